This is an optimization exercise on Yosys and OpenROAD, whose aim is small area, a short achievable clock period and few clock cycles per item, not a production implementation.
RTL that was checked went through simulation tests only; none was proved equivalent to the original.
The runs stand in the order in which they began. Some may have run side by side, so a run need not build on the results above it, and the first need not be the original design.
Some runs may be left out. An edit can pass the tests and still lose a function that they never use.
No functional check of the RTL was part of runs 2, 14, 19 and 21 to 24.
Power figures rest on the tool's default switching activity, not on a simulated workload.

[flow/config.mk]
export PLATFORM = sky130hd
export DESIGN_NAME = BoothRadix4
export DESIGN_NICKNAME = BoothRadix4
export VERILOG_FILES = /design/flow/design.v
export SDC_FILE = /design/flow/constraint.sdc
export NUM_CORES = 4
export LEC_CHECK = 0
export CAP_MARGIN = 20
export CORE_MARGIN = 2
export CORE_UTILIZATION = 40
export PLACE_DENSITY = 0.6
export SLEW_MARGIN = 20
[flow/constraint.sdc]
create_clock -name core_clock -period 3.5 [get_ports {clk}]
set_input_delay 0.7000 -clock core_clock [delete_from_list [all_inputs] [get_ports {clk}]]
set_output_delay 0.7000 -clock core_clock [all_outputs]
set_load 0.01 [all_outputs]
[flow/design.v]
`timescale 1ns / 100 ps
module BoothRadix4 #(parameter N = 18)   
(
    output reg [2*N-1:0] product,    
    output reg           done,       
    input wire [N-1:0]   mplier,     
    input wire [N-1:0]   mcand,      
    input wire           n_reset,    
    input wire           start,      
    input wire           clk         
);
parameter IDLE = 2'b01, BUSY = 2'b10;   
reg [1:0] state_reg, state_next;   
reg [$clog2(N>>1):0] q_reg, q_next;   
reg [2*N+1:0] prod_reg, prod_next;   
reg result_reg;   
reg [N-1:0] mcand_reg, mcand_next;   
reg q_add, q_reset;   
always @ (posedge clk) begin : FSM_Synch
    if (n_reset == 1'b0) begin   
        state_reg <= IDLE;   
        q_reg <= {($clog2(N>>1)+1){1'b0}};   
        prod_reg <= {(2*N+2){1'b0}};   
        result_reg <= 1'b0;   
        mcand_reg <= {N{1'b0}};   
    end else begin   
        q_reg <= q_next;   
        state_reg <= state_next;   
        prod_reg <= {prod_next[2*N+1], prod_next[2*N+1:1]};   
        result_reg <= prod_next[0];   
        mcand_reg <= mcand_next;   
    end
end
always @ (q_reset, q_add, q_reg) begin : Counter
    case ({q_reset, q_add})   
        2'b00: q_next = q_reg;   
        2'b01: q_next = q_reg + 1;   
        default: q_next = {($clog2(N>>1)+1){1'b0}};   
    endcase
end
always @ (*) begin : FSM_Comb
    q_add = 1'b0;   
    q_reset = 1'b0;   
    done = 1'b0;   
    state_next = state_reg;   
    prod_next = prod_reg;   
    mcand_next = mcand_reg;   
    /*verilator lint_off CASEINCOMPLETE*/
    case (state_reg)
        IDLE: begin   
            if (start == 1'b1) begin   
                mcand_next = mcand;   
                prod_next = {{(N+1){1'b0}}, mplier, 1'b0};   
                state_next = BUSY;   
            end else begin
                mcand_next = mcand_reg;   
            end
        end
        BUSY: begin   
            q_add = 1'b1;   
            if ((q_reg == (N >> 1)) && (start != 1'b1)) begin   
                done = 1'b1;   
                q_add = 1'b0;   
                q_reset = 1'b1;   
                state_next = IDLE;   
            end
            case ({prod_reg[1:0], result_reg})
                3'b001: prod_next = {({prod_reg[2*N+1], prod_reg[2*N+1:N+1]} + {{2{mcand_reg[N-1]}}, mcand_reg}), prod_reg[N:1]};   
                3'b010: prod_next = {({prod_reg[2*N+1], prod_reg[2*N+1:N+1]} + {{2{mcand_reg[N-1]}}, mcand_reg}), prod_reg[N:1]};   
                3'b011: prod_next = {({prod_reg[2*N+1], prod_reg[2*N+1:N+1]} + {mcand_reg[N-1], mcand_reg, 1'b0}), prod_reg[N:1]};   
                3'b100: prod_next = {({prod_reg[2*N+1], prod_reg[2*N+1:N+1]} - {mcand_reg[N-1], mcand_reg, 1'b0}), prod_reg[N:1]};   
                3'b101: prod_next = {({prod_reg[2*N+1], prod_reg[2*N+1:N+1]} - {{2{mcand_reg[N-1]}}, mcand_reg}), prod_reg[N:1]};   
                3'b110: prod_next = {({prod_reg[2*N+1], prod_reg[2*N+1:N+1]} - {{2{mcand_reg[N-1]}}, mcand_reg}), prod_reg[N:1]};   
                default: prod_next = {prod_reg[2*N+1], prod_reg[2*N+1:1]};   
            endcase
        end
    endcase
    /*verilator lint_on CASEINCOMPLETE*/
end
always @ (posedge clk) begin : Synch_Output
    if (done) begin   
        product <= prod_reg[2*N:1];   
    end
end
endmodule
[flow/run.sh]
#!/bin/bash
# synth_recipe.tcl (not shown) runs the flow's synth.tcl, then flattens the netlist and writes it again
# the make line also repeats each setting of config.mk as NAME=value (left out here)
make -C /OpenROAD-flow-scripts/flow DESIGN_CONFIG=/design/flow/config.mk WORK_HOME=/design/flow/orfs CLKGATE_MAP_FILE= SYNTH_SCRIPT=/design/flow/synth_recipe.tcl finish
==> reports/metrics.yaml, run 1 <==
status: "timing/DRC/antenna clean"
cts_buffers: 9
maxSlewViolCount: 0
start_util_pct: 40.90
yosysWarnings: 1
leakagePower_uw: 0.003224
cts.clk_slew.worst_paths_ns: 0.08
nFillCells: 1562
cts_buffer_depth: 2
drv_cap: 0
synthFlopType: "dfxtp_1"
largest_reg_flops: 37
skew_ns: 0.01135
dp_cells: 1071
synth_edf_count: 36
syn_avg_cell_area_um2: 8.809
ios: 76
die_w_um: 134.2
ys_top_cells_by_area: "dfxtp_1 (19%), edfxtp_1 (16%), ha_1 (11%)"
period_needed_ns: 3.326
die_h_um: 134.2
grt_max_degree: 39
endpoint_kind: "register"
setup_viol: 0
die_area_mm2: 0.01802
fin_nets: 963
yosys.area.top_type: "dfxtp_1"
cp.arrival_ns: 3.55
cts.sinks: 99
hold_viol: 0
fp.coreArea_mm2: 0.01658
routed_wl_mm: 19.75
tightest_slew_ns: 1.047
relSlewSlack_pct: 29.94
p_per_area_mw_per_mm2: 419.8
post-route-util_pct: 50.45
syn_inst: 770
portBuffers: 75
tritoncts: "done"
yosysTopAreaCellShare_pct: 18.59
hp-class: "register to register"
cts_resized: 0
area_delta_synth_final_pct: 23.34
worst_setup_path_start_kind: "register"
grt_first_pass_wirelength_mm: 31.22
path_class: "register to register"
setup_slack_ns: 0.1743
ctsHtreeMaxLevel: 3
ys_ff_latch: 99
fin_crit_sh_pct: 95.02
fmax_ghz: 0.3007
rsz0062_at_grt: "true"
drc: 0
hold_slack_ns: 0.4629
post_cts_buffers: 0
synthArstFlopShare_pct: 0
peakVddDrop_v: 0.0002355
firstDrtPassIters: 8
grt.total_usage_pct: 21.95
diodes: 0
wire_per_inst_um: 18.17
grt_overflow: 0
syn-cell-area_mm2: 0.006783
cts-root-buf: "clkbuf_16"
ctsHoldBuffers: 0
antenna_found_initial: 0
drive_above_1_share_pct: 10.96
grt_pass1_vias: 5895
drt-vias-per-instance: 5.698
path_max_fanout: 4
place_ws_ns: 0.06493
drt_iter0_markers: 492
synth.net_count: 871
hpwl_mm: 14.95
place.gp.congestion: 0.8979
finalNonFillerCells: 1087
crit_required_ns: 3.72
postRouteAntennaNets: 0
ys_types: 68
row_count: 47
ys_seq_area_share_pct: 34.53
vias: 6194
rrSetupSlack_ns: 0.17
clock_latency_ns: 0.35
## critical path, stage by stage, from the launching register on
cell      delay [ns]
dfxtp_1         0.35
nor4_2          0.26
buf_4           0.18
nand3_2         0.15
o41ai_4         0.32
xnor2_1         0.17
ha_1            0.28
and2_1          0.18
a31oi_1         0.17
o21a_2          0.22
nand2b_1        0.11
a41oi_2         0.20
xnor2_1         0.09
a222oi_1        0.35
a21boi_0        0.14
## logic make-up after synthesis
group | synth area share (%)
AOI/OAI and AO/OA | 24.11
xor gates and xnor gates | 6.715
adders and majority gates | 11.94
buffers and inverters | 5.017
DFF | 34.53
muxes | 0.7379
and+or+nand+nor | 16.95
## metrics by stage
stage	setup TNS (ns)	total power [uW]	area, um^2
floorplan	0	2081	6783
global placement	0	2432	7983
detailed placement	0	2445	7983
CTS	0	3508	8292
global route	-0.004054	3709	8366
finish	0	3512	8366
## cell usage after synthesis, drive strengths merged, types with 9 or more instances
library cell,count
inv,42
o21ai,52
dfxtp,63
nor3,10
ha,59
a21oi,43
a22oi,10
buf,10
nand2b,13
a21boi,23
a222oi,22
xor2,17
edfxtp,36
a21o,9
clkbuf,32
xnor2,35
nand2,73
nand3,12
nor2,53
nor2b,43
## power breakdown
group | internal [uW] | switching (uW) | total (uW)
registers | 1230 | 44.8 | 1270
logic | 510 | 674 | 1180
clock network | 568 | 486 | 1050
## area by class of cell
class | count | area [um^2] | share of cell area, %
repair buffers | 123 | 1106 | 13.22
well taps | 220 | 275.3 | 3.290
flip-flops and latches | 99 | 2347 | 28.06
multi-input cells | 587 | 4170 | 49.85
clock inverters | 7 | 83.83 | 1.002
clock buffers | 9 | 225.2 | 2.692
inverters | 42 | 157.7 | 1.885
## cell usage in the layout, fill, tap and decap left out, types with 9 or more instances in the layout
master and count:
inv_1 42, a21boi_0 23, nor2_1 52, clkdlybuf4s50_1 74, a22oi_1 10, clkbuf_16 9, a222oi_1 22, buf_4 48
edfxtp_1 36, ha_1 57, a21oi_1 41, nand3_1 11, o21ai_0 48, xnor2_1 35, nand2_1 73, dfxtp_1 59
a21o_1 9, nor2b_1 42, xor2_1 17, nor3_1 10, nand2b_1 13
## metal layers
layer	vias up	GRT usage, %	routed length, um
met5	-	0	0
met4	0	5.731	280
met3	23	2.948	1298
met2	226	36.28	9166
met1	2951	30.26	9004
li1	2994	-	-
## worst paths after layout
check                     from           end  depth (start not counted)
setup reg to reg  mcand_reg[3]  prod_reg[34]                         14
hold / removal     prod_reg[8]    product[7]                          0
setup / recovery  mcand_reg[3]  prod_reg[34]                         14
hold reg to reg    prod_reg[8]    product[7]                          0
Testbench counts, summed over its fixed seeds: cycles 26,408, items 2,400.
==> inputs of run 2 (changes only) <==
==> flow/design.v (replaced) <==
`timescale 1ns / 100 ps
module BoothRadix4 #(parameter N = 18)
(
    output wire [2*N-1:0] product,
    output wire          done,
    input wire [N-1:0]   mplier,
    input wire [N-1:0]   mcand,
    input wire           n_reset,
    input wire           start,
    input wire           clk
);
reg [N-1:0] a_reg, b_reg;
assign done = start & n_reset;
always @(posedge clk)
    if (done) begin a_reg <= mplier; b_reg <= mcand; end
assign product = $signed(a_reg) * $signed(b_reg);
endmodule
==> run 2 against run 1 <==
The layout now fails its checks (setup timing). Global-route usage shrank 0.90 points. Cell area grew 110%. Via count grew 60%. First-iteration DRC count shrank 21%. Worst hold slack gained 0.51 ns. Maximum frequency shrank 52%.
==> reports/metrics.yaml, run 2 <==
status: "finished with violations"  # was timing/DRC/antenna clean
violatedChecks: "setup timing"
rsz0062_at_grt: "true"  # unchanged
grt.total_usage_pct: 21.05  # was 21.95%
setup_viol: 32  # was 0
fin_crit_sh_pct: 199.4  # was 95.02%
fmax_ghz: 0.1433  # was 0.3007 GHz
worst_setup_path_start_kind: "register"  # unchanged
final_common_cell: "inv_1"  # was clkdlybuf4s50_1
grt_first_pass_wirelength_mm: 56.90  # was 31.22 mm
synthArstFlopShare_pct: 0  # unchanged
wire_per_inst_um: 15.99  # was 18.17 um
hp-class: "primary input to register"  # was register to register
syn_avg_cell_area_um2: 9.593  # was 8.809 um^2
yosysTopAreaCellShare_pct: 49.72  # was 18.59%
cts-root-buf: "clkbuf_16"  # unchanged
synthTopCellsByCount: "inv_1 (369), fa_1 (329), nand2_1 (166)"  # was nand2_1 (73), dfxtp_1 (63), ha_1 (59)
yosysWarnings: 1  # unchanged
synth.net_count: 1842  # was 871
synthFlopType: "edfxtp_1"  # was dfxtp_1
syn-cell-area_mm2: 0.01325  # was 0.006783 mm^2
tightest_slew_ns: 0.4667  # was 1.047 ns
synth_edf_count: 36  # unchanged
fp.coreArea_mm2: 0.03254  # was 0.01658 mm^2
cp_top_family: "adder cells"  # was compound AO/OA/AOI/OAI gates
synth_most_common_cell: "inv_1"  # was nand2_1
ios: 76  # unchanged
drt-vias-per-instance: 4.668  # was 5.698
grt_pass1_vias: 11150  # was 5895
cts.sinks: 36  # was 99
drive_above_1_share_pct: 30.87  # was 10.96%
relSlewSlack_pct: 68.89  # was 29.94%
dp_cells: 2048  # was 1071
path_class: "register to output port"  # was register to register
start_util_pct: 40.72  # was 40.90%
ys_top_cells_by_area: "fa_1 (50%), inv_1 (10%), ha_1 (8.8%)"  # was dfxtp_1 (19%), edfxtp_1 (16%), ha_1 (11%)
die_h_um: 186.0  # was 134.2 um
ys_ff_latch: 36  # was 99
endpoint_kind: "output port"  # was register
die_area_mm2: 0.03459  # was 0.01802 mm^2
grt_overflow: 0  # unchanged
area_delta_synth_final_pct: 35.56  # was 23.34%
place.gp.congestion: 0.8847  # was 0.8979
nFillCells: 2896  # was 1562
cts_buffer_depth: 2  # unchanged
cp_slowest_cell: "fa_2"  # was dfxtp_1
crit_buf_inv: 7  # was 1
hold_viol: 0  # unchanged
ctsHtreeMaxLevel: 2  # was 3
antenna_found_initial: 0  # unchanged
crit_chain: "buf_6 > buf_8 > buf_4 > nor2b_2 > fa_2 > fa_2 > fa_2 > fa_2 > fa_1 > inv_1 > fa_1 > inv_1 > ha_4 > and4_4 > nand2_2 > a221o_1 > buf_6 > a21oi_4 > o31ai_4 > a2111o_1 > o211ai_1 > buf_2"  # was nor4_2 > buf_4 > nand3_2 > o41ai_4 > xnor2_1 > ha_1 > and2_1 > a31oi_1 > o21a_2 > nand2b_1 > a41oi_2 > xnor2_1 > a222oi_1 > a21boi_0
portBuffers: 75  # unchanged
vias: 9914  # was 6194
syn_inst: 1381  # was 770
maxSlewViolCount: 0  # unchanged
cts_buffers: 5  # was 9
hpwl_mm: 28.68  # was 14.95 mm
row_count: 66  # was 47
routed_wl_mm: 33.97  # was 19.75 mm
die_w_um: 186.0  # was 134.2 um
place_ws_ns: -3.893  # was 0.06493 ns
firstDrtPassIters: 5  # was 8
ys_types: 45  # was 68
setup_slack_ns: -3.479  # was 0.1743 ns
path_max_fanout: 7  # was 4
worst_path_most_repeated_cell: "fa_2"  # was xnor2_1
postRouteAntennaNets: 0  # unchanged
drc: 0  # unchanged
crit_required_ns: 2.80  # was 3.72 ns
grt_max_degree: 37  # was 39
final_cell_mix: "inv_1 (332), fa_1 (304), buf_4 (182)"  # was clkdlybuf4s50_1 (74), nand2_1 (73), dfxtp_1 (59)
period_needed_ns: 6.979  # was 3.326 ns
finalNonFillerCells: 2124  # was 1087
cts.clk_slew.worst_paths_ns: 0.05  # was 0.08 ns
tritoncts: "done"  # unchanged
fin_nets: 2141  # was 963
yosys.area.top_type: "fa_1"  # was dfxtp_1
ys_seq_area_share_pct: 8.160  # was 34.53%
drt_iter0_markers: 390  # was 492
cp.arrival_ns: 6.28  # was 3.55 ns
drv_cap: 0  # unchanged
cpPeakStageDelay_ns: 0.59  # was 0.35 ns
[run 2: changes by cell type in the layout (fill, tap and decap cells not counted), moves of 59 or more]
cell,previous run,this run
and2_1,6,139
dfxtp_1,59,0
fa_1,3,304
buf_6,0,70
inv_1,42,332
buf_4,48,182
nand2_1,73,146
[run 2: stage by stage]
stage,area (um^2),util [%],setup TNS [ns],hold WS [ns]
after global placement,16400,50.41,-93.62,1.257
after floorplan,13850,-,-66.51,0.7989
after detailed placement,16400,50.41,-94.94,1.258
after CTS,17390,53.44,-90.53,0.9649
final,17960,55.20,-88.98,0.9715
after global routing,17960,55.19,-95.26,0.9661
[run 2: cell type report]
type	instances	area, um^2	area share, %
multi-input cells	929	11760	65.47
repair buffers	339	3015	16.79
inverters	369	1385	7.713
flip-flops and latches	36	1081	6.020
well taps	442	553.0	3.079
clock buffers	6	128.9	0.7176
clock inverters	2	35.03	0.1951
diodes	1	2.502	0.01393
[run 2: path summary, 6_finish.rpt]
check	end	start	cells after the start
max	product[34]	a_reg[6]	22
min	a_reg[13]	mplier[13]	1
[run 2: layer usage]
layer	track usage (%)	wire length, um
met2	37.13	17080
met1	28.47	14930
met5	0	0
met4	5.102	817
met3	1.272	1142
[run 2: cells by family (layout without fill, tap and decap cells)]
| family | after synthesis | after routing | share of synthesized area, % |
|---|---|---|---|
| muxes | 2 | 2 | 0.1606 |
| DFF | 36 | 36 | 8.160 |
| buffers and inverters | 416 | 716 | 11.80 |
| AOI/OAI and AO/OA | 82 | 82 | 4.241 |
| other | 0 | 1 | 0 |
| adders and majority gates | 422 | 422 | 58.50 |
| xor gates and xnor gates | 34 | 34 | 2.248 |
| and+or+nand+nor | 389 | 389 | 14.89 |
[run 2: what timing repair did]
item                       4_1_cts  5_1_grt
pin swaps                      113      108
buffers inserted                44       29
setup endpoints to repair       33       33
hold buffers                     0        0
gates resized for setup        286      101
gates cloned                     1        0
Power of run 2 is not shown: default switching activity piles up to over one toggle a cycle in this logic, so the estimate is an artifact.
==> inputs of run 3 (changes only) <==
==> flow/design.v (replaced) <==
`timescale 1ns / 100 ps
module BoothRadix4 #(parameter N = 18)
(
    output wire [2*N-1:0] product,
    output wire           done,
    input wire [N-1:0]    mplier,
    input wire [N-1:0]    mcand,
    input wire            n_reset,
    input wire            start,
    input wire            clk
);
assign done = start & n_reset;
wire [N+1:0] b = {mplier, 1'b0};    
wire [N:0] x = {mcand[N-1], mcand};   
wire [8:0] one, two, neg;
genvar gi;
generate for (gi = 0; gi < 9; gi = gi + 1) begin : enc
    assign one[gi] = b[2*gi+1] ^ b[2*gi];
    assign two[gi] = (b[2*gi+2] & ~b[2*gi+1] & ~b[2*gi]) | (~b[2*gi+2] & b[2*gi+1] & b[2*gi]);
    assign neg[gi] = b[2*gi+2];
end endgenerate
wire [18:0] pp0 = (({19{one[0]}} & x) | ({19{two[0]}} & {x[17:0], 1'b0})) ^ {19{neg[0]}};
wire [18:0] pp1 = (({19{one[1]}} & x) | ({19{two[1]}} & {x[17:0], 1'b0})) ^ {19{neg[1]}};
wire [18:0] pp2 = (({19{one[2]}} & x) | ({19{two[2]}} & {x[17:0], 1'b0})) ^ {19{neg[2]}};
wire [18:0] pp3 = (({19{one[3]}} & x) | ({19{two[3]}} & {x[17:0], 1'b0})) ^ {19{neg[3]}};
wire [18:0] pp4 = (({19{one[4]}} & x) | ({19{two[4]}} & {x[17:0], 1'b0})) ^ {19{neg[4]}};
wire [18:0] pp5 = (({19{one[5]}} & x) | ({19{two[5]}} & {x[17:0], 1'b0})) ^ {19{neg[5]}};
wire [18:0] pp6 = (({19{one[6]}} & x) | ({19{two[6]}} & {x[17:0], 1'b0})) ^ {19{neg[6]}};
wire [18:0] pp7 = (({19{one[7]}} & x) | ({19{two[7]}} & {x[17:0], 1'b0})) ^ {19{neg[7]}};
wire [18:0] pp8 = (({19{one[8]}} & x) | ({19{two[8]}} & {x[17:0], 1'b0})) ^ {19{neg[8]}};
wire h0_s = neg[1] ^ pp0[2];
wire h0_c = neg[1] & pp0[2];
wire h1_s = pp0[3] ^ pp1[1];
wire h1_c = pp0[3] & pp1[1];
wire f0_s = neg[2] ^ pp0[4] ^ pp1[2];
wire f0_c = (neg[2] & pp0[4]) | (neg[2] & pp1[2]) | (pp0[4] & pp1[2]);
wire h2_s = pp2[0] ^ h1_c;
wire h2_c = pp2[0] & h1_c;
wire f1_s = pp0[5] ^ pp1[3] ^ pp2[1];
wire f1_c = (pp0[5] & pp1[3]) | (pp0[5] & pp2[1]) | (pp1[3] & pp2[1]);
wire h3_s = f0_c ^ f1_s;
wire h3_c = f0_c & f1_s;
wire f2_s = neg[3] ^ pp0[6] ^ pp1[4];
wire f2_c = (neg[3] & pp0[6]) | (neg[3] & pp1[4]) | (pp0[6] & pp1[4]);
wire f3_s = pp2[2] ^ pp3[0] ^ f1_c;
wire f3_c = (pp2[2] & pp3[0]) | (pp2[2] & f1_c) | (pp3[0] & f1_c);
wire h4_s = f2_s ^ h3_c;
wire h4_c = f2_s & h3_c;
wire f4_s = pp0[7] ^ pp1[5] ^ pp2[3];
wire f4_c = (pp0[7] & pp1[5]) | (pp0[7] & pp2[3]) | (pp1[5] & pp2[3]);
wire f5_s = pp3[1] ^ f2_c ^ f4_s;
wire f5_c = (pp3[1] & f2_c) | (pp3[1] & f4_s) | (f2_c & f4_s);
wire h5_s = f3_c ^ f5_s;
wire h5_c = f3_c & f5_s;
wire f6_s = neg[4] ^ pp0[8] ^ pp1[6];
wire f6_c = (neg[4] & pp0[8]) | (neg[4] & pp1[6]) | (pp0[8] & pp1[6]);
wire f7_s = pp2[4] ^ pp3[2] ^ pp4[0];
wire f7_c = (pp2[4] & pp3[2]) | (pp2[4] & pp4[0]) | (pp3[2] & pp4[0]);
wire f8_s = f4_c ^ f6_s ^ f7_s;
wire f8_c = (f4_c & f6_s) | (f4_c & f7_s) | (f6_s & f7_s);
wire h6_s = f5_c ^ f8_s;
wire h6_c = f5_c & f8_s;
wire f9_s = pp0[9] ^ pp1[7] ^ pp2[5];
wire f9_c = (pp0[9] & pp1[7]) | (pp0[9] & pp2[5]) | (pp1[7] & pp2[5]);
wire f10_s = pp3[3] ^ pp4[1] ^ f6_c;
wire f10_c = (pp3[3] & pp4[1]) | (pp3[3] & f6_c) | (pp4[1] & f6_c);
wire f11_s = f7_c ^ f9_s ^ f10_s;
wire f11_c = (f7_c & f9_s) | (f7_c & f10_s) | (f9_s & f10_s);
wire h7_s = f8_c ^ f11_s;
wire h7_c = f8_c & f11_s;
wire f12_s = neg[5] ^ pp0[10] ^ pp1[8];
wire f12_c = (neg[5] & pp0[10]) | (neg[5] & pp1[8]) | (pp0[10] & pp1[8]);
wire f13_s = pp2[6] ^ pp3[4] ^ pp4[2];
wire f13_c = (pp2[6] & pp3[4]) | (pp2[6] & pp4[2]) | (pp3[4] & pp4[2]);
wire f14_s = pp5[0] ^ f9_c ^ f12_s;
wire f14_c = (pp5[0] & f9_c) | (pp5[0] & f12_s) | (f9_c & f12_s);
wire f15_s = f13_s ^ f10_c ^ f14_s;
wire f15_c = (f13_s & f10_c) | (f13_s & f14_s) | (f10_c & f14_s);
wire h8_s = f11_c ^ f15_s;
wire h8_c = f11_c & f15_s;
wire f16_s = pp0[11] ^ pp1[9] ^ pp2[7];
wire f16_c = (pp0[11] & pp1[9]) | (pp0[11] & pp2[7]) | (pp1[9] & pp2[7]);
wire f17_s = pp3[5] ^ pp4[3] ^ pp5[1];
wire f17_c = (pp3[5] & pp4[3]) | (pp3[5] & pp5[1]) | (pp4[3] & pp5[1]);
wire f18_s = f12_c ^ f13_c ^ f16_s;
wire f18_c = (f12_c & f13_c) | (f12_c & f16_s) | (f13_c & f16_s);
wire f19_s = f17_s ^ f14_c ^ f18_s;
wire f19_c = (f17_s & f14_c) | (f17_s & f18_s) | (f14_c & f18_s);
wire h9_s = f15_c ^ f19_s;
wire h9_c = f15_c & f19_s;
wire f20_s = neg[6] ^ pp0[12] ^ pp1[10];
wire f20_c = (neg[6] & pp0[12]) | (neg[6] & pp1[10]) | (pp0[12] & pp1[10]);
wire f21_s = pp2[8] ^ pp3[6] ^ pp4[4];
wire f21_c = (pp2[8] & pp3[6]) | (pp2[8] & pp4[4]) | (pp3[6] & pp4[4]);
wire f22_s = pp5[2] ^ pp6[0] ^ f16_c;
wire f22_c = (pp5[2] & pp6[0]) | (pp5[2] & f16_c) | (pp6[0] & f16_c);
wire f23_s = f17_c ^ f20_s ^ f21_s;
wire f23_c = (f17_c & f20_s) | (f17_c & f21_s) | (f20_s & f21_s);
wire f24_s = f22_s ^ f18_c ^ f23_s;
wire f24_c = (f22_s & f18_c) | (f22_s & f23_s) | (f18_c & f23_s);
wire f25_s = pp0[13] ^ pp1[11] ^ pp2[9];
wire f25_c = (pp0[13] & pp1[11]) | (pp0[13] & pp2[9]) | (pp1[11] & pp2[9]);
wire f26_s = pp3[7] ^ pp4[5] ^ pp5[3];
wire f26_c = (pp3[7] & pp4[5]) | (pp3[7] & pp5[3]) | (pp4[5] & pp5[3]);
wire f27_s = pp6[1] ^ f20_c ^ f21_c;
wire f27_c = (pp6[1] & f20_c) | (pp6[1] & f21_c) | (f20_c & f21_c);
wire f28_s = f25_s ^ f26_s ^ f22_c;
wire f28_c = (f25_s & f26_s) | (f25_s & f22_c) | (f26_s & f22_c);
wire h10_s = f23_c ^ f27_s;
wire h10_c = f23_c & f27_s;
wire f29_s = neg[7] ^ pp0[14] ^ pp1[12];
wire f29_c = (neg[7] & pp0[14]) | (neg[7] & pp1[12]) | (pp0[14] & pp1[12]);
wire f30_s = pp2[10] ^ pp3[8] ^ pp4[6];
wire f30_c = (pp2[10] & pp3[8]) | (pp2[10] & pp4[6]) | (pp3[8] & pp4[6]);
wire f31_s = pp5[4] ^ pp6[2] ^ pp7[0];
wire f31_c = (pp5[4] & pp6[2]) | (pp5[4] & pp7[0]) | (pp6[2] & pp7[0]);
wire f32_s = f25_c ^ f26_c ^ f29_s;
wire f32_c = (f25_c & f26_c) | (f25_c & f29_s) | (f26_c & f29_s);
wire f33_s = f30_s ^ f31_s ^ f27_c;
wire f33_c = (f30_s & f31_s) | (f30_s & f27_c) | (f31_s & f27_c);
wire h11_s = f32_s ^ f28_c;
wire h11_c = f32_s & f28_c;
wire f34_s = pp0[15] ^ pp1[13] ^ pp2[11];
wire f34_c = (pp0[15] & pp1[13]) | (pp0[15] & pp2[11]) | (pp1[13] & pp2[11]);
wire f35_s = pp3[9] ^ pp4[7] ^ pp5[5];
wire f35_c = (pp3[9] & pp4[7]) | (pp3[9] & pp5[5]) | (pp4[7] & pp5[5]);
wire f36_s = pp6[3] ^ pp7[1] ^ f29_c;
wire f36_c = (pp6[3] & pp7[1]) | (pp6[3] & f29_c) | (pp7[1] & f29_c);
wire f37_s = f30_c ^ f31_c ^ f34_s;
wire f37_c = (f30_c & f31_c) | (f30_c & f34_s) | (f31_c & f34_s);
wire f38_s = f35_s ^ f36_s ^ f32_c;
wire f38_c = (f35_s & f36_s) | (f35_s & f32_c) | (f36_s & f32_c);
wire h12_s = f37_s ^ f33_c;
wire h12_c = f37_s & f33_c;
wire f39_s = neg[8] ^ pp0[16] ^ pp1[14];
wire f39_c = (neg[8] & pp0[16]) | (neg[8] & pp1[14]) | (pp0[16] & pp1[14]);
wire f40_s = pp2[12] ^ pp3[10] ^ pp4[8];
wire f40_c = (pp2[12] & pp3[10]) | (pp2[12] & pp4[8]) | (pp3[10] & pp4[8]);
wire f41_s = pp5[6] ^ pp6[4] ^ pp7[2];
wire f41_c = (pp5[6] & pp6[4]) | (pp5[6] & pp7[2]) | (pp6[4] & pp7[2]);
wire f42_s = pp8[0] ^ f34_c ^ f35_c;
wire f42_c = (pp8[0] & f34_c) | (pp8[0] & f35_c) | (f34_c & f35_c);
wire f43_s = f39_s ^ f40_s ^ f41_s;
wire f43_c = (f39_s & f40_s) | (f39_s & f41_s) | (f40_s & f41_s);
wire f44_s = f36_c ^ f37_c ^ f42_s;
wire f44_c = (f36_c & f37_c) | (f36_c & f42_s) | (f37_c & f42_s);
wire h13_s = f43_s ^ f38_c;
wire h13_c = f43_s & f38_c;
wire f45_s = pp0[17] ^ pp1[15] ^ pp2[13];
wire f45_c = (pp0[17] & pp1[15]) | (pp0[17] & pp2[13]) | (pp1[15] & pp2[13]);
wire f46_s = pp3[11] ^ pp4[9] ^ pp5[7];
wire f46_c = (pp3[11] & pp4[9]) | (pp3[11] & pp5[7]) | (pp4[9] & pp5[7]);
wire f47_s = pp6[5] ^ pp7[3] ^ pp8[1];
wire f47_c = (pp6[5] & pp7[3]) | (pp6[5] & pp8[1]) | (pp7[3] & pp8[1]);
wire f48_s = f39_c ^ f40_c ^ f41_c;
wire f48_c = (f39_c & f40_c) | (f39_c & f41_c) | (f40_c & f41_c);
wire f49_s = f45_s ^ f46_s ^ f47_s;
wire f49_c = (f45_s & f46_s) | (f45_s & f47_s) | (f46_s & f47_s);
wire f50_s = f42_c ^ f43_c ^ f48_s;
wire f50_c = (f42_c & f43_c) | (f42_c & f48_s) | (f43_c & f48_s);
wire h14_s = f49_s ^ f44_c;
wire h14_c = f49_s & f44_c;
wire f51_s = 1'b1 ^ pp1[16] ^ pp2[14];
wire f51_c = (1'b1 & pp1[16]) | (1'b1 & pp2[14]) | (pp1[16] & pp2[14]);
wire f52_s = pp3[12] ^ pp4[10] ^ pp5[8];
wire f52_c = (pp3[12] & pp4[10]) | (pp3[12] & pp5[8]) | (pp4[10] & pp5[8]);
wire f53_s = pp6[6] ^ pp7[4] ^ pp8[2];
wire f53_c = (pp6[6] & pp7[4]) | (pp6[6] & pp8[2]) | (pp7[4] & pp8[2]);
wire f54_s = ~pp0[18] ^ f45_c ^ f46_c;
wire f54_c = (~pp0[18] & f45_c) | (~pp0[18] & f46_c) | (f45_c & f46_c);
wire f55_s = f47_c ^ f51_s ^ f52_s;
wire f55_c = (f47_c & f51_s) | (f47_c & f52_s) | (f51_s & f52_s);
wire f56_s = f53_s ^ f48_c ^ f49_c;
wire f56_c = (f53_s & f48_c) | (f53_s & f49_c) | (f48_c & f49_c);
wire f57_s = f54_s ^ f55_s ^ f50_c;
wire f57_c = (f54_s & f55_s) | (f54_s & f50_c) | (f55_s & f50_c);
wire f58_s = 1'b1 ^ pp1[17] ^ pp2[15];
wire f58_c = (1'b1 & pp1[17]) | (1'b1 & pp2[15]) | (pp1[17] & pp2[15]);
wire f59_s = pp3[13] ^ pp4[11] ^ pp5[9];
wire f59_c = (pp3[13] & pp4[11]) | (pp3[13] & pp5[9]) | (pp4[11] & pp5[9]);
wire f60_s = pp6[7] ^ pp7[5] ^ pp8[3];
wire f60_c = (pp6[7] & pp7[5]) | (pp6[7] & pp8[3]) | (pp7[5] & pp8[3]);
wire f61_s = f51_c ^ f52_c ^ f53_c;
wire f61_c = (f51_c & f52_c) | (f51_c & f53_c) | (f52_c & f53_c);
wire f62_s = f58_s ^ f59_s ^ f60_s;
wire f62_c = (f58_s & f59_s) | (f58_s & f60_s) | (f59_s & f60_s);
wire f63_s = f54_c ^ f55_c ^ f61_s;
wire f63_c = (f54_c & f55_c) | (f54_c & f61_s) | (f55_c & f61_s);
wire h15_s = f62_s ^ f56_c;
wire h15_c = f62_s & f56_c;
wire f64_s = pp2[16] ^ pp3[14] ^ pp4[12];
wire f64_c = (pp2[16] & pp3[14]) | (pp2[16] & pp4[12]) | (pp3[14] & pp4[12]);
wire f65_s = pp5[10] ^ pp6[8] ^ pp7[6];
wire f65_c = (pp5[10] & pp6[8]) | (pp5[10] & pp7[6]) | (pp6[8] & pp7[6]);
wire f66_s = pp8[4] ^ ~pp1[18] ^ f58_c;
wire f66_c = (pp8[4] & ~pp1[18]) | (pp8[4] & f58_c) | (~pp1[18] & f58_c);
wire f67_s = f59_c ^ f60_c ^ f64_s;
wire f67_c = (f59_c & f60_c) | (f59_c & f64_s) | (f60_c & f64_s);
wire f68_s = f65_s ^ f66_s ^ f61_c;
wire f68_c = (f65_s & f66_s) | (f65_s & f61_c) | (f66_s & f61_c);
wire f69_s = f62_c ^ f67_s ^ f68_s;
wire f69_c = (f62_c & f67_s) | (f62_c & f68_s) | (f67_s & f68_s);
wire f70_s = 1'b1 ^ pp2[17] ^ pp3[15];
wire f70_c = (1'b1 & pp2[17]) | (1'b1 & pp3[15]) | (pp2[17] & pp3[15]);
wire f71_s = pp4[13] ^ pp5[11] ^ pp6[9];
wire f71_c = (pp4[13] & pp5[11]) | (pp4[13] & pp6[9]) | (pp5[11] & pp6[9]);
wire f72_s = pp7[7] ^ pp8[5] ^ f64_c;
wire f72_c = (pp7[7] & pp8[5]) | (pp7[7] & f64_c) | (pp8[5] & f64_c);
wire f73_s = f65_c ^ f70_s ^ f71_s;
wire f73_c = (f65_c & f70_s) | (f65_c & f71_s) | (f70_s & f71_s);
wire f74_s = f66_c ^ f72_s ^ f67_c;
wire f74_c = (f66_c & f72_s) | (f66_c & f67_c) | (f72_s & f67_c);
wire h16_s = f73_s ^ f68_c;
wire h16_c = f73_s & f68_c;
wire f75_s = pp3[16] ^ pp4[14] ^ pp5[12];
wire f75_c = (pp3[16] & pp4[14]) | (pp3[16] & pp5[12]) | (pp4[14] & pp5[12]);
wire f76_s = pp6[10] ^ pp7[8] ^ pp8[6];
wire f76_c = (pp6[10] & pp7[8]) | (pp6[10] & pp8[6]) | (pp7[8] & pp8[6]);
wire f77_s = ~pp2[18] ^ f70_c ^ f71_c;
wire f77_c = (~pp2[18] & f70_c) | (~pp2[18] & f71_c) | (f70_c & f71_c);
wire f78_s = f75_s ^ f76_s ^ f72_c;
wire f78_c = (f75_s & f76_s) | (f75_s & f72_c) | (f76_s & f72_c);
wire f79_s = f73_c ^ f77_s ^ f78_s;
wire f79_c = (f73_c & f77_s) | (f73_c & f78_s) | (f77_s & f78_s);
wire f80_s = 1'b1 ^ pp3[17] ^ pp4[15];
wire f80_c = (1'b1 & pp3[17]) | (1'b1 & pp4[15]) | (pp3[17] & pp4[15]);
wire f81_s = pp5[13] ^ pp6[11] ^ pp7[9];
wire f81_c = (pp5[13] & pp6[11]) | (pp5[13] & pp7[9]) | (pp6[11] & pp7[9]);
wire f82_s = pp8[7] ^ f75_c ^ f76_c;
wire f82_c = (pp8[7] & f75_c) | (pp8[7] & f76_c) | (f75_c & f76_c);
wire f83_s = f80_s ^ f81_s ^ f77_c;
wire f83_c = (f80_s & f81_s) | (f80_s & f77_c) | (f81_s & f77_c);
wire h17_s = f82_s ^ f78_c;
wire h17_c = f82_s & f78_c;
wire f84_s = pp4[16] ^ pp5[14] ^ pp6[12];
wire f84_c = (pp4[16] & pp5[14]) | (pp4[16] & pp6[12]) | (pp5[14] & pp6[12]);
wire f85_s = pp7[10] ^ pp8[8] ^ ~pp3[18];
wire f85_c = (pp7[10] & pp8[8]) | (pp7[10] & ~pp3[18]) | (pp8[8] & ~pp3[18]);
wire f86_s = f80_c ^ f81_c ^ f84_s;
wire f86_c = (f80_c & f81_c) | (f80_c & f84_s) | (f81_c & f84_s);
wire f87_s = f85_s ^ f82_c ^ f86_s;
wire f87_c = (f85_s & f82_c) | (f85_s & f86_s) | (f82_c & f86_s);
wire f88_s = 1'b1 ^ pp4[17] ^ pp5[15];
wire f88_c = (1'b1 & pp4[17]) | (1'b1 & pp5[15]) | (pp4[17] & pp5[15]);
wire f89_s = pp6[13] ^ pp7[11] ^ pp8[9];
wire f89_c = (pp6[13] & pp7[11]) | (pp6[13] & pp8[9]) | (pp7[11] & pp8[9]);
wire f90_s = f84_c ^ f85_c ^ f88_s;
wire f90_c = (f84_c & f85_c) | (f84_c & f88_s) | (f85_c & f88_s);
wire h18_s = f89_s ^ f86_c;
wire h18_c = f89_s & f86_c;
wire f91_s = pp5[16] ^ pp6[14] ^ pp7[12];
wire f91_c = (pp5[16] & pp6[14]) | (pp5[16] & pp7[12]) | (pp6[14] & pp7[12]);
wire f92_s = pp8[10] ^ ~pp4[18] ^ f88_c;
wire f92_c = (pp8[10] & ~pp4[18]) | (pp8[10] & f88_c) | (~pp4[18] & f88_c);
wire f93_s = f89_c ^ f91_s ^ f92_s;
wire f93_c = (f89_c & f91_s) | (f89_c & f92_s) | (f91_s & f92_s);
wire f94_s = 1'b1 ^ pp5[17] ^ pp6[15];
wire f94_c = (1'b1 & pp5[17]) | (1'b1 & pp6[15]) | (pp5[17] & pp6[15]);
wire f95_s = pp7[13] ^ pp8[11] ^ f91_c;
wire f95_c = (pp7[13] & pp8[11]) | (pp7[13] & f91_c) | (pp8[11] & f91_c);
wire f96_s = f94_s ^ f92_c ^ f95_s;
wire f96_c = (f94_s & f92_c) | (f94_s & f95_s) | (f92_c & f95_s);
wire f97_s = pp6[16] ^ pp7[14] ^ pp8[12];
wire f97_c = (pp6[16] & pp7[14]) | (pp6[16] & pp8[12]) | (pp7[14] & pp8[12]);
wire f98_s = ~pp5[18] ^ f94_c ^ f97_s;
wire f98_c = (~pp5[18] & f94_c) | (~pp5[18] & f97_s) | (f94_c & f97_s);
wire h19_s = f95_c ^ f98_s;
wire h19_c = f95_c & f98_s;
wire f99_s = 1'b1 ^ pp6[17] ^ pp7[15];
wire f99_c = (1'b1 & pp6[17]) | (1'b1 & pp7[15]) | (pp6[17] & pp7[15]);
wire f100_s = pp8[13] ^ f97_c ^ f99_s;
wire f100_c = (pp8[13] & f97_c) | (pp8[13] & f99_s) | (f97_c & f99_s);
wire h20_s = f98_c ^ f100_s;
wire h20_c = f98_c & f100_s;
wire f101_s = pp7[16] ^ pp8[14] ^ ~pp6[18];
wire f101_c = (pp7[16] & pp8[14]) | (pp7[16] & ~pp6[18]) | (pp8[14] & ~pp6[18]);
wire f102_s = f99_c ^ f101_s ^ f100_c;
wire f102_c = (f99_c & f101_s) | (f99_c & f100_c) | (f101_s & f100_c);
wire f103_s = 1'b1 ^ pp7[17] ^ pp8[15];
wire f103_c = (1'b1 & pp7[17]) | (1'b1 & pp8[15]) | (pp7[17] & pp8[15]);
wire h21_s = f101_c ^ f103_s;
wire h21_c = f101_c & f103_s;
wire f104_s = pp8[16] ^ ~pp7[18] ^ f103_c;
wire f104_c = (pp8[16] & ~pp7[18]) | (pp8[16] & f103_c) | (~pp7[18] & f103_c);
wire f105_s = 1'b1 ^ pp8[17] ^ f104_c;
wire f105_c = (1'b1 & pp8[17]) | (1'b1 & f104_c) | (pp8[17] & f104_c);
reg r0_0;
reg r0_1;
reg r1_0;
reg r2_0;
reg r2_1;
reg r3_0;
reg r3_1;
reg r4_0;
reg r4_1;
reg r5_0;
reg r5_1;
reg r6_0;
reg r6_1;
reg r7_0;
reg r7_1;
reg r8_0;
reg r8_1;
reg r9_0;
reg r9_1;
reg r10_0;
reg r10_1;
reg r11_0;
reg r11_1;
reg r12_0;
reg r12_1;
reg r12_2;
reg r13_0;
reg r13_1;
reg r13_2;
reg r14_0;
reg r14_1;
reg r14_2;
reg r15_0;
reg r15_1;
reg r15_2;
reg r16_0;
reg r16_1;
reg r16_2;
reg r17_0;
reg r17_1;
reg r17_2;
reg r18_0;
reg r18_1;
reg r18_2;
reg r19_0;
reg r19_1;
reg r19_2;
reg r20_0;
reg r20_1;
reg r20_2;
reg r21_0;
reg r21_1;
reg r21_2;
reg r22_0;
reg r22_1;
reg r22_2;
reg r23_0;
reg r23_1;
reg r23_2;
reg r24_0;
reg r24_1;
reg r24_2;
reg r25_0;
reg r25_1;
reg r25_2;
reg r26_0;
reg r26_1;
reg r26_2;
reg r27_0;
reg r27_1;
reg r28_0;
reg r28_1;
reg r29_0;
reg r29_1;
reg r30_0;
reg r30_1;
reg r31_0;
reg r31_1;
reg r32_0;
reg r32_1;
reg r33_0;
reg r34_0;
reg r34_1;
always @(posedge clk) begin
    if (done) begin
        r0_0 <= neg[0];
        r0_1 <= pp0[0];
        r1_0 <= pp0[1];
        r2_0 <= pp1[0];
        r2_1 <= h0_s;
        r3_0 <= h0_c;
        r3_1 <= h1_s;
        r4_0 <= f0_s;
        r4_1 <= h2_s;
        r5_0 <= h2_c;
        r5_1 <= h3_s;
        r6_0 <= f3_s;
        r6_1 <= h4_s;
        r7_0 <= h4_c;
        r7_1 <= h5_s;
        r8_0 <= h5_c;
        r8_1 <= h6_s;
        r9_0 <= h6_c;
        r9_1 <= h7_s;
        r10_0 <= h7_c;
        r10_1 <= h8_s;
        r11_0 <= h8_c;
        r11_1 <= h9_s;
        r12_0 <= f19_c;
        r12_1 <= f24_s;
        r12_2 <= h9_c;
        r13_0 <= f28_s;
        r13_1 <= h10_s;
        r13_2 <= f24_c;
        r14_0 <= h10_c;
        r14_1 <= f33_s;
        r14_2 <= h11_s;
        r15_0 <= f38_s;
        r15_1 <= h11_c;
        r15_2 <= h12_s;
        r16_0 <= f44_s;
        r16_1 <= h12_c;
        r16_2 <= h13_s;
        r17_0 <= f50_s;
        r17_1 <= h13_c;
        r17_2 <= h14_s;
        r18_0 <= f56_s;
        r18_1 <= h14_c;
        r18_2 <= f57_s;
        r19_0 <= f63_s;
        r19_1 <= h15_s;
        r19_2 <= f57_c;
        r20_0 <= f63_c;
        r20_1 <= h15_c;
        r20_2 <= f69_s;
        r21_0 <= f74_s;
        r21_1 <= h16_s;
        r21_2 <= f69_c;
        r22_0 <= f74_c;
        r22_1 <= h16_c;
        r22_2 <= f79_s;
        r23_0 <= f83_s;
        r23_1 <= h17_s;
        r23_2 <= f79_c;
        r24_0 <= f83_c;
        r24_1 <= f87_s;
        r24_2 <= h17_c;
        r25_0 <= f90_s;
        r25_1 <= h18_s;
        r25_2 <= f87_c;
        r26_0 <= f90_c;
        r26_1 <= h18_c;
        r26_2 <= f93_s;
        r27_0 <= f93_c;
        r27_1 <= f96_s;
        r28_0 <= f96_c;
        r28_1 <= h19_s;
        r29_0 <= h19_c;
        r29_1 <= h20_s;
        r30_0 <= h20_c;
        r30_1 <= f102_s;
        r31_0 <= h21_s;
        r31_1 <= f102_c;
        r32_0 <= h21_c;
        r32_1 <= f104_s;
        r33_0 <= f105_s;
        r34_0 <= ~pp8[18];
        r34_1 <= f105_c;
    end
end
wire oh22_s = r12_0 ^ r12_1;
wire oh22_c = r12_0 & r12_1;
wire of106_s = r13_0 ^ r13_1 ^ r13_2;
wire of106_c = (r13_0 & r13_1) | (r13_0 & r13_2) | (r13_1 & r13_2);
wire of107_s = r14_0 ^ r14_1 ^ r14_2;
wire of107_c = (r14_0 & r14_1) | (r14_0 & r14_2) | (r14_1 & r14_2);
wire of108_s = r15_0 ^ r15_1 ^ r15_2;
wire of108_c = (r15_0 & r15_1) | (r15_0 & r15_2) | (r15_1 & r15_2);
wire of109_s = r16_0 ^ r16_1 ^ r16_2;
wire of109_c = (r16_0 & r16_1) | (r16_0 & r16_2) | (r16_1 & r16_2);
wire of110_s = r17_0 ^ r17_1 ^ r17_2;
wire of110_c = (r17_0 & r17_1) | (r17_0 & r17_2) | (r17_1 & r17_2);
wire of111_s = r18_0 ^ r18_1 ^ r18_2;
wire of111_c = (r18_0 & r18_1) | (r18_0 & r18_2) | (r18_1 & r18_2);
wire of112_s = r19_0 ^ r19_1 ^ r19_2;
wire of112_c = (r19_0 & r19_1) | (r19_0 & r19_2) | (r19_1 & r19_2);
wire of113_s = r20_0 ^ r20_1 ^ r20_2;
wire of113_c = (r20_0 & r20_1) | (r20_0 & r20_2) | (r20_1 & r20_2);
wire of114_s = r21_0 ^ r21_1 ^ r21_2;
wire of114_c = (r21_0 & r21_1) | (r21_0 & r21_2) | (r21_1 & r21_2);
wire of115_s = r22_0 ^ r22_1 ^ r22_2;
wire of115_c = (r22_0 & r22_1) | (r22_0 & r22_2) | (r22_1 & r22_2);
wire of116_s = r23_0 ^ r23_1 ^ r23_2;
wire of116_c = (r23_0 & r23_1) | (r23_0 & r23_2) | (r23_1 & r23_2);
wire of117_s = r24_0 ^ r24_1 ^ r24_2;
wire of117_c = (r24_0 & r24_1) | (r24_0 & r24_2) | (r24_1 & r24_2);
wire of118_s = r25_0 ^ r25_1 ^ r25_2;
wire of118_c = (r25_0 & r25_1) | (r25_0 & r25_2) | (r25_1 & r25_2);
wire of119_s = r26_0 ^ r26_1 ^ r26_2;
wire of119_c = (r26_0 & r26_1) | (r26_0 & r26_2) | (r26_1 & r26_2);
wire oh23_s = r27_0 ^ r27_1;
wire oh23_c = r27_0 & r27_1;
wire oh24_s = r28_0 ^ r28_1;
wire oh24_c = r28_0 & r28_1;
wire oh25_s = r29_0 ^ r29_1;
wire oh25_c = r29_0 & r29_1;
wire oh26_s = r30_0 ^ r30_1;
wire oh26_c = r30_0 & r30_1;
wire oh27_s = r31_0 ^ r31_1;
wire oh27_c = r31_0 & r31_1;
wire oh28_s = r32_0 ^ r32_1;
wire oh28_c = r32_0 & r32_1;
wire [35:0] sum_a = {1'b1, r34_0, r33_0, oh27_c, oh26_c, oh25_c, oh24_c, oh23_c, oh23_s, of118_c, of117_c, of116_c, of115_c, of114_c, of113_c, of112_c, of111_c, of110_c, of109_c, of108_c, of107_c, of106_c, oh22_c, r12_2, r11_0, r10_0, r9_0, r8_0, r7_0, r6_0, r5_0, r4_0, r3_0, r2_0, r1_0, r0_0};
wire [35:0] sum_b = {1'b0, r34_1, oh28_c, oh28_s, oh27_s, oh26_s, oh25_s, oh24_s, of119_c, of119_s, of118_s, of117_s, of116_s, of115_s, of114_s, of113_s, of112_s, of111_s, of110_s, of109_s, of108_s, of107_s, of106_s, oh22_s, r11_1, r10_1, r9_1, r8_1, r7_1, r6_1, r5_1, r4_1, r3_1, r2_1, 1'b0, r0_1};
assign product = sum_a + sum_b;
endmodule
--- a/flow/config.mk
+++ b/flow/config.mk
@@ -5,6 +5,7 @@
 export SDC_FILE = /design/flow/constraint.sdc
 export NUM_CORES = 4
 export LEC_CHECK = 0
+export ABC_AREA = 1
 export CAP_MARGIN = 20
 export CORE_MARGIN = 2
 export CORE_UTILIZATION = 40
==> run 3 against run 2 <==
The run now finishes clean. Synthesized cell count fell by 6.9%. Utilization is 1.5 points lower. Clock-buffer cell count is 3 higher. Global-route usage rose by 1.7 points. Via count down 3.8%. Setup slack better by 3.5 ns. First-iteration DRC count up 110%. Final cell count shrank 12%. Sequential share of layout area grew 11 points. Cell area is 17% lower. Area after synthesis decreased by 16%. Highest routed layer unchanged.
==> reports/metrics.yaml, run 3 <==
final_common_cell: "nand2_1"  # was inv_1
status: "timing/DRC/antenna clean"  # was finished with violations
cts-root-buf: "clkbuf_16"  # unchanged
synth_most_common_cell: "nand2_1"  # was inv_1
vias: 9538  # was 9914
ys_seq_area_share_pct: 22.32  # was 8.160%
place.gp.congestion: 0.9402  # was 0.8847
final_cell_mix: "nand2_1 (188), inv_1 (186), xor2_1 (161)"  # was inv_1 (332), fa_1 (304), buf_4 (182)
leakagePower_uw: 0.006759
hold_viol: 0  # unchanged
setup_slack_ns: 0.05498  # was -3.479 ns
cts.sinks: 83  # was 36
path_max_fanout: 5  # was 7
tightest_slew_ns: 0.5527  # was 0.4667 ns
synth_edf_count: 83  # was 36
hpwl_mm: 27.11  # was 28.68 mm
die_h_um: 171.1  # was 186.0 um
row_count: 61  # was 66
p_per_area_mw_per_mm2: 839.6
nFillCells: 2553  # was 2896
synth.net_count: 1509  # was 1842
grt_pass1_vias: 9497  # was 11150
grt.total_usage_pct: 22.75  # was 21.05%
routed_wl_mm: 33.18  # was 33.97 mm
place_ws_ns: -0.8298  # was -3.893 ns
synthArstFlopShare_pct: 0  # unchanged
yosysTopAreaCellShare_pct: 22.32  # was 49.72%
maxSlewViolCount: 0  # unchanged
fmax_ghz: 0.2903  # was 0.1433 GHz
yosys.area.top_type: "edfxtp_1"  # was fa_1
die_area_mm2: 0.02927  # was 0.03459 mm^2
crit_chain: "clkdlybuf4s50_1 > clkinv_2 > buf_4 > o22ai_2 > xor2_1 > fa_1 > fa_2 > fa_2 > fa_1"  # was buf_6 > buf_8 > buf_4 > nor2b_2 > fa_2 > fa_2 > fa_2 > fa_2 > fa_1 > inv_1 > fa_1 > inv_1 > ha_4 > and4_4 > nand2_2 > a221o_1 > buf_6 > a21oi_4 > o31ai_4 > a2111o_1 > o211ai_1 > buf_2
cpPeakStageDelay_ns: 0.48  # was 0.59 ns
cts_buffer_depth: 2  # unchanged
setup_viol: 0  # was 32
syn_inst: 1286  # was 1381
fin_nets: 1718  # was 2141
crit_required_ns: 3.56  # was 2.80 ns
cp.arrival_ns: 3.50  # was 6.28 ns
grt_overflow: 0  # unchanged
drc: 0  # unchanged
wire_per_inst_um: 17.67  # was 15.99 um
area_delta_synth_final_pct: 32.97  # was 35.56%
portBuffers: 75  # unchanged
ctsHtreeMaxLevel: 3  # was 2
grt_max_degree: 84  # was 37
antenna_found_initial: 1  # was 0
path_class: "primary input to register"  # was register to output port
worst_setup_path_start_kind: "primary input"  # was register
start_util_pct: 40.42  # was 40.72%
postRouteAntennaNets: 0  # unchanged
ys_top_cells_by_area: "edfxtp_1 (22%), fa_1 (20%), xor2_1 (14%)"  # was fa_1 (50%), inv_1 (10%), ha_1 (8.8%)
crit_buf_inv: 3  # was 7
cp_top_family: "adder cells"  # unchanged
diodes: 0  # was 1
die_w_um: 171.1  # was 186.0 um
drive_above_1_share_pct: 28.00  # was 30.87%
fin_crit_sh_pct: 98.43  # was 199.4%
drv_cap: 0  # unchanged
period_needed_ns: 3.445  # was 6.979 ns
fp.coreArea_mm2: 0.02763  # was 0.03254 mm^2
relSlewSlack_pct: 62.77  # was 68.89%
cts.clk_slew.worst_paths_ns: 0.06  # was 0.05 ns
report.power.total_uw: 12470
drt-vias-per-instance: 5.079  # was 4.668
cts_buffers: 9  # was 5
firstDrtPassIters: 5  # unchanged
peakVddDrop_v: 0.0004491
yosysWarnings: 1  # unchanged
syn_avg_cell_area_um2: 8.683  # was 9.593 um^2
drt_iter0_markers: 816  # was 390
hp-class: "primary input to register"  # unchanged
setup-tns-final_ns: 0  # was -88.98 ns
ys_types: 34  # was 45
synthTopCellsByCount: "nand2_1 (217), inv_1 (197), xor2_1 (177)"  # was inv_1 (369), fa_1 (329), nand2_1 (166)
endpoint_kind: "register"  # was output port
tritoncts: "done"  # unchanged
grt_first_pass_wirelength_mm: 51.72  # was 56.90 mm
ios: 76  # unchanged
syn-cell-area_mm2: 0.01117  # was 0.01325 mm^2
synthFlopType: "edfxtp_1"  # unchanged
cp_slowest_cell: "fa_1"  # was fa_2
ys_ff_latch: 83  # was 36
rsz0062_at_grt: "true"  # unchanged
run 3: changes by cell type in the layout (fill, tap and decap cells not counted), sizes merged, moves of 119 or more:
cell	delta
and2	-162
fa	-218
inv	-157
buf	-119
xor2	+171
o22ai	+152
run 3: timing repair:
item,CTS,global route
pin swaps,30,61
setup buffers,11,11
resized for setup,139,170
setup endpoints to repair,68,37
gates cloned,0,2
hold buffers,0,0
run 3: final cells by class:
class / count / area (um^2) / share of cell area [%]
inverters: 223 / 863.3 / 5.814
multi-input cells: 925 / 8498 / 57.23
repair buffers: 253 / 2198 / 14.80
well taps: 378 / 473.0 / 3.185
clock inverters: 7 / 98.84 / 0.6657
flip-flops and latches: 83 / 2492 / 16.78
clock buffers: 9 / 225.2 / 1.517
run 3: worst paths after layout:
check             startpoint     to  cells after the start
setup / recovery   mcand[16]  r18_2                      9
hold / removal     mplier[1]   r0_0                      1
run 3: power by group:
part	switching, uW	internal (uW)
registers	130	1650
clock network	371	629
logic	5430	4260
run 3: per-stage QoR:
step	area (um^2)	instances	hold WS, ns	utilization (%)
2_1_floorplan	11340	1286	0.7989	-
3_5_place_dp	13440	1838	1.438	48.66
6_report	14850	1878	0.6738	53.75
5_1_grt	14850	1878	0.6813	53.75
4_1_cts	14200	1865	0.8164	51.40
3_3_place_gp	13440	1838	1.415	48.66
run 3: cells by family after synthesis:
| family | count (synthesis) | synth area share (%) |
|---|---|---|
| buffers and inverters | 278 | 10.53 |
| and+or+nand+nor | 324 | 11.59 |
| AOI/OAI and AO/OA | 239 | 13.52 |
| xor gates and xnor gates | 178 | 13.96 |
| DFF | 83 | 22.32 |
| adders and majority gates | 184 | 28.08 |
run 3: metal layers:
metal / vias up / wire length [um] / track usage, %
li1: 4621 / - / -
met3: 48 / 1601 / 1.550
met5: - / 0 / 0
met2: 305 / 14990 / 37.03
met1: 4564 / 15590 / 32.65
met4: 0 / 1009 / 6.595
Testbench counts for the RTL of run 3, summed over its fixed seeds: cycles 2,408, items 2,400.
==> inputs of run 4 (changes only) <==
--- a/flow/config.mk
+++ b/flow/config.mk
@@ -6,8 +6,9 @@
 export NUM_CORES = 4
 export LEC_CHECK = 0
 export ABC_AREA = 1
-export CAP_MARGIN = 20
+export CAP_MARGIN = 0
 export CORE_MARGIN = 2
-export CORE_UTILIZATION = 40
-export PLACE_DENSITY = 0.6
-export SLEW_MARGIN = 20
+export CORE_UTILIZATION = 60
+export GPL_TIMING_DRIVEN = 0
+export PLACE_DENSITY = 0.7
+export SLEW_MARGIN = 0
==> run 4 against run 3 <==
The layout now fails its checks (setup timing). Non-clock buffer count decreased by 11. Final cell count is 8.5% lower. Critical path depth up 2. Worst hold slack lost 0.099 ns. Clock-buffer cell count is 2 higher. Wire length is 14% higher.
==> reports/metrics.yaml, run 4 <==
status: "finished with violations"  # was timing/DRC/antenna clean
violatedChecks: "setup timing"
die_h_um: 140.4  # was 171.1 um
peakVddDrop_v: 0.0005504  # was 0.0004491 V
postRouteAntennaNets: 0  # unchanged
grt_first_pass_wirelength_mm: 56.37  # was 51.72 mm
firstDrtPassIters: 8  # was 5
syn-cell-area_mm2: 0.01117  # unchanged
place.gp.congestion: 1.040  # was 0.9402
synth_most_common_cell: "nand2_1"  # unchanged
p_sw_uw: 6170  # was 5931 uW
drive_above_1_share_pct: 28.68  # was 28.00%
area_delta_synth_final_pct: 30.49  # was 32.97%
cts-root-buf: "clkbuf_16"  # unchanged
leakagePower_uw: 0.006737  # was 0.006759 uW
maxSlewViolCount: 0  # unchanged
seqPwrFrac_pct: 14.2  # was 14.3%
setup_viol: 1  # was 0
hpwl_mm: 25.92  # was 27.11 mm
synthTopCellsByCount: "nand2_1 (217), inv_1 (197), xor2_1 (177)"  # unchanged
setup_slack_ns: -0.01001  # was 0.05498 ns
cp_slowest_cell: "fa_1"  # unchanged
yosysTopAreaCellShare_pct: 22.32  # unchanged
regArea_mm2: 0.002492  # unchanged
crit_chain: "clkbuf_4 > nand2_2 > nand2_2 > o21ai_4 > buf_6 > buf_4 > o22ai_1 > xor2_1 > fa_1 > fa_1 > fa_1"  # was clkdlybuf4s50_1 > clkinv_2 > buf_4 > o22ai_2 > xor2_1 > fa_1 > fa_2 > fa_2 > fa_1
wire_per_inst_um: 22.03  # was 17.67 um
hold_slack_ns: 0.5746  # was 0.6738 ns
crit_buf_inv: 3  # unchanged
final_common_cell: "nand2_1"  # unchanged
clock_power_share_pct: 7.0  # was 8.0%
placed_area_mm2: 0.01239  # was 0.01344 mm^2
ys_top_cells_by_area: "edfxtp_1 (22%), fa_1 (20%), xor2_1 (14%)"  # unchanged
relSlewSlack_pct: 49.37  # was 62.77%
fin_nets: 1707  # was 1718
min_to: "r0_0"  # unchanged
grt_overflow: 0  # unchanged
ys_seq_area_share_pct: 22.32  # unchanged
fp.coreArea_mm2: 0.01809  # was 0.02763 mm^2
cpPeakStageDelay_ns: 0.59  # was 0.48 ns
drc: 0  # unchanged
die_w_um: 140.4  # was 171.1 um
fmax_ghz: 0.2849  # was 0.2903 GHz
cts_buffers: 9  # unchanged
syn_inst: 1286  # unchanged
synth.net_count: 1509  # unchanged
fin_crit_sh_pct: 100.3  # was 98.43%
yosysWarnings: 1  # unchanged
drt-vias-per-instance: 6.062  # was 5.079
die_area_mm2: 0.01972  # was 0.02927 mm^2
combPwrFrac_pct: 78.8  # was 77.7%
synthFlopType: "edfxtp_1"  # unchanged
p_per_area_mw_per_mm2: 866.4  # was 839.6 mW/mm^2
routed_wl_mm: 37.85  # was 33.18 mm
post-route-util_pct: 80.57  # was 53.75%
worst_path_most_repeated_cell: "fa_1"
vias: 10420  # was 9538
ys_ff_latch: 83  # unchanged
holdPathStages: 1  # unchanged
worst_setup_path_start_kind: "primary input"  # unchanged
path_class: "primary input to register"  # unchanged
cts.sinks: 83  # unchanged
period_needed_ns: 3.510  # was 3.445 ns
multi_input_area_mm2: 0.008408  # was 0.008498 mm^2
syn_avg_cell_area_um2: 8.683  # unchanged
ios: 76  # unchanged
fin_area_mm2: 0.01457  # was 0.01485 mm^2
hold_viol: 0  # unchanged
path_max_fanout: 7  # was 5
yosys.area.top_type: "edfxtp_1"  # unchanged
grt_max_degree: 84  # unchanged
nFillCells: 1123  # was 2553
endpoint_kind: "register"  # unchanged
power.internal_uw: 6455  # was 6537 uW
hp-class: "primary input to register"  # unchanged
final_cell_mix: "nand2_1 (188), inv_1 (181), xor2_1 (167)"  # was nand2_1 (188), inv_1 (186), xor2_1 (161)
start_util_pct: 61.74  # was 40.42%
p_sw_share_pct: 48.87  # was 47.57%
antenna_found_initial: 1  # unchanged
grt_pass1_vias: 10060  # was 9497
grt.total_usage_pct: 37.49  # was 22.75%
drt_iter0_markers: 1342  # was 816
diodes: 0  # unchanged
setup-tns-final_ns: -0.01001  # was 0 ns
drv_cap: 0  # unchanged
synthArstFlopShare_pct: 0  # unchanged
cts.clk_slew.worst_paths_ns: 0.06  # about the same
tritoncts: "done"  # unchanged
cp.arrival_ns: 3.57  # was 3.50 ns
tightest_slew_ns: 0.7594  # was 0.5527 ns
crit_required_ns: 3.56  # about the same
cp_top_family: "adder cells"  # unchanged
synth_edf_count: 83  # unchanged
worstHoldStart: "mplier[1]"  # unchanged
ctsHtreeMaxLevel: 3  # unchanged
row_count: 49  # was 61
cts_buffer_depth: 2  # unchanged
ys_types: 34  # unchanged
portBuffers: 73  # was 75
==> run 4: cell count changes in the layout (fill, tap and decap cells not counted), sizes merged <==
cell,before,now
buf,178,162
clkbuf,30,43
clkdlybuf4s50,32,19
inv,212,203
clkinv,15,22
dlymetal6s2s,6,12
dlygate4sd2,12,14
bufinv,2,1
clkdlybuf4s15,4,3
clkinvlp,1,2
==> run 4: cell families (layout without fill, tap and decap cells) <==
family          count (synthesis)  after routing  share of synthesized area [%]
flops                          83             83                          22.32
compound gates                239            239                          13.52
xor+xnor                      178            178                          13.96
buf+inv                       278            481                          10.53
fa+ha+maj                     184            184                          28.08
simple gates                  324            324                          11.59
==> run 4: final cells by class <==
type | count | area share (%)
plain buffers | 54 | 3.984
clock buffers | 11 | 1.597
clock inverters | 5 | 0.3692
inverters | 223 | 6.569
multi-input cells | 925 | 57.70
flip-flops and latches | 83 | 17.10
well taps | 229 | 1.966
repair buffers | 188 | 10.71
==> run 4: power by group through the flow <==
stage                     clock network, uW  logic [uW]  registers (uW)
final                                   889        9950            1790
after floorplan                           0        5150            1760
after global routing                    932       10900            1820
after CTS                               899        9150            1790
after global placement                    0        8150            1790
after detailed placement                  0        8330            1800
==> run 4: timing repair <==
item                                    CTS  global route
pin swaps                                52            52
setup buffers                            78            36
resized for setup                       267           145
endpoints found under the setup margin   80            38
hold buffers                              0             0
==> run 4: worst max path at each step <==
stage          slack (ns)  cells past startpoint  startpoint          end
2_1_floorplan      -0.006                     11  mplier[15]        r18_2
4_1_cts             -0.02                     10    mcand[3]        r18_2
3_5_place_dp        -1.12                     12  mplier[13]        r18_2
6_report            -0.01                     11   mplier[3]        r12_1
5_1_grt             -0.05                     11       r14_1  product[35]
3_3_place_gp        -1.34                      4       start         done
==> run 4: through the flow <==
step	setup slack (ns)	power, uW	cells
after floorplan	-0.006289	6913	1286
final	-0.01001	12630	1718
after detailed placement	-1.115	10140	1589
after global routing	-0.05109	13650	1718
after global placement	-1.340	9936	1588
after CTS	-0.02303	11840	1683
==> run 4: layer usage <==
metal / wire, um / vias to the layer above / GRT usage (%) / share of wire (%)
met1: 14500 / 4820 / 49.39 / 38
met5: 8 / - / 0 / 0.021
met3: 4085 / 189 / 7.145 / 11
li1: - / 4608 / - / -
met2: 16980 / 796 / 61.20 / 45
met4: 2276 / 2 / 15.68 / 6.0
==> inputs of run 5 (changes only) <==
==> flow/flow/run.sh (new file) <==
#!/bin/bash
# Own layout flow: the standard ORFS flow, with the port buffers made of
# plain sky130 buffers (buf_4) instead of the cell buffer_ports picks by itself.
# The full make output goes to standard.log in the work folder; ORFS's per-step
# logs stay under orfs/logs/.
set -euo pipefail
export BUFFER_PORTS_ARGS="-buffer_cell sky130_fd_sc_hd__buf_4"
if ! bash standard.sh > standard.log 2>&1; then
  tail -40 standard.log
  exit 1
fi
tail -5 standard.log
==> flow/standard.sh (new file) <==
#!/bin/bash
# synth_recipe.tcl (not shown) runs the flow's synth.tcl, then flattens the netlist and writes it again
# the make line also repeats each setting of config.mk as NAME=value (left out here)
make -C /OpenROAD-flow-scripts/flow DESIGN_CONFIG=/design/flow/config.mk WORK_HOME=/design/flow/orfs CLKGATE_MAP_FILE= SYNTH_SCRIPT=/design/flow/synth_recipe.tcl "${@:-finish}"
==> flow/config.mk (replaced) <==
export PLATFORM = sky130hd
export DESIGN_NAME = BoothRadix4
export DESIGN_NICKNAME = BoothRadix4
export VERILOG_FILES = /design/flow/design.v
export SDC_FILE = /design/flow/constraint.sdc
export NUM_CORES = 4
export LEC_CHECK = 0
export ABC_AREA = 1
export CAP_MARGIN = 20
export CORE_MARGIN = 2
export CORE_UTILIZATION = 40
export PLACE_DENSITY = 0.6
export SLEW_MARGIN = 20
removed: flow/run.sh
==> run 5 against run 4 <==
Maximum frequency is 4.5% higher. Largest cell class unchanged. Critical endpoint is now product[31]. Now clean on timing, DRC and antenna. First-iteration DRC count down 51%. Sequential power barely moved.
==> reports/metrics.yaml, run 5 <==
crit_required_ns: 2.80  # was 3.56 ns
leakagePower_uw: 0.006315  # was 0.006737 uW
area_delta_synth_final_pct: 22.32  # was 30.49%
min_to: "r0_1"  # was r0_0
period_needed_ns: 3.359  # was 3.510 ns
fp.coreArea_mm2: 0.02763  # was 0.01809 mm^2
start_util_pct: 40.42  # was 61.74%
path_max_fanout: 5  # was 7
hold_slack_ns: 0.7495  # was 0.5746 ns
hold_viol: 0  # unchanged
yosysTopAreaCellShare_pct: 22.32  # unchanged
drt-vias-per-instance: 5.129  # was 6.062
drc: 0  # unchanged
antenna_found_initial: 1  # unchanged
final_cell_mix: "nand2_1 (202), inv_1 (194), buf_4 (188)"  # was nand2_1 (188), inv_1 (181), xor2_1 (167)
cts-root-buf: "clkbuf_16"  # unchanged
drt_iter0_markers: 663  # was 1342
die_area_mm2: 0.02927  # was 0.01972 mm^2
placed_area_mm2: 0.01311  # was 0.01239 mm^2
cts.sinks: 83  # unchanged
path_class: "register to output port"  # was primary input to register
grt_overflow: 0  # unchanged
endpoint_kind: "output port"  # was register
yosysWarnings: 1  # unchanged
ys_top_cells_by_area: "edfxtp_1 (22%), fa_1 (20%), xor2_1 (14%)"  # unchanged
fin_nets: 1666  # was 1707
synth_edf_count: 83  # unchanged
status: "timing/DRC/antenna clean"  # was finished with violations
cts_buffer_depth: 2  # unchanged
ys_types: 34  # unchanged
die_w_um: 171.1  # was 140.4 um
cp.arrival_ns: 2.66  # was 3.57 ns
ctsHtreeMaxLevel: 3  # unchanged
row_count: 61  # was 49
finalNonFillerCells: 1827  # was 1718
dp_cells: 1809  # was 1589
syn_inst: 1286  # unchanged
portBuffers: 75  # was 73
routed_wl_mm: 32.89  # was 37.85 mm
place.gp.congestion: 0.9296  # was 1.040
post-route-util_pct: 49.44  # was 80.57%
cts.clk_slew.worst_paths_ns: 0.07  # was 0.06 ns
hp-class: "primary input to register"  # unchanged
grt_max_degree: 85  # was 84
grt.total_usage_pct: 23.10  # was 37.49%
grt_pass1_vias: 9450  # was 10060
peakVddDrop_v: 0.0005160  # was 0.0005504 V
grt_first_pass_wirelength_mm: 52.40  # was 56.37 mm
fin_crit_sh_pct: 95.96  # was 100.3%
report.power.total_uw: 11710  # was 12630 uW
drv_cap: 0  # unchanged
relSlewSlack_pct: 59.41  # was 49.37%
synth_most_common_cell: "nand2_1"  # unchanged
syn-cell-area_mm2: 0.01117  # unchanged
worstHoldStart: "mcand[0]"  # was mplier[1]
final_common_cell: "nand2_1"  # unchanged
worst_setup_path_start_kind: "register"  # was primary input
firstDrtPassIters: 5  # was 8
synthFlopType: "edfxtp_1"  # unchanged
synth.net_count: 1509  # unchanged
yosys.area.top_type: "edfxtp_1"  # unchanged
wire_per_inst_um: 18.00  # was 22.03 um
fin_area_mm2: 0.01366  # was 0.01457 mm^2
synthArstFlopShare_pct: 0  # unchanged
tightest_slew_ns: 0.6025  # was 0.7594 ns
ctsHoldBuffers: 0  # unchanged
synthTopCellsByCount: "nand2_1 (217), inv_1 (197), xor2_1 (177)"  # unchanged
holdPathStages: 3  # was 1
cts_buffers: 9  # unchanged
maxSlewViolCount: 0  # unchanged
fmax_ghz: 0.2978  # was 0.2849 GHz
hpwl_mm: 27.27  # was 25.92 mm
setup_viol: 0  # was 1
ys_ff_latch: 83  # unchanged
tritoncts: "done"  # unchanged
vias: 9371  # was 10420
p_per_area_mw_per_mm2: 857.1  # was 866.4 mW/mm^2
postRouteAntennaNets: 0  # unchanged
drive_above_1_share_pct: 21.69  # was 28.68%
ios: 76  # unchanged
syn_avg_cell_area_um2: 8.683  # unchanged
ys_seq_area_share_pct: 22.32  # unchanged
die_h_um: 171.1  # was 140.4 um
[run 5: cell counts after synthesis]
Identical to the previous run, type by type.
[run 5: timing repair]
item	CTS	global route
endpoints found under the setup margin	0	19
gates resized for setup	0	60
setup buffers	0	1
[run 5: kinds of logic after synthesis]
logic type               synth area share, %
AO/OA/AOI/OAI                          13.52
XOR/XNOR                               13.96
adder cells (fa/ha/maj)                28.08
buffers and inverters                  10.53
flip-flops                             22.32
AND/OR/NAND/NOR                        11.59
[run 5: stage by stage]
step           setup TNS [ns]  worst slack, ns
2_1_floorplan       -0.006289        -0.006289
3_3_place_gp           -1.104          -0.1623
3_5_place_dp           -1.838          -0.1855
4_1_cts                     0          0.02655
5_1_grt              -0.01847         -0.01122
6_report                    0           0.1415
[run 5: worst max path at each step]
stage	start	to	slack, ns	cells past startpoint
finish	r22_0	product[31]	0.14	11
global route	r24_0	product[30]	-0.01	11
CTS	r17_0	product[34]	0.03	11
detailed placement	mplier[3]	r10_1	-0.19	12
global placement	mplier[3]	r10_1	-0.16	12
floorplan	mplier[15]	r18_2	-0.006	11
[run 5: critical path: stages, from the launching register on]
cell and delay, ns:
edfxtp_1 0.40, fa_1 0.55, ha_2 0.32, a21oi_2 0.20, o21ai_0 0.16, inv_1 0.08
nand2_1 0.07, a21oi_1 0.24, nand2_1 0.08, nand2_1 0.06, nand2_1 0.04, buf_4 0.13
[run 5: layout make-up]
type	instances	area, um^2
tap	378	473.0
clock inverter	6	88.84
timing repair buffer	201	1672
inverter	223	854.6
fill	2722	13970
antenna	1	2.502
multi-input combinational	925	7848
clock buffer	10	229.0
sequential	83	2492
[run 5: power breakdown]
part	switching (uW)	leakage (uW)	internal, uW
sequential	148	0.000768	1650
combinational	5180	0.00540	3720
clock	380	0.000151	627
[run 5: layer usage]
metal	track usage, %	vias to the layer above	routed length [um]
met4	7.443	0	990
li1	-	4538	-
met3	3.539	49	2198
met5	0	-	0
met2	36.71	341	14740
met1	32.35	4443	14960
==> inputs of run 6 (changes only) <==
==> flow/flow/run.sh (replaced) <==
#!/bin/bash
# Own layout flow: the standard ORFS flow (standard.sh, unchanged synthesis)
# with these changes to the layout steps:
#  - port buffers are plain sky130 buffers (buf_2) instead of the cell
#    buffer_ports picks by itself;
#  - extra ORFS make settings: MATCH_CELL_FOOTPRINT=0 RECOVER_POWER=100
# The full make output goes to standard.log in the work folder; ORFS's per-step
# logs stay under orfs/logs/.
set -euo pipefail
export BUFFER_PORTS_ARGS="-buffer_cell sky130_fd_sc_hd__buf_2"
if ! bash standard.sh MATCH_CELL_FOOTPRINT=0 RECOVER_POWER=100 finish > standard.log 2>&1; then
  tail -40 standard.log
  exit 1
fi
tail -5 standard.log
==> run 6 against run 5 <==
Now fails the layout checks on capacitance limit, slew limit. Die area did not move. Final cell count up 0.11%. First-iteration DRC count down 13%. Via count decreased by 1.4%. Combinational power fell by 8.7%. Sequential power about the same. Worst hold slack improved by 0.0060 ns. Clock power hardly changed. Sequential share of layout area rose by 0.61 points. Area after synthesis is the same. Maximum frequency down 1.1%.
==> reports/metrics.yaml, run 6 <==
post-route-util_pct: 47.84  # was 49.44%
p_per_area_mw_per_mm2: 827.3  # was 857.1 mW/mm^2
row_count: 61  # unchanged
peakVddDrop_v: 0.0003957  # was 0.0005160 V
ys_seq_area_share_pct: 22.32  # unchanged
path_class: "primary input to register"  # was register to output port
ys_types: 34  # unchanged
ys_ff_latch: 83  # unchanged
tritoncts: "done"  # unchanged
ys_top_cells_by_area: "edfxtp_1 (22%), fa_1 (20%), xor2_1 (14%)"  # unchanged
crit_required_ns: 3.55  # was 2.80 ns
syn_avg_cell_area_um2: 8.683  # unchanged
place.gp.congestion: 0.9430  # was 0.9296
grt_pass1_vias: 9172  # was 9450
synth_edf_count: 83  # unchanged
status: "finished with violations"  # was timing/DRC/antenna clean
postRouteAntennaNets: 0  # unchanged
hold_viol: 0  # unchanged
setup_viol: 0  # unchanged
setup-tns-final_ns: 0  # unchanged
hpwl_mm: 26.87  # was 27.27 mm
final_cell_mix: "nand2_1 (203), inv_1 (195), xor2_1 (177)"  # was nand2_1 (202), inv_1 (194), buf_4 (188)
area_delta_synth_final_pct: 18.35  # was 22.32%
place_ws_ns: -0.2586  # was -0.1855 ns
final_common_cell: "nand2_1"  # unchanged
ctsHtreeMaxLevel: 3  # unchanged
synth.net_count: 1509  # unchanged
hp-class: "primary input to register"  # unchanged
cts_buffer_depth: 2  # unchanged
wire_per_inst_um: 17.47  # was 18.00 um
nFillCells: 2762  # was 2722
leakagePower_uw: 0.006131  # was 0.006315 uW
synthArstFlopShare_pct: 0  # unchanged
finalNonFillerCells: 1829  # was 1827
grt_max_degree: 84  # was 85
cts-root-buf: "clkbuf_16"  # unchanged
yosys.area.top_type: "edfxtp_1"  # unchanged
cp.arrival_ns: 3.44  # was 2.66 ns
die_w_um: 171.1  # unchanged
synthTopCellsByCount: "nand2_1 (217), inv_1 (197), xor2_1 (177)"  # unchanged
synthFlopType: "edfxtp_1"  # unchanged
cts.clk_slew.worst_paths_ns: 0.07  # about the same
path_max_fanout: 8  # was 5
syn-cell-area_mm2: 0.01117  # unchanged
grt_first_pass_wirelength_mm: 50.72  # was 52.40 mm
yosysTopAreaCellShare_pct: 22.32  # unchanged
antenna_found_initial: 1  # unchanged
violatedChecks: "capacitance limit, slew limit"
ctsHoldBuffers: 0  # unchanged
maxSlewViolCount: 84  # was 0
fin_nets: 1669  # was 1666
syn_inst: 1286  # unchanged
yosysWarnings: 1  # unchanged
cp-startpoint: "mcand[9]"  # was r22_0
diodes: 0  # was 1
tightest_slew_ns: 2.051  # was 0.6025 ns
endpoint_kind: "register"  # was output port
routed_wl_mm: 31.95  # was 32.89 mm
grt_overflow: 0  # unchanged
drc: 0  # unchanged
worst_setup_path_start_kind: "primary input"  # was register
firstDrtPassIters: 5  # unchanged
cts_buffers: 9  # unchanged
period_needed_ns: 3.396  # was 3.359 ns
fp.coreArea_mm2: 0.02763  # unchanged
portBuffers: 75  # unchanged
grt.total_usage_pct: 22.44  # was 23.10%
synth_most_common_cell: "nand2_1"  # unchanged
start_util_pct: 40.42  # unchanged
dp_cells: 1812  # was 1809
vias: 9243  # was 9371
rsz0062_at_grt: "true"
setup_slack_ns: 0.1044  # was 0.1415 ns
drive_above_1_share_pct: 19.09  # was 21.69%
relSlewSlack_pct: -36.70  # was 59.41%
report.power.total_uw: 10930  # was 11710 uW
die_h_um: 171.1  # unchanged
fin_crit_sh_pct: 97.02  # was 95.96%
critPathCapture: "r19_2"  # was product[31]
fmax_ghz: 0.2945  # was 0.2978 GHz
drv_cap: 1  # was 0
ios: 76  # unchanged
drt_iter0_markers: 576  # was 663
cts.sinks: 83  # unchanged
drt-vias-per-instance: 5.054  # was 5.129
die_area_mm2: 0.02927  # unchanged
run 6: final cells by class:
class,count,area [um^2],share of cell area (%)
clock inverters,6,86.33,0.6532
inverters,223,854.6,6.466
multi-input cells,925,7750,58.64
clock buffers,10,229.0,1.732
well taps,378,473.0,3.579
flip-flops and latches,83,2492,18.86
repair buffers,204,1331,10.07
run 6: cells by family (layout without fill, tap and decap cells):
logic type                 Yosys count  count (layout)  share of synthesized area (%)
and+or+nand+nor                    324             324                          11.59
adders and majority gates          184             184                          28.08
buffers and inverters              278             443                          10.53
xor gates and xnor gates           178             178                          13.96
DFF                                 83              83                          22.32
AOI/OAI and AO/OA                  239             239                          13.52
run 6: routing by layer:
layer,share of wire [%],vias up,wire length [um],global-route usage (%)
met5,0,-,0,0
li1,-,4538,-,-
met3,6.7,44,2146,2.822
met1,46,4346,14610,31.95
met4,3.2,0,1030,7.775
met2,44,315,14160,35.26
run 6: what timing repair did:
item                       CTS  global route
buffers inserted             0             1
pin swaps                    1             1
setup endpoints to repair    1            19
resized for setup            0            44
run 6: worst min-delay path by stage:
| stage | slack (ns) | start | cells after the start | to |
|---|---|---|---|---|
| 2_1_floorplan | 0.80 | mplier[1] | 0 | r0_0 |
| 3_3_place_gp | 1.08 | mcand[0] | 3 | r0_1 |
| 3_5_place_dp | 1.10 | mcand[0] | 3 | r0_1 |
| 4_1_cts | 0.75 | mcand[0] | 3 | r0_1 |
| 5_1_grt | 0.78 | mcand[0] | 3 | r0_1 |
| 6_report | 0.76 | mcand[0] | 3 | r0_1 |
run 6: worst max-delay path, cell delays in order:
cell	delay [ns]
buf_2	0.08
clkinv_1	0.28
clkbuf_4	0.25
o22ai_1	0.15
xor2_1	0.26
fa_1	0.52
fa_2	0.39
fa_2	0.37
fa_1	0.44
run 6: per-stage QoR:
step	hold WS, ns	cell area, um^2
global route	0.7816	13220
detailed placement	1.097	12830
finish	0.7554	13220
CTS	0.7486	13150
global placement	1.084	12830
floorplan	0.7989	11340
run 6: where the power goes:
part / switching (uW) / leakage [uW] / internal (uW)
clock network: 379 / 0.000155 / 627
logic: 4980 / 0.00521 / 3150
registers: 143 / 0.000768 / 1650
==> inputs of run 7 (changes only) <==
==> flow/flow/run.sh (replaced) <==
#!/bin/bash
# Own layout flow: the ORFS flow through standard.sh, with these changes:
#  - synthesis: synth_recipe.tcl with -noabc added to its synth calls, so Yosys's quick
#    ABC pass does not remap the adder logic before extract_fa (all else as standard);
#  - port buffers are plain sky130 buffers (buf_4) instead of the cell
#    buffer_ports picks by itself;
#  - extra ORFS make settings for the layout steps: MATCH_CELL_FOOTPRINT=0 RECOVER_POWER=100
# The full make output goes to standard.log in the work folder; ORFS's per-step
# logs stay under orfs/logs/.
set -euo pipefail
SYNTH=""
sed "1s/-nofsm -noshare /-nofsm -noshare -noabc /" synth_recipe.tcl > own_synth.tcl
SYNTH="SYNTH_SCRIPT=$PWD/own_synth.tcl"
export BUFFER_PORTS_ARGS="-buffer_cell sky130_fd_sc_hd__buf_4"
if ! bash standard.sh $SYNTH MATCH_CELL_FOOTPRINT=0 RECOVER_POWER=100 finish > standard.log 2>&1; then
  tail -40 standard.log
  exit 1
fi
tail -5 standard.log
==> run 7 against run 6 <==
Now clean on timing, DRC and antenna. Global-route usage shrank 2.1 points. Clock-buffer cell count shrank 1. Maximum frequency shrank 1.3%. Via count shrank 1.4%. Combinational power grew 12%. Clock power shrank 6%. Area after synthesis grew 4.5%. Critical path depth grew 1. Setup slack lost 0.044 ns. Synthesized cell count shrank 4.3%. Wire length shrank 3.0%. Largest cell class unchanged. Largest power group unchanged.
==> reports/metrics.yaml, run 7 <==
diodes: 0  # unchanged
cpPeakStageDelay_ns: 0.56  # was 0.52 ns
yosys.area.top_type: "edfxtp_1"  # unchanged
ys_top_cells_by_area: "edfxtp_1 (21%), fa_1 (19%), xor2_1 (13%)"  # was edfxtp_1 (22%), fa_1 (20%), xor2_1 (14%)
cts_buffers: 9  # unchanged
grt_max_degree: 37  # was 84
p_per_area_mw_per_mm2: 859.2  # was 827.3 mW/mm^2
crit_chain: "clkbuf_2 > inv_6 > nor2_1 > o21ai_4 > o22ai_1 > xor2_1 > fa_1 > fa_2 > fa_1 > fa_1"  # was buf_2 > clkinv_1 > clkbuf_4 > o22ai_1 > xor2_1 > fa_1 > fa_2 > fa_2 > fa_1
worst_path_most_repeated_cell: "fa_1"
power.internal_uw: 6034  # was 5430 uW
leakagePower_uw: 0.006016  # was 0.006131 uW
place_ws_ns: -0.2126  # was -0.2586 ns
path_max_fanout: 7  # was 8
die_h_um: 174.8  # was 171.1 um
p_sw_share_pct: 49.28  # was 50.34%
area_delta_synth_final_pct: 18.65  # was 18.35%
period_needed_ns: 3.440  # was 3.396 ns
grt.total_usage_pct: 20.29  # was 22.44%
peakVddDrop_v: 0.0005002  # was 0.0003957 V
tightest_slew_ns: 1.238  # was 2.051 ns
vias: 9116  # was 9243
clock_power_share_pct: 8.0  # was 9.2%
maxSlewViolCount: 0  # was 84
row_count: 62  # was 61
crit_buf_inv: 2  # was 3
path_class: "primary input to register"  # unchanged
antenna_found_initial: 0  # was 1
wire_per_inst_um: 17.59  # was 17.47 um
yosysTopAreaCellShare_pct: 21.36  # was 22.32%
final_common_cell: "nand2_1"  # unchanged
nFillCells: 2749  # was 2762
ios: 76  # unchanged
post-route-util_pct: 48.23  # was 47.84%
setup_slack_ns: 0.06024  # was 0.1044 ns
cts-root-buf: "clkbuf_16"  # unchanged
synthArstFlopShare_pct: 0  # unchanged
fp.coreArea_mm2: 0.02870  # was 0.02763 mm^2
grt_overflow: 0  # unchanged
start_util_pct: 40.65  # was 40.42%
crit_required_ns: 3.56  # was 3.55 ns
die_w_um: 174.8  # was 171.1 um
combPwrFrac_pct: 76.6  # was 74.4%
synthFlopType: "edfxtp_1"  # unchanged
hold_viol: 0  # unchanged
drt-vias-per-instance: 5.177  # was 5.054
drt_iter0_markers: 620  # was 576
tritoncts: "done"  # unchanged
hp-class: "primary input to register"  # unchanged
fmax_ghz: 0.2907  # was 0.2945 GHz
fin_area_mm2: 0.01384  # was 0.01322 mm^2
worst_setup_path_start_kind: "primary input"  # unchanged
syn-cell-area_mm2: 0.01167  # was 0.01117 mm^2
p_sw_uw: 5862  # was 5503 uW
synthTopCellsByCount: "nand2_1 (204), xor2_1 (176), inv_1 (136)"  # was nand2_1 (217), inv_1 (197), xor2_1 (177)
ys_seq_area_share_pct: 21.36  # was 22.32%
portBuffers: 75  # unchanged
ys_ff_latch: 83  # unchanged
syn_inst: 1231  # was 1286
cts.clk_slew.worst_paths_ns: 0.06  # was 0.07 ns
grt_pass1_vias: 9193  # was 9172
cts.sinks: 83  # unchanged
cp_top_family: "adder cells"  # unchanged
grt_first_pass_wirelength_mm: 49.39  # was 50.72 mm
report.power.total_uw: 11900  # was 10930 uW
relSlewSlack_pct: 17.44  # was -36.70%
fin_crit_sh_pct: 98.28  # was 97.02%
cp_slowest_cell: "fa_1"  # unchanged
rsz0062_at_grt: "true"  # unchanged
ctsHtreeMaxLevel: 3  # unchanged
cts_buffer_depth: 2  # unchanged
hpwl_mm: 25.69  # was 26.87 mm
postRouteAntennaNets: 0  # unchanged
endpoint_kind: "register"  # unchanged
status: "timing/DRC/antenna clean"  # was finished with violations
seqPwrFrac_pct: 15.4  # was 16.4%
final_cell_mix: "nand2_1 (201), xor2_1 (176), inv_1 (136)"  # was nand2_1 (203), inv_1 (195), xor2_1 (177)
ys_types: 37  # was 34
placed_area_mm2: 0.01349  # was 0.01283 mm^2
drc: 0  # unchanged
routed_wl_mm: 30.98  # was 31.95 mm
place.gp.congestion: 0.9310  # was 0.9430
setup_viol: 0  # unchanged
fin_nets: 1595  # was 1669
cp.arrival_ns: 3.50  # was 3.44 ns
drv_cap: 0  # was 1
syn_avg_cell_area_um2: 9.479  # was 8.683 um^2
synth_most_common_cell: "nand2_1"  # unchanged
yosysWarnings: 1  # unchanged
die_area_mm2: 0.03055  # was 0.02927 mm^2
drive_above_1_share_pct: 23.89  # was 19.09%
synth.net_count: 1454  # was 1509
synth_edf_count: 83  # unchanged
firstDrtPassIters: 5  # unchanged
==> run 7: cell count changes in the layout (fill, tap and decap cells not counted), moves of 15 or more <==
cell     delta
o22ai_2    +67
buf_2      -50
buf_4      +21
inv_1      -59
o22ai_1    -67
buf_12     +15
==> run 7: kinds of logic after synthesis <==
family | synth area share, %
and+or+nand+nor | 11.49
DFF | 21.36
buffers and inverters | 8.331
xor gates and xnor gates | 14.98
AOI/OAI and AO/OA | 16.96
adders and majority gates | 26.87
==> run 7: power groups by stage <==
stage	clock [uW]	combinational, uW	sequential [uW]
after floorplan	0	5540	1800
after global placement	0	8540	1850
after detailed placement	0	8710	1860
after CTS	968	8890	1830
after global routing	1010	10200	1860
final	948	9120	1830
==> run 7: layer usage <==
metal,share of wire (%),up-vias,GRT usage [%]
met5,0,-,0
met4,2.1,0,6.076
met3,5.9,38,1.871
met2,45,305,32.11
met1,47,4375,29.55
li1,-,4398,-
==> run 7: final timing paths <==
kind	startpoint	to	slack [ns]	cells after the start
hold / removal	mcand[0]	r0_1	0.88	3
setup / recovery	mplier[9]	r22_2	0.06	10
==> run 7: worst min-delay path: cells and delay by family <==
family                 cells  cell delay, ns
AND/OR/NAND/NOR            1            0.06
XOR/XNOR                   1            0.15
buffers and inverters      1            0.11
==> run 7: cell type report <==
class	instances	area [um^2]	share of cell area, %
Clock buffer	9	225.2	1.627
Clock inverter	7	75.07	0.5423
Inverter	163	661.9	4.781
Multi-Input combinational cell	931	8404	60.71
Sequential cell	83	2492	18.00
Tap cell	384	480.5	3.470
Timing Repair Buffer	184	1505	10.87
==> run 7: stage by stage <==
step	hold slack, ns	cells	setup TNS, ns
2_1_floorplan	0.7989	1231	-0.05299
3_3_place_gp	1.216	1743	-1.320
3_5_place_dp	1.216	1743	-1.979
4_1_cts	0.8633	1759	0
5_1_grt	0.9045	1761	-0.3677
6_report	0.8832	1761	0
==> run 7: what timing repair did <==
action	CTS	global route
setup endpoints to repair	1	15
resized for setup	6	40
hold buffers	0	0
setup buffers	0	2
pin swaps	0	5
==> inputs of run 8 (changes only) <==
==> flow/flow/run.sh (replaced) <==
#!/bin/bash
# Own layout flow: the standard ORFS flow (standard.sh, unchanged synthesis)
# with these changes to the layout steps:
#  - port buffers are plain sky130 buffers (buf_4) instead of the cell
#    buffer_ports picks by itself;
#  - extra ORFS make settings: MATCH_CELL_FOOTPRINT=0 RECOVER_POWER=100
# The full make output goes to standard.log in the work folder; ORFS's per-step
# logs stay under orfs/logs/.
set -euo pipefail
export BUFFER_PORTS_ARGS="-buffer_cell sky130_fd_sc_hd__buf_4"
if ! bash standard.sh MATCH_CELL_FOOTPRINT=0 RECOVER_POWER=100 finish > standard.log 2>&1; then
  tail -40 standard.log
  exit 1
fi
tail -5 standard.log
==> run 8 against run 7 <==
Final cell count is 3.7% higher. Flip-flop and latch count stayed put. Still clean. Worst hold slack worse by 0.13 ns. Die area is 4.2% lower. Maximum frequency is 2.3% higher. Critical path type is now register to output port. Non-clock buffer count is 17 higher. Sequential power hardly changed. Largest cell class unchanged. Setup slack better by 0.079 ns. Synthesized cell count is 4.5% higher. Combinational power is 4.3% lower. Largest power group unchanged. Via count is 2.4% higher.
==> reports/metrics.yaml, run 8 <==
synth_edf_count: 83  # unchanged
die_w_um: 171.1  # was 174.8 um
cts.sinks: 83  # unchanged
routed_wl_mm: 32.86  # was 30.98 mm
worst_path_most_repeated_cell: "nand2_1"  # was fa_1
vias: 9335  # was 9116
maxSlewViolCount: 0  # unchanged
yosys.area.top_type: "edfxtp_1"  # unchanged
worstHoldStart: "mcand[0]"  # unchanged
die_h_um: 171.1  # was 174.8 um
row_count: 61  # was 62
drv_cap: 0  # unchanged
drc: 0  # unchanged
synth.net_count: 1509  # was 1454
hold_viol: 0  # unchanged
ys_seq_area_share_pct: 22.32  # was 21.36%
grt_first_pass_wirelength_mm: 52.40  # was 49.39 mm
synthFlopType: "edfxtp_1"  # unchanged
grt_overflow: 0  # unchanged
setup-tns-final_ns: 0  # unchanged
grt.total_usage_pct: 23.10  # was 20.29%
hp-class: "primary input to register"  # unchanged
fmax_ghz: 0.2975  # was 0.2907 GHz
worst_setup_path_start_kind: "register"  # was primary input
cts-root-buf: "clkbuf_16"  # unchanged
portBuffers: 75  # unchanged
dp_cells: 1809  # was 1743
ios: 76  # unchanged
final_cell_mix: "nand2_1 (204), inv_1 (195), xor2_1 (177)"  # was nand2_1 (201), xor2_1 (176), inv_1 (136)
crit_chain: "fa_1 > ha_2 > a21oi_2 > o21ai_0 > inv_1 > nand2_1 > a21oi_1 > nand2_1 > nand2_1 > nand2_1 > buf_4"  # was clkbuf_2 > inv_6 > nor2_1 > o21ai_4 > o22ai_1 > xor2_1 > fa_1 > fa_2 > fa_1 > fa_1
tightest_slew_ns: 0.5820  # was 1.238 ns
firstDrtPassIters: 5  # unchanged
ys_types: 34  # was 37
cp_slowest_cell: "fa_1"  # unchanged
syn_inst: 1286  # was 1231
start_util_pct: 40.42  # was 40.65%
hpwl_mm: 27.27  # was 25.69 mm
grt_max_degree: 85  # was 37
drt-vias-per-instance: 5.109  # was 5.177
fin_nets: 1666  # was 1595
fp.coreArea_mm2: 0.02763  # was 0.02870 mm^2
ctsHtreeMaxLevel: 3  # unchanged
syn-cell-area_mm2: 0.01117  # was 0.01167 mm^2
synth_most_common_cell: "nand2_1"  # unchanged
p_per_area_mw_per_mm2: 853.9  # was 859.2 mW/mm^2
yosysTopAreaCellShare_pct: 22.32  # was 21.36%
place.gp.congestion: 0.9296  # was 0.9310
cts_buffers: 9  # unchanged
ys_top_cells_by_area: "edfxtp_1 (22%), fa_1 (20%), xor2_1 (14%)"  # was edfxtp_1 (21%), fa_1 (19%), xor2_1 (13%)
ys_ff_latch: 83  # unchanged
die_area_mm2: 0.02927  # was 0.03055 mm^2
final_common_cell: "nand2_1"  # unchanged
cpPeakStageDelay_ns: 0.55  # was 0.56 ns
synthTopCellsByCount: "nand2_1 (217), inv_1 (197), xor2_1 (177)"  # was nand2_1 (204), xor2_1 (176), inv_1 (136)
leakagePower_uw: 0.006203  # was 0.006016 uW
area_delta_synth_final_pct: 20.92  # was 18.65%
period_needed_ns: 3.361  # was 3.440 ns
peakVddDrop_v: 0.0004961  # was 0.0005002 V
postRouteAntennaNets: 0  # unchanged
cp-startpoint: "r22_0"  # was mplier[9]
status: "timing/DRC/antenna clean"  # unchanged
syn_avg_cell_area_um2: 8.683  # was 9.479 um^2
crit_required_ns: 2.80  # was 3.56 ns
path_class: "register to output port"  # was primary input to register
relSlewSlack_pct: 60.79  # was 17.44%
drt_iter0_markers: 660  # was 620
tritoncts: "done"  # unchanged
wire_per_inst_um: 17.99  # was 17.59 um
cts_buffer_depth: 2  # unchanged
endpoint_kind: "output port"  # was register
finalNonFillerCells: 1827  # was 1761
drive_above_1_share_pct: 19.20  # was 23.89%
ctsHoldBuffers: 0  # unchanged
cp.arrival_ns: 2.66  # was 3.50 ns
yosysWarnings: 1  # unchanged
grt_pass1_vias: 9450  # was 9193
synthArstFlopShare_pct: 0  # unchanged
antenna_found_initial: 1  # was 0
cts.clk_slew.worst_paths_ns: 0.07  # was 0.06 ns
path_max_fanout: 5  # was 7
fin_crit_sh_pct: 96.03  # was 98.28%
setup_viol: 0  # unchanged
run 8: changes by cell type after synthesis, moves of 8 or more:
cell | before | now
o21ai_4 | 8 | 0
o22ai_2 | 80 | 10
a21oi_1 | 36 | 44
o21ai_2 | 0 | 8
inv_1 | 136 | 197
nand2_1 | 204 | 217
nor2_1 | 71 | 60
o22ai_1 | 72 | 142
run 8: final timing paths:
check	cells after the start	slack [ns]	endpoint
max	11	0.14	product[31]
min	3	0.75	r0_1
run 8: stage by stage:
step	total power (uW)	instance area (um^2)	hold WS, ns	setup slack [ns]	utilization, %
floorplan	6913	11340	0.7989	-0.006289	-
global placement	9874	13110	1.082	-0.1623	47.46
detailed placement	9985	13110	1.090	-0.1855	47.46
CTS	11030	13430	0.7406	0.02655	48.61
global route	12720	13500	0.7700	-0.01524	48.87
finish	11530	13500	0.7491	0.1391	48.87
run 8: area by class of cell:
type,instances,area [um^2]
fill,2756,14130
multi-input combinational,925,7787
sequential,83,2492
timing repair buffer,201,1575
inverter,223,854.6
tap,378,473.0
clock buffer,10,229.0
clock inverter,6,88.84
antenna,1,2.502
run 8: what timing repair did:
item | CTS | global route
setup buffers | 0 | 1
resized for setup | 0 | 60
setup endpoints to repair | 0 | 19
run 8: per-layer routing:
metal	routed length (um)	GRT usage, %	vias to the layer above
met5	0	0	-
met4	940	7.443	0
met3	2217	3.539	48
met2	14800	36.71	340
met1	14900	32.35	4416
li1	-	-	4531
run 8: cell families after synthesis:
family / synth area share, %
flip-flops: 22.32
buffers and inverters: 10.53
adder cells (fa/ha/maj): 28.08
AND/OR/NAND/NOR: 11.59
XOR/XNOR: 13.96
AO/OA/AOI/OAI: 13.52
run 8: worst max-delay path: cells and delay by family (launching register included):
kind | cells | cell delay (ns)
buffers and inverters | 2 | 0.21
adders and majority gates | 2 | 0.86
AOI/OAI and AO/OA | 3 | 0.60
DFF | 1 | 0.40
and+or+nand+nor | 4 | 0.25
run 8: where the power goes:
group | total [uW] | internal, uW | switching, uW | leakage (uW)
Clock | 1010 | 627 | 381 | 0.000151
Combinational | 8730 | 3560 | 5170 | 0.00528
Sequential | 1800 | 1650 | 146 | 0.000768
Total | 11500 | 5830 | 5700 | 0.00620
==> inputs of run 9 (changes only) <==
==> flow/flow/run.sh (replaced) <==
#!/bin/bash
# Own layout flow: the ORFS flow through standard.sh, with these changes:
#  - synthesis: standard synthesis (synth_recipe.tcl unchanged);
#  - port buffers are plain sky130 buffers (buf_4) instead of the cell
#    buffer_ports picks by itself;
#  - extra ORFS make settings for the layout steps: MATCH_CELL_FOOTPRINT=0 PRE_GLOBAL_PLACE_TCL=$PWD/flow/fanout.tcl
# The full make output goes to standard.log in the work folder; ORFS's per-step
# logs stay under orfs/logs/.
set -euo pipefail
SYNTH=""

export BUFFER_PORTS_ARGS="-buffer_cell sky130_fd_sc_hd__buf_4"
if ! bash standard.sh $SYNTH MATCH_CELL_FOOTPRINT=0 PRE_GLOBAL_PLACE_TCL=$PWD/flow/fanout.tcl finish > standard.log 2>&1; then
  tail -40 standard.log
  exit 1
fi
tail -5 standard.log
==> flow/flow/fanout.tcl (new file) <==
set_max_fanout 10 [current_design]
==> run 9 against run 8 <==
Maximum frequency decreased by 2.2%. Still clean on timing, DRC and antenna. Largest power group unchanged. Final cell count increased by 2.4%. Worst hold slack got worse by 0.011 ns. Clock power decreased by 5%. Non-clock buffer count increased by 46. Flip-flop and latch count unchanged. Cell area increased by 2.5%. Via count increased by 2.4%. Wire length decreased by 1.2%. Sequential share of layout area decreased by 0.45 points. Sequential power about the same.
==> reports/metrics.yaml, run 9 <==
setup-tns-final_ns: 0  # unchanged
min_to: "r0_0"  # was r0_1
p_sw_uw: 5557  # was 5695 uW
hpwl_mm: 27.81  # was 27.27 mm
endpoint_kind: "output port"  # unchanged
drt_iter0_markers: 556  # was 660
cts.sinks: 83  # unchanged
worstHoldStart: "mplier[1]"  # was mcand[0]
ios: 76  # unchanged
ys_seq_area_share_pct: 22.32  # unchanged
wire_per_inst_um: 17.36  # was 17.99 um
routed_wl_mm: 32.48  # was 32.86 mm
synthFlopType: "edfxtp_1"  # unchanged
ys_top_cells_by_area: "edfxtp_1 (22%), fa_1 (20%), xor2_1 (14%)"  # unchanged
die_area_mm2: 0.02927  # unchanged
die_w_um: 171.1  # unchanged
start_util_pct: 40.42  # unchanged
syn_avg_cell_area_um2: 8.683  # unchanged
die_h_um: 171.1  # unchanged
ctsHtreeMaxLevel: 3  # unchanged
ys_types: 34  # unchanged
drc: 0  # unchanged
p_sw_share_pct: 48.30  # was 49.40%
peakVddDrop_v: 0.0004471  # was 0.0004961 V
cp.arrival_ns: 2.74  # was 2.66 ns
path_max_fanout: 4  # was 5
final_cell_mix: "buf_4 (243), nand2_1 (205), inv_1 (195)"  # was nand2_1 (204), inv_1 (195), xor2_1 (177)
ctsHoldBuffers: 0  # unchanged
yosys.area.top_type: "edfxtp_1"  # unchanged
period_needed_ns: 3.438  # was 3.361 ns
fp.coreArea_mm2: 0.02763  # unchanged
cts-root-buf: "clkbuf_16"  # unchanged
postRouteAntennaNets: 0  # unchanged
yosysTopAreaCellShare_pct: 22.32  # unchanged
combPwrFrac_pct: 76.1  # was 75.7%
grt_overflow: 0  # unchanged
clock_power_share_pct: 8.4  # was 8.7%
setup_viol: 0  # unchanged
post-route-util_pct: 50.08  # was 48.87%
cts_buffer_depth: 2  # unchanged
firstDrtPassIters: 5  # unchanged
seqPwrFrac_pct: 15.5  # was 15.6%
antenna_found_initial: 0  # was 1
synthArstFlopShare_pct: 0  # unchanged
crit_required_ns: 2.80  # about the same
place.gp.congestion: 0.9551  # was 0.9296
portBuffers: 75  # unchanged
place_ws_ns: -0.2657  # was -0.1855 ns
tightest_slew_ns: 0.5869  # was 0.5820 ns
synth_edf_count: 83  # unchanged
hp-class: "primary input to register"  # unchanged
p_per_area_mw_per_mm2: 831.4  # was 853.9 mW/mm^2
row_count: 61  # unchanged
synthTopCellsByCount: "nand2_1 (217), inv_1 (197), xor2_1 (177)"  # unchanged
fin_crit_sh_pct: 98.22  # was 96.03%
worst_setup_path_start_kind: "register"  # unchanged
yosysWarnings: 1  # unchanged
vias: 9560  # was 9335
cts_buffers: 9  # unchanged
grt_max_degree: 14  # was 85
rsz0062_at_grt: "true"
status: "timing/DRC/antenna clean"  # unchanged
cts.clk_slew.worst_paths_ns: 0.06  # was 0.07 ns
diodes: 0  # was 1
leakagePower_uw: 0.006488  # was 0.006203 uW
fin_nets: 1712  # was 1666
hold_viol: 0  # unchanged
setup_slack_ns: 0.06231  # was 0.1391 ns
drive_above_1_share_pct: 23.58  # was 19.20%
holdPathStages: 2  # was 3
synth_most_common_cell: "nand2_1"  # unchanged
synth.net_count: 1509  # unchanged
syn-cell-area_mm2: 0.01117  # unchanged
grt_first_pass_wirelength_mm: 51.12  # was 52.40 mm
relSlewSlack_pct: 60.46  # was 60.79%
drv_cap: 0  # unchanged
syn_inst: 1286  # unchanged
drt-vias-per-instance: 5.110  # was 5.109
tritoncts: "done"  # unchanged
grt_pass1_vias: 9465  # was 9450
final_common_cell: "buf_4"  # was nand2_1
ys_ff_latch: 83  # unchanged
grt.total_usage_pct: 22.56  # was 23.10%
path_class: "register to output port"  # unchanged
area_delta_synth_final_pct: 23.91  # was 20.92%
power.internal_uw: 5947  # was 5835 uW
maxSlewViolCount: 0  # unchanged
hold_slack_ns: 0.7384  # was 0.7491 ns
fmax_ghz: 0.2909  # was 0.2975 GHz
==> run 9: cell counts after synthesis <==
No cell type changed its count.
==> run 9: how the worst max path moves through the flow <==
stage                     from          end  slack, ns  depth (start not counted)
floorplan           mplier[15]        r18_2     -0.006                         11
global placement     mplier[5]        r18_2      -0.17                         10
detailed placement   mplier[3]        r18_2      -0.27                         10
CTS                      r17_0  product[34]      0.005                         11
global route             r16_1  product[33]      -0.05                         13
finish                   r16_1  product[33]       0.06                         13
==> run 9: critical path, stage by stage, from the launching register on <==
cell	delay, ns
edfxtp_1	0.39
fa_1	0.62
ha_4	0.24
nand2_2	0.12
inv_1	0.05
nand2_1	0.06
nand2_1	0.10
a21oi_1	0.23
nand3_4	0.14
nand2_1	0.12
nand2_1	0.06
nand2_1	0.06
nand2_1	0.06
buf_4	0.14
==> run 9: kinds of logic after synthesis <==
logic type                 count (synthesis)  share of synthesized area (%)
AOI/OAI and AO/OA                        239                          13.52
xor gates and xnor gates                 178                          13.96
adders and majority gates                184                          28.08
and+or+nand+nor                          324                          11.59
buffers and inverters                    278                          10.53
DFF                                       83                          22.32
==> run 9: area by class of cell <==
type	instances	area, um^2
Clock buffer	10	229.0
Inverter	223	854.6
Fill cell	2674	13790
Timing Repair Buffer	247	1904
Sequential cell	83	2492
Tap cell	378	473.0
Clock inverter	5	78.83
Multi-Input combinational cell	925	7805
==> run 9: what timing repair did <==
action | 4_1_cts | 5_1_grt
endpoints found under the setup margin | 2 | 20
pin swaps | 0 | 4
gates resized for setup | 1 | 49
setup buffers | 0 | 1
==> run 9: metal layers <==
metal  wire, um  part of all wire (%)  track usage, %
met5          0                     0               0
met4        738                   2.3           6.669
met3       1666                   5.1           1.897
met2      14910                    46           36.87
met1      15160                    47           31.97
==> run 9: through the flow <==
step                instances  total power [uW]  instance area (um^2)
global placement         1855              9857                 13350
global route             1871             12740                 13840
floorplan                1286              6913                 11340
CTS                      1870             10990                 13660
detailed placement       1855              9967                 13350
finish                   1871             11500                 13840
==> run 9: power by group through the flow <==
stage | sequential [uW] | combinational (uW) | clock [uW]
after floorplan | 1760 | 5150 | 0
after global placement | 1800 | 8060 | 0
after detailed placement | 1810 | 8160 | 0
after CTS | 1790 | 8210 | 988
after global routing | 1810 | 9890 | 1030
final | 1790 | 8750 | 964
==> inputs of run 10 (changes only) <==
==> flow/flow/run.sh (replaced) <==
#!/bin/bash
# Own layout flow: the ORFS flow through standard.sh, with these changes:
#  - synthesis: standard synthesis (synth_recipe.tcl unchanged);
#  - port buffers are plain sky130 buffers (buf_2) instead of the cell
#    buffer_ports picks by itself;
#  - extra ORFS make settings for the layout steps: MATCH_CELL_FOOTPRINT=0
# The full make output goes to standard.log in the work folder; ORFS's per-step
# logs stay under orfs/logs/.
set -euo pipefail
SYNTH=""

export BUFFER_PORTS_ARGS="-buffer_cell sky130_fd_sc_hd__buf_2"
if ! bash standard.sh $SYNTH MATCH_CELL_FOOTPRINT=0 finish > standard.log 2>&1; then
  tail -40 standard.log
  exit 1
fi
tail -5 standard.log
removed: flow/flow/fanout.tcl
==> run 10 against run 9 <==
Highest routed layer is now met5. Final cell count shrank 2.2%. Maximum frequency grew 1.1%. Synthesized cell count is the same. Combinational power shrank 6.1%. Sequential power is essentially flat. Area after synthesis is the same. Die area is the same. Via count shrank 3.5%. Non-clock buffer count shrank 43. Power shrank 4.2%. Clock-buffer cell count is the same.
==> reports/metrics.yaml, run 10 <==
rsz0062_at_grt: "true"  # unchanged
die_area_mm2: 0.02927  # unchanged
crit_required_ns: 3.55  # was 2.80 ns
cp.arrival_ns: 3.45  # was 2.74 ns
final_cell_mix: "nand2_1 (203), inv_1 (194), xor2_1 (177)"  # was buf_4 (243), nand2_1 (205), inv_1 (195)
drt_iter0_markers: 606  # was 556
drt-vias-per-instance: 5.044  # was 5.110
fmax_ghz: 0.2940  # was 0.2909 GHz
cts_buffers: 9  # unchanged
p_per_area_mw_per_mm2: 827.4  # was 831.4 mW/mm^2
placed_area_mm2: 0.01283  # was 0.01335 mm^2
maxSlewViolCount: 0  # unchanged
synth_most_common_cell: "nand2_1"  # unchanged
ys_seq_area_share_pct: 22.32  # unchanged
start_util_pct: 40.42  # unchanged
min_to: "r0_1"  # was r0_0
row_count: 61  # unchanged
synth_edf_count: 83  # unchanged
holdPathStages: 3  # was 2
ios: 76  # unchanged
ctsHoldBuffers: 0  # unchanged
synthXorXnorAreaFrac_pct: 13.96  # unchanged
ys_types: 34  # unchanged
area_delta_synth_final_pct: 19.26  # was 23.91%
synth_compound_area_share_pct: 13.52  # unchanged
grt.total_usage_pct: 22.44  # was 22.56%
die_h_um: 171.1  # unchanged
yosys.area.top_type: "edfxtp_1"  # unchanged
synthArstFlopShare_pct: 0  # unchanged
hpwl_mm: 26.87  # was 27.81 mm
portBuffers: 75  # unchanged
fin_area_mm2: 0.01332  # was 0.01384 mm^2
relSlewSlack_pct: 66.15  # was 60.46%
cts.sinks: 83  # unchanged
drv_cap: 0  # unchanged
worstHoldStart: "mcand[0]"  # was mplier[1]
endpoint_kind: "register"  # was output port
antenna_found_initial: 2  # was 0
cts.clk_slew.worst_paths_ns: 0.07  # was 0.06 ns
final_common_cell: "nand2_1"  # was buf_4
routed_wl_mm: 32.00  # was 32.48 mm
place.gp.congestion: 0.9430  # was 0.9551
setup_viol: 0  # unchanged
fp.coreArea_mm2: 0.02763  # unchanged
syn_avg_cell_area_um2: 8.683  # unchanged
tightest_slew_ns: 0.5024  # was 0.5869 ns
ys_ff_latch: 83  # unchanged
synthFlopType: "edfxtp_1"  # unchanged
path_class: "primary input to register"  # was register to output port
wire_per_inst_um: 17.49  # was 17.36 um
ys_top_cells_by_area: "edfxtp_1 (22%), fa_1 (20%), xor2_1 (14%)"  # unchanged
yosysWarnings: 1  # unchanged
report.power.total_uw: 11020  # was 11500 uW
hp-class: "primary input to register"  # unchanged
synth.net_count: 1509  # unchanged
leakagePower_uw: 0.006227  # was 0.006488 uW
grt_first_pass_wirelength_mm: 50.72  # was 51.12 mm
yosysTopAreaCellShare_pct: 22.32  # unchanged
yosys.area_share.adder_pct: 28.08  # unchanged
synthTopCellsByCount: "nand2_1 (217), inv_1 (197), xor2_1 (177)"  # unchanged
vias: 9226  # was 9560
syn-cell-area_mm2: 0.01117  # unchanged
period_needed_ns: 3.402  # was 3.438 ns
diodes: 0  # unchanged
grt_max_degree: 84  # was 14
peakVddDrop_v: 0.0003984  # was 0.0004471 V
ctsHtreeMaxLevel: 3  # unchanged
synth_top_family_by_area: "adder cells"  # unchanged
hold_viol: 0  # unchanged
drc: 0  # unchanged
postRouteAntennaNets: 0  # unchanged
grt_overflow: 0  # unchanged
grt_pass1_vias: 9172  # was 9465
status: "timing/DRC/antenna clean"  # unchanged
die_w_um: 171.1  # unchanged
synthSimpleGateAreaFrac_pct: 11.59  # unchanged
drive_above_1_share_pct: 21.36  # was 23.58%
path_max_fanout: 8  # was 4
cts-root-buf: "clkbuf_16"  # unchanged
tritoncts: "done"  # unchanged
syn_inst: 1286  # unchanged
firstDrtPassIters: 5  # unchanged
fin_nets: 1669  # was 1712
cts_buffer_depth: 2  # unchanged
muxShareOfSynthArea_pct: 0  # unchanged
worst_setup_path_start_kind: "primary input"  # was register
fin_crit_sh_pct: 97.20  # was 98.22%
-- run 10: cell count changes in the layout (fill, tap and decap cells not counted), moves of 2 or more --
cell / previous run / this run
o21ai_0: 19 / 21
o21ai_1: 5 / 3
nor2_1: 46 / 48
inv_6: 3 / 5
clkinvlp_4: 2 / 0
nand2_1: 205 / 203
buf_2: 0 / 75
nand2_2: 13 / 15
buf_4: 243 / 125
-- run 10: critical path, cell delays in order --
cell and delay (ns):
buf_2 0.21, inv_4 0.07, nand2_1 0.11, o21ai_4 0.11, buf_4 0.19, o22ai_1 0.22, xor2_1 0.27, fa_1 0.21
inv_1 0.05, fa_1 0.45, fa_2 0.41, fa_1 0.44
-- run 10: power by group --
part	leakage, uW	internal (uW)	switching, uW
sequential	0.000768	1650	143
combinational	0.00530	3240	4980
clock	0.000155	627	381
total	0.00623	5520	5500
-- run 10: worst max-delay path by stage --
stage | startpoint | endpoint | slack [ns]
after floorplan | mplier[15] | r18_2 | -0.006
after global placement | mplier[13] | r20_2 | -0.21
after detailed placement | mcand[9] | r18_2 | -0.26
after CTS | r13_0 | product[33] | 0.007
after global routing | r19_0 | product[33] | -0.02
final | mplier[7] | r19_2 | 0.1
-- run 10: kinds of logic after synthesis --
group                      Yosys count
and+or+nand+nor                    324
xor gates and xnor gates           178
AOI/OAI and AO/OA                  239
buffers and inverters              278
DFF                                 83
adders and majority gates          184
-- run 10: routing by layer --
metal / part of all wire [%] / track usage [%]
met1: 46 / 31.95
met2: 44 / 35.26
met3: 6.3 / 2.822
met4: 3.3 / 7.775
met5: 0.034 / 0
-- run 10: timing repair --
action	in CTS	in global routing
pin swaps	1	1
endpoints found under the setup margin	1	19
resized for setup	0	44
setup buffers	0	1
-- run 10: layout make-up --
type,count,area (um^2)
clock buffers,10,229.0
clock inverters,6,86.33
fillers,2735,14310
inverters,223,854.6
multi-input cells,925,7789
flip-flops and latches,83,2492
well taps,378,473.0
repair buffers,204,1394
-- run 10: per-stage QoR --
| step | setup WS, ns | TNS (ns) | hold slack [ns] | cells | utilization [%] |
|---|---|---|---|---|---|
| CTS | 0.006640 | 0 | 0.7486 | 1828 | 47.60 |
| global route | -0.01580 | -0.02100 | 0.7816 | 1829 | 48.20 |
| global placement | -0.2070 | -2.448 | 1.084 | 1812 | 46.45 |
| floorplan | -0.006289 | -0.006289 | 0.7989 | 1286 | - |
| finish | 0.09806 | 0 | 0.7555 | 1829 | 48.20 |
| detailed placement | -0.2586 | -2.962 | 1.097 | 1812 | 46.45 |
==> inputs of run 11 (changes only) <==
==> flow/flow/run.sh (replaced) <==
#!/bin/bash
# Own layout flow: the ORFS flow through standard.sh, with these changes:
#  - synthesis: standard synthesis (synth_recipe.tcl unchanged);
#  - port buffers are plain sky130 buffers (buf_4) instead of the cell
#    buffer_ports picks by itself;
#  - extra ORFS make settings for the layout steps: MATCH_CELL_FOOTPRINT=0
# The full make output goes to standard.log in the work folder; ORFS's per-step
# logs stay under orfs/logs/.
set -euo pipefail
SYNTH=""

export BUFFER_PORTS_ARGS="-buffer_cell sky130_fd_sc_hd__buf_4"
if ! bash standard.sh $SYNTH MATCH_CELL_FOOTPRINT=0 finish > standard.log 2>&1; then
  tail -40 standard.log
  exit 1
fi
tail -5 standard.log
==> run 11 against run 10 <==
Still clean. Setup slack better by 0.043 ns. Die area unchanged. Final cell count fell by 0.11%. Power is 6.2% higher. Maximum frequency is 1.3% higher. First-iteration DRC count is 9.4% higher. Wire length rose by 2.8%. Critical path type is now register to output port. Largest cell class unchanged.
==> reports/metrics.yaml, run 11 <==
hold_viol: 0  # unchanged
wire_per_inst_um: 18.00  # was 17.49 um
cts.sinks: 83  # unchanged
die_h_um: 171.1  # unchanged
die_area_mm2: 0.02927  # unchanged
postRouteAntennaNets: 0  # unchanged
yosysWarnings: 1  # unchanged
cts_buffers: 9  # unchanged
syn_inst: 1286  # unchanged
maxSlewViolCount: 0  # unchanged
multi_input_area_mm2: 0.007848  # was 0.007789 mm^2
cp.arrival_ns: 2.66  # was 3.45 ns
ctsHoldBuffers: 0  # unchanged
drt_iter0_markers: 663  # was 606
fmax_ghz: 0.2978  # was 0.2940 GHz
peakVddDrop_v: 0.0005160  # was 0.0003984 V
min_to: "r0_1"  # unchanged
syn_avg_cell_area_um2: 8.683  # unchanged
worstHoldStart: "mcand[0]"  # unchanged
worst_path_most_repeated_cell: "nand2_1"  # was fa_1
fp.coreArea_mm2: 0.02763  # unchanged
synth_edf_count: 83  # unchanged
hpwl_mm: 27.27  # was 26.87 mm
status: "timing/DRC/antenna clean"  # unchanged
antenna_found_initial: 1  # was 2
period_needed_ns: 3.359  # was 3.402 ns
holdPathStages: 3  # unchanged
placed_area_mm2: 0.01311  # was 0.01283 mm^2
hp-class: "primary input to register"  # unchanged
die_w_um: 171.1  # unchanged
place.gp.congestion: 0.9296  # was 0.9430
vias: 9371  # was 9226
portBuffers: 75  # unchanged
drv_cap: 0  # unchanged
cpPeakStageDelay_ns: 0.55  # was 0.45 ns
tritoncts: "done"  # unchanged
nFillCells: 2722  # was 2735
synthTopCellsByCount: "nand2_1 (217), inv_1 (197), xor2_1 (177)"  # unchanged
grt_max_degree: 85  # was 84
crit_chain: "fa_1 > ha_2 > a21oi_2 > o21ai_0 > inv_1 > nand2_1 > a21oi_1 > nand2_1 > nand2_1 > nand2_1 > buf_4"  # was buf_2 > inv_4 > nand2_1 > o21ai_4 > buf_4 > o22ai_1 > xor2_1 > fa_1 > inv_1 > fa_1 > fa_2 > fa_1
syn-cell-area_mm2: 0.01117  # unchanged
area_delta_synth_final_pct: 22.32  # was 19.26%
synthFlopType: "edfxtp_1"  # unchanged
hold_slack_ns: 0.7495  # was 0.7555 ns
fin_area_mm2: 0.01366  # was 0.01332 mm^2
drc: 0  # unchanged
setup_viol: 0  # unchanged
synth.net_count: 1509  # unchanged
crit_required_ns: 2.80  # was 3.55 ns
cts-root-buf: "clkbuf_16"  # unchanged
drt-vias-per-instance: 5.129  # was 5.044
leakagePower_uw: 0.006315  # was 0.006227 uW
final_common_cell: "nand2_1"  # unchanged
firstDrtPassIters: 5  # unchanged
p_per_area_mw_per_mm2: 857.1  # was 827.4 mW/mm^2
grt_pass1_vias: 9450  # was 9172
ys_ff_latch: 83  # unchanged
ctsHtreeMaxLevel: 3  # unchanged
yosys.area.top_type: "edfxtp_1"  # unchanged
ios: 76  # unchanged
endpoint_kind: "output port"  # was register
crit_buf_inv: 2  # was 4
fin_nets: 1666  # was 1669
regArea_mm2: 0.002492  # unchanged
grt.total_usage_pct: 23.10  # was 22.44%
ys_types: 34  # unchanged
cp_top_family: "adder cells"  # unchanged
ys_top_cells_by_area: "edfxtp_1 (22%), fa_1 (20%), xor2_1 (14%)"  # unchanged
final_cell_mix: "nand2_1 (202), inv_1 (194), buf_4 (188)"  # was nand2_1 (203), inv_1 (194), xor2_1 (177)
cp_slowest_cell: "fa_1"  # unchanged
path_max_fanout: 5  # was 8
synth_most_common_cell: "nand2_1"  # unchanged
tightest_slew_ns: 0.6025  # was 0.5024 ns
cts_buffer_depth: 2  # unchanged
synthArstFlopShare_pct: 0  # unchanged
cts.clk_slew.worst_paths_ns: 0.07  # about the same
relSlewSlack_pct: 59.41  # was 66.15%
routed_wl_mm: 32.89  # was 32.00 mm
yosysTopAreaCellShare_pct: 22.32  # unchanged
drive_above_1_share_pct: 21.69  # was 21.36%
fin_crit_sh_pct: 95.96  # was 97.20%
grt_overflow: 0  # unchanged
start_util_pct: 40.42  # unchanged
row_count: 61  # unchanged
ys_seq_area_share_pct: 22.32  # unchanged
grt_first_pass_wirelength_mm: 52.40  # was 50.72 mm
path_class: "register to output port"  # was primary input to register
worst_setup_path_start_kind: "register"  # was primary input
-- run 11: cell counts after synthesis --
No cell type changed its count.
-- run 11: what timing repair did --
| item | CTS | global route |
|---|---|---|
| buffers inserted | 0 | 1 |
| endpoints found under the setup margin | 0 | 19 |
| gates resized for setup | 0 | 60 |
-- run 11: area by class of cell --
type	instances	share of cell area, %
inverter	223	6.256
tap	378	3.462
multi-input combinational	925	57.45
sequential	83	18.25
clock buffer	10	1.676
timing repair buffer	201	12.24
antenna	1	0.01832
clock inverter	6	0.6504
-- run 11: per-layer routing --
metal | vias up | global-route usage [%] | wire length, um
li1 | 4538 | - | -
met1 | 4443 | 32.35 | 14960
met2 | 341 | 36.71 | 14740
met3 | 49 | 3.539 | 2198
met4 | 0 | 7.443 | 990
met5 | - | 0 | 0
-- run 11: kinds of logic (layout without fill, tap and decap cells) --
kind of cell / count (synthesis) / count (layout) / synth area share, %
simple gates: 324 / 324 / 11.59
buf+inv: 278 / 440 / 10.53
compound gates: 239 / 239 / 13.52
fa+ha+maj: 184 / 184 / 28.08
xor+xnor: 178 / 178 / 13.96
flops: 83 / 83 / 22.32
other cells: 0 / 1 / 0
-- run 11: stage by stage --
| stage | cells | utilization [%] | TNS [ns] | worst slack (ns) | power (uW) |
|---|---|---|---|---|---|
| after floorplan | 1286 | - | -0.006289 | -0.006289 | 6913 |
| after global placement | 1809 | 47.46 | -1.104 | -0.1623 | 9874 |
| after detailed placement | 1809 | 47.46 | -1.838 | -0.1855 | 9985 |
| after CTS | 1825 | 48.61 | 0 | 0.02655 | 11030 |
| after global routing | 1827 | 49.44 | -0.01847 | -0.01122 | 12900 |
| final | 1827 | 49.44 | 0 | 0.1415 | 11710 |
-- run 11: worst min-delay path, cell delays in order --
cell and delay (ns):
buf_4 0.09, nand2_1 0.05, xor2_1 0.12
-- run 11: worst max path at each step --
stage | start | endpoint | slack [ns] | cells past startpoint
2_1_floorplan | mplier[15] | r18_2 | -0.006 | 11
3_3_place_gp | mplier[3] | r10_1 | -0.16 | 12
3_5_place_dp | mplier[3] | r10_1 | -0.19 | 12
4_1_cts | r17_0 | product[34] | 0.03 | 11
5_1_grt | r24_0 | product[30] | -0.01 | 11
6_report | r22_0 | product[31] | 0.14 | 11
-- run 11: power by group --
part,switching [uW],internal (uW)
clock network,380,627
registers,148,1650
logic,5180,3720
total,5710,6000
==> inputs of run 12 (changes only) <==
==> flow/flow/run.sh (replaced) <==
#!/bin/bash
# Own layout flow: the ORFS flow through standard.sh, with these changes:
#  - synthesis: standard synthesis (synth_recipe.tcl unchanged);
#  - port buffers are plain sky130 buffers (buf_2) instead of the cell
#    buffer_ports picks by itself;
#  - extra ORFS make settings for the layout steps: MATCH_CELL_FOOTPRINT=0 RECOVER_POWER=100 PRE_GLOBAL_ROUTE_TCL=$PWD/flow/dt.tcl
# The full make output goes to standard.log in the work folder; ORFS's per-step
# logs stay under orfs/logs/.
set -euo pipefail
SYNTH=""

export BUFFER_PORTS_ARGS="-buffer_cell sky130_fd_sc_hd__buf_2"
if ! bash standard.sh $SYNTH MATCH_CELL_FOOTPRINT=0 RECOVER_POWER=100 PRE_GLOBAL_ROUTE_TCL=$PWD/flow/dt.tcl finish > standard.log 2>&1; then
  tail -40 standard.log
  exit 1
fi
tail -5 standard.log
==> flow/flow/dt.tcl (new file) <==
# Keep the drivers of the register enable net as repaired so far: power
# recovery must not downsize them (their fanout is every register).
set dt_cells {}
foreach pin [get_pins -hierarchical */DE] {
  set net [get_nets -of_objects $pin]
  foreach drv [get_pins -of_objects $net -filter "direction == output"] {
    lappend dt_cells [get_full_name [get_cells -of_objects $drv]]
  }
}
set dt_cells [lsort -unique $dt_cells]
puts "dont_touch on enable drivers: $dt_cells"
foreach c $dt_cells { set_dont_touch [get_cells $c] }
==> run 12 against run 11 <==
Clock power hardly changed. Combinational power is 8.4% lower. Die area stayed put. Via count is 1.1% lower. Flip-flop and latch count stayed put. Power is 6.5% lower. Synthesized cell count stayed put. Maximum frequency is 1.2% lower.
==> reports/metrics.yaml, run 12 <==
place.gp.congestion: 0.9430  # was 0.9296
yosys.area.top_type: "edfxtp_1"  # unchanged
syn_avg_cell_area_um2: 8.683  # unchanged
hold_viol: 0  # unchanged
p_sw_share_pct: 50.37  # was 48.76%
met3_usage_pct: 2.822  # was 3.539%
hold_slack_ns: 0.7555  # was 0.7495 ns
synth_most_common_cell: "nand2_1"  # unchanged
yosysWarnings: 1  # unchanged
hp-class: "primary input to register"  # unchanged
antenna_found_initial: 1  # unchanged
placed_area_mm2: 0.01283  # was 0.01311 mm^2
setup_viol: 0  # unchanged
ctsHoldBuffers: 0  # unchanged
hpwl_mm: 26.87  # was 27.27 mm
fp.coreArea_mm2: 0.02763  # unchanged
cts-root-buf: "clkbuf_16"  # unchanged
vias: 9268  # was 9371
clock_power_share_pct: 9.2  # was 8.6%
synth.net_count: 1509  # unchanged
endpoint_kind: "register"  # was output port
synthArstFlopShare_pct: 0  # unchanged
postRouteAntennaNets: 0  # unchanged
path_class: "primary input to register"  # was register to output port
die_w_um: 171.1  # unchanged
tightest_slew_ns: 0.5360  # was 0.6025 ns
relSlewSlack_pct: 64.27  # was 59.41%
nFillCells: 2761  # was 2722
grt_max_degree: 84  # was 85
place_ws_ns: -0.2586  # was -0.1855 ns
firstDrtPassIters: 5  # unchanged
area_delta_synth_final_pct: 18.49  # was 22.32%
p_sw_uw: 5514  # was 5708 uW
cts.sinks: 83  # unchanged
period_needed_ns: 3.400  # was 3.359 ns
worst_setup_path_start_kind: "primary input"  # was register
p_per_area_mw_per_mm2: 827.3  # was 857.1 mW/mm^2
path_max_fanout: 8  # was 5
fin_crit_sh_pct: 97.14  # was 95.96%
grt.total_usage_pct: 22.44  # was 23.10%
final_common_cell: "nand2_1"  # unchanged
drc: 0  # unchanged
syn-cell-area_mm2: 0.01117  # unchanged
portBuffers: 75  # unchanged
ys_types: 34  # unchanged
rsz0062_at_grt: "true"
grt_overflow: 0  # unchanged
peakVddDrop_v: 0.0003966  # was 0.0005160 V
row_count: 61  # unchanged
status: "timing/DRC/antenna clean"  # unchanged
fmax_ghz: 0.2941  # was 0.2978 GHz
drt-vias-per-instance: 5.067  # was 5.129
diodes: 0  # was 1
die_area_mm2: 0.02927  # unchanged
syn_inst: 1286  # unchanged
cts.clk_slew.worst_paths_ns: 0.07  # about the same
power.internal_uw: 5432  # was 5999 uW
drive_above_1_share_pct: 19.09  # was 21.69%
synthFlopType: "edfxtp_1"  # unchanged
fin_nets: 1669  # was 1666
ios: 76  # unchanged
cp.arrival_ns: 3.45  # was 2.66 ns
crit_required_ns: 3.55  # was 2.80 ns
start_util_pct: 40.42  # unchanged
cts_buffer_depth: 2  # unchanged
ys_seq_area_share_pct: 22.32  # unchanged
cts_buffers: 9  # unchanged
seqPwrFrac_pct: 16.4  # was 15.4%
drv_cap: 0  # unchanged
maxSlewViolCount: 0  # unchanged
setup_slack_ns: 0.09993  # was 0.1415 ns
grt_pass1_vias: 9172  # was 9450
ys_top_cells_by_area: "edfxtp_1 (22%), fa_1 (20%), xor2_1 (14%)"  # unchanged
leakagePower_uw: 0.006141  # was 0.006315 uW
final_cell_mix: "nand2_1 (203), inv_1 (196), xor2_1 (177)"  # was nand2_1 (202), inv_1 (194), buf_4 (188)
combPwrFrac_pct: 74.4  # was 76.0%
ctsHtreeMaxLevel: 3  # unchanged
globalRouteMet2Util_pct: 35.26  # was 36.71%
synth_edf_count: 83  # unchanged
drt_iter0_markers: 680  # was 663
tritoncts: "done"  # unchanged
yosysTopAreaCellShare_pct: 22.32  # unchanged
synthTopCellsByCount: "nand2_1 (217), inv_1 (197), xor2_1 (177)"  # unchanged
grt_first_pass_wirelength_mm: 50.72  # was 52.40 mm
gr-usage-met1_pct: 31.95  # was 32.35%
fin_area_mm2: 0.01323  # was 0.01366 mm^2
report.power.total_uw: 10950  # was 11710 uW
die_h_um: 171.1  # unchanged
grt_busiest_layer: "met2"  # unchanged
ys_ff_latch: 83  # unchanged
wire_per_inst_um: 17.49  # was 18.00 um
routed_wl_mm: 31.99  # was 32.89 mm
[run 12: path summary, 6_finish.rpt]
| path | from | endpoint | slack [ns] | cells after the start |
|---|---|---|---|---|
| worst max-delay path | mcand[9] | r19_2 | 0.1 | 9 |
| worst min-delay path | mcand[0] | r0_1 | 0.76 | 3 |
[run 12: cell families after synthesis]
family	synth area share (%)
AND/OR/NAND/NOR	11.59
AO/OA/AOI/OAI	13.52
adder cells (fa/ha/maj)	28.08
XOR/XNOR	13.96
buffers and inverters	10.53
flip-flops	22.32
[run 12: per-stage QoR]
step                      setup TNS, ns  std cells  util, %
after detailed placement         -2.962       1812    46.45
after CTS                             0       1828    47.60
after global placement           -2.448       1812    46.45
final                                 0       1829    47.89
after floorplan               -0.006289       1286        -
after global routing           -0.02430       1829    47.89
[run 12: final cells by class]
type | count | area, um^2 | share of cell area (%)
multi-input cells | 925 | 7750 | 58.57
flip-flops and latches | 83 | 2492 | 18.84
repair buffers | 204 | 1346 | 10.17
inverters | 223 | 854.6 | 6.459
well taps | 378 | 473.0 | 3.574
clock buffers | 10 | 229.0 | 1.731
clock inverters | 6 | 86.33 | 0.6525
[run 12: power by group through the flow]
stage / logic, uW / clock network, uW / registers (uW)
6_report: 8150 / 1010 / 1790
4_1_cts: 7780 / 1020 / 1800
5_1_grt: 9270 / 1070 / 1830
3_5_place_dp: 7750 / 0 / 1820
2_1_floorplan: 5150 / 0 / 1760
3_3_place_gp: 7600 / 0 / 1810
[run 12: routing by layer]
metal / wire [um] / share of wire, %
met5: 0 / 0
met4: 1043 / 3.3
met3: 1979 / 6.2
met2: 14180 / 44
met1: 14790 / 46
[run 12: what timing repair did]
action,CTS,global route
pin swaps,1,1
setup endpoints to repair,1,19
hold endpoints to repair,0,0
resized for setup,0,44
setup buffers,0,1
cloned,0,0
[run 12: critical path: stages]
cell	delay, ns
buf_2	0.08
clkinv_1	0.28
clkbuf_4	0.25
o22ai_1	0.15
xor2_1	0.26
fa_1	0.52
fa_2	0.40
fa_2	0.37
fa_1	0.44
==> inputs of run 13 (changes only) <==
--- a/flow/config.mk
+++ b/flow/config.mk
@@ -8,6 +8,6 @@
 export ABC_AREA = 1
 export CAP_MARGIN = 20
 export CORE_MARGIN = 2
-export CORE_UTILIZATION = 40
-export PLACE_DENSITY = 0.6
+export CORE_UTILIZATION = 55
+export PLACE_DENSITY = 0.7
 export SLEW_MARGIN = 20
==> run 13 against run 12 <==
Area after synthesis did not move. Critical path depth is the same. Critical path type unchanged. Highest routed layer unchanged. First-iteration DRC count shrank 6.6%. Utilization up 18 points. Die area down 27%. Setup slack better by 0.026 ns. Final cell count fell by 5.2%. Cell area rose by 0.20%. Flip-flop and latch count unchanged.
==> reports/metrics.yaml, run 13 <==
globalRouteMet2Util_pct: 48.44  # was 35.26%
synth.net_count: 1509  # unchanged
diodes: 0  # unchanged
finalNonFillerCells: 1734  # was 1829
endpoint_kind: "register"  # unchanged
ys_top_cells_by_area: "edfxtp_1 (22%), fa_1 (20%), xor2_1 (14%)"  # unchanged
ys_types: 34  # unchanged
grt_first_pass_wirelength_mm: 50.33  # was 50.72 mm
portBuffers: 75  # unchanged
yosysWarnings: 1  # unchanged
met3_usage_pct: 5.656  # was 2.822%
crit_required_ns: 3.57  # was 3.55 ns
grt_max_degree: 84  # unchanged
grt_overflow: 0  # unchanged
setup_viol: 0  # unchanged
synthFlopType: "edfxtp_1"  # unchanged
cts-root-buf: "clkbuf_16"  # unchanged
cts.sinks: 83  # unchanged
hold_viol: 0  # unchanged
cts_buffer_depth: 2  # unchanged
row_count: 52  # was 61
setup-tns-final_ns: 0  # unchanged
fmax_ghz: 0.2964  # was 0.2941 GHz
rsz0062_at_grt: "true"  # unchanged
worst_setup_path_start_kind: "primary input"  # unchanged
grt.total_usage_pct: 30.16  # was 22.44%
maxSlewViolCount: 0  # unchanged
cpPeakStageDelay_ns: 0.49  # was 0.52 ns
relSlewSlack_pct: 62.15  # was 64.27%
yosysTopAreaCellShare_pct: 22.32  # unchanged
vias: 9535  # was 9268
die_h_um: 146.5  # was 171.1 um
setup_slack_ns: 0.1263  # was 0.09993 ns
path_class: "primary input to register"  # unchanged
drv_cap: 0  # unchanged
leakagePower_uw: 0.006219  # was 0.006141 uW
ctsHtreeMaxLevel: 3  # unchanged
synthArstFlopShare_pct: 0  # unchanged
peakVddDrop_v: 0.0005251  # was 0.0003966 V
ios: 76  # unchanged
antenna_found_initial: 0  # was 1
syn-cell-area_mm2: 0.01117  # unchanged
synth_edf_count: 83  # unchanged
postRouteAntennaNets: 0  # unchanged
crit_chain: "buf_2 > clkbuf_1 > inv_2 > xor2_1 > fa_1 > fa_1 > inv_1 > fa_1 > ha_1"  # was buf_2 > clkinv_1 > clkbuf_4 > o22ai_1 > xor2_1 > fa_1 > fa_2 > fa_2 > fa_1
final_cell_mix: "nand2_1 (206), inv_1 (195), xor2_1 (177)"  # was nand2_1 (203), inv_1 (196), xor2_1 (177)
hpwl_mm: 26.13  # was 26.87 mm
dp_cells: 1716  # was 1812
grt_busiest_layer: "met2"  # unchanged
synth_most_common_cell: "nand2_1"  # unchanged
status: "timing/DRC/antenna clean"  # unchanged
routed_wl_mm: 31.71  # was 31.99 mm
gr-usage-met1_pct: 41.36  # was 31.95%
fin_area_mm2: 0.01326  # was 0.01323 mm^2
final_common_cell: "nand2_1"  # unchanged
period_needed_ns: 3.374  # was 3.400 ns
fin_nets: 1682  # was 1669
ys_seq_area_share_pct: 22.32  # unchanged
syn_inst: 1286  # unchanged
die_w_um: 146.5  # was 171.1 um
firstDrtPassIters: 5  # unchanged
die_area_mm2: 0.02146  # was 0.02927 mm^2
nFillCells: 1705  # was 2761
tritoncts: "done"  # unchanged
wire_per_inst_um: 18.28  # was 17.49 um
start_util_pct: 55.55  # was 40.42%
drt_iter0_markers: 635  # was 680
synthTopCellsByCount: "nand2_1 (217), inv_1 (197), xor2_1 (177)"  # unchanged
cp.arrival_ns: 3.45  # about the same
placed_area_mm2: 0.01283  # about the same
drt-vias-per-instance: 5.499  # was 5.067
cts_buffers: 9  # unchanged
syn_avg_cell_area_um2: 8.683  # unchanged
place.gp.congestion: 0.9709  # was 0.9430
hp-class: "primary input to register"  # unchanged
post-route-util_pct: 65.94  # was 47.89%
drc: 0  # unchanged
ys_ff_latch: 83  # unchanged
tightest_slew_ns: 0.5677  # was 0.5360 ns
place_ws_ns: -0.2457  # was -0.2586 ns
multi_input_area_mm2: 0.007805  # was 0.007750 mm^2
cts.clk_slew.worst_paths_ns: 0.07  # about the same
yosys.area.top_type: "edfxtp_1"  # unchanged
worst_path_most_repeated_cell: "fa_1"
regArea_mm2: 0.002492  # unchanged
drive_above_1_share_pct: 20.36  # was 19.09%
area_delta_synth_final_pct: 18.72  # was 18.49%
fin_crit_sh_pct: 96.39  # was 97.14%
grt_pass1_vias: 9357  # was 9172
cp_slowest_cell: "fa_1"  # unchanged
p_per_area_mw_per_mm2: 830.0  # was 827.3 mW/mm^2
fp.coreArea_mm2: 0.02010  # was 0.02763 mm^2
path_max_fanout: 8  # unchanged
-- run 13: cells by family after synthesis --
family          Yosys count  synth area share [%]
fa+ha+maj               184                 28.08
buf+inv                 278                 10.53
compound gates          239                 13.52
flops                    83                 22.32
simple gates            324                 11.59
xor+xnor                178                 13.96
-- run 13: through the flow --
| stage | hold slack [ns] | total power, uW |
|---|---|---|
| finish | 0.7549 | 11000 |
| CTS | 0.7424 | 10440 |
| global placement | 1.083 | 9226 |
| floorplan | 0.7989 | 6913 |
| global route | 0.7520 | 12080 |
| detailed placement | 1.094 | 9453 |
-- run 13: path summary, 6_finish.rpt --
kind	startpoint	to	slack, ns	cells past startpoint
worst min-delay path	mcand[0]	r0_1	0.75	3
worst max-delay path	mplier[1]	r11_1	0.13	9
-- run 13: worst max-delay path: cells and delay by family --
kind	cells	cell delay (ns)
buffers and inverters	4	0.84
adder cells (fa/ha/maj)	4	1.68
XOR/XNOR	1	0.22
-- run 13: where the power goes --
part / leakage (uW) / switching, uW / total, uW / internal, uW
Clock: 0.000139 / 404 / 897 / 493
Sequential: 0.000768 / 147 / 1800 / 1650
Combinational: 0.00531 / 5040 / 8310 / 3270
-- run 13: layout make-up --
cell class | instances | share of cell area, %
clock inverter | 7 | 0.4436
inverter | 223 | 6.446
tap | 270 | 2.548
clock buffer | 9 | 1.699
timing repair buffer | 217 | 11.19
sequential | 83 | 18.80
multi-input combinational | 925 | 58.87
-- run 13: routing by layer --
metal	part of all wire [%]	wire length (um)
met5	0	0
met4	3.1	991
met1	42	13470
met2	46	14560
met3	8.5	2684
-- run 13: repair_timing --
item / CTS / global route
hold buffers: 0 / 0
resized for setup: 1 / 52
pin swaps: 0 / 2
buffers inserted: 0 / 2
endpoints found under the setup margin: 2 / 21
==> inputs of run 14 (changes only) <==
--- a/flow/design.v
+++ b/flow/design.v
@@ -498,5 +498,184 @@
 wire oh28_c = r32_0 & r32_1;
 wire [35:0] sum_a = {1'b1, r34_0, r33_0, oh27_c, oh26_c, oh25_c, oh24_c, oh23_c, oh23_s, of118_c, of117_c, of116_c, of115_c, of114_c, of113_c, of112_c, of111_c, of110_c, of109_c, of108_c, of107_c, of106_c, oh22_c, r12_2, r11_0, r10_0, r9_0, r8_0, r7_0, r6_0, r5_0, r4_0, r3_0, r2_0, r1_0, r0_0};
 wire [35:0] sum_b = {1'b0, r34_1, oh28_c, oh28_s, oh27_s, oh26_s, oh25_s, oh24_s, of119_c, of119_s, of118_s, of117_s, of116_s, of115_s, of114_s, of113_s, of112_s, of111_s, of110_s, of109_s, of108_s, of107_s, of106_s, oh22_s, r11_1, r10_1, r9_1, r8_1, r7_1, r6_1, r5_1, r4_1, r3_1, r2_1, 1'b0, r0_1};
-assign product = sum_a + sum_b;
+wire [35:0] g0 = sum_a & sum_b;
+wire [35:0] p0 = sum_a ^ sum_b;
+wire gg0 = g0[1] | (p0[1] & g0[0]);
+wire pp_0 = p0[1] & p0[0];
+wire gg1 = g0[3] | (p0[3] & g0[2]);
+wire pp_1 = p0[3] & p0[2];
+wire gg2 = g0[5] | (p0[5] & g0[4]);
+wire pp_2 = p0[5] & p0[4];
+wire gg3 = g0[7] | (p0[7] & g0[6]);
+wire pp_3 = p0[7] & p0[6];
+wire gg4 = g0[9] | (p0[9] & g0[8]);
+wire pp_4 = p0[9] & p0[8];
+wire gg5 = g0[11] | (p0[11] & g0[10]);
+wire pp_5 = p0[11] & p0[10];
+wire gg6 = g0[13] | (p0[13] & g0[12]);
+wire pp_6 = p0[13] & p0[12];
+wire gg7 = g0[15] | (p0[15] & g0[14]);
+wire pp_7 = p0[15] & p0[14];
+wire gg8 = g0[17] | (p0[17] & g0[16]);
+wire pp_8 = p0[17] & p0[16];
+wire gg9 = g0[19] | (p0[19] & g0[18]);
+wire pp_9 = p0[19] & p0[18];
+wire gg10 = g0[21] | (p0[21] & g0[20]);
+wire pp_10 = p0[21] & p0[20];
+wire gg11 = g0[23] | (p0[23] & g0[22]);
+wire pp_11 = p0[23] & p0[22];
+wire gg12 = g0[25] | (p0[25] & g0[24]);
+wire pp_12 = p0[25] & p0[24];
+wire gg13 = g0[27] | (p0[27] & g0[26]);
+wire pp_13 = p0[27] & p0[26];
+wire gg14 = g0[29] | (p0[29] & g0[28]);
+wire pp_14 = p0[29] & p0[28];
+wire gg15 = g0[31] | (p0[31] & g0[30]);
+wire pp_15 = p0[31] & p0[30];
+wire gg16 = g0[33] | (p0[33] & g0[32]);
+wire pp_16 = p0[33] & p0[32];
+wire gg17 = g0[35] | (p0[35] & g0[34]);
+wire pp_17 = p0[35] & p0[34];
+wire gg18 = g0[2] | (p0[2] & gg0);
+wire pp_18 = p0[2] & pp_0;
+wire gg19 = gg1 | (pp_1 & gg0);
+wire pp_19 = pp_1 & pp_0;
+wire gg20 = g0[6] | (p0[6] & gg2);
+wire pp_20 = p0[6] & pp_2;
+wire gg21 = gg3 | (pp_3 & gg2);
+wire pp_21 = pp_3 & pp_2;
+wire gg22 = g0[10] | (p0[10] & gg4);
+wire pp_22 = p0[10] & pp_4;
+wire gg23 = gg5 | (pp_5 & gg4);
+wire pp_23 = pp_5 & pp_4;
+wire gg24 = g0[14] | (p0[14] & gg6);
+wire pp_24 = p0[14] & pp_6;
+wire gg25 = gg7 | (pp_7 & gg6);
+wire pp_25 = pp_7 & pp_6;
+wire gg26 = g0[18] | (p0[18] & gg8);
+wire pp_26 = p0[18] & pp_8;
+wire gg27 = gg9 | (pp_9 & gg8);
+wire pp_27 = pp_9 & pp_8;
+wire gg28 = g0[22] | (p0[22] & gg10);
+wire pp_28 = p0[22] & pp_10;
+wire gg29 = gg11 | (pp_11 & gg10);
+wire pp_29 = pp_11 & pp_10;
+wire gg30 = g0[26] | (p0[26] & gg12);
+wire pp_30 = p0[26] & pp_12;
+wire gg31 = gg13 | (pp_13 & gg12);
+wire pp_31 = pp_13 & pp_12;
+wire gg32 = g0[30] | (p0[30] & gg14);
+wire pp_32 = p0[30] & pp_14;
+wire gg33 = gg15 | (pp_15 & gg14);
+wire pp_33 = pp_15 & pp_14;
+wire gg34 = g0[34] | (p0[34] & gg16);
+wire pp_34 = p0[34] & pp_16;
+wire gg35 = gg17 | (pp_17 & gg16);
+wire pp_35 = pp_17 & pp_16;
+wire gg36 = g0[4] | (p0[4] & gg19);
+wire pp_36 = p0[4] & pp_19;
+wire gg37 = gg2 | (pp_2 & gg19);
+wire pp_37 = pp_2 & pp_19;
+wire gg38 = gg20 | (pp_20 & gg19);
+wire pp_38 = pp_20 & pp_19;
+wire gg39 = gg21 | (pp_21 & gg19);
+wire pp_39 = pp_21 & pp_19;
+wire gg40 = g0[12] | (p0[12] & gg23);
+wire pp_40 = p0[12] & pp_23;
+wire gg41 = gg6 | (pp_6 & gg23);
+wire pp_41 = pp_6 & pp_23;
+wire gg42 = gg24 | (pp_24 & gg23);
+wire pp_42 = pp_24 & pp_23;
+wire gg43 = gg25 | (pp_25 & gg23);
+wire pp_43 = pp_25 & pp_23;
+wire gg44 = g0[20] | (p0[20] & gg27);
+wire pp_44 = p0[20] & pp_27;
+wire gg45 = gg10 | (pp_10 & gg27);
+wire pp_45 = pp_10 & pp_27;
+wire gg46 = gg28 | (pp_28 & gg27);
+wire pp_46 = pp_28 & pp_27;
+wire gg47 = gg29 | (pp_29 & gg27);
+wire pp_47 = pp_29 & pp_27;
+wire gg48 = g0[28] | (p0[28] & gg31);
+wire pp_48 = p0[28] & pp_31;
+wire gg49 = gg14 | (pp_14 & gg31);
+wire pp_49 = pp_14 & pp_31;
+wire gg50 = gg32 | (pp_32 & gg31);
+wire pp_50 = pp_32 & pp_31;
+wire gg51 = gg33 | (pp_33 & gg31);
+wire pp_51 = pp_33 & pp_31;
+wire gg52 = g0[8] | (p0[8] & gg39);
+wire pp_52 = p0[8] & pp_39;
+wire gg53 = gg4 | (pp_4 & gg39);
+wire pp_53 = pp_4 & pp_39;
+wire gg54 = gg22 | (pp_22 & gg39);
+wire pp_54 = pp_22 & pp_39;
+wire gg55 = gg23 | (pp_23 & gg39);
+wire pp_55 = pp_23 & pp_39;
+wire gg56 = gg40 | (pp_40 & gg39);
+wire pp_56 = pp_40 & pp_39;
+wire gg57 = gg41 | (pp_41 & gg39);
+wire pp_57 = pp_41 & pp_39;
+wire gg58 = gg42 | (pp_42 & gg39);
+wire pp_58 = pp_42 & pp_39;
+wire gg59 = gg43 | (pp_43 & gg39);
+wire pp_59 = pp_43 & pp_39;
+wire gg60 = g0[24] | (p0[24] & gg47);
+wire pp_60 = p0[24] & pp_47;
+wire gg61 = gg12 | (pp_12 & gg47);
+wire pp_61 = pp_12 & pp_47;
+wire gg62 = gg30 | (pp_30 & gg47);
+wire pp_62 = pp_30 & pp_47;
+wire gg63 = gg31 | (pp_31 & gg47);
+wire pp_63 = pp_31 & pp_47;
+wire gg64 = gg48 | (pp_48 & gg47);
+wire pp_64 = pp_48 & pp_47;
+wire gg65 = gg49 | (pp_49 & gg47);
+wire pp_65 = pp_49 & pp_47;
+wire gg66 = gg50 | (pp_50 & gg47);
+wire pp_66 = pp_50 & pp_47;
+wire gg67 = gg51 | (pp_51 & gg47);
+wire pp_67 = pp_51 & pp_47;
+wire gg68 = g0[16] | (p0[16] & gg59);
+wire pp_68 = p0[16] & pp_59;
+wire gg69 = gg8 | (pp_8 & gg59);
+wire pp_69 = pp_8 & pp_59;
+wire gg70 = gg26 | (pp_26 & gg59);
+wire pp_70 = pp_26 & pp_59;
+wire gg71 = gg27 | (pp_27 & gg59);
+wire pp_71 = pp_27 & pp_59;
+wire gg72 = gg44 | (pp_44 & gg59);
+wire pp_72 = pp_44 & pp_59;
+wire gg73 = gg45 | (pp_45 & gg59);
+wire pp_73 = pp_45 & pp_59;
+wire gg74 = gg46 | (pp_46 & gg59);
+wire pp_74 = pp_46 & pp_59;
+wire gg75 = gg47 | (pp_47 & gg59);
+wire pp_75 = pp_47 & pp_59;
+wire gg76 = gg60 | (pp_60 & gg59);
+wire pp_76 = pp_60 & pp_59;
+wire gg77 = gg61 | (pp_61 & gg59);
+wire pp_77 = pp_61 & pp_59;
+wire gg78 = gg62 | (pp_62 & gg59);
+wire pp_78 = pp_62 & pp_59;
+wire gg79 = gg63 | (pp_63 & gg59);
+wire pp_79 = pp_63 & pp_59;
+wire gg80 = gg64 | (pp_64 & gg59);
+wire pp_80 = pp_64 & pp_59;
+wire gg81 = gg65 | (pp_65 & gg59);
+wire pp_81 = pp_65 & pp_59;
+wire gg82 = gg66 | (pp_66 & gg59);
+wire pp_82 = pp_66 & pp_59;
+wire gg83 = gg67 | (pp_67 & gg59);
+wire pp_83 = pp_67 & pp_59;
+wire gg84 = g0[32] | (p0[32] & gg83);
+wire pp_84 = p0[32] & pp_83;
+wire gg85 = gg16 | (pp_16 & gg83);
+wire pp_85 = pp_16 & pp_83;
+wire gg86 = gg34 | (pp_34 & gg83);
+wire pp_86 = pp_34 & pp_83;
+wire gg87 = gg35 | (pp_35 & gg83);
+wire pp_87 = pp_35 & pp_83;
+wire [35:0] cpre = {gg87, gg86, gg85, gg84, gg83, gg82, gg81, gg80, gg79, gg78, gg77, gg76, gg75, gg74, gg73, gg72, gg71, gg70, gg69, gg68, gg59, gg58, gg57, gg56, gg55, gg54, gg53, gg52, gg39, gg38, gg37, gg36, gg19, gg18, gg0, g0[0]};
+assign product = p0 ^ {cpre[34:0], 1'b0};
 endmodule
--- a/flow/config.mk
+++ b/flow/config.mk
@@ -8,6 +8,6 @@
 export ABC_AREA = 1
 export CAP_MARGIN = 20
 export CORE_MARGIN = 2
-export CORE_UTILIZATION = 55
-export PLACE_DENSITY = 0.7
+export CORE_UTILIZATION = 40
+export PLACE_DENSITY = 0.6
 export SLEW_MARGIN = 20
==> run 14 against run 13 <==
The layout now fails its checks (setup timing). Clock-buffer cell count rose by 1. Sequential share of layout area hardly changed. Sequential power down 3%. Combinational power decreased by 0.8%. Clock power rose by 23%. Power up 0.79%. Critical path type is now register to output port. Critical endpoint is now product[32].
==> reports/metrics.yaml, run 14 <==
cts.clk_slew.worst_paths_ns: 0.07  # about the same
diodes: 0  # unchanged
endpoint_kind: "output port"  # was register
syn_inst: 1110  # was 1286
highest_layer: "met4"  # unchanged
final_common_cell: "xor2_1"  # was nand2_1
grt_pass1_vias: 8596  # was 9357
crit_required_ns: 2.80  # was 3.57 ns
report.power.total_uw: 11090  # was 11000 uW
cpPeakStageDelay_ns: 0.61  # was 0.49 ns
tritoncts: "done"  # unchanged
synth.net_count: 1338  # was 1509
setup_viol: 19  # was 0
p_sw_share_pct: 45.50  # was 50.83%
drive_above_1_share_pct: 26.88  # was 20.36%
cp_slowest_cell: "fa_1"  # unchanged
drt_iter0_markers: 582  # was 635
synthTopCellsByCount: "inv_1 (181), xor2_1 (175), o22ai_1 (142)"  # was nand2_1 (217), inv_1 (197), xor2_1 (177)
grt_max_degree: 57  # was 84
start_util_pct: 40.58  # was 55.55%
crit_buf_inv: 1  # was 4
cts_buffer_depth: 2  # unchanged
fin_nets: 1530  # was 1682
hold_viol: 0  # unchanged
ys_types: 31  # was 34
hp-class: "primary input to register"  # unchanged
seqPwrFrac_pct: 15.8  # was 16.3%
tightest_slew_ns: 0.8838  # was 0.5677 ns
p_sw_uw: 5046  # was 5593 uW
routed_wl_mm: 29.11  # was 31.71 mm
setup-tns-final_ns: -0.8178  # was 0 ns
cp_top_family: "adder cells"  # unchanged
syn_avg_cell_area_um2: 9.499  # was 8.683 um^2
grt.total_usage_pct: 21.78  # was 30.16%
combPwrFrac_pct: 74.3  # was 75.5%
area_delta_synth_final_pct: 25.45  # was 18.72%
rsz0062_at_grt: "true"  # unchanged
yosys.area.top_type: "edfxtp_1"  # unchanged
detailroute.wirelength.met2_mm: 13.17  # was 14.56 mm
die_h_um: 166.4  # was 146.5 um
nFillCells: 2462  # was 1705
cts_buffers: 9  # unchanged
cts-root-buf: "clkbuf_16"  # unchanged
ios: 76  # unchanged
wire_per_inst_um: 17.74  # was 18.28 um
fin_crit_sh_pct: 103.0  # was 96.39%
critPathCapture: "product[32]"  # was r11_1
wl_met3_mm: 1.953  # was 2.684 mm
yosysTopAreaCellShare_pct: 23.64  # was 22.32%
ctsHoldBuffers: 0  # unchanged
drt-vias-per-instance: 5.138  # was 5.499
path_class: "register to output port"  # was primary input to register
die_w_um: 166.4  # was 146.5 um
cp.arrival_ns: 2.90  # was 3.45 ns
hpwl_mm: 23.19  # was 26.13 mm
synth_most_common_cell: "inv_1"  # was nand2_1
maxSlewViolCount: 0  # unchanged
portBuffers: 75  # unchanged
fp.coreArea_mm2: 0.02598  # was 0.02010 mm^2
path_max_fanout: 3  # was 8
vias: 8432  # was 9535
synthArstFlopShare_pct: 0  # unchanged
leakagePower_uw: 0.006083  # was 0.006219 uW
grt_first_pass_wirelength_mm: 47.32  # was 50.33 mm
ys_seq_area_share_pct: 23.64  # was 22.32%
cts.sinks: 83  # unchanged
p_per_area_mw_per_mm2: 838.5  # was 830.0 mW/mm^2
setup_slack_ns: -0.1033  # was 0.1263 ns
status: "finished with violations"  # was timing/DRC/antenna clean
ys_ff_latch: 83  # unchanged
drc: 0  # unchanged
power.internal_uw: 6045  # was 5410 uW
synthFlopType: "edfxtp_1"  # unchanged
cp-startpoint: "r13_0"  # was mplier[1]
place.gp.congestion: 0.9560  # was 0.9709
firstDrtPassIters: 5  # unchanged
ctsHtreeMaxLevel: 3  # unchanged
worst_setup_path_start_kind: "register"  # was primary input
fmax_ghz: 0.2775  # was 0.2964 GHz
crit_chain: "fa_1 > ha_4 > nand2_4 > nand2_4 > nand2_2 > nand2_2 > a21oi_4 > nand2_8 > nand2_4 > nand2_4 > fa_2 > buf_6"  # was buf_2 > clkbuf_1 > inv_2 > xor2_1 > fa_1 > fa_1 > inv_1 > fa_1 > ha_1
final_cell_mix: "xor2_1 (174), inv_1 (173), o22ai_1 (143)"  # was nand2_1 (206), inv_1 (195), xor2_1 (177)
cp.depth: 12  # was 9
drv_cap: 0  # unchanged
ys_top_cells_by_area: "edfxtp_1 (24%), fa_1 (22%), xor2_1 (15%)"  # was edfxtp_1 (22%), fa_1 (20%), xor2_1 (14%)
syn-cell-area_mm2: 0.01054  # was 0.01117 mm^2
synth_edf_count: 83  # unchanged
row_count: 59  # was 52
worst_path_most_repeated_cell: "nand2_4"  # was fa_1
period_needed_ns: 3.603  # was 3.374 ns
postRouteAntennaNets: 0  # unchanged
antenna_found_initial: 0  # unchanged
peakVddDrop_v: 0.0008294  # was 0.0005251 V
violatedChecks: "setup timing"
clock_power_share_pct: 9.9  # was 8.1%
die_area_mm2: 0.02767  # was 0.02146 mm^2
hold_slack_ns: 0.7377  # was 0.7549 ns
grt_overflow: 0  # unchanged
relSlewSlack_pct: 41.08  # was 62.15%
wl_met1_mm: 13.75  # was 13.47 mm
yosysWarnings: 1  # unchanged
## run 14: changes by cell type in the layout (fill, tap and decap cells not counted), moves of 7 or more
cell and delta:
buf_2 -8, inv_1 -22, nand2_4 +10, nand2_1 -123
a21oi_1 -18, nor2_1 -22, nand2_2 +21, o21ai_0 -14
nand3_1 -9, nor2_2 -7, buf_6 +10, buf_4 +12
## run 14: worst min path at each step
stage / from / end / cells past startpoint
2_1_floorplan: mplier[1] / r0_0 / 0
3_5_place_dp: mplier[1] / r0_0 / 1
6_report: mcand[0] / r0_1 / 3
5_1_grt: mcand[0] / r0_1 / 3
3_3_place_gp: mplier[1] / r0_0 / 1
4_1_cts: mplier[1] / r0_0 / 1
## run 14: logic make-up after synthesis
kind of cell | after synthesis | share of synthesized area (%)
AO/OA/AOI/OAI | 206 | 12.84
XOR/XNOR | 180 | 14.95
adder cells (fa/ha/maj) | 189 | 30.69
buffers and inverters | 263 | 10.53
flip-flops | 83 | 23.64
AND/OR/NAND/NOR | 189 | 7.357
## run 14: power by group through the flow
stage          sequential, uW  combinational, uW  clock [uW]
2_1_floorplan            1750               4510           0
3_3_place_gp             1770               6670           0
3_5_place_dp             1780               6810           0
4_1_cts                  1760               7770        1120
5_1_grt                  1790               9310        1160
6_report                 1750               8240        1100
## run 14: timing repair
item,in CTS,in global routing
setup endpoints to repair,22,30
pin swaps,24,20
buffers inserted,2,7
resized for setup,53,48
## run 14: layout make-up
cell class,instances,area [um^2],area share (%)
inverter,207,795.8,6.016
clock buffer,10,229.0,1.731
sequential,83,2492,18.84
timing repair buffer,237,1728,13.06
tap,335,419.2,3.169
clock inverter,5,102.6,0.7756
multi-input combinational,764,7461,56.40
## run 14: stage by stage
| stage | setup WS (ns) | std cells | utilization (%) | cell area (um^2) |
|---|---|---|---|---|
| 2_1_floorplan | -0.004609 | 1110 | - | 10770 |
| 3_3_place_gp | -0.3841 | 1617 | 47.88 | 12440 |
| 3_5_place_dp | -0.4160 | 1617 | 47.88 | 12440 |
| 4_1_cts | -0.1546 | 1634 | 50.34 | 13080 |
| 5_1_grt | -0.2138 | 1641 | 50.91 | 13230 |
| 6_report | -0.1033 | 1641 | 50.91 | 13230 |
## run 14: per-layer routing
layer / vias to the layer above / global-route usage, %
met1: 4165 / 31.43
met5: - / 0
li1: 4029 / -
met3: 17 / 4.671
met2: 221 / 34.49
met4: 0 / 3.373
==> inputs of run 15 (changes only) <==
--- a/flow/design.v
+++ b/flow/design.v
@@ -160,68 +160,70 @@
 wire f50_c = (f42_c & f43_c) | (f42_c & f48_s) | (f43_c & f48_s);
 wire h14_s = f49_s ^ f44_c;
 wire h14_c = f49_s & f44_c;
-wire f51_s = 1'b1 ^ pp1[16] ^ pp2[14];
-wire f51_c = (1'b1 & pp1[16]) | (1'b1 & pp2[14]) | (pp1[16] & pp2[14]);
+wire f51_s = pp0[18] ^ pp1[16] ^ pp2[14];
+wire f51_c = (pp0[18] & pp1[16]) | (pp0[18] & pp2[14]) | (pp1[16] & pp2[14]);
 wire f52_s = pp3[12] ^ pp4[10] ^ pp5[8];
 wire f52_c = (pp3[12] & pp4[10]) | (pp3[12] & pp5[8]) | (pp4[10] & pp5[8]);
 wire f53_s = pp6[6] ^ pp7[4] ^ pp8[2];
 wire f53_c = (pp6[6] & pp7[4]) | (pp6[6] & pp8[2]) | (pp7[4] & pp8[2]);
-wire f54_s = ~pp0[18] ^ f45_c ^ f46_c;
-wire f54_c = (~pp0[18] & f45_c) | (~pp0[18] & f46_c) | (f45_c & f46_c);
-wire f55_s = f47_c ^ f51_s ^ f52_s;
-wire f55_c = (f47_c & f51_s) | (f47_c & f52_s) | (f51_s & f52_s);
-wire f56_s = f53_s ^ f48_c ^ f49_c;
-wire f56_c = (f53_s & f48_c) | (f53_s & f49_c) | (f48_c & f49_c);
-wire f57_s = f54_s ^ f55_s ^ f50_c;
-wire f57_c = (f54_s & f55_s) | (f54_s & f50_c) | (f55_s & f50_c);
-wire f58_s = 1'b1 ^ pp1[17] ^ pp2[15];
-wire f58_c = (1'b1 & pp1[17]) | (1'b1 & pp2[15]) | (pp1[17] & pp2[15]);
-wire f59_s = pp3[13] ^ pp4[11] ^ pp5[9];
-wire f59_c = (pp3[13] & pp4[11]) | (pp3[13] & pp5[9]) | (pp4[11] & pp5[9]);
-wire f60_s = pp6[7] ^ pp7[5] ^ pp8[3];
-wire f60_c = (pp6[7] & pp7[5]) | (pp6[7] & pp8[3]) | (pp7[5] & pp8[3]);
-wire f61_s = f51_c ^ f52_c ^ f53_c;
-wire f61_c = (f51_c & f52_c) | (f51_c & f53_c) | (f52_c & f53_c);
-wire f62_s = f58_s ^ f59_s ^ f60_s;
-wire f62_c = (f58_s & f59_s) | (f58_s & f60_s) | (f59_s & f60_s);
-wire f63_s = f54_c ^ f55_c ^ f61_s;
-wire f63_c = (f54_c & f55_c) | (f54_c & f61_s) | (f55_c & f61_s);
-wire h15_s = f62_s ^ f56_c;
-wire h15_c = f62_s & f56_c;
-wire f64_s = pp2[16] ^ pp3[14] ^ pp4[12];
-wire f64_c = (pp2[16] & pp3[14]) | (pp2[16] & pp4[12]) | (pp3[14] & pp4[12]);
-wire f65_s = pp5[10] ^ pp6[8] ^ pp7[6];
-wire f65_c = (pp5[10] & pp6[8]) | (pp5[10] & pp7[6]) | (pp6[8] & pp7[6]);
-wire f66_s = pp8[4] ^ ~pp1[18] ^ f58_c;
-wire f66_c = (pp8[4] & ~pp1[18]) | (pp8[4] & f58_c) | (~pp1[18] & f58_c);
-wire f67_s = f59_c ^ f60_c ^ f64_s;
-wire f67_c = (f59_c & f60_c) | (f59_c & f64_s) | (f60_c & f64_s);
-wire f68_s = f65_s ^ f66_s ^ f61_c;
-wire f68_c = (f65_s & f66_s) | (f65_s & f61_c) | (f66_s & f61_c);
-wire f69_s = f62_c ^ f67_s ^ f68_s;
-wire f69_c = (f62_c & f67_s) | (f62_c & f68_s) | (f67_s & f68_s);
-wire f70_s = 1'b1 ^ pp2[17] ^ pp3[15];
-wire f70_c = (1'b1 & pp2[17]) | (1'b1 & pp3[15]) | (pp2[17] & pp3[15]);
-wire f71_s = pp4[13] ^ pp5[11] ^ pp6[9];
-wire f71_c = (pp4[13] & pp5[11]) | (pp4[13] & pp6[9]) | (pp5[11] & pp6[9]);
-wire f72_s = pp7[7] ^ pp8[5] ^ f64_c;
-wire f72_c = (pp7[7] & pp8[5]) | (pp7[7] & f64_c) | (pp8[5] & f64_c);
-wire f73_s = f65_c ^ f70_s ^ f71_s;
-wire f73_c = (f65_c & f70_s) | (f65_c & f71_s) | (f70_s & f71_s);
-wire f74_s = f66_c ^ f72_s ^ f67_c;
-wire f74_c = (f66_c & f72_s) | (f66_c & f67_c) | (f72_s & f67_c);
-wire h16_s = f73_s ^ f68_c;
-wire h16_c = f73_s & f68_c;
+wire f54_s = f45_c ^ f46_c ^ f47_c;
+wire f54_c = (f45_c & f46_c) | (f45_c & f47_c) | (f46_c & f47_c);
+wire f55_s = f51_s ^ f52_s ^ f53_s;
+wire f55_c = (f51_s & f52_s) | (f51_s & f53_s) | (f52_s & f53_s);
+wire f56_s = f48_c ^ f49_c ^ f54_s;
+wire f56_c = (f48_c & f49_c) | (f48_c & f54_s) | (f49_c & f54_s);
+wire h15_s = f55_s ^ f50_c;
+wire h15_c = f55_s & f50_c;
+wire f57_s = pp0[18] ^ pp1[17] ^ pp2[15];
+wire f57_c = (pp0[18] & pp1[17]) | (pp0[18] & pp2[15]) | (pp1[17] & pp2[15]);
+wire f58_s = pp3[13] ^ pp4[11] ^ pp5[9];
+wire f58_c = (pp3[13] & pp4[11]) | (pp3[13] & pp5[9]) | (pp4[11] & pp5[9]);
+wire f59_s = pp6[7] ^ pp7[5] ^ pp8[3];
+wire f59_c = (pp6[7] & pp7[5]) | (pp6[7] & pp8[3]) | (pp7[5] & pp8[3]);
+wire f60_s = f51_c ^ f52_c ^ f53_c;
+wire f60_c = (f51_c & f52_c) | (f51_c & f53_c) | (f52_c & f53_c);
+wire f61_s = f57_s ^ f58_s ^ f59_s;
+wire f61_c = (f57_s & f58_s) | (f57_s & f59_s) | (f58_s & f59_s);
+wire f62_s = f54_c ^ f55_c ^ f60_s;
+wire f62_c = (f54_c & f55_c) | (f54_c & f60_s) | (f55_c & f60_s);
+wire h16_s = f61_s ^ f56_c;
+wire h16_c = f61_s & f56_c;
+wire f63_s = pp2[16] ^ pp3[14] ^ pp4[12];
+wire f63_c = (pp2[16] & pp3[14]) | (pp2[16] & pp4[12]) | (pp3[14] & pp4[12]);
+wire f64_s = pp5[10] ^ pp6[8] ^ pp7[6];
+wire f64_c = (pp5[10] & pp6[8]) | (pp5[10] & pp7[6]) | (pp6[8] & pp7[6]);
+wire f65_s = pp8[4] ^ ~pp0[18] ^ ~pp1[18];
+wire f65_c = (pp8[4] & ~pp0[18]) | (pp8[4] & ~pp1[18]) | (~pp0[18] & ~pp1[18]);
+wire f66_s = f57_c ^ f58_c ^ f59_c;
+wire f66_c = (f57_c & f58_c) | (f57_c & f59_c) | (f58_c & f59_c);
+wire f67_s = f63_s ^ f64_s ^ f65_s;
+wire f67_c = (f63_s & f64_s) | (f63_s & f65_s) | (f64_s & f65_s);
+wire f68_s = f60_c ^ f61_c ^ f66_s;
+wire f68_c = (f60_c & f61_c) | (f60_c & f66_s) | (f61_c & f66_s);
+wire h17_s = f67_s ^ f62_c;
+wire h17_c = f67_s & f62_c;
+wire f69_s = 1'b1 ^ pp2[17] ^ pp3[15];
+wire f69_c = (1'b1 & pp2[17]) | (1'b1 & pp3[15]) | (pp2[17] & pp3[15]);
+wire f70_s = pp4[13] ^ pp5[11] ^ pp6[9];
+wire f70_c = (pp4[13] & pp5[11]) | (pp4[13] & pp6[9]) | (pp5[11] & pp6[9]);
+wire f71_s = pp7[7] ^ pp8[5] ^ f63_c;
+wire f71_c = (pp7[7] & pp8[5]) | (pp7[7] & f63_c) | (pp8[5] & f63_c);
+wire f72_s = f64_c ^ f65_c ^ f69_s;
+wire f72_c = (f64_c & f65_c) | (f64_c & f69_s) | (f65_c & f69_s);
+wire f73_s = f70_s ^ f71_s ^ f66_c;
+wire f73_c = (f70_s & f71_s) | (f70_s & f66_c) | (f71_s & f66_c);
+wire f74_s = f67_c ^ f72_s ^ f73_s;
+wire f74_c = (f67_c & f72_s) | (f67_c & f73_s) | (f72_s & f73_s);
 wire f75_s = pp3[16] ^ pp4[14] ^ pp5[12];
 wire f75_c = (pp3[16] & pp4[14]) | (pp3[16] & pp5[12]) | (pp4[14] & pp5[12]);
 wire f76_s = pp6[10] ^ pp7[8] ^ pp8[6];
 wire f76_c = (pp6[10] & pp7[8]) | (pp6[10] & pp8[6]) | (pp7[8] & pp8[6]);
-wire f77_s = ~pp2[18] ^ f70_c ^ f71_c;
-wire f77_c = (~pp2[18] & f70_c) | (~pp2[18] & f71_c) | (f70_c & f71_c);
-wire f78_s = f75_s ^ f76_s ^ f72_c;
-wire f78_c = (f75_s & f76_s) | (f75_s & f72_c) | (f76_s & f72_c);
-wire f79_s = f73_c ^ f77_s ^ f78_s;
-wire f79_c = (f73_c & f77_s) | (f73_c & f78_s) | (f77_s & f78_s);
+wire f77_s = ~pp2[18] ^ f69_c ^ f70_c;
+wire f77_c = (~pp2[18] & f69_c) | (~pp2[18] & f70_c) | (f69_c & f70_c);
+wire f78_s = f75_s ^ f76_s ^ f71_c;
+wire f78_c = (f75_s & f76_s) | (f75_s & f71_c) | (f76_s & f71_c);
+wire f79_s = f72_c ^ f77_s ^ f78_s;
+wire f79_c = (f72_c & f77_s) | (f72_c & f78_s) | (f77_s & f78_s);
 wire f80_s = 1'b1 ^ pp3[17] ^ pp4[15];
 wire f80_c = (1'b1 & pp3[17]) | (1'b1 & pp4[15]) | (pp3[17] & pp4[15]);
 wire f81_s = pp5[13] ^ pp6[11] ^ pp7[9];
@@ -230,8 +232,8 @@
 wire f82_c = (pp8[7] & f75_c) | (pp8[7] & f76_c) | (f75_c & f76_c);
 wire f83_s = f80_s ^ f81_s ^ f77_c;
 wire f83_c = (f80_s & f81_s) | (f80_s & f77_c) | (f81_s & f77_c);
-wire h17_s = f82_s ^ f78_c;
-wire h17_c = f82_s & f78_c;
+wire h18_s = f82_s ^ f78_c;
+wire h18_c = f82_s & f78_c;
 wire f84_s = pp4[16] ^ pp5[14] ^ pp6[12];
 wire f84_c = (pp4[16] & pp5[14]) | (pp4[16] & pp6[12]) | (pp5[14] & pp6[12]);
 wire f85_s = pp7[10] ^ pp8[8] ^ ~pp3[18];
@@ -246,8 +248,8 @@
 wire f89_c = (pp6[13] & pp7[11]) | (pp6[13] & pp8[9]) | (pp7[11] & pp8[9]);
 wire f90_s = f84_c ^ f85_c ^ f88_s;
 wire f90_c = (f84_c & f85_c) | (f84_c & f88_s) | (f85_c & f88_s);
-wire h18_s = f89_s ^ f86_c;
-wire h18_c = f89_s & f86_c;
+wire h19_s = f89_s ^ f86_c;
+wire h19_c = f89_s & f86_c;
 wire f91_s = pp5[16] ^ pp6[14] ^ pp7[12];
 wire f91_c = (pp5[16] & pp6[14]) | (pp5[16] & pp7[12]) | (pp6[14] & pp7[12]);
 wire f92_s = pp8[10] ^ ~pp4[18] ^ f88_c;
@@ -264,22 +266,22 @@
 wire f97_c = (pp6[16] & pp7[14]) | (pp6[16] & pp8[12]) | (pp7[14] & pp8[12]);
 wire f98_s = ~pp5[18] ^ f94_c ^ f97_s;
 wire f98_c = (~pp5[18] & f94_c) | (~pp5[18] & f97_s) | (f94_c & f97_s);
-wire h19_s = f95_c ^ f98_s;
-wire h19_c = f95_c & f98_s;
+wire h20_s = f95_c ^ f98_s;
+wire h20_c = f95_c & f98_s;
 wire f99_s = 1'b1 ^ pp6[17] ^ pp7[15];
 wire f99_c = (1'b1 & pp6[17]) | (1'b1 & pp7[15]) | (pp6[17] & pp7[15]);
 wire f100_s = pp8[13] ^ f97_c ^ f99_s;
 wire f100_c = (pp8[13] & f97_c) | (pp8[13] & f99_s) | (f97_c & f99_s);
-wire h20_s = f98_c ^ f100_s;
-wire h20_c = f98_c & f100_s;
+wire h21_s = f98_c ^ f100_s;
+wire h21_c = f98_c & f100_s;
 wire f101_s = pp7[16] ^ pp8[14] ^ ~pp6[18];
 wire f101_c = (pp7[16] & pp8[14]) | (pp7[16] & ~pp6[18]) | (pp8[14] & ~pp6[18]);
 wire f102_s = f99_c ^ f101_s ^ f100_c;
 wire f102_c = (f99_c & f101_s) | (f99_c & f100_c) | (f101_s & f100_c);
 wire f103_s = 1'b1 ^ pp7[17] ^ pp8[15];
 wire f103_c = (1'b1 & pp7[17]) | (1'b1 & pp8[15]) | (pp7[17] & pp8[15]);
-wire h21_s = f101_c ^ f103_s;
-wire h21_c = f101_c & f103_s;
+wire h22_s = f101_c ^ f103_s;
+wire h22_c = f101_c & f103_s;
 wire f104_s = pp8[16] ^ ~pp7[18] ^ f103_c;
 wire f104_c = (pp8[16] & ~pp7[18]) | (pp8[16] & f103_c) | (~pp7[18] & f103_c);
 wire f105_s = 1'b1 ^ pp8[17] ^ f104_c;
@@ -412,50 +414,50 @@
         r17_2 <= h14_s;
         r18_0 <= f56_s;
         r18_1 <= h14_c;
-        r18_2 <= f57_s;
-        r19_0 <= f63_s;
-        r19_1 <= h15_s;
-        r19_2 <= f57_c;
-        r20_0 <= f63_c;
-        r20_1 <= h15_c;
-        r20_2 <= f69_s;
-        r21_0 <= f74_s;
-        r21_1 <= h16_s;
-        r21_2 <= f69_c;
-        r22_0 <= f74_c;
-        r22_1 <= h16_c;
-        r22_2 <= f79_s;
+        r18_2 <= h15_s;
+        r19_0 <= f62_s;
+        r19_1 <= h15_c;
+        r19_2 <= h16_s;
+        r20_0 <= f68_s;
+        r20_1 <= h16_c;
+        r20_2 <= h17_s;
+        r21_0 <= f68_c;
+        r21_1 <= h17_c;
+        r21_2 <= f74_s;
+        r22_0 <= f73_c;
+        r22_1 <= f79_s;
+        r22_2 <= f74_c;
         r23_0 <= f83_s;
-        r23_1 <= h17_s;
+        r23_1 <= h18_s;
         r23_2 <= f79_c;
         r24_0 <= f83_c;
         r24_1 <= f87_s;
-        r24_2 <= h17_c;
+        r24_2 <= h18_c;
         r25_0 <= f90_s;
-        r25_1 <= h18_s;
+        r25_1 <= h19_s;
         r25_2 <= f87_c;
         r26_0 <= f90_c;
-        r26_1 <= h18_c;
+        r26_1 <= h19_c;
         r26_2 <= f93_s;
         r27_0 <= f93_c;
         r27_1 <= f96_s;
         r28_0 <= f96_c;
-        r28_1 <= h19_s;
-        r29_0 <= h19_c;
-        r29_1 <= h20_s;
-        r30_0 <= h20_c;
+        r28_1 <= h20_s;
+        r29_0 <= h20_c;
+        r29_1 <= h21_s;
+        r30_0 <= h21_c;
         r30_1 <= f102_s;
-        r31_0 <= h21_s;
+        r31_0 <= h22_s;
         r31_1 <= f102_c;
-        r32_0 <= h21_c;
+        r32_0 <= h22_c;
         r32_1 <= f104_s;
         r33_0 <= f105_s;
         r34_0 <= ~pp8[18];
         r34_1 <= f105_c;
     end
 end
-wire oh22_s = r12_0 ^ r12_1;
-wire oh22_c = r12_0 & r12_1;
+wire oh23_s = r12_0 ^ r12_1;
+wire oh23_c = r12_0 & r12_1;
 wire of106_s = r13_0 ^ r13_1 ^ r13_2;
 wire of106_c = (r13_0 & r13_1) | (r13_0 & r13_2) | (r13_1 & r13_2);
 wire of107_s = r14_0 ^ r14_1 ^ r14_2;
@@ -484,20 +486,20 @@
 wire of118_c = (r25_0 & r25_1) | (r25_0 & r25_2) | (r25_1 & r25_2);
 wire of119_s = r26_0 ^ r26_1 ^ r26_2;
 wire of119_c = (r26_0 & r26_1) | (r26_0 & r26_2) | (r26_1 & r26_2);
-wire oh23_s = r27_0 ^ r27_1;
-wire oh23_c = r27_0 & r27_1;
-wire oh24_s = r28_0 ^ r28_1;
-wire oh24_c = r28_0 & r28_1;
-wire oh25_s = r29_0 ^ r29_1;
-wire oh25_c = r29_0 & r29_1;
-wire oh26_s = r30_0 ^ r30_1;
-wire oh26_c = r30_0 & r30_1;
-wire oh27_s = r31_0 ^ r31_1;
-wire oh27_c = r31_0 & r31_1;
-wire oh28_s = r32_0 ^ r32_1;
-wire oh28_c = r32_0 & r32_1;
-wire [35:0] sum_a = {1'b1, r34_0, r33_0, oh27_c, oh26_c, oh25_c, oh24_c, oh23_c, oh23_s, of118_c, of117_c, of116_c, of115_c, of114_c, of113_c, of112_c, of111_c, of110_c, of109_c, of108_c, of107_c, of106_c, oh22_c, r12_2, r11_0, r10_0, r9_0, r8_0, r7_0, r6_0, r5_0, r4_0, r3_0, r2_0, r1_0, r0_0};
-wire [35:0] sum_b = {1'b0, r34_1, oh28_c, oh28_s, oh27_s, oh26_s, oh25_s, oh24_s, of119_c, of119_s, of118_s, of117_s, of116_s, of115_s, of114_s, of113_s, of112_s, of111_s, of110_s, of109_s, of108_s, of107_s, of106_s, oh22_s, r11_1, r10_1, r9_1, r8_1, r7_1, r6_1, r5_1, r4_1, r3_1, r2_1, 1'b0, r0_1};
+wire oh24_s = r27_0 ^ r27_1;
+wire oh24_c = r27_0 & r27_1;
+wire oh25_s = r28_0 ^ r28_1;
+wire oh25_c = r28_0 & r28_1;
+wire oh26_s = r29_0 ^ r29_1;
+wire oh26_c = r29_0 & r29_1;
+wire oh27_s = r30_0 ^ r30_1;
+wire oh27_c = r30_0 & r30_1;
+wire oh28_s = r31_0 ^ r31_1;
+wire oh28_c = r31_0 & r31_1;
+wire oh29_s = r32_0 ^ r32_1;
+wire oh29_c = r32_0 & r32_1;
+wire [35:0] sum_a = {1'b1, r34_0, r33_0, oh28_c, oh27_c, oh26_c, oh25_c, oh24_c, oh24_s, of118_c, of117_c, of116_c, of115_c, of114_c, of113_c, of112_c, of111_c, of110_c, of109_c, of108_c, of107_c, of106_c, oh23_c, r12_2, r11_0, r10_0, r9_0, r8_0, r7_0, r6_0, r5_0, r4_0, r3_0, r2_0, r1_0, r0_0};
+wire [35:0] sum_b = {1'b0, r34_1, oh29_c, oh29_s, oh28_s, oh27_s, oh26_s, oh25_s, of119_c, of119_s, of118_s, of117_s, of116_s, of115_s, of114_s, of113_s, of112_s, of111_s, of110_s, of109_s, of108_s, of107_s, of106_s, oh23_s, r11_1, r10_1, r9_1, r8_1, r7_1, r6_1, r5_1, r4_1, r3_1, r2_1, 1'b0, r0_1};
 wire [35:0] g0 = sum_a & sum_b;
 wire [35:0] p0 = sum_a ^ sum_b;
 wire gg0 = g0[1] | (p0[1] & g0[0]);
@@ -536,8 +538,8 @@
 wire pp_16 = p0[33] & p0[32];
 wire gg17 = g0[35] | (p0[35] & g0[34]);
 wire pp_17 = p0[35] & p0[34];
-wire gg18 = g0[2] | (p0[2] & gg0);
-wire pp_18 = p0[2] & pp_0;
+wire gq18 = g0[2] | (p0[2] & g0[1]);
+wire gg18 = gq18 | (p0[2] & p0[1] & g0[0]);
 wire gg19 = gg1 | (pp_1 & gg0);
 wire pp_19 = pp_1 & pp_0;
 wire gg20 = g0[6] | (p0[6] & gg2);
@@ -572,8 +574,8 @@
 wire pp_34 = p0[34] & pp_16;
 wire gg35 = gg17 | (pp_17 & gg16);
 wire pp_35 = pp_17 & pp_16;
-wire gg36 = g0[4] | (p0[4] & gg19);
-wire pp_36 = p0[4] & pp_19;
+wire gq36 = g0[4] | (p0[4] & g0[3]);
+wire gg36 = gq36 | (p0[4] & p0[3] & gg18);
 wire gg37 = gg2 | (pp_2 & gg19);
 wire pp_37 = pp_2 & pp_19;
 wire gg38 = gg20 | (pp_20 & gg19);
@@ -604,8 +606,8 @@
 wire pp_50 = pp_32 & pp_31;
 wire gg51 = gg33 | (pp_33 & gg31);
 wire pp_51 = pp_33 & pp_31;
-wire gg52 = g0[8] | (p0[8] & gg39);
-wire pp_52 = p0[8] & pp_39;
+wire gq52 = g0[8] | (p0[8] & g0[7]);
+wire gg52 = gq52 | (p0[8] & p0[7] & gg38);
 wire gg53 = gg4 | (pp_4 & gg39);
 wire pp_53 = pp_4 & pp_39;
 wire gg54 = gg22 | (pp_22 & gg39);
@@ -636,8 +638,8 @@
 wire pp_66 = pp_50 & pp_47;
 wire gg67 = gg51 | (pp_51 & gg47);
 wire pp_67 = pp_51 & pp_47;
-wire gg68 = g0[16] | (p0[16] & gg59);
-wire pp_68 = p0[16] & pp_59;
+wire gq68 = g0[16] | (p0[16] & g0[15]);
+wire gg68 = gq68 | (p0[16] & p0[15] & gg58);
 wire gg69 = gg8 | (pp_8 & gg59);
 wire pp_69 = pp_8 & pp_59;
 wire gg70 = gg26 | (pp_26 & gg59);
@@ -668,8 +670,8 @@
 wire pp_82 = pp_66 & pp_59;
 wire gg83 = gg67 | (pp_67 & gg59);
 wire pp_83 = pp_67 & pp_59;
-wire gg84 = g0[32] | (p0[32] & gg83);
-wire pp_84 = p0[32] & pp_83;
+wire gq84 = g0[32] | (p0[32] & g0[31]);
+wire gg84 = gq84 | (p0[32] & p0[31] & gg82);
 wire gg85 = gg16 | (pp_16 & gg83);
 wire pp_85 = pp_16 & pp_83;
 wire gg86 = gg34 | (pp_34 & gg83);
==> flow/flow/run.sh (replaced) <==
#!/bin/bash
# Own layout flow: the ORFS flow through standard.sh, with these changes:
#  - synthesis: standard synthesis (synth_recipe.tcl unchanged);
#  - port buffers are plain sky130 buffers (buf_2) instead of the cell
#    buffer_ports picks by itself;
#  - extra ORFS make settings for the layout steps: MATCH_CELL_FOOTPRINT=0
# The full make output goes to standard.log in the work folder; ORFS's per-step
# logs stay under orfs/logs/.
set -euo pipefail
SYNTH=""

export BUFFER_PORTS_ARGS="-buffer_cell sky130_fd_sc_hd__buf_2"
if ! bash standard.sh $SYNTH MATCH_CELL_FOOTPRINT=0 finish > standard.log 2>&1; then
  tail -40 standard.log
  exit 1
fi
tail -5 standard.log
--- a/flow/config.mk
+++ b/flow/config.mk
@@ -10,4 +10,5 @@
 export CORE_MARGIN = 2
 export CORE_UTILIZATION = 40
 export PLACE_DENSITY = 0.6
+export SETUP_SLACK_MARGIN = 0.04
 export SLEW_MARGIN = 20
removed: flow/flow/dt.tcl
==> run 15 against run 14 <==
The run now finishes clean. Critical path depth is 1 lower. Flip-flop and latch count stayed put. Combinational power is 2% higher. Sequential power hardly changed. Utilization is 0.42 points lower.
==> reports/metrics.yaml, run 15 <==
area_delta_synth_final_pct: 23.94  # was 25.45%
drv_cap: 0  # unchanged
synthArstFlopShare_pct: 0  # unchanged
antenna_found_initial: 0  # unchanged
cts_buffer_depth: 2  # unchanged
start_util_pct: 40.73  # was 40.58%
crit_required_ns: 2.80  # about the same
relSlewSlack_pct: 53.69  # was 41.08%
path_max_fanout: 7  # was 3
die_w_um: 166.9  # was 166.4 um
worst_setup_path_start_kind: "register"  # unchanged
tritoncts: "done"  # unchanged
syn_avg_cell_area_um2: 9.460  # was 9.499 um^2
cp_top_family: "adder cells"  # unchanged
finalNonFillerCells: 1626  # was 1641
syn_inst: 1122  # was 1110
cts.clk_slew.worst_paths_ns: 0.07  # about the same
fin_crit_sh_pct: 98.68  # was 103.0%
synth_most_common_cell: "xor2_1"  # was inv_1
syn-cell-area_mm2: 0.01061  # was 0.01054 mm^2
cts_buffers: 9  # unchanged
cp.arrival_ns: 2.75  # was 2.90 ns
die_area_mm2: 0.02785  # was 0.02767 mm^2
rsz0062_at_grt: "true"  # unchanged
wire_per_inst_um: 17.76  # was 17.74 um
ys_types: 36  # was 31
ios: 76  # unchanged
endpoint_kind: "output port"  # unchanged
vias: 8412  # was 8432
grt.total_usage_pct: 21.08  # was 21.78%
grt_max_degree: 55  # was 57
drt_iter0_markers: 459  # was 582
hpwl_mm: 22.40  # was 23.19 mm
ys_ff_latch: 83  # unchanged
cts-root-buf: "clkbuf_16"  # unchanged
period_needed_ns: 3.454  # was 3.603 ns
grt_first_pass_wirelength_mm: 46.49  # was 47.32 mm
crit_chain: "fa_1 > ha_4 > a21oi_1 > nand2_2 > a21oi_4 > nand2_8 > buf_12 > nand3_4 > nand2_2 > xor2_1 > buf_2"  # was fa_1 > ha_4 > nand2_4 > nand2_4 > nand2_2 > nand2_2 > a21oi_4 > nand2_8 > nand2_4 > nand2_4 > fa_2 > buf_6
ys_seq_area_share_pct: 23.48  # was 23.64%
drc: 0  # unchanged
post-route-util_pct: 50.48  # was 50.91%
die_h_um: 166.9  # was 166.4 um
yosysTopAreaCellShare_pct: 23.48  # was 23.64%
setup_viol: 0  # was 19
hp-class: "primary input to register"  # unchanged
yosys.area.top_type: "edfxtp_1"  # unchanged
worst_path_most_repeated_cell: "nand2_2"  # was nand2_4
status: "timing/DRC/antenna clean"  # was finished with violations
grt_overflow: 0  # unchanged
final_cell_mix: "xor2_1 (182), inv_1 (167), o22ai_1 (151)"  # was xor2_1 (174), inv_1 (173), o22ai_1 (143)
cpPeakStageDelay_ns: 0.60  # was 0.61 ns
maxSlewViolCount: 0  # unchanged
diodes: 0  # unchanged
portBuffers: 75  # unchanged
ctsHtreeMaxLevel: 3  # unchanged
ys_top_cells_by_area: "edfxtp_1 (23%), fa_1 (21%), xor2_1 (15%)"  # was edfxtp_1 (24%), fa_1 (22%), xor2_1 (15%)
fin_nets: 1510  # was 1530
firstDrtPassIters: 5  # unchanged
drive_above_1_share_pct: 27.19  # was 26.88%
synth_edf_count: 83  # unchanged
synth.net_count: 1346  # was 1338
postRouteAntennaNets: 0  # unchanged
dp_cells: 1598  # was 1617
fmax_ghz: 0.2895  # was 0.2775 GHz
crit_buf_inv: 2  # was 1
tightest_slew_ns: 0.6874  # was 0.8838 ns
cts.sinks: 83  # unchanged
synthTopCellsByCount: "xor2_1 (182), inv_1 (169), o22ai_1 (152)"  # was inv_1 (181), xor2_1 (175), o22ai_1 (142)
drt-vias-per-instance: 5.173  # was 5.138
hold_viol: 0  # unchanged
yosysWarnings: 1  # unchanged
leakagePower_uw: 0.006059  # was 0.006083 uW
fp.coreArea_mm2: 0.02606  # was 0.02598 mm^2
cp_slowest_cell: "fa_1"  # unchanged
synthFlopType: "edfxtp_1"  # unchanged
path_class: "register to output port"  # unchanged
place.gp.congestion: 0.9160  # was 0.9560
row_count: 59  # unchanged
final_common_cell: "xor2_1"  # unchanged
peakVddDrop_v: 0.0006106  # was 0.0008294 V
grt_pass1_vias: 8738  # was 8596
p_per_area_mw_per_mm2: 856.8  # was 838.5 mW/mm^2
routed_wl_mm: 28.88  # was 29.11 mm
## run 15: area by class of cell
class	instances	area, um^2
clock buffer	9	225.2
clock inverter	7	98.84
fill	2392	12900
inverter	201	783.3
multi-input combinational	783	7576
sequential	83	2492
tap	335	419.2
timing repair buffer	208	1560
## run 15: layer usage
metal / share of wire, % / vias to the layer above / global-route usage [%]
met5: 0 / - / 0
met4: 1.7 / 0 / 5.547
met3: 6.1 / 34 / 4.515
met2: 47 / 277 / 34.35
met1: 45 / 4084 / 28.60
li1: - / 4017 / -
## run 15: cells by family after synthesis
logic type | share of synthesized area (%)
AOI/OAI and AO/OA | 12.40
xor gates and xnor gates | 15.35
adders and majority gates | 29.80
buffers and inverters | 10.03
DFF | 23.48
and+or+nand+nor | 8.936
## run 15: power breakdown
part / internal (uW) / switching [uW] / leakage (uW) / total (uW)
combinational: 3650 / 4790 / 0.00514 / 8440
clock: 630 / 426 / 0.000156 / 1060
sequential: 1660 / 120 / 0.000767 / 1780
total: 5930 / 5340 / 0.00606 / 11300
## run 15: timing repair
| item | 4_1_cts | 5_1_grt |
|---|---|---|
| cloned | 1 | 0 |
| buffers inserted | 7 | 4 |
| hold buffers | 0 | 0 |
| endpoints found under the setup margin | 17 | 21 |
| pin swaps | 10 | 24 |
| gates resized for setup | 25 | 49 |
## run 15: path summary, 6_finish.rpt
kind | end | startpoint | slack [ns] | cells past startpoint
hold / removal | r0_0 | mplier[1] | 0.60 | 1
setup / recovery | product[29] | r15_2 | 0.05 | 11
## run 15: per-stage QoR
step / setup TNS, ns / cell area, um^2 / power [uW] / hold WS, ns / setup slack [ns]
final: 0 / 13160 / 11270 / 0.6011 / 0.04605
after global placement: -1.810 / 12340 / 8528 / 0.9685 / -0.1954
after global routing: -0.6522 / 13160 / 12440 / 0.6132 / -0.07662
after detailed placement: -2.744 / 12340 / 8750 / 0.9776 / -0.2394
after floorplan: 0 / 10860 / 6646 / 0.7989 / 0.02730
after CTS: 0 / 12890 / 10600 / 0.5986 / 0.04165
Testbench counts for the RTL of run 15, summed over its fixed seeds: cycles 2,408, items 2,400.
==> inputs of run 16 (changes only) <==
==> flow/flow/run.sh (replaced) <==
#!/bin/bash
# Own layout flow: the ORFS flow through standard.sh, with these changes:
#  - synthesis: synth_recipe.tcl and ORFS's synth.tcl, except that
#    (a) Yosys's synth runs with -noabc (as well as -nofsm -noshare), so its
#        quick ABC pass does not remap the adder logic before extract_fa, and
#    (b) the final ABC mapping runs flow/abc_own.script (plain technology
#        mapping, no ABC buffering or gate sizing; OpenROAD's resizer sizes and
#        buffers the netlist instead).
#    Registers, flattening and renaming are as in the standard synthesis;
#  - port buffers are plain sky130 buffers (buf_2) instead of the cell
#    buffer_ports picks by itself;
#  - flow/dt.tcl (before global routing) keeps the drivers of the register
#    enable net from being downsized by power recovery;
#  - extra ORFS make settings for the layout steps: MATCH_CELL_FOOTPRINT=0 RECOVER_POWER=100
# The full make output goes to standard.log in the work folder; ORFS's per-step
# logs (synthesis included) stay under orfs/logs/.
set -euo pipefail
sed "s#log_cmd abc {\*}\$abc_args#log_cmd abc {*}[lreplace \$abc_args 1 1 $PWD/flow/abc_own.script]#" "$FLOW_HOME/scripts/synth.tcl" > own_synth_core.tcl
grep -q abc_own.script own_synth_core.tcl
sed -e "s#source \$::env(SCRIPTS_DIR)/synth.tcl#source $PWD/own_synth_core.tcl#" -e "1s/-nofsm -noshare /-nofsm -noshare -noabc /" synth_recipe.tcl > own_synth.tcl
grep -q own_synth_core.tcl own_synth.tcl
grep -q -- "-noabc" own_synth.tcl
export BUFFER_PORTS_ARGS="-buffer_cell sky130_fd_sc_hd__buf_2"
if ! bash standard.sh SYNTH_SCRIPT=$PWD/own_synth.tcl PRE_GLOBAL_ROUTE_TCL=$PWD/flow/dt.tcl MATCH_CELL_FOOTPRINT=0 RECOVER_POWER=100 finish > standard.log 2>&1; then
  tail -40 standard.log
  exit 1
fi
tail -5 standard.log
==> flow/flow/abc_own.script (new file) <==
strash
dch
map -B 0.9
topo
==> flow/flow/dt.tcl (new file) <==
# Keep the drivers of the register enable net as repaired so far: power
# recovery must not downsize them (their fanout is every register).
set dt_cells {}
foreach pin [get_pins -hierarchical */DE] {
  set net [get_nets -of_objects $pin]
  foreach drv [get_pins -of_objects $net -filter "direction == output"] {
    lappend dt_cells [get_full_name [get_cells -of_objects $drv]]
  }
}
set dt_cells [lsort -unique $dt_cells]
puts "dont_touch on enable drivers: $dt_cells"
foreach c $dt_cells { set_dont_touch [get_cells $c] }
==> run 16 against run 15 <==
Still clean. Combinational power fell by 6.0%. Clock power barely moved. Die area fell by 7.6%. First-iteration DRC count rose by 27%. Global-route usage rose by 0.91 points. Critical path type is now primary input to register. Critical endpoint is now r19_2. Largest power group unchanged.
==> reports/metrics.yaml, run 16 <==
p_per_area_mw_per_mm2: 850.0  # was 856.8 mW/mm^2
drive_above_1_share_pct: 25.52  # was 27.19%
cpPeakStageDelay_ns: 0.43  # was 0.60 ns
antenna_found_initial: 0  # unchanged
row_count: 57  # was 59
drt-vias-per-instance: 5.377  # was 5.173
hpwl_mm: 21.60  # was 22.40 mm
rsz0062_at_grt: "true"  # unchanged
cts.clk_slew.worst_paths_ns: 0.07  # about the same
tritoncts: "done"  # unchanged
cp_top_family: "adder cells"  # unchanged
place_ws_ns: -0.3474  # was -0.2394 ns
syn_inst: 976  # was 1122
synth_most_common_cell: "xor2_1"  # unchanged
syn_avg_cell_area_um2: 10.03  # was 9.460 um^2
grt_max_degree: 59  # was 55
period_needed_ns: 3.435  # was 3.454 ns
ctsHtreeMaxLevel: 3  # unchanged
leakagePower_uw: 0.005144  # was 0.006059 uW
relSlewSlack_pct: 52.11  # was 53.69%
die_w_um: 160.4  # was 166.9 um
firstDrtPassIters: 7  # was 5
yosysTopAreaCellShare_pct: 25.46  # was 23.48%
final_cell_mix: "xor2_1 (184), o22ai_1 (145), fa_1 (107)"  # was xor2_1 (182), inv_1 (167), o22ai_1 (151)
crit_required_ns: 3.60  # was 2.80 ns
critPathCapture: "r19_2"  # was product[29]
ys_top_cells_by_area: "edfxtp_1 (25%), fa_1 (23%), xor2_1 (17%)"  # was edfxtp_1 (23%), fa_1 (21%), xor2_1 (15%)
crit_chain: "buf_4 > clkinvlp_4 > nor2_4 > o21ai_4 > o22ai_1 > xor2_1 > buf_4 > fa_1 > fa_1 > fa_1 > ha_1"  # was fa_1 > ha_4 > a21oi_1 > nand2_2 > a21oi_4 > nand2_8 > buf_12 > nand3_4 > nand2_2 > xor2_1 > buf_2
hp-class: "primary input to register"  # unchanged
routed_wl_mm: 28.21  # was 28.88 mm
status: "timing/DRC/antenna clean"  # unchanged
area_delta_synth_final_pct: 29.58  # was 23.94%
cp.arrival_ns: 3.53  # was 2.75 ns
report.power.total_uw: 10780  # was 11270 uW
vias: 8168  # was 8412
synthArstFlopShare_pct: 0  # unchanged
postRouteAntennaNets: 0  # unchanged
path_max_fanout: 6  # was 7
finalNonFillerCells: 1519  # was 1626
cp.depth: 11  # unchanged
hold_viol: 0  # unchanged
setup-tns-final_ns: 0  # unchanged
ios: 76  # unchanged
start_util_pct: 40.49  # was 40.73%
syn-cell-area_mm2: 0.009789  # was 0.01061 mm^2
fp.coreArea_mm2: 0.02418  # was 0.02606 mm^2
diodes: 0  # unchanged
synthFlopType: "edfxtp_1"  # unchanged
cp_slowest_cell: "fa_1"  # unchanged
crit_buf_inv: 3  # was 2
setup_slack_ns: 0.06526  # was 0.04605 ns
ys_seq_area_share_pct: 25.46  # was 23.48%
wire_per_inst_um: 18.57  # was 17.76 um
fmax_ghz: 0.2911  # was 0.2895 GHz
regArea_mm2: 0.002492  # unchanged
hold_slack_ns: 0.8279  # was 0.6011 ns
drc: 0  # unchanged
synthTopCellsByCount: "xor2_1 (189), o22ai_1 (152), nand2_1 (129)"  # was xor2_1 (182), inv_1 (169), o22ai_1 (152)
cts_buffers: 9  # unchanged
dp_cells: 1491  # was 1598
ctsHoldBuffers: 0  # unchanged
synth_edf_count: 83  # unchanged
place.gp.congestion: 0.9040  # was 0.9160
drt_iter0_markers: 582  # was 459
peakVddDrop_v: 0.0007063  # was 0.0006106 V
worstHoldStart: "mplier[16]"  # was mplier[1]
grt_first_pass_wirelength_mm: 44.13  # was 46.49 mm
synth.net_count: 1200  # was 1346
endpoint_kind: "register"  # was output port
worst_setup_path_start_kind: "primary input"  # was register
grt.total_usage_pct: 22.00  # was 21.08%
yosys.area.top_type: "edfxtp_1"  # unchanged
setup_viol: 0  # unchanged
yosysWarnings: 1  # unchanged
worst_path_most_repeated_cell: "fa_1"  # was nand2_2
fin_crit_sh_pct: 98.14  # was 98.68%
grt_overflow: 0  # unchanged
maxSlewViolCount: 0  # unchanged
portBuffers: 75  # unchanged
cts_buffer_depth: 2  # unchanged
nFillCells: 2188  # was 2392
cts.sinks: 83  # unchanged
tightest_slew_ns: 0.7183  # was 0.6874 ns
grt_pass1_vias: 8316  # was 8738
final_common_cell: "xor2_1"  # unchanged
ys_ff_latch: 83  # unchanged
fin_nets: 1414  # was 1510
cp-startpoint: "mplier[5]"  # was r15_2
cts-root-buf: "clkbuf_16"  # unchanged
die_h_um: 160.4  # was 166.9 um
path_class: "primary input to register"  # was register to output port
multi_input_area_mm2: 0.007495  # was 0.007576 mm^2
drv_cap: 0  # unchanged
ys_types: 20  # was 36
die_area_mm2: 0.02574  # was 0.02785 mm^2
-- run 16: cell families after synthesis --
family                     share of synthesized area (%)
AOI/OAI and AO/OA                                  12.85
and+or+nand+nor                                    7.784
xor gates and xnor gates                           17.27
adders and majority gates                          32.31
buffers and inverters                              4.333
DFF                                                25.46
-- run 16: worst min-delay path by stage --
stage / end / slack [ns] / depth (start not counted)
CTS: r34_0 / 0.83 / 4
finish: r34_0 / 0.83 / 4
detailed placement: r34_0 / 1.18 / 4
global placement: r34_0 / 1.21 / 4
floorplan: r0_0 / 0.80 / 0
global route: r34_0 / 0.86 / 4
-- run 16: cell type report --
type | count | share of cell area (%)
flip-flops and latches | 83 | 19.65
clock buffers | 9 | 1.775
multi-input cells | 783 | 59.08
inverters | 111 | 3.502
clock inverters | 7 | 0.7694
well taps | 324 | 3.196
repair buffers | 202 | 12.02
-- run 16: power by group --
part	total, uW	internal [uW]	leakage, uW	switching, uW
clock	1040	629	0.000154	413
sequential	1810	1680	0.000767	130
combinational	7930	3470	0.00422	4450
total	10800	5790	0.00514	5000
-- run 16: what timing repair did --
action / CTS / global route
resized for setup: 25 / 78
setup endpoints to repair: 20 / 37
setup buffers: 1 / 9
cloned: 0 / 2
pin swaps: 4 / 20
-- run 16: layer usage --
layer | part of all wire, % | global-route usage [%]
met2 | 46 | 35.97
met1 | 44 | 29.64
met5 | 0 | 0
met3 | 6.5 | 4.158
met4 | 2.9 | 7.125
-- run 16: metrics by stage --
step | utilization, % | area [um^2]
floorplan | - | 9998
finish | 52.47 | 12680
detailed placement | 49.07 | 11860
global route | 52.47 | 12680
global placement | 49.07 | 11860
CTS | 51.10 | 12360
==> inputs of run 17 (changes only) <==
--- a/flow/flow/run.sh
+++ b/flow/flow/run.sh
@@ -11,7 +11,7 @@
 #    buffer_ports picks by itself;
 #  - flow/dt.tcl (before global routing) keeps the drivers of the register
 #    enable net from being downsized by power recovery;
-#  - extra ORFS make settings for the layout steps: MATCH_CELL_FOOTPRINT=0 RECOVER_POWER=100
+#  - extra ORFS make settings for the layout steps: MATCH_CELL_FOOTPRINT=0 RECOVER_POWER=50 GPL_TIMING_DRIVEN=0
 # The full make output goes to standard.log in the work folder; ORFS's per-step
 # logs (synthesis included) stay under orfs/logs/.
 set -euo pipefail
@@ -21,7 +21,7 @@
 grep -q own_synth_core.tcl own_synth.tcl
 grep -q -- "-noabc" own_synth.tcl
 export BUFFER_PORTS_ARGS="-buffer_cell sky130_fd_sc_hd__buf_2"
-if ! bash standard.sh SYNTH_SCRIPT=$PWD/own_synth.tcl PRE_GLOBAL_ROUTE_TCL=$PWD/flow/dt.tcl MATCH_CELL_FOOTPRINT=0 RECOVER_POWER=100 finish > standard.log 2>&1; then
+if ! bash standard.sh SYNTH_SCRIPT=$PWD/own_synth.tcl PRE_GLOBAL_ROUTE_TCL=$PWD/flow/dt.tcl MATCH_CELL_FOOTPRINT=0 RECOVER_POWER=50 GPL_TIMING_DRIVEN=0 finish > standard.log 2>&1; then
   tail -40 standard.log
   exit 1
 fi
==> run 17 against run 16 <==
Setup slack worse by 0.12 ns. Sequential share of layout area hardly changed. Synthesized cell count stayed put. Cell area hardly changed. Worst hold slack worse by 0.094 ns. Now fails the layout checks on setup timing. Global-route usage is 0.48 points lower. First-iteration DRC count is 5.5% lower. Clock power is 16% lower. Critical endpoint is now r11_1. Clock-buffer cell count is 1 higher. Critical path depth is 1 lower.
==> reports/metrics.yaml, run 17 <==
drc: 0  # unchanged
yosysWarnings: 1  # unchanged
drive_above_1_share_pct: 27.71  # was 25.52%
hold_slack_ns: 0.7341  # was 0.8279 ns
crit_required_ns: 3.60  # about the same
drt_iter0_markers: 550  # was 582
antenna_found_initial: 0  # unchanged
synthTopCellsByCount: "xor2_1 (189), o22ai_1 (152), nand2_1 (129)"  # unchanged
relSlewSlack_pct: 43.31  # was 52.11%
p_sw_uw: 5159  # was 4997 uW
vias: 8194  # was 8168
routed_wl_mm: 28.53  # was 28.21 mm
ios: 76  # unchanged
cts.clk_slew.worst_paths_ns: 0.07  # about the same
leakagePower_uw: 0.005030  # was 0.005144 uW
ys_top_cells_by_area: "edfxtp_1 (25%), fa_1 (23%), xor2_1 (17%)"  # unchanged
syn_inst: 976  # unchanged
synth_most_common_cell: "xor2_1"  # unchanged
cp_top_family: "adder cells"  # unchanged
tritoncts: "done"  # unchanged
worst_path_most_repeated_cell: "fa_1"  # unchanged
combPwrFrac_pct: 75.3  # was 73.5%
nFillCells: 2158  # was 2188
ys_seq_area_share_pct: 25.46  # unchanged
die_h_um: 160.4  # unchanged
cts_buffers: 9  # unchanged
fin_area_mm2: 0.01267  # was 0.01268 mm^2
area_delta_synth_final_pct: 29.45  # was 29.58%
p_per_area_mw_per_mm2: 855.6  # was 850.0 mW/mm^2
cts.sinks: 83  # unchanged
place.gp.congestion: 0.8398  # was 0.9040
drt-vias-per-instance: 5.582  # was 5.377
grt.total_usage_pct: 21.52  # was 22.00%
power.internal_uw: 5683  # was 5785 uW
endpoint_kind: "register"  # unchanged
path_class: "primary input to register"  # unchanged
drv_cap: 0  # unchanged
setup_viol: 1  # was 0
hpwl_mm: 18.29  # was 21.60 mm
fmax_ghz: 0.2811  # was 0.2911 GHz
grt_first_pass_wirelength_mm: 43.45  # was 44.13 mm
postRouteAntennaNets: 0  # unchanged
hp-class: "primary input to register"  # unchanged
worstHoldStart: "mplier[3]"  # was mplier[16]
start_util_pct: 40.49  # unchanged
period_needed_ns: 3.558  # was 3.435 ns
multi_input_area_mm2: 0.007701  # was 0.007495 mm^2
grt_max_degree: 57  # was 59
p_sw_share_pct: 47.58  # was 46.34%
tightest_slew_ns: 0.8504  # was 0.7183 ns
syn_avg_cell_area_um2: 10.03  # unchanged
yosys.area.top_type: "edfxtp_1"  # unchanged
wire_per_inst_um: 19.43  # was 18.57 um
cp_slowest_cell: "fa_1"  # unchanged
peakVddDrop_v: 0.0004888  # was 0.0007063 V
setup_slack_ns: -0.05805  # was 0.06526 ns
syn-cell-area_mm2: 0.009789  # unchanged
crit_chain: "buf_16 > clkinvlp_2 > nor2_4 > o21ai_2 > o22ai_1 > xor2_1 > fa_1 > fa_1 > fa_1 > ha_1"  # was buf_4 > clkinvlp_4 > nor2_4 > o21ai_4 > o22ai_1 > xor2_1 > buf_4 > fa_1 > fa_1 > fa_1 > ha_1
report.power.total_uw: 10840  # was 10780 uW
path_max_fanout: 11  # was 6
die_area_mm2: 0.02574  # unchanged
ctsHtreeMaxLevel: 3  # unchanged
fin_nets: 1364  # was 1414
die_w_um: 160.4  # unchanged
crit_buf_inv: 2  # was 3
violatedChecks: "setup timing"
diodes: 0  # unchanged
maxSlewViolCount: 0  # unchanged
synth.net_count: 1200  # unchanged
rsz0062_at_grt: "true"  # unchanged
cp-startpoint: "mplier[3]"  # was mplier[5]
fp.coreArea_mm2: 0.02418  # unchanged
firstDrtPassIters: 5  # was 7
yosysTopAreaCellShare_pct: 25.46  # unchanged
final_cell_mix: "xor2_1 (181), o22ai_1 (135), nand2_1 (103)"  # was xor2_1 (184), o22ai_1 (145), fa_1 (107)
cts-root-buf: "clkbuf_16"  # unchanged
final_common_cell: "xor2_1"  # unchanged
cpPeakStageDelay_ns: 0.57  # was 0.43 ns
worst_setup_path_start_kind: "primary input"  # unchanged
ys_types: 20  # unchanged
status: "finished with violations"  # was timing/DRC/antenna clean
synthFlopType: "edfxtp_1"  # unchanged
synth_edf_count: 83  # unchanged
synthArstFlopShare_pct: 0  # unchanged
grt_overflow: 0  # unchanged
ys_ff_latch: 83  # unchanged
cp.arrival_ns: 3.66  # was 3.53 ns
placed_area_mm2: 0.01081  # was 0.01186 mm^2
fin_crit_sh_pct: 101.7  # was 98.14%
clock_power_share_pct: 8.1  # was 9.7%
regArea_mm2: 0.002492  # unchanged
grt_pass1_vias: 7924  # was 8316
seqPwrFrac_pct: 16.7  # was 16.8%
row_count: 57  # unchanged
cts_buffer_depth: 2  # unchanged
hold_viol: 0  # unchanged
portBuffers: 75  # unchanged
run 17: cell counts after synthesis:
No cell type changed its count.
run 17: kinds of logic after synthesis:
group | Yosys count | synth area share [%]
AO/OA/AOI/OAI | 209 | 12.85
AND/OR/NAND/NOR | 194 | 7.784
XOR/XNOR | 193 | 17.27
adder cells (fa/ha/maj) | 185 | 32.31
buffers and inverters | 112 | 4.333
flip-flops | 83 | 25.46
run 17: worst paths after layout:
path                  endpoint  slack (ns)  cells after the start
worst max-delay path     r11_1       -0.06                     10
worst min-delay path      r2_1        0.73                      2
run 17: metrics by stage:
step | worst slack (ns) | util, % | setup TNS, ns | instances
final | -0.05805 | 52.41 | -0.05805 | 1468
after global routing | -0.1505 | 52.41 | -1.618 | 1468
after CTS | 0.02365 | 49.11 | 0 | 1437
after detailed placement | -1.053 | 44.71 | -42.82 | 1376
after global placement | -1.128 | 44.58 | -105.71 | 1375
after floorplan | 0.01537 | - | 0 | 976
run 17: repair_timing:
action                     in CTS  in global routing
pin swaps                      13                 47
buffers inserted               45                 24
setup endpoints to repair      80                 42
hold buffers                    0                  0
gates cloned                    1                  7
gates resized for setup       100                115
run 17: layout make-up:
type | count | area share (%)
Buffer | 1 | 0.05924
Clock buffer | 10 | 1.807
Clock inverter | 5 | 0.2468
Inverter | 111 | 4.512
Multi-Input combinational cell | 785 | 60.77
Sequential cell | 83 | 19.67
Tap cell | 324 | 3.199
Timing Repair Buffer | 149 | 9.735
run 17: power groups by stage:
stage	Clock, uW	Sequential [uW]	Combinational [uW]
2_1_floorplan	0	1800	4570
3_5_place_dp	0	1830	6670
4_1_cts	888	1810	7450
3_3_place_gp	0	1830	6550
5_1_grt	926	1840	9200
6_report	873	1810	8160
run 17: metal layers:
metal / share of wire, % / track usage (%)
met1: 41 / 28.74
met2: 47 / 35.11
met3: 8.3 / 4.726
met4: 2.9 / 6.716
met5: 0 / 0
==> inputs of run 18 (changes only) <==
--- a/flow/flow/run.sh
+++ b/flow/flow/run.sh
@@ -10,8 +10,9 @@
 #  - port buffers are plain sky130 buffers (buf_2) instead of the cell
 #    buffer_ports picks by itself;
 #  - flow/dt.tcl (before global routing) keeps the drivers of the register
-#    enable net from being downsized by power recovery;
-#  - extra ORFS make settings for the layout steps: MATCH_CELL_FOOTPRINT=0 RECOVER_POWER=50 GPL_TIMING_DRIVEN=0
+#    enable net from being downsized by power recovery; flow/undt.tcl lifts that
+#    again once global routing is done;
+#  - extra ORFS make settings for the layout steps: MATCH_CELL_FOOTPRINT=0 RECOVER_POWER=100
 # The full make output goes to standard.log in the work folder; ORFS's per-step
 # logs (synthesis included) stay under orfs/logs/.
 set -euo pipefail
@@ -21,7 +22,7 @@
 grep -q own_synth_core.tcl own_synth.tcl
 grep -q -- "-noabc" own_synth.tcl
 export BUFFER_PORTS_ARGS="-buffer_cell sky130_fd_sc_hd__buf_2"
-if ! bash standard.sh SYNTH_SCRIPT=$PWD/own_synth.tcl PRE_GLOBAL_ROUTE_TCL=$PWD/flow/dt.tcl MATCH_CELL_FOOTPRINT=0 RECOVER_POWER=50 GPL_TIMING_DRIVEN=0 finish > standard.log 2>&1; then
+if ! bash standard.sh SYNTH_SCRIPT=$PWD/own_synth.tcl PRE_GLOBAL_ROUTE_TCL=$PWD/flow/dt.tcl POST_GLOBAL_ROUTE_TCL=$PWD/flow/undt.tcl MATCH_CELL_FOOTPRINT=0 RECOVER_POWER=100 finish > standard.log 2>&1; then
   tail -40 standard.log
   exit 1
 fi
==> flow/flow/dt.tcl (replaced) <==
# Keep the drivers of the register enable net as repaired so far: power
# recovery must not downsize them (their fanout is every register).
proc enable_drivers {} {
  set cells {}
  foreach pin [get_pins -hierarchical */DE] {
    set net [get_nets -of_objects $pin]
    foreach drv [get_pins -of_objects $net -filter "direction == output"] {
      lappend cells [get_full_name [get_cells -of_objects $drv]]
    }
  }
  return [lsort -unique $cells]
}
set ::dt_cells [enable_drivers]
puts "dont_touch on enable drivers: $::dt_cells"
foreach c $::dt_cells { set_dont_touch [get_cells $c] }
==> flow/flow/undt.tcl (new file) <==
# Lift the dont_touch that flow/dt.tcl set, now that power recovery is done,
# so later steps treat those cells like any other (power hookup included).
foreach c $::dt_cells { unset_dont_touch [get_cells $c] }
puts "dont_touch lifted: $::dt_cells"
==> run 18 against run 17 <==
The run now finishes clean. First-iteration DRC count increased by 5.8%. Final cell count increased by 3.5%. Area after synthesis unchanged. Sequential power about the same. Flip-flop and latch count unchanged. Power decreased by 0.55%. Worst hold slack improved by 0.094 ns. Highest routed layer unchanged. Largest power group unchanged. Maximum frequency increased by 3.6%. Non-clock buffer count increased by 52.
==> reports/metrics.yaml, run 18 <==
antenna_found_initial: 0  # unchanged
routed_wl_mm: 28.21  # was 28.53 mm
portBuffers: 75  # unchanged
status: "timing/DRC/antenna clean"  # was finished with violations
synthArstFlopShare_pct: 0  # unchanged
drt_iter0_markers: 582  # was 550
hold_viol: 0  # unchanged
fin_area_mm2: 0.01268  # was 0.01267 mm^2
hpwl_mm: 21.60  # was 18.29 mm
syn_avg_cell_area_um2: 10.03  # unchanged
setup_viol: 0  # was 1
final_cell_mix: "xor2_1 (184), o22ai_1 (145), fa_1 (107)"  # was xor2_1 (181), o22ai_1 (135), nand2_1 (103)
cts_resized: 25  # was 100
synthFlopType: "edfxtp_1"  # unchanged
ys_seq_area_share_pct: 25.46  # unchanged
post_cts_buffers: 1  # was 45
drive_above_1_share_pct: 25.52  # was 27.71%
ios: 76  # unchanged
finalNonFillerCells: 1519  # was 1468
firstDrtPassIters: 7  # was 5
yosysTopAreaCellShare_pct: 25.46  # unchanged
relSlewSlack_pct: 52.11  # was 43.31%
drt-vias-per-instance: 5.377  # was 5.582
postRouteAntennaNets: 0  # unchanged
grt_overflow: 0  # unchanged
synth.net_count: 1200  # unchanged
cp.arrival_ns: 3.53  # was 3.66 ns
tritoncts: "done"  # unchanged
ys_top_cells_by_area: "edfxtp_1 (25%), fa_1 (23%), xor2_1 (17%)"  # unchanged
path_max_fanout: 6  # was 11
cts_buffer_depth: 2  # unchanged
die_area_mm2: 0.02574  # unchanged
cts_buffers: 9  # unchanged
placed_area_mm2: 0.01186  # was 0.01081 mm^2
die_w_um: 160.4  # unchanged
p_per_area_mw_per_mm2: 850.0  # was 855.6 mW/mm^2
diodes: 0  # unchanged
cts.sinks: 83  # unchanged
drv_cap: 0  # unchanged
hp-class: "primary input to register"  # unchanged
ctsHoldBuffers: 0  # unchanged
synth_most_common_cell: "xor2_1"  # unchanged
hold_slack_ns: 0.8279  # was 0.7341 ns
die_h_um: 160.4  # unchanged
synth_edf_count: 83  # unchanged
ys_ff_latch: 83  # unchanged
grt_max_degree: 59  # was 57
ys_types: 20  # unchanged
grt.total_usage_pct: 22.00  # was 21.52%
row_count: 57  # unchanged
fin_crit_sh_pct: 98.14  # was 101.7%
yosysWarnings: 1  # unchanged
area_delta_synth_final_pct: 29.58  # was 29.45%
crit_required_ns: 3.60  # about the same
cts.clk_slew.worst_paths_ns: 0.07  # about the same
worst_setup_path_start_kind: "primary input"  # unchanged
place.gp.congestion: 0.9040  # was 0.8398
leakagePower_uw: 0.005144  # was 0.005030 uW
dp_cells: 1491  # was 1376
fp.coreArea_mm2: 0.02418  # unchanged
final_common_cell: "xor2_1"  # unchanged
endpoint_kind: "register"  # unchanged
maxSlewViolCount: 0  # unchanged
grt_pass1_vias: 8316  # was 7924
drc: 0  # unchanged
start_util_pct: 40.49  # unchanged
grt_first_pass_wirelength_mm: 44.13  # was 43.45 mm
period_needed_ns: 3.435  # was 3.558 ns
fmax_ghz: 0.2911  # was 0.2811 GHz
syn-cell-area_mm2: 0.009789  # unchanged
tightest_slew_ns: 0.7183  # was 0.8504 ns
fin_nets: 1414  # was 1364
ctsHtreeMaxLevel: 3  # unchanged
vias: 8168  # was 8194
syn_inst: 976  # unchanged
cts-root-buf: "clkbuf_16"  # unchanged
wire_per_inst_um: 18.57  # was 19.43 um
synthTopCellsByCount: "xor2_1 (189), o22ai_1 (152), nand2_1 (129)"  # unchanged
yosys.area.top_type: "edfxtp_1"  # unchanged
peakVddDrop_v: 0.0007063  # was 0.0004888 V
path_class: "primary input to register"  # unchanged
[run 18: changes by cell type in the layout (fill, tap and decap cells not counted), moves of 12 or more]
| cell | delta |
|---|---|
| clkinv_1 | +22 |
| buf_2 | -12 |
| clkbuf_1 | +20 |
| buf_4 | +41 |
| clkinvlp_4 | -21 |
[run 18: per-layer routing]
layer	vias up	track usage (%)	wire, um
met4	0	7.125	814
met5	-	0	0
met1	3976	29.64	12480
met3	61	4.158	1843
li1	3825	-	-
met2	306	35.97	13070
[run 18: per-stage QoR]
step           setup WS [ns]  setup TNS (ns)  power [uW]  utilization, %
2_1_floorplan        0.01537               0        6377               -
3_3_place_gp         -0.2804          -5.186        8621           49.07
3_5_place_dp         -0.3474          -6.519        8798           49.07
4_1_cts              0.03385               0       10350           51.10
6_report             0.06526               0       10780           52.47
[run 18: cells by family (layout without fill, tap and decap cells)]
logic type | after synthesis | in the layout | synth area share (%)
AOI/OAI and AO/OA | 209 | 211 | 12.85
xor gates and xnor gates | 193 | 193 | 17.27
adders and majority gates | 185 | 185 | 32.31
buffers and inverters | 112 | 329 | 4.333
DFF | 83 | 83 | 25.46
and+or+nand+nor | 194 | 194 | 7.784
[run 18: final timing paths]
check	start	end	slack [ns]	cells past startpoint
min	mplier[16]	r34_0	0.83	4
max	mplier[5]	r19_2	0.07	11
[run 18: final cells by class]
| class | instances | area, um^2 |
|---|---|---|
| clock buffer | 9 | 225.2 |
| multi-input combinational | 783 | 7495 |
| sequential | 83 | 2492 |
| fill | 2188 | 11490 |
| inverter | 111 | 444.2 |
| tap | 324 | 405.4 |
| clock inverter | 7 | 97.59 |
| timing repair buffer | 202 | 1525 |
[run 18: worst max-delay path: stages]
cell	delay, ns
buf_4	0.17
clkinvlp_4	0.18
nor2_4	0.21
o21ai_4	0.13
o22ai_1	0.18
xor2_1	0.26
buf_4	0.17
fa_1	0.40
fa_1	0.43
fa_1	0.40
ha_1	0.30
[run 18: power breakdown]
| group | switching, uW | internal (uW) |
|---|---|---|
| registers | 130 | 1680 |
| clock network | 413 | 629 |
| logic | 4450 | 3470 |
==> inputs of run 19 (changes only) <==
==> flow/design.v (replaced) <==
`timescale 1ns / 100 ps
module BoothRadix4 #(parameter N = 18)
(
    output wire [2*N-1:0] product,
    output wire           done,
    input wire [N-1:0]    mplier,
    input wire [N-1:0]    mcand,
    input wire            n_reset,
    input wire            start,
    input wire            clk
);
assign done = start & n_reset;
wire [N+1:0] b = {mplier, 1'b0};    
wire [N:0] x = {mcand[N-1], mcand};   
wire [8:0] one, two, neg;
genvar gi;
generate for (gi = 0; gi < 9; gi = gi + 1) begin : enc
    assign one[gi] = b[2*gi+1] ^ b[2*gi];
    assign two[gi] = (b[2*gi+2] & ~b[2*gi+1] & ~b[2*gi]) | (~b[2*gi+2] & b[2*gi+1] & b[2*gi]);
    assign neg[gi] = b[2*gi+2];
end endgenerate
wire [18:0] pp0 = (({19{one[0]}} & x) | ({19{two[0]}} & {x[17:0], 1'b0})) ^ {19{neg[0]}};
wire [18:0] pp1 = (({19{one[1]}} & x) | ({19{two[1]}} & {x[17:0], 1'b0})) ^ {19{neg[1]}};
wire [18:0] pp2 = (({19{one[2]}} & x) | ({19{two[2]}} & {x[17:0], 1'b0})) ^ {19{neg[2]}};
wire [18:0] pp3 = (({19{one[3]}} & x) | ({19{two[3]}} & {x[17:0], 1'b0})) ^ {19{neg[3]}};
wire [18:0] pp4 = (({19{one[4]}} & x) | ({19{two[4]}} & {x[17:0], 1'b0})) ^ {19{neg[4]}};
wire [18:0] pp5 = (({19{one[5]}} & x) | ({19{two[5]}} & {x[17:0], 1'b0})) ^ {19{neg[5]}};
wire [18:0] pp6 = (({19{one[6]}} & x) | ({19{two[6]}} & {x[17:0], 1'b0})) ^ {19{neg[6]}};
wire [18:0] pp7 = (({19{one[7]}} & x) | ({19{two[7]}} & {x[17:0], 1'b0})) ^ {19{neg[7]}};
wire [18:0] pp8 = (({19{one[8]}} & x) | ({19{two[8]}} & {x[17:0], 1'b0})) ^ {19{neg[8]}};
wire h0_s = neg[1] ^ pp0[2];
wire h0_c = neg[1] & pp0[2];
wire h1_s = pp0[3] ^ pp1[1];
wire h1_c = pp0[3] & pp1[1];
wire f0_s = neg[2] ^ pp0[4] ^ pp1[2];
wire f0_c = (neg[2] & pp0[4]) | (neg[2] & pp1[2]) | (pp0[4] & pp1[2]);
wire h2_s = pp2[0] ^ h1_c;
wire h2_c = pp2[0] & h1_c;
wire f1_s = pp0[5] ^ pp1[3] ^ pp2[1];
wire f1_c = (pp0[5] & pp1[3]) | (pp0[5] & pp2[1]) | (pp1[3] & pp2[1]);
wire h3_s = f0_c ^ f1_s;
wire h3_c = f0_c & f1_s;
wire f2_s = neg[3] ^ pp0[6] ^ pp1[4];
wire f2_c = (neg[3] & pp0[6]) | (neg[3] & pp1[4]) | (pp0[6] & pp1[4]);
wire f3_s = pp2[2] ^ pp3[0] ^ f1_c;
wire f3_c = (pp2[2] & pp3[0]) | (pp2[2] & f1_c) | (pp3[0] & f1_c);
wire h4_s = f2_s ^ h3_c;
wire h4_c = f2_s & h3_c;
wire f4_s = pp0[7] ^ pp1[5] ^ pp2[3];
wire f4_c = (pp0[7] & pp1[5]) | (pp0[7] & pp2[3]) | (pp1[5] & pp2[3]);
wire f5_s = pp3[1] ^ f2_c ^ f4_s;
wire f5_c = (pp3[1] & f2_c) | (pp3[1] & f4_s) | (f2_c & f4_s);
wire h5_s = f3_c ^ f5_s;
wire h5_c = f3_c & f5_s;
wire f6_s = neg[4] ^ pp0[8] ^ pp1[6];
wire f6_c = (neg[4] & pp0[8]) | (neg[4] & pp1[6]) | (pp0[8] & pp1[6]);
wire f7_s = pp2[4] ^ pp3[2] ^ pp4[0];
wire f7_c = (pp2[4] & pp3[2]) | (pp2[4] & pp4[0]) | (pp3[2] & pp4[0]);
wire f8_s = f4_c ^ f6_s ^ f7_s;
wire f8_c = (f4_c & f6_s) | (f4_c & f7_s) | (f6_s & f7_s);
wire h6_s = f5_c ^ f8_s;
wire h6_c = f5_c & f8_s;
wire f9_s = pp0[9] ^ pp1[7] ^ pp2[5];
wire f9_c = (pp0[9] & pp1[7]) | (pp0[9] & pp2[5]) | (pp1[7] & pp2[5]);
wire f10_s = pp3[3] ^ pp4[1] ^ f6_c;
wire f10_c = (pp3[3] & pp4[1]) | (pp3[3] & f6_c) | (pp4[1] & f6_c);
wire f11_s = f7_c ^ f9_s ^ f10_s;
wire f11_c = (f7_c & f9_s) | (f7_c & f10_s) | (f9_s & f10_s);
wire h7_s = f8_c ^ f11_s;
wire h7_c = f8_c & f11_s;
wire f12_s = neg[5] ^ pp0[10] ^ pp1[8];
wire f12_c = (neg[5] & pp0[10]) | (neg[5] & pp1[8]) | (pp0[10] & pp1[8]);
wire f13_s = pp2[6] ^ pp3[4] ^ pp4[2];
wire f13_c = (pp2[6] & pp3[4]) | (pp2[6] & pp4[2]) | (pp3[4] & pp4[2]);
wire f14_s = pp5[0] ^ f9_c ^ f12_s;
wire f14_c = (pp5[0] & f9_c) | (pp5[0] & f12_s) | (f9_c & f12_s);
wire f15_s = f13_s ^ f10_c ^ f14_s;
wire f15_c = (f13_s & f10_c) | (f13_s & f14_s) | (f10_c & f14_s);
wire f16_s = pp0[11] ^ pp1[9] ^ pp2[7];
wire f16_c = (pp0[11] & pp1[9]) | (pp0[11] & pp2[7]) | (pp1[9] & pp2[7]);
wire f17_s = pp3[5] ^ pp4[3] ^ pp5[1];
wire f17_c = (pp3[5] & pp4[3]) | (pp3[5] & pp5[1]) | (pp4[3] & pp5[1]);
wire f18_s = f12_c ^ f13_c ^ f16_s;
wire f18_c = (f12_c & f13_c) | (f12_c & f16_s) | (f13_c & f16_s);
wire h8_s = f17_s ^ f14_c;
wire h8_c = f17_s & f14_c;
wire f19_s = neg[6] ^ pp0[12] ^ pp1[10];
wire f19_c = (neg[6] & pp0[12]) | (neg[6] & pp1[10]) | (pp0[12] & pp1[10]);
wire f20_s = pp2[8] ^ pp3[6] ^ pp4[4];
wire f20_c = (pp2[8] & pp3[6]) | (pp2[8] & pp4[4]) | (pp3[6] & pp4[4]);
wire f21_s = pp5[2] ^ pp6[0] ^ f16_c;
wire f21_c = (pp5[2] & pp6[0]) | (pp5[2] & f16_c) | (pp6[0] & f16_c);
wire f22_s = f17_c ^ f19_s ^ f20_s;
wire f22_c = (f17_c & f19_s) | (f17_c & f20_s) | (f19_s & f20_s);
wire h9_s = f21_s ^ f18_c;
wire h9_c = f21_s & f18_c;
wire f23_s = pp0[13] ^ pp1[11] ^ pp2[9];
wire f23_c = (pp0[13] & pp1[11]) | (pp0[13] & pp2[9]) | (pp1[11] & pp2[9]);
wire f24_s = pp3[7] ^ pp4[5] ^ pp5[3];
wire f24_c = (pp3[7] & pp4[5]) | (pp3[7] & pp5[3]) | (pp4[5] & pp5[3]);
wire f25_s = pp6[1] ^ f19_c ^ f20_c;
wire f25_c = (pp6[1] & f19_c) | (pp6[1] & f20_c) | (f19_c & f20_c);
wire f26_s = f23_s ^ f24_s ^ f21_c;
wire f26_c = (f23_s & f24_s) | (f23_s & f21_c) | (f24_s & f21_c);
wire h10_s = f22_c ^ f25_s;
wire h10_c = f22_c & f25_s;
wire f27_s = neg[7] ^ pp0[14] ^ pp1[12];
wire f27_c = (neg[7] & pp0[14]) | (neg[7] & pp1[12]) | (pp0[14] & pp1[12]);
wire f28_s = pp2[10] ^ pp3[8] ^ pp4[6];
wire f28_c = (pp2[10] & pp3[8]) | (pp2[10] & pp4[6]) | (pp3[8] & pp4[6]);
wire f29_s = pp5[4] ^ pp6[2] ^ pp7[0];
wire f29_c = (pp5[4] & pp6[2]) | (pp5[4] & pp7[0]) | (pp6[2] & pp7[0]);
wire f30_s = f23_c ^ f24_c ^ f27_s;
wire f30_c = (f23_c & f24_c) | (f23_c & f27_s) | (f24_c & f27_s);
wire f31_s = f28_s ^ f29_s ^ f25_c;
wire f31_c = (f28_s & f29_s) | (f28_s & f25_c) | (f29_s & f25_c);
wire h11_s = f30_s ^ f26_c;
wire h11_c = f30_s & f26_c;
wire f32_s = pp0[15] ^ pp1[13] ^ pp2[11];
wire f32_c = (pp0[15] & pp1[13]) | (pp0[15] & pp2[11]) | (pp1[13] & pp2[11]);
wire f33_s = pp3[9] ^ pp4[7] ^ pp5[5];
wire f33_c = (pp3[9] & pp4[7]) | (pp3[9] & pp5[5]) | (pp4[7] & pp5[5]);
wire f34_s = pp6[3] ^ pp7[1] ^ f27_c;
wire f34_c = (pp6[3] & pp7[1]) | (pp6[3] & f27_c) | (pp7[1] & f27_c);
wire f35_s = f28_c ^ f29_c ^ f32_s;
wire f35_c = (f28_c & f29_c) | (f28_c & f32_s) | (f29_c & f32_s);
wire f36_s = f33_s ^ f34_s ^ f30_c;
wire f36_c = (f33_s & f34_s) | (f33_s & f30_c) | (f34_s & f30_c);
wire h12_s = f35_s ^ f31_c;
wire h12_c = f35_s & f31_c;
wire f37_s = neg[8] ^ pp0[16] ^ pp1[14];
wire f37_c = (neg[8] & pp0[16]) | (neg[8] & pp1[14]) | (pp0[16] & pp1[14]);
wire f38_s = pp2[12] ^ pp3[10] ^ pp4[8];
wire f38_c = (pp2[12] & pp3[10]) | (pp2[12] & pp4[8]) | (pp3[10] & pp4[8]);
wire f39_s = pp5[6] ^ pp6[4] ^ pp7[2];
wire f39_c = (pp5[6] & pp6[4]) | (pp5[6] & pp7[2]) | (pp6[4] & pp7[2]);
wire f40_s = pp8[0] ^ f32_c ^ f33_c;
wire f40_c = (pp8[0] & f32_c) | (pp8[0] & f33_c) | (f32_c & f33_c);
wire f41_s = f37_s ^ f38_s ^ f39_s;
wire f41_c = (f37_s & f38_s) | (f37_s & f39_s) | (f38_s & f39_s);
wire f42_s = f34_c ^ f35_c ^ f40_s;
wire f42_c = (f34_c & f35_c) | (f34_c & f40_s) | (f35_c & f40_s);
wire h13_s = f41_s ^ f36_c;
wire h13_c = f41_s & f36_c;
wire f43_s = pp0[17] ^ pp1[15] ^ pp2[13];
wire f43_c = (pp0[17] & pp1[15]) | (pp0[17] & pp2[13]) | (pp1[15] & pp2[13]);
wire f44_s = pp3[11] ^ pp4[9] ^ pp5[7];
wire f44_c = (pp3[11] & pp4[9]) | (pp3[11] & pp5[7]) | (pp4[9] & pp5[7]);
wire f45_s = pp6[5] ^ pp7[3] ^ pp8[1];
wire f45_c = (pp6[5] & pp7[3]) | (pp6[5] & pp8[1]) | (pp7[3] & pp8[1]);
wire f46_s = f37_c ^ f38_c ^ f39_c;
wire f46_c = (f37_c & f38_c) | (f37_c & f39_c) | (f38_c & f39_c);
wire f47_s = f43_s ^ f44_s ^ f45_s;
wire f47_c = (f43_s & f44_s) | (f43_s & f45_s) | (f44_s & f45_s);
wire f48_s = f40_c ^ f41_c ^ f46_s;
wire f48_c = (f40_c & f41_c) | (f40_c & f46_s) | (f41_c & f46_s);
wire h14_s = f47_s ^ f42_c;
wire h14_c = f47_s & f42_c;
wire f49_s = pp0[18] ^ pp1[16] ^ pp2[14];
wire f49_c = (pp0[18] & pp1[16]) | (pp0[18] & pp2[14]) | (pp1[16] & pp2[14]);
wire f50_s = pp3[12] ^ pp4[10] ^ pp5[8];
wire f50_c = (pp3[12] & pp4[10]) | (pp3[12] & pp5[8]) | (pp4[10] & pp5[8]);
wire f51_s = pp6[6] ^ pp7[4] ^ pp8[2];
wire f51_c = (pp6[6] & pp7[4]) | (pp6[6] & pp8[2]) | (pp7[4] & pp8[2]);
wire f52_s = f43_c ^ f44_c ^ f45_c;
wire f52_c = (f43_c & f44_c) | (f43_c & f45_c) | (f44_c & f45_c);
wire f53_s = f49_s ^ f50_s ^ f51_s;
wire f53_c = (f49_s & f50_s) | (f49_s & f51_s) | (f50_s & f51_s);
wire f54_s = f46_c ^ f47_c ^ f52_s;
wire f54_c = (f46_c & f47_c) | (f46_c & f52_s) | (f47_c & f52_s);
wire h15_s = f53_s ^ f48_c;
wire h15_c = f53_s & f48_c;
wire f55_s = pp0[18] ^ pp1[17] ^ pp2[15];
wire f55_c = (pp0[18] & pp1[17]) | (pp0[18] & pp2[15]) | (pp1[17] & pp2[15]);
wire f56_s = pp3[13] ^ pp4[11] ^ pp5[9];
wire f56_c = (pp3[13] & pp4[11]) | (pp3[13] & pp5[9]) | (pp4[11] & pp5[9]);
wire f57_s = pp6[7] ^ pp7[5] ^ pp8[3];
wire f57_c = (pp6[7] & pp7[5]) | (pp6[7] & pp8[3]) | (pp7[5] & pp8[3]);
wire f58_s = f49_c ^ f50_c ^ f51_c;
wire f58_c = (f49_c & f50_c) | (f49_c & f51_c) | (f50_c & f51_c);
wire f59_s = f55_s ^ f56_s ^ f57_s;
wire f59_c = (f55_s & f56_s) | (f55_s & f57_s) | (f56_s & f57_s);
wire f60_s = f52_c ^ f53_c ^ f58_s;
wire f60_c = (f52_c & f53_c) | (f52_c & f58_s) | (f53_c & f58_s);
wire h16_s = f59_s ^ f54_c;
wire h16_c = f59_s & f54_c;
wire f61_s = pp2[16] ^ pp3[14] ^ pp4[12];
wire f61_c = (pp2[16] & pp3[14]) | (pp2[16] & pp4[12]) | (pp3[14] & pp4[12]);
wire f62_s = pp5[10] ^ pp6[8] ^ pp7[6];
wire f62_c = (pp5[10] & pp6[8]) | (pp5[10] & pp7[6]) | (pp6[8] & pp7[6]);
wire f63_s = pp8[4] ^ ~pp0[18] ^ ~pp1[18];
wire f63_c = (pp8[4] & ~pp0[18]) | (pp8[4] & ~pp1[18]) | (~pp0[18] & ~pp1[18]);
wire f64_s = f55_c ^ f56_c ^ f57_c;
wire f64_c = (f55_c & f56_c) | (f55_c & f57_c) | (f56_c & f57_c);
wire f65_s = f61_s ^ f62_s ^ f63_s;
wire f65_c = (f61_s & f62_s) | (f61_s & f63_s) | (f62_s & f63_s);
wire f66_s = f58_c ^ f59_c ^ f64_s;
wire f66_c = (f58_c & f59_c) | (f58_c & f64_s) | (f59_c & f64_s);
wire h17_s = f65_s ^ f60_c;
wire h17_c = f65_s & f60_c;
wire f67_s = 1'b1 ^ pp2[17] ^ pp3[15];
wire f67_c = (1'b1 & pp2[17]) | (1'b1 & pp3[15]) | (pp2[17] & pp3[15]);
wire f68_s = pp4[13] ^ pp5[11] ^ pp6[9];
wire f68_c = (pp4[13] & pp5[11]) | (pp4[13] & pp6[9]) | (pp5[11] & pp6[9]);
wire f69_s = pp7[7] ^ pp8[5] ^ f61_c;
wire f69_c = (pp7[7] & pp8[5]) | (pp7[7] & f61_c) | (pp8[5] & f61_c);
wire f70_s = f62_c ^ f63_c ^ f67_s;
wire f70_c = (f62_c & f63_c) | (f62_c & f67_s) | (f63_c & f67_s);
wire f71_s = f68_s ^ f69_s ^ f64_c;
wire f71_c = (f68_s & f69_s) | (f68_s & f64_c) | (f69_s & f64_c);
wire f72_s = f65_c ^ f70_s ^ f71_s;
wire f72_c = (f65_c & f70_s) | (f65_c & f71_s) | (f70_s & f71_s);
wire f73_s = pp3[16] ^ pp4[14] ^ pp5[12];
wire f73_c = (pp3[16] & pp4[14]) | (pp3[16] & pp5[12]) | (pp4[14] & pp5[12]);
wire f74_s = pp6[10] ^ pp7[8] ^ pp8[6];
wire f74_c = (pp6[10] & pp7[8]) | (pp6[10] & pp8[6]) | (pp7[8] & pp8[6]);
wire f75_s = ~pp2[18] ^ f67_c ^ f68_c;
wire f75_c = (~pp2[18] & f67_c) | (~pp2[18] & f68_c) | (f67_c & f68_c);
wire f76_s = f73_s ^ f74_s ^ f69_c;
wire f76_c = (f73_s & f74_s) | (f73_s & f69_c) | (f74_s & f69_c);
wire f77_s = f70_c ^ f75_s ^ f76_s;
wire f77_c = (f70_c & f75_s) | (f70_c & f76_s) | (f75_s & f76_s);
wire f78_s = 1'b1 ^ pp3[17] ^ pp4[15];
wire f78_c = (1'b1 & pp3[17]) | (1'b1 & pp4[15]) | (pp3[17] & pp4[15]);
wire f79_s = pp5[13] ^ pp6[11] ^ pp7[9];
wire f79_c = (pp5[13] & pp6[11]) | (pp5[13] & pp7[9]) | (pp6[11] & pp7[9]);
wire f80_s = pp8[7] ^ f73_c ^ f74_c;
wire f80_c = (pp8[7] & f73_c) | (pp8[7] & f74_c) | (f73_c & f74_c);
wire f81_s = f78_s ^ f79_s ^ f75_c;
wire f81_c = (f78_s & f79_s) | (f78_s & f75_c) | (f79_s & f75_c);
wire h18_s = f80_s ^ f76_c;
wire h18_c = f80_s & f76_c;
wire f82_s = pp4[16] ^ pp5[14] ^ pp6[12];
wire f82_c = (pp4[16] & pp5[14]) | (pp4[16] & pp6[12]) | (pp5[14] & pp6[12]);
wire f83_s = pp7[10] ^ pp8[8] ^ ~pp3[18];
wire f83_c = (pp7[10] & pp8[8]) | (pp7[10] & ~pp3[18]) | (pp8[8] & ~pp3[18]);
wire f84_s = f78_c ^ f79_c ^ f82_s;
wire f84_c = (f78_c & f79_c) | (f78_c & f82_s) | (f79_c & f82_s);
wire f85_s = f83_s ^ f80_c ^ f84_s;
wire f85_c = (f83_s & f80_c) | (f83_s & f84_s) | (f80_c & f84_s);
wire f86_s = 1'b1 ^ pp4[17] ^ pp5[15];
wire f86_c = (1'b1 & pp4[17]) | (1'b1 & pp5[15]) | (pp4[17] & pp5[15]);
wire f87_s = pp6[13] ^ pp7[11] ^ pp8[9];
wire f87_c = (pp6[13] & pp7[11]) | (pp6[13] & pp8[9]) | (pp7[11] & pp8[9]);
wire f88_s = f82_c ^ f83_c ^ f86_s;
wire f88_c = (f82_c & f83_c) | (f82_c & f86_s) | (f83_c & f86_s);
wire h19_s = f87_s ^ f84_c;
wire h19_c = f87_s & f84_c;
wire f89_s = pp5[16] ^ pp6[14] ^ pp7[12];
wire f89_c = (pp5[16] & pp6[14]) | (pp5[16] & pp7[12]) | (pp6[14] & pp7[12]);
wire f90_s = pp8[10] ^ ~pp4[18] ^ f86_c;
wire f90_c = (pp8[10] & ~pp4[18]) | (pp8[10] & f86_c) | (~pp4[18] & f86_c);
wire f91_s = f87_c ^ f89_s ^ f90_s;
wire f91_c = (f87_c & f89_s) | (f87_c & f90_s) | (f89_s & f90_s);
wire f92_s = 1'b1 ^ pp5[17] ^ pp6[15];
wire f92_c = (1'b1 & pp5[17]) | (1'b1 & pp6[15]) | (pp5[17] & pp6[15]);
wire f93_s = pp7[13] ^ pp8[11] ^ f89_c;
wire f93_c = (pp7[13] & pp8[11]) | (pp7[13] & f89_c) | (pp8[11] & f89_c);
wire f94_s = f92_s ^ f90_c ^ f93_s;
wire f94_c = (f92_s & f90_c) | (f92_s & f93_s) | (f90_c & f93_s);
wire f95_s = pp6[16] ^ pp7[14] ^ pp8[12];
wire f95_c = (pp6[16] & pp7[14]) | (pp6[16] & pp8[12]) | (pp7[14] & pp8[12]);
wire f96_s = ~pp5[18] ^ f92_c ^ f95_s;
wire f96_c = (~pp5[18] & f92_c) | (~pp5[18] & f95_s) | (f92_c & f95_s);
wire h20_s = f93_c ^ f96_s;
wire h20_c = f93_c & f96_s;
wire f97_s = 1'b1 ^ pp6[17] ^ pp7[15];
wire f97_c = (1'b1 & pp6[17]) | (1'b1 & pp7[15]) | (pp6[17] & pp7[15]);
wire f98_s = pp8[13] ^ f95_c ^ f97_s;
wire f98_c = (pp8[13] & f95_c) | (pp8[13] & f97_s) | (f95_c & f97_s);
wire h21_s = f96_c ^ f98_s;
wire h21_c = f96_c & f98_s;
wire f99_s = pp7[16] ^ pp8[14] ^ ~pp6[18];
wire f99_c = (pp7[16] & pp8[14]) | (pp7[16] & ~pp6[18]) | (pp8[14] & ~pp6[18]);
wire f100_s = f97_c ^ f99_s ^ f98_c;
wire f100_c = (f97_c & f99_s) | (f97_c & f98_c) | (f99_s & f98_c);
wire f101_s = 1'b1 ^ pp7[17] ^ pp8[15];
wire f101_c = (1'b1 & pp7[17]) | (1'b1 & pp8[15]) | (pp7[17] & pp8[15]);
wire h22_s = f99_c ^ f101_s;
wire h22_c = f99_c & f101_s;
wire f102_s = pp8[16] ^ ~pp7[18] ^ f101_c;
wire f102_c = (pp8[16] & ~pp7[18]) | (pp8[16] & f101_c) | (~pp7[18] & f101_c);
wire f103_s = 1'b1 ^ pp8[17] ^ f102_c;
wire f103_c = (1'b1 & pp8[17]) | (1'b1 & f102_c) | (pp8[17] & f102_c);
reg r0_0;
reg r0_1;
reg r1_0;
reg r2_0;
reg r2_1;
reg r3_0;
reg r3_1;
reg r4_0;
reg r4_1;
reg r5_0;
reg r5_1;
reg r6_0;
reg r6_1;
reg r7_0;
reg r7_1;
reg r8_0;
reg r8_1;
reg r9_0;
reg r9_1;
reg r10_0;
reg r10_1;
reg r10_2;
reg r11_0;
reg r11_1;
reg r11_2;
reg r12_0;
reg r12_1;
reg r12_2;
reg r13_0;
reg r13_1;
reg r13_2;
reg r14_0;
reg r14_1;
reg r14_2;
reg r15_0;
reg r15_1;
reg r15_2;
reg r16_0;
reg r16_1;
reg r16_2;
reg r17_0;
reg r17_1;
reg r17_2;
reg r18_0;
reg r18_1;
reg r18_2;
reg r19_0;
reg r19_1;
reg r19_2;
reg r20_0;
reg r20_1;
reg r20_2;
reg r21_0;
reg r21_1;
reg r21_2;
reg r22_0;
reg r22_1;
reg r22_2;
reg r23_0;
reg r23_1;
reg r23_2;
reg r24_0;
reg r24_1;
reg r24_2;
reg r25_0;
reg r25_1;
reg r25_2;
reg r26_0;
reg r26_1;
reg r26_2;
reg r27_0;
reg r27_1;
reg r28_0;
reg r28_1;
reg r29_0;
reg r29_1;
reg r30_0;
reg r30_1;
reg r31_0;
reg r31_1;
reg r32_0;
reg r32_1;
reg r33_0;
reg r34_0;
reg r34_1;
always @(posedge clk) begin
    if (done) begin
        r0_0 <= neg[0];
        r0_1 <= pp0[0];
        r1_0 <= pp0[1];
        r2_0 <= pp1[0];
        r2_1 <= h0_s;
        r3_0 <= h0_c;
        r3_1 <= h1_s;
        r4_0 <= f0_s;
        r4_1 <= h2_s;
        r5_0 <= h2_c;
        r5_1 <= h3_s;
        r6_0 <= f3_s;
        r6_1 <= h4_s;
        r7_0 <= h4_c;
        r7_1 <= h5_s;
        r8_0 <= h5_c;
        r8_1 <= h6_s;
        r9_0 <= h6_c;
        r9_1 <= h7_s;
        r10_0 <= f11_c;
        r10_1 <= f15_s;
        r10_2 <= h7_c;
        r11_0 <= f18_s;
        r11_1 <= h8_s;
        r11_2 <= f15_c;
        r12_0 <= f22_s;
        r12_1 <= h8_c;
        r12_2 <= h9_s;
        r13_0 <= h9_c;
        r13_1 <= f26_s;
        r13_2 <= h10_s;
        r14_0 <= h10_c;
        r14_1 <= f31_s;
        r14_2 <= h11_s;
        r15_0 <= f36_s;
        r15_1 <= h11_c;
        r15_2 <= h12_s;
        r16_0 <= f42_s;
        r16_1 <= h12_c;
        r16_2 <= h13_s;
        r17_0 <= f48_s;
        r17_1 <= h13_c;
        r17_2 <= h14_s;
        r18_0 <= f54_s;
        r18_1 <= h14_c;
        r18_2 <= h15_s;
        r19_0 <= f60_s;
        r19_1 <= h15_c;
        r19_2 <= h16_s;
        r20_0 <= f66_s;
        r20_1 <= h16_c;
        r20_2 <= h17_s;
        r21_0 <= f66_c;
        r21_1 <= h17_c;
        r21_2 <= f72_s;
        r22_0 <= f71_c;
        r22_1 <= f77_s;
        r22_2 <= f72_c;
        r23_0 <= f81_s;
        r23_1 <= h18_s;
        r23_2 <= f77_c;
        r24_0 <= f81_c;
        r24_1 <= f85_s;
        r24_2 <= h18_c;
        r25_0 <= f88_s;
        r25_1 <= h19_s;
        r25_2 <= f85_c;
        r26_0 <= f88_c;
        r26_1 <= h19_c;
        r26_2 <= f91_s;
        r27_0 <= f91_c;
        r27_1 <= f94_s;
        r28_0 <= f94_c;
        r28_1 <= h20_s;
        r29_0 <= h20_c;
        r29_1 <= h21_s;
        r30_0 <= h21_c;
        r30_1 <= f100_s;
        r31_0 <= h22_s;
        r31_1 <= f100_c;
        r32_0 <= h22_c;
        r32_1 <= f102_s;
        r33_0 <= f103_s;
        r34_0 <= ~pp8[18];
        r34_1 <= f103_c;
    end
end
wire oh23_s = r10_0 ^ r10_1;
wire oh23_c = r10_0 & r10_1;
wire of104_s = r11_0 ^ r11_1 ^ r11_2;
wire of104_c = (r11_0 & r11_1) | (r11_0 & r11_2) | (r11_1 & r11_2);
wire of105_s = r12_0 ^ r12_1 ^ r12_2;
wire of105_c = (r12_0 & r12_1) | (r12_0 & r12_2) | (r12_1 & r12_2);
wire of106_s = r13_0 ^ r13_1 ^ r13_2;
wire of106_c = (r13_0 & r13_1) | (r13_0 & r13_2) | (r13_1 & r13_2);
wire of107_s = r14_0 ^ r14_1 ^ r14_2;
wire of107_c = (r14_0 & r14_1) | (r14_0 & r14_2) | (r14_1 & r14_2);
wire of108_s = r15_0 ^ r15_1 ^ r15_2;
wire of108_c = (r15_0 & r15_1) | (r15_0 & r15_2) | (r15_1 & r15_2);
wire of109_s = r16_0 ^ r16_1 ^ r16_2;
wire of109_c = (r16_0 & r16_1) | (r16_0 & r16_2) | (r16_1 & r16_2);
wire of110_s = r17_0 ^ r17_1 ^ r17_2;
wire of110_c = (r17_0 & r17_1) | (r17_0 & r17_2) | (r17_1 & r17_2);
wire of111_s = r18_0 ^ r18_1 ^ r18_2;
wire of111_c = (r18_0 & r18_1) | (r18_0 & r18_2) | (r18_1 & r18_2);
wire of112_s = r19_0 ^ r19_1 ^ r19_2;
wire of112_c = (r19_0 & r19_1) | (r19_0 & r19_2) | (r19_1 & r19_2);
wire of113_s = r20_0 ^ r20_1 ^ r20_2;
wire of113_c = (r20_0 & r20_1) | (r20_0 & r20_2) | (r20_1 & r20_2);
wire of114_s = r21_0 ^ r21_1 ^ r21_2;
wire of114_c = (r21_0 & r21_1) | (r21_0 & r21_2) | (r21_1 & r21_2);
wire of115_s = r22_0 ^ r22_1 ^ r22_2;
wire of115_c = (r22_0 & r22_1) | (r22_0 & r22_2) | (r22_1 & r22_2);
wire of116_s = r23_0 ^ r23_1 ^ r23_2;
wire of116_c = (r23_0 & r23_1) | (r23_0 & r23_2) | (r23_1 & r23_2);
wire of117_s = r24_0 ^ r24_1 ^ r24_2;
wire of117_c = (r24_0 & r24_1) | (r24_0 & r24_2) | (r24_1 & r24_2);
wire of118_s = r25_0 ^ r25_1 ^ r25_2;
wire of118_c = (r25_0 & r25_1) | (r25_0 & r25_2) | (r25_1 & r25_2);
wire of119_s = r26_0 ^ r26_1 ^ r26_2;
wire of119_c = (r26_0 & r26_1) | (r26_0 & r26_2) | (r26_1 & r26_2);
wire oh24_s = r27_0 ^ r27_1;
wire oh24_c = r27_0 & r27_1;
wire oh25_s = r28_0 ^ r28_1;
wire oh25_c = r28_0 & r28_1;
wire oh26_s = r29_0 ^ r29_1;
wire oh26_c = r29_0 & r29_1;
wire oh27_s = r30_0 ^ r30_1;
wire oh27_c = r30_0 & r30_1;
wire oh28_s = r31_0 ^ r31_1;
wire oh28_c = r31_0 & r31_1;
wire oh29_s = r32_0 ^ r32_1;
wire oh29_c = r32_0 & r32_1;
wire [35:0] sum_a = {1'b1, r34_0, r33_0, oh28_c, oh27_c, oh26_c, oh25_c, oh24_c, oh24_s, of118_c, of117_c, of116_c, of115_c, of114_c, of113_c, of112_c, of111_c, of110_c, of109_c, of108_c, of107_c, of106_c, of105_c, of104_c, oh23_c, r10_2, r9_0, r8_0, r7_0, r6_0, r5_0, r4_0, r3_0, r2_0, r1_0, r0_0};
wire [35:0] sum_b = {1'b0, r34_1, oh29_c, oh29_s, oh28_s, oh27_s, oh26_s, oh25_s, of119_c, of119_s, of118_s, of117_s, of116_s, of115_s, of114_s, of113_s, of112_s, of111_s, of110_s, of109_s, of108_s, of107_s, of106_s, of105_s, of104_s, oh23_s, r9_1, r8_1, r7_1, r6_1, r5_1, r4_1, r3_1, r2_1, 1'b0, r0_1};
wire [35:0] g0 = sum_a & sum_b;
wire [35:0] p0 = sum_a ^ sum_b;
wire gg0 = g0[1] | (p0[1] & g0[0]);
wire pp_0 = p0[1] & p0[0];
wire gg1 = g0[3] | (p0[3] & g0[2]);
wire pp_1 = p0[3] & p0[2];
wire gg2 = g0[5] | (p0[5] & g0[4]);
wire pp_2 = p0[5] & p0[4];
wire gg3 = g0[7] | (p0[7] & g0[6]);
wire pp_3 = p0[7] & p0[6];
wire gg4 = g0[9] | (p0[9] & g0[8]);
wire pp_4 = p0[9] & p0[8];
wire gg5 = g0[11] | (p0[11] & g0[10]);
wire pp_5 = p0[11] & p0[10];
wire gg6 = g0[13] | (p0[13] & g0[12]);
wire pp_6 = p0[13] & p0[12];
wire gg7 = g0[15] | (p0[15] & g0[14]);
wire pp_7 = p0[15] & p0[14];
wire gg8 = g0[17] | (p0[17] & g0[16]);
wire pp_8 = p0[17] & p0[16];
wire gg9 = g0[19] | (p0[19] & g0[18]);
wire pp_9 = p0[19] & p0[18];
wire gg10 = g0[21] | (p0[21] & g0[20]);
wire pp_10 = p0[21] & p0[20];
wire gg11 = g0[23] | (p0[23] & g0[22]);
wire pp_11 = p0[23] & p0[22];
wire gg12 = g0[25] | (p0[25] & g0[24]);
wire pp_12 = p0[25] & p0[24];
wire gg13 = g0[27] | (p0[27] & g0[26]);
wire pp_13 = p0[27] & p0[26];
wire gg14 = g0[29] | (p0[29] & g0[28]);
wire pp_14 = p0[29] & p0[28];
wire gg15 = g0[31] | (p0[31] & g0[30]);
wire pp_15 = p0[31] & p0[30];
wire gg16 = g0[33] | (p0[33] & g0[32]);
wire pp_16 = p0[33] & p0[32];
wire gg17 = g0[35] | (p0[35] & g0[34]);
wire pp_17 = p0[35] & p0[34];
wire gq18 = g0[2] | (p0[2] & g0[1]);
wire gg18 = gq18 | (p0[2] & p0[1] & g0[0]);
wire gg19 = gg1 | (pp_1 & gg0);
wire pp_19 = pp_1 & pp_0;
wire gg20 = g0[6] | (p0[6] & gg2);
wire pp_20 = p0[6] & pp_2;
wire gg21 = gg3 | (pp_3 & gg2);
wire pp_21 = pp_3 & pp_2;
wire gg22 = g0[10] | (p0[10] & gg4);
wire pp_22 = p0[10] & pp_4;
wire gg23 = gg5 | (pp_5 & gg4);
wire pp_23 = pp_5 & pp_4;
wire gg24 = g0[14] | (p0[14] & gg6);
wire pp_24 = p0[14] & pp_6;
wire gg25 = gg7 | (pp_7 & gg6);
wire pp_25 = pp_7 & pp_6;
wire gg26 = g0[18] | (p0[18] & gg8);
wire pp_26 = p0[18] & pp_8;
wire gg27 = gg9 | (pp_9 & gg8);
wire pp_27 = pp_9 & pp_8;
wire gg28 = g0[22] | (p0[22] & gg10);
wire pp_28 = p0[22] & pp_10;
wire gg29 = gg11 | (pp_11 & gg10);
wire pp_29 = pp_11 & pp_10;
wire gg30 = g0[26] | (p0[26] & gg12);
wire pp_30 = p0[26] & pp_12;
wire gg31 = gg13 | (pp_13 & gg12);
wire pp_31 = pp_13 & pp_12;
wire gg32 = g0[30] | (p0[30] & gg14);
wire pp_32 = p0[30] & pp_14;
wire gg33 = gg15 | (pp_15 & gg14);
wire pp_33 = pp_15 & pp_14;
wire gg34 = g0[34] | (p0[34] & gg16);
wire pp_34 = p0[34] & pp_16;
wire gg35 = gg17 | (pp_17 & gg16);
wire pp_35 = pp_17 & pp_16;
wire gq36 = g0[4] | (p0[4] & g0[3]);
wire gg36 = gq36 | (p0[4] & p0[3] & gg18);
wire gg37 = gg2 | (pp_2 & gg19);
wire pp_37 = pp_2 & pp_19;
wire gg38 = gg20 | (pp_20 & gg19);
wire pp_38 = pp_20 & pp_19;
wire gg39 = gg21 | (pp_21 & gg19);
wire pp_39 = pp_21 & pp_19;
wire gg40 = g0[12] | (p0[12] & gg23);
wire pp_40 = p0[12] & pp_23;
wire gg41 = gg6 | (pp_6 & gg23);
wire pp_41 = pp_6 & pp_23;
wire gg42 = gg24 | (pp_24 & gg23);
wire pp_42 = pp_24 & pp_23;
wire gg43 = gg25 | (pp_25 & gg23);
wire pp_43 = pp_25 & pp_23;
wire gg44 = g0[20] | (p0[20] & gg27);
wire pp_44 = p0[20] & pp_27;
wire gg45 = gg10 | (pp_10 & gg27);
wire pp_45 = pp_10 & pp_27;
wire gg46 = gg28 | (pp_28 & gg27);
wire pp_46 = pp_28 & pp_27;
wire gg47 = gg29 | (pp_29 & gg27);
wire pp_47 = pp_29 & pp_27;
wire gg48 = g0[28] | (p0[28] & gg31);
wire pp_48 = p0[28] & pp_31;
wire gg49 = gg14 | (pp_14 & gg31);
wire pp_49 = pp_14 & pp_31;
wire gg50 = gg32 | (pp_32 & gg31);
wire pp_50 = pp_32 & pp_31;
wire gg51 = gg33 | (pp_33 & gg31);
wire pp_51 = pp_33 & pp_31;
wire gq52 = g0[8] | (p0[8] & g0[7]);
wire gg52 = gq52 | (p0[8] & p0[7] & gg38);
wire gg53 = gg4 | (pp_4 & gg39);
wire pp_53 = pp_4 & pp_39;
wire gg54 = gg22 | (pp_22 & gg39);
wire pp_54 = pp_22 & pp_39;
wire gg55 = gg23 | (pp_23 & gg39);
wire pp_55 = pp_23 & pp_39;
wire gg56 = gg40 | (pp_40 & gg39);
wire pp_56 = pp_40 & pp_39;
wire gg57 = gg41 | (pp_41 & gg39);
wire pp_57 = pp_41 & pp_39;
wire gg58 = gg42 | (pp_42 & gg39);
wire pp_58 = pp_42 & pp_39;
wire gg59 = gg43 | (pp_43 & gg39);
wire pp_59 = pp_43 & pp_39;
wire gg60 = g0[24] | (p0[24] & gg47);
wire pp_60 = p0[24] & pp_47;
wire gg61 = gg12 | (pp_12 & gg47);
wire pp_61 = pp_12 & pp_47;
wire gg62 = gg30 | (pp_30 & gg47);
wire pp_62 = pp_30 & pp_47;
wire gg63 = gg31 | (pp_31 & gg47);
wire pp_63 = pp_31 & pp_47;
wire gg64 = gg48 | (pp_48 & gg47);
wire pp_64 = pp_48 & pp_47;
wire gg65 = gg49 | (pp_49 & gg47);
wire pp_65 = pp_49 & pp_47;
wire gg66 = gg50 | (pp_50 & gg47);
wire pp_66 = pp_50 & pp_47;
wire gg67 = gg51 | (pp_51 & gg47);
wire pp_67 = pp_51 & pp_47;
wire gq68 = g0[16] | (p0[16] & g0[15]);
wire gg68 = gq68 | (p0[16] & p0[15] & gg58);
wire gg69 = gg8 | (pp_8 & gg59);
wire pp_69 = pp_8 & pp_59;
wire gg70 = gg26 | (pp_26 & gg59);
wire pp_70 = pp_26 & pp_59;
wire gg71 = gg27 | (pp_27 & gg59);
wire pp_71 = pp_27 & pp_59;
wire gg72 = gg44 | (pp_44 & gg59);
wire pp_72 = pp_44 & pp_59;
wire gg73 = gg45 | (pp_45 & gg59);
wire pp_73 = pp_45 & pp_59;
wire gg74 = gg46 | (pp_46 & gg59);
wire pp_74 = pp_46 & pp_59;
wire gg75 = gg47 | (pp_47 & gg59);
wire pp_75 = pp_47 & pp_59;
wire gg76 = gg60 | (pp_60 & gg59);
wire pp_76 = pp_60 & pp_59;
wire gg77 = gg61 | (pp_61 & gg59);
wire pp_77 = pp_61 & pp_59;
wire gg78 = gg62 | (pp_62 & gg59);
wire pp_78 = pp_62 & pp_59;
wire gg79 = gg63 | (pp_63 & gg59);
wire pp_79 = pp_63 & pp_59;
wire gg80 = gg64 | (pp_64 & gg59);
wire pp_80 = pp_64 & pp_59;
wire gg81 = gg65 | (pp_65 & gg59);
wire pp_81 = pp_65 & pp_59;
wire gg82 = gg66 | (pp_66 & gg59);
wire pp_82 = pp_66 & pp_59;
wire gg83 = gg67 | (pp_67 & gg59);
wire pp_83 = pp_67 & pp_59;
wire gq84 = g0[32] | (p0[32] & g0[31]);
wire gg84 = gq84 | (p0[32] & p0[31] & gg82);
wire gg85 = gg16 | (pp_16 & gg83);
wire pp_85 = pp_16 & pp_83;
wire gg86 = gg34 | (pp_34 & gg83);
wire pp_86 = pp_34 & pp_83;
wire gg87 = gg35 | (pp_35 & gg83);
wire pp_87 = pp_35 & pp_83;
wire [35:0] cpre = {gg87, gg86, gg85, gg84, gg83, gg82, gg81, gg80, gg79, gg78, gg77, gg76, gg75, gg74, gg73, gg72, gg71, gg70, gg69, gg68, gg59, gg58, gg57, gg56, gg55, gg54, gg53, gg52, gg39, gg38, gg37, gg36, gg19, gg18, gg0, g0[0]};
assign product = p0 ^ {cpre[34:0], 1'b0};
endmodule
==> run 19 against run 18 <==
The layout now fails its checks (setup timing). Non-clock buffer count grew 14. Sequential power is essentially flat. Global-route usage grew 0.25 points. Cell area grew 0.85%.
==> reports/metrics.yaml, run 19 <==
cts_resized: 20  # was 25
place.gp.congestion: 0.9389  # was 0.9040
p_sw_share_pct: 46.29  # was 46.34%
path_max_fanout: 5  # was 6
fp.coreArea_mm2: 0.02425  # was 0.02418 mm^2
die_h_um: 160.9  # was 160.4 um
tightest_slew_ns: 0.7224  # was 0.7183 ns
wire_per_inst_um: 18.77  # was 18.57 um
ctsHtreeMaxLevel: 3  # unchanged
final_cell_mix: "xor2_1 (184), o22ai_1 (144), buf_4 (121)"  # was xor2_1 (184), o22ai_1 (145), fa_1 (107)
setup_viol: 11  # was 0
drt_iter0_markers: 648  # was 582
peakVddDrop_v: 0.0006831  # was 0.0007063 V
postRouteAntennaNets: 0  # unchanged
tritoncts: "done"  # unchanged
cts-root-buf: "clkbuf_16"  # unchanged
clock_power_share_pct: 9.4  # was 9.7%
ys_top_cells_by_area: "edfxtp_1 (26%), fa_1 (23%), xor2_1 (17%)"  # was edfxtp_1 (25%), fa_1 (23%), xor2_1 (17%)
ys_seq_area_share_pct: 25.91  # was 25.46%
cpPeakStageDelay_ns: 0.60  # was 0.43 ns
antenna_found_initial: 1  # was 0
diodes: 0  # unchanged
leakagePower_uw: 0.005260  # was 0.005144 uW
post_cts_buffers: 1  # unchanged
drt-vias-per-instance: 5.411  # was 5.377
ctsHoldBuffers: 0  # unchanged
syn_inst: 978  # was 976
grt_max_degree: 60  # was 59
die_w_um: 160.9  # was 160.4 um
grt.total_usage_pct: 22.25  # was 22.00%
cp.arrival_ns: 2.88  # was 3.53 ns
fin_area_mm2: 0.01279  # was 0.01268 mm^2
synth.net_count: 1202  # was 1200
crit_chain: "fa_1 > ha_4 > nand2_2 > clkinv_1 > nand2_1 > nand2_1 > a21oi_2 > nand2_4 > buf_12 > clkbuf_16 > a21oi_1 > xnor2_1 > buf_2"  # was buf_4 > clkinvlp_4 > nor2_4 > o21ai_4 > o22ai_1 > xor2_1 > buf_4 > fa_1 > fa_1 > fa_1 > ha_1
maxSlewViolCount: 0  # unchanged
vias: 8295  # was 8168
setup-tns-final_ns: -0.4121  # was 0 ns
synthFlopType: "edfxtp_1"  # unchanged
status: "finished with violations"  # was timing/DRC/antenna clean
setup_slack_ns: -0.07615  # was 0.06526 ns
worst_path_most_repeated_cell: "nand2_1"  # was fa_1
syn_avg_cell_area_um2: 10.07  # was 10.03 um^2
drive_above_1_share_pct: 27.54  # was 25.52%
combPwrFrac_pct: 74.3  # was 73.5%
endpoint_kind: "output port"  # was register
hp-class: "primary input to register"  # unchanged
grt_pass1_vias: 8210  # was 8316
period_needed_ns: 3.576  # was 3.435 ns
die_area_mm2: 0.02590  # was 0.02574 mm^2
fin_nets: 1428  # was 1414
report.power.total_uw: 11160  # was 10780 uW
yosys.area.top_type: "edfxtp_1"  # unchanged
yosysTopAreaCellShare_pct: 25.91  # was 25.46%
routed_wl_mm: 28.77  # was 28.21 mm
seqPwrFrac_pct: 16.3  # was 16.8%
p_per_area_mw_per_mm2: 872.5  # was 850.0 mW/mm^2
synthArstFlopShare_pct: 0  # unchanged
row_count: 57  # unchanged
final_common_cell: "xor2_1"  # unchanged
cts.sinks: 85  # was 83
hold_slack_ns: 0.7907  # was 0.8279 ns
yosysWarnings: 1  # unchanged
fin_crit_sh_pct: 102.2  # was 98.14%
crit_required_ns: 2.80  # was 3.60 ns
synthTopCellsByCount: "xor2_1 (189), o22ai_1 (152), nand2_1 (130)"  # was xor2_1 (189), o22ai_1 (152), nand2_1 (129)
placed_area_mm2: 0.01185  # was 0.01186 mm^2
cts.clk_slew.worst_paths_ns: 0.07  # about the same
hold_viol: 0  # unchanged
worst_setup_path_start_kind: "register"  # was primary input
violatedChecks: "setup timing"
power.internal_uw: 5995  # was 5785 uW
drv_cap: 0  # unchanged
drc: 0  # unchanged
ys_ff_latch: 85  # was 83
grt_first_pass_wirelength_mm: 44.85  # was 44.13 mm
syn-cell-area_mm2: 0.009849  # was 0.009789 mm^2
cts_buffer_depth: 2  # unchanged
cp_slowest_cell: "fa_1"  # unchanged
synth_most_common_cell: "xor2_1"  # unchanged
cts_buffers: 9  # unchanged
synth_edf_count: 85  # was 83
relSlewSlack_pct: 51.84  # was 52.11%
area_delta_synth_final_pct: 29.88  # was 29.58%
ys_types: 20  # unchanged
firstDrtPassIters: 5  # was 7
path_class: "register to output port"  # was primary input to register
fmax_ghz: 0.2796  # was 0.2911 GHz
start_util_pct: 40.62  # was 40.49%
hpwl_mm: 21.85  # was 21.60 mm
portBuffers: 75  # unchanged
ios: 76  # unchanged
p_sw_uw: 5166  # was 4997 uW
grt_overflow: 0  # unchanged
[run 19: cell families after synthesis]
kind of cell	share of synthesized area (%)
AO/OA/AOI/OAI	12.77
XOR/XNOR	17.16
AND/OR/NAND/NOR	7.736
adder cells (fa/ha/maj)	32.11
flip-flops	25.91
buffers and inverters	4.306
[run 19: final cells by class]
cell class | count | area [um^2]
inverter | 111 | 442.9
sequential | 85 | 2552
fill | 2213 | 11460
timing repair buffer | 216 | 1584
clock buffer | 9 | 225.2
tap | 324 | 405.4
multi-input combinational | 781 | 7485
clock inverter | 7 | 97.59
[run 19: final timing paths]
| path | from | to | slack, ns | depth (start not counted) |
|---|---|---|---|---|
| min | mplier[0] | r0_1 | 0.79 | 3 |
| max | r15_0 | product[24] | -0.08 | 13 |
[run 19: critical path: cells and delay by family (launching register included)]
family	cells	cell delay, ns
flops	1	0.41
compound gates	2	0.32
simple gates	4	0.33
xor+xnor	1	0.13
buf+inv	4	0.50
fa+ha+maj	2	0.83
[run 19: power by group through the flow]
| stage | Combinational [uW] | Clock, uW | Sequential (uW) |
|---|---|---|---|
| after CTS | 7150 | 1070 | 1820 |
| final | 8300 | 1050 | 1820 |
| after detailed placement | 6770 | 0 | 1850 |
| after global placement | 6680 | 0 | 1830 |
| after floorplan | 4500 | 0 | 1810 |
[run 19: routing by layer]
layer	global-route usage, %	vias up	share of wire (%)
met4	6.818	0	2.8
met1	30.34	4043	43
met5	0	-	0
met3	4.700	60	7.8
met2	35.76	332	47
li1	-	3860	-
[run 19: per-stage QoR]
stage,util [%],setup slack [ns],cells
after CTS,50.62,-0.01085,1516
final,52.76,-0.07615,1533
after floorplan,-,0.01865,978
after detailed placement,48.86,-0.2855,1499
after global placement,48.86,-0.2409,1499
==> inputs of run 20 (changes only) <==
==> flow/design.v: back to that of run 15 <==
--- a/flow/flow/run.sh
+++ b/flow/flow/run.sh
@@ -21,6 +21,8 @@
 sed -e "s#source \$::env(SCRIPTS_DIR)/synth.tcl#source $PWD/own_synth_core.tcl#" -e "1s/-nofsm -noshare /-nofsm -noshare -noabc /" synth_recipe.tcl > own_synth.tcl
 grep -q own_synth_core.tcl own_synth.tcl
 grep -q -- "-noabc" own_synth.tcl
+# Clock tree: no dummy loads (CTS otherwise adds unused buffers only to balance it).
+export CTS_ARGS="-sink_clustering_enable -repair_clock_nets -dont_use_dummy_load"
 export BUFFER_PORTS_ARGS="-buffer_cell sky130_fd_sc_hd__buf_2"
 if ! bash standard.sh SYNTH_SCRIPT=$PWD/own_synth.tcl PRE_GLOBAL_ROUTE_TCL=$PWD/flow/dt.tcl POST_GLOBAL_ROUTE_TCL=$PWD/flow/undt.tcl MATCH_CELL_FOOTPRINT=0 RECOVER_POWER=100 finish > standard.log 2>&1; then
   tail -40 standard.log
--- a/flow/config.mk
+++ b/flow/config.mk
@@ -9,6 +9,7 @@
 export CAP_MARGIN = 20
 export CORE_MARGIN = 2
 export CORE_UTILIZATION = 40
+export CTS_BUF_LIST = sky130_fd_sc_hd__clkbuf_8
 export PLACE_DENSITY = 0.6
 export SETUP_SLACK_MARGIN = 0.04
 export SLEW_MARGIN = 20
==> run 20 against run 19 <==
The run now finishes clean. First-iteration DRC count is 2.8% higher. Via count is 2.4% lower. Critical path depth fell by 3. Utilization shrank 0.78 points. Setup slack improved by 0.12 ns. Non-clock buffer count is 17 lower. Clock-buffer cell count did not move. Sequential share of layout area shrank 0.12 points. Wire length is 1.7% lower. Sequential power hardly changed. Maximum frequency up 3.5%.
==> reports/metrics.yaml, run 20 <==
yosysTopAreaCellShare_pct: 25.46  # was 25.91%
grt_first_pass_wirelength_mm: 44.09  # was 44.85 mm
routed_wl_mm: 28.29  # was 28.77 mm
status: "timing/DRC/antenna clean"  # was finished with violations
crit_chain: "buf_6 > clkinvlp_2 > nor2_4 > o21ai_4 > o22ai_1 > xor2_1 > fa_2 > fa_2 > fa_1 > fa_1"  # was fa_1 > ha_4 > nand2_2 > clkinv_1 > nand2_1 > nand2_1 > a21oi_2 > nand2_4 > buf_12 > clkbuf_16 > a21oi_1 > xnor2_1 > buf_2
hpwl_mm: 21.60  # was 21.85 mm
drv_cap: 0  # unchanged
dp_cells: 1491  # was 1499
synth_most_common_cell: "xor2_1"  # unchanged
yosys.area.top_type: "edfxtp_1"  # unchanged
finalNonFillerCells: 1510  # was 1533
setup_slack_ns: 0.04468  # was -0.07615 ns
final_common_cell: "xor2_1"  # unchanged
drt_iter0_markers: 666  # was 648
antenna_found_initial: 0  # was 1
cts.sinks: 83  # was 85
vias: 8100  # was 8295
die_area_mm2: 0.02574  # was 0.02590 mm^2
leakagePower_uw: 0.005094  # was 0.005260 uW
path_max_fanout: 5  # unchanged
worst_setup_path_start_kind: "primary input"  # was register
yosysWarnings: 1  # unchanged
fin_area_mm2: 0.01257  # was 0.01279 mm^2
synthArstFlopShare_pct: 0  # unchanged
ctsHoldBuffers: 0  # unchanged
setup_viol: 0  # was 11
final_cell_mix: "xor2_1 (184), o22ai_1 (142), fa_1 (107)"  # was xor2_1 (184), o22ai_1 (144), buf_4 (121)
fp.coreArea_mm2: 0.02418  # was 0.02425 mm^2
tightest_slew_ns: 0.7144  # was 0.7224 ns
cts.clk_slew.worst_paths_ns: 0.07  # about the same
grt_max_degree: 59  # was 60
fin_nets: 1412  # was 1428
synth_edf_count: 83  # was 85
relSlewSlack_pct: 51.87  # was 51.84%
path_class: "primary input to register"  # was register to output port
ys_types: 20  # unchanged
ios: 76  # unchanged
start_util_pct: 40.49  # was 40.62%
crit_buf_inv: 2  # was 4
area_delta_synth_final_pct: 28.37  # was 29.88%
fmax_ghz: 0.2894  # was 0.2796 GHz
placed_area_mm2: 0.01186  # was 0.01185 mm^2
cts_buffer_depth: 2  # unchanged
fin_crit_sh_pct: 98.72  # was 102.2%
ys_seq_area_share_pct: 25.46  # was 25.91%
postRouteAntennaNets: 0  # unchanged
crit_required_ns: 3.57  # was 2.80 ns
place.gp.congestion: 0.9040  # was 0.9389
ys_top_cells_by_area: "edfxtp_1 (25%), fa_1 (23%), xor2_1 (17%)"  # was edfxtp_1 (26%), fa_1 (23%), xor2_1 (17%)
drive_above_1_share_pct: 24.96  # was 27.54%
hp-class: "primary input to register"  # unchanged
cp.arrival_ns: 3.52  # was 2.88 ns
synth.net_count: 1200  # was 1202
post_cts_buffers: 1  # unchanged
p_per_area_mw_per_mm2: 839.7  # was 872.5 mW/mm^2
place_ws_ns: -0.3474  # was -0.2855 ns
drc: 0  # unchanged
synthFlopType: "edfxtp_1"  # unchanged
wire_per_inst_um: 18.74  # was 18.77 um
row_count: 57  # unchanged
ys_ff_latch: 83  # was 85
synthTopCellsByCount: "xor2_1 (189), o22ai_1 (152), nand2_1 (129)"  # was xor2_1 (189), o22ai_1 (152), nand2_1 (130)
firstDrtPassIters: 5  # unchanged
peakVddDrop_v: 0.0007041  # was 0.0006831 V
cpPeakStageDelay_ns: 0.57  # was 0.60 ns
syn_inst: 976  # was 978
hold_viol: 0  # unchanged
maxSlewViolCount: 0  # unchanged
cts_buffers: 9  # unchanged
syn-cell-area_mm2: 0.009789  # was 0.009849 mm^2
cts-root-buf: "clkbuf_16"  # unchanged
grt_overflow: 0  # unchanged
diodes: 0  # unchanged
die_w_um: 160.4  # was 160.9 um
period_needed_ns: 3.455  # was 3.576 ns
cp_top_family: "adder cells"  # unchanged
drt-vias-per-instance: 5.364  # was 5.411
portBuffers: 75  # unchanged
post-route-util_pct: 51.98  # was 52.76%
cts_resized: 25  # was 20
grt_pass1_vias: 8316  # was 8210
syn_avg_cell_area_um2: 10.03  # was 10.07 um^2
cp_slowest_cell: "fa_1"  # unchanged
setup-tns-final_ns: 0  # was -0.4121 ns
grt.total_usage_pct: 21.98  # was 22.25%
die_h_um: 160.4  # was 160.9 um
tritoncts: "done"  # unchanged
endpoint_kind: "register"  # was output port
ctsHtreeMaxLevel: 3  # unchanged
==> run 20: cell types whose count changed after synthesis, sizes merged <==
| cell | before | now |
|---|---|---|
| nor2 | 38 | 39 |
| edfxtp | 85 | 83 |
| a21oi | 27 | 26 |
| nand2 | 130 | 129 |
| o21ai | 22 | 23 |
==> run 20: stage by stage <==
step	power, uW	hold slack [ns]
6_report	10550	0.8327
4_1_cts	10110	0.8324
3_5_place_dp	8798	1.180
3_3_place_gp	8621	1.208
2_1_floorplan	6377	0.7989
==> run 20: per-layer routing <==
layer | vias up | track usage (%) | wire length (um)
met1 | 3926 | 29.55 | 12670
met5 | - | 0 | 0
met2 | 303 | 36.09 | 13130
met4 | 0 | 7.002 | 719
li1 | 3819 | - | -
met3 | 52 | 4.158 | 1774
==> run 20: final cells by class <==
cell class | instances | area, um^2
clock buffer | 9 | 225.2
timing repair buffer | 199 | 1486
inverter | 111 | 441.7
sequential | 83 | 2492
multi-input combinational | 784 | 7516
fill | 2204 | 11610
tap | 324 | 405.4
==> run 20: report_power, final <==
part | internal, uW | switching [uW] | total [uW]
clock network | 451 | 347 | 798
registers | 1680 | 130 | 1810
logic | 3440 | 4500 | 7940
total | 5570 | 4980 | 10600
==> run 20: path summary, 6_finish.rpt <==
check / cells past startpoint / slack [ns] / end / startpoint
hold / removal: 4 / 0.83 / r34_0 / mplier[16]
setup / recovery: 10 / 0.04 / r21_2 / mplier[11]
==> run 20: logic make-up after synthesis <==
logic type / count (synthesis) / share of synthesized area [%]
compound gates: 209 / 12.85
simple gates: 194 / 7.784
xor+xnor: 193 / 17.27
fa+ha+maj: 185 / 32.31
buf+inv: 112 / 4.333
flops: 83 / 25.46
Testbench counts for the RTL of run 20, summed over its fixed seeds: cycles 2,408, items 2,400.
==> inputs of run 21 (changes only) <==
--- a/flow/design.v
+++ b/flow/design.v
@@ -12,36 +12,46 @@
 assign done = start & n_reset;
 wire [N+1:0] b = {mplier, 1'b0};    
 wire [N:0] x = {mcand[N-1], mcand};   
-wire [8:0] one, two, neg;
+wire [8:0] one, two, neg, nadd;
 genvar gi;
 generate for (gi = 0; gi < 9; gi = gi + 1) begin : enc
     assign one[gi] = b[2*gi+1] ^ b[2*gi];
     assign two[gi] = (b[2*gi+2] & ~b[2*gi+1] & ~b[2*gi]) | (~b[2*gi+2] & b[2*gi+1] & b[2*gi]);
     assign neg[gi] = b[2*gi+2];
+    assign nadd[gi] = b[2*gi+2] & ~(b[2*gi+1] & b[2*gi]);
 end endgenerate
-wire [18:0] pp0 = (({19{one[0]}} & x) | ({19{two[0]}} & {x[17:0], 1'b0})) ^ {19{neg[0]}};
-wire [18:0] pp1 = (({19{one[1]}} & x) | ({19{two[1]}} & {x[17:0], 1'b0})) ^ {19{neg[1]}};
-wire [18:0] pp2 = (({19{one[2]}} & x) | ({19{two[2]}} & {x[17:0], 1'b0})) ^ {19{neg[2]}};
-wire [18:0] pp3 = (({19{one[3]}} & x) | ({19{two[3]}} & {x[17:0], 1'b0})) ^ {19{neg[3]}};
-wire [18:0] pp4 = (({19{one[4]}} & x) | ({19{two[4]}} & {x[17:0], 1'b0})) ^ {19{neg[4]}};
-wire [18:0] pp5 = (({19{one[5]}} & x) | ({19{two[5]}} & {x[17:0], 1'b0})) ^ {19{neg[5]}};
-wire [18:0] pp6 = (({19{one[6]}} & x) | ({19{two[6]}} & {x[17:0], 1'b0})) ^ {19{neg[6]}};
-wire [18:0] pp7 = (({19{one[7]}} & x) | ({19{two[7]}} & {x[17:0], 1'b0})) ^ {19{neg[7]}};
-wire [18:0] pp8 = (({19{one[8]}} & x) | ({19{two[8]}} & {x[17:0], 1'b0})) ^ {19{neg[8]}};
-wire h0_s = neg[1] ^ pp0[2];
-wire h0_c = neg[1] & pp0[2];
+wire [18:0] xn0 = x ^ {19{neg[0]}};
+wire [18:0] pp0 = ({19{one[0]}} & xn0) | ({19{two[0]}} & {xn0[17:0], neg[0]});
+wire [18:0] xn1 = x ^ {19{neg[1]}};
+wire [18:0] pp1 = ({19{one[1]}} & xn1) | ({19{two[1]}} & {xn1[17:0], neg[1]});
+wire [18:0] xn2 = x ^ {19{neg[2]}};
+wire [18:0] pp2 = ({19{one[2]}} & xn2) | ({19{two[2]}} & {xn2[17:0], neg[2]});
+wire [18:0] xn3 = x ^ {19{neg[3]}};
+wire [18:0] pp3 = ({19{one[3]}} & xn3) | ({19{two[3]}} & {xn3[17:0], neg[3]});
+wire [18:0] xn4 = x ^ {19{neg[4]}};
+wire [18:0] pp4 = ({19{one[4]}} & xn4) | ({19{two[4]}} & {xn4[17:0], neg[4]});
+wire [18:0] xn5 = x ^ {19{neg[5]}};
+wire [18:0] pp5 = ({19{one[5]}} & xn5) | ({19{two[5]}} & {xn5[17:0], neg[5]});
+wire [18:0] xn6 = x ^ {19{neg[6]}};
+wire [18:0] pp6 = ({19{one[6]}} & xn6) | ({19{two[6]}} & {xn6[17:0], neg[6]});
+wire [18:0] xn7 = x ^ {19{neg[7]}};
+wire [18:0] pp7 = ({19{one[7]}} & xn7) | ({19{two[7]}} & {xn7[17:0], neg[7]});
+wire [18:0] xn8 = x ^ {19{neg[8]}};
+wire [18:0] pp8 = ({19{one[8]}} & xn8) | ({19{two[8]}} & {xn8[17:0], neg[8]});
+wire h0_s = nadd[1] ^ pp0[2];
+wire h0_c = nadd[1] & pp0[2];
 wire h1_s = pp0[3] ^ pp1[1];
 wire h1_c = pp0[3] & pp1[1];
-wire f0_s = neg[2] ^ pp0[4] ^ pp1[2];
-wire f0_c = (neg[2] & pp0[4]) | (neg[2] & pp1[2]) | (pp0[4] & pp1[2]);
+wire f0_s = nadd[2] ^ pp0[4] ^ pp1[2];
+wire f0_c = (nadd[2] & pp0[4]) | (nadd[2] & pp1[2]) | (pp0[4] & pp1[2]);
 wire h2_s = pp2[0] ^ h1_c;
 wire h2_c = pp2[0] & h1_c;
 wire f1_s = pp0[5] ^ pp1[3] ^ pp2[1];
 wire f1_c = (pp0[5] & pp1[3]) | (pp0[5] & pp2[1]) | (pp1[3] & pp2[1]);
 wire h3_s = f0_c ^ f1_s;
 wire h3_c = f0_c & f1_s;
-wire f2_s = neg[3] ^ pp0[6] ^ pp1[4];
-wire f2_c = (neg[3] & pp0[6]) | (neg[3] & pp1[4]) | (pp0[6] & pp1[4]);
+wire f2_s = nadd[3] ^ pp0[6] ^ pp1[4];
+wire f2_c = (nadd[3] & pp0[6]) | (nadd[3] & pp1[4]) | (pp0[6] & pp1[4]);
 wire f3_s = pp2[2] ^ pp3[0] ^ f1_c;
 wire f3_c = (pp2[2] & pp3[0]) | (pp2[2] & f1_c) | (pp3[0] & f1_c);
 wire h4_s = f2_s ^ h3_c;
@@ -52,8 +62,8 @@
 wire f5_c = (pp3[1] & f2_c) | (pp3[1] & f4_s) | (f2_c & f4_s);
 wire h5_s = f3_c ^ f5_s;
 wire h5_c = f3_c & f5_s;
-wire f6_s = neg[4] ^ pp0[8] ^ pp1[6];
-wire f6_c = (neg[4] & pp0[8]) | (neg[4] & pp1[6]) | (pp0[8] & pp1[6]);
+wire f6_s = nadd[4] ^ pp0[8] ^ pp1[6];
+wire f6_c = (nadd[4] & pp0[8]) | (nadd[4] & pp1[6]) | (pp0[8] & pp1[6]);
 wire f7_s = pp2[4] ^ pp3[2] ^ pp4[0];
 wire f7_c = (pp2[4] & pp3[2]) | (pp2[4] & pp4[0]) | (pp3[2] & pp4[0]);
 wire f8_s = f4_c ^ f6_s ^ f7_s;
@@ -68,8 +78,8 @@
 wire f11_c = (f7_c & f9_s) | (f7_c & f10_s) | (f9_s & f10_s);
 wire h7_s = f8_c ^ f11_s;
 wire h7_c = f8_c & f11_s;
-wire f12_s = neg[5] ^ pp0[10] ^ pp1[8];
-wire f12_c = (neg[5] & pp0[10]) | (neg[5] & pp1[8]) | (pp0[10] & pp1[8]);
+wire f12_s = nadd[5] ^ pp0[10] ^ pp1[8];
+wire f12_c = (nadd[5] & pp0[10]) | (nadd[5] & pp1[8]) | (pp0[10] & pp1[8]);
 wire f13_s = pp2[6] ^ pp3[4] ^ pp4[2];
 wire f13_c = (pp2[6] & pp3[4]) | (pp2[6] & pp4[2]) | (pp3[4] & pp4[2]);
 wire f14_s = pp5[0] ^ f9_c ^ f12_s;
@@ -88,8 +98,8 @@
 wire f19_c = (f17_s & f14_c) | (f17_s & f18_s) | (f14_c & f18_s);
 wire h9_s = f15_c ^ f19_s;
 wire h9_c = f15_c & f19_s;
-wire f20_s = neg[6] ^ pp0[12] ^ pp1[10];
-wire f20_c = (neg[6] & pp0[12]) | (neg[6] & pp1[10]) | (pp0[12] & pp1[10]);
+wire f20_s = nadd[6] ^ pp0[12] ^ pp1[10];
+wire f20_c = (nadd[6] & pp0[12]) | (nadd[6] & pp1[10]) | (pp0[12] & pp1[10]);
 wire f21_s = pp2[8] ^ pp3[6] ^ pp4[4];
 wire f21_c = (pp2[8] & pp3[6]) | (pp2[8] & pp4[4]) | (pp3[6] & pp4[4]);
 wire f22_s = pp5[2] ^ pp6[0] ^ f16_c;
@@ -108,8 +118,8 @@
 wire f28_c = (f25_s & f26_s) | (f25_s & f22_c) | (f26_s & f22_c);
 wire h10_s = f23_c ^ f27_s;
 wire h10_c = f23_c & f27_s;
-wire f29_s = neg[7] ^ pp0[14] ^ pp1[12];
-wire f29_c = (neg[7] & pp0[14]) | (neg[7] & pp1[12]) | (pp0[14] & pp1[12]);
+wire f29_s = nadd[7] ^ pp0[14] ^ pp1[12];
+wire f29_c = (nadd[7] & pp0[14]) | (nadd[7] & pp1[12]) | (pp0[14] & pp1[12]);
 wire f30_s = pp2[10] ^ pp3[8] ^ pp4[6];
 wire f30_c = (pp2[10] & pp3[8]) | (pp2[10] & pp4[6]) | (pp3[8] & pp4[6]);
 wire f31_s = pp5[4] ^ pp6[2] ^ pp7[0];
@@ -132,8 +142,8 @@
 wire f38_c = (f35_s & f36_s) | (f35_s & f32_c) | (f36_s & f32_c);
 wire h12_s = f37_s ^ f33_c;
 wire h12_c = f37_s & f33_c;
-wire f39_s = neg[8] ^ pp0[16] ^ pp1[14];
-wire f39_c = (neg[8] & pp0[16]) | (neg[8] & pp1[14]) | (pp0[16] & pp1[14]);
+wire f39_s = nadd[8] ^ pp0[16] ^ pp1[14];
+wire f39_c = (nadd[8] & pp0[16]) | (nadd[8] & pp1[14]) | (pp0[16] & pp1[14]);
 wire f40_s = pp2[12] ^ pp3[10] ^ pp4[8];
 wire f40_c = (pp2[12] & pp3[10]) | (pp2[12] & pp4[8]) | (pp3[10] & pp4[8]);
 wire f41_s = pp5[6] ^ pp6[4] ^ pp7[2];
@@ -371,7 +381,7 @@
 reg r34_1;
 always @(posedge clk) begin
     if (done) begin
-        r0_0 <= neg[0];
+        r0_0 <= nadd[0];
         r0_1 <= pp0[0];
         r1_0 <= pp0[1];
         r2_0 <= pp1[0];
--- a/flow/flow/run.sh
+++ b/flow/flow/run.sh
@@ -21,8 +21,6 @@
 sed -e "s#source \$::env(SCRIPTS_DIR)/synth.tcl#source $PWD/own_synth_core.tcl#" -e "1s/-nofsm -noshare /-nofsm -noshare -noabc /" synth_recipe.tcl > own_synth.tcl
 grep -q own_synth_core.tcl own_synth.tcl
 grep -q -- "-noabc" own_synth.tcl
-# Clock tree: no dummy loads (CTS otherwise adds unused buffers only to balance it).
-export CTS_ARGS="-sink_clustering_enable -repair_clock_nets -dont_use_dummy_load"
 export BUFFER_PORTS_ARGS="-buffer_cell sky130_fd_sc_hd__buf_2"
 if ! bash standard.sh SYNTH_SCRIPT=$PWD/own_synth.tcl PRE_GLOBAL_ROUTE_TCL=$PWD/flow/dt.tcl POST_GLOBAL_ROUTE_TCL=$PWD/flow/undt.tcl MATCH_CELL_FOOTPRINT=0 RECOVER_POWER=100 finish > standard.log 2>&1; then
   tail -40 standard.log
--- a/flow/config.mk
+++ b/flow/config.mk
@@ -9,7 +9,6 @@
 export CAP_MARGIN = 20
 export CORE_MARGIN = 2
 export CORE_UTILIZATION = 40
-export CTS_BUF_LIST = sky130_fd_sc_hd__clkbuf_8
 export PLACE_DENSITY = 0.6
-export SETUP_SLACK_MARGIN = 0.04
+export SETUP_SLACK_MARGIN = 0.02
 export SLEW_MARGIN = 20
==> run 21 against run 20 <==
Now fails the layout checks on setup timing. Combinational power shrank 5.2%. Sequential share of layout area is essentially flat. Flip-flop and latch count is the same. Largest cell class unchanged. Largest power group unchanged.
==> reports/metrics.yaml, run 21 <==
grt_max_degree: 84  # was 59
ys_types: 23  # was 20
tightest_slew_ns: 0.6486  # was 0.7144 ns
multi_input_area_mm2: 0.007446  # was 0.007516 mm^2
ys_ff_latch: 83  # unchanged
gr-usage-met1_pct: 33.61  # was 29.55%
crit_chain: "buf_2 > buf_4 > buf_4 > clkbuf_2 > xnor2_1 > o22ai_1 > fa_1 > fa_1 > fa_1 > ha_1"  # was buf_6 > clkinvlp_2 > nor2_4 > o21ai_4 > o22ai_1 > xor2_1 > fa_2 > fa_2 > fa_1 > fa_1
grt_busiest_layer: "met2"  # unchanged
cp_top_family: "adder cells"  # unchanged
synth_edf_count: 83  # unchanged
setup-tns-final_ns: -0.05274  # was 0 ns
globalRouteMet2Util_pct: 35.90  # was 36.09%
crit_required_ns: 3.60  # was 3.57 ns
endpoint_kind: "register"  # unchanged
vias: 8247  # was 8100
path_class: "primary input to register"  # unchanged
post-route-util_pct: 51.79  # was 51.98%
routed_wl_mm: 29.61  # was 28.29 mm
status: "finished with violations"  # was timing/DRC/antenna clean
syn_inst: 982  # was 976
met3_usage_pct: 3.672  # was 4.158%
drive_above_1_share_pct: 24.55  # was 24.96%
violatedChecks: "setup timing"
crit_buf_inv: 4  # was 2
synth_most_common_cell: "nand2_1"  # was xor2_1
cts.sinks: 83  # unchanged
portBuffers: 75  # unchanged
diodes: 0  # unchanged
tritoncts: "done"  # unchanged
final_common_cell: "xnor2_1"  # was xor2_1
grt_overflow: 0  # unchanged
post_cts_buffers: 0  # was 1
cts-root-buf: "clkbuf_16"  # unchanged
wire_per_inst_um: 19.15  # was 18.74 um
final_cell_mix: "xnor2_1 (135), buf_4 (133), o22ai_1 (112)"  # was xor2_1 (184), o22ai_1 (142), fa_1 (107)
fin_crit_sh_pct: 101.0  # was 98.72%
drt-vias-per-instance: 5.334  # was 5.364
ys_seq_area_share_pct: 25.25  # was 25.46%
die_h_um: 161.1  # was 160.4 um
cp.arrival_ns: 3.63  # was 3.52 ns
area_delta_synth_final_pct: 27.24  # was 28.37%
worst_path_most_repeated_cell: "fa_1"
synthArstFlopShare_pct: 0  # unchanged
fmax_ghz: 0.2830  # was 0.2894 GHz
maxSlewViolCount: 0  # unchanged
cts_buffer_depth: 2  # unchanged
fp.coreArea_mm2: 0.02425  # was 0.02418 mm^2
syn_avg_cell_area_um2: 10.05  # was 10.03 um^2
die_w_um: 161.1  # was 160.4 um
cts_resized: 22  # was 25
cpPeakStageDelay_ns: 0.50  # was 0.57 ns
drv_cap: 0  # unchanged
ios: 76  # unchanged
place.gp.congestion: 0.9743  # was 0.9040
yosysTopAreaCellShare_pct: 25.25  # was 25.46%
hpwl_mm: 23.93  # was 21.60 mm
synthFlopType: "edfxtp_1"  # unchanged
die_area_mm2: 0.02595  # was 0.02574 mm^2
grt.total_usage_pct: 22.99  # was 21.98%
postRouteAntennaNets: 0  # unchanged
grt_first_pass_wirelength_mm: 45.54  # was 44.09 mm
setup_slack_ns: -0.03377  # was 0.04468 ns
yosysWarnings: 1  # unchanged
path_max_fanout: 10  # was 5
report.power.total_uw: 10210  # was 10550 uW
start_util_pct: 40.70  # was 40.49%
ctsHoldBuffers: 0  # unchanged
regArea_mm2: 0.002492  # unchanged
drt_iter0_markers: 720  # was 666
syn-cell-area_mm2: 0.009869  # was 0.009789 mm^2
drc: 0  # unchanged
hold_slack_ns: 0.7204  # was 0.8327 ns
row_count: 57  # unchanged
nFillCells: 2290  # was 2204
cts_buffers: 9  # unchanged
ys_top_cells_by_area: "edfxtp_1 (25%), fa_1 (23%), xnor2_1 (12%)"  # was edfxtp_1 (25%), fa_1 (23%), xor2_1 (17%)
period_needed_ns: 3.534  # was 3.455 ns
hold_viol: 0  # unchanged
cp_slowest_cell: "fa_1"  # unchanged
hp-class: "primary input to register"  # unchanged
place_ws_ns: -0.2983  # was -0.3474 ns
worst_setup_path_start_kind: "primary input"  # unchanged
fin_nets: 1449  # was 1412
grt_pass1_vias: 8300  # was 8316
p_per_area_mw_per_mm2: 812.7  # was 839.7 mW/mm^2
peakVddDrop_v: 0.0006024  # was 0.0007041 V
yosys.area.top_type: "edfxtp_1"  # unchanged
ctsHtreeMaxLevel: 3  # unchanged
antenna_found_initial: 0  # unchanged
relSlewSlack_pct: 56.30  # was 51.87%
synth.net_count: 1214  # was 1200
setup_viol: 4  # was 0
synthTopCellsByCount: "nand2_1 (144), xnor2_1 (135), o22ai_1 (114)"  # was xor2_1 (189), o22ai_1 (152), nand2_1 (129)
firstDrtPassIters: 5  # unchanged
cts.clk_slew.worst_paths_ns: 0.07  # about the same
leakagePower_uw: 0.004963  # was 0.005094 uW
## run 21: cell types whose count changed after synthesis, moves of 5 or more
cell / change
xor2_1: -137
xnor2_1: +131
o22ai_1: -38
nand2_1: +15
a22oi_1: +14
a21oi_1: +13
clkinv_1: -11
ha_1: +8
nand3_1: +7
a22o_2: +5
## run 21: final cells by class
cell class | count | area share, %
Multi-Input combinational cell | 798 | 59.29
Sequential cell | 83 | 19.85
Timing Repair Buffer | 224 | 12.09
Tap cell | 324 | 3.228
Inverter | 100 | 3.108
Clock buffer | 9 | 1.793
Clock inverter | 7 | 0.6078
Timing Repair inverter | 1 | 0.03985
## run 21: power breakdown
part           total, uW  switching, uW  internal [uW]
clock network        991            433            558
registers           1680            107           1580
logic               7530           4180           3350
total              10200           4720           5490
## run 21: per-stage QoR
stage / cells / cell area (um^2)
6_report: 1546 / 12560
4_1_cts: 1536 / 12160
3_5_place_dp: 1520 / 11720
2_1_floorplan: 982 / 9872
3_3_place_gp: 1520 / 11720
## run 21: kinds of logic (layout without fill, tap and decap cells)
group,count (synthesis),after routing,share of synthesized area [%]
AND/OR/NAND/NOR,214,214,8.595
adder cells (fa/ha/maj),193,193,33.06
AO/OA/AOI/OAI,204,204,12.61
XOR/XNOR,187,187,16.59
flip-flops,83,83,25.25
buffers and inverters,101,341,3.879
## run 21: per-layer routing
layer,up-vias,routed length (um)
met2,272,13300
met4,0,659
met3,31,2067
met1,4045,13580
met5,-,0
li1,3899,-
## run 21: path summary, 6_finish.rpt
check                      from  depth (start not counted)    end
worst min-delay path  mplier[1]                          2   r0_0
worst max-delay path  mplier[3]                         10  r20_2
==> inputs of run 22 (changes only) <==
--- a/flow/flow/run.sh
+++ b/flow/flow/run.sh
@@ -21,6 +21,8 @@
 sed -e "s#source \$::env(SCRIPTS_DIR)/synth.tcl#source $PWD/own_synth_core.tcl#" -e "1s/-nofsm -noshare /-nofsm -noshare -noabc /" synth_recipe.tcl > own_synth.tcl
 grep -q own_synth_core.tcl own_synth.tcl
 grep -q -- "-noabc" own_synth.tcl
+# Clock tree: no dummy loads (CTS otherwise adds unused buffers only to balance it).
+export CTS_ARGS="-sink_clustering_enable -repair_clock_nets -dont_use_dummy_load"
 export BUFFER_PORTS_ARGS="-buffer_cell sky130_fd_sc_hd__buf_2"
 if ! bash standard.sh SYNTH_SCRIPT=$PWD/own_synth.tcl PRE_GLOBAL_ROUTE_TCL=$PWD/flow/dt.tcl POST_GLOBAL_ROUTE_TCL=$PWD/flow/undt.tcl MATCH_CELL_FOOTPRINT=0 RECOVER_POWER=100 finish > standard.log 2>&1; then
   tail -40 standard.log
--- a/flow/config.mk
+++ b/flow/config.mk
@@ -10,5 +10,5 @@
 export CORE_MARGIN = 2
 export CORE_UTILIZATION = 40
 export PLACE_DENSITY = 0.6
-export SETUP_SLACK_MARGIN = 0.02
+export SETUP_SLACK_MARGIN = 0.04
 export SLEW_MARGIN = 20
==> run 22 against run 21 <==
Largest cell class unchanged. Synthesized cell count did not move. Setup slack improved by 0.015 ns. Worst hold slack better by 0.0038 ns. Via count down 0.96%. Still fails the layout checks on setup timing. First-iteration DRC count rose by 3.9%. Flip-flop and latch count is the same.
==> reports/metrics.yaml, run 22 <==
fp.coreArea_mm2: 0.02425  # unchanged
place_ws_ns: -0.2983  # unchanged
drc: 0  # unchanged
fmax_ghz: 0.2842  # was 0.2830 GHz
grt_max_degree: 84  # unchanged
leakagePower_uw: 0.004956  # was 0.004963 uW
grt.total_usage_pct: 22.89  # was 22.99%
finalNonFillerCells: 1542  # was 1546
grt_first_pass_wirelength_mm: 45.51  # was 45.54 mm
holdPathStages: 2  # unchanged
hold_slack_ns: 0.7242  # was 0.7204 ns
path_class: "primary input to register"  # unchanged
diodes: 0  # unchanged
row_count: 57  # unchanged
ctsHtreeMaxLevel: 3  # unchanged
cts.clk_slew.worst_paths_ns: 0.06  # was 0.07 ns
setup_viol: 4  # unchanged
p_sw_uw: 4670  # was 4718 uW
ys_ff_latch: 83  # unchanged
setup-tns-final_ns: -0.03876  # was -0.05274 ns
hpwl_mm: 23.93  # unchanged
wire_per_inst_um: 19.18  # was 19.15 um
post_cts_buffers: 0  # unchanged
peakVddDrop_v: 0.0005974  # was 0.0006024 V
p_per_area_mw_per_mm2: 801.0  # was 812.7 mW/mm^2
p_sw_share_pct: 46.56  # was 46.23%
cts_resized: 25  # was 22
clock_power_share_pct: 8.1  # was 9.7%
yosysWarnings: 1  # unchanged
relSlewSlack_pct: 59.10  # was 56.30%
cp.arrival_ns: 3.61  # was 3.63 ns
routed_wl_mm: 29.58  # was 29.61 mm
ys_seq_area_share_pct: 25.25  # unchanged
cts-root-buf: "clkbuf_16"  # unchanged
start_util_pct: 40.70  # unchanged
ios: 76  # unchanged
endpoint_kind: "register"  # unchanged
worst_setup_path_start_kind: "primary input"  # unchanged
yosysTopAreaCellShare_pct: 25.25  # unchanged
drt_iter0_markers: 748  # was 720
crit_required_ns: 3.59  # was 3.60 ns
die_h_um: 161.1  # unchanged
post-route-util_pct: 51.64  # was 51.79%
dp_cells: 1520  # unchanged
drt-vias-per-instance: 5.297  # was 5.334
area_delta_synth_final_pct: 26.88  # was 27.24%
final_cell_mix: "xnor2_1 (134), buf_4 (133), o22ai_1 (110), fa_1 (110), nand2_1 (109)"  # was xnor2_1 (135), buf_4 (133), o22ai_1 (112)
seqPwrFrac_pct: 16.8  # was 16.5%
synth.net_count: 1214  # unchanged
drive_above_1_share_pct: 24.88  # was 24.55%
die_area_mm2: 0.02595  # unchanged
tritoncts: "done"  # unchanged
maxSlewViolCount: 0  # unchanged
synth_edf_count: 83  # unchanged
hp-class: "primary input to register"  # unchanged
combPwrFrac_pct: 75.1  # was 73.8%
fin_nets: 1452  # was 1449
drv_cap: 0  # unchanged
grt_pass1_vias: 8287  # was 8300
synthArstFlopShare_pct: 0  # unchanged
worstHoldStart: "mplier[1]"  # unchanged
die_w_um: 161.1  # unchanged
tightest_slew_ns: 0.6071  # was 0.6486 ns
syn_inst: 982  # unchanged
vias: 8168  # was 8247
fin_crit_sh_pct: 100.5  # was 101.0%
ctsHoldBuffers: 0  # unchanged
cts_buffers: 9  # unchanged
min_to: "r0_0"  # unchanged
yosys.area.top_type: "edfxtp_1"  # unchanged
synthTopCellsByCount: "nand2_1 (144), xnor2_1 (135), o22ai_1 (114)"  # unchanged
violatedChecks: "setup timing"  # unchanged
period_needed_ns: 3.519  # was 3.534 ns
firstDrtPassIters: 5  # unchanged
grt_overflow: 0  # unchanged
cts.sinks: 83  # unchanged
syn-cell-area_mm2: 0.009869  # unchanged
antenna_found_initial: 0  # unchanged
syn_avg_cell_area_um2: 10.05  # unchanged
hold_viol: 0  # unchanged
setup_slack_ns: -0.01916  # was -0.03377 ns
synthFlopType: "edfxtp_1"  # unchanged
final_common_cell: "xnor2_1"  # unchanged
postRouteAntennaNets: 0  # unchanged
power.internal_uw: 5360  # was 5488 uW
status: "finished with violations"  # unchanged
synth_most_common_cell: "nand2_1"  # unchanged
ys_types: 23  # unchanged
place.gp.congestion: 0.9743  # unchanged
cts_buffer_depth: 2  # unchanged
path_max_fanout: 10  # unchanged
ys_top_cells_by_area: "edfxtp_1 (25%), fa_1 (23%), xnor2_1 (12%)"  # unchanged
portBuffers: 75  # unchanged
run 22: cell types whose count changed in the layout (fill, tap and decap cells not counted), sizes merged:
| cell | previous run | this run |
|---|---|---|
| clkinvlp | 9 | 8 |
| buf | 193 | 196 |
| nand2 | 144 | 145 |
| clkbuf | 40 | 39 |
| bufinv | 1 | 0 |
| clkinv | 95 | 90 |
run 22: cell type report:
class                   instances  area, um^2
repair buffers                226        1548
repair inverters                1       7.507
well taps                     324       405.4
flip-flops and latches         83        2492
clock buffers                   9       225.2
multi-input cells             799        7452
inverters                     100       391.6
fillers                      2301       11730
run 22: how the worst max path moves through the flow:
stage / end / cells past startpoint / startpoint
after floorplan: r21_2 / 7 / mplier[5]
after global placement: r21_2 / 9 / mplier[11]
after detailed placement: r11_1 / 10 / mplier[3]
after CTS: product[21] / 14 / r13_2
final: r20_2 / 10 / mplier[3]
run 22: routing by layer:
layer  up-vias  routed length [um]  track usage, %
li1       3897                   -               -
met1      3969               13970           33.85
met2       280               13430           36.54
met3        22                1805           3.005
met4         0                 368           3.977
met5         -                   0               0
run 22: logic make-up after synthesis:
logic type / synth area share [%]
AND/OR/NAND/NOR: 8.595
flip-flops: 25.25
adder cells (fa/ha/maj): 33.06
buffers and inverters: 3.879
AO/OA/AOI/OAI: 12.61
XOR/XNOR: 16.59
run 22: power by group through the flow:
stage                     clock, uW  sequential (uW)  combinational, uW
after CTS                       831             1690               6480
after global placement            0             1700               5970
after detailed placement          0             1710               6080
final                           814             1690               7530
after floorplan                   0             1680               3950
run 22: stage by stage:
| stage | cell area (um^2) | total power (uW) |
|---|---|---|
| floorplan | 9872 | 5631 |
| global placement | 11720 | 7671 |
| detailed placement | 11720 | 7792 |
| CTS | 12090 | 9004 |
| finish | 12520 | 10030 |
run 22: critical path, stage by stage:
cell	delay [ns]
buf_2	0.12
buf_4	0.14
buf_4	0.16
clkbuf_2	0.26
xnor2_1	0.36
o22ai_1	0.16
fa_1	0.48
fa_1	0.50
fa_1	0.44
ha_1	0.30
==> inputs of run 23 (changes only) <==
--- a/flow/design.v
+++ b/flow/design.v
@@ -258,44 +258,48 @@
 wire f89_c = (pp6[13] & pp7[11]) | (pp6[13] & pp8[9]) | (pp7[11] & pp8[9]);
 wire f90_s = f84_c ^ f85_c ^ f88_s;
 wire f90_c = (f84_c & f85_c) | (f84_c & f88_s) | (f85_c & f88_s);
-wire h19_s = f89_s ^ f86_c;
-wire h19_c = f89_s & f86_c;
-wire f91_s = pp5[16] ^ pp6[14] ^ pp7[12];
-wire f91_c = (pp5[16] & pp6[14]) | (pp5[16] & pp7[12]) | (pp6[14] & pp7[12]);
-wire f92_s = pp8[10] ^ ~pp4[18] ^ f88_c;
-wire f92_c = (pp8[10] & ~pp4[18]) | (pp8[10] & f88_c) | (~pp4[18] & f88_c);
-wire f93_s = f89_c ^ f91_s ^ f92_s;
-wire f93_c = (f89_c & f91_s) | (f89_c & f92_s) | (f91_s & f92_s);
-wire f94_s = 1'b1 ^ pp5[17] ^ pp6[15];
-wire f94_c = (1'b1 & pp5[17]) | (1'b1 & pp6[15]) | (pp5[17] & pp6[15]);
-wire f95_s = pp7[13] ^ pp8[11] ^ f91_c;
-wire f95_c = (pp7[13] & pp8[11]) | (pp7[13] & f91_c) | (pp8[11] & f91_c);
-wire f96_s = f94_s ^ f92_c ^ f95_s;
-wire f96_c = (f94_s & f92_c) | (f94_s & f95_s) | (f92_c & f95_s);
-wire f97_s = pp6[16] ^ pp7[14] ^ pp8[12];
-wire f97_c = (pp6[16] & pp7[14]) | (pp6[16] & pp8[12]) | (pp7[14] & pp8[12]);
-wire f98_s = ~pp5[18] ^ f94_c ^ f97_s;
-wire f98_c = (~pp5[18] & f94_c) | (~pp5[18] & f97_s) | (f94_c & f97_s);
-wire h20_s = f95_c ^ f98_s;
-wire h20_c = f95_c & f98_s;
-wire f99_s = 1'b1 ^ pp6[17] ^ pp7[15];
-wire f99_c = (1'b1 & pp6[17]) | (1'b1 & pp7[15]) | (pp6[17] & pp7[15]);
-wire f100_s = pp8[13] ^ f97_c ^ f99_s;
-wire f100_c = (pp8[13] & f97_c) | (pp8[13] & f99_s) | (f97_c & f99_s);
-wire h21_s = f98_c ^ f100_s;
-wire h21_c = f98_c & f100_s;
-wire f101_s = pp7[16] ^ pp8[14] ^ ~pp6[18];
-wire f101_c = (pp7[16] & pp8[14]) | (pp7[16] & ~pp6[18]) | (pp8[14] & ~pp6[18]);
-wire f102_s = f99_c ^ f101_s ^ f100_c;
-wire f102_c = (f99_c & f101_s) | (f99_c & f100_c) | (f101_s & f100_c);
-wire f103_s = 1'b1 ^ pp7[17] ^ pp8[15];
-wire f103_c = (1'b1 & pp7[17]) | (1'b1 & pp8[15]) | (pp7[17] & pp8[15]);
-wire h22_s = f101_c ^ f103_s;
-wire h22_c = f101_c & f103_s;
-wire f104_s = pp8[16] ^ ~pp7[18] ^ f103_c;
-wire f104_c = (pp8[16] & ~pp7[18]) | (pp8[16] & f103_c) | (~pp7[18] & f103_c);
-wire f105_s = 1'b1 ^ pp8[17] ^ f104_c;
-wire f105_c = (1'b1 & pp8[17]) | (1'b1 & f104_c) | (pp8[17] & f104_c);
+wire f91_s = f89_s ^ f86_c ^ f90_s;
+wire f91_c = (f89_s & f86_c) | (f89_s & f90_s) | (f86_c & f90_s);
+wire f92_s = pp5[16] ^ pp6[14] ^ pp7[12];
+wire f92_c = (pp5[16] & pp6[14]) | (pp5[16] & pp7[12]) | (pp6[14] & pp7[12]);
+wire f93_s = pp8[10] ^ ~pp4[18] ^ f88_c;
+wire f93_c = (pp8[10] & ~pp4[18]) | (pp8[10] & f88_c) | (~pp4[18] & f88_c);
+wire f94_s = f89_c ^ f92_s ^ f93_s;
+wire f94_c = (f89_c & f92_s) | (f89_c & f93_s) | (f92_s & f93_s);
+wire h19_s = f90_c ^ f94_s;
+wire h19_c = f90_c & f94_s;
+wire f95_s = 1'b1 ^ pp5[17] ^ pp6[15];
+wire f95_c = (1'b1 & pp5[17]) | (1'b1 & pp6[15]) | (pp5[17] & pp6[15]);
+wire f96_s = pp7[13] ^ pp8[11] ^ f92_c;
+wire f96_c = (pp7[13] & pp8[11]) | (pp7[13] & f92_c) | (pp8[11] & f92_c);
+wire f97_s = f95_s ^ f93_c ^ f96_s;
+wire f97_c = (f95_s & f93_c) | (f95_s & f96_s) | (f93_c & f96_s);
+wire h20_s = f94_c ^ f97_s;
+wire h20_c = f94_c & f97_s;
+wire f98_s = pp6[16] ^ pp7[14] ^ pp8[12];
+wire f98_c = (pp6[16] & pp7[14]) | (pp6[16] & pp8[12]) | (pp7[14] & pp8[12]);
+wire f99_s = ~pp5[18] ^ f95_c ^ f98_s;
+wire f99_c = (~pp5[18] & f95_c) | (~pp5[18] & f98_s) | (f95_c & f98_s);
+wire f100_s = f96_c ^ f99_s ^ f97_c;
+wire f100_c = (f96_c & f99_s) | (f96_c & f97_c) | (f99_s & f97_c);
+wire f101_s = 1'b1 ^ pp6[17] ^ pp7[15];
+wire f101_c = (1'b1 & pp6[17]) | (1'b1 & pp7[15]) | (pp6[17] & pp7[15]);
+wire f102_s = pp8[13] ^ f98_c ^ f101_s;
+wire f102_c = (pp8[13] & f98_c) | (pp8[13] & f101_s) | (f98_c & f101_s);
+wire h21_s = f99_c ^ f102_s;
+wire h21_c = f99_c & f102_s;
+wire f103_s = pp7[16] ^ pp8[14] ^ ~pp6[18];
+wire f103_c = (pp7[16] & pp8[14]) | (pp7[16] & ~pp6[18]) | (pp8[14] & ~pp6[18]);
+wire f104_s = f101_c ^ f103_s ^ f102_c;
+wire f104_c = (f101_c & f103_s) | (f101_c & f102_c) | (f103_s & f102_c);
+wire f105_s = 1'b1 ^ pp7[17] ^ pp8[15];
+wire f105_c = (1'b1 & pp7[17]) | (1'b1 & pp8[15]) | (pp7[17] & pp8[15]);
+wire h22_s = f103_c ^ f105_s;
+wire h22_c = f103_c & f105_s;
+wire f106_s = pp8[16] ^ ~pp7[18] ^ f105_c;
+wire f106_c = (pp8[16] & ~pp7[18]) | (pp8[16] & f105_c) | (~pp7[18] & f105_c);
+wire f107_s = 1'b1 ^ pp8[17] ^ f106_c;
+wire f107_c = (1'b1 & pp8[17]) | (1'b1 & f106_c) | (pp8[17] & f106_c);
 reg r0_0;
 reg r0_1;
 reg r1_0;
@@ -360,10 +364,8 @@
 reg r24_2;
 reg r25_0;
 reg r25_1;
-reg r25_2;
 reg r26_0;
 reg r26_1;
-reg r26_2;
 reg r27_0;
 reg r27_1;
 reg r28_0;
@@ -443,73 +445,71 @@
         r24_0 <= f83_c;
         r24_1 <= f87_s;
         r24_2 <= h18_c;
-        r25_0 <= f90_s;
-        r25_1 <= h19_s;
-        r25_2 <= f87_c;
-        r26_0 <= f90_c;
-        r26_1 <= h19_c;
-        r26_2 <= f93_s;
-        r27_0 <= f93_c;
-        r27_1 <= f96_s;
-        r28_0 <= f96_c;
-        r28_1 <= h20_s;
-        r29_0 <= h20_c;
-        r29_1 <= h21_s;
+        r25_0 <= f87_c;
+        r25_1 <= f91_s;
+        r26_0 <= f91_c;
+        r26_1 <= h19_s;
+        r27_0 <= h19_c;
+        r27_1 <= h20_s;
+        r28_0 <= h20_c;
+        r28_1 <= f100_s;
+        r29_0 <= h21_s;
+        r29_1 <= f100_c;
         r30_0 <= h21_c;
-        r30_1 <= f102_s;
+        r30_1 <= f104_s;
         r31_0 <= h22_s;
-        r31_1 <= f102_c;
+        r31_1 <= f104_c;
         r32_0 <= h22_c;
-        r32_1 <= f104_s;
-        r33_0 <= f105_s;
+        r32_1 <= f106_s;
+        r33_0 <= f107_s;
         r34_0 <= ~pp8[18];
-        r34_1 <= f105_c;
+        r34_1 <= f107_c;
     end
 end
 wire oh23_s = r12_0 ^ r12_1;
 wire oh23_c = r12_0 & r12_1;
-wire of106_s = r13_0 ^ r13_1 ^ r13_2;
-wire of106_c = (r13_0 & r13_1) | (r13_0 & r13_2) | (r13_1 & r13_2);
-wire of107_s = r14_0 ^ r14_1 ^ r14_2;
-wire of107_c = (r14_0 & r14_1) | (r14_0 & r14_2) | (r14_1 & r14_2);
-wire of108_s = r15_0 ^ r15_1 ^ r15_2;
-wire of108_c = (r15_0 & r15_1) | (r15_0 & r15_2) | (r15_1 & r15_2);
-wire of109_s = r16_0 ^ r16_1 ^ r16_2;
-wire of109_c = (r16_0 & r16_1) | (r16_0 & r16_2) | (r16_1 & r16_2);
-wire of110_s = r17_0 ^ r17_1 ^ r17_2;
-wire of110_c = (r17_0 & r17_1) | (r17_0 & r17_2) | (r17_1 & r17_2);
-wire of111_s = r18_0 ^ r18_1 ^ r18_2;
-wire of111_c = (r18_0 & r18_1) | (r18_0 & r18_2) | (r18_1 & r18_2);
-wire of112_s = r19_0 ^ r19_1 ^ r19_2;
-wire of112_c = (r19_0 & r19_1) | (r19_0 & r19_2) | (r19_1 & r19_2);
-wire of113_s = r20_0 ^ r20_1 ^ r20_2;
-wire of113_c = (r20_0 & r20_1) | (r20_0 & r20_2) | (r20_1 & r20_2);
-wire of114_s = r21_0 ^ r21_1 ^ r21_2;
-wire of114_c = (r21_0 & r21_1) | (r21_0 & r21_2) | (r21_1 & r21_2);
-wire of115_s = r22_0 ^ r22_1 ^ r22_2;
-wire of115_c = (r22_0 & r22_1) | (r22_0 & r22_2) | (r22_1 & r22_2);
-wire of116_s = r23_0 ^ r23_1 ^ r23_2;
-wire of116_c = (r23_0 & r23_1) | (r23_0 & r23_2) | (r23_1 & r23_2);
-wire of117_s = r24_0 ^ r24_1 ^ r24_2;
-wire of117_c = (r24_0 & r24_1) | (r24_0 & r24_2) | (r24_1 & r24_2);
-wire of118_s = r25_0 ^ r25_1 ^ r25_2;
-wire of118_c = (r25_0 & r25_1) | (r25_0 & r25_2) | (r25_1 & r25_2);
-wire of119_s = r26_0 ^ r26_1 ^ r26_2;
-wire of119_c = (r26_0 & r26_1) | (r26_0 & r26_2) | (r26_1 & r26_2);
-wire oh24_s = r27_0 ^ r27_1;
-wire oh24_c = r27_0 & r27_1;
-wire oh25_s = r28_0 ^ r28_1;
-wire oh25_c = r28_0 & r28_1;
-wire oh26_s = r29_0 ^ r29_1;
-wire oh26_c = r29_0 & r29_1;
-wire oh27_s = r30_0 ^ r30_1;
-wire oh27_c = r30_0 & r30_1;
-wire oh28_s = r31_0 ^ r31_1;
-wire oh28_c = r31_0 & r31_1;
-wire oh29_s = r32_0 ^ r32_1;
-wire oh29_c = r32_0 & r32_1;
-wire [35:0] sum_a = {1'b1, r34_0, r33_0, oh28_c, oh27_c, oh26_c, oh25_c, oh24_c, oh24_s, of118_c, of117_c, of116_c, of115_c, of114_c, of113_c, of112_c, of111_c, of110_c, of109_c, of108_c, of107_c, of106_c, oh23_c, r12_2, r11_0, r10_0, r9_0, r8_0, r7_0, r6_0, r5_0, r4_0, r3_0, r2_0, r1_0, r0_0};
-wire [35:0] sum_b = {1'b0, r34_1, oh29_c, oh29_s, oh28_s, oh27_s, oh26_s, oh25_s, of119_c, of119_s, of118_s, of117_s, of116_s, of115_s, of114_s, of113_s, of112_s, of111_s, of110_s, of109_s, of108_s, of107_s, of106_s, oh23_s, r11_1, r10_1, r9_1, r8_1, r7_1, r6_1, r5_1, r4_1, r3_1, r2_1, 1'b0, r0_1};
+wire of108_s = r13_0 ^ r13_1 ^ r13_2;
+wire of108_c = (r13_0 & r13_1) | (r13_0 & r13_2) | (r13_1 & r13_2);
+wire of109_s = r14_0 ^ r14_1 ^ r14_2;
+wire of109_c = (r14_0 & r14_1) | (r14_0 & r14_2) | (r14_1 & r14_2);
+wire of110_s = r15_0 ^ r15_1 ^ r15_2;
+wire of110_c = (r15_0 & r15_1) | (r15_0 & r15_2) | (r15_1 & r15_2);
+wire of111_s = r16_0 ^ r16_1 ^ r16_2;
+wire of111_c = (r16_0 & r16_1) | (r16_0 & r16_2) | (r16_1 & r16_2);
+wire of112_s = r17_0 ^ r17_1 ^ r17_2;
+wire of112_c = (r17_0 & r17_1) | (r17_0 & r17_2) | (r17_1 & r17_2);
+wire of113_s = r18_0 ^ r18_1 ^ r18_2;
+wire of113_c = (r18_0 & r18_1) | (r18_0 & r18_2) | (r18_1 & r18_2);
+wire of114_s = r19_0 ^ r19_1 ^ r19_2;
+wire of114_c = (r19_0 & r19_1) | (r19_0 & r19_2) | (r19_1 & r19_2);
+wire of115_s = r20_0 ^ r20_1 ^ r20_2;
+wire of115_c = (r20_0 & r20_1) | (r20_0 & r20_2) | (r20_1 & r20_2);
+wire of116_s = r21_0 ^ r21_1 ^ r21_2;
+wire of116_c = (r21_0 & r21_1) | (r21_0 & r21_2) | (r21_1 & r21_2);
+wire of117_s = r22_0 ^ r22_1 ^ r22_2;
+wire of117_c = (r22_0 & r22_1) | (r22_0 & r22_2) | (r22_1 & r22_2);
+wire of118_s = r23_0 ^ r23_1 ^ r23_2;
+wire of118_c = (r23_0 & r23_1) | (r23_0 & r23_2) | (r23_1 & r23_2);
+wire of119_s = r24_0 ^ r24_1 ^ r24_2;
+wire of119_c = (r24_0 & r24_1) | (r24_0 & r24_2) | (r24_1 & r24_2);
+wire oh24_s = r25_0 ^ r25_1;
+wire oh24_c = r25_0 & r25_1;
+wire oh25_s = r26_0 ^ r26_1;
+wire oh25_c = r26_0 & r26_1;
+wire oh26_s = r27_0 ^ r27_1;
+wire oh26_c = r27_0 & r27_1;
+wire oh27_s = r28_0 ^ r28_1;
+wire oh27_c = r28_0 & r28_1;
+wire oh28_s = r29_0 ^ r29_1;
+wire oh28_c = r29_0 & r29_1;
+wire oh29_s = r30_0 ^ r30_1;
+wire oh29_c = r30_0 & r30_1;
+wire oh30_s = r31_0 ^ r31_1;
+wire oh30_c = r31_0 & r31_1;
+wire oh31_s = r32_0 ^ r32_1;
+wire oh31_c = r32_0 & r32_1;
+wire [35:0] sum_a = {1'b1, r34_0, r33_0, oh30_c, oh29_c, oh28_c, oh27_c, oh26_c, oh25_c, oh24_c, oh24_s, of118_c, of117_c, of116_c, of115_c, of114_c, of113_c, of112_c, of111_c, of110_c, of109_c, of108_c, oh23_c, r12_2, r11_0, r10_0, r9_0, r8_0, r7_0, r6_0, r5_0, r4_0, r3_0, r2_0, r1_0, r0_0};
+wire [35:0] sum_b = {1'b0, r34_1, oh31_c, oh31_s, oh30_s, oh29_s, oh28_s, oh27_s, oh26_s, oh25_s, of119_c, of119_s, of118_s, of117_s, of116_s, of115_s, of114_s, of113_s, of112_s, of111_s, of110_s, of109_s, of108_s, oh23_s, r11_1, r10_1, r9_1, r8_1, r7_1, r6_1, r5_1, r4_1, r3_1, r2_1, 1'b0, r0_1};
 wire [35:0] g0 = sum_a & sum_b;
 wire [35:0] p0 = sum_a ^ sum_b;
 wire gg0 = g0[1] | (p0[1] & g0[0]);
--- a/flow/flow/run.sh
+++ b/flow/flow/run.sh
@@ -21,8 +21,6 @@
 sed -e "s#source \$::env(SCRIPTS_DIR)/synth.tcl#source $PWD/own_synth_core.tcl#" -e "1s/-nofsm -noshare /-nofsm -noshare -noabc /" synth_recipe.tcl > own_synth.tcl
 grep -q own_synth_core.tcl own_synth.tcl
 grep -q -- "-noabc" own_synth.tcl
-# Clock tree: no dummy loads (CTS otherwise adds unused buffers only to balance it).
-export CTS_ARGS="-sink_clustering_enable -repair_clock_nets -dont_use_dummy_load"
 export BUFFER_PORTS_ARGS="-buffer_cell sky130_fd_sc_hd__buf_2"
 if ! bash standard.sh SYNTH_SCRIPT=$PWD/own_synth.tcl PRE_GLOBAL_ROUTE_TCL=$PWD/flow/dt.tcl POST_GLOBAL_ROUTE_TCL=$PWD/flow/undt.tcl MATCH_CELL_FOOTPRINT=0 RECOVER_POWER=100 finish > standard.log 2>&1; then
   tail -40 standard.log
--- a/flow/config.mk
+++ b/flow/config.mk
@@ -10,5 +10,5 @@
 export CORE_MARGIN = 2
 export CORE_UTILIZATION = 40
 export PLACE_DENSITY = 0.6
-export SETUP_SLACK_MARGIN = 0.04
+export SETUP_SLACK_MARGIN = 0.06
 export SLEW_MARGIN = 20
==> run 23 against run 22 <==
The layout still fails its checks (setup timing). Synthesized cell count is 0.10% lower. Maximum frequency down 0.92%. Clock power grew 12%. Worst hold slack improved by 0.11 ns. Utilization rose by 1.1 points. Setup slack worse by 0.033 ns. Largest cell class unchanged.
==> reports/metrics.yaml, run 23 <==
fin_area_mm2: 0.01280  # was 0.01252 mm^2
drive_above_1_share_pct: 26.73  # was 24.88%
syn_avg_cell_area_um2: 10.03  # was 10.05 um^2
fin_crit_sh_pct: 101.5  # was 100.5%
synth.net_count: 1215  # was 1214
worst_setup_path_start_kind: "primary input"  # unchanged
synthTopCellsByCount: "nand2_1 (142), xnor2_1 (135), o22ai_1 (114)"  # was nand2_1 (144), xnor2_1 (135), o22ai_1 (114)
final_cell_mix: "buf_4 (149), xnor2_1 (135), nand2_1 (114)"  # was xnor2_1 (134), buf_4 (133), o22ai_1 (110), fa_1 (110), nand2_1 (109)
die_w_um: 160.8  # was 161.1 um
post_cts_buffers: 1  # was 0
routed_wl_mm: 30.23  # was 29.58 mm
setup_slack_ns: -0.05201  # was -0.01916 ns
yosys.area_share.adder_pct: 33.43  # was 33.06%
maxSlewViolCount: 0  # unchanged
drt_iter0_markers: 629  # was 748
muxShareOfSynthArea_pct: 0  # unchanged
hold_viol: 0  # unchanged
diodes: 0  # unchanged
grt_pass1_vias: 8269  # was 8287
fin_nets: 1475  # was 1452
min_to: "r0_0"  # unchanged
hpwl_mm: 24.30  # was 23.93 mm
synthFlopType: "edfxtp_1"  # unchanged
start_util_pct: 40.56  # was 40.70%
hold_slack_ns: 0.8364  # was 0.7242 ns
grt_overflow: 0  # unchanged
yosys.area.top_type: "edfxtp_1"  # unchanged
status: "finished with violations"  # unchanged
placed_area_mm2: 0.01197  # was 0.01172 mm^2
ctsHtreeMaxLevel: 3  # unchanged
yosysTopAreaCellShare_pct: 24.73  # was 25.25%
cts.clk_slew.worst_paths_ns: 0.07  # was 0.06 ns
peakVddDrop_v: 0.0006304  # was 0.0005974 V
fmax_ghz: 0.2815  # was 0.2842 GHz
cts_buffers: 9  # unchanged
ios: 76  # unchanged
grt_first_pass_wirelength_mm: 45.48  # was 45.51 mm
tritoncts: "done"  # unchanged
endpoint_kind: "register"  # unchanged
cts_resized: 24  # was 25
final_common_cell: "buf_4"  # was xnor2_1
portBuffers: 75  # unchanged
grt.total_usage_pct: 23.16  # was 22.89%
synthSimpleGateAreaFrac_pct: 8.498  # was 8.595%
path_max_fanout: 5  # was 10
worstHoldStart: "mplier[1]"  # unchanged
nFillCells: 2220  # was 2301
place_ws_ns: -0.4071  # was -0.2983 ns
die_h_um: 160.8  # was 161.1 um
drv_cap: 0  # unchanged
setup_viol: 2  # was 4
syn-cell-area_mm2: 0.009836  # was 0.009869 mm^2
hp-class: "primary input to register"  # unchanged
p_per_area_mw_per_mm2: 794.2  # was 801.0 mW/mm^2
fp.coreArea_mm2: 0.02425  # unchanged
leakagePower_uw: 0.005098  # was 0.004956 uW
cp.arrival_ns: 3.65  # was 3.61 ns
drt-vias-per-instance: 5.335  # was 5.297
finalNonFillerCells: 1570  # was 1542
yosysWarnings: 1  # unchanged
synthXorXnorAreaFrac_pct: 16.74  # was 16.59%
cts.sinks: 81  # was 83
vias: 8376  # was 8168
cts-root-buf: "clkbuf_16"  # unchanged
die_area_mm2: 0.02586  # was 0.02595 mm^2
row_count: 57  # unchanged
postRouteAntennaNets: 0  # unchanged
synth_top_family_by_area: "adder cells"  # unchanged
synth_most_common_cell: "nand2_1"  # unchanged
relSlewSlack_pct: 58.03  # was 59.10%
report.power.total_uw: 10160  # was 10030 uW
place.gp.congestion: 1.000  # was 0.9743
cts_buffer_depth: 2  # unchanged
firstDrtPassIters: 5  # unchanged
grt_max_degree: 62  # was 84
holdPathStages: 2  # unchanged
area_delta_synth_final_pct: 30.11  # was 26.88%
drc: 0  # unchanged
crit_required_ns: 3.60  # was 3.59 ns
tightest_slew_ns: 0.6296  # was 0.6071 ns
synth_edf_count: 81  # was 83
ys_top_cells_by_area: "edfxtp_1 (25%), fa_1 (23%), xnor2_1 (12%)"  # unchanged
violatedChecks: "setup timing"  # unchanged
dp_cells: 1542  # was 1520
path_class: "primary input to register"  # unchanged
ctsHoldBuffers: 0  # unchanged
ys_seq_area_share_pct: 24.73  # was 25.25%
ys_types: 23  # unchanged
antenna_found_initial: 0  # unchanged
wire_per_inst_um: 19.25  # was 19.18 um
synthArstFlopShare_pct: 0  # unchanged
syn_inst: 981  # was 982
period_needed_ns: 3.552  # was 3.519 ns
synth_compound_area_share_pct: 12.71  # was 12.61%
ys_ff_latch: 81  # was 83
[run 23: critical path: stages]
cell        delay [ns]
buf_2             0.17
clkinvlp_4        0.17
nor2_1            0.11
nand2_1           0.09
nand2_2           0.17
clkinvlp_2        0.28
o22ai_1           0.32
fa_1              0.50
fa_1              0.43
fa_1              0.41
ha_1              0.31
[run 23: worst max-delay path by stage]
stage | slack [ns] | to | startpoint
after floorplan | 0.07 | r11_1 | mplier[0]
after global placement | -0.38 | r19_2 | mplier[9]
after detailed placement | -0.41 | r19_2 | mplier[9]
after CTS | 0.01 | product[23] | r13_2
final | -0.05 | r19_2 | mplier[9]
[run 23: area by class of cell]
type / instances / area [um^2] / area share, %
inverters: 100 / 420.4 / 3.285
repair buffers: 245 / 1748 / 13.66
clock inverters: 7 / 53.80 / 0.4204
flip-flops and latches: 81 / 2432 / 19.01
clock buffers: 9 / 225.2 / 1.760
repair inverters: 4 / 27.53 / 0.2151
well taps: 324 / 405.4 / 3.168
multi-input cells: 800 / 7485 / 58.49
[run 23: logic make-up after synthesis]
family	count (synthesis)
flip-flops	81
AND/OR/NAND/NOR	211
buffers and inverters	101
adder cells (fa/ha/maj)	195
XOR/XNOR	188
AO/OA/AOI/OAI	205
[run 23: layer usage]
layer	share of wire [%]	GRT usage, %	vias to the layer above	wire, um
met3	6.9	3.719	45	2089
met4	2.6	7.914	0	794
met2	45	37.46	318	13750
met1	45	31.81	4074	13600
li1	-	-	3939	-
met5	0	0	-	0
[run 23: power by group]
group	switching [uW]	leakage, uW	internal, uW
clock	429	0.000128	486
sequential	106	0.000738	1560
combinational	4220	0.00423	3360
[run 23: metrics by stage]
stage                     TNS [ns]  util (%)
after detailed placement    -6.766     49.34
after global placement      -6.608     49.34
after CTS                        0     51.10
after floorplan                  0         -
final                     -0.07288     52.78
==> inputs of run 24 (changes only) <==
==> flow/design.v: back to that of run 21 <==
--- a/flow/config.mk
+++ b/flow/config.mk
@@ -10,5 +10,5 @@
 export CORE_MARGIN = 2
 export CORE_UTILIZATION = 40
 export PLACE_DENSITY = 0.6
-export SETUP_SLACK_MARGIN = 0.06
+export SETUP_SLACK_MARGIN = 0.08
 export SLEW_MARGIN = 20
==> run 24 against run 23 <==
The run now finishes clean. Final cell count unchanged. Clock power up 13%. Worst hold slack worse by 0.10 ns. Flip-flop and latch count grew 2. Largest power group unchanged.
==> reports/metrics.yaml, run 24 <==
yosysWarnings: 1  # unchanged
ys_ff_latch: 83  # was 81
fmax_ghz: 0.2910  # was 0.2815 GHz
worst_setup_path_start_kind: "primary input"  # unchanged
dp_cells: 1541  # was 1542
synth_edf_count: 83  # was 81
hp-class: "primary input to register"  # unchanged
routed_wl_mm: 31.18  # was 30.23 mm
synth_most_common_cell: "nand2_1"  # unchanged
firstDrtPassIters: 5  # unchanged
worstHoldStart: "mplier[1]"  # unchanged
setup_slack_ns: 0.06404  # was -0.05201 ns
cts.sinks: 83  # was 81
cts_buffer_depth: 2  # unchanged
report.power.total_uw: 10400  # was 10160 uW
postRouteAntennaNets: 0  # unchanged
post_cts_buffers: 5  # was 1
die_h_um: 161.1  # was 160.8 um
ctsHoldBuffers: 0  # unchanged
fin_crit_sh_pct: 98.17  # was 101.5%
drv_cap: 0  # unchanged
leakagePower_uw: 0.005132  # was 0.005098 uW
ys_types: 23  # unchanged
antenna_found_initial: 0  # unchanged
place_ws_ns: -0.3156  # was -0.4071 ns
drt-vias-per-instance: 5.378  # was 5.335
path_class: "primary input to register"  # unchanged
tritoncts: "done"  # unchanged
yosys.area.top_type: "edfxtp_1"  # unchanged
start_util_pct: 40.70  # was 40.56%
place.gp.congestion: 1.034  # was 1.000
p_per_area_mw_per_mm2: 807.0  # was 794.2 mW/mm^2
die_w_um: 161.1  # was 160.8 um
cts-root-buf: "clkbuf_16"  # unchanged
finalNonFillerCells: 1570  # unchanged
status: "timing/DRC/antenna clean"  # was finished with violations
die_area_mm2: 0.02595  # was 0.02586 mm^2
wl_met3_mm: 2.363  # was 2.089 mm
syn_avg_cell_area_um2: 10.05  # was 10.03 um^2
detailroute.wirelength.met2_mm: 14.36  # was 13.75 mm
ios: 76  # unchanged
highest_layer: "met4"  # unchanged
grt.total_usage_pct: 24.53  # was 23.16%
maxSlewViolCount: 0  # unchanged
cts.clk_slew.worst_paths_ns: 0.07  # about the same
diodes: 0  # unchanged
grt_pass1_vias: 8553  # was 8269
cts_resized: 47  # was 24
grt_first_pass_wirelength_mm: 47.90  # was 45.48 mm
syn-cell-area_mm2: 0.009869  # was 0.009836 mm^2
synthFlopType: "edfxtp_1"  # unchanged
final_cell_mix: "buf_4 (151), xnor2_1 (135), nand2_1 (114)"  # was buf_4 (149), xnor2_1 (135), nand2_1 (114)
peakVddDrop_v: 0.0007880  # was 0.0006304 V
yosysTopAreaCellShare_pct: 25.25  # was 24.73%
hpwl_mm: 25.23  # was 24.30 mm
grt_overflow: 0  # unchanged
relSlewSlack_pct: 51.52  # was 58.03%
syn_inst: 982  # was 981
setup_viol: 0  # was 2
endpoint_kind: "register"  # unchanged
period_needed_ns: 3.436  # was 3.552 ns
final_common_cell: "buf_4"  # unchanged
setup-tns-final_ns: 0  # was -0.07288 ns
portBuffers: 75  # unchanged
hold_viol: 0  # unchanged
cts_buffers: 9  # unchanged
drive_above_1_share_pct: 26.97  # was 26.73%
row_count: 57  # unchanged
cp.arrival_ns: 3.52  # was 3.65 ns
tightest_slew_ns: 0.7196  # was 0.6296 ns
ys_seq_area_share_pct: 25.25  # was 24.73%
synthArstFlopShare_pct: 0  # unchanged
fin_nets: 1475  # unchanged
crit_required_ns: 3.59  # was 3.60 ns
ctsHtreeMaxLevel: 3  # unchanged
area_delta_synth_final_pct: 30.60  # was 30.11%
synth.net_count: 1214  # was 1215
cp-startpoint: "mplier[11]"  # was mplier[9]
nFillCells: 2289  # was 2220
drc: 0  # unchanged
vias: 8443  # was 8376
hold_slack_ns: 0.7325  # was 0.8364 ns
wl_met1_mm: 13.69  # was 13.60 mm
drt_iter0_markers: 740  # was 629
fp.coreArea_mm2: 0.02425  # unchanged
path_max_fanout: 6  # was 5
wire_per_inst_um: 19.86  # was 19.25 um
ys_top_cells_by_area: "edfxtp_1 (25%), fa_1 (23%), xnor2_1 (12%)"  # unchanged
synthTopCellsByCount: "nand2_1 (144), xnor2_1 (135), o22ai_1 (114)"  # was nand2_1 (142), xnor2_1 (135), o22ai_1 (114)
grt_max_degree: 51  # was 62
==> run 24: area by class of cell <==
class / instances / area, um^2 / area share [%]
clock buffer: 9 / 225.2 / 1.747
clock inverter: 5 / 80.08 / 0.6212
inverter: 100 / 404.1 / 3.135
multi-input combinational: 798 / 7486 / 58.08
sequential: 83 / 2492 / 19.34
tap: 324 / 405.4 / 3.145
timing repair buffer: 250 / 1789 / 13.88
timing repair inverter: 1 / 7.507 / 0.05824
==> run 24: where the power goes <==
| part | switching [uW] | internal (uW) | total, uW |
|---|---|---|---|
| Sequential | 107 | 1580 | 1680 |
| Clock | 411 | 616 | 1030 |
| Combinational | 4240 | 3450 | 7690 |
| Total | 4760 | 5650 | 10400 |
==> run 24: critical path, cell delays in order <==
cell	delay [ns]
buf_2	0.14
clkbuf_1	0.23
ha_1	0.30
inv_2	0.13
o22ai_1	0.12
fa_1	0.47
fa_1	0.45
fa_1	0.58
fa_1	0.41
==> run 24: kinds of logic after synthesis <==
family | synth area share [%]
simple gates | 8.595
fa+ha+maj | 33.06
buf+inv | 3.879
flops | 25.25
compound gates | 12.61
xor+xnor | 16.59
==> run 24: final timing paths <==
kind	endpoint	slack (ns)	cells after the start
setup / recovery	r21_2	0.06	9
hold / removal	r0_0	0.73	2
==> run 24: layer usage <==
| metal | vias to the layer above | track usage [%] |
|---|---|---|
| met5 | - | 0 |
| met4 | 0 | 6.575 |
| met3 | 53 | 4.700 |
| met2 | 322 | 39.60 |
| met1 | 4122 | 34.00 |
| li1 | 3946 | - |
==> run 24: per-stage QoR <==
step           instance area (um^2)  util (%)
2_1_floorplan                  9888         -
3_3_place_gp                  12000     49.47
3_5_place_dp                  12000     49.47
4_1_cts                       12640     52.13
6_report                      12890     53.16
==> inputs of run 25 (changes only) <==
==> flow/design.v: back to that of run 15 <==
--- a/flow/flow/run.sh
+++ b/flow/flow/run.sh
@@ -21,6 +21,8 @@
 sed -e "s#source \$::env(SCRIPTS_DIR)/synth.tcl#source $PWD/own_synth_core.tcl#" -e "1s/-nofsm -noshare /-nofsm -noshare -noabc /" synth_recipe.tcl > own_synth.tcl
 grep -q own_synth_core.tcl own_synth.tcl
 grep -q -- "-noabc" own_synth.tcl
+# Clock tree: no dummy loads (CTS otherwise adds unused buffers only to balance it).
+export CTS_ARGS="-sink_clustering_enable -repair_clock_nets -dont_use_dummy_load -sink_clustering_size 40 -sink_clustering_max_diameter 100"
 export BUFFER_PORTS_ARGS="-buffer_cell sky130_fd_sc_hd__buf_2"
 if ! bash standard.sh SYNTH_SCRIPT=$PWD/own_synth.tcl PRE_GLOBAL_ROUTE_TCL=$PWD/flow/dt.tcl POST_GLOBAL_ROUTE_TCL=$PWD/flow/undt.tcl MATCH_CELL_FOOTPRINT=0 RECOVER_POWER=100 finish > standard.log 2>&1; then
   tail -40 standard.log
--- a/flow/config.mk
+++ b/flow/config.mk
@@ -10,5 +10,5 @@
 export CORE_MARGIN = 2
 export CORE_UTILIZATION = 40
 export PLACE_DENSITY = 0.6
-export SETUP_SLACK_MARGIN = 0.08
+export SETUP_SLACK_MARGIN = 0.04
 export SLEW_MARGIN = 20
==> run 25 against run 24 <==
Still clean on timing, DRC and antenna. Flip-flop and latch count did not move. Combinational power rose by 3.3%. Clock power fell by 23%. Die area fell by 0.79%. Utilization fell by 1.2 points. Critical endpoint unchanged. First-iteration DRC count fell by 10%. Via count fell by 4.1%.
==> reports/metrics.yaml, run 25 <==
ys_seq_area_share_pct: 25.46  # was 25.25%
firstDrtPassIters: 5  # unchanged
post-route-util_pct: 51.98  # was 53.16%
hold_viol: 0  # unchanged
grt_overflow: 0  # unchanged
ys_types: 20  # was 23
vias: 8100  # was 8443
area_delta_synth_final_pct: 28.37  # was 30.60%
fin_nets: 1412  # was 1475
status: "timing/DRC/antenna clean"  # unchanged
start_util_pct: 40.49  # was 40.70%
cts.sinks: 83  # unchanged
ctsHtreeMaxLevel: 3  # unchanged
p_sw_uw: 4980  # was 4756 uW
die_w_um: 160.4  # was 161.1 um
regArea_mm2: 0.002492  # unchanged
worst_setup_path_start_kind: "primary input"  # unchanged
ctsHoldBuffers: 0  # unchanged
nFillCells: 2204  # was 2289
tightest_slew_ns: 0.7144  # was 0.7196 ns
ys_ff_latch: 83  # unchanged
relSlewSlack_pct: 51.87  # was 51.52%
synthTopCellsByCount: "xor2_1 (189), o22ai_1 (152), nand2_1 (129)"  # was nand2_1 (144), xnor2_1 (135), o22ai_1 (114)
syn_inst: 976  # was 982
grt_pass1_vias: 8316  # was 8553
synth_most_common_cell: "xor2_1"  # was nand2_1
portBuffers: 75  # unchanged
gr-usage-met1_pct: 29.55  # was 34.00%
postRouteAntennaNets: 0  # unchanged
power.internal_uw: 5572  # was 5647 uW
synth_edf_count: 83  # unchanged
drive_above_1_share_pct: 24.96  # was 26.97%
hold_slack_ns: 0.8327  # was 0.7325 ns
syn-cell-area_mm2: 0.009789  # was 0.009869 mm^2
combPwrFrac_pct: 75.2  # was 73.9%
crit_required_ns: 3.57  # was 3.59 ns
endpoint_kind: "register"  # unchanged
clock_power_share_pct: 7.6  # was 9.9%
final_common_cell: "xor2_1"  # was buf_4
synth.net_count: 1200  # was 1214
cp-startpoint: "mplier[11]"  # unchanged
p_per_area_mw_per_mm2: 839.7  # was 807.0 mW/mm^2
globalRouteMet2Util_pct: 36.09  # was 39.60%
final_cell_mix: "xor2_1 (184), o22ai_1 (142), fa_1 (107)"  # was buf_4 (151), xnor2_1 (135), nand2_1 (114)
cts-root-buf: "clkbuf_16"  # unchanged
report.power.total_uw: 10550  # was 10400 uW
cts.clk_slew.worst_paths_ns: 0.07  # about the same
drt_iter0_markers: 666  # was 740
finalNonFillerCells: 1510  # was 1570
fin_crit_sh_pct: 98.72  # was 98.17%
p_sw_share_pct: 47.20  # was 45.72%
path_max_fanout: 5  # was 6
met3_usage_pct: 4.158  # was 4.700%
fmax_ghz: 0.2894  # was 0.2910 GHz
yosys.area.top_type: "edfxtp_1"  # unchanged
yosysTopAreaCellShare_pct: 25.46  # was 25.25%
fp.coreArea_mm2: 0.02418  # was 0.02425 mm^2
grt_max_degree: 59  # was 51
diodes: 0  # unchanged
place.gp.congestion: 0.9040  # was 1.034
period_needed_ns: 3.455  # was 3.436 ns
wire_per_inst_um: 18.74  # was 19.86 um
seqPwrFrac_pct: 17.2  # was 16.2%
syn_avg_cell_area_um2: 10.03  # was 10.05 um^2
cts_buffer_depth: 2  # unchanged
die_area_mm2: 0.02574  # was 0.02595 mm^2
cts_resized: 25  # was 47
multi_input_area_mm2: 0.007516  # was 0.007486 mm^2
cts_buffers: 9  # unchanged
peakVddDrop_v: 0.0007041  # was 0.0007880 V
post_cts_buffers: 1  # was 5
row_count: 57  # unchanged
grt_busiest_layer: "met2"  # unchanged
ys_top_cells_by_area: "edfxtp_1 (25%), fa_1 (23%), xor2_1 (17%)"  # was edfxtp_1 (25%), fa_1 (23%), xnor2_1 (12%)
routed_wl_mm: 28.29  # was 31.18 mm
drc: 0  # unchanged
leakagePower_uw: 0.005094  # was 0.005132 uW
yosysWarnings: 1  # unchanged
hpwl_mm: 21.60  # was 25.23 mm
critPathCapture: "r21_2"  # unchanged
ios: 76  # unchanged
die_h_um: 160.4  # was 161.1 um
synthFlopType: "edfxtp_1"  # unchanged
grt.total_usage_pct: 21.98  # was 24.53%
dp_cells: 1491  # was 1541
setup_viol: 0  # unchanged
cp.arrival_ns: 3.52  # about the same
drt-vias-per-instance: 5.364  # was 5.378
maxSlewViolCount: 0  # unchanged
tritoncts: "done"  # unchanged
drv_cap: 0  # unchanged
hp-class: "primary input to register"  # unchanged
path_class: "primary input to register"  # unchanged
grt_first_pass_wirelength_mm: 44.09  # was 47.90 mm
antenna_found_initial: 0  # unchanged
synthArstFlopShare_pct: 0  # unchanged
[run 25: logic make-up (layout without fill, tap and decap cells)]
family / after synthesis / in the layout / share of synthesized area [%]
XOR/XNOR: 193 / 193 / 17.27
AO/OA/AOI/OAI: 209 / 211 / 12.85
flip-flops: 83 / 83 / 25.46
adder cells (fa/ha/maj): 185 / 185 / 32.31
buffers and inverters: 112 / 319 / 4.333
AND/OR/NAND/NOR: 194 / 195 / 7.784
[run 25: worst min-delay path by stage]
stage | from | end | slack [ns] | cells after the start
floorplan | mplier[1] | r0_0 | 0.80 | 0
global placement | mplier[16] | r34_0 | 1.21 | 4
detailed placement | mplier[16] | r34_0 | 1.18 | 4
CTS | mplier[16] | r34_0 | 0.83 | 4
finish | mplier[16] | r34_0 | 0.83 | 4
[run 25: metrics by stage]
| stage | instance area (um^2) | setup TNS [ns] | setup slack, ns |
|---|---|---|---|
| floorplan | 9998 | 0 | 0.01537 |
| global placement | 11860 | -5.186 | -0.2804 |
| detailed placement | 11860 | -6.519 | -0.3474 |
| CTS | 12260 | 0 | 0.04155 |
| finish | 12570 | 0 | 0.04468 |
[run 25: layout make-up]
type,instances,area share (%)
Inverter,111,3.515
Multi-Input combinational cell,784,59.81
Clock buffer,9,1.792
Tap cell,324,3.226
Timing Repair Buffer,199,11.83
Sequential cell,83,19.83
[run 25: power groups by stage]
stage               Clock, uW  Sequential [uW]  Combinational (uW)
floorplan                   0             1800                4570
global placement            0             1830                6790
detailed placement          0             1840                6960
CTS                       821             1820                7470
finish                    798             1810                7940
[run 25: critical path, cell delays in order]
cell,delay [ns]
buf_6,0.14
clkinvlp_2,0.24
nor2_4,0.27
o21ai_4,0.14
o22ai_1,0.16
xor2_1,0.11
fa_2,0.38
fa_2,0.39
fa_1,0.57
fa_1,0.42
[run 25: layer usage]
layer  wire, um  share of wire (%)
met5          0                  0
met3       1774                6.3
met1      12670                 45
met4        719                2.5
met2      13130                 46
Testbench counts for the RTL of run 25, summed over its fixed seeds: cycles 2,408, items 2,400.
==> inputs of run 26 (changes only) <==
--- a/flow/flow/run.sh
+++ b/flow/flow/run.sh
@@ -22,7 +22,7 @@
 grep -q own_synth_core.tcl own_synth.tcl
 grep -q -- "-noabc" own_synth.tcl
 # Clock tree: no dummy loads (CTS otherwise adds unused buffers only to balance it).
-export CTS_ARGS="-sink_clustering_enable -repair_clock_nets -dont_use_dummy_load -sink_clustering_size 40 -sink_clustering_max_diameter 100"
+export CTS_ARGS="-sink_clustering_enable -repair_clock_nets -dont_use_dummy_load"
 export BUFFER_PORTS_ARGS="-buffer_cell sky130_fd_sc_hd__buf_2"
 if ! bash standard.sh SYNTH_SCRIPT=$PWD/own_synth.tcl PRE_GLOBAL_ROUTE_TCL=$PWD/flow/dt.tcl POST_GLOBAL_ROUTE_TCL=$PWD/flow/undt.tcl MATCH_CELL_FOOTPRINT=0 RECOVER_POWER=100 finish > standard.log 2>&1; then
   tail -40 standard.log
==> run 26 against run 25 <==
Via count stayed put. Clock power about the same. Sequential power barely moved. Clock-buffer cell count stayed put. First-iteration DRC count is the same. Still clean on timing, DRC and antenna. Area after synthesis stayed put. Critical path type unchanged. Die area did not move.
==> reports/metrics.yaml, run 26 <==
status: "timing/DRC/antenna clean"  # unchanged
synthTopCellsByCount: "xor2_1 (189), o22ai_1 (152), nand2_1 (129)"  # unchanged
leakagePower_uw: 0.005094  # unchanged
crit_required_ns: 3.57  # about the same
period_needed_ns: 3.455  # unchanged
endpoint_kind: "register"  # unchanged
worst_setup_path_start_kind: "primary input"  # unchanged
drive_above_1_share_pct: 24.96  # unchanged
fin_nets: 1412  # unchanged
ys_types: 20  # unchanged
yosys.area.top_type: "edfxtp_1"  # unchanged
cpPeakStageDelay_ns: 0.57  # about the same
detailroute.wirelength.met2_mm: 13.13  # unchanged
cp_slowest_cell: "fa_1"  # unchanged
final_common_cell: "xor2_1"  # unchanged
cts_buffers: 9  # unchanged
p_per_area_mw_per_mm2: 839.7  # unchanged
syn_avg_cell_area_um2: 10.03  # unchanged
syn-cell-area_mm2: 0.009789  # unchanged
path_max_fanout: 5  # unchanged
post-route-util_pct: 51.98  # unchanged
grt_pass1_vias: 8316  # unchanged
yosysTopAreaCellShare_pct: 25.46  # unchanged
setup-tns-final_ns: 0  # unchanged
ios: 76  # unchanged
fp.coreArea_mm2: 0.02418  # unchanged
grt_first_pass_wirelength_mm: 44.09  # unchanged
nFillCells: 2204  # unchanged
worstHoldStart: "mplier[16]"  # unchanged
drt-vias-per-instance: 5.364  # unchanged
grt_max_degree: 59  # unchanged
portBuffers: 75  # unchanged
yosysWarnings: 1  # unchanged
peakVddDrop_v: 0.0007041  # unchanged
wl_met1_mm: 12.67  # unchanged
synth_most_common_cell: "xor2_1"  # unchanged
firstDrtPassIters: 5  # unchanged
hpwl_mm: 21.60  # unchanged
drc: 0  # unchanged
antenna_found_initial: 0  # unchanged
synth.net_count: 1200  # unchanged
path_class: "primary input to register"  # unchanged
synth_edf_count: 83  # unchanged
crit_chain: "buf_6 > clkinvlp_2 > nor2_4 > o21ai_4 > o22ai_1 > xor2_1 > fa_2 > fa_2 > fa_1 > fa_1"  # unchanged
cts-root-buf: "clkbuf_16"  # unchanged
tritoncts: "done"  # unchanged
final_cell_mix: "xor2_1 (184), o22ai_1 (142), fa_1 (107)"  # unchanged
ys_top_cells_by_area: "edfxtp_1 (25%), fa_1 (23%), xor2_1 (17%)"  # unchanged
hold_viol: 0  # unchanged
wire_per_inst_um: 18.74  # unchanged
post_cts_buffers: 1  # unchanged
hp-class: "primary input to register"  # unchanged
postRouteAntennaNets: 0  # unchanged
cts_resized: 25  # unchanged
regArea_mm2: 0.002492  # unchanged
fin_crit_sh_pct: 98.72  # unchanged
multi_input_area_mm2: 0.007516  # unchanged
routed_wl_mm: 28.29  # unchanged
grt.total_usage_pct: 21.98  # unchanged
relSlewSlack_pct: 51.87  # unchanged
synthArstFlopShare_pct: 0  # unchanged
place.gp.congestion: 0.9040  # unchanged
row_count: 57  # unchanged
drt_iter0_markers: 666  # unchanged
die_h_um: 160.4  # unchanged
synthFlopType: "edfxtp_1"  # unchanged
cts_buffer_depth: 2  # unchanged
drv_cap: 0  # unchanged
cts.sinks: 83  # unchanged
highest_layer: "met4"  # unchanged
die_area_mm2: 0.02574  # unchanged
ys_ff_latch: 83  # unchanged
area_delta_synth_final_pct: 28.37  # unchanged
ctsHoldBuffers: 0  # unchanged
wl_met3_mm: 1.774  # unchanged
diodes: 0  # unchanged
vias: 8100  # unchanged
die_w_um: 160.4  # unchanged
holdPathStages: 4  # unchanged
maxSlewViolCount: 0  # unchanged
start_util_pct: 40.49  # unchanged
tightest_slew_ns: 0.7144  # unchanged
fmax_ghz: 0.2894  # unchanged
ys_seq_area_share_pct: 25.46  # unchanged
grt_overflow: 0  # unchanged
cts.clk_slew.worst_paths_ns: 0.07  # about the same
fin_area_mm2: 0.01257  # unchanged
ctsHtreeMaxLevel: 3  # unchanged
setup_viol: 0  # unchanged
placed_area_mm2: 0.01186  # unchanged
cp.arrival_ns: 3.52  # about the same
min_to: "r34_0"  # unchanged
syn_inst: 976  # unchanged
run 26: cells by family (layout without fill, tap and decap cells):
kind of cell | Yosys count | after routing | share of synthesized area, %
DFF | 83 | 83 | 25.46
xor gates and xnor gates | 193 | 193 | 17.27
adders and majority gates | 185 | 185 | 32.31
buffers and inverters | 112 | 319 | 4.333
AOI/OAI and AO/OA | 209 | 211 | 12.85
and+or+nand+nor | 194 | 195 | 7.784
run 26: worst max path at each step:
| stage | from | end | slack (ns) | cells past startpoint |
|---|---|---|---|---|
| final | mplier[11] | r21_2 | 0.04 | 10 |
| after CTS | r24_2 | product[34] | 0.04 | 15 |
| after detailed placement | mplier[11] | r21_2 | -0.35 | 10 |
| after global placement | mplier[7] | r22_1 | -0.28 | 9 |
| after floorplan | mplier[5] | r22_1 | 0.02 | 9 |
run 26: cell type report:
type	count	share of cell area, %
clock buffers	9	1.792
well taps	324	3.226
repair buffers	199	11.83
inverters	111	3.515
multi-input cells	784	59.81
flip-flops and latches	83	19.83
run 26: stage by stage:
stage	worst slack (ns)	total power (uW)	hold slack, ns	cells
after floorplan	0.01537	6377	0.7989	976
after global placement	-0.2804	8621	1.208	1491
after detailed placement	-0.3474	8798	1.180	1491
after CTS	0.04155	10110	0.8324	1501
final	0.04468	10550	0.8327	1510
run 26: metal layers:
layer / vias up / global-route usage [%]
met3: 52 / 4.158
met1: 3926 / 29.55
li1: 3819 / -
met2: 303 / 36.09
met5: - / 0
met4: 0 / 7.002
run 26: power breakdown:
| group | switching (uW) | internal [uW] | total (uW) |
|---|---|---|---|
| Clock | 347 | 451 | 798 |
| Sequential | 130 | 1680 | 1810 |
| Combinational | 4500 | 3440 | 7940 |
| Total | 4980 | 5570 | 10600 |
run 26: worst max-delay path: cells and delay by family:
| family | cells | cell delay [ns] |
|---|---|---|
| fa+ha+maj | 4 | 1.76 |
| buf+inv | 2 | 0.38 |
| compound gates | 2 | 0.30 |
| simple gates | 1 | 0.27 |
| xor+xnor | 1 | 0.11 |
==> inputs of run 27 (changes only) <==
--- a/flow/config.mk
+++ b/flow/config.mk
@@ -6,9 +6,9 @@
 export NUM_CORES = 4
 export LEC_CHECK = 0
 export ABC_AREA = 1
-export CAP_MARGIN = 20
+export CAP_MARGIN = 10
 export CORE_MARGIN = 2
 export CORE_UTILIZATION = 40
 export PLACE_DENSITY = 0.6
 export SETUP_SLACK_MARGIN = 0.04
-export SLEW_MARGIN = 20
+export SLEW_MARGIN = 10
==> run 27 against run 26 <==
Setup slack stayed put. Clock power hardly changed. Die area stayed put. Sequential power hardly changed. Critical path type unchanged. Via count stayed put. Global-route usage stayed put. Wire length stayed put. Critical path depth stayed put. Final cell count stayed put. Highest routed layer unchanged. First-iteration DRC count stayed put. Still clean. Largest power group unchanged. Worst hold slack stayed put.
==> reports/metrics.yaml, run 27 <==
status: "timing/DRC/antenna clean"  # unchanged
crit_required_ns: 3.57  # about the same
hp-class: "primary input to register"  # unchanged
ys_top_cells_by_area: "edfxtp_1 (25%), fa_1 (23%), xor2_1 (17%)"  # unchanged
maxSlewViolCount: 0  # unchanged
cts.sinks: 83  # unchanged
placed_area_mm2: 0.01186  # unchanged
area_delta_synth_final_pct: 28.37  # unchanged
ios: 76  # unchanged
syn-cell-area_mm2: 0.009789  # unchanged
grt.total_usage_pct: 21.98  # unchanged
diodes: 0  # unchanged
cp.arrival_ns: 3.52  # about the same
yosysTopAreaCellShare_pct: 25.46  # unchanged
endpoint_kind: "register"  # unchanged
synth_edf_count: 83  # unchanged
row_count: 57  # unchanged
tritoncts: "done"  # unchanged
wire_per_inst_um: 18.74  # unchanged
min_to: "r34_0"  # unchanged
tightest_slew_ns: 0.7144  # unchanged
final_cell_mix: "xor2_1 (184), o22ai_1 (142), fa_1 (107)"  # unchanged
gr-usage-met1_pct: 29.55  # unchanged
path_max_fanout: 5  # unchanged
globalRouteMet2Util_pct: 36.09  # unchanged
yosys.area.top_type: "edfxtp_1"  # unchanged
cpPeakStageDelay_ns: 0.57  # about the same
post_cts_buffers: 1  # unchanged
cp_slowest_cell: "fa_1"  # unchanged
place.gp.congestion: 0.9040  # unchanged
cp_top_family: "adder cells"  # unchanged
worst_setup_path_start_kind: "primary input"  # unchanged
grt_overflow: 0  # unchanged
vias: 8100  # unchanged
drive_above_1_share_pct: 24.96  # unchanged
drc: 0  # unchanged
ys_seq_area_share_pct: 25.46  # unchanged
cts_buffer_depth: 2  # unchanged
grt_first_pass_wirelength_mm: 44.09  # unchanged
report.power.total_uw: 10550  # unchanged
fin_area_mm2: 0.01257  # unchanged
fin_crit_sh_pct: 98.72  # unchanged
p_per_area_mw_per_mm2: 839.7  # unchanged
syn_inst: 976  # unchanged
ctsHoldBuffers: 0  # unchanged
path_class: "primary input to register"  # unchanged
met3_usage_pct: 4.158  # unchanged
synthTopCellsByCount: "xor2_1 (189), o22ai_1 (152), nand2_1 (129)"  # unchanged
hold_viol: 0  # unchanged
cts_resized: 25  # unchanged
synth.net_count: 1200  # unchanged
die_area_mm2: 0.02574  # unchanged
die_h_um: 160.4  # unchanged
period_needed_ns: 3.455  # unchanged
synth_most_common_cell: "xor2_1"  # unchanged
peakVddDrop_v: 0.0007041  # unchanged
yosysWarnings: 1  # unchanged
crit_buf_inv: 2  # unchanged
syn_avg_cell_area_um2: 10.03  # unchanged
cts-root-buf: "clkbuf_16"  # unchanged
holdPathStages: 4  # unchanged
setup_viol: 0  # unchanged
worstHoldStart: "mplier[16]"  # unchanged
grt_busiest_layer: "met2"  # unchanged
ys_types: 20  # unchanged
portBuffers: 75  # unchanged
final_common_cell: "xor2_1"  # unchanged
postRouteAntennaNets: 0  # unchanged
drt-vias-per-instance: 5.364  # unchanged
grt_pass1_vias: 8316  # unchanged
routed_wl_mm: 28.29  # unchanged
grt_max_degree: 59  # unchanged
nFillCells: 2204  # unchanged
leakagePower_uw: 0.005094  # unchanged
fin_nets: 1412  # unchanged
cts_buffers: 9  # unchanged
die_w_um: 160.4  # unchanged
start_util_pct: 40.49  # unchanged
hpwl_mm: 21.60  # unchanged
synthArstFlopShare_pct: 0  # unchanged
antenna_found_initial: 0  # unchanged
synthFlopType: "edfxtp_1"  # unchanged
ys_ff_latch: 83  # unchanged
relSlewSlack_pct: 51.87  # unchanged
firstDrtPassIters: 5  # unchanged
ctsHtreeMaxLevel: 3  # unchanged
fp.coreArea_mm2: 0.02418  # unchanged
setup-tns-final_ns: 0  # unchanged
cts.clk_slew.worst_paths_ns: 0.07  # about the same
fmax_ghz: 0.2894  # unchanged
drt_iter0_markers: 666  # unchanged
crit_chain: "buf_6 > clkinvlp_2 > nor2_4 > o21ai_4 > o22ai_1 > xor2_1 > fa_2 > fa_2 > fa_1 > fa_1"  # unchanged
drv_cap: 0  # unchanged
run 27: kinds of logic (layout without fill, tap and decap cells):
family | after synthesis | in the layout | share of synthesized area, %
AOI/OAI and AO/OA | 209 | 211 | 12.85
and+or+nand+nor | 194 | 195 | 7.784
xor gates and xnor gates | 193 | 193 | 17.27
adders and majority gates | 185 | 185 | 32.31
buffers and inverters | 112 | 319 | 4.333
DFF | 83 | 83 | 25.46
run 27: worst max path at each step:
stage,start,endpoint,slack [ns],cells past startpoint
6_report,mplier[11],r21_2,0.04,10
3_3_place_gp,mplier[7],r22_1,-0.28,9
4_1_cts,r24_2,product[34],0.04,15
3_5_place_dp,mplier[11],r21_2,-0.35,10
2_1_floorplan,mplier[5],r22_1,0.02,9
run 27: per-stage QoR:
step | hold slack (ns) | util, % | cells | worst slack [ns]
finish | 0.8327 | 51.98 | 1510 | 0.04468
global placement | 1.208 | 49.07 | 1491 | -0.2804
CTS | 0.8324 | 50.70 | 1501 | 0.04155
floorplan | 0.7989 | - | 976 | 0.01537
detailed placement | 1.180 | 49.07 | 1491 | -0.3474
run 27: layout make-up:
class	count	area (um^2)	area share, %
Clock buffer	9	225.2	1.792
Inverter	111	441.7	3.515
Multi-Input combinational cell	784	7516	59.81
Sequential cell	83	2492	19.83
Tap cell	324	405.4	3.226
Timing Repair Buffer	199	1486	11.83
run 27: power by group:
group | internal, uW | switching, uW | leakage [uW]
combinational | 3440 | 4500 | 0.00422
clock | 451 | 347 | 0.000111
sequential | 1680 | 130 | 0.000767
run 27: worst min-delay path, cell delays in order:
cell	delay [ns]
buf_2	0.11
nor2_1	0.10
nor3_1	0.05
a21oi_1	0.11
run 27: metal layers:
metal	vias up	part of all wire [%]
met2	303	46
met3	52	6.3
li1	3819	-
met4	0	2.5
met1	3926	45
met5	-	0
==> inputs of run 28 (changes only) <==
--- a/flow/config.mk
+++ b/flow/config.mk
@@ -6,9 +6,9 @@
 export NUM_CORES = 4
 export LEC_CHECK = 0
 export ABC_AREA = 1
-export CAP_MARGIN = 10
+export CAP_MARGIN = 0
 export CORE_MARGIN = 2
 export CORE_UTILIZATION = 40
 export PLACE_DENSITY = 0.6
 export SETUP_SLACK_MARGIN = 0.04
-export SLEW_MARGIN = 10
+export SLEW_MARGIN = 0
==> run 28 against run 27 <==
Still clean. Cell area unchanged. Non-clock buffer count unchanged. Synthesized cell count unchanged. Area after synthesis unchanged. Sequential power about the same. Maximum frequency unchanged. Combinational power about the same. Clock-buffer cell count unchanged. Utilization unchanged. Sequential share of layout area unchanged. Via count unchanged. Setup slack unchanged. Largest power group unchanged. Highest routed layer unchanged.
==> reports/metrics.yaml, run 28 <==
status: "timing/DRC/antenna clean"  # unchanged
ctsHoldBuffers: 0  # unchanged
grt_pass1_vias: 8316  # unchanged
yosys.area_share.adder_pct: 32.31  # unchanged
crit_required_ns: 3.57  # about the same
synthFlopType: "edfxtp_1"  # unchanged
muxShareOfSynthArea_pct: 0  # unchanged
cts-root-buf: "clkbuf_16"  # unchanged
place.gp.congestion: 0.9040  # unchanged
relSlewSlack_pct: 51.87  # unchanged
clock_power_share_pct: 7.6  # about the same
ctsHtreeMaxLevel: 3  # unchanged
endpoint_kind: "register"  # unchanged
dp_cells: 1491  # unchanged
final_cell_mix: "xor2_1 (184), o22ai_1 (142), fa_1 (107)"  # unchanged
synth_edf_count: 83  # unchanged
start_util_pct: 40.49  # unchanged
row_count: 57  # unchanged
drt-vias-per-instance: 5.364  # unchanged
hold_slack_ns: 0.8327  # unchanged
syn_avg_cell_area_um2: 10.03  # unchanged
drv_cap: 0  # unchanged
fin_nets: 1412  # unchanged
area_delta_synth_final_pct: 28.37  # unchanged
yosysTopAreaCellShare_pct: 25.46  # unchanged
power.internal_uw: 5572  # unchanged
tritoncts: "done"  # unchanged
cts_resized: 25  # unchanged
fp.coreArea_mm2: 0.02418  # unchanged
cts_buffers: 9  # unchanged
finalNonFillerCells: 1510  # unchanged
cts_buffer_depth: 2  # unchanged
setup_viol: 0  # unchanged
drc: 0  # unchanged
tightest_slew_ns: 0.7144  # unchanged
ios: 76  # unchanged
ys_top_cells_by_area: "edfxtp_1 (25%), fa_1 (23%), xor2_1 (17%)"  # unchanged
combPwrFrac_pct: 75.2  # about the same
cp-startpoint: "mplier[11]"  # unchanged
multi_input_area_mm2: 0.007516  # unchanged
fin_crit_sh_pct: 98.72  # unchanged
cts.clk_slew.worst_paths_ns: 0.07  # about the same
synthXorXnorAreaFrac_pct: 17.27  # unchanged
path_class: "primary input to register"  # unchanged
final_common_cell: "xor2_1"  # unchanged
synthArstFlopShare_pct: 0  # unchanged
portBuffers: 75  # unchanged
hpwl_mm: 21.60  # unchanged
ys_ff_latch: 83  # unchanged
synthTopCellsByCount: "xor2_1 (189), o22ai_1 (152), nand2_1 (129)"  # unchanged
path_max_fanout: 5  # unchanged
grt_first_pass_wirelength_mm: 44.09  # unchanged
drive_above_1_share_pct: 24.96  # unchanged
die_w_um: 160.4  # unchanged
antenna_found_initial: 0  # unchanged
seqPwrFrac_pct: 17.2  # about the same
critPathCapture: "r21_2"  # unchanged
report.power.total_uw: 10550  # unchanged
leakagePower_uw: 0.005094  # unchanged
wire_per_inst_um: 18.74  # unchanged
ys_types: 20  # unchanged
grt.total_usage_pct: 21.98  # unchanged
fmax_ghz: 0.2894  # unchanged
syn-cell-area_mm2: 0.009789  # unchanged
cts.sinks: 83  # unchanged
setup_slack_ns: 0.04468  # unchanged
synth_compound_area_share_pct: 12.85  # unchanged
firstDrtPassIters: 5  # unchanged
p_per_area_mw_per_mm2: 839.7  # unchanged
postRouteAntennaNets: 0  # unchanged
synthSimpleGateAreaFrac_pct: 7.784  # unchanged
yosys.area.top_type: "edfxtp_1"  # unchanged
grt_max_degree: 59  # unchanged
synth.net_count: 1200  # unchanged
regArea_mm2: 0.002492  # unchanged
drt_iter0_markers: 666  # unchanged
routed_wl_mm: 28.29  # unchanged
grt_overflow: 0  # unchanged
diodes: 0  # unchanged
post_cts_buffers: 1  # unchanged
syn_inst: 976  # unchanged
maxSlewViolCount: 0  # unchanged
peakVddDrop_v: 0.0007041  # unchanged
synth_top_family_by_area: "adder cells"  # unchanged
p_sw_share_pct: 47.20  # unchanged
vias: 8100  # unchanged
period_needed_ns: 3.455  # unchanged
die_area_mm2: 0.02574  # unchanged
nFillCells: 2204  # unchanged
p_sw_uw: 4980  # unchanged
place_ws_ns: -0.3474  # unchanged
synth_most_common_cell: "xor2_1"  # unchanged
worst_setup_path_start_kind: "primary input"  # unchanged
ys_seq_area_share_pct: 25.46  # unchanged
hold_viol: 0  # unchanged
yosysWarnings: 1  # unchanged
die_h_um: 160.4  # unchanged
cp.arrival_ns: 3.52  # about the same
hp-class: "primary input to register"  # unchanged
[run 28: cell counts in the layout (fill, tap and decap cells not counted)]
No cell type changed its count.
[run 28: final cells by class]
class | instances | area share, %
clock buffers | 9 | 1.792
multi-input cells | 784 | 59.81
repair buffers | 199 | 11.83
inverters | 111 | 3.515
flip-flops and latches | 83 | 19.83
well taps | 324 | 3.226
[run 28: kinds of logic (layout without fill, tap and decap cells)]
| group | Yosys count | after routing |
|---|---|---|
| buf+inv | 112 | 319 |
| simple gates | 194 | 195 |
| xor+xnor | 193 | 193 |
| fa+ha+maj | 185 | 185 |
| compound gates | 209 | 211 |
| flops | 83 | 83 |
[run 28: metrics by stage]
stage | instance area (um^2) | TNS, ns | utilization, %
after detailed placement | 11860 | -6.519 | 49.07
after CTS | 12260 | 0 | 50.70
after global placement | 11860 | -5.186 | 49.07
after floorplan | 9998 | 0 | -
final | 12570 | 0 | 51.98
[run 28: metal layers]
layer	up-vias	GRT usage, %	wire length (um)
li1	3819	-	-
met1	3926	29.55	12670
met2	303	36.09	13130
met3	52	4.158	1774
met4	0	7.002	719
met5	-	0	0
[run 28: critical path: stages]
cell and delay (ns):
buf_6 0.14, clkinvlp_2 0.24, nor2_4 0.27, o21ai_4 0.14, o22ai_1 0.16, xor2_1 0.11, fa_2 0.38, fa_2 0.39
fa_1 0.57, fa_1 0.42
[run 28: worst min-delay path by stage]
| stage | start | end | cells past startpoint |
|---|---|---|---|
| global placement | mplier[16] | r34_0 | 4 |
| floorplan | mplier[1] | r0_0 | 0 |
| finish | mplier[16] | r34_0 | 4 |
| CTS | mplier[16] | r34_0 | 4 |
| detailed placement | mplier[16] | r34_0 | 4 |
[run 28: power groups by stage]
stage	Sequential (uW)	Clock, uW	Combinational (uW)
finish	1810	798	7940
CTS	1820	821	7470
detailed placement	1840	0	6960
global placement	1830	0	6790
floorplan	1800	0	4570

-- what the ideal ports hide --
How much do the figures lean on ideal ports? The routed layouts below were timed once more, with nothing changed but the port constraints.
Step 1: set_driving_cell puts a clkbuf_16 on clk and a buf_2 on each other input, an assumption about the parent block.
Step 2, shift: input delay + t, output delay - t, t = (earliest + latest rising clock arrival at the registers) / 2. This alone moves slack from input paths to output paths.
a / b / c = no drivers / after step 1 / after step 2; a / b = the first two.
run	t, ns	slack for setup (ns)	worst hold slack (ns)	slew at the worst register clock pin (ns)
run 1	0.388	0.174 / 0.174 / 0.174	0.463 / 0.463 / 0.463	0.08 / 0.08
run 2	0.305	-3.479 / -3.508 / -3.202	0.972 / 0.967 / 1.273	0.05 / 0.05
run 3	0.363	0.055 / 0.045 / -0.300	0.674 / 0.661 / 1.025	0.06 / 0.06
run 4	0.368	-0.010 / 0.000 / -0.368	0.575 / 0.558 / 0.927	0.06 / 0.06
run 5	0.362	0.141 / 0.105 / -0.181	0.749 / 0.737 / 1.099	0.07 / 0.07
run 6	0.364	0.104 / 0.116 / -0.241	0.755 / 0.741 / 1.105	0.07 / 0.07
run 7	0.363	0.060 / 0.066 / -0.288	0.883 / 0.867 / 1.230	0.07 / 0.07
run 8	0.362	0.139 / 0.102 / -0.212	0.749 / 0.737 / 1.099	0.07 / 0.07
run 9	0.362	0.062 / 0.025 / -0.271	0.738 / 0.727 / 1.089	0.06 / 0.06
run 10	0.363	0.098 / 0.111 / -0.252	0.755 / 0.741 / 1.104	0.07 / 0.07
run 11	0.362	0.141 / 0.105 / -0.181	0.749 / 0.737 / 1.099	0.07 / 0.07
run 12	0.363	0.100 / 0.106 / -0.245	0.756 / 0.741 / 1.104	0.07 / 0.07
run 13	0.369	0.126 / 0.106 / -0.234	0.755 / 0.735 / 1.105	0.07 / 0.07
run 14	0.395	-0.103 / -0.151 / -0.438	0.738 / 0.710 / 1.104	0.07 / 0.07
run 15	0.401	0.046 / 0.000 / -0.248	0.601 / 0.575 / 0.976	0.07 / 0.07
run 16	0.392	0.065 / 0.065 / -0.324	0.828 / 0.803 / 1.195	0.07 / 0.07
run 17	0.397	-0.058 / -0.157 / -0.554	0.734 / 0.742 / 1.139	0.07 / 0.07
run 18	0.392	0.065 / 0.065 / -0.324	0.828 / 0.803 / 1.195	0.07 / 0.07
run 19	0.393	-0.076 / -0.122 / -0.409	0.791 / 0.781 / 1.174	0.08 / 0.08
run 20	0.387	0.045 / 0.051 / -0.336	0.833 / 0.808 / 1.195	0.07 / 0.07
run 21	0.397	-0.034 / -0.047 / -0.407	0.720 / 0.698 / 1.095	0.08 / 0.08
run 22	0.391	-0.019 / -0.052 / -0.384	0.724 / 0.699 / 1.090	0.07 / 0.07
run 23	0.399	-0.052 / -0.025 / -0.424	0.836 / 0.826 / 1.225	0.07 / 0.07
run 24	0.391	0.064 / 0.022 / -0.305	0.733 / 0.715 / 1.106	0.07 / 0.07
run 25	0.387	0.045 / 0.051 / -0.336	0.833 / 0.808 / 1.195	0.07 / 0.07
run 26	0.387	0.045 / 0.051 / -0.336	0.833 / 0.808 / 1.195	0.07 / 0.07
run 27	0.387	0.045 / 0.051 / -0.336	0.833 / 0.808 / 1.195	0.07 / 0.07
run 28	0.387	0.045 / 0.051 / -0.336	0.833 / 0.808 / 1.195	0.07 / 0.07
The setup slack of run 17, which loses most, moves by -0.099 ns with the drivers and by -0.496 ns with both steps.
